Context: an optimization exercise on an open-source flow, tuned for small area, a short achievable clock period and few clock cycles. The choices shown serve that exercise and are no tape-out recipe. RTL that was checked went through simulation tests only; none was proved equivalent to the original. The runs stand in the order in which they began. Some may have run side by side, so a run need not build on the results above it, and the first need not be the original design. Not every run is shown, and edits may drop behaviour that the tests do not exercise. Only the layout flow was run in runs 2 to 12, 15, 16, 19, 21, 22, 37, 39, 42, 45, 46, 48 and 49; the RTL was not checked for function there. The flow treats the clock pin as an ideal source, which a real chip does not have.

$ cat flow/config.mk
export PLATFORM = sky130hd
export DESIGN_NAME = xlr8_float_div
export DESIGN_NICKNAME = xlr8_float_div
export VERILOG_FILES = /design/flow/design.v
export SDC_FILE = /design/flow/constraint.sdc
export NUM_CORES = 4
export LEC_CHECK = 0
export CAP_MARGIN = 20
export CORE_MARGIN = 2
export CORE_UTILIZATION = 40
export SLEW_MARGIN = 20
$ cat flow/constraint.sdc
create_clock -name core_clock -period 5.0 [get_ports {clk}]
set_input_delay 1.0000 -clock core_clock [delete_from_list [all_inputs] [get_ports {clk}]]
set_output_delay 1.0000 -clock core_clock [all_outputs]
set_load 0.01 [all_outputs]
$ cat flow/design.v
module xlr8_fdiv
  #(parameter DENOM_W = 32,
    parameter NUMER_W = 32,
    parameter EXP_W   = 8,
    parameter FRAC_W =  23,
    parameter QUOTI_W = 32,
    parameter REMAI_W = DENOM_W)
  (input logic clk,
   input logic                rst_n,
   input logic                clken,
   input logic [DENOM_W-1:0]  denom,
   input logic [NUMER_W-1:0]  numer,
   input logic                start,  
   output logic [QUOTI_W-1:0] q_out
   );
   localparam MANT_W = FRAC_W+1;
   localparam QUO_W = MANT_W+3;
   localparam CNT_W = $clog2(MANT_W+1);
   localparam SUB_W = 28;  
  logic                       sign;
  logic [EXP_W-1:0]           exp_q;
  logic [EXP_W-1:0]           temp_exp;
  logic [EXP_W-1:0]           exp_numer;
  logic [EXP_W-1:0]           exp_denom;
  logic [FRAC_W-1:0]          frac_numer;
  logic [FRAC_W-1:0]          frac_denom;
  logic [MANT_W-1:0]          mant_numer;
  logic [MANT_W-1:0]          mant_denom;
  logic [MANT_W-1:0]          mant_q;
  logic                     exp_numer_0;
  logic                     exp_denom_0;
  logic                     exp_numer_255;
  logic                     exp_denom_255;
  logic                     frac_numer_0;
  logic                     frac_denom_0;
  logic                     numer_nan;
  logic                     denom_nan;
  logic                     numer_inf;
  logic                     denom_inf;
  logic                     numer_0;
  logic                     denom_0;
  logic [CNT_W-1:0]         cnt;
  logic [CNT_W-1:0]         cnt_nxt;
  logic [MANT_W:0]          q_rnd;
   logic [QUO_W:0]          quotient;
   logic [QUO_W:0]          quotient_nxt;
   logic                    bsy;
  logic [MANT_W-1:0]        divisor, divisor_nxt;
  logic [MANT_W:0]          dividend, dividend_nxt, dividend_mux;
  logic                     quotient_val;        
  logic [QUO_W:0] q_adjst;
  logic [EXP_W-1:0] exp_adjst;
  assign exp_numer = numer[23 +: EXP_W];
  assign exp_denom = denom[23 +: EXP_W];
  assign frac_numer = numer[FRAC_W-1:0];
  assign frac_denom = denom[FRAC_W-1:0];
  assign mant_numer = {1'b1,numer[FRAC_W-1:0]};
  assign mant_denom = {1'b1,denom[FRAC_W-1:0]};
  always_ff @(posedge clk or negedge rst_n)
    if (!rst_n) begin
      sign <= 1'b0;
      temp_exp <= 8'h0;
    end
    else begin
      sign <= numer[31]^denom[31];  
      temp_exp <= exp_numer - exp_denom + 'd127;  
    end
  always_comb begin
    exp_numer_0 = exp_numer == 0;
    exp_denom_0 = exp_denom == 0;
    exp_numer_255 = exp_numer == 8'hff;
    exp_denom_255 = exp_denom == 8'hff;
    frac_numer_0 = frac_numer == 0;
    frac_denom_0 = frac_denom == 0;
    numer_nan = (exp_numer_255) && !frac_numer_0;
    denom_nan = (exp_denom_255) && !frac_denom_0;
    numer_inf = (exp_numer_255) && frac_numer_0;
    denom_inf = (exp_denom_255) && frac_denom_0;
    numer_0 = exp_numer_0;
    denom_0 = exp_denom_0;
  end
  always_comb begin
    if (numer_nan || denom_nan || (numer_0 && denom_0) || (numer_inf && denom_inf)) begin
      q_out = 32'h7fffffff;
    end
    else if (numer_inf || denom_0) begin
      q_out = {sign,8'hff,23'h0};
    end
         else if (numer_0 || denom_inf) begin
           q_out = {sign,31'h0};
         end
              else begin
                q_out = {sign,exp_adjst,q_rnd[FRAC_W-1:0]};
              end
  end  
   logic [23:0] rslt;
   logic        brw;       
  always_comb begin: calc_nxt
    {brw,rslt} = dividend - divisor;
     dividend_mux = brw ? dividend : rslt;
     dividend_nxt = dividend_mux << 1;
     quotient_nxt = (brw) ? {quotient[26:0],1'b0} : {quotient[26:0],1'b1};
     divisor_nxt = divisor;
    cnt_nxt = cnt - 'd1;
    bsy = |cnt;
  end
  always_ff @(posedge clk or negedge rst_n)
    if (!rst_n) begin
      cnt <= {CNT_W{1'b0}};
      dividend <= {25{1'b0}};
      divisor <= {MANT_W{1'b0}};
      quotient <= {QUO_W{1'b0}};
    end
    else begin
      if (clken) begin
         cnt <= start && !bsy ? SUB_W :
                   bsy ? cnt_nxt : cnt;
         divisor <= start && !bsy ? mant_denom :
                       bsy ? divisor_nxt :
                       divisor;
        dividend <= start && !bsy ? {1'b0, mant_numer} :
                        bsy ? dividend_nxt :
                        dividend;
        quotient <= start && !bsy ? '0 :
                        bsy ? quotient_nxt :
                        quotient;
      end
    end  
  logic stcky, g, r;
  logic [25:0] q_inc_g;
  always_comb begin
    if (quotient >= 28'h8000000) begin
      exp_adjst = temp_exp ;
      q_adjst = quotient >>1;
    end
    else begin
      q_adjst = quotient;
      exp_adjst = temp_exp-1;
    end  
  end  
  always_comb begin
    stcky = q_adjst[0] || |dividend;
    g = q_adjst[2];
    r = q_adjst[1];
    q_inc_g = q_adjst[27:2] +1;
    q_rnd[0] = g&&!r&&!stcky ? 1'b0 : q_inc_g[1];
    q_rnd[24:1] = q_inc_g[25:2];
  end
  always_ff @(posedge clk) begin
    quotient_val <= bsy && (~|cnt_nxt);
  end
endmodule  
`timescale 1 ns / 1 ns
module xlr8_xf #(
                 parameter STGI_XF_CTRL_ADR   = 8'h10,
                 parameter STGI_XF_STATUS_ADR = 8'h11,
                 parameter STGI_XF_R0_ADR     = 8'h0C,  
                 parameter STGI_XF_R1_ADR     = 8'h0D,
                 parameter STGI_XF_R2_ADR     = 8'h0E,
                 parameter STGI_XF_R3_ADR     = 8'h0F,
                 parameter STGI_XF_PRELOAD_DELTA = 8'h03,
                 parameter STGI_XF_P0_LATENCY = 8'h01,     
                 parameter STGI_XF_P1_LATENCY = 8'h02,     
                 parameter STGI_XF_P2_LATENCY = 8'h05,     
                 parameter STGI_XF_P3_LATENCY = 8'h03,     
                 parameter STGI_XF_P4_LATENCY = 8'h1C,     
                 parameter STGI_XF_P5_LATENCY = 8'h06,     
                 parameter STGI_XF_P6_LATENCY = 8'h01,     
                 parameter STGI_XF_P7_LATENCY = 8'h01      
         )
   (cp2,
    ireset,
    adr,
    dbus_in,
    dbus_out,
    iore,
    iowe,
    out_en,
    core_ramadr,
    core_ramre,
    core_ramwe,
    core_dm_sel,
    gprf,
    xf_dataa,
    xf_datab,
    xf_en,
    xf_p0_result,
    xf_p1_result,
    xf_p2_result,
    xf_p3_result,
    xf_p4_result,
    xf_p5_result,
    xf_p6_result,
    xf_p7_result
    );
   input               ireset;
   input               cp2;
   input [5:0]         adr;
   input [7:0]         dbus_in;
   output[7:0]         dbus_out;
   input               iore;
   input               iowe;
   output              out_en;
   input [7:0]         core_ramadr;
   input               core_ramre;
   input               core_ramwe;
   input               core_dm_sel;
   input [8*32-1:0]     gprf;
   output [31:0]        xf_dataa;
   output [31:0]        xf_datab;
   output [7:0]         xf_en;          
   input [31:0]         xf_p0_result;
   input [31:0]         xf_p1_result;
   input [31:0]         xf_p2_result;
   input [31:0]         xf_p3_result;
   input [31:0]         xf_p4_result;
   input [31:0]         xf_p5_result;
   input [31:0]         xf_p6_result;
   input [31:0]         xf_p7_result;
   localparam STGI_XF_P0_CMD  = 3'h0;
   localparam STGI_XF_P1_CMD  = 3'h1;
   localparam STGI_XF_P2_CMD  = 3'h2;
   localparam STGI_XF_P3_CMD  = 3'h3;
   localparam STGI_XF_P4_CMD  = 3'h4;
   localparam STGI_XF_P5_CMD  = 3'h5;
   localparam STGI_XF_P6_CMD  = 3'h6;
   localparam STGI_XF_P7_CMD  = 3'h7;
   localparam CTRL_DM_LOC   = (STGI_XF_CTRL_ADR   >= 16'h60) ? 1 : 0;
   localparam STATUS_DM_LOC = (STGI_XF_STATUS_ADR >= 16'h60) ? 1 : 0;
   localparam R_DM_LOC      = (STGI_XF_R0_ADR     >= 16'h60) ? 1 : 0;
   logic [31:0]         result; 
   logic [7:0]  ctrl_reg;
   logic [7:0]  status_reg;
   logic [31:0] xf_dataa;
   logic [31:0] xf_datab;
   logic [7:0]  xf_sel;
   logic [2:0]  current_cmd;
   logic [7:0]  port_complete;
   logic        fp_complete;
   logic        function_start;
   logic        function_active;
   logic [7:0]  result_tc;
   logic ctrl_adr;
   logic status_adr;
   logic r0_adr;
   logic r1_adr;
   logic r2_adr;
   logic r3_adr;
   logic ctrl_re;
   logic ctrl_we;
   logic status_re;
   logic r0_re;
   logic r1_re;
   logic r2_re;
   logic r3_re;
   logic [7:0]         xf_en;          
   assign ctrl_adr   = CTRL_DM_LOC   ? 
                       (core_dm_sel && core_ramadr == STGI_XF_CTRL_ADR) :
                       ({2'h0,adr} == STGI_XF_CTRL_ADR);
   assign status_adr = STATUS_DM_LOC ? 
                       (core_dm_sel && core_ramadr == STGI_XF_STATUS_ADR) :
                       ({2'h0,adr} == STGI_XF_STATUS_ADR);
   assign r0_adr    = R_DM_LOC     ? 
                       (core_dm_sel && core_ramadr == STGI_XF_R0_ADR) :
                       ({2'h0,adr} == STGI_XF_R0_ADR);
   assign r1_adr    = R_DM_LOC     ? 
                       (core_dm_sel && core_ramadr == STGI_XF_R1_ADR) :
                       ({2'h0,adr} == STGI_XF_R1_ADR);
   assign r2_adr     = R_DM_LOC      ? 
                       (core_dm_sel && core_ramadr == STGI_XF_R2_ADR) :
                       ({2'h0,adr} == STGI_XF_R2_ADR);
   assign r3_adr     = R_DM_LOC      ? 
                       (core_dm_sel && core_ramadr == STGI_XF_R3_ADR) :
                       ({2'h0,adr} == STGI_XF_R3_ADR);
   assign ctrl_re   = ctrl_adr   && (CTRL_DM_LOC   ? core_ramre : iore);
   assign ctrl_we   = ctrl_adr   && (CTRL_DM_LOC   ? core_ramwe : iowe);
   assign status_re = status_adr && (STATUS_DM_LOC ? core_ramre : iore);
   assign r0_re     = r0_adr     && (R_DM_LOC      ? core_ramre : iore);
   assign r1_re     = r1_adr     && (R_DM_LOC      ? core_ramre : iore);
   assign r2_re     = r2_adr     && (R_DM_LOC      ? core_ramre : iore);
   assign r3_re     = r3_adr     && (R_DM_LOC      ? core_ramre : iore);
   assign dbus_out = ({8{ctrl_re}}   & ctrl_reg)        |
                     ({8{status_re}} & status_reg)      |
                     ({8{r0_re}}     & result[7:0])     |
                     ({8{r1_re}}     & result[15:8])    |
                     ({8{r2_re}}     & result[23:16])   |
                     ({8{r3_re}}     & result[31:24]);
   assign out_en   = ctrl_re   ||
                     status_re ||
                     r0_re     ||
                     r1_re     ||
                     r2_re     ||
                     r3_re;
   always@(posedge cp2 or negedge ireset) begin: ctrlreg
      if (!ireset) begin
         ctrl_reg <= 8'h00;
      end
      else begin
         ctrl_reg <= (ctrl_we) ? {1'b0, dbus_in[6:0]} : ctrl_reg;
      end
   end
   assign current_cmd = (ctrl_we) ? dbus_in[2:0] : ctrl_reg[2:0];
   assign function_start = ctrl_we & (dbus_in[6] == 1'b1);
   always@(posedge cp2 or negedge ireset)
     begin
        if (!ireset) begin
           function_active <= 1'h0;
        end
        else begin
           if (function_start && ~fp_complete) begin
              function_active <= 1'b1;
           end else if (fp_complete) begin
              function_active <= 1'b0;
           end
        end
     end
   always@(posedge cp2 or negedge ireset)
     begin
        if (!ireset) begin
           status_reg <= 8'h00;
        end
        else begin
           if (fp_complete) begin
              status_reg[7] <= 1'b1;
              status_reg[6] <= ~|xf_sel;  
              status_reg[5:0] <= 6'h0;
           end else if (function_start) begin  
              status_reg <= 8'h00;
           end else if (dbus_out[7] && status_re) begin  
              status_reg[7] <= 1'b0;
           end
        end  
     end  
   always@(posedge cp2 or negedge ireset)
     begin
        if (!ireset) begin
           xf_dataa <= 32'h00000000;
           xf_datab <= 32'h00000000;
        end
        else begin   
           xf_dataa <= gprf[22*8 +: 4*8];
           xf_datab <= gprf[18*8 +: 4*8];
        end
     end  
   always_comb begin
      xf_sel[0] = (current_cmd == STGI_XF_P0_CMD) && (STGI_XF_P0_LATENCY != 8'd0);
      xf_sel[1] = (current_cmd == STGI_XF_P1_CMD) && (STGI_XF_P1_LATENCY != 8'd0);
      xf_sel[2] = (current_cmd == STGI_XF_P2_CMD) && (STGI_XF_P2_LATENCY != 8'd0);
      xf_sel[3] = (current_cmd == STGI_XF_P3_CMD) && (STGI_XF_P3_LATENCY != 8'd0);
      xf_sel[4] = (current_cmd == STGI_XF_P4_CMD) && (STGI_XF_P4_LATENCY != 8'd0);
      xf_sel[5] = (current_cmd == STGI_XF_P5_CMD) && (STGI_XF_P5_LATENCY != 8'd0);
      xf_sel[6] = (current_cmd == STGI_XF_P6_CMD) && (STGI_XF_P6_LATENCY != 8'd0);
      xf_sel[7] = (current_cmd == STGI_XF_P7_CMD) && (STGI_XF_P7_LATENCY != 8'd0);
   end
   always_comb xf_en = xf_sel & {8{function_start}};
   always_comb begin
      port_complete[0] = (((STGI_XF_PRELOAD_DELTA >= STGI_XF_P0_LATENCY) && function_start) ||
                          ((result_tc == STGI_XF_P0_LATENCY) && function_active)) && 
                         (current_cmd == STGI_XF_P0_CMD);
      port_complete[1] = (((STGI_XF_PRELOAD_DELTA >= STGI_XF_P1_LATENCY) && function_start) ||
                          ((result_tc == STGI_XF_P1_LATENCY) && function_active)) && 
                         (current_cmd == STGI_XF_P1_CMD);
      port_complete[2] = (((STGI_XF_PRELOAD_DELTA >= STGI_XF_P2_LATENCY) && function_start) ||
                          ((result_tc == STGI_XF_P2_LATENCY) && function_active)) && 
                         (current_cmd == STGI_XF_P2_CMD);
      port_complete[3] = (((STGI_XF_PRELOAD_DELTA >= STGI_XF_P3_LATENCY) && function_start) ||
                          ((result_tc == STGI_XF_P3_LATENCY) && function_active)) && 
                         (current_cmd == STGI_XF_P3_CMD);
      port_complete[4] = (((STGI_XF_PRELOAD_DELTA >= STGI_XF_P4_LATENCY) && function_start) ||
                          ((result_tc == STGI_XF_P4_LATENCY) && function_active)) && 
                         (current_cmd == STGI_XF_P4_CMD);
      port_complete[5] = (((STGI_XF_PRELOAD_DELTA >= STGI_XF_P5_LATENCY) && function_start) ||
                          ((result_tc == STGI_XF_P5_LATENCY) && function_active)) && 
                         (current_cmd == STGI_XF_P5_CMD);
      port_complete[6] = (((STGI_XF_PRELOAD_DELTA >= STGI_XF_P6_LATENCY) && function_start) ||
                          ((result_tc == STGI_XF_P6_LATENCY) && function_active)) && 
                         (current_cmd == STGI_XF_P6_CMD);
      port_complete[7] = (((STGI_XF_PRELOAD_DELTA >= STGI_XF_P7_LATENCY) && function_start) ||
                          ((result_tc == STGI_XF_P7_LATENCY) && function_active)) && 
                         (current_cmd == STGI_XF_P7_CMD);
   end
   assign fp_complete = |port_complete;
   always@(posedge cp2 or negedge ireset)
     begin: resulttimingchain
        if (!ireset) begin
           result_tc <= STGI_XF_PRELOAD_DELTA;
           result <= 32'h00000000;
        end
        else begin
           if ((result_tc > STGI_XF_PRELOAD_DELTA) || function_start) begin 
                result_tc <= result_tc + 1;
           end
           if (fp_complete) begin: snagresults
              result_tc <= STGI_XF_PRELOAD_DELTA;
              case (port_complete)
                8'h01: result <= xf_p0_result;
                8'h02: result <= xf_p1_result;
                8'h04: result <= xf_p2_result;
                8'h08: result <= xf_p3_result;
                8'h10: result <= xf_p4_result;
                8'h20: result <= xf_p5_result;
                8'h40: result <= xf_p6_result;
                8'h80: result <= xf_p7_result;
                default: result <= result;
              endcase  
           end  
        end
     end  
   wire _unused_ok = &{1'b0,
                       gprf[255:208],gprf[143:0],  
                       1'b0};
endmodule 
`timescale 1 ns / 1 ns
module xlr8_float_div
  (input  logic        clk,
   input  logic        rstn,
   input  logic [5:0]  adr,
   input  logic [7:0]  dbus_in,
   output logic [7:0]  dbus_out,
   input  logic        iore,
   input  logic        iowe,
   output logic        out_en,
   input  logic [31:0] opa,    
   input  logic [31:0] opb     
   );
   logic [31:0] xf_dataa;
   logic [31:0] xf_datab;
   logic [7:0]  xf_en;
   logic [31:0] xf_p3_result;
   logic [8*32-1:0] gprf;
   assign gprf = {48'h0, opa, opb, 144'h0};
   xlr8_xf
     #(.STGI_XF_PRELOAD_DELTA (8'd3),
       .STGI_XF_P0_LATENCY    (8'd0),
       .STGI_XF_P1_LATENCY    (8'd0),
       .STGI_XF_P2_LATENCY    (8'd0),
       .STGI_XF_P3_LATENCY    (8'd32),
       .STGI_XF_P4_LATENCY    (8'd0),
       .STGI_XF_P5_LATENCY    (8'd0),
       .STGI_XF_P6_LATENCY    (8'd0),
       .STGI_XF_P7_LATENCY    (8'd0),
       .STGI_XF_CTRL_ADR      (8'h10),
       .STGI_XF_STATUS_ADR    (8'h11),
       .STGI_XF_R0_ADR        (8'h0C),
       .STGI_XF_R1_ADR        (8'h0D),
       .STGI_XF_R2_ADR        (8'h0E),
       .STGI_XF_R3_ADR        (8'h0F))
   xf_inst
     (.ireset       (rstn),
      .cp2          (clk),
      .adr          (adr),
      .dbus_in      (dbus_in),
      .dbus_out     (dbus_out),
      .iore         (iore),
      .iowe         (iowe),
      .out_en       (out_en),
      .core_ramadr  (8'h00),
      .core_ramre   (1'b0),
      .core_ramwe   (1'b0),
      .core_dm_sel  (1'b0),
      .gprf         (gprf),
      .xf_dataa     (xf_dataa),
      .xf_datab     (xf_datab),
      .xf_en        (xf_en),
      .xf_p0_result (32'h0),
      .xf_p1_result (32'h0),
      .xf_p2_result (32'h0),
      .xf_p3_result (xf_p3_result),
      .xf_p4_result (32'h0),
      .xf_p5_result (32'h0),
      .xf_p6_result (32'h0),
      .xf_p7_result (32'h0));
   xlr8_fdiv
     fdiv_inst
       (.clk    (clk),
        .rst_n  (rstn),
        .clken  (1'b1),
        .start  (xf_en[3]),
        .numer  (xf_dataa),
        .denom  (xf_datab),
        .q_out  (xf_p3_result));
endmodule
$ cat flow/run.sh
#!/bin/bash
# synth_recipe.tcl (not shown) runs the flow's synth.tcl, then flattens the netlist and writes it again
# the make line also repeats each setting of config.mk as NAME=value (left out here)
make -C /OpenROAD-flow-scripts/flow DESIGN_CONFIG=/design/flow/config.mk WORK_HOME=/design/flow/orfs CLKGATE_MAP_FILE= SYNTH_SCRIPT=/design/flow/synth_recipe.tcl finish
==> parameters.txt, run 1 <==
Parameter                              Value

Run status
  Run status  no timing/DRC/antenna violations

Route
  Detailed-route wire length per cell    15.7 um
  Violation count after the first detailed-route iteration    around 570
  Antenna-violating nets left    0
  Number of vias per cell after detailed routing    5.26
  Final routed DRC violation total    0
  Detailed Route WL    24.8 mm
  Via Count    8,272
  First-pass DRT Iterations    4

Global route
  Aggregate global-route resource usage    ~17%
  Global-route wire length before repair    40.7 mm
  Number of antenna violations at the first check in global routing    0
  Via count of the first global-routing pass    8,108
  Leftover overflow at the end of global routing    0
  Pin count of the biggest net entering global routing    97

Floorplan
  Total die area    0.0287 mm^2
  Count of pins on the block boundary    91
  Height of the chip    169 um
  Initial Utilization    around two fifths
  Row count    60
  Area of the core region    0.0270 mm^2
  Horizontal die dimension    169 um

STA
  Post-route fraction of the period consumed by the critical path    just under 90%
  Final slew viol count    0
  Fin Clk Skew    0.0118 ns
  Final Hold Violating Endpoints    0
  # setup viols final    0
  Shortest clock period the worst path allows after layout    4.35 ns
  Relative slew slack    between 30 and 40%
  Pin slew with the least headroom to its limit    0.931 ns
  Unrepaired setup endpoints after global routing    no
  Sum Neg Setup Slack    0 ns
  Highest clock rate    230 MHz

CTS
  Total number of clock tree sinks    205
  Post-CTS setup buffers    0
  Clock edge transition at the registers on the reported setup and hold paths    0.06 ns
  Clock insertion delay at the later pin of the skew report    about 0.52 ns
  # resized after CTS    0
  Number of hold buffers added after cts    0
  H-tree Lvls    1
  Number of buffers created by CTS    25
  Clock tree root driver cell    clkbuf_16
  Number of buffers on the longest clock path    3
  TritonCTS clock tree    done

Logic synthesis
  Top post-synthesis cells by area    dfrtp_1 46%, nand2_1 6.9%, ha_1 4.8%
  Proportion of synthesized flip-flops having asynchronous set or reset    between 90% and 100%
  Post-Syn Area    roughly 0.011 mm^2
  Post-synth cell types    68
  Post-synthesis sequential area ratio    a little under half
  Net count after synthesis    between 1,000 and 1,500
  Top-area cell type share of the netlist area    46.4%
  Yosys warning count    2
  Cell type contributing the most total cell area after synthesis    dfrtp_1
  Number of instances in the synthesized netlist    1,145
  Post-synth EDFFs    0
  Mean instance size in the synthesized netlist    9.56 um^2
  Number of synthesized register bits    205
  Synth Flop Type    dfrtp_1

Placed design
  Port Buffers    89
  Placement-stage cell area    0.0122 mm^2
  Final weighted congestion of routability-driven global placement    0.895
  Post-DP HPWL    between 15 and 20 mm

Critical path
  Max FO, Critical Path    8
  Data arrival, critical path    about 3.4 ns
  Required time of the critical path    4.00 ns
  Critical setup path kind    primary input to primary output
  Critical Path Source Type    primary input
  Category of the worst setup path capture point    primary output

Layout
  Syn-to-layout area delta    18.7%
  Largest registers    xf_inst.result: 32 flops, xf_inst.xf_dataa: 32 flops, xf_inst.xf_datab: 32 flops
  Ratio of cells with drive above 1 in the final layout    9.16%
  Inserted Diodes    0
  Final design instance area without fill    0.0130 mm^2
  Net count, final    1,343

Flow run
  Total of max-cap violations    0

Worst hold path
  Class of the tightest hold or removal check    flip-flop to flip-flop
## path summary, 6_finish.rpt
| kind | from | slack, ns | end | cells past startpoint |
|---|---|---|---|---|
| max in group asynchronous | rstn | 3.49 | xf_inst.xf_dataa[9] | 2 |
| worst max register to register | fdiv_inst.dividend[0] | 1.41 | fdiv_inst.dividend[6] | 13 |
| worst min register to register | xf_inst.xf_datab[31] | 0.44 | fdiv_inst.sign | 1 |
| min in group asynchronous | rstn | 0.52 | xf_inst.result_tc[4] | 1 |
| worst min-delay path | xf_inst.xf_datab[31] | 0.44 | fdiv_inst.sign | 1 |
| worst max-delay path | adr[1] | 0.65 | dbus_out[0] | 7 |
## stage by stage
| stage | worst slack [ns] | hold WS, ns | cells | utilization, % |
|---|---|---|---|---|
| 5_1_grt | 0.486 | 0.448 | 1574 | 48.2 |
| 3_3_place_gp | 0.725 | 0.421 | 1531 | 45.1 |
| 2_1_floorplan | 1.25 | 0.417 | 1145 | - |
| 6_report | 0.655 | 0.439 | 1574 | 48.2 |
| 4_1_cts | 0.671 | 0.444 | 1574 | 48.2 |
| 3_5_place_dp | 0.673 | 0.434 | 1531 | 45.1 |
## cell type report
class                           count  area, um^2
Fill cell                        2560       14000
Multi-Input combinational cell    833        5370
Sequential cell                   205        5130
Timing Repair Buffer              107        1050
Clock buffer                       31         688
Tap cell                          341         427
Inverter                           45         169
Clock inverter                     12         156
## worst max-delay path, stage by stage
cell and delay (ns):
clkdlybuf4s50_1 0.51, or3b_2 0.52, nor2_1 0.43, nand2_1 0.09
o21ai_0 0.09, a221o_1 0.15, clkdlybuf4s50_1 0.54
## layer usage
layer  track usage (%)  share of wire (%)  up-vias
met1              22.4                 45     3962
li1                  -                  -     4133
met5                 0                  0        -
met3              2.03                3.1       33
met4              3.86                2.0        0
met2              31.3                 50      144
## cells in the mapped netlist (3+ instances only)
cell type,number
a211o_1,5
a211oi_1,4
a21o_1,9
a21oi_1,70
a221o_1,12
a31oi_1,15
and2_1,12
and3_1,17
buf_1,4
buf_2,4
buf_4,6
buf_6,3
clkbuf_1,45
dfrtp_1,203
ha_1,42
inv_1,45
mux2_2,15
mux2_4,17
mux2i_1,27
nand2_1,202
nand2b_1,10
nand3_1,33
nand4_1,12
nor2_1,59
nor2b_1,8
nor3_1,11
nor4_1,22
o211ai_1,6
o21a_1,5
o21ai_0,85
o21bai_1,4
o221ai_1,3
or3_1,7
or4_1,3
xnor2_1,53
xor2_1,24
## cell usage in the layout (no fill, tap or decap), drive strengths merged, types with 4 or more instances in the layout
cell,n
xor2,24
and3,17
mux2i,27
nor2b,8
a211oi,4
xnor2,53
a211o,5
clkbuf,32
nor2,59
a21o,9
o21ai,86
nor4,22
ha,42
buf,18
or3,7
o21bai,4
dfrtp,203
a21oi,70
mux2,32
o211ai,6
nand2b,10
a2111oi,4
inv,48
nor3,11
nand3,33
o21a,6
and2,12
nand4,12
clkdlybuf4s50,88
a31oi,16
a221o,12
nand2,204
## logic make-up after synthesis
group | share of synthesized area, %
buffers and inverters | 4.12
flip-flops | 46.9
multiplexers | 6.34
adder cells (fa/ha/maj) | 5.16
AO/OA/AOI/OAI | 14.1
AND/OR/NAND/NOR | 17.2
XOR/XNOR | 6.16
Testbench counts, summed over its fixed seeds: cycles 84,000.
Power of run 1 is not shown: the default activity estimate is doubtful for this run.
==> run 2, diff against run 1 <==
==> flow/design.v (replaced) <==
module xlr8_fdiv
  #(parameter K = 3)
  (input  logic        clk,
   input  logic        rst_n,
   input  logic        start_div,   
   input  logic        start_nop,   
   input  logic [31:0] numer,
   input  logic [31:0] denom,
   output logic        fin,
   output logic [31:0] result);
   localparam NCYC = (27 + K - 1) / K;      
   localparam LASTK = 27 - (NCYC - 1) * K;  
   logic [3:0]  cnt;         
   logic        busy;
   logic        rnd;         
   logic [23:0] dvs;         
   logic [23:0] rem;         
   logic        q1;          
   logic [24:0] t1;
   assign t1 = {1'b0, 1'b1, numer[22:0]} - {1'b0, 1'b1, denom[22:0]};
   logic [23:0] r_row [0:K];
   logic [K-1:0] q_row;
   logic [25:0] t_row [0:K-1];
   logic [23:0] rem_nxt;
   logic [27:0] q_nxt;
   always_comb begin
      r_row[0] = rem;
      for (int i = 0; i < K; i++) begin
         t_row[i] = {1'b0, r_row[i], 1'b0} - {2'b00, dvs};
         q_row[K-1-i] = !t_row[i][25];
         r_row[i+1] = t_row[i][25] ? {r_row[i][22:0], 1'b0} : t_row[i][23:0];
      end
      if (fin && LASTK != K) begin
         rem_nxt = r_row[LASTK];
         q_nxt = {result[27-LASTK:0], q_row[K-1 -: LASTK]};
      end
      else begin
         rem_nxt = r_row[K];
         q_nxt = {result[27-K:0], q_row};
      end
   end
   logic [7:0]  exp_n, exp_d, exp_q;
   logic        n_nan, d_nan, n_inf, d_inf, n_0, d_0;
   logic        norm, stcky, g, r;
   logic [27:0] q_adjst;
   logic [25:0] q_inc_g;
   logic [24:0] q_rnd;
   logic [31:0] q_out;
   always_comb begin
      exp_n = numer[30:23];
      exp_d = denom[30:23];
      n_nan = (exp_n == 8'hff) && (numer[22:0] != 0);
      d_nan = (exp_d == 8'hff) && (denom[22:0] != 0);
      n_inf = (exp_n == 8'hff) && (numer[22:0] == 0);
      d_inf = (exp_d == 8'hff) && (denom[22:0] == 0);
      n_0 = (exp_n == 0);
      d_0 = (exp_d == 0);
      norm = result[27];
      q_adjst = norm ? {1'b0, result[27:1]} : result[27:0];
      exp_q = exp_n - exp_d + 8'd126 + {7'd0, norm};
      stcky = q_adjst[0] || (|rem);
      g = q_adjst[2];
      r = q_adjst[1];
      q_inc_g = q_adjst[27:2] + 26'd1;
      q_rnd[0] = (g && !r && !stcky) ? 1'b0 : q_inc_g[1];
      q_rnd[24:1] = q_inc_g[25:2];
      if (n_nan || d_nan || (n_0 && d_0) || (n_inf && d_inf))
        q_out = 32'h7fffffff;
      else if (n_inf || d_0)
        q_out = {numer[31] ^ denom[31], 8'hff, 23'h0};
      else if (n_0 || d_inf)
        q_out = {numer[31] ^ denom[31], 31'h0};
      else
        q_out = {numer[31] ^ denom[31], exp_q, q_rnd[22:0]};
   end
   assign busy = (cnt != 4'd0);
   assign fin = (NCYC == 1) ? start_div : (busy && cnt == 4'd1);
   always_ff @(posedge clk or negedge rst_n)
     if (!rst_n) begin
        cnt <= 4'd0;
        rnd <= 1'b0;
     end
     else begin
        rnd <= fin;
        if (start_div)
          cnt <= NCYC[3:0] - 4'd1;
        else if (busy)
          cnt <= cnt - 4'd1;
     end
   always_ff @(posedge clk)
     dvs <= {1'b1, denom[22:0]};
   always_ff @(posedge clk)
     if (start_div || busy)
       rem <= rem_nxt;
     else begin
        rem <= t1[24] ? {1'b1, numer[22:0]} : t1[23:0];
        q1 <= !t1[24];
     end
   always_ff @(posedge clk or negedge rst_n)
     if (!rst_n)
       result <= 32'h0;
     else if (start_nop)
       result <= 32'h0;
     else if (start_div)
       result <= {4'h0, result[26-K:0], q1, q_row};
     else if (busy)
       result <= {4'h0, q_nxt};
     else if (rnd)
       result <= q_out;
endmodule  
`timescale 1 ns / 1 ns
module xlr8_xf
  (input  logic        clk,
   input  logic        rstn,
   input  logic [5:0]  adr,
   input  logic [7:0]  dbus_in,
   output logic [7:0]  dbus_out,
   input  logic        iore,
   input  logic        iowe,
   output logic        out_en,
   output logic        start_div,   
   output logic        start_nop,   
   input  logic        fin,         
   input  logic [31:0] result);
   logic [6:0] ctrl_reg;
   logic       flag;       
   logic       unsup;      
   logic       ctrl_we;
   logic       status_re;
   logic       start;
   logic [7:0] rbyte;
   logic [7:0] creg;
   assign ctrl_we   = iowe && (adr == 6'h10);
   assign status_re = iore && (adr == 6'h11);
   assign start     = ctrl_we && dbus_in[6];
   assign start_div = start && (dbus_in[2:0] == 3'd3);
   assign start_nop = start && (dbus_in[2:0] != 3'd3);
   assign out_en = iore && !adr[5] &&
                   (adr[4] ? (adr[3:1] == 3'b000) : (adr[3:2] == 2'b11));
   always_comb begin
      case (adr[1:0])
        2'd0:    rbyte = result[7:0];
        2'd1:    rbyte = result[15:8];
        2'd2:    rbyte = result[23:16];
        default: rbyte = result[31:24];
      endcase
      creg = adr[0] ? {flag, unsup, 6'h00} : {1'b0, ctrl_reg};
      dbus_out = adr[4] ? creg : rbyte;
   end
   always_ff @(posedge clk or negedge rstn)
     if (!rstn)
       ctrl_reg <= 7'h00;
     else if (ctrl_we)
       ctrl_reg <= dbus_in[6:0];
   always_ff @(posedge clk or negedge rstn)
     if (!rstn) begin
        flag  <= 1'b0;
        unsup <= 1'b0;
     end
     else if (start_nop) begin
        flag  <= 1'b1;
        unsup <= 1'b1;
     end
     else if (fin) begin
        flag  <= 1'b1;
        unsup <= 1'b0;
     end
     else if (start) begin
        flag  <= 1'b0;
        unsup <= 1'b0;
     end
     else if (status_re)
       flag <= 1'b0;
endmodule
`timescale 1 ns / 1 ns
module xlr8_float_div
  (input  logic        clk,
   input  logic        rstn,
   input  logic [5:0]  adr,
   input  logic [7:0]  dbus_in,
   output logic [7:0]  dbus_out,
   input  logic        iore,
   input  logic        iowe,
   output logic        out_en,
   input  logic [31:0] opa,    
   input  logic [31:0] opb     
   );
   logic        start_div;
   logic        start_nop;
   logic        fin;
   logic [31:0] result;
   xlr8_xf xf_inst
     (.clk       (clk),
      .rstn      (rstn),
      .adr       (adr),
      .dbus_in   (dbus_in),
      .dbus_out  (dbus_out),
      .iore      (iore),
      .iowe      (iowe),
      .out_en    (out_en),
      .start_div (start_div),
      .start_nop (start_nop),
      .fin       (fin),
      .result    (result));
   xlr8_fdiv fdiv_inst
     (.clk       (clk),
      .rst_n     (rstn),
      .start_div (start_div),
      .start_nop (start_nop),
      .numer     (opa),
      .denom     (opb),
      .fin       (fin),
      .result    (result));
endmodule
==> parameters.txt, run 2 <==
Parameter                              Value

Critical path
  Required time of the critical path    5.30 ns
  Worst path slowest cell    a2111oi_4
  Max FO, Critical Path    8
  Critical Path Source Type    flip-flop
  Buf/Inv on CP    7
  Category of the worst setup path capture point    flip-flop
  CP delay by family, top    compound AO/OA/AOI/OAI gates
  Critical setup path kind    flip-flop to flip-flop
  Data arrival, critical path    between 7 and 8 ns
  Slowest cell delay on critical path    0.39 ns

Worst hold path
  Class of the tightest hold or removal check    flip-flop to flip-flop

Placed design
  Final weighted congestion of routability-driven global placement    0.987
  Port Buffers    89
  Placement-stage cell area    about 0.015 mm^2
  Post-DP HPWL    35.0 mm
  Setup Slack @ Placement    -2.36 ns

Logic synthesis
  Net count after synthesis    1,732
  Post-synth EDFFs    1
  Top-area cell type share of the netlist area    11.7%
  Post-synth cell types    87
  Proportion of synthesized flip-flops having asynchronous set or reset    48.9%
  Yosys warning count    4
  Top post-synthesis cells by area    ha_1 12%, dfrtp_1 10%, dfxtp_1 8.2%
  Synth top cells by count    140 x nand2_1, 128 x a21oi_1, 123 x nor2_1
  Synth Flop Type    dfxtp_1
  Cell type contributing the most total cell area after synthesis    ha_1
  Post-synthesis sequential area ratio    18.5%
  Mean instance size in the synthesized netlist    7.43 um^2
  Leading cell type by number of instances after synthesis    nand2_1
  Number of instances in the synthesized netlist    approximately 1,500
  Post-Syn Area    0.0114 mm^2
  Number of synthesized register bits    94

Floorplan
  Initial Utilization    40.9%
  Height of the chip    173 um
  Total die area    0.0300 mm^2
  Row count    61
  Count of pins on the block boundary    91
  Area of the core region    0.0280 mm^2
  Horizontal die dimension    173 um

STA
  Fin Clk Skew    0.0120 ns
  Pin slew with the least headroom to its limit    1.14 ns
  Unrepaired setup endpoints after global routing    yes
  Final Hold Violating Endpoints    0
  Post-route fraction of the period consumed by the critical path    137%
  # setup viols final    25
  Worst Slack Setup Final    -1.86 ns
  Relative slew slack    23.1%
  Highest clock rate    around 150 MHz
  Shortest clock period the worst path allows after layout    roughly 7 ns
  Final slew viol count    0

Global route
  Aggregate global-route resource usage    29.8%
  Global-route wire length before repair    71.4 mm
  Via count of the first global-routing pass    13,100
  Number of antenna violations at the first check in global routing    0
  Pin count of the biggest net entering global routing    47
  Leftover overflow at the end of global routing    0

Route
  Via Count    ~14,000
  Antenna-violating nets left    0
  Number of vias per cell after detailed routing    5.86
  Detailed Route WL    roughly 46 mm
  First-pass DRT Iterations    5
  Final routed DRC violation total    0
  Violation count after the first detailed-route iteration    roughly 1,200
  Detailed-route wire length per cell    20.0 um

Flow run
  Total of max-cap violations    0

Layout
  Largest registers    fdiv_inst.result: 32 flops, fdiv_inst.rem: 24 flops, fdiv_inst.dvs: 23 flops
  Final design instance area without fill    0.0171 mm^2
  Net count, final    approximately 2,100
  Max reg flops    32
  Finished Core Util    60.9%
  Largest reg by FF count    fdiv_inst.result
  Most common library cell in the layout ignoring fill and taps    buf_4
  Ratio of cells with drive above 1 in the final layout    31.7%
  Top library cells by usage in the layout, fill and taps aside    354 x buf_4, 138 x nand2_1, 117 x nor2_1
  Inserted Diodes    0
  Fill cells    2,469
  Syn-to-layout area delta    49.1%

CTS
  Total number of clock tree sinks    94
  Clock tree root driver cell    clkbuf_16
  H-tree Lvls    3
  Number of buffers on the longest clock path    2
  Clock edge transition at the registers on the reported setup and hold paths    0.08 ns
  Number of hold buffers added after cts    0
  Clock insertion delay at the later pin of the skew report    ~0.36 ns
  TritonCTS clock tree    done
  Number of buffers created by CTS    9

Run status
  Layout Check Fail Reasons    negative setup slack
  Run status    complete, but fails checks
-- run 2: cell count changes after synthesis, moves of 47 or more --
cell     before  now
a21oi_1      70  128
dfrtp_1     203   46
nor2_1       59  123
nand2_1     202  140
dfxtp_1       0   47
inv_1        45  110
ha_1         42  107
-- run 2: per-layer routing --
metal  part of all wire, %  vias up  global-route usage [%]  wire (um)
met1                    43     6471                    38.4      19900
li1                      -     6479                       -          -
met4                   5.1        0                    13.5       2390
met2                    46      564                    49.2      21400
met5                     0        -                       0          0
met3                   5.9      115                    4.29       2760
-- run 2: logic make-up (layout without fill, tap and decap cells) --
logic type | count (synthesis) | after routing | synth area share [%]
buffers and inverters | 192 | 601 | 6.88
AND/OR/NAND/NOR | 501 | 501 | 21.1
flip-flops | 94 | 94 | 18.5
adder cells (fa/ha/maj) | 110 | 110 | 12.2
AO/OA/AOI/OAI | 502 | 502 | 29.6
XOR/XNOR | 98 | 98 | 7.50
multiplexers | 43 | 43 | 4.24
-- run 2: what timing repair did --
item / CTS / global route
pin swaps: 42 / 39
resized for setup: 165 / 67
gates cloned: 2 / 1
setup endpoints to repair: 25 / 25
buffers inserted: 54 / 18
-- run 2: cell type report --
class | count | area (um^2) | share of cell area [%]
repair buffers | 475 | 4040 | 23.7
multi-input cells | 1254 | 9700 | 56.8
flip-flops and latches | 94 | 2140 | 12.5
inverters | 110 | 413 | 2.42
well taps | 378 | 473 | 2.77
clock buffers | 10 | 229 | 1.34
clock inverters | 6 | 76.3 | 0.447
-- run 2: path summary, 6_finish.rpt --
kind                            slack, ns                   end  cells after the start                start
worst min-delay path                 0.51   xf_inst.ctrl_reg[6]                      1  xf_inst.ctrl_reg[6]
min in group asynchronous            0.64   xf_inst.ctrl_reg[3]                      1                 rstn
worst min register to register       0.51   xf_inst.ctrl_reg[6]                      1  xf_inst.ctrl_reg[6]
worst max register to register      -1.86     fdiv_inst.rem[13]                     32     fdiv_inst.rem[9]
max in group asynchronous            3.91  fdiv_inst.result[30]                      1                 rstn
worst max-delay path                -1.86     fdiv_inst.rem[13]                     32     fdiv_inst.rem[9]
-- run 2: stage by stage --
stage | TNS [ns] | hold WS [ns] | instances
global placement | -54.30 | 0.477 | 2240
finish | -44.17 | 0.509 | 2327
floorplan | -39.76 | 0.443 | 1540
global route | -51.02 | 0.512 | 2327
detailed placement | -56.22 | 0.485 | 2240
CTS | -39.35 | 0.503 | 2311
Power of run 2 is not shown: default switching activity piles up to over one toggle a cycle in this logic, so the estimate is an artifact.
==> run 3, diff against run 2 <==
--- a/flow/design.v
+++ b/flow/design.v
@@ -1,5 +1,5 @@
 module xlr8_fdiv
-  #(parameter K = 3)
+  #(parameter K = 2)
   (input  logic        clk,
    input  logic        rst_n,
    input  logic        start_div,   
==> parameters.txt, run 3 <==
Parameter                              Value

Critical path
  Max FO, Critical Path    17
  Required time of the critical path    5.25 ns
  Category of the worst setup path capture point    flip-flop
  Data arrival, critical path    around 5 ns
  Critical Path Source Type    flip-flop
  Critical setup path kind    flip-flop to flip-flop

Route
  Wire length on met3    1.98 mm
  Violation count after the first detailed-route iteration    746
  Number of vias per cell after detailed routing    5.68
  Post-Route M1 WL    about 15 mm
  First-pass DRT Iterations    5
  Final routed DRC violation total    0
  Routed met2 length    15.4 mm
  Antenna-violating nets left    0
  Top layer in use    met4
  Via Count    10,400
  Detailed Route WL    33.1 mm
  Detailed-route wire length per cell    18.0 um

STA
  Final Hold Violating Endpoints    0
  Pin slew with the least headroom to its limit    between 0.9 and 1 ns
  # setup viols final    0
  Final slew viol count    0
  Highest clock rate    205 MHz
  Post-route fraction of the period consumed by the critical path    97.6%
  Shortest clock period the worst path allows after layout    4.88 ns
  Relative slew slack    roughly two fifths
  Fin Clk Skew    between 0.01 and 0.015 ns
  Worst Slack Setup Final    0.121 ns

Floorplan
  Initial Utilization    40.7%
  Count of pins on the block boundary    91
  Horizontal die dimension    164 um
  Area of the core region    0.0251 mm^2
  Row count    58
  Total die area    ~0.027 mm^2
  Height of the chip    164 um

Layout
  Max reg flops    32
  Most common library cell in the layout ignoring fill and taps    nand2_1
  Top library cells by usage in the layout, fill and taps aside    161 x nand2_1, 120 x buf_4, 110 x a21oi_1
  Post-Layout Cell Count    1,837
  Largest registers    fdiv_inst.result: 32 flops, fdiv_inst.rem: 24 flops, fdiv_inst.dvs: 23 flops
  Net count, final    approximately 1,700
  Syn-to-layout area delta    23.4%
  Ratio of cells with drive above 1 in the final layout    14.2%
  Finished Core Util    approximately half
  Inserted Diodes    0
  Largest reg by FF count    fdiv_inst.result

Logic synthesis
  Post-synth EDFFs    1
  Leading cell type by number of instances after synthesis    nand2_1
  Number of synthesized register bits    94
  Post-synthesis sequential area ratio    20.8%
  Number of instances in the synthesized netlist    1,362
  Post-Syn Area    0.0102 mm^2
  Proportion of synthesized flip-flops having asynchronous set or reset    48.9%
  Yosys warning count    4
  Cell type contributing the most total cell area after synthesis    dfrtp_1
  Top post-synthesis cells by area    dfrtp_1 11%, ha_1 10%, dfxtp_1 9.2%
  Net count after synthesis    1,531
  Top-area cell type share of the netlist area    a little under an eighth
  Synth Flop Type    dfxtp_1
  Synth top cells by count    161 x nand2_1, 117 x a21oi_1, 104 x o21ai_0
  Post-synth cell types    78
  Mean instance size in the synthesized netlist    7.50 um^2

Placed design
  Setup Slack @ Placement    -0.142 ns
  Post-DP HPWL    25.3 mm
  Final weighted congestion of routability-driven global placement    slightly above 0.9
  Port Buffers    89
  Number of cells after detailed placement    1,817

Global route
  Number of antenna violations at the first check in global routing    0
  Pin count of the biggest net entering global routing    47
  Routing usage on met3    2.95%
  Leftover overflow at the end of global routing    0
  Most used routing layer in global routing    met2
  Grt met1 use    34.5%
  Global-route wire length before repair    52.7 mm
  Aggregate global-route resource usage    24.8%
  Via count of the first global-routing pass    9,967
  GR met2 Demand/Resource    41.1%

CTS
  Number of buffers on the longest clock path    2
  Total number of clock tree sinks    94
  Clock insertion delay at the later pin of the skew report    0.36 ns
  Clock edge transition at the registers on the reported setup and hold paths    0.07 ns
  TritonCTS clock tree    done
  H-tree Lvls    3
  Clock tree root driver cell    clkbuf_16
  Number of buffers created by CTS    9

Flow run
  Total of max-cap violations    0

Run status
  Run status  no timing/DRC/antenna violations

Worst hold path
  Class of the tightest hold or removal check    flip-flop to flip-flop
run 3: changes by cell type after synthesis, sizes merged, moves of 22 or more:
cell    change
ha         -23
nor2       -52
a211oi     -22
mux2i      +32
o22ai      +23
nor3       -27
run 3: cells by family after synthesis:
logic type	Yosys count	synth area share, %
AOI/OAI and AO/OA	426	26.5
DFF	94	20.8
adders and majority gates	87	10.9
xor gates and xnor gates	99	8.49
and+or+nand+nor	404	19.0
muxes	70	7.33
buffers and inverters	182	7.08
run 3: critical path: stages, from the launching register on:
cell and delay [ns]:
dfxtp_1 0.31, inv_1 0.06, ha_1 0.32, nand4_1 0.14, or3_4 0.41, a21oi_4 0.18, o21ai_2 0.10, a21oi_2 0.25
nor2_2 0.09, buf_12 0.15, buf_8 0.15, o21ai_0 0.25, buf_4 0.17, ha_1 0.23, nor2b_1 0.14, a41o_1 0.22
or4_4 0.44, a21oi_4 0.16, o31ai_2 0.09, inv_1 0.12, o21ai_4 0.09, buf_12 0.17, or4_1 0.40, o311a_1 0.11
run 3: final cells by class:
type,count,area [um^2]
multi-input combinational,1086,7550
fill,2539,12500
clock inverter,5,57.6
clock buffer,11,233
sequential,94,2120
inverter,98,368
timing repair buffer,213,1870
tap,330,413
run 3: repair_timing:
action,4_1_cts,5_1_grt
setup endpoints to repair,9,24
resized for setup,9,32
hold buffers,0,0
cloned,0,1
pin swaps,0,10
buffers inserted,0,3
run 3: worst paths after layout:
check | end | cells past startpoint | start | slack [ns]
worst max-delay path | fdiv_inst.rem[1] | 23 | fdiv_inst.dvs[10] | 0.12
worst min-delay path | xf_inst.ctrl_reg[6] | 2 | xf_inst.ctrl_reg[6] | 0.48
worst max register to register | fdiv_inst.rem[1] | 23 | fdiv_inst.dvs[10] | 0.12
worst min register to register | xf_inst.ctrl_reg[6] | 2 | xf_inst.ctrl_reg[6] | 0.48
max in group asynchronous | fdiv_inst.result[9] | 2 | rstn | 3.82
min in group asynchronous | xf_inst.ctrl_reg[5] | 2 | rstn | 0.75
run 3: stage by stage:
stage	instance area (um^2)	hold slack [ns]	setup TNS [ns]
3_3_place_gp	12100	0.466	-0.688
2_1_floorplan	10200	0.443	0
6_report	12600	0.482	0
3_5_place_dp	12100	0.472	-0.685
5_1_grt	12600	0.505	-0.341
4_1_cts	12400	0.487	0
Power of run 3 is not shown: the default activity estimate is doubtful for this run.
==> run 4, diff against run 3 <==
--- a/flow/design.v
+++ b/flow/design.v
@@ -1,5 +1,5 @@
 module xlr8_fdiv
-  #(parameter K = 2)
+  #(parameter K = 1)
   (input  logic        clk,
    input  logic        rst_n,
    input  logic        start_div,   
@@ -8,35 +8,22 @@
    input  logic [31:0] denom,
    output logic        fin,
    output logic [31:0] result);
-   localparam NCYC = (27 + K - 1) / K;      
-   localparam LASTK = 27 - (NCYC - 1) * K;  
-   logic [3:0]  cnt;         
+   localparam NCYC = 28 / K;    
+   logic [4:0]  cnt;         
    logic        busy;
    logic        rnd;         
-   logic [23:0] dvs;         
-   logic [23:0] rem;         
-   logic        q1;          
-   logic [24:0] t1;
-   assign t1 = {1'b0, 1'b1, numer[22:0]} - {1'b0, 1'b1, denom[22:0]};
-   logic [23:0] r_row [0:K];
+   logic [22:0] dvs;         
+   logic [24:0] dvd;         
+   logic [24:0] d_row [0:K];
    logic [K-1:0] q_row;
    logic [25:0] t_row [0:K-1];
-   logic [23:0] rem_nxt;
-   logic [27:0] q_nxt;
    always_comb begin
-      r_row[0] = rem;
+      d_row[0] = dvd;
       for (int i = 0; i < K; i++) begin
-         t_row[i] = {1'b0, r_row[i], 1'b0} - {2'b00, dvs};
+         t_row[i] = {1'b0, d_row[i]} - {2'b01, dvs};
          q_row[K-1-i] = !t_row[i][25];
-         r_row[i+1] = t_row[i][25] ? {r_row[i][22:0], 1'b0} : t_row[i][23:0];
-      end
-      if (fin && LASTK != K) begin
-         rem_nxt = r_row[LASTK];
-         q_nxt = {result[27-LASTK:0], q_row[K-1 -: LASTK]};
-      end
-      else begin
-         rem_nxt = r_row[K];
-         q_nxt = {result[27-K:0], q_row};
+         d_row[i+1] = t_row[i][25] ? {d_row[i][23:0], 1'b0}
+                                   : {t_row[i][23:0], 1'b0};
       end
    end
    logic [7:0]  exp_n, exp_d, exp_q;
@@ -58,7 +45,7 @@
       norm = result[27];
       q_adjst = norm ? {1'b0, result[27:1]} : result[27:0];
       exp_q = exp_n - exp_d + 8'd126 + {7'd0, norm};
-      stcky = q_adjst[0] || (|rem);
+      stcky = q_adjst[0] || (|dvd);
       g = q_adjst[2];
       r = q_adjst[1];
       q_inc_g = q_adjst[27:2] + 26'd1;
@@ -73,38 +60,34 @@
       else
         q_out = {numer[31] ^ denom[31], exp_q, q_rnd[22:0]};
    end
-   assign busy = (cnt != 4'd0);
-   assign fin = (NCYC == 1) ? start_div : (busy && cnt == 4'd1);
+   assign busy = (cnt != 5'd0);
+   assign fin = (NCYC == 1) ? start_div : (busy && cnt == 5'd1);
    always_ff @(posedge clk or negedge rst_n)
      if (!rst_n) begin
-        cnt <= 4'd0;
+        cnt <= 5'd0;
         rnd <= 1'b0;
      end
      else begin
         rnd <= fin;
         if (start_div)
-          cnt <= NCYC[3:0] - 4'd1;
+          cnt <= NCYC[4:0] - 5'd1;
         else if (busy)
-          cnt <= cnt - 4'd1;
+          cnt <= cnt - 5'd1;
      end
    always_ff @(posedge clk)
-     dvs <= {1'b1, denom[22:0]};
+     dvs <= denom[22:0];
    always_ff @(posedge clk)
      if (start_div || busy)
-       rem <= rem_nxt;
-     else begin
-        rem <= t1[24] ? {1'b1, numer[22:0]} : t1[23:0];
-        q1 <= !t1[24];
-     end
+       dvd <= d_row[K];
+     else
+       dvd <= {2'b01, numer[22:0]};
    always_ff @(posedge clk or negedge rst_n)
      if (!rst_n)
        result <= 32'h0;
      else if (start_nop)
        result <= 32'h0;
-     else if (start_div)
-       result <= {4'h0, result[26-K:0], q1, q_row};
-     else if (busy)
-       result <= {4'h0, q_nxt};
+     else if (start_div || busy)
+       result <= {result[31-K:0], q_row};
      else if (rnd)
        result <= q_out;
 endmodule  
==> parameters.txt, run 4 <==
Parameter                              Value

Placed design
  Setup Slack @ Placement    between 0.7 and 0.8 ns
  Final weighted congestion of routability-driven global placement    0.887
  Port Buffers    89
  Post-DP HPWL    14.4 mm
  Number of cells after detailed placement    1,153

CTS
  Total number of clock tree sinks    95
  # resized after CTS    0
  Number of hold buffers added after cts    0
  Clock tree root driver cell    clkbuf_16
  Number of buffers created by CTS    9
  Post-CTS setup buffers    0
  Number of buffers on the longest clock path    2
  TritonCTS clock tree    done
  Clock edge transition at the registers on the reported setup and hold paths    0.07 ns
  H-tree Lvls    3
  Clock insertion delay at the later pin of the skew report    0.36 ns

Logic synthesis
  Net count after synthesis    1,001
  Yosys warning count    4
  Cell type contributing the most total cell area after synthesis    dfrtp_1
  Leading cell type by number of instances after synthesis    nand2_1
  Top-area cell type share of the netlist area    16.6%
  Post-synth EDFFs    0
  Synth top cells by count    98 x nand2_1, 79 x a21oi_1, 72 x o21ai_0
  Post-synthesis sequential area ratio    30.2%
  Proportion of synthesized flip-flops having asynchronous set or reset    49.5%
  Top post-synthesis cells by area    dfrtp_1 17%, dfxtp_1 14%, ha_1 7.1%
  Number of instances in the synthesized netlist    877
  Post-synth cell types    73
  Mean instance size in the synthesized netlist    about 8 um^2
  Synth Flop Type    dfxtp_1
  Post-Syn Area    0.00707 mm^2
  Number of synthesized register bits    95

STA
  Pin slew with the least headroom to its limit    0.734 ns
  Post-route fraction of the period consumed by the critical path    84.5%
  Highest clock rate    237 MHz
  Shortest clock period the worst path allows after layout    4.22 ns
  Unrepaired setup endpoints after global routing    no
  Final slew viol count    0
  # setup viols final    0
  Sum Neg Setup Slack    0 ns
  Final Hold Violating Endpoints    0
  Fin Clk Skew    0.00832 ns
  Relative slew slack    51.1%
  Worst Slack Setup Final    a little under 0.8 ns

Critical path
  Required time of the critical path    4.00 ns
  Data arrival, critical path    3.22 ns
  Max FO, Critical Path    12
  Critical setup path kind    primary input to primary output
  Critical Path Source Type    primary input
  Category of the worst setup path capture point    primary output

Layout
  Largest registers    fdiv_inst.result: 32 flops, fdiv_inst.dvd: 25 flops, fdiv_inst.dvs: 23 flops
  Net count, final    1,063
  Max reg flops    32
  Finished Core Util    48.6%
  Fill cells    roughly 1,700
  Top library cells by usage in the layout, fill and taps aside    98 x nand2_1, 88 x clkdlybuf4s50_1, 79 x a21oi_1
  Ratio of cells with drive above 1 in the final layout    6.57%
  Post-Layout Cell Count    1,168
  Most common library cell in the layout ignoring fill and taps    nand2_1
  Syn-to-layout area delta    18.9%
  Largest reg by FF count    fdiv_inst.result
  Inserted Diodes    0

Flow run
  Total of max-cap violations    0

Floorplan
  Horizontal die dimension    approximately 140 um
  Total die area    0.0188 mm^2
  Row count    48
  Initial Utilization    between 40% and 50%
  Area of the core region    0.0173 mm^2
  Count of pins on the block boundary    91
  Height of the chip    137 um

Global route
  Number of antenna violations at the first check in global routing    0
  Pin count of the biggest net entering global routing    66
  Leftover overflow at the end of global routing    0
  Global-route wire length before repair    31.9 mm
  Aggregate global-route resource usage    21.6%
  Via count of the first global-routing pass    6,151

Route
  First-pass DRT Iterations    4
  Number of vias per cell after detailed routing    5.54
  Detailed Route WL    approximately 19 mm
  Detailed-route wire length per cell    16.6 um
  Final routed DRC violation total    0
  Violation count after the first detailed-route iteration    roughly 460
  Antenna-violating nets left    0
  Via Count    6,473

Worst hold path
  Class of the tightest hold or removal check    flip-flop to flip-flop

Run status
  Run status  no timing/DRC/antenna violations
-- run 4: logic make-up after synthesis --
kind of cell	count (synthesis)	synth area share (%)
AOI/OAI and AO/OA	265	24.7
and+or+nand+nor	260	17.7
buffers and inverters	122	7.17
DFF	95	30.2
xor gates and xnor gates	55	6.81
adders and majority gates	42	7.64
muxes	38	5.77
-- run 4: metal layers --
metal	vias to the layer above	wire, um	global-route usage (%)
met1	3028	9720	31.6
met2	154	8330	31.8
met4	0	374	7.22
met3	27	912	3.85
met5	-	0	0
li1	3264	-	-
-- run 4: area by class of cell --
class / instances / area [um^2] / share of cell area (%)
inverter: 71 / 267 / 3.17
multi-input combinational: 660 / 4450 / 52.9
timing repair buffer: 102 / 983 / 11.7
clock buffer: 12 / 268 / 3.18
clock inverter: 3 / 23.8 / 0.283
tap: 225 / 282 / 3.35
sequential: 95 / 2140 / 25.4
-- run 4: worst paths after layout --
kind                                      startpoint              endpoint  slack (ns)  cells after the start
min in group asynchronous                       rstn      fdiv_inst.cnt[4]        0.72                      2
worst min register to register      fdiv_inst.dvd[0]      fdiv_inst.dvd[1]        0.49                      2
worst max register to register  fdiv_inst.result[27]  fdiv_inst.result[29]        1.78                     12
max in group asynchronous                       rstn   xf_inst.ctrl_reg[4]        3.82                      2
worst max-delay path                          adr[0]           dbus_out[2]        0.78                      6
worst min-delay path                fdiv_inst.dvd[0]      fdiv_inst.dvd[1]        0.49                      2
-- run 4: critical path: stages --
cell             delay [ns]
clkdlybuf4s50_1        0.77
buf_4                  0.28
mux2i_1                0.28
o21ai_0                0.13
o221a_2                0.28
clkdlybuf4s50_1        0.48
-- run 4: through the flow --
stage	instance area (um^2)	hold WS [ns]
finish	8410	0.493
global route	8410	0.537
CTS	8410	0.493
detailed placement	8120	0.482
global placement	8120	0.471
floorplan	7070	0.445
Power of run 4 is not shown: the default activity estimate is doubtful for this run.
==> run 5, diff against run 4 <==
--- a/flow/design.v
+++ b/flow/design.v
@@ -1,5 +1,5 @@
 module xlr8_fdiv
-  #(parameter K = 1)
+  #(parameter K = 2)
   (input  logic        clk,
    input  logic        rst_n,
    input  logic        start_div,   
==> parameters.txt, run 5 <==
Parameter                              Value

Run status
  Run status  no timing/DRC/antenna violations

Logic synthesis
  Post-Syn Area    0.00858 mm^2
  Number of synthesized register bits    95
  Mean instance size in the synthesized netlist    7.82 um^2
  Area share of fa/ha/maj cells after synthesis    9.74%
  Portion of netlist area occupied by mux cells    5.42%
  Post-synthesis sequential area ratio    24.9%
  Number of instances in the synthesized netlist    1,097
  Leading cell type by number of instances after synthesis    a21oi_1
  Post-synth cell types    78
  Xor and xnor fraction of the mapped netlist area    8.16%
  Proportion of synthesized flip-flops having asynchronous set or reset    49.5%
  Net count after synthesis    roughly 1,200
  Top-area cell type share of the netlist area    13.7%
  Top post-synthesis cells by area    dfrtp_1 14%, dfxtp_1 11%, ha_1 9.0%
  Cell type contributing the most total cell area after synthesis    dfrtp_1
  Synth Area in Compound Gates    26.5%
  Synth Flop Type    dfxtp_1
  Synth top cells by count    106 x a21oi_1, 104 x nor2_1, 85 x nand2_1
  Main combinational cell family by area after synthesis    compound AO/OA/AOI/OAI gates
  Yosys warning count    4
  Post-synth EDFFs    0
  Simple-Gate Fraction of Synth Area    about a fifth

Global route
  Routing usage on met3    3.97%
  Aggregate global-route resource usage    24.1%
  GR met2 Demand/Resource    between 40% and 50%
  Leftover overflow at the end of global routing    0
  Global-route wire length before repair    roughly 43 mm
  Via count of the first global-routing pass    8,430
  Grt met1 use    32.4%
  Pin count of the biggest net entering global routing    between 40 and 50
  Number of antenna violations at the first check in global routing    0
  Most used routing layer in global routing    met2

CTS
  TritonCTS clock tree    done
  H-tree Lvls    3
  Clock tree root driver cell    clkbuf_16
  Number of buffers on the longest clock path    2
  Clock edge transition at the registers on the reported setup and hold paths    0.08 ns
  Total number of clock tree sinks    95
  Number of buffers created by CTS    9
  Clock insertion delay at the later pin of the skew report    around 0.37 ns

STA
  Final slew viol count    0
  Relative slew slack    between 50 and 60%
  Unrepaired setup endpoints after global routing    yes
  Post-route fraction of the period consumed by the critical path    a little over nine tenths
  Fin Clk Skew    0.0127 ns
  Final Hold Violating Endpoints    0
  Highest clock rate    just over 200 MHz
  Shortest clock period the worst path allows after layout    4.85 ns
  # setup viols final    0
  Smallest hold slack    approximately 0.52 ns
  Pin slew with the least headroom to its limit    about 0.72 ns

Critical path
  Required time of the critical path    about 5.3 ns
  Critical setup path kind    flip-flop to flip-flop
  Data arrival, critical path    5.10 ns
  Max FO, Critical Path    6
  Critical Path Source Type    flip-flop
  Worst path slowest cell    a2111oi_4
  Buf/Inv on CP    4
  Critical path cell sequence    inv_4, ha_4, o21a_1, o211ai_1, a211o_1, o21ai_4, a41oi_2, a211oi_4, buf_12, buf_12, mux2_4, ha_4, a21o_4, nor4_4, o21ai_2, a2111oi_4, o21ai_2, buf_4, a211o_1, a21o_1, o211ai_1, a21oi_1
  CP delay by family, top    compound AO/OA/AOI/OAI gates
  Category of the worst setup path capture point    flip-flop
  Slowest cell delay on critical path    around 0.42 ns

Route
  Final routed DRC violation total    0
  First-pass DRT Iterations    5
  Antenna-violating nets left    0
  Detailed-route wire length per cell    17.3 um
  Detailed Route WL    27.1 mm
  Number of vias per cell after detailed routing    5.62
  Violation count after the first detailed-route iteration    about 730
  Via Count    8,773

Placed design
  Placement-stage cell area    0.0106 mm^2
  Post-DP HPWL    19.8 mm
  Final weighted congestion of routability-driven global placement    just under 0.9
  Port Buffers    89

Layout
  Most common library cell in the layout ignoring fill and taps    buf_4
  Inserted Diodes    0
  Largest registers    fdiv_inst.result: 32 flops, fdiv_inst.dvd: 25 flops, fdiv_inst.dvs: 23 flops
  Net count, final    1,429
  Max reg flops    32
  Largest reg by FF count    fdiv_inst.result
  Top library cells by usage in the layout, fill and taps aside    146 x buf_4, 104 x nor2_1, 97 x a21oi_1
  Ratio of cells with drive above 1 in the final layout    21.4%
  Final design instance area without fill    0.0115 mm^2
  Syn-to-layout area delta    33.5%

Worst hold path
  Class of the tightest hold or removal check    flip-flop to flip-flop

Flow run
  Total of max-cap violations    0

Floorplan
  Area of the core region    0.0210 mm^2
  Total die area    0.0226 mm^2
  Height of the chip    150 um
  Row count    53
  Count of pins on the block boundary    91
  Horizontal die dimension    between 150 and 200 um
  Initial Utilization    roughly two fifths
==> run 5: logic make-up after synthesis <==
| logic type | Yosys count |
|---|---|
| compound gates | 344 |
| xor+xnor | 80 |
| fa+ha+maj | 65 |
| buf+inv | 137 |
| flops | 95 |
| mux | 40 |
| simple gates | 336 |
==> run 5: layer usage <==
metal	routed length (um)	vias to the layer above
li1	-	4329
met1	12300	4176
met2	12700	237
met3	1650	31
met4	466	0
met5	0	-
==> run 5: metrics by stage <==
stage,setup WS [ns],std cells,setup TNS [ns],util [%]
3_3_place_gp,-0.390,1531,-7.08,50.4
5_1_grt,-0.0593,1562,-0.192,54.5
2_1_floorplan,0.0479,1097,0,-
3_5_place_dp,-0.404,1531,-7.75,50.4
6_report,0.148,1562,0,54.5
4_1_cts,0.0335,1554,0,53.1
==> run 5: path summary, 6_finish.rpt <==
path | from | endpoint | slack [ns] | cells past startpoint
setup / recovery | fdiv_inst.dvs[5] | fdiv_inst.dvd[20] | 0.15 | 22
hold / removal | xf_inst.ctrl_reg[3] | xf_inst.ctrl_reg[3] | 0.52 | 1
setup reg to reg | fdiv_inst.dvs[5] | fdiv_inst.dvd[20] | 0.15 | 22
hold reg to reg | xf_inst.ctrl_reg[3] | xf_inst.ctrl_reg[3] | 0.52 | 1
max in group asynchronous | rstn | fdiv_inst.result[29] | 3.84 | 2
min in group asynchronous | rstn | fdiv_inst.cnt[3] | 0.74 | 2
==> run 5: cell type report <==
cell class / count / area [um^2]
clock buffer: 9 / 225
clock inverter: 7 / 63.8
fill: 1964 / 9570
inverter: 69 / 262
multi-input combinational: 865 / 6310
sequential: 95 / 2140
tap: 275 / 344
timing repair buffer: 242 / 2110
==> run 5: what timing repair did <==
item / CTS / global route
hold buffers: 0 / 0
pin swaps: 16 / 34
cloned: 0 / 0
endpoints found under the hold margin: 0 / 0
setup endpoints to repair: 25 / 24
buffers inserted: 8 / 8
gates resized for setup: 32 / 46
Power of run 5 is not shown: the default activity estimate is doubtful for this run.
==> run 6, diff against run 5 <==
--- a/flow/design.v
+++ b/flow/design.v
@@ -1,5 +1,5 @@
 module xlr8_fdiv
-  #(parameter K = 2)
+  #(parameter K = 1)
   (input  logic        clk,
    input  logic        rst_n,
    input  logic        start_div,   
--- a/flow/config.mk
+++ b/flow/config.mk
@@ -8,4 +8,5 @@
 export CAP_MARGIN = 20
 export CORE_MARGIN = 2
 export CORE_UTILIZATION = 40
+export SETUP_SLACK_MARGIN = 2.0
 export SLEW_MARGIN = 20
==> parameters.txt, run 6 <==
Parameter                              Value

Floorplan
  Initial Utilization    40.9%
  Area of the core region    0.0173 mm^2
  Horizontal die dimension    between 100 and 150 um
  Count of pins on the block boundary    91
  Total die area    0.0188 mm^2
  Row count    48
  Height of the chip    around 140 um

CTS
  Clock insertion delay at the later pin of the skew report    0.35 ns
  H-tree Lvls    3
  Clock edge transition at the registers on the reported setup and hold paths    around 0.070 ns
  # resized after CTS    101
  Number of buffers on the longest clock path    2
  Total number of clock tree sinks    between 90 and 100
  TritonCTS clock tree    done
  Clock tree root driver cell    clkbuf_16
  Number of buffers created by CTS    9
  Number of hold buffers added after cts    0
  Post-CTS setup buffers    9

Logic synthesis
  Number of instances in the synthesized netlist    877
  Leading cell type by number of instances after synthesis    nand2_1
  Yosys warning count    4
  Post-synth cell types    73
  Post-synthesis sequential area ratio    a little under a third
  Top-area cell type share of the netlist area    16.6%
  Proportion of synthesized flip-flops having asynchronous set or reset    just under 50%
  Mean instance size in the synthesized netlist    8.06 um^2
  Post-Syn Area    0.00707 mm^2
  Net count after synthesis    about 1,000
  Synth top cells by count    98 x nand2_1, 79 x a21oi_1, 72 x o21ai_0
  Cell type contributing the most total cell area after synthesis    dfrtp_1
  Synth Flop Type    dfxtp_1
  Number of synthesized register bits    95
  Post-synth EDFFs    0
  Top post-synthesis cells by area    dfrtp_1 17%, dfxtp_1 14%, ha_1 7.1%

Placed design
  Final weighted congestion of routability-driven global placement    0.871
  Post-DP HPWL    approximately 15 mm
  Port Buffers    just under 90

Layout
  Inserted Diodes    0
  Top library cells by usage in the layout, fill and taps aside    94 x nand2_1, 71 x a21oi_1, 66 x inv_1, 66 x clkdlybuf4s50_1, 61 x o21ai_0
  Syn-to-layout area delta    26.3%
  Most common library cell in the layout ignoring fill and taps    nand2_1
  Net count, final    around 1,100
  Largest registers    fdiv_inst.result: 32 flops, fdiv_inst.dvd: 25 flops, fdiv_inst.dvs: 23 flops
  Max reg flops    32
  Ratio of cells with drive above 1 in the final layout    between 10% and 20%
  Largest reg by FF count    fdiv_inst.result

Worst hold path
  Class of the tightest hold or removal check    flip-flop to flip-flop
  Critical hold path startpoint    fdiv_inst.dvd[0]

Route
  Via Count    6,725
  Final routed DRC violation total    0
  Antenna-violating nets left    0
  Detailed Route WL    20.9 mm
  Number of vias per cell after detailed routing    about 5.6
  First-pass DRT Iterations    5
  Detailed-route wire length per cell    around 17 um
  Violation count after the first detailed-route iteration    555

Run status
  Run status  no timing/DRC/antenna violations

Critical path
  Required time of the critical path    ~4.0 ns
  Critical setup path kind    primary input to primary output
  Critical Path Source Type    primary input
  Max FO, Critical Path    7
  Launching instance or port of the critical path    adr[0]
  Data arrival, critical path    2.01 ns
  Category of the worst setup path capture point    primary output
  Worst reg2reg path startpoint    fdiv_inst.dvd[18]

STA
  Sum Neg Setup Slack    0 ns
  Unrepaired setup endpoints after global routing    yes
  Highest clock rate    332 MHz
  Final slew viol count    0
  Post-route fraction of the period consumed by the critical path    60.2%
  Shortest clock period the worst path allows after layout    between 3 and 4 ns
  # setup viols final    0
  Fin Clk Skew    0.00752 ns
  Pin slew with the least headroom to its limit    0.640 ns
  Relative slew slack    between 50% and 60%
  Final Hold Violating Endpoints    0

Global route
  Global-route wire length before repair    32.6 mm
  Leftover overflow at the end of global routing    0
  Number of antenna violations at the first check in global routing    0
  Via count of the first global-routing pass    6,290
  Aggregate global-route resource usage    22.1%
  Pin count of the biggest net entering global routing    66

Flow run
  Total of max-cap violations    0
-- run 6: cell types whose count changed after synthesis, sizes merged, moves of 11 or more --
cell	before	now
a211oi	34	3
a21oi	106	79
clkbuf	49	28
ha	62	40
mux2	19	2
mux2i	18	34
nand2	85	98
nor2	104	50
nor3	24	13
o211ai	18	7
o31ai	4	31
xnor2	55	34
-- run 6: logic make-up (layout without fill, tap and decap cells) --
logic type / after synthesis / after routing / synth area share [%]
muxes: 38 / 38 / 5.77
xor gates and xnor gates: 55 / 55 / 6.81
DFF: 95 / 95 / 30.2
adders and majority gates: 42 / 42 / 7.64
and+or+nand+nor: 260 / 260 / 17.7
AOI/OAI and AO/OA: 265 / 268 / 24.7
buffers and inverters: 122 / 209 / 7.17
-- run 6: metrics by stage --
step / setup slack, ns / cell area [um^2] / hold slack [ns] / std cells / utilization (%)
after floorplan: 1.89 / 7090 / 0.445 / 877 / -
after global placement: 0.762 / 8150 / 0.488 / 1154 / 47.1
after detailed placement: 0.734 / 8150 / 0.494 / 1154 / 47.1
after CTS: 1.97 / 8610 / 0.508 / 1179 / 49.8
after global routing: 1.89 / 8930 / 0.537 / 1192 / 51.7
final: 1.99 / 8930 / 0.506 / 1192 / 51.7
-- run 6: per-layer routing --
metal / vias to the layer above / track usage, % / part of all wire (%)
met5: - / 0 / 0
li1: 3320 / - / -
met2: 193 / 33.8 / 45
met3: 25 / 2.89 / 5.0
met1: 3187 / 32.1 / 49
met4: 0 / 7.50 / 1.7
-- run 6: final timing paths --
check,end,slack (ns),cells past startpoint
worst max-delay path,dbus_out[5],1.99,7
worst min-delay path,fdiv_inst.dvd[1],0.51,2
worst max register to register,fdiv_inst.dvd[17],2.13,9
worst min register to register,fdiv_inst.dvd[1],0.51,2
min in group asynchronous,fdiv_inst.cnt[3],0.74,2
max in group asynchronous,fdiv_inst.result[27],3.77,2
-- run 6: area by class of cell --
type | instances | area, um^2
clock inverters | 2 | 17.5
well taps | 225 | 282
multi-input cells | 663 | 4770
clock buffers | 14 | 287
inverters | 71 | 267
fillers | 1665 | 8360
repair buffers | 122 | 1170
flip-flops and latches | 95 | 2140
-- run 6: critical path, stage by stage --
cell and delay, ns:
buf_8 0.10, buf_8 0.13, buf_6 0.11, mux2i_1 0.15, o21ai_1 0.10, o221a_2 0.29
buf_6 0.12
Power of run 6 is not shown: the default activity estimate is doubtful for this run.
==> run 7, diff against run 6 <==
--- a/flow/config.mk
+++ b/flow/config.mk
@@ -5,8 +5,9 @@
 export SDC_FILE = /design/flow/constraint.sdc
 export NUM_CORES = 4
 export LEC_CHECK = 0
+export ABC_CLOCK_PERIOD_IN_PS = 2500
 export CAP_MARGIN = 20
 export CORE_MARGIN = 2
 export CORE_UTILIZATION = 40
-export SETUP_SLACK_MARGIN = 2.0
+export SETUP_SLACK_MARGIN = 2.5
 export SLEW_MARGIN = 20
==> parameters.txt, run 7 <==
Parameter                              Value

Floorplan
  Initial Utilization    40.9%
  Total die area    0.0188 mm^2
  Horizontal die dimension    137 um
  Height of the chip    137 um
  Count of pins on the block boundary    ~90
  Area of the core region    0.0173 mm^2
  Row count    48

STA
  Sum Neg Setup Slack    0 ns
  Final Hold Violating Endpoints    0
  Smallest hold slack    0.505 ns
  Pin slew with the least headroom to its limit    about 0.9 ns
  # setup viols final    0
  Unrepaired setup endpoints after global routing    yes
  Highest clock rate    ~330 MHz
  Fin Clk Skew    0.00830 ns
  Post-route fraction of the period consumed by the critical path    60.8%
  Relative slew slack    39.1%
  Shortest clock period the worst path allows after layout    3.04 ns
  Final slew viol count    0

Critical path
  Depth of the most critical reg-to-reg path    10
  Critical setup path kind    primary input to primary output
  Reg-to-reg setup timing slack    2.28 ns
  Worst R2R End    fdiv_inst.result[21]
  Data arrival, critical path    2.04 ns
  End point of the critical path    dbus_out[5]
  Max FO, Critical Path    6
  Worst reg2reg path startpoint    fdiv_inst.result[27]
  Category of the worst setup path capture point    primary output
  Critical Path Source Type    primary input
  Launching instance or port of the critical path    adr[0]
  Required time of the critical path    4.00 ns

Logic synthesis
  Post-Syn Area    0.00707 mm^2
  Top-area cell type share of the netlist area    16.6%
  Proportion of synthesized flip-flops having asynchronous set or reset    just under 50%
  Synth top cells by count    98 x nand2_1, 79 x a21oi_1, 72 x o21ai_0
  Number of instances in the synthesized netlist    between 800 and 900
  Top post-synthesis cells by area    dfrtp_1 17%, dfxtp_1 14%, ha_1 7.1%
  Post-synth cell types    73
  Yosys warning count    4
  Net count after synthesis    approximately 1,000
  Number of synthesized register bits    95
  Post-synth EDFFs    0
  Synth Flop Type    dfxtp_1
  Cell type contributing the most total cell area after synthesis    dfrtp_1
  Post-synthesis sequential area ratio    30.2%
  Leading cell type by number of instances after synthesis    nand2_1
  Mean instance size in the synthesized netlist    8.06 um^2

Route
  Violation count after the first detailed-route iteration    550
  Routed met2 length    10.8 mm
  Post-Route M1 WL    10.8 mm
  Antenna-violating nets left    0
  Top layer in use    met4
  Wire length on met3    1.59 mm
  Final routed DRC violation total    0
  Number of vias per cell after detailed routing    5.85
  Detailed-route wire length per cell    19.3 um
  First-pass DRT Iterations    5
  Via Count    7,209
  Detailed Route WL    23.8 mm

Layout
  Fill cells    1,534
  Area of the multi-input gates    0.00541 mm^2
  Inserted Diodes    0
  Largest reg by FF count    fdiv_inst.result
  Max reg flops    32
  Top library cells by usage in the layout, fill and taps aside    92 x nand2_1, 57 x inv_1, 49 x a21oi_1
  Seq. cell area    approximately 0.0021 mm^2
  Largest registers    fdiv_inst.result: 32 flops, fdiv_inst.dvd: 25 flops, fdiv_inst.dvs: 23 flops
  Syn-to-layout area delta    42.6%
  Net count, final    1,126
  Most common library cell in the layout ignoring fill and taps    nand2_1
  Ratio of cells with drive above 1 in the final layout    28.1%

Run status
  Run status  no timing/DRC/antenna violations

Global route
  Aggregate global-route resource usage    24.6%
  GR met2 Demand/Resource    37.0%
  Most used routing layer in global routing    met2
  Leftover overflow at the end of global routing    0
  Global-route wire length before repair    35.4 mm
  Routing usage on met3    4.78%
  Pin count of the biggest net entering global routing    66
  Grt met1 use    35.3%
  Number of antenna violations at the first check in global routing    0
  Via count of the first global-routing pass    6,515

CTS
  TritonCTS clock tree    done
  Clock insertion delay at the later pin of the skew report    between 0.3 and 0.4 ns
  H-tree Lvls    3
  Clock tree root driver cell    clkbuf_16
  Number of buffers on the longest clock path    2
  Total number of clock tree sinks    95
  Number of buffers created by CTS    9
  Clock edge transition at the registers on the reported setup and hold paths    about 0.070 ns
  Number of hold buffers added after cts    0

Worst hold path
  Class of the tightest hold or removal check    flip-flop to flip-flop

Placed design
  Port Buffers    roughly 90
  Final weighted congestion of routability-driven global placement    0.873
  Post-DP HPWL    14.6 mm

Flow run
  Total of max-cap violations    0
==> run 7: cell counts after synthesis <==
Identical to the previous run, type by type.
==> run 7: cells by family (layout without fill, tap and decap cells) <==
group / count (synthesis) / in the layout / synth area share, %
multiplexers: 38 / 38 / 5.77
adder cells (fa/ha/maj): 42 / 42 / 7.64
XOR/XNOR: 55 / 55 / 6.81
flip-flops: 95 / 95 / 30.2
AO/OA/AOI/OAI: 265 / 271 / 24.7
AND/OR/NAND/NOR: 260 / 262 / 17.7
buffers and inverters: 122 / 244 / 7.17
==> run 7: critical path, cell delays in order <==
cell and delay (ns):
buf_12 0.11, buf_12 0.13, buf_4 0.13, mux2i_1 0.18, o21ai_1 0.09, o221a_2 0.27
buf_6 0.12
==> run 7: timing repair <==
action | in CTS | in global routing
pin swaps | 79 | 65
setup endpoints to repair | 80 | 69
endpoints found under the hold margin | 0 | 0
setup buffers | 31 | 20
cloned | 10 | 3
resized for setup | 246 | 95
==> run 7: cell type report <==
cell class              count  area share (%)
well taps                 225            2.79
clock buffers              10            2.48
multi-input cells         668            53.6
inverters                  71            2.72
repair buffers            157            16.7
clock inverters             6           0.459
flip-flops and latches     95            21.3
==> run 7: stage by stage <==
step / instances / worst slack, ns / utilization [%] / area [um^2]
6_report: 1232 / 1.96 / 58.3 / 10100
4_1_cts: 1209 / 1.96 / 55.0 / 9520
5_1_grt: 1232 / 1.94 / 58.3 / 10100
2_1_floorplan: 877 / 2.11 / - / 7370
3_3_place_gp: 1152 / 0.856 / 47.9 / 8290
3_5_place_dp: 1152 / 0.843 / 47.9 / 8290
==> run 7: worst min-delay path by stage <==
stage | slack, ns | to | cells after the start | start
floorplan | 0.44 | fdiv_inst.result[31] | 2 | fdiv_inst.result[31]
global placement | 0.48 | fdiv_inst.cnt[1] | 2 | fdiv_inst.cnt[1]
detailed placement | 0.48 | fdiv_inst.dvd[1] | 2 | fdiv_inst.dvd[0]
CTS | 0.50 | fdiv_inst.dvd[1] | 2 | fdiv_inst.dvd[0]
global route | 0.54 | fdiv_inst.dvd[1] | 2 | fdiv_inst.dvd[0]
finish | 0.51 | fdiv_inst.cnt[1] | 2 | fdiv_inst.cnt[1]
Power of run 7 is not shown: the default activity estimate is doubtful for this run.
==> run 8, diff against run 7 <==
--- a/flow/design.v
+++ b/flow/design.v
@@ -1,5 +1,5 @@
 module xlr8_fdiv
-  #(parameter K = 1)
+  #(parameter K = 2)
   (input  logic        clk,
    input  logic        rst_n,
    input  logic        start_div,   
--- a/flow/config.mk
+++ b/flow/config.mk
@@ -5,9 +5,9 @@
 export SDC_FILE = /design/flow/constraint.sdc
 export NUM_CORES = 4
 export LEC_CHECK = 0
-export ABC_CLOCK_PERIOD_IN_PS = 2500
+export ABC_CLOCK_PERIOD_IN_PS = 2400
 export CAP_MARGIN = 20
 export CORE_MARGIN = 2
 export CORE_UTILIZATION = 40
-export SETUP_SLACK_MARGIN = 2.5
+export SETUP_SLACK_MARGIN = 2.0
 export SLEW_MARGIN = 20
==> parameters.txt, run 8 <==
Parameter                              Value

Run status
  Run status  no timing/DRC/antenna violations

Floorplan
  Area of the core region    0.0210 mm^2
  Horizontal die dimension    150 um
  Row count    between 50 and 60
  Initial Utilization    40.8%
  Count of pins on the block boundary    91
  Total die area    0.0226 mm^2
  Height of the chip    150 um

Layout
  Finished Core Util    59.3%
  Seq. cell area    0.00215 mm^2
  Largest reg by FF count    fdiv_inst.result
  Ratio of cells with drive above 1 in the final layout    32.8%
  Net count, final    1,431
  Most common library cell in the layout ignoring fill and taps    buf_4
  Max reg flops    32
  Top library cells by usage in the layout, fill and taps aside    117 x buf_4, 94 x nor2_1, 77 x nand2_1
  Fill cells    1,804
  Area of the multi-input gates    0.00704 mm^2
  Syn-to-layout area delta    45.3%
  Largest registers    fdiv_inst.result: 32 flops, fdiv_inst.dvd: 25 flops, fdiv_inst.dvs: 23 flops

Route
  Antenna-violating nets left    0
  Detailed-route wire length per cell    18.7 um
  Detailed Route WL    29.2 mm
  Final routed DRC violation total    0
  Via Count    9,003
  Violation count after the first detailed-route iteration    491
  First-pass DRT Iterations    5
  Number of vias per cell after detailed routing    5.75

Logic synthesis
  Number of instances in the synthesized netlist    1,097
  Mean instance size in the synthesized netlist    7.82 um^2
  Top post-synthesis cells by area    dfrtp_1 14%, dfxtp_1 11%, ha_1 9.0%
  Post-Syn Area    0.00858 mm^2
  Post-synth cell types    78
  Cell type contributing the most total cell area after synthesis    dfrtp_1
  Post-synth EDFFs    0
  Post-synthesis sequential area ratio    24.9%
  Synth Flop Type    dfxtp_1
  Leading cell type by number of instances after synthesis    a21oi_1
  Net count after synthesis    1,244
  Number of synthesized register bits    95
  Yosys warning count    4
  Top-area cell type share of the netlist area    13.7%
  Proportion of synthesized flip-flops having asynchronous set or reset    49.5%
  Synth top cells by count    106 x a21oi_1, 104 x nor2_1, 85 x nand2_1

CTS
  TritonCTS clock tree    done
  Number of buffers on the longest clock path    2
  Clock edge transition at the registers on the reported setup and hold paths    0.08 ns
  Clock insertion delay at the later pin of the skew report    0.37 ns
  Total number of clock tree sinks    95
  Clock tree root driver cell    clkbuf_16
  Number of buffers created by CTS    9
  Number of hold buffers added after cts    0
  H-tree Lvls    3

Critical path
  Data arrival, critical path    between 5 and 6 ns
  CP delay by family, top    compound AO/OA/AOI/OAI gates
  Required time of the critical path    5.25 ns
  Slowest cell delay on critical path    roughly 0.34 ns
  Max FO, Critical Path    5
  Critical Path Source Type    flip-flop
  Category of the worst setup path capture point    flip-flop
  Most used cell along the critical path    buf_6
  Buf/Inv on CP    6
  Worst path slowest cell    a211o_1
  Critical setup path kind    flip-flop to flip-flop

STA
  Highest clock rate    205 MHz
  Pin slew with the least headroom to its limit    slightly below 0.9 ns
  Final Hold Violating Endpoints    0
  # setup viols final    0
  Shortest clock period the worst path allows after layout    4.87 ns
  Post-route fraction of the period consumed by the critical path    97.4%
  Final slew viol count    0
  Unrepaired setup endpoints after global routing    yes
  Sum Neg Setup Slack    0 ns
  Fin Clk Skew    0.0139 ns
  Relative slew slack    around two fifths

Placed design
  Final weighted congestion of routability-driven global placement    0.878
  Post-DP HPWL    approximately 20 mm
  Port Buffers    89

Global route
  Aggregate global-route resource usage    25.3%
  Pin count of the biggest net entering global routing    61
  Via count of the first global-routing pass    8,504
  Leftover overflow at the end of global routing    0
  Number of antenna violations at the first check in global routing    1
  Global-route wire length before repair    between 40 and 50 mm

Worst hold path
  Class of the tightest hold or removal check    flip-flop to flip-flop

Flow run
  Total of max-cap violations    0
-- run 8: path summary, 6_finish.rpt --
check | end | slack (ns) | depth (start not counted) | from
hold reg to reg | xf_inst.ctrl_reg[3] | 0.51 | 1 | xf_inst.ctrl_reg[3]
setup / recovery | fdiv_inst.dvd[6] | 0.13 | 25 | fdiv_inst.dvs[6]
setup reg to reg | fdiv_inst.dvd[6] | 0.13 | 25 | fdiv_inst.dvs[6]
max in group asynchronous | fdiv_inst.result[7] | 3.79 | 2 | rstn
hold / removal | xf_inst.ctrl_reg[3] | 0.51 | 1 | xf_inst.ctrl_reg[3]
min in group asynchronous | fdiv_inst.cnt[0] | 0.73 | 2 | rstn
-- run 8: repair_timing --
action,CTS,global route
pin swaps,75,86
endpoints found under the setup margin,67,59
buffers inserted,29,21
gates cloned,7,2
resized for setup,227,152
-- run 8: area by class of cell --
type | count | share of cell area (%)
repair buffers | 242 | 18.6
clock inverters | 7 | 1.05
clock buffers | 9 | 1.81
diodes | 1 | 0.0201
multi-input cells | 867 | 56.5
well taps | 275 | 2.76
inverters | 69 | 2.11
flip-flops and latches | 95 | 17.2
-- run 8: through the flow --
stage,area [um^2],hold WS [ns],instances,setup WS (ns)
detailed placement,10600,0.492,1489,-0.0590
global placement,10600,0.487,1489,-0.0520
CTS,11800,0.515,1541,0.182
floorplan,8900,0.468,1097,0.352
global route,12500,0.535,1564,-0.0616
finish,12500,0.514,1565,0.129
-- run 8: metal layers --
layer | global-route usage, % | share of wire (%)
met1 | 34.8 | 46
met2 | 40.7 | 46
met3 | 3.79 | 6.0
met4 | 8.40 | 2.6
met5 | 0 | 0
-- run 8: logic make-up (layout without fill, tap and decap cells) --
group / after synthesis / count (layout) / share of synthesized area, %
compound gates: 344 / 345 / 26.5
xor+xnor: 80 / 80 / 8.16
fa+ha+maj: 65 / 65 / 9.74
buf+inv: 137 / 327 / 6.52
flops: 95 / 95 / 24.9
mux: 40 / 40 / 5.42
other cells: 0 / 1 / 0
simple gates: 336 / 337 / 18.8
-- run 8: worst register-to-register path, delay by kind of cell (launching register included) --
kind | cells | cell delay, ns
multiplexers | 1 | 0.33
adder cells (fa/ha/maj) | 2 | 0.54
buffers and inverters | 6 | 0.78
AO/OA/AOI/OAI | 13 | 2.52
flip-flops | 1 | 0.32
AND/OR/NAND/NOR | 3 | 0.27
Power of run 8 is not shown: the default activity estimate is doubtful for this run.
==> run 9, diff against run 8 <==
--- a/flow/design.v
+++ b/flow/design.v
@@ -1,5 +1,4 @@
 module xlr8_fdiv
-  #(parameter K = 2)
   (input  logic        clk,
    input  logic        rst_n,
    input  logic        start_div,   
@@ -8,22 +7,37 @@
    input  logic [31:0] denom,
    output logic        fin,
    output logic [31:0] result);
-   localparam NCYC = 28 / K;    
+   localparam NCYC = 14;
    logic [4:0]  cnt;         
    logic        busy;
    logic        rnd;         
    logic [22:0] dvs;         
    logic [24:0] dvd;         
-   logic [24:0] d_row [0:K];
-   logic [K-1:0] q_row;
-   logic [25:0] t_row [0:K-1];
+   logic [25:0] dvs3;        
+   logic [25:0] x;
+   logic [26:0] t1, t2, t3;
+   logic [1:0]  q_dig;
+   logic [24:0] d_nxt;
    always_comb begin
-      d_row[0] = dvd;
-      for (int i = 0; i < K; i++) begin
-         t_row[i] = {1'b0, d_row[i]} - {2'b01, dvs};
-         q_row[K-1-i] = !t_row[i][25];
-         d_row[i+1] = t_row[i][25] ? {d_row[i][23:0], 1'b0}
-                                   : {t_row[i][23:0], 1'b0};
+      x  = {dvd, 1'b0};
+      t1 = {1'b0, x} - {3'b001, dvs};
+      t2 = {1'b0, x} - {2'b01, dvs, 1'b0};
+      t3 = {1'b0, x} - {1'b0, dvs3};
+      if (!t3[26]) begin
+         q_dig = 2'd3;
+         d_nxt = {t3[23:0], 1'b0};
+      end
+      else if (!t2[26]) begin
+         q_dig = 2'd2;
+         d_nxt = {t2[23:0], 1'b0};
+      end
+      else if (!t1[26]) begin
+         q_dig = 2'd1;
+         d_nxt = {t1[23:0], 1'b0};
+      end
+      else begin
+         q_dig = 2'd0;
+         d_nxt = {x[23:0], 1'b0};
       end
    end
    logic [7:0]  exp_n, exp_d, exp_q;
@@ -75,10 +89,13 @@
           cnt <= cnt - 5'd1;
      end
    always_ff @(posedge clk)
-     dvs <= denom[22:0];
+     begin
+        dvs <= denom[22:0];
+        dvs3 <= {2'b01, denom[22:0]} + {1'b1, denom[22:0], 1'b0};
+     end
    always_ff @(posedge clk)
      if (start_div || busy)
-       dvd <= d_row[K];
+       dvd <= d_nxt;
      else
        dvd <= {2'b01, numer[22:0]};
    always_ff @(posedge clk or negedge rst_n)
@@ -87,7 +104,7 @@
      else if (start_nop)
        result <= 32'h0;
      else if (start_div || busy)
-       result <= {result[31-K:0], q_row};
+       result <= {result[29:0], q_dig};
      else if (rnd)
        result <= q_out;
 endmodule  
--- a/flow/config.mk
+++ b/flow/config.mk
@@ -5,7 +5,6 @@
 export SDC_FILE = /design/flow/constraint.sdc
 export NUM_CORES = 4
 export LEC_CHECK = 0
-export ABC_CLOCK_PERIOD_IN_PS = 2400
 export CAP_MARGIN = 20
 export CORE_MARGIN = 2
 export CORE_UTILIZATION = 40
==> parameters.txt, run 9 <==
Parameter                              Value

CTS
  Number of buffers created by CTS    17
  Clock edge transition at the registers on the reported setup and hold paths    0.05 ns
  Clock tree root driver cell    clkbuf_16
  TritonCTS clock tree    done
  Number of hold buffers added after cts    0
  H-tree Lvls    4
  Total number of clock tree sinks    120
  Clock insertion delay at the later pin of the skew report    0.42 ns
  Number of buffers on the longest clock path    2

Global route
  GR met2 Demand/Resource    between 40% and 50%
  Grt met1 use    between 20% and 30%
  Number of antenna violations at the first check in global routing    0
  Global-route wire length before repair    53.9 mm
  Via count of the first global-routing pass    around 11,000
  Pin count of the biggest net entering global routing    48
  Leftover overflow at the end of global routing    0
  Most used routing layer in global routing    met2
  Aggregate global-route resource usage    23.0%
  Routing usage on met3    2.47%

Layout
  Ratio of cells with drive above 1 in the final layout    around 17%
  Fill cells    2,655
  Largest registers    fdiv_inst.result: 32 flops, fdiv_inst.dvd: 25 flops, fdiv_inst.dvs3: 25 flops
  Top library cells by usage in the layout, fill and taps aside    131 x nand2_1, 124 x inv_1, 117 x o21ai_0
  Net count, final    about 1,800
  Most common library cell in the layout ignoring fill and taps    nand2_1
  Area of the multi-input gates    0.00864 mm^2
  Seq. cell area    0.00267 mm^2
  Max reg flops    32
  Syn-to-layout area delta    26.9%
  Inserted Diodes    0
  Largest reg by FF count    fdiv_inst.result

Floorplan
  Horizontal die dimension    172 um
  Initial Utilization    40.7%
  Row count    61
  Height of the chip    172 um
  Total die area    around 0.03 mm^2
  Area of the core region    0.0279 mm^2
  Count of pins on the block boundary    between 90 and 100

STA
  Fin Clk Skew    ~0.013 ns
  Post-route fraction of the period consumed by the critical path    60.6%
  Highest clock rate    between 300 and 400 MHz
  Unrepaired setup endpoints after global routing    yes
  Final slew viol count    0
  Relative slew slack    between 50% and 60%
  Final Hold Violating Endpoints    0
  Sum Neg Setup Slack    0 ns
  Pin slew with the least headroom to its limit    0.624 ns
  # setup viols final    0
  Shortest clock period the worst path allows after layout    3.03 ns

Route
  Detailed Route WL    35.1 mm
  Violation count after the first detailed-route iteration    708
  Detailed-route wire length per cell    17.9 um
  Via Count    11,000
  First-pass DRT Iterations    5
  Final routed DRC violation total    0
  Number of vias per cell after detailed routing    5.59
  Antenna-violating nets left    0

Logic synthesis
  Yosys warning count    2
  Net count after synthesis    1,657
  Proportion of synthesized flip-flops having asynchronous set or reset    39.2%
  Cell type contributing the most total cell area after synthesis    ha_1
  Leading cell type by number of instances after synthesis    o21ai_0
  Number of instances in the synthesized netlist    1,449
  Synth top cells by count    134 x o21ai_0, 132 x nand2_1, 130 x inv_1
  Number of synthesized register bits    120
  Synth Flop Type    dfxtp_1
  Top post-synthesis cells by area    ha_1 13%, dfxtp_1 13%, dfrtp_1 10%
  Post-synth EDFFs    0
  Post-synthesis sequential area ratio    23.3%
  Post-synth cell types    80
  Top-area cell type share of the netlist area    13.4%
  Mean instance size in the synthesized netlist    ~7.8 um^2
  Post-Syn Area    about 0.011 mm^2

Worst hold path
  Class of the tightest hold or removal check    flip-flop to flip-flop
  Worst hold stages    1

Flow run
  Total of max-cap violations    0

Critical path
  Critical Path Source Type    primary input
  Critical setup path kind    primary input to primary output
  Data arrival, critical path    2.03 ns
  Category of the worst setup path capture point    primary output
  Required time of the critical path    4.00 ns
  Max FO, Critical Path    12
  Depth of the most critical reg-to-reg path    12
  Reg-to-reg setup timing slack    2.07 ns

Placed design
  Port Buffers    89
  Post-DP HPWL    25.5 mm
  Final weighted congestion of routability-driven global placement    0.915

Run status
  Run status  no timing/DRC/antenna violations
[run 9: cell type report]
cell class / instances / share of cell area [%]
clock buffer: 19 / 3.16
clock inverter: 13 / 0.913
inverter: 131 / 3.42
multi-input combinational: 1141 / 60.1
sequential: 120 / 18.5
tap: 378 / 3.29
timing repair buffer: 162 / 10.6
[run 9: kinds of logic after synthesis]
family / count (synthesis) / synth area share, %
multiplexers: 33 / 3.36
buffers and inverters: 190 / 6.62
flip-flops: 120 / 23.3
XOR/XNOR: 117 / 9.04
AND/OR/NAND/NOR: 399 / 17.3
AO/OA/AOI/OAI: 464 / 26.2
adder cells (fa/ha/maj): 126 / 14.2
[run 9: path summary, 6_finish.rpt]
check / endpoint / startpoint
worst max-delay path: dbus_out[4] / adr[0]
worst min-delay path: fdiv_inst.result[31] / fdiv_inst.result[31]
worst max register to register: fdiv_inst.dvd[5] / fdiv_inst.dvd[1]
worst min register to register: fdiv_inst.result[31] / fdiv_inst.result[31]
max in group asynchronous: fdiv_inst.result[27] / rstn
min in group asynchronous: fdiv_inst.result[21] / rstn
[run 9: through the flow]
stage / worst slack (ns) / hold slack (ns) / instances / utilization [%] / cell area [um^2]
3_3_place_gp: 0.844 / 0.484 / 1874 / 45.2 / 12600
4_1_cts: 1.95 / 0.504 / 1942 / 49.7 / 13800
3_5_place_dp: 0.830 / 0.488 / 1874 / 45.2 / 12600
5_1_grt: 1.94 / 0.524 / 1964 / 51.6 / 14400
6_report: 1.97 / 0.511 / 1964 / 51.6 / 14400
2_1_floorplan: 1.87 / 0.445 / 1449 / - / 11400
[run 9: timing repair]
action | CTS | global route
cloned | 3 | 5
buffers inserted | 33 | 17
pin swaps | 33 | 38
gates resized for setup | 173 | 99
setup endpoints to repair | 77 | 67
[run 9: critical path: stages]
cell and delay (ns):
buf_12 0.13, buf_8 0.12, buf_4 0.14, o21ai_0 0.20, o221a_2 0.22, clkdlybuf4s15_2 0.22
[run 9: routing by layer]
layer | vias to the layer above | wire (um)
met2 | 274 | 17200
li1 | 5431 | -
met3 | 64 | 1530
met4 | 0 | 1180
met1 | 5210 | 15100
met5 | - | 0
Power of run 9 is not shown: the default activity estimate is doubtful for this run.
==> run 10, diff against run 9 <==
--- a/flow/config.mk
+++ b/flow/config.mk
@@ -8,5 +8,5 @@
 export CAP_MARGIN = 20
 export CORE_MARGIN = 2
 export CORE_UTILIZATION = 40
-export SETUP_SLACK_MARGIN = 2.0
+export SETUP_SLACK_MARGIN = 1.6
 export SLEW_MARGIN = 20
==> parameters.txt, run 10 <==
Parameter                              Value

Run status
  Run status  no timing/DRC/antenna violations

CTS
  Clock tree root driver cell    clkbuf_16
  Clock edge transition at the registers on the reported setup and hold paths    roughly 0.060 ns
  Clock insertion delay at the later pin of the skew report    roughly 0.44 ns
  Number of hold buffers added after cts    0
  H-tree Lvls    4
  Number of buffers created by CTS    17
  TritonCTS clock tree    done
  Number of buffers on the longest clock path    2
  Total number of clock tree sinks    120

Layout
  Largest registers    fdiv_inst.result: 32 flops, fdiv_inst.dvd: 25 flops, fdiv_inst.dvs3: 25 flops
  Top library cells by usage in the layout, fill and taps aside    131 x nand2_1, 130 x inv_1, 123 x o21ai_0
  Syn-to-layout area delta    20.3%
  Largest reg by FF count    fdiv_inst.result
  Net count, final    roughly 1,800
  Inserted Diodes    0
  Max reg flops    32
  Most common library cell in the layout ignoring fill and taps    nand2_1
  Ratio of cells with drive above 1 in the final layout    9.99%

Logic synthesis
  Post-Syn Area    0.0113 mm^2
  Yosys warning count    2
  Leading cell type by number of instances after synthesis    o21ai_0
  Synth Flop Type    dfxtp_1
  Number of synthesized register bits    120
  Post-synth cell types    80
  Post-synthesis sequential area ratio    23.3%
  Cell type contributing the most total cell area after synthesis    ha_1
  Number of instances in the synthesized netlist    1,449
  Top post-synthesis cells by area    ha_1 13%, dfxtp_1 13%, dfrtp_1 10%
  Post-synth EDFFs    0
  Proportion of synthesized flip-flops having asynchronous set or reset    39.2%
  Mean instance size in the synthesized netlist    7.82 um^2
  Top-area cell type share of the netlist area    13.4%
  Synth top cells by count    134 x o21ai_0, 132 x nand2_1, 130 x inv_1
  Net count after synthesis    1,657

STA
  Highest clock rate    298 MHz
  Relative slew slack    a little over half
  Shortest clock period the worst path allows after layout    between 3 and 4 ns
  # setup viols final    0
  Fin Clk Skew    0.0134 ns
  Final Hold Violating Endpoints    0
  Final slew viol count    0
  Pin slew with the least headroom to its limit    around 0.7 ns
  Post-route fraction of the period consumed by the critical path    67.2%
  Unrepaired setup endpoints after global routing    yes
  Sum Neg Setup Slack    0 ns

Flow run
  Total of max-cap violations    0

Critical path
  Max FO, Critical Path    15
  Data arrival, critical path    2.36 ns
  Category of the worst setup path capture point    primary output
  Critical Path Source Type    primary input
  Critical setup path kind    primary input to primary output
  Required time of the critical path    4.00 ns

Global route
  Leftover overflow at the end of global routing    0
  Pin count of the biggest net entering global routing    48
  Most used routing layer in global routing    met2
  Grt met1 use    28.7%
  Via count of the first global-routing pass    10,200
  Routing usage on met3    2.79%
  GR met2 Demand/Resource    39.2%
  Global-route wire length before repair    about 53 mm
  Number of antenna violations at the first check in global routing    0
  Aggregate global-route resource usage    a little under a quarter

Floorplan
  Row count    around 60
  Total die area    0.0297 mm^2
  Initial Utilization    40.7%
  Count of pins on the block boundary    91
  Area of the core region    0.0279 mm^2
  Horizontal die dimension    172 um
  Height of the chip    about 170 um

Route
  Final routed DRC violation total    0
  Detailed-route wire length per cell    17.2 um
  Wire length on met3    1.59 mm
  Antenna-violating nets left    0
  Via Count    10,800
  Post-Route M1 WL    about 15 mm
  Number of vias per cell after detailed routing    5.59
  Routed met2 length    ~16 mm
  First-pass DRT Iterations    9
  Top layer in use    met4
  Detailed Route WL    33.3 mm
  Violation count after the first detailed-route iteration    629

Placed design
  Post-DP HPWL    25.3 mm
  Port Buffers    89
  Final weighted congestion of routability-driven global placement    0.936

Worst hold path
  Class of the tightest hold or removal check    flip-flop to flip-flop
run 10: logic make-up (layout without fill, tap and decap cells):
logic type               count (synthesis)  after routing  share of synthesized area (%)
AO/OA/AOI/OAI                          464            464                           26.2
AND/OR/NAND/NOR                        399            399                           17.3
buffers and inverters                  190            302                           6.62
adder cells (fa/ha/maj)                126            126                           14.2
flip-flops                             120            120                           23.3
XOR/XNOR                               117            117                           9.04
multiplexers                            33             33                           3.36
run 10: layout make-up:
type	instances	area, um^2
repair buffers	139	1330
well taps	378	473
flip-flops and latches	120	2640
fillers	2700	14200
multi-input cells	1139	8110
inverters	131	492
clock inverters	14	163
clock buffers	18	429
run 10: what timing repair did:
action | CTS | global route
gates cloned | 1 | 1
resized for setup | 54 | 32
setup buffers | 20 | 9
hold endpoints to repair | 0 | 0
endpoints found under the setup margin | 70 | 63
pin swaps | 10 | 10
run 10: critical path, stage by stage:
cell and delay [ns]:
buf_6 0.17, mux4_1 0.57, inv_1 0.07, o21ai_0 0.06, clkdlybuf4s50_1 0.48
run 10: path summary, 6_finish.rpt:
| check | start | endpoint | depth (start not counted) | slack [ns] |
|---|---|---|---|---|
| min in group asynchronous | rstn | fdiv_inst.result[22] | 2 | 0.66 |
| worst min-delay path | fdiv_inst.result[31] | fdiv_inst.result[31] | 1 | 0.51 |
| worst max-delay path | adr[0] | dbus_out[7] | 5 | 1.64 |
| worst min register to register | fdiv_inst.result[31] | fdiv_inst.result[31] | 1 | 0.51 |
| max in group asynchronous | rstn | xf_inst.flag | 2 | 3.89 |
| worst max register to register | fdiv_inst.dvd[18] | fdiv_inst.dvd[16] | 10 | 1.77 |
run 10: metrics by stage:
| stage | instance area [um^2] | cells | setup WS [ns] | hold slack (ns) | util [%] |
|---|---|---|---|---|---|
| final | 13600 | 1939 | 1.64 | 0.513 | 49.0 |
| after global routing | 13600 | 1939 | 1.56 | 0.535 | 49.0 |
| after CTS | 13500 | 1929 | 1.43 | 0.516 | 48.3 |
| after detailed placement | 12600 | 1876 | 0.734 | 0.498 | 45.2 |
| after global placement | 12600 | 1876 | 0.772 | 0.491 | 45.2 |
| after floorplan | 11300 | 1449 | 1.75 | 0.445 | - |
Power of run 10 is not shown: the default activity estimate is doubtful for this run.
==> run 11, diff against run 10 <==
--- a/flow/design.v
+++ b/flow/design.v
@@ -7,13 +7,12 @@
    input  logic [31:0] denom,
    output logic        fin,
    output logic [31:0] result);
-   localparam NCYC = 14;
-   logic [4:0]  cnt;         
+   logic [3:0]  cnt;         
    logic        busy;
-   logic        rnd;         
+   logic        last;        
    logic [22:0] dvs;         
+   logic [25:0] dvs3;        
    logic [24:0] dvd;         
-   logic [25:0] dvs3;        
    logic [25:0] x;
    logic [26:0] t1, t2, t3;
    logic [1:0]  q_dig;
@@ -42,10 +41,8 @@
    end
    logic [7:0]  exp_n, exp_d, exp_q;
    logic        n_nan, d_nan, n_inf, d_inf, n_0, d_0;
-   logic        norm, stcky, g, r;
-   logic [27:0] q_adjst;
-   logic [25:0] q_inc_g;
-   logic [24:0] q_rnd;
+   logic        norm;
+   logic [22:0] inc, m_rnd;
    logic [31:0] q_out;
    always_comb begin
       exp_n = numer[30:23];
@@ -56,15 +53,15 @@
       d_inf = (exp_d == 8'hff) && (denom[22:0] == 0);
       n_0 = (exp_n == 0);
       d_0 = (exp_d == 0);
-      norm = result[27];
-      q_adjst = norm ? {1'b0, result[27:1]} : result[27:0];
+      norm = result[23];
       exp_q = exp_n - exp_d + 8'd126 + {7'd0, norm};
-      stcky = q_adjst[0] || (|dvd);
-      g = q_adjst[2];
-      r = q_adjst[1];
-      q_inc_g = q_adjst[27:2] + 26'd1;
-      q_rnd[0] = (g && !r && !stcky) ? 1'b0 : q_inc_g[1];
-      q_rnd[24:1] = q_inc_g[25:2];
+      for (int i = 0; i < 23; i++)
+        inc[i] = result[i] ^ (i == 0 || &(result[22:0] | ~((23'd1 << i) - 23'd1)));
+      if (norm)          
+        m_rnd = q_dig[1] ? inc : result[22:0];
+      else               
+        m_rnd = (q_dig == 2'd3) ? {inc[21:0], 1'b0}
+                                : {result[21:0], q_dig[1] | q_dig[0]};
       if (n_nan || d_nan || (n_0 && d_0) || (n_inf && d_inf))
         q_out = 32'h7fffffff;
       else if (n_inf || d_0)
@@ -72,29 +69,25 @@
       else if (n_0 || d_inf)
         q_out = {numer[31] ^ denom[31], 31'h0};
       else
-        q_out = {numer[31] ^ denom[31], exp_q, q_rnd[22:0]};
+        q_out = {numer[31] ^ denom[31], exp_q, m_rnd};
    end
-   assign busy = (cnt != 5'd0);
-   assign fin = (NCYC == 1) ? start_div : (busy && cnt == 5'd1);
+   assign busy = (cnt != 4'd0);
+   assign fin  = (cnt == 4'd2);
+   assign last = (cnt == 4'd1);
    always_ff @(posedge clk or negedge rst_n)
-     if (!rst_n) begin
-        cnt <= 5'd0;
-        rnd <= 1'b0;
-     end
-     else begin
-        rnd <= fin;
-        if (start_div)
-          cnt <= NCYC[4:0] - 5'd1;
-        else if (busy)
-          cnt <= cnt - 5'd1;
-     end
+     if (!rst_n)
+       cnt <= 4'd0;
+     else if (start_div)
+       cnt <= 4'd12;
+     else if (busy)
+       cnt <= cnt - 4'd1;
    always_ff @(posedge clk)
      begin
         dvs <= denom[22:0];
         dvs3 <= {2'b01, denom[22:0]} + {1'b1, denom[22:0], 1'b0};
      end
    always_ff @(posedge clk)
-     if (start_div || busy)
+     if (start_div || (busy && !last))
        dvd <= d_nxt;
      else
        dvd <= {2'b01, numer[22:0]};
@@ -103,10 +96,10 @@
        result <= 32'h0;
      else if (start_nop)
        result <= 32'h0;
+     else if (last)
+       result <= q_out;
      else if (start_div || busy)
        result <= {result[29:0], q_dig};
-     else if (rnd)
-       result <= q_out;
 endmodule  
 `timescale 1 ns / 1 ns
 module xlr8_xf
--- a/flow/config.mk
+++ b/flow/config.mk
@@ -8,5 +8,5 @@
 export CAP_MARGIN = 20
 export CORE_MARGIN = 2
 export CORE_UTILIZATION = 40
-export SETUP_SLACK_MARGIN = 1.6
+export SETUP_SLACK_MARGIN = 2.0
 export SLEW_MARGIN = 20
==> parameters.txt, run 11 <==
Parameter                              Value

CTS
  Total number of clock tree sinks    118
  Number of buffers on the longest clock path    2
  H-tree Lvls    4
  Clock edge transition at the registers on the reported setup and hold paths    0.07 ns
  TritonCTS clock tree    done
  Clock tree root driver cell    clkbuf_16
  Number of buffers created by CTS    17
  Clock insertion delay at the later pin of the skew report    0.43 ns

Worst hold path
  Worst hold stages    2
  Class of the tightest hold or removal check    flip-flop to flip-flop
  Critical hold path startpoint    fdiv_inst.result[31]
  Worst Hold End    fdiv_inst.result[31]

Route
  Detailed-route wire length per cell    17.9 um
  Antenna-violating nets left    0
  Number of vias per cell after detailed routing    between 5 and 6
  Final routed DRC violation total    0
  First-pass DRT Iterations    5
  Detailed Route WL    35.3 mm
  Via Count    11,200
  Violation count after the first detailed-route iteration    between 600 and 700

Logic synthesis
  Leading cell type by number of instances after synthesis    ha_1
  Post-synth EDFFs    0
  Top post-synthesis cells by area    ha_1 14%, dfxtp_1 13%, dfrtp_1 10%
  Cell type contributing the most total cell area after synthesis    ha_1
  Post-synthesis sequential area ratio    23.1%
  Post-synth cell types    78
  Mean instance size in the synthesized netlist    7.90 um^2
  Net count after synthesis    1,635
  Synth Flop Type    dfxtp_1
  Proportion of synthesized flip-flops having asynchronous set or reset    a little under two fifths
  Yosys warning count    2
  Top-area cell type share of the netlist area    14.2%
  Number of synthesized register bits    118
  Synth top cells by count    127 x ha_1, 126 x inv_1, 122 x nand2_1
  Post-Syn Area    0.0112 mm^2
  Number of instances in the synthesized netlist    1,421

Layout
  Largest reg by FF count    fdiv_inst.result
  Net count, final    1,800
  Ratio of cells with drive above 1 in the final layout    25.8%
  Inserted Diodes    0
  Most common library cell in the layout ignoring fill and taps    nand2_1
  Fill cells    2,502
  Seq. cell area    0.00264 mm^2
  Area of the multi-input gates    0.00916 mm^2
  Largest registers    fdiv_inst.result: 32 flops, fdiv_inst.dvs3: 26 flops, fdiv_inst.dvd: 25 flops
  Top library cells by usage in the layout, fill and taps aside    114 x nand2_1, 109 x inv_1, 88 x buf_4
  Syn-to-layout area delta    37.7%
  Max reg flops    32

Global route
  Via count of the first global-routing pass    ~11,000
  Pin count of the biggest net entering global routing    46
  Leftover overflow at the end of global routing    0
  Number of antenna violations at the first check in global routing    0
  Aggregate global-route resource usage    23.7%
  Global-route wire length before repair    55.0 mm

STA
  Final slew viol count    0
  Highest clock rate    273 MHz
  Unrepaired setup endpoints after global routing    yes
  # setup viols final    0
  Final Hold Violating Endpoints    0
  Shortest clock period the worst path allows after layout    3.67 ns
  Relative slew slack    47.7%
  Sum Neg Setup Slack    0 ns
  Fin Clk Skew    0.0189 ns
  Pin slew with the least headroom to its limit    0.778 ns
  Worst Slack Setup Final    1.33 ns
  Post-route fraction of the period consumed by the critical path    between 70% and 80%

Placed design
  Final weighted congestion of routability-driven global placement    0.878
  Port Buffers    89
  Setup Slack @ Placement    just under 0.8 ns
  Post-DP HPWL    between 20 and 25 mm

Critical path
  Max FO, Critical Path    5
  Critical setup path kind    flip-flop to flip-flop
  Depth of the most critical reg-to-reg path    18
  Buf/Inv on CP    3
  Worst reg2reg path startpoint    fdiv_inst.dvd[0]
  Slowest cell delay on critical path    roughly 0.4 ns
  Required time of the critical path    between 5 and 6 ns
  Worst path slowest cell    fa_2
  Critical path cell sequence    fa_2, a211oi_2, o21a_2, o22ai_4, o32ai_4, o32ai_4, a311oi_4, buf_6, o21ai_4, ha_4, buf_12, nor2b_4, buf_4, a21oi_1, o21ai_1, nor3_1, o221ai_1, o21ai_1
  CP delay by family, top    compound AO/OA/AOI/OAI gates
  Reg-to-reg setup timing slack    1.33 ns
  Category of the worst setup path capture point    flip-flop
  Data arrival, critical path    approximately 4.0 ns
  Critical Path Source Type    flip-flop
  Worst R2R End    fdiv_inst.result[19]

Floorplan
  Row count    a little over 60
  Area of the core region    0.0277 mm^2
  Total die area    0.0294 mm^2
  Horizontal die dimension    171 um
  Initial Utilization    40.5%
  Count of pins on the block boundary    91
  Height of the chip    171 um

Run status
  Run status  no timing/DRC/antenna violations

Flow run
  Total of max-cap violations    0
run 11: cell count changes in the layout (fill, tap and decap cells not counted), sizes merged, moves of 13 or more:
cell / previous run / this run
buf: 52 / 132
clkdlybuf4s50: 73 / 42
a21oi: 120 / 101
o221ai: 4 / 22
a21o: 41 / 25
o21ai: 135 / 119
o31ai: 6 / 19
run 11: kinds of logic (layout without fill, tap and decap cells):
group / count (synthesis) / after routing / synth area share, %
AOI/OAI and AO/OA: 460 / 460 / 27.8
adders and majority gates: 132 / 132 / 15.1
DFF: 118 / 118 / 23.1
and+or+nand+nor: 390 / 390 / 16.7
xor gates and xnor gates: 101 / 101 / 7.88
muxes: 28 / 28 / 2.78
buffers and inverters: 192 / 369 / 6.70
run 11: how the worst max path moves through the flow:
stage,start,to,slack (ns),cells after the start
floorplan,fdiv_inst.dvs3[0],fdiv_inst.result[8],1.62,20
global placement,adr[0],dbus_out[5],0.83,6
detailed placement,opb[1],fdiv_inst.dvs3[23],0.78,13
CTS,fdiv_inst.dvd[0],fdiv_inst.result[22],1.36,16
global route,fdiv_inst.dvs3[0],fdiv_inst.result[14],1.18,19
finish,fdiv_inst.dvd[0],fdiv_inst.result[19],1.33,18
run 11: per-layer routing:
metal / GRT usage [%] / part of all wire, % / vias to the layer above
met4: 8.73 / 2.7 / 0
met5: 0 / 0 / -
met3: 2.90 / 5.1 / 61
li1: - / - / 5504
met1: 29.3 / 43 / 5261
met2: 42.1 / 49 / 351
run 11: metrics by stage:
step / area (um^2) / hold WS [ns] / util (%) / std cells
floorplan: 11400 / 0.443 / - / 1421
global placement: 12700 / 0.472 / 45.8 / 1845
detailed placement: 12700 / 0.477 / 45.8 / 1845
CTS: 14600 / 0.491 / 52.8 / 1941
global route: 15500 / 0.515 / 55.8 / 1976
finish: 15500 / 0.482 / 55.8 / 1976
run 11: area by class of cell:
class	count	area share [%]
tap	378	3.06
timing repair buffer	212	13.6
clock inverter	13	1.10
inverter	126	3.09
sequential	118	17.1
clock buffer	18	2.84
multi-input combinational	1111	59.3
run 11: what timing repair did:
| action | CTS | global route |
|---|---|---|
| hold buffers | 0 | 0 |
| pin swaps | 82 | 96 |
| endpoints found under the setup margin | 79 | 70 |
| resized for setup | 268 | 160 |
| buffers inserted | 60 | 35 |
| gates cloned | 5 | 0 |
| endpoints found under the hold margin | 0 | 0 |
Power of run 11 is not shown: the default activity estimate is doubtful for this run.
==> run 12, diff against run 11 <==
--- a/flow/config.mk
+++ b/flow/config.mk
@@ -8,5 +8,5 @@
 export CAP_MARGIN = 20
 export CORE_MARGIN = 2
 export CORE_UTILIZATION = 40
-export SETUP_SLACK_MARGIN = 2.0
+export SETUP_SLACK_MARGIN = 2.3
 export SLEW_MARGIN = 20
==> parameters.txt, run 12 <==
Parameter                              Value

CTS
  Number of buffers created by CTS    17
  Total number of clock tree sinks    118
  Clock tree root driver cell    clkbuf_16
  TritonCTS clock tree    done
  Clock insertion delay at the later pin of the skew report    0.44 ns
  Clock edge transition at the registers on the reported setup and hold paths    roughly 0.070 ns
  Number of hold buffers added after cts    0
  H-tree Lvls    4
  Number of buffers on the longest clock path    2

Layout
  Net count, final    1,789
  Largest reg by FF count    fdiv_inst.result
  Ratio of cells with drive above 1 in the final layout    26.4%
  Syn-to-layout area delta    36.4%
  Fill cells    2,526
  Area of the multi-input gates    slightly above 0.009 mm^2
  Seq. cell area    0.00262 mm^2
  Max reg flops    32
  Top library cells by usage in the layout, fill and taps aside    113 x nand2_1, 105 x inv_1, 87 x ha_1
  Most common library cell in the layout ignoring fill and taps    nand2_1
  Final design instance area without fill    0.0153 mm^2
  Inserted Diodes    0
  Largest registers    fdiv_inst.result: 32 flops, fdiv_inst.dvs3: 26 flops, fdiv_inst.dvd: 25 flops

Logic synthesis
  Synth Flop Type    dfxtp_1
  Number of instances in the synthesized netlist    around 1,400
  Mean instance size in the synthesized netlist    7.90 um^2
  Post-Syn Area    between 0.01 and 0.015 mm^2
  Post-synth EDFFs    0
  Net count after synthesis    about 1,600
  Number of synthesized register bits    118
  Cell type contributing the most total cell area after synthesis    ha_1
  Leading cell type by number of instances after synthesis    ha_1
  Synth top cells by count    127 x ha_1, 126 x inv_1, 122 x nand2_1
  Proportion of synthesized flip-flops having asynchronous set or reset    a little under two fifths
  Post-synth cell types    slightly below 80
  Yosys warning count    2
  Post-synthesis sequential area ratio    23.1%
  Top-area cell type share of the netlist area    between 10% and 20%
  Top post-synthesis cells by area    ha_1 14%, dfxtp_1 13%, dfrtp_1 10%

Floorplan
  Area of the core region    0.0277 mm^2
  Height of the chip    171 um
  Horizontal die dimension    between 150 and 200 um
  Count of pins on the block boundary    91
  Row count    between 60 and 70
  Initial Utilization    40.5%
  Total die area    0.0294 mm^2

Critical path
  CP delay by family, top    compound AO/OA/AOI/OAI gates
  Worst reg2reg path startpoint    fdiv_inst.dvd[0]
  Data arrival, critical path    3.91 ns
  Category of the worst setup path capture point    flip-flop
  Slowest cell delay on critical path    between 0.4 and 0.5 ns
  Required time of the critical path    5.31 ns
  Worst path slowest cell    fa_1
  Critical setup path kind    flip-flop to flip-flop
  Critical path cell sequence    buf_4, fa_1, a21o_1, a22oi_1, a21o_1, o31ai_4, o2111ai_4, and2_1, o21ai_4, ha_4, buf_4, nand3_2, xor2_1, nor3_1, o32a_1, a22o_1
  Critical Path Source Type    flip-flop
  Buf/Inv on CP    2
  Launching instance or port of the critical path    fdiv_inst.dvd[0]
  Max FO, Critical Path    6

Route
  Final routed DRC violation total    0
  Antenna-violating nets left    0
  Number of vias per cell after detailed routing    between 5 and 6
  First-pass DRT Iterations    7
  Detailed Route WL    34.9 mm
  Violation count after the first detailed-route iteration    738
  Detailed-route wire length per cell    17.8 um
  Via Count    about 11,000

STA
  Relative slew slack    38.9%
  Highest clock rate    277 MHz
  Smallest hold slack    approximately 0.49 ns
  Pin slew with the least headroom to its limit    0.916 ns
  Unrepaired setup endpoints after global routing    yes
  # setup viols final    0
  Fin Clk Skew    0.0187 ns
  Final Hold Violating Endpoints    0
  Worst Slack Setup Final    1.39 ns
  Sum Neg Setup Slack    0 ns
  Shortest clock period the worst path allows after layout    3.61 ns
  Final slew viol count    0
  Post-route fraction of the period consumed by the critical path    72.1%

Placed design
  Placement-stage cell area    0.0129 mm^2
  Final weighted congestion of routability-driven global placement    0.873
  Setup Slack @ Placement    about 0.75 ns
  Post-DP HPWL    24.3 mm
  Port Buffers    89

Worst hold path
  Class of the tightest hold or removal check    flip-flop to flip-flop
  Critical hold path startpoint    fdiv_inst.result[31]

Global route
  Number of antenna violations at the first check in global routing    0
  Via count of the first global-routing pass    10,600
  Global-route wire length before repair    54.5 mm
  Leftover overflow at the end of global routing    0
  Pin count of the biggest net entering global routing    46
  Aggregate global-route resource usage    23.4%

Flow run
  Total of max-cap violations    0

Run status
  Run status  no timing/DRC/antenna violations
[run 12: cell counts after synthesis]
No cell type changed its count.
[run 12: per-stage QoR]
| stage | util, % | instances |
|---|---|---|
| final | 55.2 | 1966 |
| after global routing | 55.2 | 1966 |
| after CTS | 53.2 | 1942 |
| after detailed placement | 46.4 | 1842 |
| after global placement | 46.4 | 1842 |
| after floorplan | - | 1421 |
[run 12: worst paths after layout]
path / end / slack (ns) / cells past startpoint
setup / recovery: fdiv_inst.result[22] / 1.39 / 16
hold / removal: fdiv_inst.result[31] / 0.49 / 2
setup reg to reg: fdiv_inst.result[22] / 1.39 / 16
hold reg to reg: fdiv_inst.result[31] / 0.49 / 2
max in group asynchronous: fdiv_inst.result[2] / 4.00 / 1
min in group asynchronous: xf_inst.ctrl_reg[3] / 0.57 / 1
[run 12: timing repair]
action | CTS | global route
setup buffers | 63 | 23
gates resized for setup | 371 | 120
pin swaps | 84 | 70
cloned | 5 | 1
endpoints found under the setup margin | 87 | 72
[run 12: final cells by class]
cell class              count  area share (%)
clock inverters            13           0.875
flip-flops and latches    118            17.1
multi-input cells        1111            60.0
repair buffers            201            12.7
well taps                 378            3.09
clock buffers              19            2.97
inverters                 126            3.25
[run 12: worst min-delay path: stages, from the launching register on]
cell,delay [ns]
dfrtp_1,0.34
nand2_1,0.05
o31ai_1,0.06
[run 12: logic make-up after synthesis]
| family | Yosys count | share of synthesized area, % |
|---|---|---|
| XOR/XNOR | 101 | 7.88 |
| flip-flops | 118 | 23.1 |
| AO/OA/AOI/OAI | 460 | 27.8 |
| multiplexers | 28 | 2.78 |
| AND/OR/NAND/NOR | 390 | 16.7 |
| buffers and inverters | 192 | 6.70 |
| adder cells (fa/ha/maj) | 132 | 15.1 |
[run 12: per-layer routing]
metal | global-route usage [%] | vias up | part of all wire, %
met5 | 0 | - | 0
met4 | 7.96 | 0 | 2.3
li1 | - | 5482 | -
met3 | 2.90 | 52 | 5.0
met1 | 29.6 | 5253 | 44
met2 | 40.9 | 346 | 49
Power of run 12 is not shown: the default activity estimate is doubtful for this run.
==> run 13, diff against run 12 <==
--- a/flow/design.v
+++ b/flow/design.v
@@ -9,7 +9,7 @@
    output logic [31:0] result);
    logic [3:0]  cnt;         
    logic        busy;
-   logic        last;        
+   logic        rnd;         
    logic [22:0] dvs;         
    logic [25:0] dvs3;        
    logic [24:0] dvd;         
@@ -53,15 +53,14 @@
       d_inf = (exp_d == 8'hff) && (denom[22:0] == 0);
       n_0 = (exp_n == 0);
       d_0 = (exp_d == 0);
-      norm = result[23];
+      norm = result[25];
       exp_q = exp_n - exp_d + 8'd126 + {7'd0, norm};
-      for (int i = 0; i < 23; i++)
-        inc[i] = result[i] ^ (i == 0 || &(result[22:0] | ~((23'd1 << i) - 23'd1)));
+      inc = result[24:2] + 23'd1;
       if (norm)          
-        m_rnd = q_dig[1] ? inc : result[22:0];
+        m_rnd = result[1] ? inc : result[24:2];
       else               
-        m_rnd = (q_dig == 2'd3) ? {inc[21:0], 1'b0}
-                                : {result[21:0], q_dig[1] | q_dig[0]};
+        m_rnd = (result[1] && result[0]) ? {inc[21:0], 1'b0}
+                                         : {result[23:2], result[1] | result[0]};
       if (n_nan || d_nan || (n_0 && d_0) || (n_inf && d_inf))
         q_out = 32'h7fffffff;
       else if (n_inf || d_0)
@@ -72,22 +71,26 @@
         q_out = {numer[31] ^ denom[31], exp_q, m_rnd};
    end
    assign busy = (cnt != 4'd0);
-   assign fin  = (cnt == 4'd2);
-   assign last = (cnt == 4'd1);
+   assign fin  = (cnt == 4'd1);
    always_ff @(posedge clk or negedge rst_n)
-     if (!rst_n)
-       cnt <= 4'd0;
-     else if (start_div)
-       cnt <= 4'd12;
-     else if (busy)
-       cnt <= cnt - 4'd1;
+     if (!rst_n) begin
+        cnt <= 4'd0;
+        rnd <= 1'b0;
+     end
+     else begin
+        rnd <= fin;
+        if (start_div)
+          cnt <= 4'd12;
+        else if (busy)
+          cnt <= cnt - 4'd1;
+     end
    always_ff @(posedge clk)
      begin
         dvs <= denom[22:0];
         dvs3 <= {2'b01, denom[22:0]} + {1'b1, denom[22:0], 1'b0};
      end
    always_ff @(posedge clk)
-     if (start_div || (busy && !last))
+     if (start_div || busy)
        dvd <= d_nxt;
      else
        dvd <= {2'b01, numer[22:0]};
@@ -96,10 +99,10 @@
        result <= 32'h0;
      else if (start_nop)
        result <= 32'h0;
-     else if (last)
-       result <= q_out;
      else if (start_div || busy)
        result <= {result[29:0], q_dig};
+     else if (rnd)
+       result <= q_out;
 endmodule  
 `timescale 1 ns / 1 ns
 module xlr8_xf
--- a/flow/config.mk
+++ b/flow/config.mk
@@ -7,6 +7,6 @@
 export LEC_CHECK = 0
 export CAP_MARGIN = 20
 export CORE_MARGIN = 2
-export CORE_UTILIZATION = 40
-export SETUP_SLACK_MARGIN = 2.3
+export CORE_UTILIZATION = 60
+export SETUP_SLACK_MARGIN = 2.0
 export SLEW_MARGIN = 20
==> parameters.txt, run 13 <==
Parameter                              Value

Run status
  Run status  no timing/DRC/antenna violations

Floorplan
  Total die area    0.0197 mm^2
  Count of pins on the block boundary    91
  Horizontal die dimension    ~140 um
  Area of the core region    0.0181 mm^2
  Row count    49
  Height of the chip    140 um
  Initial Utilization    around three fifths

Critical path
  Critical setup path kind    flip-flop to flip-flop
  Category of the worst setup path capture point    flip-flop
  Reg-to-reg setup timing slack    1.84 ns
  Worst R2R End    fdiv_inst.dvd[24]
  Worst path slowest cell    or3_4
  Critical path cell sequence    inv_1, ha_1, nor2b_1, o2111ai_2, and3_4, nor3_1, or3_4, o21ai_4, buf_4, nand4_4, buf_4, a21oi_1, or3_1
  Critical Path Source Type    flip-flop
  Depth of the most critical reg-to-reg path    13
  Required time of the critical path    roughly 5.4 ns
  Worst reg2reg path startpoint    fdiv_inst.dvs[1]
  Data arrival, critical path    3.54 ns
  Most used cell along the critical path    buf_4
  Slowest cell delay on critical path    0.43 ns
  Max FO, Critical Path    5

STA
  Unrepaired setup endpoints after global routing    yes
  # setup viols final    0
  Shortest clock period the worst path allows after layout    3.16 ns
  Post-route fraction of the period consumed by the critical path    between 60% and 70%
  Worst Slack Setup Final    roughly 1.8 ns
  Pin slew with the least headroom to its limit    1.07 ns
  Sum Neg Setup Slack    0 ns
  Highest clock rate    about 320 MHz
  Relative slew slack    28.7%
  Final Hold Violating Endpoints    0
  Final slew viol count    0
  Fin Clk Skew    0.0111 ns

Logic synthesis
  Synth top cells by count    134 x inv_1, 125 x a21oi_1, 124 x nand2_1
  Post-Syn Area    0.0111 mm^2
  Net count after synthesis    1,660
  Synth Area in Compound Gates    26.7%
  Top post-synthesis cells by area    ha_1 14%, dfxtp_1 13%, dfrtp_1 10%
  Leading cell type by number of instances after synthesis    inv_1
  Number of instances in the synthesized netlist    1,451
  Main combinational cell family by area after synthesis    compound AO/OA/AOI/OAI gates
  Mean instance size in the synthesized netlist    just under 8 um^2
  Post-synthesis sequential area ratio    a little under a quarter
  Number of synthesized register bits    between 100 and 150
  Post-synth EDFFs    0
  Cell type contributing the most total cell area after synthesis    ha_1
  Xor and xnor fraction of the mapped netlist area    8.09%
  Proportion of synthesized flip-flops having asynchronous set or reset    38.7%
  Post-synth cell types    78
  Portion of netlist area occupied by mux cells    1.96%
  Top-area cell type share of the netlist area    about 14%
  Synth Flop Type    dfxtp_1
  Simple-Gate Fraction of Synth Area    18.3%
  Area share of fa/ha/maj cells after synthesis    14.6%
  Yosys warning count    2

CTS
  Total number of clock tree sinks    119
  H-tree Lvls    4
  Clock tree root driver cell    clkbuf_16
  TritonCTS clock tree    done
  Clock edge transition at the registers on the reported setup and hold paths    0.06 ns
  Clock insertion delay at the later pin of the skew report    0.43 ns
  Number of buffers created by CTS    17
  Number of buffers on the longest clock path    2
  Number of hold buffers added after cts    0

Route
  Detailed Route WL    36.4 mm
  First-pass DRT Iterations    8
  Final routed DRC violation total    0
  Antenna-violating nets left    0
  Number of vias per cell after detailed routing    6.42
  Top layer in use    met4
  Post-Route M1 WL    about 14 mm
  Detailed-route wire length per cell    19.8 um
  Routed met2 length    17.4 mm
  Wire length on met3    2.82 mm
  Via Count    11,800
  Violation count after the first detailed-route iteration    1,281

Layout
  Largest registers    fdiv_inst.result: 32 flops, fdiv_inst.dvd: 25 flops, fdiv_inst.dvs3: 25 flops
  Max reg flops    32
  Top library cells by usage in the layout, fill and taps aside    125 x inv_1, 120 x nand2_1, 105 x ha_1
  Net count, final    1,810
  Fill cells    ~1,200
  Largest reg by FF count    fdiv_inst.result
  Seq. cell area    about 0.0026 mm^2
  Ratio of cells with drive above 1 in the final layout    21.0%
  Most common library cell in the layout ignoring fill and taps    inv_1
  Inserted Diodes    0
  Area of the multi-input gates    0.00887 mm^2
  Syn-to-layout area delta    32.6%

Global route
  Pin count of the biggest net entering global routing    59
  Aggregate global-route resource usage    around a third
  Via count of the first global-routing pass    between 10,000 and 15,000
  Global-route wire length before repair    about 55 mm
  Leftover overflow at the end of global routing    0
  Number of antenna violations at the first check in global routing    0

Worst hold path
  Worst Hold End    xf_inst.unsup
  Class of the tightest hold or removal check    flip-flop to flip-flop
  Worst hold stages    2
  Critical hold path startpoint    xf_inst.unsup

Placed design
  Final weighted congestion of routability-driven global placement    0.896
  Setup Slack @ Placement    0.724 ns
  Post-DP HPWL    23.0 mm
  Port Buffers    89

Flow run
  Total of max-cap violations    0
==> run 13: final cells by class <==
type,count,area share (%)
multi-input combinational,1139,60.0
sequential,119,17.8
timing repair buffer,190,12.4
inverter,134,3.44
clock buffer,19,3.14
tap,229,1.94
clock inverter,12,1.27
==> run 13: kinds of logic (layout without fill, tap and decap cells) <==
family                   Yosys count  after routing
multiplexers                      18             18
XOR/XNOR                         103            103
flip-flops                       119            119
AND/OR/NAND/NOR                  419            422
adder cells (fa/ha/maj)          127            127
buffers and inverters            197            355
AO/OA/AOI/OAI                    468            469
==> run 13: stage by stage <==
stage / cells / hold WS, ns / instance area (um^2) / util, %
final: 1842 / 0.516 / 14800 / 81.7
after global routing: 1842 / 0.549 / 14800 / 81.7
after CTS: 1804 / 0.517 / 13900 / 76.8
after detailed placement: 1720 / 0.504 / 12300 / 68.0
after global placement: 1720 / 0.488 / 12300 / 68.0
after floorplan: 1451 / 0.445 / 11300 / -
==> run 13: worst max-delay path by stage <==
| stage | startpoint | to | slack [ns] | depth (start not counted) |
|---|---|---|---|---|
| 2_1_floorplan | opb[0] | fdiv_inst.dvs3[23] | 1.89 | 13 |
| 3_3_place_gp | adr[1] | fdiv_inst.dvd[20] | 0.81 | 11 |
| 3_5_place_dp | adr[1] | fdiv_inst.dvd[6] | 0.72 | 10 |
| 4_1_cts | adr[1] | out_en | 1.91 | 6 |
| 5_1_grt | fdiv_inst.dvd[0] | fdiv_inst.dvd[24] | 1.80 | 13 |
| 6_report | fdiv_inst.dvs[1] | fdiv_inst.dvd[24] | 1.84 | 13 |
==> run 13: worst max-delay path: cells and delay by family, from the launching register on <==
kind	cells	cell delay [ns]
compound gates	3	0.69
flops	1	0.37
buf+inv	3	0.47
simple gates	6	1.28
fa+ha+maj	1	0.27
==> run 13: repair_timing <==
item / in CTS / in global routing
resized for setup: 206 / 140
cloned: 3 / 4
hold endpoints to repair: 0 / 0
endpoints found under the setup margin: 81 / 70
buffers inserted: 50 / 34
pin swaps: 46 / 63
==> run 13: layer usage <==
layer  up-vias  GRT usage [%]
met5         -              0
met4         0           17.1
met3       182           5.06
met2       652           60.3
met1      5457           41.0
li1       5542              -
Testbench counts for the RTL of run 13, summed over its fixed seeds: cycles 43,200.
Power of run 13 is not shown: the default activity estimate is doubtful for this run.
==> run 14, diff against run 13 <==
--- a/flow/config.mk
+++ b/flow/config.mk
@@ -7,6 +7,6 @@
 export LEC_CHECK = 0
 export CAP_MARGIN = 20
 export CORE_MARGIN = 2
-export CORE_UTILIZATION = 60
+export CORE_UTILIZATION = 40
 export SETUP_SLACK_MARGIN = 2.0
 export SLEW_MARGIN = 20
==> parameters.txt, run 14 <==
Parameter                              Value

Run status
  Run status  no timing/DRC/antenna violations

Route
  First-pass DRT Iterations    5
  Via Count    11,000
  Detailed Route WL    about 34 mm
  Number of vias per cell after detailed routing    5.60
  Antenna-violating nets left    0
  Final routed DRC violation total    0
  Detailed-route wire length per cell    17.4 um
  Violation count after the first detailed-route iteration    510

Layout
  Fill cells    between 2,000 and 3,000
  Ratio of cells with drive above 1 in the final layout    17.9%
  Largest registers    fdiv_inst.result: 32 flops, fdiv_inst.dvd: 25 flops, fdiv_inst.dvs3: 25 flops
  Inserted Diodes    0
  Net count, final    1,781
  Most common library cell in the layout ignoring fill and taps    inv_1
  Top library cells by usage in the layout, fill and taps aside    129 x inv_1, 119 x nand2_1, 107 x ha_1
  Max reg flops    32
  Syn-to-layout area delta    29.2%
  Largest reg by FF count    fdiv_inst.result
  Finished Core Util    52.1%

Critical path
  Critical path cell sequence    buf_6, or4b_4, o21ai_2, and3b_1, buf_2
  Data arrival, critical path    2.00 ns
  Slowest cell delay on critical path    0.57 ns
  Buf/Inv on CP    2
  Worst reg2reg path startpoint    fdiv_inst.dvd[2]
  Reg-to-reg setup timing slack    2.00 ns
  CP delay by family, top    simple AND/OR/NAND/NOR gates
  Worst R2R End    fdiv_inst.dvd[22]
  Worst path slowest cell    or4b_4
  Required time of the critical path    4.00 ns
  Critical setup path kind    primary input to primary output
  Category of the worst setup path capture point    primary output
  Max FO, Critical Path    3
  Critical Path Source Type    primary input
  Depth of the most critical reg-to-reg path    12

CTS
  Total number of clock tree sinks    119
  Number of hold buffers added after cts    0
  Number of buffers created by CTS    17
  H-tree Lvls    4
  Clock insertion delay at the later pin of the skew report    0.43 ns
  Clock edge transition at the registers on the reported setup and hold paths    about 0.060 ns
  Number of buffers on the longest clock path    2
  Clock tree root driver cell    clkbuf_16
  TritonCTS clock tree    done

Placed design
  Post-DP HPWL    between 20 and 25 mm
  Setup Slack @ Placement    between 0.6 and 0.7 ns
  Port Buffers    89
  Final weighted congestion of routability-driven global placement    0.930

Logic synthesis
  Top-area cell type share of the netlist area    13.7%
  Yosys warning count    2
  Main combinational cell family by area after synthesis    compound AO/OA/AOI/OAI gates
  Post-Syn Area    0.0111 mm^2
  Number of synthesized register bits    around 120
  Post-synth cell types    slightly below 80
  Post-synth EDFFs    0
  Synth Area in Compound Gates    26.7%
  Area share of fa/ha/maj cells after synthesis    between 10% and 20%
  Xor and xnor fraction of the mapped netlist area    8.09%
  Number of instances in the synthesized netlist    between 1,000 and 1,500
  Simple-Gate Fraction of Synth Area    18.3%
  Synth Flop Type    dfxtp_1
  Cell type contributing the most total cell area after synthesis    ha_1
  Net count after synthesis    1,660
  Mean instance size in the synthesized netlist    7.68 um^2
  Portion of netlist area occupied by mux cells    1.96%
  Leading cell type by number of instances after synthesis    inv_1
  Top post-synthesis cells by area    ha_1 14%, dfxtp_1 13%, dfrtp_1 10%
  Proportion of synthesized flip-flops having asynchronous set or reset    38.7%
  Post-synthesis sequential area ratio    23.4%
  Synth top cells by count    134 x inv_1, 125 x a21oi_1, 124 x nand2_1

STA
  Worst Slack Setup Final    approximately 2.0 ns
  Final Hold Violating Endpoints    0
  Smallest hold slack    between 0.5 and 0.6 ns
  # setup viols final    0
  Pin slew with the least headroom to its limit    0.643 ns
  Fin Clk Skew    0.0196 ns
  Sum Neg Setup Slack    0 ns
  Post-route fraction of the period consumed by the critical path    60.1%
  Shortest clock period the worst path allows after layout    3.00 ns
  Highest clock rate    333 MHz
  Relative slew slack    57.1%
  Final slew viol count    0
  Unrepaired setup endpoints after global routing    yes

Global route
  Global-route wire length before repair    53.3 mm
  Pin count of the biggest net entering global routing    59
  Aggregate global-route resource usage    23.0%
  Via count of the first global-routing pass    about 11,000
  Number of antenna violations at the first check in global routing    0
  Leftover overflow at the end of global routing    0

Floorplan
  Area of the core region    0.0276 mm^2
  Horizontal die dimension    171 um
  Count of pins on the block boundary    91
  Height of the chip    between 150 and 200 um
  Initial Utilization    40.3%
  Total die area    0.0292 mm^2
  Row count    61

Worst hold path
  Critical hold path startpoint    xf_inst.unsup
  Worst hold stages    2
  Class of the tightest hold or removal check    flip-flop to flip-flop
  Worst Hold End    xf_inst.unsup

Flow run
  Total of max-cap violations    0
run 14: worst max-delay path by stage:
stage,startpoint,to,slack [ns],depth (start not counted)
after floorplan,opb[0],fdiv_inst.dvs3[23],1.89,13
after global placement,adr[4],fdiv_inst.dvd[21],0.73,11
after detailed placement,adr[4],fdiv_inst.dvd[6],0.69,11
after CTS,opb[23],fdiv_inst.result[29],1.95,15
after global routing,fdiv_inst.dvd[0],fdiv_inst.dvd[22],1.90,15
final,adr[3],out_en,2.00,5
run 14: final cells by class:
type	instances	area, um^2	share of cell area, %
Tap cell	378	473	3.28
Clock buffer	18	450	3.13
Clock inverter	13	135	0.938
Timing Repair Buffer	162	1520	10.6
Multi-Input combinational cell	1138	8690	60.3
Sequential cell	119	2630	18.2
Inverter	134	505	3.51
run 14: what timing repair did:
item,CTS,global route
resized for setup,183,88
cloned,1,2
pin swaps,42,37
buffers inserted,39,16
endpoints found under the setup margin,79,64
run 14: metal layers:
metal	vias up	wire [um]	global-route usage, %
met2	309	16600	40.3
met5	-	0	0
met4	0	859	8.29
li1	5483	-	-
met1	5137	15200	29.1
met3	51	1480	2.73
run 14: cell families after synthesis:
family / after synthesis
compound gates: 468
xor+xnor: 103
fa+ha+maj: 127
buf+inv: 197
flops: 119
mux: 18
simple gates: 419
run 14: per-stage QoR:
| step | area (um^2) | cells |
|---|---|---|
| after floorplan | 11300 | 1451 |
| after global placement | 12500 | 1873 |
| after detailed placement | 12500 | 1873 |
| after CTS | 13900 | 1944 |
| after global routing | 14400 | 1962 |
| final | 14400 | 1962 |
run 14: worst reg2reg max path: stages (launching register included):
cell	delay (ns)
dfxtp_4	0.38
ha_4	0.24
o211ai_1	0.27
a21oi_4	0.07
o41ai_4	0.34
a2111oi_2	0.12
buf_4	0.17
o21a_4	0.22
a211o_1	0.32
buf_6	0.20
nand2_8	0.14
nor2_1	0.08
a311o_1	0.32
Power of run 14 is not shown: the default activity estimate is doubtful for this run.
==> run 15, diff against run 14 <==
--- a/flow/design.v
+++ b/flow/design.v
@@ -7,42 +7,23 @@
    input  logic [31:0] denom,
    output logic        fin,
    output logic [31:0] result);
-   logic [3:0]  cnt;         
+   logic [4:0]  cnt;         
    logic        busy;
    logic        rnd;         
+   logic        norm;        
    logic [22:0] dvs;         
-   logic [25:0] dvs3;        
    logic [24:0] dvd;         
-   logic [25:0] x;
-   logic [26:0] t1, t2, t3;
-   logic [1:0]  q_dig;
+   logic [25:0] t;
+   logic        q;
    logic [24:0] d_nxt;
    always_comb begin
-      x  = {dvd, 1'b0};
-      t1 = {1'b0, x} - {3'b001, dvs};
-      t2 = {1'b0, x} - {2'b01, dvs, 1'b0};
-      t3 = {1'b0, x} - {1'b0, dvs3};
-      if (!t3[26]) begin
-         q_dig = 2'd3;
-         d_nxt = {t3[23:0], 1'b0};
-      end
-      else if (!t2[26]) begin
-         q_dig = 2'd2;
-         d_nxt = {t2[23:0], 1'b0};
-      end
-      else if (!t1[26]) begin
-         q_dig = 2'd1;
-         d_nxt = {t1[23:0], 1'b0};
-      end
-      else begin
-         q_dig = 2'd0;
-         d_nxt = {x[23:0], 1'b0};
-      end
+      t = {1'b0, dvd} - {2'b01, dvs};
+      q = !t[25];
+      d_nxt = q ? {t[23:0], 1'b0} : {dvd[23:0], 1'b0};
    end
    logic [7:0]  exp_n, exp_d, exp_q;
    logic        n_nan, d_nan, n_inf, d_inf, n_0, d_0;
-   logic        norm;
-   logic [22:0] inc, m_rnd;
+   logic [22:0] m_rnd;
    logic [31:0] q_out;
    always_comb begin
       exp_n = numer[30:23];
@@ -53,14 +34,8 @@
       d_inf = (exp_d == 8'hff) && (denom[22:0] == 0);
       n_0 = (exp_n == 0);
       d_0 = (exp_d == 0);
-      norm = result[25];
       exp_q = exp_n - exp_d + 8'd126 + {7'd0, norm};
-      inc = result[24:2] + 23'd1;
-      if (norm)          
-        m_rnd = result[1] ? inc : result[24:2];
-      else               
-        m_rnd = (result[1] && result[0]) ? {inc[21:0], 1'b0}
-                                         : {result[23:2], result[1] | result[0]};
+      m_rnd = result[23:1] + {22'd0, result[0]};
       if (n_nan || d_nan || (n_0 && d_0) || (n_inf && d_inf))
         q_out = 32'h7fffffff;
       else if (n_inf || d_0)
@@ -70,25 +45,25 @@
       else
         q_out = {numer[31] ^ denom[31], exp_q, m_rnd};
    end
-   assign busy = (cnt != 4'd0);
-   assign fin  = (cnt == 4'd1);
+   assign busy = (cnt != 5'd0);
+   assign fin = busy && (cnt == 5'd1);
    always_ff @(posedge clk or negedge rst_n)
      if (!rst_n) begin
-        cnt <= 4'd0;
+        cnt <= 5'd0;
         rnd <= 1'b0;
      end
      else begin
         rnd <= fin;
         if (start_div)
-          cnt <= 4'd12;
+          cnt <= q ? 5'd24 : 5'd25;
         else if (busy)
-          cnt <= cnt - 4'd1;
+          cnt <= cnt - 5'd1;
      end
    always_ff @(posedge clk)
-     begin
-        dvs <= denom[22:0];
-        dvs3 <= {2'b01, denom[22:0]} + {1'b1, denom[22:0], 1'b0};
-     end
+     if (start_div)
+       norm <= q;
+   always_ff @(posedge clk)
+     dvs <= denom[22:0];
    always_ff @(posedge clk)
      if (start_div || busy)
        dvd <= d_nxt;
@@ -99,8 +74,8 @@
        result <= 32'h0;
      else if (start_nop)
        result <= 32'h0;
-     else if (start_div || busy)
-       result <= {result[29:0], q_dig};
+     else if (busy || (start_div && q))
+       result <= {result[30:0], q};
      else if (rnd)
        result <= q_out;
 endmodule  
==> parameters.txt, run 15 <==
Parameter                              Value

Layout
  Seq cells    96
  Fill cells    1,490
  Seq. cell area    0.00217 mm^2
  Top library cells by usage in the layout, fill and taps aside    76 x nand2_1, 66 x clkdlybuf4s50_1, 65 x inv_1, 65 x nor2_1, 57 x a21oi_1
  Inserted Diodes    0
  Dominant kind of cell by area    multi-input combinational cells
  Area of the multi-input gates    0.00424 mm^2
  Net count, final    between 1,000 and 1,500
  Most common library cell in the layout ignoring fill and taps    nand2_1
  Largest registers    fdiv_inst.result: 32 flops, fdiv_inst.dvd: 25 flops, fdiv_inst.dvs: 23 flops
  Number of multi-input combinational cells in the layout    602
  Number of signal-net inverters in the final layout    69
  Largest reg by FF count    fdiv_inst.result
  Ratio of cells with drive above 1 in the final layout    17.5%
  Register fraction of the total cell area    ~25%
  Syn-to-layout area delta    30.9%
  Clock network area share    3.38%
  Bufs w/o clock    137
  Max reg flops    32
  Final-layout non-clock buffer area share    15.7%
  Multi-input gate share of the layout cell area    49.4%
  Clock buffer cells    9

Floorplan
  Initial Utilization    41.1%
  Height of the chip    ~130 um
  Area of the core region    0.0159 mm^2
  Horizontal die dimension    132 um
  Count of pins on the block boundary    91
  Total die area    0.0174 mm^2
  Well-tap cell count    216
  Row count    46

STA
  # setup viols final    0
  Unrepaired setup endpoints after global routing    yes
  Final Hold Violating Endpoints    0
  Shortest clock period the worst path allows after layout    3.03 ns
  Smallest hold slack    0.493 ns
  Relative slew slack    43.9%
  Post-route fraction of the period consumed by the critical path    60.6%
  Pin slew with the least headroom to its limit    0.834 ns
  Sum Neg Setup Slack    0 ns
  Fin Clk Skew    about 0.018 ns
  Final slew viol count    0
  Highest clock rate    between 300 and 400 MHz

CTS
  H-tree Lvls    3
  Total number of clock tree sinks    96
  Number of buffers created by CTS    9
  TritonCTS clock tree    done
  Clock edge transition at the registers on the reported setup and hold paths    ~0.070 ns
  Clock tree root driver cell    clkbuf_16
  Number of hold buffers added after cts    0
  Clock insertion delay at the later pin of the skew report    roughly 0.37 ns
  Number of buffers on the longest clock path    2

Placed design
  Port Buffers    89
  Post-DP HPWL    about 14 mm
  Final weighted congestion of routability-driven global placement    0.915

Critical path
  Required time of the critical path    4.00 ns
  Max FO, Critical Path    12
  Data arrival, critical path    2.03 ns
  Reg-to-reg setup timing slack    2.18 ns
  Critical setup path kind    primary input to primary output
  Critical Path Source Type    primary input
  Category of the worst setup path capture point    primary output

Global route
  Aggregate global-route resource usage    21.9%
  Number of antenna violations at the first check in global routing    0
  Leftover overflow at the end of global routing    0
  Global-route wire length before repair    30.9 mm
  Pin count of the biggest net entering global routing    48
  Via count of the first global-routing pass    around 6,000

Logic synthesis
  Leading cell type by number of instances after synthesis    nand2_1
  Number of instances in the synthesized netlist    approximately 800
  Top-area cell type share of the netlist area    17.9%
  Synth top cells by count    83 x nand2_1, 72 x nor2_1, 67 x a21oi_1, 67 x inv_1, 57 x o21ai_0
  Post-Syn Area    0.00656 mm^2
  Simple-Gate Fraction of Synth Area    18.9%
  Mean instance size in the synthesized netlist    8.13 um^2
  Post-synth cell types    71
  Portion of netlist area occupied by mux cells    2.08%
  Synth Flop Type    dfxtp_1
  Xor and xnor fraction of the mapped netlist area    6.28%
  Area share of fa/ha/maj cells after synthesis    roughly 8.4%
  Synth Area in Compound Gates    24.3%
  Post-synth EDFFs    1
  Number of synthesized register bits    96
  Cell type contributing the most total cell area after synthesis    dfrtp_1
  Main combinational cell family by area after synthesis    compound AO/OA/AOI/OAI gates
  Top post-synthesis cells by area    dfrtp_1 18%, dfxtp_1 15%, ha_1 7.8%
  Post-synthesis sequential area ratio    between 30 and 40%
  Proportion of synthesized flip-flops having asynchronous set or reset    49.0%
  Yosys warning count    2
  Net count after synthesis    just over 900

Flow run
  Total of max-cap violations    0

Route
  First-pass DRT Iterations    5
  Number of vias per cell after detailed routing    5.65
  Violation count after the first detailed-route iteration    435
  Antenna-violating nets left    0
  Detailed Route WL    19.5 mm
  Final routed DRC violation total    0
  Detailed-route wire length per cell    17.1 um
  Via Count    6,423

Run status
  Run status  no timing/DRC/antenna violations

Worst hold path
  Class of the tightest hold or removal check    flip-flop to flip-flop
run 15: cell count changes in the layout (fill, tap and decap cells not counted), moves of 18 or more:
cell	change
a21oi_1	-44
o21ai_0	-47
buf_4	-24
nand2_1	-43
ha_1	-70
nor2_1	-39
inv_1	-64
xnor2_1	-48
clkdlybuf4s50_1	+18
run 15: cell families (layout without fill, tap and decap cells):
logic type | Yosys count | count (layout)
xor+xnor | 47 | 47
simple gates | 253 | 253
buf+inv | 110 | 222
mux | 11 | 11
flops | 96 | 96
compound gates | 247 | 248
fa+ha+maj | 43 | 43
run 15: repair_timing:
item | CTS | global route
gates resized for setup | 92 | 66
gates cloned | 3 | 1
setup buffers | 13 | 16
pin swaps | 12 | 23
endpoints found under the setup margin | 69 | 50
run 15: through the flow:
| stage | instances | instance area (um^2) | utilization, % | setup slack, ns |
|---|---|---|---|---|
| finish | 1136 | 8580 | 53.8 | 1.97 |
| global route | 1136 | 8580 | 53.8 | 1.93 |
| CTS | 1119 | 8260 | 51.8 | 1.92 |
| detailed placement | 1087 | 7650 | 48.0 | 0.644 |
| global placement | 1087 | 7650 | 48.0 | 0.729 |
| floorplan | 807 | 6600 | - | 1.89 |
run 15: layer usage:
layer  vias up  share of wire, %  GRT usage [%]
li1       3106                 -              -
met1      3063                47           30.9
met2       220                44           34.2
met3        34               6.2           3.61
met4         0               2.8           7.00
met5         -                 0              0
run 15: worst max-delay path: stages:
cell	delay [ns]
buf_12	0.12
mux2i_1	0.29
o21ai_1	0.10
o221a_2	0.24
dlygate4sd2_1	0.28
run 15: path summary, 6_finish.rpt:
path                                        from                   end  cells after the start
worst min-delay path            fdiv_inst.dvd[7]      fdiv_inst.dvd[8]                      2
worst min register to register  fdiv_inst.dvd[7]      fdiv_inst.dvd[8]                      2
worst max register to register  fdiv_inst.dvs[6]  fdiv_inst.result[27]                     11
min in group asynchronous                   rstn   xf_inst.ctrl_reg[0]                      2
worst max-delay path                      adr[0]           dbus_out[1]                      5
max in group asynchronous                   rstn  fdiv_inst.result[26]                      2
Power of run 15 is not shown: the default activity estimate is doubtful for this run.
==> run 16, diff against run 15 <==
--- a/flow/config.mk
+++ b/flow/config.mk
@@ -8,5 +8,5 @@
 export CAP_MARGIN = 20
 export CORE_MARGIN = 2
 export CORE_UTILIZATION = 40
-export SETUP_SLACK_MARGIN = 2.0
+export SETUP_SLACK_MARGIN = 2.4
 export SLEW_MARGIN = 20
==> parameters.txt, run 16 <==
Parameter                              Value

Logic synthesis
  Net count after synthesis    932
  Synth top cells by count    83 x nand2_1, 72 x nor2_1, 67 x a21oi_1, 67 x inv_1, 57 x o21ai_0
  Cell type contributing the most total cell area after synthesis    dfrtp_1
  Proportion of synthesized flip-flops having asynchronous set or reset    49.0%
  Yosys warning count    2
  Synth Flop Type    dfxtp_1
  Mean instance size in the synthesized netlist    8.13 um^2
  Post-synth EDFFs    1
  Leading cell type by number of instances after synthesis    nand2_1
  Post-Syn Area    roughly 0.0066 mm^2
  Top-area cell type share of the netlist area    17.9%
  Number of synthesized register bits    96
  Top post-synthesis cells by area    dfrtp_1 18%, dfxtp_1 15%, ha_1 7.8%
  Post-synth cell types    71
  Number of instances in the synthesized netlist    807
  Post-synthesis sequential area ratio    roughly 33%

Global route
  Number of antenna violations at the first check in global routing    0
  Leftover overflow at the end of global routing    0
  Via count of the first global-routing pass    6,386
  GR met2 Demand/Resource    around 37%
  Pin count of the biggest net entering global routing    48
  Aggregate global-route resource usage    between 20% and 30%
  Grt met1 use    32.5%
  Most used routing layer in global routing    met2
  Routing usage on met3    5.23%
  Global-route wire length before repair    33.1 mm

Floorplan
  Initial Utilization    41.1%
  Height of the chip    132 um
  Row count    46
  Count of pins on the block boundary    a little over 90
  Area of the core region    0.0159 mm^2
  Horizontal die dimension    roughly 130 um
  Total die area    0.0174 mm^2

Layout
  Fill cells    1,367
  Net count, final    1,087
  Final design instance area without fill    0.00962 mm^2
  Largest registers    fdiv_inst.result: 32 flops, fdiv_inst.dvd: 25 flops, fdiv_inst.dvs: 23 flops
  Syn-to-layout area delta    46.7%
  Largest reg by FF count    fdiv_inst.result
  Inserted Diodes    0
  Most common library cell in the layout ignoring fill and taps    clkdlybuf4s50_1
  Ratio of cells with drive above 1 in the final layout    27.7%
  Top library cells by usage in the layout, fill and taps aside    66 x clkdlybuf4s50_1, 65 x inv_1, 65 x nor2_1
  Max reg flops    32

STA
  Final Hold Violating Endpoints    0
  Worst Slack Setup Final    1.86 ns
  Unrepaired setup endpoints after global routing    yes
  Relative slew slack    36.1%
  Fin Clk Skew    0.0128 ns
  Pin slew with the least headroom to its limit    0.949 ns
  Highest clock rate    319 MHz
  Post-route fraction of the period consumed by the critical path    between 60% and 70%
  Shortest clock period the worst path allows after layout    3.14 ns
  Sum Neg Setup Slack    0 ns
  Final slew viol count    0
  # setup viols final    0

Route
  Violation count after the first detailed-route iteration    ~560
  First-pass DRT Iterations    5
  Final routed DRC violation total    0
  Antenna-violating nets left    0
  Detailed Route WL    22.1 mm
  Number of vias per cell after detailed routing    roughly 5.8
  Via Count    6,848
  Detailed-route wire length per cell    18.7 um

CTS
  Clock edge transition at the registers on the reported setup and hold paths    0.07 ns
  H-tree Lvls    3
  Number of buffers created by CTS    9
  Number of buffers on the longest clock path    2
  Total number of clock tree sinks    96
  Clock insertion delay at the later pin of the skew report    0.37 ns
  Number of hold buffers added after cts    0
  Clock tree root driver cell    clkbuf_16
  TritonCTS clock tree    done

Critical path
  Worst R2R End    fdiv_inst.result[30]
  Category of the worst setup path capture point    primary output
  Data arrival, critical path    2.14 ns
  Required time of the critical path    4.00 ns
  Worst reg2reg path startpoint    fdiv_inst.dvs[18]
  Depth of the most critical reg-to-reg path    11
  Critical setup path kind    primary input to primary output
  Max FO, Critical Path    5
  Critical path cell sequence    buf_8, buf_6, or4b_4, o21ai_2, and3b_2, buf_6
  Reg-to-reg setup timing slack    about 2 ns
  Most used cell along the critical path    buf_6
  Critical Path Source Type    primary input
  Worst path slowest cell    or4b_4
  Slowest cell delay on critical path    0.57 ns

Flow run
  Total of max-cap violations    0

Run status
  Run status  no timing/DRC/antenna violations

Worst hold path
  Worst Hold End    fdiv_inst.dvd[8]
  Critical hold path startpoint    fdiv_inst.dvd[7]
  Class of the tightest hold or removal check    flip-flop to flip-flop
  Worst hold stages    2

Placed design
  Post-DP HPWL    between 10 and 15 mm
  Placement-stage cell area    0.00773 mm^2
  Port Buffers    between 80 and 90
  Setup Slack @ Placement    0.806 ns
  Final weighted congestion of routability-driven global placement    0.903
## run 16: cell counts after synthesis
No cell type changed its count.
## run 16: layer usage
layer	share of wire [%]	wire, um	vias up
li1	-	-	3217
met1	44	9840	3303
met2	46	10200	288
met3	7.5	1650	40
met4	2.0	435	0
met5	0	0	-
## run 16: cell families after synthesis
| group | Yosys count | share of synthesized area [%] |
|---|---|---|
| fa+ha+maj | 43 | 8.43 |
| mux | 11 | 2.08 |
| flops | 96 | 33.0 |
| buf+inv | 110 | 6.96 |
| simple gates | 253 | 18.9 |
| xor+xnor | 47 | 6.27 |
| compound gates | 247 | 24.3 |
## run 16: final cells by class
cell class | count | area, um^2 | area share [%]
Clock buffer | 9 | 225 | 2.34
Clock inverter | 7 | 67.6 | 0.702
Inverter | 69 | 277 | 2.87
Multi-Input combinational cell | 607 | 4680 | 48.7
Sequential cell | 96 | 2170 | 22.5
Tap cell | 216 | 270 | 2.81
Timing Repair Buffer | 178 | 1920 | 20.0
Timing Repair inverter | 1 | 8.76 | 0.0910
## run 16: timing repair
| item | CTS | global route |
|---|---|---|
| gates resized for setup | 163 | 115 |
| pin swaps | 36 | 35 |
| endpoints found under the setup margin | 72 | 66 |
| cloned | 10 | 10 |
| setup buffers | 35 | 24 |
## run 16: per-stage QoR
| stage | instances | util, % | hold slack (ns) |
|---|---|---|---|
| 4_1_cts | 1149 | 55.4 | 0.491 |
| 2_1_floorplan | 807 | - | 0.450 |
| 3_3_place_gp | 1088 | 48.5 | 0.469 |
| 3_5_place_dp | 1088 | 48.5 | 0.469 |
| 6_report | 1183 | 60.4 | 0.493 |
| 5_1_grt | 1183 | 60.4 | 0.513 |
## run 16: worst max-delay path by stage
stage | from | to | slack, ns | cells after the start
global route | adr[1] | fdiv_inst.result[11] | 1.83 | 12
global placement | adr[4] | fdiv_inst.result[12] | 0.86 | 12
floorplan | adr[4] | fdiv_inst.result[11] | 1.93 | 10
detailed placement | adr[4] | fdiv_inst.result[19] | 0.81 | 12
CTS | adr[1] | out_en | 1.86 | 6
finish | adr[1] | out_en | 1.86 | 6
## run 16: critical path: cells and delay by family
family,cells,cell delay [ns]
simple gates,2,0.75
buf+inv,3,0.31
compound gates,1,0.07
Power of run 16 is not shown: the default activity estimate is doubtful for this run.
==> run 17, diff against run 16 <==
--- a/flow/design.v
+++ b/flow/design.v
@@ -24,6 +24,7 @@
    logic [7:0]  exp_n, exp_d, exp_q;
    logic        n_nan, d_nan, n_inf, d_inf, n_0, d_0;
    logic [22:0] m_rnd;
+   logic [8:0]  s9;
    logic [31:0] q_out;
    always_comb begin
       exp_n = numer[30:23];
@@ -34,8 +35,10 @@
       d_inf = (exp_d == 8'hff) && (denom[22:0] == 0);
       n_0 = (exp_n == 0);
       d_0 = (exp_d == 0);
-      exp_q = exp_n - exp_d + 8'd126 + {7'd0, norm};
-      m_rnd = result[23:1] + {22'd0, result[0]};
+      s9 = {exp_n, 1'b1} + {~exp_d, norm};
+      exp_q = (s9[8:1] - 8'd1) ^ 8'h80;
+      for (int i = 0; i < 23; i++)
+        m_rnd[i] = result[i+1] ^ (result[0] && (i == 0 || &(result[23:1] | ~((23'd1 << i) - 23'd1))));
       if (n_nan || d_nan || (n_0 && d_0) || (n_inf && d_inf))
         q_out = 32'h7fffffff;
       else if (n_inf || d_0)
@@ -74,7 +77,7 @@
        result <= 32'h0;
      else if (start_nop)
        result <= 32'h0;
-     else if (busy || (start_div && q))
+     else if (start_div || busy)
        result <= {result[30:0], q};
      else if (rnd)
        result <= q_out;
@@ -106,8 +109,7 @@
    assign start     = ctrl_we && dbus_in[6];
    assign start_div = start && (dbus_in[2:0] == 3'd3);
    assign start_nop = start && (dbus_in[2:0] != 3'd3);
-   assign out_en = iore && !adr[5] &&
-                   (adr[4] ? (adr[3:1] == 3'b000) : (adr[3:2] == 2'b11));
+   assign out_en = iore && ((adr[5:2] == 4'b0011) || (adr[5:1] == 5'b01000));
    always_comb begin
       case (adr[1:0])
         2'd0:    rbyte = result[7:0];
--- a/flow/config.mk
+++ b/flow/config.mk
@@ -5,8 +5,9 @@
 export SDC_FILE = /design/flow/constraint.sdc
 export NUM_CORES = 4
 export LEC_CHECK = 0
+export ABC_CLOCK_PERIOD_IN_PS = 2600
 export CAP_MARGIN = 20
 export CORE_MARGIN = 2
 export CORE_UTILIZATION = 40
-export SETUP_SLACK_MARGIN = 2.4
+export SETUP_SLACK_MARGIN = 2.2
 export SLEW_MARGIN = 20
==> parameters.txt, run 17 <==
Parameter                              Value

STA
  # setup viols final    0
  Highest clock rate    334 MHz
  Pin slew with the least headroom to its limit    0.622 ns
  Shortest clock period the worst path allows after layout    around 3 ns
  Relative slew slack    ~59%
  Post-route fraction of the period consumed by the critical path    about 60%
  Fin Clk Skew    around 0.011 ns
  Final slew viol count    0
  Sum Neg Setup Slack    0 ns
  Unrepaired setup endpoints after global routing    yes
  Final Hold Violating Endpoints    0
  Worst Slack Setup Final    about 2.0 ns

Global route
  Number of antenna violations at the first check in global routing    1
  Aggregate global-route resource usage    22.3%
  Global-route wire length before repair    29.9 mm
  Pin count of the biggest net entering global routing    48
  Leftover overflow at the end of global routing    0
  Via count of the first global-routing pass    6,067

Layout
  Largest registers    fdiv_inst.result: 32 flops, fdiv_inst.dvd: 25 flops, fdiv_inst.dvs: 23 flops
  Top library cells by usage in the layout, fill and taps aside    81 x nand2_1, 51 x nor2_1, 48 x buf_4
  Max reg flops    32
  Fill cells    roughly 1,400
  Post-Layout Cell Count    about 1,100
  Net count, final    between 1,000 and 1,500
  Most common library cell in the layout ignoring fill and taps    nand2_1
  Ratio of cells with drive above 1 in the final layout    28.2%
  Largest reg by FF count    fdiv_inst.result
  Syn-to-layout area delta    45.1%
  Inserted Diodes    0

Logic synthesis
  Post-synthesis sequential area ratio    about a third
  Synth top cells by count    86 x nand2_1, 80 x o21ai_0, 56 x nor2_1
  Post-Syn Area    0.00640 mm^2
  Post-synth cell types    72
  Number of synthesized register bits    96
  Cell type contributing the most total cell area after synthesis    dfrtp_1
  Top post-synthesis cells by area    dfrtp_1 18%, dfxtp_1 15%, ha_1 6.8%
  Net count after synthesis    888
  Mean instance size in the synthesized netlist    8.32 um^2
  Leading cell type by number of instances after synthesis    nand2_1
  Proportion of synthesized flip-flops having asynchronous set or reset    49.0%
  Post-synth EDFFs    1
  Top-area cell type share of the netlist area    18.4%
  Number of instances in the synthesized netlist    769
  Yosys warning count    2
  Synth Flop Type    dfxtp_1

Floorplan
  Total die area    0.0170 mm^2
  Initial Utilization    40.6%
  Height of the chip    131 um
  Row count    46
  Horizontal die dimension    131 um
  Count of pins on the block boundary    91
  Area of the core region    0.0158 mm^2

Route
  Top layer in use    met5
  Via Count    6,358
  Detailed Route WL    between 20 and 25 mm
  First-pass DRT Iterations    6
  Wire length on met3    1.12 mm
  Number of vias per cell after detailed routing    between 5 and 6
  Final routed DRC violation total    0
  Post-Route M1 WL    8.59 mm
  Detailed-route wire length per cell    18.0 um
  Violation count after the first detailed-route iteration    493
  Antenna-violating nets left    0
  Routed met2 length    approximately 10 mm

CTS
  Number of buffers on the longest clock path    2
  Number of buffers created by CTS    9
  Clock insertion delay at the later pin of the skew report    0.36 ns
  Clock edge transition at the registers on the reported setup and hold paths    ~0.060 ns
  Clock tree root driver cell    clkbuf_16
  Number of hold buffers added after cts    0
  Total number of clock tree sinks    96
  TritonCTS clock tree    done
  H-tree Lvls    3

Critical path
  Reg-to-reg setup timing slack    2.27 ns
  Worst R2R End    fdiv_inst.dvd[22]
  Depth of the most critical reg-to-reg path    12
  Critical Path Source Type    primary input
  Required time of the critical path    4.00 ns
  Worst reg2reg path startpoint    fdiv_inst.dvd[13]
  Category of the worst setup path capture point    primary output
  Critical setup path kind    primary input to primary output
  Data arrival, critical path    1.99 ns
  Max FO, Critical Path    2

Worst hold path
  Critical hold path startpoint    xf_inst.unsup
  Worst Hold End    xf_inst.unsup
  Class of the tightest hold or removal check    flip-flop to flip-flop
  Worst hold stages    2

Run status
  Run status  no timing/DRC/antenna violations

Flow run
  Total of max-cap violations    0

Placed design
  Port Buffers    89
  Number of cells after detailed placement    1,044
  Setup Slack @ Placement    0.813 ns
  Final weighted congestion of routability-driven global placement    0.842
  Post-DP HPWL    12.6 mm
## run 17: what timing repair did
| action | 4_1_cts | 5_1_grt |
|---|---|---|
| cloned | 5 | 10 |
| endpoints found under the setup margin | 75 | 65 |
| gates resized for setup | 190 | 143 |
| setup buffers | 18 | 33 |
| pin swaps | 39 | 53 |
## run 17: stage by stage
stage | util, % | cell area (um^2) | hold WS [ns]
floorplan | - | 6550 | 0.446
global placement | 47.6 | 7500 | 0.477
detailed placement | 47.6 | 7500 | 0.499
CTS | 53.5 | 8430 | 0.514
global route | 58.9 | 9290 | 0.543
finish | 58.9 | 9290 | 0.505
## run 17: cell families (layout without fill, tap and decap cells)
kind of cell	count (synthesis)	after routing	share of synthesized area, %
compound gates	242	242	25.3
xor+xnor	53	53	7.25
fa+ha+maj	37	37	7.47
buf+inv	90	225	6.06
flops	96	96	33.9
mux	11	11	2.13
simple gates	240	246	18.0
## run 17: worst max-delay path: stages
cell and delay [ns]:
buf_6 0.09, or4b_4 0.53, o21ai_2 0.07, and3b_2 0.19
buf_6 0.10
## run 17: layout make-up
type / instances / area, um^2 / area share, %
tap: 216 / 270 / 2.91
clock buffer: 14 / 295 / 3.18
clock inverter: 2 / 10.0 / 0.108
sequential: 96 / 2170 / 23.4
inverter: 51 / 196 / 2.12
timing repair buffer: 158 / 1730 / 18.7
multi-input combinational: 589 / 4610 / 49.6
## run 17: worst max-delay path by stage
| stage | endpoint | cells past startpoint | slack, ns | start |
|---|---|---|---|---|
| 2_1_floorplan | fdiv_inst.result[10] | 11 | 2.09 | adr[4] |
| 3_3_place_gp | out_en | 5 | 0.83 | adr[4] |
| 3_5_place_dp | out_en | 5 | 0.81 | adr[4] |
| 4_1_cts | out_en | 5 | 1.94 | adr[1] |
| 5_1_grt | out_en | 5 | 1.98 | adr[3] |
| 6_report | out_en | 5 | 2.01 | adr[3] |
## run 17: per-layer routing
metal | track usage [%] | up-vias
met1 | 28.1 | 3071
met5 | 0 | -
met2 | 38.5 | 203
li1 | - | 3046
met3 | 4.40 | 36
met4 | 7.63 | 2
Testbench counts for the RTL of run 17, summed over its fixed seeds: cycles 73,192.
Power of run 17 is not shown: the default activity estimate is doubtful for this run.
==> run 18, diff against run 17 <==
--- a/flow/config.mk
+++ b/flow/config.mk
@@ -5,9 +5,8 @@
 export SDC_FILE = /design/flow/constraint.sdc
 export NUM_CORES = 4
 export LEC_CHECK = 0
-export ABC_CLOCK_PERIOD_IN_PS = 2600
 export CAP_MARGIN = 20
 export CORE_MARGIN = 2
 export CORE_UTILIZATION = 40
-export SETUP_SLACK_MARGIN = 2.2
+export SETUP_SLACK_MARGIN = 2.0
 export SLEW_MARGIN = 20
==> parameters.txt, run 18 <==
Parameter                              Value

Logic synthesis
  Synth Flop Type    dfxtp_1
  Post-synth cell types    72
  Number of instances in the synthesized netlist    769
  Cell type contributing the most total cell area after synthesis    dfrtp_1
  Post-synthesis sequential area ratio    33.9%
  Number of synthesized register bits    96
  Net count after synthesis    888
  Leading cell type by number of instances after synthesis    nand2_1
  Top-area cell type share of the netlist area    18.4%
  Post-synth EDFFs    1
  Post-Syn Area    0.00640 mm^2
  Mean instance size in the synthesized netlist    between 8 and 9 um^2
  Proportion of synthesized flip-flops having asynchronous set or reset    49.0%
  Top post-synthesis cells by area    dfrtp_1 18%, dfxtp_1 15%, ha_1 6.8%
  Synth top cells by count    86 x nand2_1, 80 x o21ai_0, 56 x nor2_1
  Yosys warning count    2

STA
  Shortest clock period the worst path allows after layout    3.00 ns
  Fin Clk Skew    0.0121 ns
  Pin slew with the least headroom to its limit    between 0.6 and 0.7 ns
  Unrepaired setup endpoints after global routing    yes
  # setup viols final    0
  Highest clock rate    roughly 330 MHz
  Post-route fraction of the period consumed by the critical path    around 60%
  Relative slew slack    58.0%
  Sum Neg Setup Slack    0 ns
  Final Hold Violating Endpoints    0
  Final slew viol count    0

Flow run
  Total of max-cap violations    0

Route
  Final routed DRC violation total    0
  Detailed Route WL    18.5 mm
  Violation count after the first detailed-route iteration    357
  Number of vias per cell after detailed routing    between 5 and 6
  Detailed-route wire length per cell    17.0 um
  First-pass DRT Iterations    5
  Antenna-violating nets left    0
  Via Count    6,076

Global route
  Via count of the first global-routing pass    5,888
  Pin count of the biggest net entering global routing    48
  Aggregate global-route resource usage    between 20% and 30%
  Global-route wire length before repair    29.1 mm
  Number of antenna violations at the first check in global routing    0
  Leftover overflow at the end of global routing    0

CTS
  Number of hold buffers added after cts    0
  Clock edge transition at the registers on the reported setup and hold paths    0.07 ns
  Total number of clock tree sinks    96
  Clock tree root driver cell    clkbuf_16
  Number of buffers created by CTS    9
  H-tree Lvls    3
  Number of buffers on the longest clock path    2
  TritonCTS clock tree    done
  Clock insertion delay at the later pin of the skew report    0.35 ns

Critical path
  Max FO, Critical Path    3
  Critical Path Source Type    primary input
  Reg-to-reg setup timing slack    2.07 ns
  Depth of the most critical reg-to-reg path    11
  Data arrival, critical path    2.00 ns
  Worst R2R End    fdiv_inst.result[0]
  Required time of the critical path    4.00 ns
  Critical setup path kind    primary input to primary output
  Category of the worst setup path capture point    primary output
  Worst reg2reg path startpoint    fdiv_inst.dvd[13]

Layout
  Syn-to-layout area delta    30.9%
  Top library cells by usage in the layout, fill and taps aside    81 x nand2_1, 68 x o21ai_0, 62 x clkdlybuf4s50_1
  Fill cells    1,486
  Most common library cell in the layout ignoring fill and taps    nand2_1
  Ratio of cells with drive above 1 in the final layout    18.8%
  Inserted Diodes    0
  Largest reg by FF count    fdiv_inst.result
  Max reg flops    32
  Net count, final    985
  Largest registers    fdiv_inst.result: 32 flops, fdiv_inst.dvd: 25 flops, fdiv_inst.dvs: 23 flops

Worst hold path
  Worst hold stages    1
  Critical hold path startpoint    fdiv_inst.result[31]
  Class of the tightest hold or removal check    flip-flop to flip-flop
  Worst Hold End    fdiv_inst.result[31]

Floorplan
  Row count    46
  Area of the core region    0.0158 mm^2
  Count of pins on the block boundary    91
  Total die area    0.0170 mm^2
  Horizontal die dimension    131 um
  Initial Utilization    40.6%
  Height of the chip    131 um

Placed design
  Port Buffers    89
  Final weighted congestion of routability-driven global placement    approximately 0.86
  Post-DP HPWL    about 13 mm

Run status
  Run status  no timing/DRC/antenna violations
## run 18: what timing repair did
item	in CTS	in global routing
pin swaps	19	27
setup endpoints to repair	75	62
resized for setup	114	71
cloned	2	2
setup buffers	10	12
## run 18: metrics by stage
step	cell area (um^2)	hold slack, ns	util [%]	cells	setup slack [ns]
6_report	8380	0.515	53.1	1087	2.00
5_1_grt	8380	0.543	53.1	1087	1.94
4_1_cts	8030	0.519	50.9	1073	1.97
3_5_place_dp	7440	0.494	47.2	1045	0.750
3_3_place_gp	7440	0.484	47.2	1045	0.795
2_1_floorplan	6410	0.446	-	769	2.02
## run 18: worst max path at each step
stage,start,end,slack [ns],depth (start not counted)
after floorplan,opb[24],fdiv_inst.result[30],2.02,11
after global placement,adr[4],fdiv_inst.result[0],0.79,7
after detailed placement,adr[4],fdiv_inst.result[0],0.75,7
after CTS,adr[1],out_en,1.97,5
after global routing,adr[2],out_en,1.94,5
final,adr[2],out_en,2.00,5
## run 18: worst max-delay path: stages
cell and delay, ns:
buf_6 0.09, or4b_4 0.56, o21ai_2 0.07, and3b_1 0.15, buf_2 0.12
## run 18: final cells by class
class | instances | area [um^2] | share of cell area (%)
multi-input combinational | 586 | 4260 | 50.8
timing repair buffer | 122 | 1160 | 13.8
inverter | 51 | 191 | 2.28
sequential | 96 | 2170 | 25.9
clock inverter | 5 | 67.6 | 0.806
clock buffer | 11 | 264 | 3.15
tap | 216 | 270 | 3.23
## run 18: layer usage
metal	wire length, um	GRT usage, %	part of all wire [%]	up-vias
li1	-	-	-	2956
met1	8300	28.1	45	2937
met2	9110	37.1	49	167
met3	862	3.18	4.7	16
met4	204	5.76	1.1	0
met5	0	0	0	-
## run 18: cell families after synthesis
| family | synth area share [%] |
|---|---|
| mux | 2.13 |
| flops | 33.9 |
| fa+ha+maj | 7.47 |
| compound gates | 25.3 |
| simple gates | 18.0 |
| buf+inv | 6.06 |
| xor+xnor | 7.25 |
Power of run 18 is not shown: the default activity estimate is doubtful for this run.
==> run 19, diff against run 18 <==
--- a/flow/design.v
+++ b/flow/design.v
@@ -9,7 +9,7 @@
    output logic [31:0] result);
    logic [4:0]  cnt;         
    logic        busy;
-   logic        rnd;         
+   logic        last;        
    logic        norm;        
    logic [22:0] dvs;         
    logic [24:0] dvd;         
@@ -23,7 +23,7 @@
    end
    logic [7:0]  exp_n, exp_d, exp_q;
    logic        n_nan, d_nan, n_inf, d_inf, n_0, d_0;
-   logic [22:0] m_rnd;
+   logic [22:0] inc, m_rnd;
    logic [8:0]  s9;
    logic [31:0] q_out;
    always_comb begin
@@ -37,8 +37,8 @@
       d_0 = (exp_d == 0);
       s9 = {exp_n, 1'b1} + {~exp_d, norm};
       exp_q = (s9[8:1] - 8'd1) ^ 8'h80;
-      for (int i = 0; i < 23; i++)
-        m_rnd[i] = result[i+1] ^ (result[0] && (i == 0 || &(result[23:1] | ~((23'd1 << i) - 23'd1))));
+      inc = result[22:0] + 23'd1;
+      m_rnd = q ? inc : result[22:0];
       if (n_nan || d_nan || (n_0 && d_0) || (n_inf && d_inf))
         q_out = 32'h7fffffff;
       else if (n_inf || d_0)
@@ -49,26 +49,22 @@
         q_out = {numer[31] ^ denom[31], exp_q, m_rnd};
    end
    assign busy = (cnt != 5'd0);
-   assign fin = busy && (cnt == 5'd1);
+   assign fin  = (cnt == 5'd2);
+   assign last = (cnt == 5'd1);
    always_ff @(posedge clk or negedge rst_n)
-     if (!rst_n) begin
-        cnt <= 5'd0;
-        rnd <= 1'b0;
-     end
-     else begin
-        rnd <= fin;
-        if (start_div)
-          cnt <= q ? 5'd24 : 5'd25;
-        else if (busy)
-          cnt <= cnt - 5'd1;
-     end
+     if (!rst_n)
+       cnt <= 5'd0;
+     else if (start_div)
+       cnt <= q ? 5'd24 : 5'd25;
+     else if (busy)
+       cnt <= cnt - 5'd1;
    always_ff @(posedge clk)
      if (start_div)
        norm <= q;
    always_ff @(posedge clk)
      dvs <= denom[22:0];
    always_ff @(posedge clk)
-     if (start_div || busy)
+     if (start_div || (busy && !last))
        dvd <= d_nxt;
      else
        dvd <= {2'b01, numer[22:0]};
@@ -77,10 +73,10 @@
        result <= 32'h0;
      else if (start_nop)
        result <= 32'h0;
+     else if (last)
+       result <= q_out;
      else if (start_div || busy)
        result <= {result[30:0], q};
-     else if (rnd)
-       result <= q_out;
 endmodule  
 `timescale 1 ns / 1 ns
 module xlr8_xf
==> parameters.txt, run 19 <==
Parameter                              Value

Run status
  Run status  no timing/DRC/antenna violations

Logic synthesis
  Top post-synthesis cells by area    dfrtp_1 17%, dfxtp_1 15%, o21ai_0 6.8%
  Number of instances in the synthesized netlist    826
  Proportion of synthesized flip-flops having asynchronous set or reset    48.4%
  Synth top cells by count    98 x nand2_1, 90 x o21ai_0, 60 x nor2_1
  Area share of fa/ha/maj cells after synthesis    7.25%
  Simple-Gate Fraction of Synth Area    approximately a fifth
  Synth Flop Type    dfxtp_1
  Cell type contributing the most total cell area after synthesis    dfrtp_1
  Main combinational cell family by area after synthesis    compound AO/OA/AOI/OAI gates
  Yosys warning count    2
  Xor and xnor fraction of the mapped netlist area    under 10%
  Synth Area in Compound Gates    25.6%
  Post-synth EDFFs    1
  Post-synthesis sequential area ratio    32.5%
  Portion of netlist area occupied by mux cells    2.05%
  Net count after synthesis    945
  Number of synthesized register bits    95
  Leading cell type by number of instances after synthesis    nand2_1
  Mean instance size in the synthesized netlist    7.98 um^2
  Post-synth cell types    69
  Top-area cell type share of the netlist area    roughly 17%
  Post-Syn Area    0.00659 mm^2

Worst hold path
  Class of the tightest hold or removal check    flip-flop to flip-flop
  Critical hold path startpoint    fdiv_inst.result[31]
  Worst hold stages    2

Layout
  Net count, final    1,050
  Largest reg by FF count    fdiv_inst.result
  Syn-to-layout area delta    35.7%
  Ratio of cells with drive above 1 in the final layout    19.3%
  Top library cells by usage in the layout, fill and taps aside    95 x nand2_1, 65 x o21ai_0, 56 x nor2_1
  Largest registers    fdiv_inst.result: 32 flops, fdiv_inst.dvd: 25 flops, fdiv_inst.dvs: 23 flops
  Most common library cell in the layout ignoring fill and taps    nand2_1
  Max reg flops    32
  Inserted Diodes    0

Global route
  Leftover overflow at the end of global routing    0
  Via count of the first global-routing pass    6,379
  Pin count of the biggest net entering global routing    47
  Number of antenna violations at the first check in global routing    0
  Aggregate global-route resource usage    between 20 and 25%
  Global-route wire length before repair    32.1 mm

Floorplan
  Initial Utilization    41.2%
  Horizontal die dimension    roughly 130 um
  Area of the core region    0.0160 mm^2
  Count of pins on the block boundary    91
  Height of the chip    between 100 and 150 um
  Row count    46
  Total die area    0.0175 mm^2

STA
  Relative slew slack    58.4%
  Pin slew with the least headroom to its limit    0.624 ns
  Unrepaired setup endpoints after global routing    yes
  Highest clock rate    330 MHz
  Sum Neg Setup Slack    0 ns
  Fin Clk Skew    about 0.0076 ns
  Final Hold Violating Endpoints    0
  Final slew viol count    0
  Post-route fraction of the period consumed by the critical path    60.6%
  # setup viols final    0
  Shortest clock period the worst path allows after layout    3.03 ns

Placed design
  Post-DP HPWL    13.0 mm
  Port Buffers    89
  Final weighted congestion of routability-driven global placement    0.842

Critical path
  Reg-to-reg setup timing slack    2.09 ns
  Worst reg2reg path startpoint    fdiv_inst.dvs[11]
  Launching instance or port of the critical path    adr[3]
  End point of the critical path    out_en
  Depth of the most critical reg-to-reg path    11
  Max FO, Critical Path    3
  Category of the worst setup path capture point    primary output
  Required time of the critical path    4.00 ns
  Worst R2R End    fdiv_inst.dvd[18]
  Critical setup path kind    primary input to primary output
  Critical Path Source Type    primary input
  Data arrival, critical path    2.03 ns

CTS
  Number of buffers created by CTS    9
  TritonCTS clock tree    done
  Clock insertion delay at the later pin of the skew report    0.35 ns
  Clock edge transition at the registers on the reported setup and hold paths    0.06 ns
  Number of buffers on the longest clock path    2
  Clock tree root driver cell    clkbuf_16
  H-tree Lvls    3
  Total number of clock tree sinks    95

Route
  Violation count after the first detailed-route iteration    roughly 400
  First-pass DRT Iterations    5
  Via Count    6,548
  Antenna-violating nets left    0
  Detailed Route WL    about 20 mm
  Final routed DRC violation total    0
  Number of vias per cell after detailed routing    5.69
  Detailed-route wire length per cell    17.0 um

Flow run
  Total of max-cap violations    0
run 19: worst min-delay path by stage:
| stage | to | slack (ns) |
|---|---|---|
| floorplan | fdiv_inst.result[31] | 0.44 |
| finish | fdiv_inst.result[31] | 0.47 |
| CTS | fdiv_inst.result[31] | 0.48 |
| detailed placement | fdiv_inst.result[31] | 0.46 |
| global placement | fdiv_inst.result[31] | 0.45 |
| global route | fdiv_inst.result[31] | 0.49 |
run 19: kinds of logic after synthesis:
group | Yosys count
AND/OR/NAND/NOR | 281
flip-flops | 95
buffers and inverters | 100
multiplexers | 11
adder cells (fa/ha/maj) | 37
AO/OA/AOI/OAI | 264
XOR/XNOR | 38
run 19: critical path, stage by stage:
cell	delay, ns
buf_6	0.09
or4b_4	0.57
o21ai_2	0.07
and3b_1	0.19
buf_6	0.11
run 19: what timing repair did:
| item | in CTS | in global routing |
|---|---|---|
| pin swaps | 33 | 24 |
| resized for setup | 168 | 78 |
| buffers inserted | 21 | 10 |
| hold buffers | 0 | 0 |
| gates cloned | 4 | 2 |
| endpoints found under the setup margin | 74 | 44 |
run 19: layer usage:
metal	part of all wire, %	GRT usage [%]	vias up
li1	-	-	3223
met3	5.0	4.46	21
met5	0	0	-
met1	45	29.1	3102
met2	48	38.2	202
met4	1.2	5.08	0
run 19: stage by stage:
stage,hold WS [ns],std cells,instance area (um^2),worst slack (ns),util [%]
after floorplan,0.443,826,6630,1.94,-
after global placement,0.454,1099,7640,0.730,47.7
after detailed placement,0.465,1099,7640,0.731,47.7
after CTS,0.479,1139,8520,1.95,53.3
after global routing,0.494,1151,8950,1.92,55.9
final,0.474,1151,8950,1.97,55.9
run 19: layout make-up:
| type | count | area [um^2] |
|---|---|---|
| clock inverter | 4 | 30.0 |
| clock buffer | 11 | 275 |
| multi-input combinational | 632 | 4580 |
| tap | 216 | 270 |
| fill | 1517 | 7050 |
| inverter | 57 | 214 |
| sequential | 95 | 2140 |
| timing repair buffer | 136 | 1440 |
Power of run 19 is not shown: the default activity estimate is doubtful for this run.
==> run 20, diff against run 19 <==
--- a/flow/design.v
+++ b/flow/design.v
@@ -9,7 +9,7 @@
    output logic [31:0] result);
    logic [4:0]  cnt;         
    logic        busy;
-   logic        last;        
+   logic        rnd;         
    logic        norm;        
    logic [22:0] dvs;         
    logic [24:0] dvd;         
@@ -23,7 +23,7 @@
    end
    logic [7:0]  exp_n, exp_d, exp_q;
    logic        n_nan, d_nan, n_inf, d_inf, n_0, d_0;
-   logic [22:0] inc, m_rnd;
+   logic [22:0] m_rnd;
    logic [8:0]  s9;
    logic [31:0] q_out;
    always_comb begin
@@ -37,8 +37,8 @@
       d_0 = (exp_d == 0);
       s9 = {exp_n, 1'b1} + {~exp_d, norm};
       exp_q = (s9[8:1] - 8'd1) ^ 8'h80;
-      inc = result[22:0] + 23'd1;
-      m_rnd = q ? inc : result[22:0];
+      for (int i = 0; i < 23; i++)
+        m_rnd[i] = result[i+1] ^ (result[0] && (i == 0 || &(result[23:1] | ~((23'd1 << i) - 23'd1))));
       if (n_nan || d_nan || (n_0 && d_0) || (n_inf && d_inf))
         q_out = 32'h7fffffff;
       else if (n_inf || d_0)
@@ -49,22 +49,26 @@
         q_out = {numer[31] ^ denom[31], exp_q, m_rnd};
    end
    assign busy = (cnt != 5'd0);
-   assign fin  = (cnt == 5'd2);
-   assign last = (cnt == 5'd1);
+   assign fin = busy && (cnt == 5'd1);
    always_ff @(posedge clk or negedge rst_n)
-     if (!rst_n)
-       cnt <= 5'd0;
-     else if (start_div)
-       cnt <= q ? 5'd24 : 5'd25;
-     else if (busy)
-       cnt <= cnt - 5'd1;
+     if (!rst_n) begin
+        cnt <= 5'd0;
+        rnd <= 1'b0;
+     end
+     else begin
+        rnd <= fin;
+        if (start_div)
+          cnt <= q ? 5'd24 : 5'd25;
+        else if (busy)
+          cnt <= cnt - 5'd1;
+     end
    always_ff @(posedge clk)
      if (start_div)
        norm <= q;
    always_ff @(posedge clk)
      dvs <= denom[22:0];
    always_ff @(posedge clk)
-     if (start_div || (busy && !last))
+     if (start_div || busy)
        dvd <= d_nxt;
      else
        dvd <= {2'b01, numer[22:0]};
@@ -73,10 +77,10 @@
        result <= 32'h0;
      else if (start_nop)
        result <= 32'h0;
-     else if (last)
-       result <= q_out;
      else if (start_div || busy)
        result <= {result[30:0], q};
+     else if (rnd)
+       result <= q_out;
 endmodule  
 `timescale 1 ns / 1 ns
 module xlr8_xf
--- a/flow/config.mk
+++ b/flow/config.mk
@@ -7,6 +7,6 @@
 export LEC_CHECK = 0
 export CAP_MARGIN = 20
 export CORE_MARGIN = 2
-export CORE_UTILIZATION = 40
+export CORE_UTILIZATION = 30
 export SETUP_SLACK_MARGIN = 2.0
 export SLEW_MARGIN = 20
==> parameters.txt, run 20 <==
Parameter                              Value

STA
  Fin Clk Skew    0.00960 ns
  Pin slew with the least headroom to its limit    0.623 ns
  Smallest hold slack    0.487 ns
  Relative slew slack    ~58%
  Unrepaired setup endpoints after global routing    yes
  Highest clock rate    331 MHz
  Post-route fraction of the period consumed by the critical path    a little over 60%
  Sum Neg Setup Slack    0 ns
  Final Hold Violating Endpoints    0
  Shortest clock period the worst path allows after layout    3.02 ns
  # setup viols final    0
  Final slew viol count    0

Critical path
  Required time of the critical path    ~4.0 ns
  Critical path cell sequence    buf_6, or4b_4, o21ai_2, and3b_1, buf_2
  Critical Path Source Type    primary input
  Number of cells on the critical path    5
  Critical setup path kind    primary input to primary output
  Buf/Inv on CP    2
  Reg-to-reg setup timing slack    2.09 ns
  Max FO, Critical Path    3
  Worst R2R End    fdiv_inst.dvd[4]
  CP delay by family, top    simple AND/OR/NAND/NOR gates
  Category of the worst setup path capture point    primary output
  Worst path slowest cell    or4b_4
  Worst reg2reg path startpoint    fdiv_inst.dvs[11]
  Depth of the most critical reg-to-reg path    12
  Launching instance or port of the critical path    adr[3]
  Data arrival, critical path    2.02 ns
  Slowest cell delay on critical path    0.57 ns

Worst hold path
  Critical hold path startpoint    fdiv_inst.dvd[22]
  Worst hold stages    2
  Worst Hold End    fdiv_inst.dvd[23]
  Class of the tightest hold or removal check    flip-flop to flip-flop

Global route
  Global-route wire length before repair    29.0 mm
  Aggregate global-route resource usage    approximately 16%
  Via count of the first global-routing pass    5,567
  Number of antenna violations at the first check in global routing    0
  Pin count of the biggest net entering global routing    48
  Leftover overflow at the end of global routing    0

Route
  Antenna-violating nets left    0
  Violation count after the first detailed-route iteration    about 320
  Final routed DRC violation total    0
  Via Count    5,900
  Number of vias per cell after detailed routing    5.13
  Detailed Route WL    18.5 mm
  Detailed-route wire length per cell    16.1 um
  First-pass DRT Iterations    5

Layout
  Fill cells    2,147
  Inserted Diodes    0
  Largest registers    fdiv_inst.result: 32 flops, fdiv_inst.dvd: 25 flops, fdiv_inst.dvs: 23 flops
  Most common library cell in the layout ignoring fill and taps    nand2_1
  Area of the multi-input gates    0.00423 mm^2
  Top library cells by usage in the layout, fill and taps aside    81 x nand2_1, 66 x o21ai_0, 58 x clkdlybuf4s50_1
  Largest reg by FF count    fdiv_inst.result
  Net count, final    990
  Seq. cell area    0.00217 mm^2
  Syn-to-layout area delta    33.3%
  Ratio of cells with drive above 1 in the final layout    17.6%
  Finished Core Util    40.7%
  Max reg flops    32

CTS
  Clock edge transition at the registers on the reported setup and hold paths    0.07 ns
  Number of hold buffers added after cts    0
  H-tree Lvls    3
  TritonCTS clock tree    done
  Clock insertion delay at the later pin of the skew report    0.35 ns
  Total number of clock tree sinks    96
  Number of buffers on the longest clock path    2
  Number of buffers created by CTS    9
  Clock tree root driver cell    clkbuf_16

Floorplan
  Count of pins on the block boundary    91
  Horizontal die dimension    150 um
  Total die area    ~0.023 mm^2
  Row count    53
  Height of the chip    150 um
  Initial Utilization    30.5%
  Area of the core region    0.0210 mm^2

Run status
  Run status  no timing/DRC/antenna violations

Logic synthesis
  Post-Syn Area    0.00640 mm^2
  Cell type contributing the most total cell area after synthesis    dfrtp_1
  Top-area cell type share of the netlist area    18.4%
  Post-synth EDFFs    1
  Number of instances in the synthesized netlist    769
  Synth top cells by count    86 x nand2_1, 80 x o21ai_0, 56 x nor2_1
  Top post-synthesis cells by area    dfrtp_1 18%, dfxtp_1 15%, ha_1 6.8%
  Net count after synthesis    888
  Yosys warning count    2
  Mean instance size in the synthesized netlist    8.32 um^2
  Proportion of synthesized flip-flops having asynchronous set or reset    49.0%
  Synth Flop Type    dfxtp_1
  Leading cell type by number of instances after synthesis    nand2_1
  Post-synth cell types    just over 70
  Post-synthesis sequential area ratio    around a third
  Number of synthesized register bits    96

Placed design
  Port Buffers    a little under 90
  Post-DP HPWL    between 10 and 15 mm
  Final weighted congestion of routability-driven global placement    between 0.8 and 0.9

Flow run
  Total of max-cap violations    0
[run 20: cell types whose count changed in the layout (fill, tap and decap cells not counted), moves of 10 or more]
| cell | delta |
|---|---|
| a31oi_1 | -26 |
| clkdlybuf4s50_1 | +21 |
| a21oi_2 | +19 |
| o2111ai_1 | +15 |
| dlygate4sd2_1 | -14 |
| nand2_1 | -14 |
| xor2_1 | +14 |
| o21ai_2 | -13 |
| nor3_1 | -10 |
[run 20: tightest hold or removal path, stage by stage (launching register included)]
cell     delay, ns
dfxtp_1       0.34
a21oi_1       0.06
o21ai_0       0.06
[run 20: cell type report]
cell class	count	area share, %
timing repair buffer	127	15.5
multi-input combinational	586	49.6
tap	275	4.03
sequential	96	25.4
clock inverter	5	0.381
clock buffer	11	2.84
inverter	51	2.24
[run 20: worst max-delay path by stage]
stage	end	slack [ns]
after floorplan	fdiv_inst.result[30]	2.02
after global placement	fdiv_inst.result[0]	0.58
after detailed placement	fdiv_inst.result[0]	0.58
after CTS	dbus_out[1]	1.94
after global routing	out_en	1.95
final	out_en	1.98
[run 20: cells by family after synthesis]
kind of cell	after synthesis	synth area share, %
multiplexers	11	2.13
adder cells (fa/ha/maj)	37	7.47
AO/OA/AOI/OAI	242	25.3
AND/OR/NAND/NOR	240	18.0
XOR/XNOR	53	7.25
flip-flops	96	33.9
buffers and inverters	90	6.06
[run 20: timing repair]
action | 4_1_cts | 5_1_grt
buffers inserted | 11 | 13
pin swaps | 18 | 23
cloned | 3 | 3
endpoints found under the setup margin | 75 | 63
resized for setup | 111 | 58
[run 20: through the flow]
step                      instances  instance area, um^2  worst slack (ns)
after floorplan                 769                 6410              2.02
after global placement         1105                 7530             0.580
after detailed placement       1105                 7530             0.577
after CTS                      1135                 8200              1.94
after global routing           1151                 8530              1.95
final                          1151                 8530              1.98
[run 20: layer usage]
| metal | vias to the layer above | part of all wire (%) | track usage (%) |
|---|---|---|---|
| met4 | 0 | 1.4 | 4.91 |
| met2 | 113 | 49 | 26.8 |
| li1 | 2963 | - | - |
| met5 | - | 0 | 0 |
| met1 | 2804 | 45 | 22.2 |
| met3 | 20 | 3.7 | 2.53 |
Testbench counts for the RTL of run 20, summed over its fixed seeds: cycles 73,192.
Power of run 20 is not shown: the default activity estimate is doubtful for this run.
==> run 21, diff against run 20 <==
--- a/flow/design.v
+++ b/flow/design.v
@@ -7,24 +7,47 @@
    input  logic [31:0] denom,
    output logic        fin,
    output logic [31:0] result);
-   logic [4:0]  cnt;         
-   logic        busy;
+   logic [3:0]  dcnt;        
+   logic        vld;         
+   logic        pend;        
    logic        rnd;         
-   logic        norm;        
+   logic [22:0] fa;          
    logic [22:0] dvs;         
+   logic [25:0] dvs3;        
    logic [24:0] dvd;         
-   logic [25:0] t;
-   logic        q;
+   logic [25:0] quo;         
+   logic        chg;         
+   logic [3:0]  dcnt_nxt;
+   logic [25:0] x;
+   logic [26:0] t1, t2, t3;
+   logic [1:0]  q_dig;
    logic [24:0] d_nxt;
    always_comb begin
-      t = {1'b0, dvd} - {2'b01, dvs};
-      q = !t[25];
-      d_nxt = q ? {t[23:0], 1'b0} : {dvd[23:0], 1'b0};
+      x  = {dvd, 1'b0};
+      t1 = {1'b0, x} - {3'b001, dvs};
+      t2 = {1'b0, x} - {2'b01, dvs, 1'b0};
+      t3 = {1'b0, x} - {1'b0, dvs3};
+      if (!t3[26]) begin
+         q_dig = 2'd3;
+         d_nxt = {t3[23:0], 1'b0};
+      end
+      else if (!t2[26]) begin
+         q_dig = 2'd2;
+         d_nxt = {t2[23:0], 1'b0};
+      end
+      else if (!t1[26]) begin
+         q_dig = 2'd1;
+         d_nxt = {t1[23:0], 1'b0};
+      end
+      else begin
+         q_dig = 2'd0;
+         d_nxt = {x[23:0], 1'b0};
+      end
    end
    logic [7:0]  exp_n, exp_d, exp_q;
    logic        n_nan, d_nan, n_inf, d_inf, n_0, d_0;
-   logic [22:0] m_rnd;
-   logic [8:0]  s9;
+   logic        norm;
+   logic [22:0] inc, m_rnd;
    logic [31:0] q_out;
    always_comb begin
       exp_n = numer[30:23];
@@ -35,10 +58,14 @@
       d_inf = (exp_d == 8'hff) && (denom[22:0] == 0);
       n_0 = (exp_n == 0);
       d_0 = (exp_d == 0);
-      s9 = {exp_n, 1'b1} + {~exp_d, norm};
-      exp_q = (s9[8:1] - 8'd1) ^ 8'h80;
-      for (int i = 0; i < 23; i++)
-        m_rnd[i] = result[i+1] ^ (result[0] && (i == 0 || &(result[23:1] | ~((23'd1 << i) - 23'd1))));
+      norm = quo[25];
+      exp_q = exp_n - exp_d + 8'd126 + {7'd0, norm};
+      inc = quo[24:2] + 23'd1;
+      if (norm)          
+        m_rnd = quo[1] ? inc : quo[24:2];
+      else               
+        m_rnd = (quo[1] && quo[0]) ? {inc[21:0], 1'b0}
+                                   : {quo[23:2], quo[1] | quo[0]};
       if (n_nan || d_nan || (n_0 && d_0) || (n_inf && d_inf))
         q_out = 32'h7fffffff;
       else if (n_inf || d_0)
@@ -48,37 +75,40 @@
       else
         q_out = {numer[31] ^ denom[31], exp_q, m_rnd};
    end
-   assign busy = (cnt != 5'd0);
-   assign fin = busy && (cnt == 5'd1);
+   assign chg = !vld || (numer[22:0] != fa) || (denom[22:0] != dvs);
+   assign dcnt_nxt = chg ? 4'd0 : (dcnt == 4'd13) ? dcnt : dcnt + 4'd1;
+   assign fin = (pend || start_div) && (dcnt_nxt == 4'd13);
    always_ff @(posedge clk or negedge rst_n)
      if (!rst_n) begin
-        cnt <= 5'd0;
-        rnd <= 1'b0;
+        vld  <= 1'b0;
+        dcnt <= 4'd0;
+        pend <= 1'b0;
+        rnd  <= 1'b0;
      end
      else begin
-        rnd <= fin;
-        if (start_div)
-          cnt <= q ? 5'd24 : 5'd25;
-        else if (busy)
-          cnt <= cnt - 5'd1;
+        vld  <= 1'b1;
+        dcnt <= dcnt_nxt;
+        pend <= (pend || start_div) && !fin;
+        rnd  <= fin;
      end
    always_ff @(posedge clk)
-     if (start_div)
-       norm <= q;
+     begin
+        fa <= numer[22:0];
+        dvs <= denom[22:0];
+        dvs3 <= {2'b01, denom[22:0]} + {1'b1, denom[22:0], 1'b0};
+     end
    always_ff @(posedge clk)
-     dvs <= denom[22:0];
-   always_ff @(posedge clk)
-     if (start_div || busy)
-       dvd <= d_nxt;
-     else
+     if (chg)
        dvd <= {2'b01, numer[22:0]};
+     else if (dcnt != 4'd13) begin
+        dvd <= d_nxt;
+        quo <= {quo[23:0], q_dig};
+     end
    always_ff @(posedge clk or negedge rst_n)
      if (!rst_n)
        result <= 32'h0;
      else if (start_nop)
        result <= 32'h0;
-     else if (start_div || busy)
-       result <= {result[30:0], q};
      else if (rnd)
        result <= q_out;
 endmodule  
@@ -109,7 +139,8 @@
    assign start     = ctrl_we && dbus_in[6];
    assign start_div = start && (dbus_in[2:0] == 3'd3);
    assign start_nop = start && (dbus_in[2:0] != 3'd3);
-   assign out_en = iore && ((adr[5:2] == 4'b0011) || (adr[5:1] == 5'b01000));
+   assign out_en = iore && !adr[5] &&
+                   (adr[4] ? (adr[3:1] == 3'b000) : (adr[3:2] == 2'b11));
    always_comb begin
       case (adr[1:0])
         2'd0:    rbyte = result[7:0];
--- a/flow/config.mk
+++ b/flow/config.mk
@@ -7,6 +7,6 @@
 export LEC_CHECK = 0
 export CAP_MARGIN = 20
 export CORE_MARGIN = 2
-export CORE_UTILIZATION = 30
+export CORE_UTILIZATION = 40
 export SETUP_SLACK_MARGIN = 2.0
 export SLEW_MARGIN = 20
==> parameters.txt, run 21 <==
Parameter                              Value

Run status
  Run status  no timing/DRC/antenna violations

STA
  Relative slew slack    between 20 and 25%
  Shortest clock period the worst path allows after layout    3.31 ns
  Final Hold Violating Endpoints    0
  Post-route fraction of the period consumed by the critical path    66.2%
  Unrepaired setup endpoints after global routing    yes
  Pin slew with the least headroom to its limit    1.17 ns
  Sum Neg Setup Slack    0 ns
  # setup viols final    0
  Final slew viol count    0
  Fin Clk Skew    between 0.02 and 0.025 ns
  Highest clock rate    ~300 MHz

Route
  First-pass DRT Iterations    8
  Via Count    12,100
  Detailed-route wire length per cell    around 19 um
  Antenna-violating nets left    0
  Number of vias per cell after detailed routing    5.62
  Detailed Route WL    39.8 mm
  Violation count after the first detailed-route iteration    between 800 and 900
  Final routed DRC violation total    0

Layout
  Inserted Diodes    0
  Largest registers    fdiv_inst.result: 32 flops, fdiv_inst.quo: 26 flops
  Net count, final    1,901
  Fill cells    2,995
  Syn-to-layout area delta    27.8%
  Top library cells by usage in the layout, fill and taps aside    129 x inv_1, 117 x nor2_1, 101 x a21oi_1, 101 x ha_1, 97 x nand2_1
  Ratio of cells with drive above 1 in the final layout    between 10% and 20%
  Most common library cell in the layout ignoring fill and taps    inv_1
  Max reg flops    32
  Largest reg by FF count    fdiv_inst.result

Critical path
  Reg-to-reg setup timing slack    1.69 ns
  Critical setup path kind    flip-flop to flip-flop
  Max FO, Critical Path    4
  Depth of the most critical reg-to-reg path    15
  Worst R2R End    fdiv_inst.dvd[17]
  Category of the worst setup path capture point    flip-flop
  Required time of the critical path    around 5.3 ns
  Data arrival, critical path    3.62 ns
  Critical Path Source Type    flip-flop
  Worst reg2reg path startpoint    fdiv_inst.dvd[0]

CTS
  Total number of clock tree sinks    170
  Clock tree root driver cell    clkbuf_16
  Clock insertion delay at the later pin of the skew report    0.45 ns
  Number of buffers created by CTS    17
  H-tree Lvls    4
  TritonCTS clock tree    done
  Clock edge transition at the registers on the reported setup and hold paths    0.07 ns
  Number of buffers on the longest clock path    2

Logic synthesis
  Number of synthesized register bits    170
  Yosys warning count    2
  Mean instance size in the synthesized netlist    8.53 um^2
  Post-synth EDFFs    49
  Net count after synthesis    1,743
  Synth Flop Type    dfxtp_1
  Post-synth cell types    87
  Top post-synthesis cells by area    ha_1 12%, edfxtp_1 11%, dfxtp_1 11%
  Top-area cell type share of the netlist area    11.7%
  Number of instances in the synthesized netlist    1,534
  Synth top cells by count    135 x inv_1, 123 x nor2_1, 122 x ha_1
  Leading cell type by number of instances after synthesis    inv_1
  Proportion of synthesized flip-flops having asynchronous set or reset    28.2%
  Cell type contributing the most total cell area after synthesis    ha_1
  Post-Syn Area    0.0131 mm^2
  Post-synthesis sequential area ratio    31.6%

Global route
  GR met2 Demand/Resource    41.0%
  Number of antenna violations at the first check in global routing    0
  Aggregate global-route resource usage    23.0%
  Most used routing layer in global routing    met2
  Routing usage on met3    2.65%
  Via count of the first global-routing pass    11,700
  Leftover overflow at the end of global routing    0
  Pin count of the biggest net entering global routing    between 50 and 60
  Global-route wire length before repair    61.4 mm
  Grt met1 use    29.0%

Placed design
  Post-DP HPWL    28.5 mm
  Port Buffers    89
  Final weighted congestion of routability-driven global placement    0.911

Flow run
  Total of max-cap violations    0

Floorplan
  Initial Utilization    40.4%
  Total die area    roughly 0.034 mm^2
  Row count    66
  Height of the chip    185 um
  Area of the core region    0.0324 mm^2
  Horizontal die dimension    about 180 um
  Count of pins on the block boundary    between 90 and 100

Worst hold path
  Class of the tightest hold or removal check    flip-flop to flip-flop
  Critical hold path startpoint    xf_inst.ctrl_reg[6]
  Worst Hold End    xf_inst.ctrl_reg[6]
  Worst hold stages    2
==> run 21: changes by cell type after synthesis, sizes merged, moves of 51 or more <==
cell and delta:
a21oi +54, ha +87, inv +84, nor2 +66
o21ai +51, xnor2 +82
==> run 21: worst max path at each step <==
stage                           from  slack [ns]                end  cells after the start
detailed placement           opb[22]        0.78   fdiv_inst.dvd[0]                      8
CTS                 fdiv_inst.dvd[0]        1.79  fdiv_inst.dvd[17]                     14
global route        fdiv_inst.dvd[0]        1.63  fdiv_inst.dvd[10]                     15
floorplan           fdiv_inst.dvd[0]        1.92  fdiv_inst.dvd[22]                     14
global placement             opb[22]        0.79   fdiv_inst.dvd[0]                      8
finish              fdiv_inst.dvd[0]        1.69  fdiv_inst.dvd[17]                     15
==> run 21: logic make-up after synthesis <==
group	share of synthesized area (%)
other	0.0287
AOI/OAI and AO/OA	23.1
muxes	2.40
xor gates and xnor gates	9.64
adders and majority gates	12.4
and+or+nand+nor	15.2
DFF	31.6
buffers and inverters	5.59
==> run 21: metrics by stage <==
step	hold slack [ns]	instances	setup WS, ns	instance area [um^2]	utilization [%]
after global routing	0.492	2147	1.63	16700	51.6
final	0.481	2147	1.69	16700	51.6
after floorplan	0.421	1534	1.92	13200	-
after CTS	0.481	2122	1.79	16100	49.9
after global placement	0.459	2034	0.791	14500	44.9
after detailed placement	0.464	2034	0.783	14500	44.9
==> run 21: timing repair <==
action	in CTS	in global routing
pin swaps	57	49
setup buffers	50	24
hold buffers	0	0
endpoints found under the setup margin	136	103
gates resized for setup	212	96
cloned	6	1
==> run 21: area by class of cell <==
cell class              instances  area (um^2)  area share [%]
inverters                     135          517            3.09
well taps                     442          553            3.31
flip-flops and latches        170         4140            24.7
multi-input cells            1185         9270            55.4
clock buffers                  18          439            2.63
repair buffers                183         1660            9.90
clock inverters                14          150           0.898
==> run 21: per-layer routing <==
metal	up-vias	part of all wire (%)
met2	395	49
met3	58	4.9
met1	5743	43
met5	-	0
met4	0	2.3
li1	5879	-
==> run 21: critical path, stage by stage (launching register included) <==
cell      delay, ns
edfxtp_1       0.40
inv_2          0.06
buf_4          0.13
fa_2           0.35
nand2b_4       0.16
a21oi_4        0.14
o211a_1        0.23
nor4_2         0.06
buf_4          0.15
or4_4          0.52
a21oi_2        0.16
buf_6          0.16
nor2_4         0.04
a22o_1         0.23
a311oi_2       0.26
a21o_1         0.12
Power of run 21 is not shown: the default activity estimate is doubtful for this run.
==> run 22, diff against run 21 <==
--- a/flow/design.v
+++ b/flow/design.v
@@ -100,10 +100,11 @@
    always_ff @(posedge clk)
      if (chg)
        dvd <= {2'b01, numer[22:0]};
-     else if (dcnt != 4'd13) begin
-        dvd <= d_nxt;
-        quo <= {quo[23:0], q_dig};
-     end
+     else
+       dvd <= d_nxt;
+   always_ff @(posedge clk)
+     if (!chg && dcnt != 4'd13)
+       quo <= {quo[23:0], q_dig};
    always_ff @(posedge clk or negedge rst_n)
      if (!rst_n)
        result <= 32'h0;
==> parameters.txt, run 22 <==
Parameter                              Value

Run status
  Run status  no timing/DRC/antenna violations

Route
  Via Count    ~12,000
  Final routed DRC violation total    0
  First-pass DRT Iterations    7
  Antenna-violating nets left    0
  Detailed-route wire length per cell    18.2 um
  Detailed Route WL    38.6 mm
  Number of vias per cell after detailed routing    5.64
  Violation count after the first detailed-route iteration    768

Logic synthesis
  Post-synthesis sequential area ratio    30.2%
  Net count after synthesis    1,767
  Post-Syn Area    roughly 0.013 mm^2
  Synth top cells by count    133 x inv_1, 131 x a21oi_1, 131 x nor2_1
  Top post-synthesis cells by area    dfxtp_1 15%, ha_1 12%, dfrtp_1 9.3%
  Cell type contributing the most total cell area after synthesis    dfxtp_1
  Synth Flop Type    dfxtp_1
  Number of instances in the synthesized netlist    1,558
  Number of synthesized register bits    170
  Leading cell type by number of instances after synthesis    inv_1
  Post-synth EDFFs    26
  Mean instance size in the synthesized netlist    8.30 um^2
  Post-synth cell types    85
  Top-area cell type share of the netlist area    between 10 and 15%
  Yosys warning count    2
  Proportion of synthesized flip-flops having asynchronous set or reset    about 28%

Floorplan
  Count of pins on the block boundary    91
  Row count    65
  Horizontal die dimension    184 um
  Initial Utilization    40.8%
  Total die area    approximately 0.034 mm^2
  Height of the chip    between 150 and 200 um
  Area of the core region    0.0317 mm^2

Layout
  Inserted Diodes    0
  Largest registers    fdiv_inst.result: 32 flops, fdiv_inst.quo: 26 flops
  Top library cells by usage in the layout, fill and taps aside    126 x nor2_1, 119 x a21oi_1, 118 x inv_1
  Max reg flops    32
  Largest reg by FF count    fdiv_inst.result
  Post-Layout Cell Count    between 2,000 and 2,500
  Finished Core Util    52.2%
  Net count, final    roughly 1,900
  Ratio of cells with drive above 1 in the final layout    20.1%
  Syn-to-layout area delta    28.1%
  Fill cells    2,948
  Final design instance area without fill    0.0166 mm^2
  Most common library cell in the layout ignoring fill and taps    nor2_1

Placed design
  Final weighted congestion of routability-driven global placement    0.966
  Post-DP HPWL    28.1 mm
  Setup Slack @ Placement    between 0.6 and 0.7 ns
  Placement-stage cell area    0.0143 mm^2
  Port Buffers    89
  Number of cells after detailed placement    2,014

Flow run
  Total of max-cap violations    0

CTS
  Clock edge transition at the registers on the reported setup and hold paths    0.07 ns
  Number of hold buffers added after cts    0
  Total number of clock tree sinks    170
  TritonCTS clock tree    done
  H-tree Lvls    4
  Clock insertion delay at the later pin of the skew report    0.46 ns
  Clock tree root driver cell    clkbuf_16
  Number of buffers created by CTS    17
  Number of buffers on the longest clock path    2

Critical path
  Category of the worst setup path capture point    flip-flop
  Required time of the critical path    5.38 ns
  Worst path slowest cell    a2111oi_4
  Worst reg2reg path startpoint    fdiv_inst.dvs[1]
  Slowest cell delay on critical path    roughly 0.4 ns
  Critical setup path kind    primary input to flip-flop
  Critical path cell sequence    clkdlybuf4s15_2, inv_1, ha_1, o21ai_0, nand2b_1, a21oi_1, a211oi_2, nor2_2, o31a_1, a2111oi_4, nor2_1, o21bai_1, xnor2_1
  Max FO, Critical Path    5
  Data arrival, critical path    3.46 ns
  Launching instance or port of the critical path    opb[6]
  Critical Path Source Type    primary input

STA
  Shortest clock period the worst path allows after layout    3.09 ns
  Fin Clk Skew    0.0182 ns
  Unrepaired setup endpoints after global routing    yes
  Final Hold Violating Endpoints    0
  Final slew viol count    0
  Worst Slack Setup Final    1.91 ns
  Relative slew slack    30.2%
  Post-route fraction of the period consumed by the critical path    61.7%
  # setup viols final    0
  Smallest hold slack    0.475 ns
  Pin slew with the least headroom to its limit    1.05 ns
  Sum Neg Setup Slack    0 ns
  Highest clock rate    324 MHz

Global route
  Global-route wire length before repair    59.2 mm
  Number of antenna violations at the first check in global routing    0
  Pin count of the biggest net entering global routing    38
  Leftover overflow at the end of global routing    0
  Via count of the first global-routing pass    11,300
  Aggregate global-route resource usage    between 20% and 30%

Worst hold path
  Critical hold path startpoint    xf_inst.ctrl_reg[6]
  Class of the tightest hold or removal check    flip-flop to flip-flop
## run 22: cell types whose count changed after synthesis, sizes merged, moves of 7 or more
cell | previous run | this run
edfxtp | 49 | 26
nand4 | 41 | 21
o22ai | 4 | 11
nor3 | 25 | 36
xor2 | 37 | 80
dfxtp | 73 | 96
nand2 | 99 | 110
or3 | 2 | 11
nor2 | 123 | 132
and3 | 15 | 22
nand3 | 37 | 29
a31oi | 32 | 20
a21oi | 118 | 132
xnor2 | 107 | 76
## run 22: cells by family (layout without fill, tap and decap cells)
| group | Yosys count | count (layout) | share of synthesized area [%] |
|---|---|---|---|
| compound gates | 457 | 457 | 22.4 |
| xor+xnor | 156 | 156 | 10.6 |
| fa+ha+maj | 127 | 127 | 12.6 |
| buf+inv | 185 | 344 | 5.75 |
| flops | 170 | 170 | 30.2 |
| mux | 27 | 27 | 2.37 |
| other cells | 1 | 1 | 0.0290 |
| simple gates | 435 | 435 | 16.1 |
## run 22: final cells by class
type | count | area [um^2] | area share, %
Timing Repair Buffer | 178 | 1770 | 10.7
Multi-Input combinational cell | 1203 | 9290 | 56.1
Sequential cell | 170 | 3940 | 23.8
Inverter | 134 | 510 | 3.08
Tap cell | 402 | 503 | 3.04
Clock inverter | 12 | 87.6 | 0.529
Clock buffer | 20 | 468 | 2.83
## run 22: worst paths after layout
check	end	slack [ns]	cells past startpoint
worst max-delay path	fdiv_inst.dvs3[23]	1.91	13
worst min-delay path	xf_inst.ctrl_reg[6]	0.48	2
worst max register to register	fdiv_inst.dvd[24]	2.00	14
worst min register to register	xf_inst.ctrl_reg[6]	0.48	2
max in group asynchronous	fdiv_inst.result[28]	3.96	2
min in group asynchronous	fdiv_inst.result[6]	0.50	1
## run 22: worst max-delay path, delay by kind of cell
kind	cells	cell delay (ns)
buffers and inverters	2	0.31
AOI/OAI and AO/OA	6	1.44
adders and majority gates	1	0.31
xor gates and xnor gates	1	0.14
and+or+nand+nor	3	0.25
## run 22: per-layer routing
metal | vias to the layer above | share of wire (%) | track usage [%]
met5 | - | 0 | 0
met4 | 0 | 3.6 | 9.09
met3 | 74 | 5.7 | 3.76
met2 | 399 | 44 | 35.4
met1 | 5604 | 46 | 30.5
li1 | 5867 | - | -
## run 22: repair_timing
item,CTS,global route
gates resized for setup,250,125
pin swaps,58,82
cloned,1,5
setup endpoints to repair,107,96
buffers inserted,37,30
endpoints found under the hold margin,0,0
Power of run 22 is not shown: the default activity estimate is doubtful for this run.
==> run 23, diff against run 22 <==
==> flow/design.v: back to that of run 17 <==
--- a/flow/config.mk
+++ b/flow/config.mk
@@ -5,6 +5,7 @@
 export SDC_FILE = /design/flow/constraint.sdc
 export NUM_CORES = 4
 export LEC_CHECK = 0
+export ABC_AREA = 1
 export CAP_MARGIN = 20
 export CORE_MARGIN = 2
 export CORE_UTILIZATION = 40
==> parameters.txt, run 23 <==
Parameter                              Value

Global route
  Number of antenna violations at the first check in global routing    0
  Routing usage on met3    roughly 2.2%
  Aggregate global-route resource usage    21.0%
  Grt met1 use    roughly 27%
  Global-route wire length before repair    33.5 mm
  Leftover overflow at the end of global routing    0
  GR met2 Demand/Resource    36.7%
  Via count of the first global-routing pass    7,006
  Most used routing layer in global routing    met2
  Pin count of the biggest net entering global routing    48

Worst hold path
  Worst Hold End    fdiv_inst.result[29]
  Worst hold stages    2
  Class of the tightest hold or removal check    flip-flop to flip-flop
  Critical hold path startpoint    fdiv_inst.result[29]

Layout
  Most common library cell in the layout ignoring fill and taps    nand2_1
  Max reg flops    32
  Ratio of cells with drive above 1 in the final layout    under 10%
  Net count, final    around 1,300
  Largest reg by FF count    fdiv_inst.result
  Inserted Diodes    0
  Seq. cell area    0.00217 mm^2
  Top library cells by usage in the layout, fill and taps aside    310 x nand2_1, 146 x inv_1, 96 x nor2_1
  Syn-to-layout area delta    20.7%
  Fill cells    1,829
  Largest registers    fdiv_inst.result: 32 flops, fdiv_inst.dvd: 25 flops, fdiv_inst.dvs: 23 flops
  Area of the multi-input gates    between 0.004 and 0.005 mm^2

Critical path
  Critical Path Source Type    primary input
  Data arrival, critical path    1.97 ns
  Critical path cell sequence    buf_8, clkinv_4, nand2_4, inv_2, nand2_1, o221ai_1, o21ai_1, nand2_1, buf_2
  Most used cell along the critical path    nand2_1
  Worst reg2reg path startpoint    fdiv_inst.dvs[8]
  Reg-to-reg setup timing slack    2.48 ns
  Critical setup path kind    primary input to primary output
  Worst path slowest cell    o21ai_1
  Required time of the critical path    4.00 ns
  Category of the worst setup path capture point    primary output
  Slowest cell delay on critical path    0.21 ns
  Max FO, Critical Path    9
  Depth of the most critical reg-to-reg path    11
  Worst R2R End    fdiv_inst.dvd[6]

Logic synthesis
  Number of synthesized register bits    96
  Post-synthesis sequential area ratio    30.0%
  Synth Flop Type    dfxtp_1
  Post-synth cell types    48
  Yosys warning count    2
  Portion of netlist area occupied by mux cells    0.623%
  Main combinational cell family by area after synthesis    simple AND/OR/NAND/NOR gates
  Net count after synthesis    1,236
  Simple-Gate Fraction of Synth Area    35.8%
  Xor and xnor fraction of the mapped netlist area    2.18%
  Mean instance size in the synthesized netlist    6.47 um^2
  Number of instances in the synthesized netlist    1,117
  Top post-synthesis cells by area    nand2_1 16%, dfrtp_1 16%, dfxtp_1 13%
  Post-synth EDFFs    1
  Area share of fa/ha/maj cells after synthesis    6.61%
  Cell type contributing the most total cell area after synthesis    nand2_1
  Leading cell type by number of instances after synthesis    nand2_1
  Synth top cells by count    314 x nand2_1, 151 x inv_1, 99 x nor2_1
  Post-Syn Area    0.00723 mm^2
  Synth Area in Compound Gates    14.3%
  Proportion of synthesized flip-flops having asynchronous set or reset    49.0%
  Top-area cell type share of the netlist area    16.3%

Floorplan
  Area of the core region    0.0178 mm^2
  Total die area    0.0192 mm^2
  Initial Utilization    40.5%
  Horizontal die dimension    138 um
  Row count    49
  Height of the chip    138 um
  Count of pins on the block boundary    91

STA
  Final slew viol count    0
  Highest clock rate    ~340 MHz
  Pin slew with the least headroom to its limit    ~0.64 ns
  Final Hold Violating Endpoints    0
  Fin Clk Skew    roughly 0.015 ns
  # setup viols final    0
  Relative slew slack    57.5%
  Smallest hold slack    0.484 ns
  Sum Neg Setup Slack    0 ns
  Post-route fraction of the period consumed by the critical path    59.3%
  Unrepaired setup endpoints after global routing    yes
  Shortest clock period the worst path allows after layout    2.97 ns

CTS
  Total number of clock tree sinks    96
  Number of buffers created by CTS    9
  Clock tree root driver cell    clkbuf_16
  TritonCTS clock tree    done
  Clock edge transition at the registers on the reported setup and hold paths    0.07 ns
  Number of hold buffers added after cts    0
  Number of buffers on the longest clock path    2
  Clock insertion delay at the later pin of the skew report    0.36 ns
  H-tree Lvls    3

Placed design
  Final weighted congestion of routability-driven global placement    0.911
  Port Buffers    between 80 and 90
  Post-DP HPWL    15.2 mm

Route
  Antenna-violating nets left    0
  First-pass DRT Iterations    5
  Detailed Route WL    just under 20 mm
  Final routed DRC violation total    0
  Violation count after the first detailed-route iteration    349
  Number of vias per cell after detailed routing    between 5 and 6
  Detailed-route wire length per cell    approximately 14 um
  Via Count    7,275

Flow run
  Total of max-cap violations    0

Run status
  Run status  no timing/DRC/antenna violations
-- run 23: cell count changes after synthesis, moves of 48 or more --
cell	delta
a21oi_1	-69
dfxtp_1	-48
ha_1	-87
nand2_1	+204
nand3_1	+66
xnor2_1	-64
xor2_1	-74
-- run 23: critical path: cells and delay by family --
kind                   cells  cell delay, ns
buffers and inverters      4            0.42
AO/OA/AOI/OAI              2            0.32
AND/OR/NAND/NOR            3            0.22
-- run 23: routing by layer --
layer,up-vias,share of wire [%]
li1,3807,-
met1,3312,46
met2,128,49
met3,28,2.7
met4,0,2.3
met5,-,0
-- run 23: kinds of logic (layout without fill, tap and decap cells) --
family,Yosys count,count (layout)
buffers and inverters,185,272
and+or+nand+nor,585,585
xor gates and xnor gates,18,18
AOI/OAI and AO/OA,192,192
muxes,4,4
adders and majority gates,37,37
DFF,96,96
-- run 23: area by class of cell --
class | instances | area share, %
clock inverter | 7 | 0.990
multi-input combinational | 836 | 50.4
inverter | 158 | 7.00
timing repair buffer | 98 | 10.9
tap | 229 | 3.29
sequential | 96 | 24.8
clock buffer | 9 | 2.58
-- run 23: worst max path at each step --
stage                                end  cells past startpoint    start
CTS                          dbus_out[6]                      7   adr[0]
floorplan                    dbus_out[0]                      5   adr[0]
global placement             dbus_out[6]                      7   adr[0]
finish                       dbus_out[1]                      9   adr[0]
detailed placement           dbus_out[2]                      9   adr[0]
global route        fdiv_inst.result[27]                     15  opb[24]
-- run 23: through the flow --
stage / setup slack (ns) / util [%] / std cells / instance area [um^2]
6_report: 2.03 / 48.9 / 1433 / 8720
5_1_grt: 1.99 / 48.9 / 1433 / 8720
4_1_cts: 1.94 / 48.5 / 1432 / 8660
3_5_place_dp: 0.992 / 46.4 / 1413 / 8270
3_3_place_gp: 0.991 / 46.4 / 1413 / 8270
2_1_floorplan: 2.25 / - / 1117 / 7230
-- run 23: timing repair --
action	CTS	global route
pin swaps	8	7
endpoints found under the setup margin	51	35
gates resized for setup	59	33
hold endpoints to repair	0	0
cloned	0	0
buffers inserted	3	1
Testbench counts for the RTL of run 23, summed over its fixed seeds: cycles 73,192.
Power of run 23 is not shown: the default activity estimate is doubtful for this run.
==> run 24, diff against run 23 <==
--- a/flow/design.v
+++ b/flow/design.v
@@ -7,38 +7,65 @@
    input  logic [31:0] denom,
    output logic        fin,
    output logic [31:0] result);
-   logic [4:0]  cnt;         
-   logic        busy;
+   logic [3:0]  dcnt;        
+   logic        vld;         
+   logic        pend;        
    logic        rnd;         
-   logic        norm;        
+   logic [22:0] fa;          
    logic [22:0] dvs;         
+   logic [25:0] dvs3;        
    logic [24:0] dvd;         
-   logic [25:0] t;
-   logic        q;
+   logic [25:0] quo;         
+   logic        chg;         
+   logic [3:0]  dcnt_nxt;
+   logic [25:0] x;
+   logic [26:0] t1, t2, t3;
+   logic [1:0]  q_dig;
    logic [24:0] d_nxt;
    always_comb begin
-      t = {1'b0, dvd} - {2'b01, dvs};
-      q = !t[25];
-      d_nxt = q ? {t[23:0], 1'b0} : {dvd[23:0], 1'b0};
+      x  = {dvd, 1'b0};
+      t1 = {1'b0, x} - {3'b001, dvs};
+      t2 = {1'b0, x} - {2'b01, dvs, 1'b0};
+      t3 = {1'b0, x} - {1'b0, dvs3};
+      if (!t3[26]) begin
+         q_dig = 2'd3;
+         d_nxt = {t3[23:0], 1'b0};
+      end
+      else if (!t2[26]) begin
+         q_dig = 2'd2;
+         d_nxt = {t2[23:0], 1'b0};
+      end
+      else if (!t1[26]) begin
+         q_dig = 2'd1;
+         d_nxt = {t1[23:0], 1'b0};
+      end
+      else begin
+         q_dig = 2'd0;
+         d_nxt = {x[23:0], 1'b0};
+      end
    end
    logic [7:0]  exp_n, exp_d, exp_q;
    logic        n_nan, d_nan, n_inf, d_inf, n_0, d_0;
-   logic [22:0] m_rnd;
-   logic [8:0]  s9;
+   logic        norm;
+   logic [22:0] inc, m_rnd;
    logic [31:0] q_out;
    always_comb begin
       exp_n = numer[30:23];
       exp_d = denom[30:23];
-      n_nan = (exp_n == 8'hff) && (numer[22:0] != 0);
-      d_nan = (exp_d == 8'hff) && (denom[22:0] != 0);
-      n_inf = (exp_n == 8'hff) && (numer[22:0] == 0);
-      d_inf = (exp_d == 8'hff) && (denom[22:0] == 0);
+      n_nan = (exp_n == 8'hff) && (fa != 0);
+      d_nan = (exp_d == 8'hff) && (dvs != 0);
+      n_inf = (exp_n == 8'hff) && (fa == 0);
+      d_inf = (exp_d == 8'hff) && (dvs == 0);
       n_0 = (exp_n == 0);
       d_0 = (exp_d == 0);
-      s9 = {exp_n, 1'b1} + {~exp_d, norm};
-      exp_q = (s9[8:1] - 8'd1) ^ 8'h80;
-      for (int i = 0; i < 23; i++)
-        m_rnd[i] = result[i+1] ^ (result[0] && (i == 0 || &(result[23:1] | ~((23'd1 << i) - 23'd1))));
+      norm = quo[25];
+      exp_q = exp_n - exp_d + 8'd126 + {7'd0, norm};
+      inc = quo[24:2] + 23'd1;
+      if (norm)          
+        m_rnd = quo[1] ? inc : quo[24:2];
+      else               
+        m_rnd = (quo[1] && quo[0]) ? {inc[21:0], 1'b0}
+                                   : {quo[23:2], quo[1] | quo[0]};
       if (n_nan || d_nan || (n_0 && d_0) || (n_inf && d_inf))
         q_out = 32'h7fffffff;
       else if (n_inf || d_0)
@@ -48,37 +75,41 @@
       else
         q_out = {numer[31] ^ denom[31], exp_q, m_rnd};
    end
-   assign busy = (cnt != 5'd0);
-   assign fin = busy && (cnt == 5'd1);
+   assign chg = !vld || (numer[22:0] != fa) || (denom[22:0] != dvs);
+   assign dcnt_nxt = chg ? 4'd0 : (dcnt == 4'd13) ? dcnt : dcnt + 4'd1;
+   assign fin = (pend || start_div) && (dcnt_nxt == 4'd13);
    always_ff @(posedge clk or negedge rst_n)
      if (!rst_n) begin
-        cnt <= 5'd0;
-        rnd <= 1'b0;
+        vld  <= 1'b0;
+        dcnt <= 4'd0;
+        pend <= 1'b0;
+        rnd  <= 1'b0;
      end
      else begin
-        rnd <= fin;
-        if (start_div)
-          cnt <= q ? 5'd24 : 5'd25;
-        else if (busy)
-          cnt <= cnt - 5'd1;
+        vld  <= 1'b1;
+        dcnt <= dcnt_nxt;
+        pend <= (pend || start_div) && !fin;
+        rnd  <= fin;
      end
    always_ff @(posedge clk)
-     if (start_div)
-       norm <= q;
+     begin
+        fa <= numer[22:0];
+        dvs <= denom[22:0];
+        dvs3 <= {2'b01, denom[22:0]} + {1'b1, denom[22:0], 1'b0};
+     end
    always_ff @(posedge clk)
-     dvs <= denom[22:0];
+     if (chg)
+       dvd <= {2'b01, numer[22:0]};
+     else
+       dvd <= d_nxt;
    always_ff @(posedge clk)
-     if (start_div || busy)
-       dvd <= d_nxt;
-     else
-       dvd <= {2'b01, numer[22:0]};
+     if (!chg && dcnt != 4'd13)
+       quo <= {quo[23:0], q_dig};
    always_ff @(posedge clk or negedge rst_n)
      if (!rst_n)
        result <= 32'h0;
      else if (start_nop)
        result <= 32'h0;
-     else if (start_div || busy)
-       result <= {result[30:0], q};
      else if (rnd)
        result <= q_out;
 endmodule  
@@ -109,7 +140,8 @@
    assign start     = ctrl_we && dbus_in[6];
    assign start_div = start && (dbus_in[2:0] == 3'd3);
    assign start_nop = start && (dbus_in[2:0] != 3'd3);
-   assign out_en = iore && ((adr[5:2] == 4'b0011) || (adr[5:1] == 5'b01000));
+   assign out_en = iore && !adr[5] &&
+                   (adr[4] ? (adr[3:1] == 3'b000) : (adr[3:2] == 2'b11));
    always_comb begin
       case (adr[1:0])
         2'd0:    rbyte = result[7:0];
--- a/flow/config.mk
+++ b/flow/config.mk
@@ -5,7 +5,6 @@
 export SDC_FILE = /design/flow/constraint.sdc
 export NUM_CORES = 4
 export LEC_CHECK = 0
-export ABC_AREA = 1
 export CAP_MARGIN = 20
 export CORE_MARGIN = 2
 export CORE_UTILIZATION = 40
==> parameters.txt, run 24 <==
Parameter                              Value

CTS
  Clock tree root driver cell    clkbuf_16
  H-tree Lvls    4
  Number of buffers on the longest clock path    2
  Clock edge transition at the registers on the reported setup and hold paths    0.07 ns
  Total number of clock tree sinks    170
  Number of buffers created by CTS    17
  TritonCTS clock tree    done
  Clock insertion delay at the later pin of the skew report    0.44 ns

Critical path
  Worst R2R End    fdiv_inst.dvd[18]
  CP delay by family, top    buffers and inverters
  Critical Path Source Type    primary input
  Reg-to-reg setup timing slack    2.06 ns
  Worst reg2reg path startpoint    fdiv_inst.dvd[0]
  Critical path cell sequence    clkdlybuf4s50_1, xnor2_1, nand4_1, nor4_4, buf_4, nand3_4, buf_6, and2_0, a211o_1
  Depth of the most critical reg-to-reg path    11
  Required time of the critical path    approximately 5.3 ns
  Critical setup path kind    primary input to flip-flop
  Category of the worst setup path capture point    flip-flop
  Max FO, Critical Path    17
  Data arrival, critical path    3.31 ns
  Slowest cell delay on critical path    0.50 ns
  Buf/Inv on CP    3
  Worst path slowest cell    clkdlybuf4s50_1

Logic synthesis
  Number of synthesized register bits    170
  Net count after synthesis    1,761
  Synth top cells by count    124 x a21oi_1, 118 x inv_1, 111 x ha_1
  Synth Flop Type    dfxtp_1
  Mean instance size in the synthesized netlist    8.42 um^2
  Top post-synthesis cells by area    dfxtp_1 15%, ha_1 11%, dfrtp_1 9.1%
  Yosys warning count    2
  Post-synth EDFFs    26
  Post-synthesis sequential area ratio    29.7%
  Number of instances in the synthesized netlist    1,563
  Leading cell type by number of instances after synthesis    a21oi_1
  Cell type contributing the most total cell area after synthesis    dfxtp_1
  Post-synth cell types    94
  Post-Syn Area    0.0132 mm^2
  Proportion of synthesized flip-flops having asynchronous set or reset    28.2%
  Top-area cell type share of the netlist area    14.6%

STA
  # setup viols final    0
  Post-route fraction of the period consumed by the critical path    59.6%
  Fin Clk Skew    0.0109 ns
  Pin slew with the least headroom to its limit    0.918 ns
  Relative slew slack    around two fifths
  Final slew viol count    0
  Sum Neg Setup Slack    0 ns
  Worst Slack Setup Final    2.02 ns
  Highest clock rate    336 MHz
  Unrepaired setup endpoints after global routing    yes
  Shortest clock period the worst path allows after layout    2.98 ns
  Final Hold Violating Endpoints    0

Floorplan
  Horizontal die dimension    ~190 um
  Height of the chip    185 um
  Total die area    approximately 0.034 mm^2
  Area of the core region    0.0325 mm^2
  Initial Utilization    between 40% and 50%
  Count of pins on the block boundary    91
  Row count    66

Worst hold path
  Class of the tightest hold or removal check    flip-flop to flip-flop
  Worst Hold End    fdiv_inst.quo[2]
  Worst hold stages    0
  Critical hold path startpoint    fdiv_inst.quo[0]

Placed design
  Setup Slack @ Placement    0.744 ns
  Number of cells after detailed placement    between 2,000 and 2,500
  Port Buffers    89
  Final weighted congestion of routability-driven global placement    approximately 0.93
  Post-DP HPWL    30.7 mm

Global route
  Global-route wire length before repair    62.6 mm
  Leftover overflow at the end of global routing    0
  Pin count of the biggest net entering global routing    57
  Number of antenna violations at the first check in global routing    1
  Via count of the first global-routing pass    11,800
  Aggregate global-route resource usage    between 20% and 30%

Layout
  Post-Layout Cell Count    2,171
  Syn-to-layout area delta    26.6%
  Net count, final    1,913
  Seq. cell area    roughly 0.004 mm^2
  Top library cells by usage in the layout, fill and taps aside    108 x a21oi_1, 107 x nand2_1, 101 x inv_1
  Largest reg by FF count    fdiv_inst.result
  Largest registers    fdiv_inst.result: 32 flops, fdiv_inst.quo: 26 flops
  Fill cells    3,096
  Most common library cell in the layout ignoring fill and taps    a21oi_1
  Max reg flops    32
  Ratio of cells with drive above 1 in the final layout    20.8%
  Area of the multi-input gates    0.00958 mm^2

Flow run
  Total of max-cap violations    0

Route
  Violation count after the first detailed-route iteration    677
  First-pass DRT Iterations    6
  Final routed DRC violation total    0
  Via Count    12,400
  Number of vias per cell after detailed routing    5.73
  Detailed Route WL    ~42 mm
  Detailed-route wire length per cell    19.2 um
  Antenna-violating nets left    0

Run status
  Run status  no timing/DRC/antenna violations
==> run 24: cell types whose count changed after synthesis, moves of 35 or more <==
cell     change
a21oi_1     +62
nand3_1     -41
xnor2_1     +91
ha_1        +76
dfxtp_1     +48
a21o_1      +35
nand2_1    -204
==> run 24: logic make-up after synthesis <==
kind of cell    synth area share (%)
compound gates                  24.3
xor+xnor                        9.19
fa+ha+maj                       11.3
buf+inv                         5.36
flops                           29.7
mux                             2.35
other cells                   0.0285
simple gates                    17.8
==> run 24: per-stage QoR <==
| stage | util, % | area (um^2) | hold slack (ns) |
|---|---|---|---|
| floorplan | - | 13200 | 0.421 |
| global placement | 44.5 | 14500 | 0.447 |
| detailed placement | 44.5 | 14500 | 0.453 |
| CTS | 48.8 | 15800 | 0.468 |
| global route | 51.3 | 16700 | 0.496 |
| finish | 51.3 | 16700 | 0.472 |
==> run 24: final cells by class <==
type	instances	area share [%]
multi-input combinational	1234	57.5
sequential	170	23.6
timing repair buffer	173	9.02
tap	442	3.32
clock buffer	24	3.17
inverter	119	2.72
clock inverter	8	0.624
antenna	1	0.0150
==> run 24: worst max path at each step <==
| stage | start | to | slack (ns) | cells past startpoint |
|---|---|---|---|---|
| final | opa[6] | fdiv_inst.dvd[14] | 2.02 | 9 |
| after global routing | opb[1] | fdiv_inst.dvs3[23] | 1.85 | 15 |
| after CTS | opb[2] | fdiv_inst.dvs3[23] | 1.88 | 14 |
| after detailed placement | adr[0] | dbus_out[3] | 0.74 | 5 |
| after global placement | adr[0] | dbus_out[3] | 0.74 | 5 |
| after floorplan | opb[2] | fdiv_inst.dvs3[17] | 2.00 | 10 |
==> run 24: timing repair <==
item / 4_1_cts / 5_1_grt
setup endpoints to repair: 110 / 76
gates cloned: 3 / 3
pin swaps: 44 / 58
hold buffers: 0 / 0
setup buffers: 42 / 34
resized for setup: 160 / 168
==> run 24: routing by layer <==
layer	global-route usage (%)	part of all wire, %	vias up
met2	39.4	47	385
li1	-	-	6069
met3	3.78	4.7	120
met4	14.5	6.2	0
met1	28.4	42	5865
met5	0	0	-
Testbench counts for the RTL of run 24, summed over its fixed seeds: cycles 35,992.
Power of run 24 is not shown: the default activity estimate is doubtful for this run.
==> run 25, diff against run 24 <==
--- a/flow/config.mk
+++ b/flow/config.mk
@@ -7,6 +7,6 @@
 export LEC_CHECK = 0
 export CAP_MARGIN = 20
 export CORE_MARGIN = 2
-export CORE_UTILIZATION = 40
-export SETUP_SLACK_MARGIN = 2.0
+export CORE_UTILIZATION = 45
+export SETUP_SLACK_MARGIN = 2.1
 export SLEW_MARGIN = 20
==> parameters.txt, run 25 <==
Parameter                              Value

Run status
  Run status  no timing/DRC/antenna violations

Route
  Via Count    12,900
  Number of vias per cell after detailed routing    slightly above 6
  Final routed DRC violation total    0
  Detailed Route WL    about 46 mm
  Detailed-route wire length per cell    21.5 um
  Antenna-violating nets left    0
  Violation count after the first detailed-route iteration    approximately 930
  First-pass DRT Iterations    7

Critical path
  Launching instance or port of the critical path    adr[0]
  Max FO, Critical Path    6
  End point of the critical path    dbus_out[3]
  Data arrival, critical path    2.04 ns
  Reg-to-reg setup timing slack    2.08 ns
  Worst reg2reg path startpoint    fdiv_inst.dvd[0]
  Critical Path Source Type    primary input
  Critical setup path kind    primary input to primary output
  Required time of the critical path    4.00 ns
  Category of the worst setup path capture point    primary output
  Worst R2R End    fdiv_inst.dvd[20]
  Depth of the most critical reg-to-reg path    14

Logic synthesis
  Number of synthesized register bits    between 150 and 200
  Post-synth cell types    between 90 and 100
  Number of instances in the synthesized netlist    1,563
  Yosys warning count    2
  Post-synth EDFFs    26
  Top post-synthesis cells by area    dfxtp_1 15%, ha_1 11%, dfrtp_1 9.1%
  Synth top cells by count    124 x a21oi_1, 118 x inv_1, 111 x ha_1
  Proportion of synthesized flip-flops having asynchronous set or reset    28.2%
  Cell type contributing the most total cell area after synthesis    dfxtp_1
  Mean instance size in the synthesized netlist    about 8.4 um^2
  Post-Syn Area    0.0132 mm^2
  Synth Flop Type    dfxtp_1
  Post-synthesis sequential area ratio    29.7%
  Net count after synthesis    1,761
  Top-area cell type share of the netlist area    14.6%
  Leading cell type by number of instances after synthesis    a21oi_1

CTS
  Clock edge transition at the registers on the reported setup and hold paths    approximately 0.070 ns
  TritonCTS clock tree    done
  Clock tree root driver cell    clkbuf_16
  Clock insertion delay at the later pin of the skew report    approximately 0.46 ns
  Total number of clock tree sinks    170
  Number of buffers created by CTS    17
  H-tree Lvls    4
  Number of buffers on the longest clock path    2

Layout
  Most common library cell in the layout ignoring fill and taps    nand2_1
  Net count, final    between 1,500 and 2,000
  Largest reg by FF count    fdiv_inst.result
  Top library cells by usage in the layout, fill and taps aside    107 x nand2_1, 105 x a21oi_1, 103 x inv_1
  Syn-to-layout area delta    33.5%
  Post-Layout Cell Count    2,130
  Finished Core Util    61.0%
  Fill cells    2,521
  Final design instance area without fill    about 0.018 mm^2
  Largest registers    fdiv_inst.result: 32 flops, fdiv_inst.quo: 26 flops
  Max reg flops    32
  Inserted Diodes    0
  Ratio of cells with drive above 1 in the final layout    between 20% and 30%

Placed design
  Port Buffers    89
  Setup Slack @ Placement    about 0.84 ns
  Final weighted congestion of routability-driven global placement    0.914
  Placement-stage cell area    0.0145 mm^2
  Number of cells after detailed placement    2,004
  Post-DP HPWL    32.5 mm

Global route
  Leftover overflow at the end of global routing    0
  Global-route wire length before repair    68.6 mm
  Number of antenna violations at the first check in global routing    0
  Via count of the first global-routing pass    12,200
  Pin count of the biggest net entering global routing    between 50 and 60
  Aggregate global-route resource usage    28.7%

STA
  Smallest hold slack    0.485 ns
  Pin slew with the least headroom to its limit    0.971 ns
  Final slew viol count    0
  # setup viols final    0
  Sum Neg Setup Slack    0 ns
  Post-route fraction of the period consumed by the critical path    approximately three fifths
  Fin Clk Skew    ~0.016 ns
  Final Hold Violating Endpoints    0
  Unrepaired setup endpoints after global routing    yes
  Worst Slack Setup Final    1.96 ns
  Highest clock rate    329 MHz
  Relative slew slack    35.3%
  Shortest clock period the worst path allows after layout    ~3 ns

Floorplan
  Area of the core region    0.0288 mm^2
  Horizontal die dimension    175 um
  Height of the chip    roughly 170 um
  Row count    62
  Initial Utilization    45.7%
  Total die area    0.0306 mm^2
  Count of pins on the block boundary    91

Flow run
  Total of max-cap violations    0

Worst hold path
  Class of the tightest hold or removal check    flip-flop to flip-flop
-- run 25: cell types whose count changed in the layout (fill, tap and decap cells not counted), sizes merged, moves of 2 or more --
cell / previous run / this run
clkdlybuf4s50: 44 / 29
buf: 93 / 123
bufinv: 2 / 0
dlymetal6s2s: 11 / 14
inv: 120 / 126
-- run 25: worst min path at each step --
stage	from	end	slack [ns]	depth (start not counted)
after global routing	fdiv_inst.quo[0]	fdiv_inst.quo[2]	0.51	0
after CTS	xf_inst.ctrl_reg[6]	xf_inst.ctrl_reg[6]	0.48	2
final	xf_inst.ctrl_reg[6]	xf_inst.ctrl_reg[6]	0.48	2
after detailed placement	fdiv_inst.quo[0]	fdiv_inst.quo[2]	0.47	0
after global placement	xf_inst.ctrl_reg[6]	xf_inst.ctrl_reg[6]	0.46	2
after floorplan	fdiv_inst.quo[4]	fdiv_inst.quo[6]	0.42	0
-- run 25: repair_timing --
action,CTS,global route
setup buffers,39,43
pin swaps,72,102
setup endpoints to repair,108,101
resized for setup,290,251
hold buffers,0,0
gates cloned,5,7
-- run 25: cell families after synthesis --
| kind of cell | Yosys count | synth area share, % |
|---|---|---|
| other cells | 1 | 0.0285 |
| buf+inv | 165 | 5.36 |
| flops | 170 | 29.7 |
| mux | 27 | 2.35 |
| xor+xnor | 138 | 9.19 |
| compound gates | 489 | 24.3 |
| simple gates | 457 | 17.8 |
| fa+ha+maj | 116 | 11.3 |
-- run 25: routing by layer --
layer / global-route usage (%) / routed length [um]
met3: 4.16 / 2740
met2: 45.7 / 21100
met1: 39.3 / 20400
met4: 11.5 / 1550
met5: 0 / 0
-- run 25: worst max-delay path: stages --
cell and delay [ns]:
buf_12 0.11, buf_12 0.12, buf_16 0.13, mux2i_4 0.18, o21ai_2 0.18, o221a_2 0.22, buf_6 0.10
-- run 25: layout make-up --
class                           instances  area, um^2  share of cell area [%]
Clock inverter                         12         121                   0.691
Tap cell                              384         480                    2.74
Sequential cell                       170        3950                    22.5
Clock buffer                           20         467                    2.66
Inverter                              119         475                    2.71
Multi-Input combinational cell       1232       10100                    57.5
Timing Repair Buffer                  193        1970                    11.2
Power of run 25 is not shown: the default activity estimate is doubtful for this run.
==> run 26, diff against run 25 <==
--- a/flow/config.mk
+++ b/flow/config.mk
@@ -7,6 +7,6 @@
 export LEC_CHECK = 0
 export CAP_MARGIN = 20
 export CORE_MARGIN = 2
-export CORE_UTILIZATION = 45
-export SETUP_SLACK_MARGIN = 2.1
+export CORE_UTILIZATION = 40
+export SETUP_SLACK_MARGIN = 1.9
 export SLEW_MARGIN = 20
==> parameters.txt, run 26 <==
Parameter                              Value

STA
  Post-route fraction of the period consumed by the critical path    around 62%
  Shortest clock period the worst path allows after layout    3.11 ns
  Unrepaired setup endpoints after global routing    no
  Fin Clk Skew    0.00753 ns
  Final slew viol count    0
  Sum Neg Setup Slack    0 ns
  Highest clock rate    roughly 320 MHz
  # setup viols final    0
  Final Hold Violating Endpoints    0
  Relative slew slack    a little over a third
  Pin slew with the least headroom to its limit    0.953 ns

CTS
  Clock edge transition at the registers on the reported setup and hold paths    0.07 ns
  Clock insertion delay at the later pin of the skew report    0.45 ns
  Number of buffers created by CTS    17
  H-tree Lvls    4
  TritonCTS clock tree    done
  Number of buffers on the longest clock path    2
  Clock tree root driver cell    clkbuf_16
  Total number of clock tree sinks    170

Logic synthesis
  Post-synth cell types    94
  Synth Flop Type    dfxtp_1
  Net count after synthesis    1,761
  Leading cell type by number of instances after synthesis    a21oi_1
  Synth top cells by count    124 x a21oi_1, 118 x inv_1, 111 x ha_1
  Top-area cell type share of the netlist area    around 15%
  Yosys warning count    2
  Proportion of synthesized flip-flops having asynchronous set or reset    28.2%
  Mean instance size in the synthesized netlist    8.42 um^2
  Number of synthesized register bits    170
  Top post-synthesis cells by area    dfxtp_1 15%, ha_1 11%, dfrtp_1 9.1%
  Cell type contributing the most total cell area after synthesis    dfxtp_1
  Post-synthesis sequential area ratio    29.7%
  Number of instances in the synthesized netlist    1,563
  Post-Syn Area    0.0132 mm^2
  Post-synth EDFFs    26

Placed design
  Post-DP HPWL    30.9 mm
  Port Buffers    89
  Final weighted congestion of routability-driven global placement    0.938

Layout
  Largest registers    fdiv_inst.result: 32 flops, fdiv_inst.quo: 26 flops
  Inserted Diodes    0
  Most common library cell in the layout ignoring fill and taps    a21oi_1
  Top library cells by usage in the layout, fill and taps aside    115 x a21oi_1, 112 x inv_1, 108 x nand2_1
  Net count, final    1,884
  Syn-to-layout area delta    21.7%
  Max reg flops    32
  Ratio of cells with drive above 1 in the final layout    between 10 and 15%
  Largest reg by FF count    fdiv_inst.result

Route
  Number of vias per cell after detailed routing    slightly below 6
  Detailed-route wire length per cell    19.3 um
  First-pass DRT Iterations    5
  Via Count    12,300
  Final routed DRC violation total    0
  Detailed Route WL    41.2 mm
  Violation count after the first detailed-route iteration    866
  Antenna-violating nets left    0

Global route
  Leftover overflow at the end of global routing    0
  Pin count of the biggest net entering global routing    57
  Number of antenna violations at the first check in global routing    0
  Aggregate global-route resource usage    23.7%
  Global-route wire length before repair    roughly 63 mm
  Via count of the first global-routing pass    around 12,000

Floorplan
  Initial Utilization    40.5%
  Area of the core region    0.0325 mm^2
  Row count    66
  Count of pins on the block boundary    91
  Total die area    0.0344 mm^2
  Height of the chip    185 um
  Horizontal die dimension    185 um

Critical path
  Max FO, Critical Path    10
  Category of the worst setup path capture point    flip-flop
  Critical Path Source Type    primary input
  Reg-to-reg setup timing slack    2.00 ns
  Launching instance or port of the critical path    opa[17]
  Worst reg2reg path startpoint    fdiv_inst.dvs[0]
  Required time of the critical path    5.39 ns
  Critical setup path kind    primary input to flip-flop
  Data arrival, critical path    3.51 ns

Run status
  Run status  no timing/DRC/antenna violations

Flow run
  Total of max-cap violations    0

Worst hold path
  Critical hold path startpoint    fdiv_inst.quo[0]
  Class of the tightest hold or removal check    flip-flop to flip-flop
[run 26: cell counts after synthesis]
No cell type changed its count.
[run 26: area by class of cell]
class | instances | area [um^2]
clock buffer | 20 | 468
clock inverter | 12 | 115
fill | 3119 | 16400
inverter | 119 | 452
multi-input combinational | 1231 | 9190
sequential | 170 | 3910
tap | 442 | 553
timing repair buffer | 147 | 1320
[run 26: worst paths after layout]
| check | end | depth (start not counted) |
|---|---|---|
| worst min register to register | fdiv_inst.quo[2] | 0 |
| min in group asynchronous | xf_inst.ctrl_reg[3] | 1 |
| worst max-delay path | fdiv_inst.dvd[14] | 8 |
| worst max register to register | fdiv_inst.dvd[9] | 13 |
| worst min-delay path | fdiv_inst.quo[2] | 0 |
| max in group asynchronous | fdiv_inst.result[2] | 1 |
[run 26: repair_timing]
item                       in CTS  in global routing
cloned                          2                  1
setup endpoints to repair      87                 44
hold buffers                    0                  0
pin swaps                      25                 30
setup buffers                  30                 18
gates resized for setup       129                 77
[run 26: worst max-delay path, stage by stage]
cell,delay (ns)
clkdlybuf4s50_1,0.55
xnor2_1,0.31
nand4_1,0.21
nor4_4,0.41
and3_4,0.38
o211ai_4,0.18
a211oi_1,0.31
a211o_1,0.15
[run 26: stage by stage]
stage          instance area (um^2)  hold WS, ns  utilization [%]  cells  setup slack, ns
2_1_floorplan                 13200        0.421                -   1563             1.91
3_3_place_gp                  14400        0.445             44.5   2058            0.722
3_5_place_dp                  14400        0.444             44.5   2058            0.706
4_1_cts                       15600        0.463             48.1   2122             1.88
5_1_grt                       16000        0.477             49.3   2141             1.88
6_report                      16000        0.467             49.3   2141             1.89
[run 26: kinds of logic after synthesis]
| group | after synthesis | synth area share, % |
|---|---|---|
| buffers and inverters | 165 | 5.36 |
| other | 1 | 0.0285 |
| multiplexers | 27 | 2.35 |
| adder cells (fa/ha/maj) | 116 | 11.3 |
| flip-flops | 170 | 29.7 |
| AO/OA/AOI/OAI | 489 | 24.3 |
| AND/OR/NAND/NOR | 457 | 17.8 |
| XOR/XNOR | 138 | 9.19 |
[run 26: routing by layer]
metal	global-route usage, %	routed length (um)
met4	13.7	2320
met1	29.5	17700
met5	0	0
met3	3.09	1630
met2	39.3	19600
Power of run 26 is not shown: the default activity estimate is doubtful for this run.
==> run 27, diff against run 26 <==
--- a/flow/config.mk
+++ b/flow/config.mk
@@ -8,5 +8,7 @@
 export CAP_MARGIN = 20
 export CORE_MARGIN = 2
 export CORE_UTILIZATION = 40
-export SETUP_SLACK_MARGIN = 1.9
+export CTS_BUF_LIST = sky130_fd_sc_hd__clkbuf_2 sky130_fd_sc_hd__clkbuf_4 sky130_fd_sc_hd__clkbuf_8
+export CTS_CLUSTER_SIZE = 30
+export SETUP_SLACK_MARGIN = 2.0
 export SLEW_MARGIN = 20
==> parameters.txt, run 27 <==
Parameter                              Value

Placed design
  Post-DP HPWL    30.7 mm
  Final weighted congestion of routability-driven global placement    0.929
  Port Buffers    89
  Placement-stage cell area    roughly 0.014 mm^2

Route
  Via Count    12,400
  First-pass DRT Iterations    5
  Post-Route M1 WL    between 15 and 20 mm
  Detailed Route WL    41.6 mm
  Wire length on met3    2.06 mm
  Detailed-route wire length per cell    19.3 um
  Number of vias per cell after detailed routing    ~5.7
  Routed met2 length    19.5 mm
  Antenna-violating nets left    0
  Final routed DRC violation total    0
  Top layer in use    met4
  Violation count after the first detailed-route iteration    737

CTS
  H-tree Lvls    4
  Clock insertion delay at the later pin of the skew report    between 0.4 and 0.5 ns
  Number of buffers on the longest clock path    2
  Clock edge transition at the registers on the reported setup and hold paths    0.09 ns
  Clock tree root driver cell    clkbuf_8
  Number of buffers created by CTS    17
  Total number of clock tree sinks    170
  Number of hold buffers added after cts    0
  TritonCTS clock tree    done

Logic synthesis
  Post-synth cell types    94
  Post-Syn Area    about 0.013 mm^2
  Top-area cell type share of the netlist area    14.6%
  Number of synthesized register bits    170
  Mean instance size in the synthesized netlist    around 8.4 um^2
  Top post-synthesis cells by area    dfxtp_1 15%, ha_1 11%, dfrtp_1 9.1%
  Number of instances in the synthesized netlist    1,563
  Cell type contributing the most total cell area after synthesis    dfxtp_1
  Post-synth EDFFs    26
  Proportion of synthesized flip-flops having asynchronous set or reset    28.2%
  Net count after synthesis    1,761
  Synth top cells by count    124 x a21oi_1, 118 x inv_1, 111 x ha_1
  Yosys warning count    2
  Synth Flop Type    dfxtp_1
  Post-synthesis sequential area ratio    29.7%
  Leading cell type by number of instances after synthesis    a21oi_1

Floorplan
  Initial Utilization    40.5%
  Count of pins on the block boundary    91
  Horizontal die dimension    185 um
  Total die area    0.0344 mm^2
  Area of the core region    around 0.032 mm^2
  Height of the chip    185 um
  Row count    66

STA
  Final slew viol count    0
  Sum Neg Setup Slack    0 ns
  Fin Clk Skew    0.0165 ns
  Final Hold Violating Endpoints    0
  # setup viols final    0
  Shortest clock period the worst path allows after layout    2.98 ns
  Relative slew slack    39.1%
  Pin slew with the least headroom to its limit    0.913 ns
  Highest clock rate    336 MHz
  Unrepaired setup endpoints after global routing    yes
  Post-route fraction of the period consumed by the critical path    59.5%

Layout
  Most common library cell in the layout ignoring fill and taps    a21oi_1
  Final design instance area without fill    about 0.016 mm^2
  Finished Core Util    roughly half
  Seq. cell area    0.00392 mm^2
  Largest registers    fdiv_inst.result: 32 flops, fdiv_inst.quo: 26 flops
  Largest reg by FF count    fdiv_inst.result
  Syn-to-layout area delta    23.5%
  Top library cells by usage in the layout, fill and taps aside    112 x a21oi_1, 107 x nand2_1, 102 x inv_1
  Net count, final    about 1,900
  Max reg flops    32
  Fill cells    3,141
  Ratio of cells with drive above 1 in the final layout    19.0%
  Area of the multi-input gates    0.00946 mm^2

Critical path
  Reg-to-reg setup timing slack    around 2.0 ns
  Worst reg2reg path startpoint    fdiv_inst.dvs[3]
  Category of the worst setup path capture point    primary output
  Critical Path Source Type    primary input
  Max FO, Critical Path    16
  Depth of the most critical reg-to-reg path    12
  End point of the critical path    dbus_out[2]
  Launching instance or port of the critical path    adr[0]
  Required time of the critical path    4.00 ns
  Worst R2R End    fdiv_inst.dvd[23]
  Data arrival, critical path    1.98 ns
  Critical setup path kind    primary input to primary output

Global route
  Leftover overflow at the end of global routing    0
  Pin count of the biggest net entering global routing    57
  Aggregate global-route resource usage    around a quarter
  Number of antenna violations at the first check in global routing    1
  Via count of the first global-routing pass    11,900
  Global-route wire length before repair    62.5 mm

Run status
  Run status  no timing/DRC/antenna violations

Flow run
  Total of max-cap violations    0

Worst hold path
  Critical hold path startpoint    fdiv_inst.quo[0]
  Class of the tightest hold or removal check    flip-flop to flip-flop
run 27: cell counts after synthesis:
No cell type changed its count.
run 27: final cells by class:
| cell class | instances | area share (%) |
|---|---|---|
| Sequential cell | 170 | 24.2 |
| Clock buffer | 22 | 1.79 |
| Antenna cell | 1 | 0.0154 |
| Clock inverter | 10 | 1.01 |
| Tap cell | 442 | 3.40 |
| Inverter | 119 | 2.79 |
| Timing Repair Buffer | 163 | 8.65 |
| Multi-Input combinational cell | 1234 | 58.2 |
run 27: cell families after synthesis:
| logic type | count (synthesis) | share of synthesized area, % |
|---|---|---|
| and+or+nand+nor | 457 | 17.8 |
| AOI/OAI and AO/OA | 489 | 24.3 |
| muxes | 27 | 2.35 |
| DFF | 170 | 29.7 |
| adders and majority gates | 116 | 11.3 |
| other | 1 | 0.0285 |
| buffers and inverters | 165 | 5.36 |
| xor gates and xnor gates | 138 | 9.19 |
run 27: what timing repair did:
item,CTS,global route
buffers inserted,43,22
pin swaps,38,52
resized for setup,151,138
cloned,4,3
setup endpoints to repair,101,74
run 27: per-layer routing:
metal | vias up | global-route usage, %
li1 | 6053 | -
met1 | 5900 | 28.3
met2 | 364 | 38.8
met3 | 105 | 4.25
met4 | 0 | 15.4
met5 | - | 0
run 27: per-stage QoR:
stage	hold WS, ns	std cells	worst slack (ns)
4_1_cts	0.473	2135	2.00
6_report	0.479	2161	2.02
2_1_floorplan	0.421	1563	2.00
5_1_grt	0.502	2160	1.96
3_5_place_dp	0.453	2056	0.744
3_3_place_gp	0.447	2056	0.741
run 27: how the worst min path moves through the flow:
| stage | slack, ns | depth (start not counted) | endpoint |
|---|---|---|---|
| floorplan | 0.42 | 0 | fdiv_inst.quo[6] |
| global placement | 0.45 | 0 | fdiv_inst.quo[2] |
| detailed placement | 0.45 | 0 | fdiv_inst.quo[2] |
| CTS | 0.47 | 0 | fdiv_inst.quo[2] |
| global route | 0.50 | 0 | fdiv_inst.quo[2] |
| finish | 0.48 | 0 | fdiv_inst.quo[2] |
run 27: critical path, stage by stage:
cell and delay (ns):
buf_12 0.13, mux2i_1 0.19, o21ai_0 0.10, o221a_2 0.27, dlygate4sd2_1 0.28
Power of run 27 is not shown: the default activity estimate is doubtful for this run.
==> run 28, diff against run 27 <==
--- a/flow/config.mk
+++ b/flow/config.mk
@@ -8,7 +8,7 @@
 export CAP_MARGIN = 20
 export CORE_MARGIN = 2
 export CORE_UTILIZATION = 40
-export CTS_BUF_LIST = sky130_fd_sc_hd__clkbuf_2 sky130_fd_sc_hd__clkbuf_4 sky130_fd_sc_hd__clkbuf_8
-export CTS_CLUSTER_SIZE = 30
+export CTS_BUF_LIST = sky130_fd_sc_hd__clkbuf_4 sky130_fd_sc_hd__clkbuf_8
+export CTS_CLUSTER_SIZE = 50
 export SETUP_SLACK_MARGIN = 2.0
 export SLEW_MARGIN = 20
==> parameters.txt, run 28 <==
Parameter                              Value

Run status
  Run status  no timing/DRC/antenna violations

Logic synthesis
  Yosys warning count    2
  Number of synthesized register bits    170
  Post-synthesis sequential area ratio    29.7%
  Synth Flop Type    dfxtp_1
  Cell type contributing the most total cell area after synthesis    dfxtp_1
  Leading cell type by number of instances after synthesis    a21oi_1
  Top-area cell type share of the netlist area    14.6%
  Post-synth cell types    94
  Net count after synthesis    approximately 1,800
  Top post-synthesis cells by area    dfxtp_1 15%, ha_1 11%, dfrtp_1 9.1%
  Proportion of synthesized flip-flops having asynchronous set or reset    28.2%
  Number of instances in the synthesized netlist    1,563
  Post-synth EDFFs    26
  Mean instance size in the synthesized netlist    8.42 um^2
  Synth top cells by count    124 x a21oi_1, 118 x inv_1, 111 x ha_1
  Post-Syn Area    approximately 0.013 mm^2

STA
  Final Hold Violating Endpoints    0
  Highest clock rate    between 300 and 400 MHz
  Final slew viol count    0
  Post-route fraction of the period consumed by the critical path    59.5%
  # setup viols final    0
  Relative slew slack    39.1%
  Worst Slack Setup Final    2.02 ns
  Unrepaired setup endpoints after global routing    yes
  Sum Neg Setup Slack    0 ns
  Pin slew with the least headroom to its limit    0.913 ns
  Fin Clk Skew    0.0165 ns
  Shortest clock period the worst path allows after layout    2.98 ns

Route
  Final routed DRC violation total    0
  First-pass DRT Iterations    5
  Via Count    roughly 12,000
  Violation count after the first detailed-route iteration    737
  Detailed-route wire length per cell    19.3 um
  Detailed Route WL    between 40 and 50 mm
  Number of vias per cell after detailed routing    5.75
  Antenna-violating nets left    0

Placed design
  Final weighted congestion of routability-driven global placement    0.929
  Port Buffers    89
  Number of cells after detailed placement    2,056
  Setup Slack @ Placement    ~0.74 ns
  Post-DP HPWL    between 30 and 40 mm

Critical path
  Depth of the most critical reg-to-reg path    12
  Slowest cell delay on critical path    around 0.28 ns
  Critical path cell sequence    buf_12, mux2i_1, o21ai_0, o221a_2, dlygate4sd2_1
  CP delay by family, top    buffers and inverters
  Required time of the critical path    about 4.0 ns
  Category of the worst setup path capture point    primary output
  Worst R2R End    fdiv_inst.dvd[23]
  Critical Path Source Type    primary input
  Reg-to-reg setup timing slack    2.04 ns
  Data arrival, critical path    1.98 ns
  Critical setup path kind    primary input to primary output
  Worst path slowest cell    dlygate4sd2_1
  Worst reg2reg path startpoint    fdiv_inst.dvs[3]
  Buf/Inv on CP    2
  Max FO, Critical Path    16

CTS
  Clock insertion delay at the later pin of the skew report    ~0.48 ns
  Number of buffers on the longest clock path    2
  Total number of clock tree sinks    170
  Number of hold buffers added after cts    0
  TritonCTS clock tree    done
  Clock tree root driver cell    clkbuf_8
  H-tree Lvls    4
  Number of buffers created by CTS    17
  Clock edge transition at the registers on the reported setup and hold paths    0.09 ns

Layout
  Largest registers    fdiv_inst.result: 32 flops, fdiv_inst.quo: 26 flops
  Post-Layout Cell Count    2,161
  Syn-to-layout area delta    23.5%
  Top library cells by usage in the layout, fill and taps aside    112 x a21oi_1, 107 x nand2_1, 102 x inv_1
  Most common library cell in the layout ignoring fill and taps    a21oi_1
  Finished Core Util    approximately half
  Net count, final    1,903
  Largest reg by FF count    fdiv_inst.result
  Max reg flops    32
  Ratio of cells with drive above 1 in the final layout    about a fifth

Worst hold path
  Critical hold path startpoint    fdiv_inst.quo[0]
  Worst hold stages    0
  Class of the tightest hold or removal check    flip-flop to flip-flop
  Worst Hold End    fdiv_inst.quo[2]

Floorplan
  Height of the chip    around 190 um
  Total die area    approximately 0.034 mm^2
  Initial Utilization    40.5%
  Row count    66
  Count of pins on the block boundary    91
  Horizontal die dimension    ~190 um
  Area of the core region    0.0325 mm^2

Flow run
  Total of max-cap violations    0

Global route
  Global-route wire length before repair    62.5 mm
  Aggregate global-route resource usage    23.6%
  Pin count of the biggest net entering global routing    57
  Number of antenna violations at the first check in global routing    1
  Via count of the first global-routing pass    11,900
  Leftover overflow at the end of global routing    0
==> run 28: cell type report <==
class | instances | area [um^2]
Antenna cell | 1 | 2.50
Clock buffer | 22 | 290
Clock inverter | 10 | 164
Fill cell | 3141 | 16200
Inverter | 119 | 453
Multi-Input combinational cell | 1234 | 9460
Sequential cell | 170 | 3920
Tap cell | 442 | 553
Timing Repair Buffer | 163 | 1410
==> run 28: cell families (layout without fill, tap and decap cells) <==
family | after synthesis | count (layout) | synth area share, %
AOI/OAI and AO/OA | 489 | 491 | 24.3
and+or+nand+nor | 457 | 461 | 17.8
DFF | 170 | 170 | 29.7
buffers and inverters | 165 | 314 | 5.36
xor gates and xnor gates | 138 | 138 | 9.19
adders and majority gates | 116 | 116 | 11.3
muxes | 27 | 27 | 2.35
other | 1 | 2 | 0.0285
==> run 28: per-stage QoR <==
stage          instance area (um^2)  hold slack (ns)
2_1_floorplan                 13200            0.421
3_3_place_gp                  14500            0.447
3_5_place_dp                  14500            0.453
4_1_cts                       15600            0.473
5_1_grt                       16200            0.502
6_report                      16200            0.479
==> run 28: worst max path at each step <==
stage	start	end	slack, ns	cells past startpoint
2_1_floorplan	opb[2]	fdiv_inst.dvs3[17]	2.00	10
5_1_grt	fdiv_inst.dvs[3]	fdiv_inst.dvd[23]	1.96	12
6_report	adr[0]	dbus_out[2]	2.02	5
3_3_place_gp	adr[0]	dbus_out[3]	0.74	5
4_1_cts	fdiv_inst.dvs[6]	fdiv_inst.dvd[19]	2.00	11
3_5_place_dp	adr[0]	dbus_out[3]	0.74	5
==> run 28: repair_timing <==
action | CTS | global route
resized for setup | 151 | 138
setup endpoints to repair | 101 | 74
gates cloned | 4 | 3
setup buffers | 43 | 22
pin swaps | 38 | 52
==> run 28: layer usage <==
layer / wire, um / vias up / track usage (%)
met5: 0 / - / 0
met4: 2720 / 0 / 15.4
met3: 2060 / 105 / 4.25
met2: 19500 / 364 / 38.8
met1: 17400 / 5900 / 28.3
li1: - / 6053 / -
Power of run 28 is not shown: the default activity estimate is doubtful for this run.
==> run 29, diff against run 28 <==
--- a/flow/config.mk
+++ b/flow/config.mk
@@ -9,6 +9,6 @@
 export CORE_MARGIN = 2
 export CORE_UTILIZATION = 40
 export CTS_BUF_LIST = sky130_fd_sc_hd__clkbuf_4 sky130_fd_sc_hd__clkbuf_8
-export CTS_CLUSTER_SIZE = 50
+export CTS_CLUSTER_SIZE = 30
 export SETUP_SLACK_MARGIN = 2.0
 export SLEW_MARGIN = 20
==> parameters.txt, run 29 <==
Parameter                              Value

Logic synthesis
  Post-synth cell types    94
  Yosys warning count    2
  Leading cell type by number of instances after synthesis    a21oi_1
  Top post-synthesis cells by area    dfxtp_1 15%, ha_1 11%, dfrtp_1 9.1%
  Post-synthesis sequential area ratio    roughly 30%
  Synth Flop Type    dfxtp_1
  Cell type contributing the most total cell area after synthesis    dfxtp_1
  Number of instances in the synthesized netlist    around 1,600
  Mean instance size in the synthesized netlist    8.42 um^2
  Number of synthesized register bits    170
  Post-synth EDFFs    26
  Post-Syn Area    0.0132 mm^2
  Top-area cell type share of the netlist area    ~15%
  Synth top cells by count    124 x a21oi_1, 118 x inv_1, 111 x ha_1
  Net count after synthesis    1,761
  Proportion of synthesized flip-flops having asynchronous set or reset    28.2%

Critical path
  CP delay by family, top    buffers and inverters
  Max FO, Critical Path    16
  Worst path slowest cell    dlygate4sd2_1
  Required time of the critical path    4.00 ns
  Critical path cell sequence    buf_12, mux2i_1, o21ai_0, o221a_2, dlygate4sd2_1
  Buf/Inv on CP    2
  Critical setup path kind    primary input to primary output
  Category of the worst setup path capture point    primary output
  Worst reg2reg path startpoint    fdiv_inst.dvs[3]
  Critical Path Source Type    primary input
  Slowest cell delay on critical path    about 0.28 ns
  Launching instance or port of the critical path    adr[0]
  Data arrival, critical path    ~2.0 ns

Floorplan
  Row count    between 60 and 70
  Horizontal die dimension    185 um
  Initial Utilization    40.5%
  Height of the chip    about 190 um
  Total die area    between 0.03 and 0.04 mm^2
  Area of the core region    0.0325 mm^2
  Count of pins on the block boundary    91

Route
  Antenna-violating nets left    0
  First-pass DRT Iterations    5
  Via Count    12,400
  Final routed DRC violation total    0
  Detailed Route WL    41.6 mm
  Violation count after the first detailed-route iteration    around 740
  Detailed-route wire length per cell    19.3 um
  Number of vias per cell after detailed routing    5.75

CTS
  H-tree Lvls    4
  Number of buffers created by CTS    17
  Clock edge transition at the registers on the reported setup and hold paths    0.09 ns
  Number of buffers on the longest clock path    2
  TritonCTS clock tree    done
  Clock tree root driver cell    clkbuf_8
  Number of hold buffers added after cts    0
  Total number of clock tree sinks    170
  Clock insertion delay at the later pin of the skew report    around 0.48 ns

Placed design
  Port Buffers    89
  Final weighted congestion of routability-driven global placement    0.929
  Post-DP HPWL    between 30 and 40 mm

STA
  Smallest hold slack    around 0.48 ns
  Shortest clock period the worst path allows after layout    2.98 ns
  # setup viols final    0
  Unrepaired setup endpoints after global routing    yes
  Relative slew slack    between 30% and 40%
  Fin Clk Skew    between 0.015 and 0.02 ns
  Pin slew with the least headroom to its limit    0.913 ns
  Highest clock rate    336 MHz
  Final Hold Violating Endpoints    0
  Sum Neg Setup Slack    0 ns
  Post-route fraction of the period consumed by the critical path    around three fifths
  Final slew viol count    0

Global route
  Leftover overflow at the end of global routing    0
  Pin count of the biggest net entering global routing    57
  Number of antenna violations at the first check in global routing    1
  Via count of the first global-routing pass    ~12,000
  Aggregate global-route resource usage    23.6%
  Global-route wire length before repair    62.5 mm

Layout
  Largest registers    fdiv_inst.result: 32 flops, fdiv_inst.quo: 26 flops
  Top library cells by usage in the layout, fill and taps aside    112 x a21oi_1, 107 x nand2_1, 102 x inv_1
  Max reg flops    32
  Fill cells    3,141
  Largest reg by FF count    fdiv_inst.result
  Seq. cell area    0.00392 mm^2
  Syn-to-layout area delta    23.5%
  Area of the multi-input gates    0.00946 mm^2
  Ratio of cells with drive above 1 in the final layout    19.0%
  Most common library cell in the layout ignoring fill and taps    a21oi_1
  Net count, final    1,903

Worst hold path
  Class of the tightest hold or removal check    flip-flop to flip-flop
  Critical hold path startpoint    fdiv_inst.quo[0]

Run status
  Run status  no timing/DRC/antenna violations

Flow run
  Total of max-cap violations    0
run 29: cell counts after synthesis:
No cell type changed its count.
run 29: final timing paths:
kind	endpoint	slack, ns	depth (start not counted)
min in group asynchronous	xf_inst.ctrl_reg[4]	0.61	2
max in group asynchronous	fdiv_inst.dcnt[0]	3.95	2
worst max-delay path	dbus_out[2]	2.02	5
worst min-delay path	fdiv_inst.quo[2]	0.48	0
worst max register to register	fdiv_inst.dvd[23]	2.04	12
worst min register to register	fdiv_inst.quo[2]	0.48	0
run 29: logic make-up (layout without fill, tap and decap cells):
family / Yosys count / after routing / share of synthesized area (%)
buf+inv: 165 / 314 / 5.36
compound gates: 489 / 491 / 24.3
xor+xnor: 138 / 138 / 9.19
mux: 27 / 27 / 2.35
fa+ha+maj: 116 / 116 / 11.3
simple gates: 457 / 461 / 17.8
flops: 170 / 170 / 29.7
other cells: 1 / 2 / 0.0285
run 29: per-stage QoR:
stage	cell area [um^2]	util [%]	setup slack (ns)	cells
3_3_place_gp	14500	44.5	0.741	2056
3_5_place_dp	14500	44.5	0.744	2056
5_1_grt	16200	50.1	1.96	2160
6_report	16200	50.1	2.02	2161
2_1_floorplan	13200	-	2.00	1563
4_1_cts	15600	48.2	2.00	2135
run 29: what timing repair did:
action | 4_1_cts | 5_1_grt
endpoints found under the hold margin | 0 | 0
setup endpoints to repair | 101 | 74
gates cloned | 4 | 3
setup buffers | 43 | 22
pin swaps | 38 | 52
resized for setup | 151 | 138
run 29: worst register-to-register path, stage by stage, from the launching register on:
cell	delay (ns)
dfxtp_1	0.43
inv_2	0.12
ha_4	0.30
o21a_1	0.13
o31a_1	0.25
o2111ai_2	0.18
a21oi_2	0.30
o211ai_2	0.16
nor3b_4	0.19
nor2_4	0.17
buf_6	0.18
a31oi_1	0.10
a221o_1	0.32
run 29: routing by layer:
layer / vias to the layer above / global-route usage [%] / routed length, um
met2: 364 / 38.8 / 19500
met3: 105 / 4.25 / 2060
li1: 6053 / - / -
met1: 5900 / 28.3 / 17400
met4: 0 / 15.4 / 2720
met5: - / 0 / 0
run 29: final cells by class:
cell class                      count  area share (%)
Tap cell                          442            3.40
Sequential cell                   170            24.2
Clock buffer                       22            1.79
Clock inverter                     10            1.01
Antenna cell                        1          0.0154
Multi-Input combinational cell   1234            58.2
Timing Repair Buffer              163            8.65
Inverter                          119            2.79
Power of run 29 is not shown: the default activity estimate is doubtful for this run.
==> run 30, diff against run 29 <==
==> flow/design.v: back to that of run 17 <==
==> parameters.txt, run 30 <==
Parameter                              Value

Layout
  Largest registers    fdiv_inst.result: 32 flops, fdiv_inst.dvd: 25 flops, fdiv_inst.dvs: 23 flops
  Seq. cell area    roughly 0.0022 mm^2
  Number of multi-input combinational cells in the layout    around 600
  Inserted Diodes    0
  Final-layout non-clock buffer area share    13.7%
  Syn-to-layout area delta    27.9%
  Area of the multi-input gates    between 0.004 and 0.005 mm^2
  Bufs w/o clock    113
  Ratio of cells with drive above 1 in the final layout    17.2%
  Clock network area share    2.87%
  Multi-input gate share of the layout cell area    51.3%
  Finished Core Util    51.9%
  Fill cells    1,496
  Top library cells by usage in the layout, fill and taps aside    82 x nand2_1, 68 x o21ai_0, 56 x clkdlybuf4s50_1
  Register fraction of the total cell area    26.5%
  Dominant kind of cell by area    multi-input combinational cells
  Most common library cell in the layout ignoring fill and taps    nand2_1
  Number of signal-net inverters in the final layout    51
  Largest reg by FF count    fdiv_inst.result
  Clock buffer cells    10
  Seq cells    96
  Max reg flops    32
  Net count, final    975

Critical path
  Required time of the critical path    approximately 4.0 ns
  Critical path cell sequence    buf_6, or4b_4, o21ai_2, and3b_1, buf_2
  Category of the worst setup path capture point    primary output
  Max FO, Critical Path    3
  Data arrival, critical path    approximately 2.0 ns
  Worst path slowest cell    or4b_4
  Critical Path Source Type    primary input
  Slowest cell delay on critical path    0.56 ns
  Critical setup path kind    primary input to primary output

Logic synthesis
  Net count after synthesis    888
  Post-synthesis sequential area ratio    33.9%
  Mean instance size in the synthesized netlist    8.32 um^2
  Synth Flop Type    dfxtp_1
  Leading cell type by number of instances after synthesis    nand2_1
  Post-synth cell types    about 70
  Post-synth EDFFs    1
  Proportion of synthesized flip-flops having asynchronous set or reset    49.0%
  Cell type contributing the most total cell area after synthesis    dfrtp_1
  Yosys warning count    2
  Synth top cells by count    86 x nand2_1, 80 x o21ai_0, 56 x nor2_1
  Number of instances in the synthesized netlist    769
  Top-area cell type share of the netlist area    18.4%
  Number of synthesized register bits    96
  Post-Syn Area    0.00640 mm^2
  Top post-synthesis cells by area    dfrtp_1 18%, dfxtp_1 15%, ha_1 6.8%

Flow run
  Total of max-cap violations    0

Floorplan
  Initial Utilization    40.6%
  Total die area    around 0.017 mm^2
  Area of the core region    0.0158 mm^2
  Horizontal die dimension    131 um
  Row count    46
  Well-tap cell count    216
  Height of the chip    131 um
  Count of pins on the block boundary    91

STA
  Final Hold Violating Endpoints    0
  Pin slew with the least headroom to its limit    0.641 ns
  Shortest clock period the worst path allows after layout    3.00 ns
  Fin Clk Skew    0.0190 ns
  Final slew viol count    0
  Unrepaired setup endpoints after global routing    yes
  Post-route fraction of the period consumed by the critical path    60.0%
  Relative slew slack    57.3%
  Highest clock rate    333 MHz
  Sum Neg Setup Slack    0 ns
  # setup viols final    0

Placed design
  Post-DP HPWL    approximately 13 mm
  Final weighted congestion of routability-driven global placement    0.863
  Port Buffers    89

Global route
  Aggregate global-route resource usage    21.2%
  Via count of the first global-routing pass    5,847
  Leftover overflow at the end of global routing    0
  Number of antenna violations at the first check in global routing    0
  Global-route wire length before repair    28.9 mm
  Pin count of the biggest net entering global routing    48

CTS
  Clock edge transition at the registers on the reported setup and hold paths    0.09 ns
  Clock insertion delay at the later pin of the skew report    0.38 ns
  H-tree Lvls    3
  Number of buffers created by CTS    9
  Number of buffers on the longest clock path    2
  Total number of clock tree sinks    96
  Number of hold buffers added after cts    0
  TritonCTS clock tree    done
  Clock tree root driver cell    clkbuf_8

Route
  Number of vias per cell after detailed routing    5.61
  Detailed Route WL    18.2 mm
  Via Count    6,037
  Detailed-route wire length per cell    16.9 um
  Antenna-violating nets left    0
  Final routed DRC violation total    0
  Violation count after the first detailed-route iteration    approximately 380
  First-pass DRT Iterations    4

Run status
  Run status  no timing/DRC/antenna violations

Worst hold path
  Class of the tightest hold or removal check    flip-flop to flip-flop
run 30: cell count changes in the layout (fill, tap and decap cells not counted), moves of 28 or more:
| cell | previous run | this run |
|---|---|---|
| xnor2_1 | 93 | 23 |
| a21oi_1 | 112 | 45 |
| buf_4 | 72 | 17 |
| ha_1 | 82 | 27 |
| inv_1 | 102 | 48 |
| dfxtp_1 | 84 | 46 |
| nand3_1 | 52 | 19 |
| nor2_1 | 82 | 52 |
| o211ai_1 | 30 | 2 |
run 30: worst max-delay path, delay by kind of cell:
family | cells | cell delay (ns)
and+or+nand+nor | 2 | 0.71
AOI/OAI and AO/OA | 1 | 0.07
buffers and inverters | 2 | 0.21
run 30: timing repair:
item / CTS / global route
resized for setup: 113 / 69
setup endpoints to repair: 72 / 63
buffers inserted: 8 / 5
cloned: 2 / 1
pin swaps: 19 / 22
run 30: cells by family (layout without fill, tap and decap cells):
| family | Yosys count | in the layout | share of synthesized area, % |
|---|---|---|---|
| adders and majority gates | 37 | 37 | 7.47 |
| DFF | 96 | 96 | 33.9 |
| and+or+nand+nor | 240 | 242 | 18.0 |
| AOI/OAI and AO/OA | 242 | 242 | 25.3 |
| xor gates and xnor gates | 53 | 53 | 7.25 |
| buffers and inverters | 90 | 180 | 6.06 |
| muxes | 11 | 11 | 2.13 |
run 30: worst paths after layout:
check                                startpoint                    to  slack, ns  cells past startpoint
setup / recovery                         adr[2]                out_en       2.00                      5
min in group asynchronous                  rstn   xf_inst.ctrl_reg[1]       0.71                      2
setup reg to reg              fdiv_inst.dvd[12]   fdiv_inst.result[0]       2.09                     11
max in group asynchronous                  rstn   fdiv_inst.result[5]       3.84                      2
hold reg to reg            fdiv_inst.result[31]  fdiv_inst.result[31]       0.52                      1
hold / removal             fdiv_inst.result[31]  fdiv_inst.result[31]       0.52                      1
run 30: stage by stage:
stage          std cells  cell area [um^2]  hold WS [ns]  setup WS (ns)
2_1_floorplan        769              6410         0.446           2.02
3_3_place_gp        1045              7440         0.484          0.795
3_5_place_dp        1045              7440         0.494          0.750
4_1_cts             1071              7920         0.526           1.97
5_1_grt             1077              8190         0.550           1.94
6_report            1077              8190         0.520           2.00
run 30: per-layer routing:
metal  track usage (%)  wire length [um]
met5                 0                 0
met4              5.44               177
met3              2.93               956
met2              36.5              8960
met1              28.3              8140
Testbench counts for the RTL of run 30, summed over its fixed seeds: cycles 73,192.
Power of run 30 is not shown: the default activity estimate is doubtful for this run.
==> run 31, diff against run 30 <==
==> flow/design.v: back to that of run 24 <==
==> flow/flow/run.sh (new file) <==
#!/bin/bash
# Own layout flow: the standard flow, with port buffers that the
# resizer may later size freely. The standard synthesis runs unchanged
# first; the layout steps then run with
#   BUFFER_PORTS_ARGS=-buffer_cell sky130_fd_sc_hd__buf_2
#     (port buffers are plain buffers instead of delay cells)
#   MATCH_CELL_FOOTPRINT=0
#     (the resizer may change a cell for one of another footprint)
# Each step's full output goes to a log file in the work folder.
set -euo pipefail
bash standard.sh synth > synth.log 2>&1
bash standard.sh MATCH_CELL_FOOTPRINT=0 \
  "BUFFER_PORTS_ARGS=-buffer_cell sky130_fd_sc_hd__buf_2" finish > layout.log 2>&1
test -s out/final.def
==> flow/standard.sh (new file) <==
#!/bin/bash
# synth_recipe.tcl (not shown) runs the flow's synth.tcl, then flattens the netlist and writes it again
# the make line also repeats each setting of config.mk as NAME=value (left out here)
make -C /OpenROAD-flow-scripts/flow DESIGN_CONFIG=/design/flow/config.mk WORK_HOME=/design/flow/orfs CLKGATE_MAP_FILE= SYNTH_SCRIPT=/design/flow/synth_recipe.tcl "${@:-finish}"
--- a/flow/config.mk
+++ b/flow/config.mk
@@ -10,5 +10,5 @@
 export CORE_UTILIZATION = 40
 export CTS_BUF_LIST = sky130_fd_sc_hd__clkbuf_4 sky130_fd_sc_hd__clkbuf_8
 export CTS_CLUSTER_SIZE = 30
-export SETUP_SLACK_MARGIN = 2.0
+export SETUP_SLACK_MARGIN = 2.2
 export SLEW_MARGIN = 20
removed: flow/run.sh
==> parameters.txt, run 31 <==
Parameter                              Value

Run status
  Run status  no timing/DRC/antenna violations

Critical path
  Max FO, Critical Path    8
  Critical setup path kind    flip-flop to flip-flop
  Category of the worst setup path capture point    flip-flop
  Critical Path Source Type    flip-flop
  Reg-to-reg setup timing slack    2.07 ns
  Depth of the most critical reg-to-reg path    12
  Data arrival, critical path    roughly 3.3 ns
  Worst reg2reg path startpoint    fdiv_inst.dvs[0]
  Required time of the critical path    5.36 ns
  Worst R2R End    fdiv_inst.dvd[19]

STA
  Relative slew slack    a little under two fifths
  Unrepaired setup endpoints after global routing    yes
  Post-route fraction of the period consumed by the critical path    58.6%
  Final Hold Violating Endpoints    0
  Fin Clk Skew    ~0.016 ns
  Sum Neg Setup Slack    0 ns
  Highest clock rate    342 MHz
  Pin slew with the least headroom to its limit    roughly 0.93 ns
  Final slew viol count    0
  Shortest clock period the worst path allows after layout    around 2.9 ns
  # setup viols final    0

Route
  Number of vias per cell after detailed routing    5.81
  Antenna-violating nets left    0
  Detailed Route WL    around 43 mm
  First-pass DRT Iterations    5
  Detailed-route wire length per cell    19.7 um
  Via Count    12,600
  Violation count after the first detailed-route iteration    slightly above 1,000
  Final routed DRC violation total    0

Logic synthesis
  Top post-synthesis cells by area    dfxtp_1 15%, ha_1 11%, dfrtp_1 9.1%
  Post-synth cell types    94
  Synth Flop Type    dfxtp_1
  Mean instance size in the synthesized netlist    ~8.4 um^2
  Leading cell type by number of instances after synthesis    a21oi_1
  Number of instances in the synthesized netlist    approximately 1,600
  Number of synthesized register bits    170
  Post-synthesis sequential area ratio    29.7%
  Post-synth EDFFs    26
  Post-Syn Area    0.0132 mm^2
  Proportion of synthesized flip-flops having asynchronous set or reset    around 28%
  Net count after synthesis    1,761
  Top-area cell type share of the netlist area    14.6%
  Cell type contributing the most total cell area after synthesis    dfxtp_1
  Yosys warning count    2
  Synth top cells by count    124 x a21oi_1, 118 x inv_1, 111 x ha_1

Layout
  Max reg flops    32
  Area of the multi-input gates    around 0.0098 mm^2
  Most common library cell in the layout ignoring fill and taps    nand2_1
  Top library cells by usage in the layout, fill and taps aside    107 x nand2_1, 105 x a21oi_1, 101 x xnor2_1
  Syn-to-layout area delta    26.0%
  Ratio of cells with drive above 1 in the final layout    26.3%
  Fill cells    3,033
  Seq. cell area    roughly 0.004 mm^2
  Inserted Diodes    0
  Post-Layout Cell Count    2,171
  Largest registers    fdiv_inst.result: 32 flops, fdiv_inst.quo: 26 flops
  Largest reg by FF count    fdiv_inst.result
  Net count, final    1,914

CTS
  TritonCTS clock tree    done
  Clock edge transition at the registers on the reported setup and hold paths    ~0.090 ns
  Number of buffers on the longest clock path    2
  # resized after CTS    170
  Clock tree root driver cell    clkbuf_8
  H-tree Lvls    4
  Clock insertion delay at the later pin of the skew report    0.47 ns
  Number of hold buffers added after cts    0
  Post-CTS setup buffers    50
  Number of buffers created by CTS    17
  Total number of clock tree sinks    170

Floorplan
  Height of the chip    185 um
  Total die area    around 0.034 mm^2
  Row count    66
  Area of the core region    0.0325 mm^2
  Initial Utilization    40.5%
  Horizontal die dimension    185 um
  Count of pins on the block boundary    91

Placed design
  Final weighted congestion of routability-driven global placement    0.963
  Post-DP HPWL    30.8 mm
  Number of cells after detailed placement    2,056
  Port Buffers    89

Worst hold path
  Worst hold stages    0
  Worst Hold End    fdiv_inst.quo[2]
  Critical hold path startpoint    fdiv_inst.quo[0]
  Class of the tightest hold or removal check    flip-flop to flip-flop

Global route
  Leftover overflow at the end of global routing    0
  Pin count of the biggest net entering global routing    58
  Via count of the first global-routing pass    11,500
  Global-route wire length before repair    63.1 mm
  Number of antenna violations at the first check in global routing    0
  Aggregate global-route resource usage    23.9%

Flow run
  Total of max-cap violations    0
-- run 31: metrics by stage --
| stage | hold WS (ns) | worst slack [ns] | utilization [%] | cell area (um^2) |
|---|---|---|---|---|
| 6_report | 0.490 | 2.07 | 51.1 | 16600 |
| 5_1_grt | 0.517 | 1.97 | 51.1 | 16600 |
| 2_1_floorplan | 0.421 | 2.02 | - | 13300 |
| 3_3_place_gp | 0.448 | 1.28 | 43.5 | 14100 |
| 4_1_cts | 0.480 | 2.11 | 48.4 | 15700 |
| 3_5_place_dp | 0.449 | 1.25 | 43.5 | 14100 |
-- run 31: worst max-delay path, stage by stage (launching register included) --
cell,delay [ns]
dfxtp_4,0.39
buf_6,0.10
inv_2,0.03
fa_2,0.42
a21oi_4,0.21
o2bb2ai_4,0.11
o21a_4,0.24
a21oi_4,0.18
o221ai_4,0.18
a21o_4,0.30
mux2_2,0.28
o211ai_1,0.25
a31oi_1,0.12
-- run 31: cell type report --
cell class              instances  share of cell area (%)
clock inverters                10                   0.845
repair buffers                174                    8.55
well taps                     442                    3.34
clock buffers                  22                    1.75
inverters                     119                    2.78
multi-input cells            1234                    59.0
flip-flops and latches        170                    23.8
-- run 31: worst max-delay path by stage --
stage / start / to / slack, ns / cells past startpoint
after floorplan: opb[0] / fdiv_inst.dvs3[23] / 2.02 / 12
after global placement: fdiv_inst.dvd[1] / fdiv_inst.dvd[1] / 1.28 / 9
after detailed placement: fdiv_inst.dvd[1] / fdiv_inst.dvd[1] / 1.25 / 9
after CTS: adr[0] / dbus_out[7] / 2.11 / 5
after global routing: fdiv_inst.dvd[0] / fdiv_inst.dvd[18] / 1.97 / 14
final: fdiv_inst.dvs[0] / fdiv_inst.dvd[19] / 2.07 / 12
-- run 31: logic make-up (layout without fill, tap and decap cells) --
kind of cell / Yosys count / in the layout / share of synthesized area [%]
xor gates and xnor gates: 138 / 138 / 9.19
adders and majority gates: 116 / 116 / 11.3
other: 1 / 1 / 0.0285
DFF: 170 / 170 / 29.7
AOI/OAI and AO/OA: 489 / 490 / 24.3
buffers and inverters: 165 / 325 / 5.36
muxes: 27 / 27 / 2.35
and+or+nand+nor: 457 / 462 / 17.8
-- run 31: per-layer routing --
layer  GRT usage [%]  vias to the layer above  wire length (um)
met5               0                        -                 0
met4            8.60                        0              1390
met3            3.03                       78              2340
met2            38.3                      410             19300
met1            32.9                     6055             19700
li1                -                     6077                 -
Testbench counts for the RTL of run 31, summed over its fixed seeds: cycles 35,992.
Power of run 31 is not shown: the default activity estimate is doubtful for this run.
==> run 32, diff against run 31 <==
--- a/flow/config.mk
+++ b/flow/config.mk
@@ -10,5 +10,5 @@
 export CORE_UTILIZATION = 40
 export CTS_BUF_LIST = sky130_fd_sc_hd__clkbuf_4 sky130_fd_sc_hd__clkbuf_8
 export CTS_CLUSTER_SIZE = 30
-export SETUP_SLACK_MARGIN = 2.2
+export SETUP_SLACK_MARGIN = 2.4
 export SLEW_MARGIN = 20
==> parameters.txt, run 32 <==
Parameter                              Value

CTS
  Clock edge transition at the registers on the reported setup and hold paths    roughly 0.090 ns
  Number of buffers created by CTS    17
  Total number of clock tree sinks    170
  TritonCTS clock tree    done
  H-tree Lvls    4
  Number of buffers on the longest clock path    2
  Clock tree root driver cell    clkbuf_8
  Clock insertion delay at the later pin of the skew report    0.48 ns

STA
  Sum Neg Setup Slack    0 ns
  Relative slew slack    34.6%
  Unrepaired setup endpoints after global routing    yes
  Final Hold Violating Endpoints    0
  Fin Clk Skew    0.0220 ns
  Highest clock rate    between 300 and 400 MHz
  # setup viols final    0
  Post-route fraction of the period consumed by the critical path    59.8%
  Final slew viol count    0
  Pin slew with the least headroom to its limit    just under 1 ns
  Shortest clock period the worst path allows after layout    2.99 ns

Logic synthesis
  Post-Syn Area    0.0132 mm^2
  Synth top cells by count    124 x a21oi_1, 118 x inv_1, 111 x ha_1
  Post-synthesis sequential area ratio    29.7%
  Top-area cell type share of the netlist area    14.6%
  Net count after synthesis    1,761
  Post-synth EDFFs    26
  Cell type contributing the most total cell area after synthesis    dfxtp_1
  Post-synth cell types    94
  Top post-synthesis cells by area    dfxtp_1 15%, ha_1 11%, dfrtp_1 9.1%
  Mean instance size in the synthesized netlist    8.42 um^2
  Yosys warning count    2
  Synth Flop Type    dfxtp_1
  Leading cell type by number of instances after synthesis    a21oi_1
  Number of synthesized register bits    170
  Number of instances in the synthesized netlist    between 1,500 and 2,000
  Proportion of synthesized flip-flops having asynchronous set or reset    28.2%

Critical path
  Category of the worst setup path capture point    primary output
  Launching instance or port of the critical path    adr[0]
  Required time of the critical path    approximately 4.0 ns
  Data arrival, critical path    1.99 ns
  Critical Path Source Type    primary input
  Max FO, Critical Path    8
  Critical setup path kind    primary input to primary output
  Worst reg2reg path startpoint    fdiv_inst.dvs[0]

Layout
  Largest reg by FF count    fdiv_inst.result
  Fill cells    3,026
  Syn-to-layout area delta    30.8%
  Finished Core Util    53.0%
  Inserted Diodes    0
  Largest registers    fdiv_inst.result: 32 flops, fdiv_inst.quo: 26 flops
  Net count, final    1,955
  Most common library cell in the layout ignoring fill and taps    a21oi_1
  Top library cells by usage in the layout, fill and taps aside    105 x a21oi_1, 101 x xnor2_1, 98 x inv_1, 98 x nand2_1, 89 x buf_4
  Max reg flops    32
  Ratio of cells with drive above 1 in the final layout    29.6%

Route
  Via Count    approximately 13,000
  Number of vias per cell after detailed routing    5.83
  Detailed-route wire length per cell    20.3 um
  Antenna-violating nets left    0
  First-pass DRT Iterations    5
  Violation count after the first detailed-route iteration    950
  Detailed Route WL    ~45 mm
  Final routed DRC violation total    0

Placed design
  Post-DP HPWL    32.1 mm
  Port Buffers    a little under 90
  Final weighted congestion of routability-driven global placement    0.958

Flow run
  Total of max-cap violations    0

Floorplan
  Total die area    around 0.034 mm^2
  Count of pins on the block boundary    91
  Height of the chip    185 um
  Area of the core region    0.0325 mm^2
  Initial Utilization    40.5%
  Row count    66
  Horizontal die dimension    roughly 190 um

Global route
  Aggregate global-route resource usage    25.1%
  Pin count of the biggest net entering global routing    57
  Number of antenna violations at the first check in global routing    1
  Via count of the first global-routing pass    12,200
  Global-route wire length before repair    66.6 mm
  Leftover overflow at the end of global routing    0

Worst hold path
  Class of the tightest hold or removal check    flip-flop to flip-flop
  Critical hold path startpoint    xf_inst.ctrl_reg[6]

Run status
  Run status  no timing/DRC/antenna violations
[run 32: worst paths after layout]
path,end,slack (ns),cells past startpoint
worst max-delay path,dbus_out[6],2.01,5
worst min register to register,xf_inst.ctrl_reg[6],0.49,2
worst min-delay path,xf_inst.ctrl_reg[6],0.49,2
worst max register to register,fdiv_inst.dvd[19],2.06,13
max in group asynchronous,fdiv_inst.result[28],3.95,2
min in group asynchronous,xf_inst.ctrl_reg[1],0.63,2
[run 32: stage by stage]
step           hold WS, ns  instance area (um^2)  instances  setup slack (ns)
2_1_floorplan        0.421                 13600       1563              2.02
3_3_place_gp         0.459                 14300       2055              1.36
3_5_place_dp         0.468                 14300       2055              1.35
4_1_cts              0.497                 16200       2167              2.02
5_1_grt              0.508                 17200       2212              1.94
6_report             0.485                 17200       2212              2.01
[run 32: cell families after synthesis]
group / Yosys count / share of synthesized area, %
flops: 170 / 29.7
buf+inv: 165 / 5.36
compound gates: 489 / 24.3
simple gates: 457 / 17.8
fa+ha+maj: 116 / 11.3
other cells: 1 / 0.0285
xor+xnor: 138 / 9.19
mux: 27 / 2.35
[run 32: critical path, cell delays in order]
cell and delay [ns]:
buf_16 0.13, mux4_2 0.57, nand2_2 0.09, o21ai_2 0.05, buf_2 0.13
[run 32: repair_timing]
action	in CTS	in global routing
gates cloned	6	2
gates resized for setup	204	139
setup buffers	74	43
endpoints found under the setup margin	93	82
pin swaps	79	93
hold buffers	0	0
[run 32: layout make-up]
type | instances | area [um^2] | area share [%]
multi-input cells | 1232 | 9960 | 57.9
flip-flops and latches | 170 | 3960 | 23.0
repair buffers | 217 | 1870 | 10.8
well taps | 442 | 553 | 3.21
inverters | 119 | 482 | 2.80
clock buffers | 19 | 255 | 1.48
clock inverters | 13 | 133 | 0.771
[run 32: routing by layer]
layer | share of wire, % | GRT usage, % | up-vias
met5 | 0.031 | 0 | -
met4 | 4.6 | 11.6 | 2
met3 | 6.1 | 3.78 | 108
met2 | 47 | 42.1 | 464
met1 | 42 | 31.7 | 6175
li1 | - | - | 6149
Power of run 32 is not shown: the default activity estimate is doubtful for this run.
==> run 33, diff against run 32 <==
--- a/flow/config.mk
+++ b/flow/config.mk
@@ -10,5 +10,5 @@
 export CORE_UTILIZATION = 40
 export CTS_BUF_LIST = sky130_fd_sc_hd__clkbuf_4 sky130_fd_sc_hd__clkbuf_8
 export CTS_CLUSTER_SIZE = 30
-export SETUP_SLACK_MARGIN = 2.4
+export SETUP_SLACK_MARGIN = 2.0
 export SLEW_MARGIN = 20
==> parameters.txt, run 33 <==
Parameter                              Value

Placed design
  Port Buffers    89
  Final weighted congestion of routability-driven global placement    0.940
  Post-DP HPWL    30.8 mm

Logic synthesis
  Mean instance size in the synthesized netlist    8.42 um^2
  Post-Syn Area    0.0132 mm^2
  Yosys warning count    2
  Number of synthesized register bits    170
  Post-synth EDFFs    26
  Proportion of synthesized flip-flops having asynchronous set or reset    between 20% and 30%
  Top post-synthesis cells by area    dfxtp_1 15%, ha_1 11%, dfrtp_1 9.1%
  Post-synthesis sequential area ratio    29.7%
  Top-area cell type share of the netlist area    between 10% and 20%
  Number of instances in the synthesized netlist    1,563
  Synth Flop Type    dfxtp_1
  Synth top cells by count    124 x a21oi_1, 118 x inv_1, 111 x ha_1
  Cell type contributing the most total cell area after synthesis    dfxtp_1
  Leading cell type by number of instances after synthesis    a21oi_1
  Post-synth cell types    between 90 and 100
  Net count after synthesis    1,761

Layout
  Area of the multi-input gates    roughly 0.009 mm^2
  Max reg flops    32
  Seq. cell area    ~0.0039 mm^2
  Net count, final    1,885
  Ratio of cells with drive above 1 in the final layout    19.7%
  Top library cells by usage in the layout, fill and taps aside    114 x a21oi_1, 110 x nand2_1, 106 x inv_1
  Most common library cell in the layout ignoring fill and taps    a21oi_1
  Fill cells    3,211
  Largest reg by FF count    fdiv_inst.result
  Largest registers    fdiv_inst.result: 32 flops, fdiv_inst.quo: 26 flops
  Syn-to-layout area delta    18.0%

STA
  Unrepaired setup endpoints after global routing    yes
  # setup viols final    0
  Pin slew with the least headroom to its limit    0.958 ns
  Highest clock rate    roughly 330 MHz
  Post-route fraction of the period consumed by the critical path    60.0%
  Final Hold Violating Endpoints    0
  Shortest clock period the worst path allows after layout    3.00 ns
  Fin Clk Skew    about 0.017 ns
  Sum Neg Setup Slack    0 ns
  Relative slew slack    a little over a third
  Final slew viol count    0

Critical path
  Depth of the most critical reg-to-reg path    11
  Reg-to-reg setup timing slack    roughly 2.1 ns
  Critical setup path kind    primary input to primary output
  Data arrival, critical path    roughly 2 ns
  Launching instance or port of the critical path    adr[0]
  Max FO, Critical Path    13
  Worst R2R End    fdiv_inst.dvd[1]
  Worst reg2reg path startpoint    fdiv_inst.dvs[6]
  Critical Path Source Type    primary input
  Required time of the critical path    4.00 ns
  Category of the worst setup path capture point    primary output

CTS
  Number of buffers created by CTS    17
  Clock insertion delay at the later pin of the skew report    between 0.4 and 0.5 ns
  TritonCTS clock tree    done
  Clock edge transition at the registers on the reported setup and hold paths    around 0.1 ns
  Number of buffers on the longest clock path    2
  Clock tree root driver cell    clkbuf_8
  H-tree Lvls    4
  Total number of clock tree sinks    170
  Number of hold buffers added after cts    0

Floorplan
  Row count    66
  Area of the core region    0.0325 mm^2
  Horizontal die dimension    185 um
  Height of the chip    185 um
  Count of pins on the block boundary    91
  Initial Utilization    40.5%
  Total die area    0.0344 mm^2

Global route
  Global-route wire length before repair    ~61 mm
  Leftover overflow at the end of global routing    0
  Via count of the first global-routing pass    11,400
  Aggregate global-route resource usage    a little under a quarter
  Number of antenna violations at the first check in global routing    1
  Pin count of the biggest net entering global routing    57

Route
  Antenna-violating nets left    0
  Final routed DRC violation total    0
  Via Count    12,300
  Detailed Route WL    41.3 mm
  Violation count after the first detailed-route iteration    roughly 900
  Number of vias per cell after detailed routing    5.76
  Detailed-route wire length per cell    19.3 um
  First-pass DRT Iterations    5

Worst hold path
  Class of the tightest hold or removal check    flip-flop to flip-flop
  Worst Hold End    xf_inst.ctrl_reg[6]
  Critical hold path startpoint    xf_inst.ctrl_reg[6]
  Worst hold stages    2

Flow run
  Total of max-cap violations    0

Run status
  Run status  no timing/DRC/antenna violations
## run 33: routing by layer
metal / share of wire (%) / global-route usage (%)
met2: 47 / 38.2
met5: 0 / 0
met1: 42 / 28.7
met4: 5.6 / 13.5
met3: 4.9 / 3.68
## run 33: stage by stage
step / utilization (%) / std cells / hold WS [ns] / worst slack, ns / area [um^2]
after floorplan: - / 1563 / 0.421 / 2.00 / 13200
after global placement: 43.1 / 2053 / 0.445 / 1.24 / 14000
after detailed placement: 43.1 / 2053 / 0.468 / 1.24 / 14000
after CTS: 46.0 / 2112 / 0.480 / 2.00 / 14900
after global routing: 47.8 / 2142 / 0.507 / 1.96 / 15500
final: 47.8 / 2143 / 0.491 / 2.00 / 15500
## run 33: cell type report
| type | count | area share (%) |
|---|---|---|
| flip-flops and latches | 170 | 25.3 |
| inverters | 119 | 2.92 |
| multi-input cells | 1233 | 59.1 |
| clock inverters | 12 | 1.20 |
| diodes | 1 | 0.0161 |
| repair buffers | 146 | 6.21 |
| clock buffers | 20 | 1.69 |
| well taps | 442 | 3.56 |
## run 33: what timing repair did
item / 4_1_cts / 5_1_grt
gates cloned: 3 / 4
resized for setup: 62 / 78
pin swaps: 22 / 28
setup endpoints to repair: 64 / 77
setup buffers: 24 / 26
## run 33: cells by family after synthesis
group | count (synthesis) | synth area share, %
XOR/XNOR | 138 | 9.19
flip-flops | 170 | 29.7
multiplexers | 27 | 2.35
buffers and inverters | 165 | 5.36
adder cells (fa/ha/maj) | 116 | 11.3
AO/OA/AOI/OAI | 489 | 24.3
AND/OR/NAND/NOR | 457 | 17.8
other | 1 | 0.0285
## run 33: worst max-delay path: stages
cell and delay, ns:
buf_16 0.13, mux2i_1 0.12, o21ai_0 0.35, o221a_2 0.27
buf_2 0.12
## run 33: worst max-delay path by stage
stage                              end  slack [ns]  cells after the start
floorplan           fdiv_inst.dvs3[17]        2.00                     10
global placement      fdiv_inst.dvd[1]        1.24                      9
detailed placement    fdiv_inst.dvd[1]        1.24                      9
CTS                   fdiv_inst.dvd[1]        2.00                     12
global route          fdiv_inst.dvd[7]        1.96                     10
finish                     dbus_out[1]        2.00                      5
Power of run 33 is not shown: the default activity estimate is doubtful for this run.
==> run 34, diff against run 33 <==
==> flow/flow/run.sh (replaced) <==
#!/bin/bash
set -euo pipefail
bash standard.sh synth > synth.log 2>&1
bash standard.sh MATCH_CELL_FOOTPRINT=0 \
  "BUFFER_PORTS_ARGS=-buffer_cell sky130_fd_sc_hd__buf_1" \
  "CTS_ARGS=-sink_clustering_enable -repair_clock_nets -sink_clustering_size 30 -buf_list {sky130_fd_sc_hd__clkbuf_4 sky130_fd_sc_hd__clkbuf_8} -dont_use_dummy_load" \
  finish > layout.log 2>&1
test -s out/final.def
==> parameters.txt, run 34 <==
Parameter                              Value

Layout
  Area of the multi-input gates    0.00921 mm^2
  Final design instance area without fill    0.0154 mm^2
  Ratio of cells with drive above 1 in the final layout    between 10% and 20%
  Largest reg by FF count    fdiv_inst.result
  Syn-to-layout area delta    17.0%
  Max reg flops    32
  Most common library cell in the layout ignoring fill and taps    a21oi_1
  Net count, final    ~1,900
  Top library cells by usage in the layout, fill and taps aside    115 x a21oi_1, 108 x nand2_1, 105 x inv_1
  Largest registers    fdiv_inst.result: 32 flops, fdiv_inst.quo: 26 flops
  Finished Core Util    47.4%
  Fill cells    around 3,200
  Seq. cell area    0.00393 mm^2

Worst hold path
  Worst hold stages    0
  Class of the tightest hold or removal check    flip-flop to flip-flop
  Worst Hold End    fdiv_inst.quo[2]
  Critical hold path startpoint    fdiv_inst.quo[0]

Floorplan
  Horizontal die dimension    around 190 um
  Area of the core region    around 0.032 mm^2
  Count of pins on the block boundary    91
  Initial Utilization    40.5%
  Total die area    around 0.034 mm^2
  Height of the chip    185 um
  Row count    between 60 and 70

STA
  Unrepaired setup endpoints after global routing    yes
  Relative slew slack    36.9%
  Post-route fraction of the period consumed by the critical path    between 50% and 60%
  Final slew viol count    0
  Shortest clock period the worst path allows after layout    2.99 ns
  # setup viols final    0
  Highest clock rate    334 MHz
  Sum Neg Setup Slack    0 ns
  Worst Slack Setup Final    2.01 ns
  Final Hold Violating Endpoints    0
  Fin Clk Skew    roughly 0.035 ns
  Pin slew with the least headroom to its limit    0.947 ns

Logic synthesis
  Net count after synthesis    1,761
  Leading cell type by number of instances after synthesis    a21oi_1
  Proportion of synthesized flip-flops having asynchronous set or reset    between 20% and 30%
  Post-synthesis sequential area ratio    29.7%
  Mean instance size in the synthesized netlist    8.42 um^2
  Number of synthesized register bits    170
  Number of instances in the synthesized netlist    1,563
  Post-synth EDFFs    26
  Post-synth cell types    94
  Post-Syn Area    roughly 0.013 mm^2
  Synth top cells by count    124 x a21oi_1, 118 x inv_1, 111 x ha_1
  Cell type contributing the most total cell area after synthesis    dfxtp_1
  Top post-synthesis cells by area    dfxtp_1 15%, ha_1 11%, dfrtp_1 9.1%
  Yosys warning count    2
  Synth Flop Type    dfxtp_1
  Top-area cell type share of the netlist area    14.6%

Placed design
  Placement-stage cell area    between 0.01 and 0.015 mm^2
  Post-DP HPWL    between 30 and 40 mm
  Setup Slack @ Placement    1.18 ns
  Port Buffers    89
  Final weighted congestion of routability-driven global placement    0.986

Global route
  Via count of the first global-routing pass    11,600
  Global-route wire length before repair    62.8 mm
  Aggregate global-route resource usage    a little under a quarter
  Leftover overflow at the end of global routing    0
  Number of antenna violations at the first check in global routing    1
  Pin count of the biggest net entering global routing    57

Critical path
  Reg-to-reg setup timing slack    roughly 2.0 ns
  Category of the worst setup path capture point    primary output
  Depth of the most critical reg-to-reg path    12
  Required time of the critical path    ~4.0 ns
  Worst reg2reg path startpoint    fdiv_inst.dvd[0]
  Data arrival, critical path    1.99 ns
  Critical setup path kind    primary input to primary output
  Max FO, Critical Path    8
  Critical Path Source Type    primary input
  Worst R2R End    fdiv_inst.dvd[24]

Route
  Violation count after the first detailed-route iteration    751
  First-pass DRT Iterations    5
  Number of vias per cell after detailed routing    5.83
  Detailed-route wire length per cell    19.5 um
  Antenna-violating nets left    0
  Detailed Route WL    approximately 42 mm
  Final routed DRC violation total    0
  Via Count    12,500

CTS
  H-tree Lvls    4
  Number of buffers on the longest clock path    2
  Clock edge transition at the registers on the reported setup and hold paths    0.08 ns
  TritonCTS clock tree    done
  Total number of clock tree sinks    170
  Clock tree root driver cell    clkbuf_8
  Clock insertion delay at the later pin of the skew report    ~0.48 ns
  Number of buffers created by CTS    17

Run status
  Run status  no timing/DRC/antenna violations

Flow run
  Total of max-cap violations    0
run 34: cell counts after synthesis:
Identical to the previous run, type by type.
run 34: final cells by class:
cell class	count	area share, %
clock buffers	17	1.52
inverters	119	2.94
repair buffers	162	6.56
multi-input cells	1233	59.8
flip-flops and latches	170	25.5
well taps	442	3.59
diodes	2	0.0325
run 34: metrics by stage:
stage,instances,hold WS [ns]
floorplan,1563,0.421
finish,2145,0.480
global route,2143,0.500
CTS,2112,0.476
detailed placement,2056,0.445
global placement,2056,0.468
run 34: routing by layer:
metal  GRT usage [%]  routed length (um)  part of all wire [%]
met1            30.0               17500                    42
met2            38.9               19500                    47
met3            3.09                2420                   5.8
met4            13.4                2370                   5.7
met5               0                   0                     0
run 34: how the worst max path moves through the flow:
stage | startpoint | endpoint | slack, ns | cells past startpoint
floorplan | opb[2] | fdiv_inst.dvs3[17] | 2.00 | 10
global placement | opb[2] | fdiv_inst.dvd[5] | 1.24 | 10
detailed placement | opb[2] | fdiv_inst.dvd[5] | 1.18 | 10
CTS | fdiv_inst.dvd[0] | fdiv_inst.dvd[20] | 1.89 | 13
global route | fdiv_inst.dvs[8] | fdiv_inst.dvd[20] | 1.91 | 11
finish | adr[0] | dbus_out[0] | 2.01 | 6
run 34: what timing repair did:
item,4_1_cts,5_1_grt
setup buffers,35,29
setup endpoints to repair,76,76
pin swaps,25,50
cloned,4,2
resized for setup,86,109
hold buffers,0,0
run 34: logic make-up (layout without fill, tap and decap cells):
family	Yosys count	after routing	synth area share (%)
and+or+nand+nor	457	460	17.8
other	1	3	0.0285
buffers and inverters	165	298	5.36
DFF	170	170	29.7
adders and majority gates	116	116	11.3
xor gates and xnor gates	138	138	9.19
muxes	27	27	2.35
AOI/OAI and AO/OA	489	491	24.3
run 34: critical path, stage by stage:
cell and delay [ns]:
buf_12 0.12, buf_4 0.13, mux2i_1 0.12, o21ai_1 0.22, o221a_2 0.24, buf_1 0.15
Power of run 34 is not shown: the default activity estimate is doubtful for this run.
==> run 35, diff against run 34 <==
==> flow/design.v: back to that of run 17 <==
--- a/flow/config.mk
+++ b/flow/config.mk
@@ -10,5 +10,5 @@
 export CORE_UTILIZATION = 40
 export CTS_BUF_LIST = sky130_fd_sc_hd__clkbuf_4 sky130_fd_sc_hd__clkbuf_8
 export CTS_CLUSTER_SIZE = 30
-export SETUP_SLACK_MARGIN = 2.0
+export SETUP_SLACK_MARGIN = 2.2
 export SLEW_MARGIN = 20
==> parameters.txt, run 35 <==
Parameter                              Value

Run status
  Run status  no timing/DRC/antenna violations

Route
  Violation count after the first detailed-route iteration    approximately 450
  Antenna-violating nets left    0
  Detailed Route WL    18.0 mm
  Number of vias per cell after detailed routing    5.48
  Via Count    5,941
  Detailed-route wire length per cell    16.6 um
  Final routed DRC violation total    0
  First-pass DRT Iterations    5

Global route
  Via count of the first global-routing pass    between 5,000 and 6,000
  Leftover overflow at the end of global routing    0
  Global-route wire length before repair    between 20 and 30 mm
  Aggregate global-route resource usage    20.4%
  Pin count of the biggest net entering global routing    48
  Number of antenna violations at the first check in global routing    0

Floorplan
  Count of pins on the block boundary    91
  Initial Utilization    40.6%
  Horizontal die dimension    about 130 um
  Total die area    0.0170 mm^2
  Area of the core region    between 0.015 and 0.02 mm^2
  Row count    between 40 and 50
  Height of the chip    131 um

Critical path
  Slowest cell delay on critical path    0.53 ns
  Most used cell along the critical path    buf_6
  Worst path slowest cell    or4b_4
  Critical path cell sequence    buf_6, or4b_4, o21ai_2, and3b_2, buf_6
  Buf/Inv on CP    2
  Data arrival, critical path    2.05 ns
  CP delay by family, top    simple AND/OR/NAND/NOR gates
  Required time of the critical path    4.00 ns
  Critical Path Source Type    primary input
  Max FO, Critical Path    16
  Critical setup path kind    primary input to primary output
  Category of the worst setup path capture point    primary output

CTS
  Clock tree root driver cell    clkbuf_8
  TritonCTS clock tree    done
  Number of hold buffers added after cts    0
  Clock insertion delay at the later pin of the skew report    0.38 ns
  H-tree Lvls    3
  Total number of clock tree sinks    96
  Number of buffers created by CTS    9
  Number of buffers on the longest clock path    2
  Clock edge transition at the registers on the reported setup and hold paths    approximately 0.090 ns

Placed design
  Number of cells after detailed placement    1,043
  Port Buffers    89
  Post-DP HPWL    11.6 mm
  Setup Slack @ Placement    1.03 ns
  Final weighted congestion of routability-driven global placement    0.817
  Placement-stage cell area    approximately 0.0070 mm^2

Flow run
  Total of max-cap violations    0

Layout
  Largest registers    fdiv_inst.result: 32 flops, fdiv_inst.dvd: 25 flops, fdiv_inst.dvs: 23 flops
  Largest reg by FF count    fdiv_inst.result
  Max reg flops    32
  Finished Core Util    50.0%
  Syn-to-layout area delta    23.3%
  Net count, final    990
  Ratio of cells with drive above 1 in the final layout    between 20 and 25%
  Post-Layout Cell Count    1,085
  Inserted Diodes    0
  Final design instance area without fill    0.00789 mm^2
  Most common library cell in the layout ignoring fill and taps    nand2_1
  Top library cells by usage in the layout, fill and taps aside    82 x nand2_1, 73 x buf_1, 52 x nor2_1

STA
  Post-route fraction of the period consumed by the critical path    61.0%
  Highest clock rate    328 MHz
  Sum Neg Setup Slack    0 ns
  Relative slew slack    42.5%
  # setup viols final    0
  Smallest hold slack    0.518 ns
  Pin slew with the least headroom to its limit    0.862 ns
  Worst Slack Setup Final    1.95 ns
  Shortest clock period the worst path allows after layout    around 3.0 ns
  Fin Clk Skew    around 0.022 ns
  Final slew viol count    0
  Final Hold Violating Endpoints    0
  Unrepaired setup endpoints after global routing    yes

Logic synthesis
  Post-synth cell types    72
  Number of instances in the synthesized netlist    a little under 800
  Top-area cell type share of the netlist area    18.4%
  Top post-synthesis cells by area    dfrtp_1 18%, dfxtp_1 15%, ha_1 6.8%
  Mean instance size in the synthesized netlist    8.32 um^2
  Number of synthesized register bits    96
  Cell type contributing the most total cell area after synthesis    dfrtp_1
  Post-synthesis sequential area ratio    33.9%
  Post-Syn Area    0.00640 mm^2
  Synth Flop Type    dfxtp_1
  Yosys warning count    2
  Proportion of synthesized flip-flops having asynchronous set or reset    49.0%
  Synth top cells by count    86 x nand2_1, 80 x o21ai_0, 56 x nor2_1
  Post-synth EDFFs    1
  Net count after synthesis    between 800 and 900
  Leading cell type by number of instances after synthesis    nand2_1

Worst hold path
  Class of the tightest hold or removal check    flip-flop to flip-flop
run 35: changes by cell type after synthesis, sizes merged, moves of 27 or more:
| cell | previous run | this run |
|---|---|---|
| inv | 119 | 51 |
| nor3 | 45 | 14 |
| xnor2 | 103 | 25 |
| dfxtp | 96 | 48 |
| o21ai | 126 | 81 |
| nor2 | 84 | 57 |
| o211ai | 32 | 3 |
| nand3 | 55 | 19 |
| ha | 111 | 35 |
| a21oi | 128 | 64 |
run 35: layer usage:
metal | part of all wire [%] | global-route usage [%] | wire length [um] | vias up
met4 | 2.2 | 7.13 | 398 | 0
met3 | 4.7 | 3.50 | 847 | 28
li1 | - | - | - | 2959
met1 | 47 | 27.8 | 8500 | 2807
met2 | 46 | 32.6 | 8220 | 147
met5 | 0 | 0 | 0 | -
run 35: cell type report:
class                   instances  area (um^2)
clock buffers                   9          124
flip-flops and latches         96         2180
inverters                      51          191
repair buffers                126          828
multi-input cells             587         4300
well taps                     216          270
fillers                      1534         7880
run 35: logic make-up after synthesis:
family / after synthesis / synth area share, %
buffers and inverters: 90 / 6.06
muxes: 11 / 2.13
xor gates and xnor gates: 53 / 7.25
DFF: 96 / 33.9
and+or+nand+nor: 240 / 18.0
AOI/OAI and AO/OA: 242 / 25.3
adders and majority gates: 37 / 7.47
run 35: worst register-to-register path: cells and delay by family, from the launching register on:
| kind | cells | cell delay (ns) |
|---|---|---|
| AND/OR/NAND/NOR | 2 | 0.36 |
| multiplexers | 1 | 0.26 |
| adder cells (fa/ha/maj) | 1 | 0.26 |
| AO/OA/AOI/OAI | 5 | 0.96 |
| buffers and inverters | 3 | 0.41 |
| flip-flops | 1 | 0.32 |
run 35: path summary, 6_finish.rpt:
kind | start | endpoint | slack [ns] | cells after the start
worst min register to register | xf_inst.unsup | xf_inst.unsup | 0.52 | 2
min in group asynchronous | rstn | fdiv_inst.result[20] | 0.72 | 2
max in group asynchronous | rstn | fdiv_inst.result[8] | 3.85 | 2
worst max-delay path | adr[1] | out_en | 1.95 | 5
worst min-delay path | xf_inst.unsup | xf_inst.unsup | 0.52 | 2
worst max register to register | fdiv_inst.dvs[14] | fdiv_inst.result[0] | 2.32 | 12
run 35: timing repair:
item | in CTS | in global routing
resized for setup | 86 | 67
pin swaps | 16 | 31
endpoints found under the setup margin | 68 | 64
cloned | 6 | 4
setup buffers | 10 | 13
Testbench counts for the RTL of run 35, summed over its fixed seeds: cycles 73,192.
Power of run 35 is not shown: the default activity estimate is doubtful for this run.
==> run 36, diff against run 35 <==
--- a/flow/config.mk
+++ b/flow/config.mk
@@ -10,5 +10,5 @@
 export CORE_UTILIZATION = 40
 export CTS_BUF_LIST = sky130_fd_sc_hd__clkbuf_4 sky130_fd_sc_hd__clkbuf_8
 export CTS_CLUSTER_SIZE = 30
-export SETUP_SLACK_MARGIN = 2.2
+export SETUP_SLACK_MARGIN = 2.0
 export SLEW_MARGIN = 20
==> parameters.txt, run 36 <==
Parameter                              Value

Layout
  Largest registers    fdiv_inst.result: 32 flops, fdiv_inst.dvd: 25 flops, fdiv_inst.dvs: 23 flops
  Area of the multi-input gates    approximately 0.0040 mm^2
  Post-Layout Cell Count    1,064
  Seq. cell area    between 0.002 and 0.0025 mm^2
  Fill cells    around 1,600
  Most common library cell in the layout ignoring fill and taps    nand2_1
  Top library cells by usage in the layout, fill and taps aside    84 x nand2_1, 79 x buf_1, 68 x o21ai_0
  Inserted Diodes    0
  Syn-to-layout area delta    14.9%
  Ratio of cells with drive above 1 in the final layout    roughly an eighth
  Net count, final    between 900 and 1,000
  Max reg flops    32
  Largest reg by FF count    fdiv_inst.result

Global route
  Global-route wire length before repair    26.4 mm
  Aggregate global-route resource usage    19.7%
  Pin count of the biggest net entering global routing    48
  Leftover overflow at the end of global routing    0
  Number of antenna violations at the first check in global routing    0
  Via count of the first global-routing pass    5,237

Logic synthesis
  Post-synthesis sequential area ratio    33.9%
  Synth Flop Type    dfxtp_1
  Net count after synthesis    888
  Number of instances in the synthesized netlist    769
  Post-synth EDFFs    1
  Leading cell type by number of instances after synthesis    nand2_1
  Top post-synthesis cells by area    dfrtp_1 18%, dfxtp_1 15%, ha_1 6.8%
  Yosys warning count    2
  Cell type contributing the most total cell area after synthesis    dfrtp_1
  Post-Syn Area    0.00640 mm^2
  Synth top cells by count    86 x nand2_1, 80 x o21ai_0, 56 x nor2_1
  Number of synthesized register bits    96
  Mean instance size in the synthesized netlist    8.32 um^2
  Post-synth cell types    72
  Top-area cell type share of the netlist area    18.4%
  Proportion of synthesized flip-flops having asynchronous set or reset    around 50%

Worst hold path
  Critical hold path startpoint    xf_inst.unsup
  Class of the tightest hold or removal check    flip-flop to flip-flop

CTS
  Clock edge transition at the registers on the reported setup and hold paths    about 0.10 ns
  Total number of clock tree sinks    96
  Clock tree root driver cell    clkbuf_8
  H-tree Lvls    3
  Clock insertion delay at the later pin of the skew report    about 0.37 ns
  Number of buffers on the longest clock path    2
  Number of hold buffers added after cts    0
  Number of buffers created by CTS    9
  TritonCTS clock tree    done

Route
  Detailed-route wire length per cell    15.9 um
  First-pass DRT Iterations    5
  Violation count after the first detailed-route iteration    between 300 and 400
  Final routed DRC violation total    0
  Via Count    5,802
  Number of vias per cell after detailed routing    5.45
  Antenna-violating nets left    0
  Detailed Route WL    16.9 mm

STA
  Fin Clk Skew    between 0.03 and 0.04 ns
  Worst Slack Setup Final    1.93 ns
  Highest clock rate    325 MHz
  Final Hold Violating Endpoints    0
  Pin slew with the least headroom to its limit    between 1 and 1.5 ns
  Relative slew slack    29.4%
  Final slew viol count    0
  Post-route fraction of the period consumed by the critical path    61.5%
  Shortest clock period the worst path allows after layout    3.07 ns
  Sum Neg Setup Slack    0 ns
  Unrepaired setup endpoints after global routing    yes
  # setup viols final    0

Critical path
  Worst path slowest cell    mux4_2
  CP delay by family, top    multiplexers
  Slowest cell delay on critical path    ~0.52 ns
  Critical Path Source Type    primary input
  Required time of the critical path    about 4.0 ns
  Launching instance or port of the critical path    adr[0]
  Critical path cell sequence    buf_12, buf_8, mux4_2, nor2_1, a21oi_1, buf_2
  Buf/Inv on CP    3
  Category of the worst setup path capture point    primary output
  Max FO, Critical Path    6
  Data arrival, critical path    2.07 ns
  Critical setup path kind    primary input to primary output
  Worst reg2reg path startpoint    fdiv_inst.dvd[13]

Floorplan
  Height of the chip    ~130 um
  Row count    46
  Total die area    0.0170 mm^2
  Horizontal die dimension    131 um
  Count of pins on the block boundary    91
  Area of the core region    ~0.016 mm^2
  Initial Utilization    40.6%

Placed design
  Number of cells after detailed placement    1,043
  Final weighted congestion of routability-driven global placement    0.796
  Port Buffers    between 80 and 90
  Post-DP HPWL    11.9 mm
  Setup Slack @ Placement    0.951 ns

Run status
  Run status  no timing/DRC/antenna violations

Flow run
  Total of max-cap violations    0
==> run 36: logic make-up (layout without fill, tap and decap cells) <==
group	count (synthesis)	after routing	share of synthesized area, %
AND/OR/NAND/NOR	240	241	18.0
XOR/XNOR	53	53	7.25
buffers and inverters	90	168	6.06
multiplexers	11	11	2.13
adder cells (fa/ha/maj)	37	37	7.47
flip-flops	96	96	33.9
AO/OA/AOI/OAI	242	242	25.3
==> run 36: area by class of cell <==
class / instances / share of cell area [%]
Multi-Input combinational cell: 584 / 54.5
Sequential cell: 96 / 29.5
Clock buffer: 9 / 1.68
Timing Repair Buffer: 108 / 8.08
Inverter: 51 / 2.60
Tap cell: 216 / 3.67
==> run 36: worst paths after layout <==
path,slack (ns),depth (start not counted),end
setup reg to reg,2.09,11,fdiv_inst.result[0]
hold reg to reg,0.51,2,xf_inst.unsup
min in group asynchronous,0.71,2,xf_inst.ctrl_reg[5]
setup / recovery,1.93,6,dbus_out[6]
max in group asynchronous,3.82,2,fdiv_inst.result[10]
hold / removal,0.51,2,xf_inst.unsup
==> run 36: worst reg2reg max path, cell delays in order, from the launching register on <==
cell and delay (ns):
dfxtp_1 0.39, ha_4 0.24, a21o_1 0.22, a31o_1 0.20
a221o_1 0.38, a31oi_4 0.21, o211ai_4 0.14, o41ai_4 0.29
buf_4 0.20, buf_12 0.15, a221oi_1 0.08, mux2_2 0.27
==> run 36: timing repair <==
item | in CTS | in global routing
gates cloned | 4 | 0
hold endpoints to repair | 0 | 0
buffers inserted | 4 | 4
resized for setup | 46 | 38
pin swaps | 5 | 6
endpoints found under the setup margin | 67 | 45
==> run 36: metal layers <==
metal  global-route usage (%)  wire (um)  vias to the layer above
li1                         -          -                     2916
met1                     28.3       8450                     2762
met2                     30.9       7770                      109
met3                     2.40        461                       15
met4                     6.07        185                        0
met5                        0          0                        -
==> run 36: stage by stage <==
step	hold WS, ns	util (%)	cell area (um^2)
after floorplan	0.446	-	6410
after global placement	0.489	43.6	6880
after detailed placement	0.485	43.6	6880
after CTS	0.523	45.7	7200
after global routing	0.549	46.6	7360
final	0.513	46.6	7360
Power of run 36 is not shown: the default activity estimate is doubtful for this run.
==> run 37, diff against run 36 <==
--- a/flow/design.v
+++ b/flow/design.v
@@ -23,9 +23,8 @@
    end
    logic [7:0]  exp_n, exp_d, exp_q;
    logic        n_nan, d_nan, n_inf, d_inf, n_0, d_0;
-   logic [22:0] m_rnd;
+   logic [1:0]  spc;         
    logic [8:0]  s9;
-   logic [31:0] q_out;
    always_comb begin
       exp_n = numer[30:23];
       exp_d = denom[30:23];
@@ -35,18 +34,28 @@
       d_inf = (exp_d == 8'hff) && (denom[22:0] == 0);
       n_0 = (exp_n == 0);
       d_0 = (exp_d == 0);
+      if (n_nan || d_nan || (n_0 && d_0) || (n_inf && d_inf))
+        spc = 2'd3;
+      else if (n_inf || d_0)
+        spc = 2'd2;
+      else if (n_0 || d_inf)
+        spc = 2'd1;
+      else
+        spc = 2'd0;
       s9 = {exp_n, 1'b1} + {~exp_d, norm};
       exp_q = (s9[8:1] - 8'd1) ^ 8'h80;
+   end
+   logic [22:0] m_rnd;
+   logic [31:0] q_out;
+   always_comb begin
       for (int i = 0; i < 23; i++)
         m_rnd[i] = result[i+1] ^ (result[0] && (i == 0 || &(result[23:1] | ~((23'd1 << i) - 23'd1))));
-      if (n_nan || d_nan || (n_0 && d_0) || (n_inf && d_inf))
-        q_out = 32'h7fffffff;
-      else if (n_inf || d_0)
-        q_out = {numer[31] ^ denom[31], 8'hff, 23'h0};
-      else if (n_0 || d_inf)
-        q_out = {numer[31] ^ denom[31], 31'h0};
-      else
-        q_out = {numer[31] ^ denom[31], exp_q, m_rnd};
+      case (dvs[10:9])
+        2'd3:    q_out = 32'h7fffffff;
+        2'd2:    q_out = {dvs[8], 8'hff, 23'h0};
+        2'd1:    q_out = {dvs[8], 31'h0};
+        default: q_out = {dvs[8], dvs[7:0], m_rnd};
+      endcase
    end
    assign busy = (cnt != 5'd0);
    assign fin = busy && (cnt == 5'd1);
@@ -66,7 +75,10 @@
      if (start_div)
        norm <= q;
    always_ff @(posedge clk)
-     dvs <= denom[22:0];
+     if (fin)
+       dvs <= {12'd0, spc, numer[31] ^ denom[31], exp_q};
+     else
+       dvs <= denom[22:0];
    always_ff @(posedge clk)
      if (start_div || busy)
        dvd <= d_nxt;
--- a/flow/config.mk
+++ b/flow/config.mk
@@ -10,5 +10,7 @@
 export CORE_UTILIZATION = 40
 export CTS_BUF_LIST = sky130_fd_sc_hd__clkbuf_4 sky130_fd_sc_hd__clkbuf_8
 export CTS_CLUSTER_SIZE = 30
-export SETUP_SLACK_MARGIN = 2.0
+export SETUP_SLACK_MARGIN = 2.3
 export SLEW_MARGIN = 20
+export SYNTH_HIERARCHICAL = 1
+export SYNTH_MINIMUM_KEEP_SIZE = 0
==> parameters.txt, run 37 <==
Parameter                              Value

CTS
  Number of hold buffers added after cts    0
  H-tree Lvls    3
  Number of buffers on the longest clock path    2
  Clock edge transition at the registers on the reported setup and hold paths    ~0.090 ns
  Total number of clock tree sinks    96
  TritonCTS clock tree    done
  Number of buffers created by CTS    9
  Clock insertion delay at the later pin of the skew report    0.39 ns
  Clock tree root driver cell    clkbuf_8

Global route
  Pin count of the biggest net entering global routing    48
  Leftover overflow at the end of global routing    0
  Via count of the first global-routing pass    slightly above 6,000
  Number of antenna violations at the first check in global routing    0
  Aggregate global-route resource usage    21.8%
  Global-route wire length before repair    31.7 mm

Logic synthesis
  Post-Syn Area    0.00677 mm^2
  Mean instance size in the synthesized netlist    8.11 um^2
  Post-synth cell types    between 60 and 70
  Cell type contributing the most total cell area after synthesis    dfrtp_1
  Post-synthesis sequential area ratio    32.0%
  Yosys warning count    8
  Net count after synthesis    954
  Proportion of synthesized flip-flops having asynchronous set or reset    49.0%
  Synth top cells by count    105 x a21oi_1, 90 x nand2_1, 71 x nor2_1
  Top-area cell type share of the netlist area    17.4%
  Number of instances in the synthesized netlist    835
  Synth Flop Type    dfxtp_1
  Leading cell type by number of instances after synthesis    a21oi_1
  Top post-synthesis cells by area    dfrtp_1 17%, dfxtp_1 14%, a21oi_1 7.8%
  Number of synthesized register bits    96
  Post-synth EDFFs    1

Route
  Wire length on met3    974 um
  Detailed-route wire length per cell    17.2 um
  Detailed Route WL    20.4 mm
  Post-Route M1 WL    9.67 mm
  Violation count after the first detailed-route iteration    449
  Top layer in use    met4
  Antenna-violating nets left    0
  Final routed DRC violation total    0
  Routed met2 length    about 9.2 mm
  Via Count    6,718
  Number of vias per cell after detailed routing    5.66
  First-pass DRT Iterations    5

Critical path
  Data arrival, critical path    2.00 ns
  Critical setup path kind    primary input to primary output
  Category of the worst setup path capture point    primary output
  Launching instance or port of the critical path    adr[0]
  Worst reg2reg path startpoint    fdiv_inst.cnt[0]
  Worst R2R End    fdiv_inst.result[18]
  Reg-to-reg setup timing slack    approximately 2.2 ns
  Depth of the most critical reg-to-reg path    10
  Critical Path Source Type    primary input
  End point of the critical path    dbus_out[1]
  Required time of the critical path    approximately 4.0 ns
  Max FO, Critical Path    6

STA
  Relative slew slack    23.5%
  Pin slew with the least headroom to its limit    1.15 ns
  Final slew viol count    0
  Shortest clock period the worst path allows after layout    3.00 ns
  # setup viols final    0
  Final Hold Violating Endpoints    0
  Post-route fraction of the period consumed by the critical path    60.1%
  Highest clock rate    333 MHz
  Unrepaired setup endpoints after global routing    yes
  Sum Neg Setup Slack    0 ns
  Fin Clk Skew    0.0274 ns

Layout
  Max reg flops    32
  Largest reg by FF count    fdiv_inst.result
  Syn-to-layout area delta    32.9%
  Post-Layout Cell Count    approximately 1,200
  Ratio of cells with drive above 1 in the final layout    27.3%
  Largest registers    fdiv_inst.result: 32 flops, fdiv_inst.dvd: 25 flops, fdiv_inst.dvs: 23 flops
  Most common library cell in the layout ignoring fill and taps    buf_1
  Fill cells    1,520
  Top library cells by usage in the layout, fill and taps aside    73 x buf_1, 64 x a21oi_1, 62 x nand2_1
  Net count, final    approximately 1,100
  Inserted Diodes    0

Placed design
  Number of cells after detailed placement    1,108
  Port Buffers    just under 90
  Final weighted congestion of routability-driven global placement    ~0.84
  Post-DP HPWL    approximately 13 mm

Floorplan
  Area of the core region    0.0166 mm^2
  Height of the chip    134 um
  Horizontal die dimension    134 um
  Count of pins on the block boundary    91
  Initial Utilization    40.8%
  Row count    47
  Total die area    0.0180 mm^2

Worst hold path
  Worst Hold End    fdiv_inst.dvd[23]
  Critical hold path startpoint    fdiv_inst.dvd[22]
  Class of the tightest hold or removal check    flip-flop to flip-flop
  Worst hold stages    2

Flow run
  Total of max-cap violations    0

Run status
  Run status  no timing/DRC/antenna violations
[run 37: changes by cell type in the layout (fill, tap and decap cells not counted), moves of 11 or more]
cell       previous run  this run
nand2_4               1        17
buf_4                11        41
nand2_1              84        62
mux2i_1               8        20
inv_1                50        39
o211ai_1              2        21
a21oi_2              17        42
o2111ai_1            17         0
a21oi_1              47        64
o21ai_0              68        18
buf_6                 4        20
[run 37: what timing repair did]
action                                  4_1_cts  5_1_grt
gates resized for setup                      69      161
cloned                                        5        4
pin swaps                                    11       66
endpoints found under the setup margin       71       70
setup buffers                                26       35
[run 37: cell type report]
class,count,area [um^2],area share (%)
Timing Repair Buffer,163,1240,13.8
Sequential cell,96,2170,24.2
Timing Repair inverter,1,8.76,0.0974
Inverter,43,181,2.02
Multi-Input combinational cell,655,4990,55.5
Tap cell,220,275,3.06
Clock buffer,9,124,1.38
[run 37: modules after synthesis (local to each module, per instance), a selection]
module / flip-flops and latches / area [um^2]
xlr8_xf: 9 / 731
xlr8_fdiv: 87 / 6040
[run 37: per-layer routing]
metal  up-vias  track usage (%)
met5         -                0
met4         0             6.32
met3        42             2.34
met2       217             34.2
met1      3181             31.9
li1       3278                -
[run 37: metrics by stage]
| stage | setup WS (ns) | hold slack [ns] | utilization [%] | instance area [um^2] |
|---|---|---|---|---|
| after floorplan | 2.04 | 0.439 | - | 7030 |
| after global routing | 1.96 | 0.526 | 54.2 | 9000 |
| after CTS | 2.00 | 0.493 | 48.3 | 8020 |
| after global placement | 0.748 | 0.485 | 44.6 | 7400 |
| after detailed placement | 0.725 | 0.485 | 44.6 | 7400 |
| final | 2.00 | 0.496 | 54.2 | 9000 |
[run 37: logic make-up after synthesis]
group                    share of synthesized area [%]
adder cells (fa/ha/maj)                           7.06
AND/OR/NAND/NOR                                   20.1
buffers and inverters                             5.30
XOR/XNOR                                          6.86
AO/OA/AOI/OAI                                     22.2
multiplexers                                      6.43
flip-flops                                        32.0
[run 37: worst max-delay path: stages]
cell and delay (ns):
buf_8 0.10, buf_8 0.12, buf_4 0.16, mux2_4 0.31, o22ai_2 0.11, a21oi_2 0.07
clkbuf_2 0.13
Power of run 37 is not shown: the default activity estimate is doubtful for this run.
==> run 38, diff against run 37 <==
--- a/flow/design.v
+++ b/flow/design.v
@@ -23,8 +23,9 @@
    end
    logic [7:0]  exp_n, exp_d, exp_q;
    logic        n_nan, d_nan, n_inf, d_inf, n_0, d_0;
-   logic [1:0]  spc;         
+   logic [22:0] m_rnd;
    logic [8:0]  s9;
+   logic [31:0] q_out;
    always_comb begin
       exp_n = numer[30:23];
       exp_d = denom[30:23];
@@ -34,28 +35,18 @@
       d_inf = (exp_d == 8'hff) && (denom[22:0] == 0);
       n_0 = (exp_n == 0);
       d_0 = (exp_d == 0);
-      if (n_nan || d_nan || (n_0 && d_0) || (n_inf && d_inf))
-        spc = 2'd3;
-      else if (n_inf || d_0)
-        spc = 2'd2;
-      else if (n_0 || d_inf)
-        spc = 2'd1;
-      else
-        spc = 2'd0;
       s9 = {exp_n, 1'b1} + {~exp_d, norm};
       exp_q = (s9[8:1] - 8'd1) ^ 8'h80;
-   end
-   logic [22:0] m_rnd;
-   logic [31:0] q_out;
-   always_comb begin
       for (int i = 0; i < 23; i++)
         m_rnd[i] = result[i+1] ^ (result[0] && (i == 0 || &(result[23:1] | ~((23'd1 << i) - 23'd1))));
-      case (dvs[10:9])
-        2'd3:    q_out = 32'h7fffffff;
-        2'd2:    q_out = {dvs[8], 8'hff, 23'h0};
-        2'd1:    q_out = {dvs[8], 31'h0};
-        default: q_out = {dvs[8], dvs[7:0], m_rnd};
-      endcase
+      if (n_nan || d_nan || (n_0 && d_0) || (n_inf && d_inf))
+        q_out = 32'h7fffffff;
+      else if (n_inf || d_0)
+        q_out = {numer[31] ^ denom[31], 8'hff, 23'h0};
+      else if (n_0 || d_inf)
+        q_out = {numer[31] ^ denom[31], 31'h0};
+      else
+        q_out = {numer[31] ^ denom[31], exp_q, m_rnd};
    end
    assign busy = (cnt != 5'd0);
    assign fin = busy && (cnt == 5'd1);
@@ -75,10 +66,7 @@
      if (start_div)
        norm <= q;
    always_ff @(posedge clk)
-     if (fin)
-       dvs <= {12'd0, spc, numer[31] ^ denom[31], exp_q};
-     else
-       dvs <= denom[22:0];
+     dvs <= denom[22:0];
    always_ff @(posedge clk)
      if (start_div || busy)
        dvd <= d_nxt;
==> parameters.txt, run 38 <==
Parameter                              Value

Layout
  Top library cells by usage in the layout, fill and taps aside    77 x nor2_1, 72 x buf_1, 58 x a21oi_1
  Post-Layout Cell Count    1,094
  Net count, final    999
  Most common library cell in the layout ignoring fill and taps    nor2_1
  Largest registers    fdiv_inst.result: 32 flops, fdiv_inst.dvd: 25 flops, fdiv_inst.dvs: 23 flops
  Final design instance area without fill    0.00806 mm^2
  Syn-to-layout area delta    22.1%
  Ratio of cells with drive above 1 in the final layout    20.0%
  Fill cells    roughly 1,600
  Inserted Diodes    0
  Max reg flops    32
  Largest reg by FF count    fdiv_inst.result
  Finished Core Util    between 50 and 60%

Worst hold path
  Critical hold path startpoint    xf_inst.ctrl_reg[6]
  Worst hold stages    1
  Class of the tightest hold or removal check    flip-flop to flip-flop
  Worst Hold End    xf_inst.ctrl_reg[6]

Critical path
  Depth of the most critical reg-to-reg path    11
  Max FO, Critical Path    2
  Worst R2R End    fdiv_inst.dvd[2]
  Slowest cell delay on critical path    0.54 ns
  Critical setup path kind    primary input to primary output
  Reg-to-reg setup timing slack    2.40 ns
  Required time of the critical path    roughly 4.0 ns
  Critical path cell sequence    buf_12, or4b_4, o21ai_2, and3b_2, buf_6
  Category of the worst setup path capture point    primary output
  Critical Path Source Type    primary input
  Worst path slowest cell    or4b_4
  Data arrival, critical path    1.99 ns
  Worst reg2reg path startpoint    fdiv_inst.dvs[20]
  Launching instance or port of the critical path    adr[1]

STA
  Post-route fraction of the period consumed by the critical path    roughly 60%
  Relative slew slack    between 50% and 60%
  Sum Neg Setup Slack    0 ns
  Final Hold Violating Endpoints    0
  Worst Slack Setup Final    2.01 ns
  Smallest hold slack    approximately 0.52 ns
  Unrepaired setup endpoints after global routing    yes
  Shortest clock period the worst path allows after layout    2.99 ns
  Final slew viol count    0
  Fin Clk Skew    between 0.02 and 0.03 ns
  # setup viols final    0
  Highest clock rate    335 MHz
  Pin slew with the least headroom to its limit    0.645 ns

Floorplan
  Total die area    between 0.015 and 0.02 mm^2
  Initial Utilization    41.2%
  Area of the core region    around 0.016 mm^2
  Horizontal die dimension    ~130 um
  Row count    46
  Count of pins on the block boundary    between 90 and 100
  Height of the chip    132 um

CTS
  Total number of clock tree sinks    96
  Clock insertion delay at the later pin of the skew report    0.38 ns
  Number of buffers created by CTS    9
  H-tree Lvls    3
  Number of hold buffers added after cts    0
  Number of buffers on the longest clock path    2
  Clock edge transition at the registers on the reported setup and hold paths    0.10 ns
  Clock tree root driver cell    clkbuf_8
  TritonCTS clock tree    done

Route
  Detailed-route wire length per cell    16.1 um
  Violation count after the first detailed-route iteration    roughly 370
  Final routed DRC violation total    0
  Via Count    6,008
  Detailed Route WL    17.6 mm
  Antenna-violating nets left    0
  Number of vias per cell after detailed routing    between 5 and 6
  First-pass DRT Iterations    5

Logic synthesis
  Post-synth EDFFs    1
  Synth top cells by count    82 x nor2_1, 71 x a21oi_1, 63 x nand2_1
  Yosys warning count    8
  Synth Flop Type    dfxtp_1
  Cell type contributing the most total cell area after synthesis    dfrtp_1
  Top-area cell type share of the netlist area    between 10% and 20%
  Number of synthesized register bits    96
  Net count after synthesis    ~900
  Proportion of synthesized flip-flops having asynchronous set or reset    between 40% and 50%
  Post-synthesis sequential area ratio    32.8%
  Number of instances in the synthesized netlist    779
  Top post-synthesis cells by area    dfrtp_1 18%, dfxtp_1 15%, ha_1 6.6%
  Post-Syn Area    0.00660 mm^2
  Leading cell type by number of instances after synthesis    nor2_1
  Mean instance size in the synthesized netlist    8.47 um^2
  Post-synth cell types    73

Run status
  Run status  no timing/DRC/antenna violations

Global route
  Aggregate global-route resource usage    20.0%
  Number of antenna violations at the first check in global routing    0
  Pin count of the biggest net entering global routing    48
  Leftover overflow at the end of global routing    0
  Via count of the first global-routing pass    5,586
  Global-route wire length before repair    28.4 mm

Placed design
  Port Buffers    89
  Number of cells after detailed placement    1,057
  Final weighted congestion of routability-driven global placement    between 0.8 and 0.9
  Placement-stage cell area    roughly 0.0073 mm^2
  Setup Slack @ Placement    0.969 ns
  Post-DP HPWL    roughly 12 mm

Flow run
  Total of max-cap violations    0
-- run 38: cell types whose count changed in the layout (fill, tap and decap cells not counted), moves of 7 or more --
cell	delta
o22ai_1	-10
o21ai_1	-9
buf_4	-18
nand2_1	-8
a21oi_2	-28
nor2_1	+16
nand2_4	-15
and2_1	-10
o21ai_0	+13
a22oi_1	+7
buf_6	-14
-- run 38: layout make-up --
type | instances | area, um^2 | area share [%]
Clock buffer | 9 | 124 | 1.54
Inverter | 46 | 179 | 2.22
Timing Repair Buffer | 123 | 786 | 9.75
Multi-Input combinational cell | 604 | 4530 | 56.2
Sequential cell | 96 | 2170 | 26.9
Tap cell | 216 | 270 | 3.35
-- run 38: kinds of logic (layout without fill, tap and decap cells) --
| group | count (synthesis) | after routing | synth area share (%) |
|---|---|---|---|
| AOI/OAI and AO/OA | 212 | 212 | 20.6 |
| and+or+nand+nor | 259 | 261 | 19.8 |
| xor gates and xnor gates | 54 | 54 | 7.17 |
| muxes | 40 | 40 | 6.83 |
| adders and majority gates | 37 | 37 | 7.24 |
| DFF | 96 | 96 | 32.8 |
| buffers and inverters | 81 | 178 | 5.54 |
-- run 38: Yosys stat by module, one instance, submodules excluded, excerpt --
module	times used	cell area (um^2)	flip-flops and latches	cells
xlr8_fdiv	1	5870	87	707
xlr8_xf	1	731	9	72
-- run 38: worst max-delay path by stage --
stage | endpoint | slack, ns
final | out_en | 2.01
after global routing | out_en | 1.98
after CTS | out_en | 2.00
after detailed placement | fdiv_inst.result[3] | 0.97
after floorplan | fdiv_inst.result[30] | 1.97
after global placement | fdiv_inst.result[17] | 0.99
-- run 38: critical path, delay by kind of cell --
kind / cells / cell delay, ns
AND/OR/NAND/NOR: 2 / 0.73
buffers and inverters: 2 / 0.20
AO/OA/AOI/OAI: 1 / 0.07
-- run 38: layer usage --
layer / up-vias / share of wire, % / GRT usage, %
li1: 3015 / - / -
met4: 0 / 1.1 / 5.62
met1: 2882 / 50 / 29.2
met2: 98 / 46 / 31.1
met5: - / 0 / 0
met3: 13 / 2.9 / 2.30
-- run 38: timing repair --
action / 4_1_cts / 5_1_grt
pin swaps: 16 / 22
endpoints found under the setup margin: 68 / 59
gates resized for setup: 56 / 58
cloned: 2 / 0
setup buffers: 14 / 12
Testbench counts for the RTL of run 38, summed over its fixed seeds: cycles 73,192.
Power of run 38 is not shown: the default activity estimate is doubtful for this run.
==> run 39, diff against run 38 <==
--- a/flow/design.v
+++ b/flow/design.v
@@ -102,14 +102,62 @@
    logic       ctrl_we;
    logic       status_re;
    logic       start;
-   logic [7:0] rbyte;
-   logic [7:0] creg;
    assign ctrl_we   = iowe && (adr == 6'h10);
    assign status_re = iore && (adr == 6'h11);
    assign start     = ctrl_we && dbus_in[6];
    assign start_div = start && (dbus_in[2:0] == 3'd3);
    assign start_nop = start && (dbus_in[2:0] != 3'd3);
+   xlr8_xf_oe oe_inst
+     (.adr    (adr),
+      .iore   (iore),
+      .out_en (out_en));
+   xlr8_xf_rd rd_inst
+     (.adr      (adr),
+      .ctrl_reg (ctrl_reg),
+      .flag     (flag),
+      .unsup    (unsup),
+      .result   (result),
+      .dbus_out (dbus_out));
+   always_ff @(posedge clk or negedge rstn)
+     if (!rstn)
+       ctrl_reg <= 7'h00;
+     else if (ctrl_we)
+       ctrl_reg <= dbus_in[6:0];
+   always_ff @(posedge clk or negedge rstn)
+     if (!rstn) begin
+        flag  <= 1'b0;
+        unsup <= 1'b0;
+     end
+     else if (start_nop) begin
+        flag  <= 1'b1;
+        unsup <= 1'b1;
+     end
+     else if (fin) begin
+        flag  <= 1'b1;
+        unsup <= 1'b0;
+     end
+     else if (start) begin
+        flag  <= 1'b0;
+        unsup <= 1'b0;
+     end
+     else if (status_re)
+       flag <= 1'b0;
+endmodule
+module xlr8_xf_oe
+  (input  logic [5:0] adr,
+   input  logic       iore,
+   output logic       out_en);
    assign out_en = iore && ((adr[5:2] == 4'b0011) || (adr[5:1] == 5'b01000));
+endmodule
+module xlr8_xf_rd
+  (input  logic [5:0]  adr,
+   input  logic [6:0]  ctrl_reg,
+   input  logic        flag,
+   input  logic        unsup,
+   input  logic [31:0] result,
+   output logic [7:0]  dbus_out);
+   logic [7:0] rbyte;
+   logic [7:0] creg;
    always_comb begin
       case (adr[1:0])
         2'd0:    rbyte = result[7:0];
@@ -120,30 +168,6 @@
       creg = adr[0] ? {flag, unsup, 6'h00} : {1'b0, ctrl_reg};
       dbus_out = adr[4] ? creg : rbyte;
    end
-   always_ff @(posedge clk or negedge rstn)
-     if (!rstn)
-       ctrl_reg <= 7'h00;
-     else if (ctrl_we)
-       ctrl_reg <= dbus_in[6:0];
-   always_ff @(posedge clk or negedge rstn)
-     if (!rstn) begin
-        flag  <= 1'b0;
-        unsup <= 1'b0;
-     end
-     else if (start_nop) begin
-        flag  <= 1'b1;
-        unsup <= 1'b1;
-     end
-     else if (fin) begin
-        flag  <= 1'b1;
-        unsup <= 1'b0;
-     end
-     else if (start) begin
-        flag  <= 1'b0;
-        unsup <= 1'b0;
-     end
-     else if (status_re)
-       flag <= 1'b0;
 endmodule
 `timescale 1 ns / 1 ns
 module xlr8_float_div
--- a/flow/config.mk
+++ b/flow/config.mk
@@ -10,7 +10,7 @@
 export CORE_UTILIZATION = 40
 export CTS_BUF_LIST = sky130_fd_sc_hd__clkbuf_4 sky130_fd_sc_hd__clkbuf_8
 export CTS_CLUSTER_SIZE = 30
-export SETUP_SLACK_MARGIN = 2.3
+export SETUP_SLACK_MARGIN = 2.0
 export SLEW_MARGIN = 20
 export SYNTH_HIERARCHICAL = 1
 export SYNTH_MINIMUM_KEEP_SIZE = 0
==> parameters.txt, run 39 <==
Parameter                              Value

STA
  # setup viols final    0
  Highest clock rate    roughly 330 MHz
  Post-route fraction of the period consumed by the critical path    60.1%
  Shortest clock period the worst path allows after layout    between 3 and 4 ns
  Final Hold Violating Endpoints    0
  Relative slew slack    53.4%
  Fin Clk Skew    0.0349 ns
  Sum Neg Setup Slack    0 ns
  Pin slew with the least headroom to its limit    about 0.70 ns
  Smallest hold slack    0.518 ns
  Final slew viol count    0
  Unrepaired setup endpoints after global routing    yes

CTS
  Total number of clock tree sinks    96
  TritonCTS clock tree    done
  H-tree Lvls    3
  Number of buffers created by CTS    9
  Clock insertion delay at the later pin of the skew report    around 0.38 ns
  Number of buffers on the longest clock path    2
  Number of hold buffers added after cts    0
  Clock tree root driver cell    clkbuf_8
  Clock edge transition at the registers on the reported setup and hold paths    ~0.090 ns

Placed design
  Final weighted congestion of routability-driven global placement    0.836
  Post-DP HPWL    12.1 mm
  Port Buffers    89

Run status
  Run status  no timing/DRC/antenna violations

Layout
  Largest reg by FF count    fdiv_inst.result
  Inserted Diodes    0
  Most common library cell in the layout ignoring fill and taps    buf_1
  Ratio of cells with drive above 1 in the final layout    a little under an eighth
  Syn-to-layout area delta    13.9%
  Top library cells by usage in the layout, fill and taps aside    80 x buf_1, 79 x nor2_1, 65 x a21oi_1
  Max reg flops    32
  Net count, final    between 900 and 1,000
  Largest registers    fdiv_inst.result: 32 flops, fdiv_inst.dvd: 25 flops, fdiv_inst.dvs: 23 flops

Critical path
  Critical setup path kind    primary input to primary output
  Required time of the critical path    4.00 ns
  Critical Path Source Type    primary input
  Data arrival, critical path    2.00 ns
  Category of the worst setup path capture point    primary output
  Max FO, Critical Path    6

Global route
  Pin count of the biggest net entering global routing    48
  GR met2 Demand/Resource    between 30% and 40%
  Via count of the first global-routing pass    5,562
  Grt met1 use    26.6%
  Routing usage on met3    between 2 and 3%
  Number of antenna violations at the first check in global routing    0
  Aggregate global-route resource usage    19.2%
  Leftover overflow at the end of global routing    0
  Global-route wire length before repair    ~27 mm
  Most used routing layer in global routing    met2

Logic synthesis
  Net count after synthesis    900
  Top-area cell type share of the netlist area    17.7%
  Synth top cells by count    82 x nor2_1, 66 x a21oi_1, 58 x nand2_1
  Top post-synthesis cells by area    dfrtp_1 18%, dfxtp_1 14%, ha_1 6.6%
  Yosys warning count    9
  Number of instances in the synthesized netlist    781
  Proportion of synthesized flip-flops having asynchronous set or reset    between 40% and 50%
  Post-synthesis sequential area ratio    32.5%
  Mean instance size in the synthesized netlist    around 8.5 um^2
  Cell type contributing the most total cell area after synthesis    dfrtp_1
  Synth Flop Type    dfxtp_1
  Number of synthesized register bits    between 90 and 100
  Leading cell type by number of instances after synthesis    nor2_1
  Post-synth cell types    78
  Post-synth EDFFs    1
  Post-Syn Area    0.00666 mm^2

Floorplan
  Row count    47
  Initial Utilization    between 40% and 50%
  Area of the core region    0.0164 mm^2
  Count of pins on the block boundary    91
  Horizontal die dimension    around 130 um
  Total die area    0.0177 mm^2
  Height of the chip    133 um

Route
  Via Count    approximately 5,900
  Detailed-route wire length per cell    15.8 um
  Number of vias per cell after detailed routing    5.46
  Violation count after the first detailed-route iteration    a little over 400
  Wire length on met3    598 um
  Antenna-violating nets left    0
  First-pass DRT Iterations    5
  Top layer in use    met4
  Post-Route M1 WL    8.28 mm
  Detailed Route WL    approximately 17 mm
  Final routed DRC violation total    0
  Routed met2 length    7.90 mm

Worst hold path
  Class of the tightest hold or removal check    flip-flop to flip-flop

Flow run
  Total of max-cap violations    0
run 39: cell types whose count changed after synthesis, sizes merged, moves of 5 or more:
cell and delta:
o221ai -6, a21oi -5, nand2 -5, mux2i +13
a21o +7, mux2 -6
run 39: worst paths after layout:
kind	slack, ns	from	end	depth (start not counted)
max	2.00	adr[0]	dbus_out[3]	6
min	0.52	xf_inst.ctrl_reg[3]	xf_inst.ctrl_reg[3]	1
max reg2reg	2.33	fdiv_inst.dvs[16]	fdiv_inst.dvd[2]	11
min reg2reg	0.52	xf_inst.ctrl_reg[3]	xf_inst.ctrl_reg[3]	1
max in group asynchronous	3.82	rstn	fdiv_inst.result[27]	2
min in group asynchronous	0.73	rstn	xf_inst.ctrl_reg[0]	2
run 39: worst max-delay path, stage by stage:
cell	delay, ns
buf_4	0.14
buf_12	0.15
mux2i_1	0.26
o22ai_1	0.16
a21o_1	0.17
buf_1	0.12
run 39: final cells by class:
class | instances | area [um^2]
Sequential cell | 96 | 2170
Tap cell | 220 | 275
Clock buffer | 9 | 124
Inverter | 45 | 171
Multi-Input combinational cell | 608 | 4320
Fill cell | 1646 | 8820
Timing Repair Buffer | 104 | 526
run 39: cell families after synthesis:
kind of cell / Yosys count / synth area share [%]
xor gates and xnor gates: 54 / 7.10
DFF: 96 / 32.5
muxes: 45 / 7.02
buffers and inverters: 78 / 5.58
AOI/OAI and AO/OA: 211 / 20.5
adders and majority gates: 37 / 7.17
and+or+nand+nor: 260 / 20.1
run 39: per-module statistics from Yosys, one instance, submodules excluded, excerpt:
module | flops+latches | copies in the design | area, um^2 | cells inside
xlr8_xf_oe | 0 | 1 | 28.8 | 4
xlr8_fdiv | 87 | 1 | 5870 | 707
xlr8_xf | 9 | 1 | 415 | 28
xlr8_xf_rd | 0 | 1 | 352 | 42
run 39: timing repair:
action	CTS	global route
gates resized for setup	15	38
cloned	2	1
endpoints found under the setup margin	65	39
setup buffers	2	3
pin swaps	2	2
run 39: stage by stage:
stage	utilization (%)	area [um^2]	cells	setup slack [ns]
5_1_grt	46.2	7590	1082	1.90
6_report	46.2	7590	1082	2.00
3_3_place_gp	43.7	7170	1065	1.24
3_5_place_dp	43.7	7170	1065	1.24
4_1_cts	45.0	7380	1078	1.98
2_1_floorplan	-	6690	781	1.97
Power of run 39 is not shown: the default activity estimate is doubtful for this run.
==> run 40, diff against run 39 <==
--- a/flow/design.v
+++ b/flow/design.v
@@ -102,22 +102,24 @@
    logic       ctrl_we;
    logic       status_re;
    logic       start;
+   logic [7:0] rbyte;
+   logic [7:0] creg;
    assign ctrl_we   = iowe && (adr == 6'h10);
    assign status_re = iore && (adr == 6'h11);
    assign start     = ctrl_we && dbus_in[6];
    assign start_div = start && (dbus_in[2:0] == 3'd3);
    assign start_nop = start && (dbus_in[2:0] != 3'd3);
-   xlr8_xf_oe oe_inst
-     (.adr    (adr),
-      .iore   (iore),
-      .out_en (out_en));
-   xlr8_xf_rd rd_inst
-     (.adr      (adr),
-      .ctrl_reg (ctrl_reg),
-      .flag     (flag),
-      .unsup    (unsup),
-      .result   (result),
-      .dbus_out (dbus_out));
+   assign out_en = iore && ((adr[5:2] == 4'b0011) || (adr[5:1] == 5'b01000));
+   always_comb begin
+      case (adr[1:0])
+        2'd0:    rbyte = result[7:0];
+        2'd1:    rbyte = result[15:8];
+        2'd2:    rbyte = result[23:16];
+        default: rbyte = result[31:24];
+      endcase
+      creg = adr[0] ? {flag, unsup, 6'h00} : {1'b0, ctrl_reg};
+      dbus_out = adr[4] ? creg : rbyte;
+   end
    always_ff @(posedge clk or negedge rstn)
      if (!rstn)
        ctrl_reg <= 7'h00;
@@ -142,32 +144,6 @@
      end
      else if (status_re)
        flag <= 1'b0;
-endmodule
-module xlr8_xf_oe
-  (input  logic [5:0] adr,
-   input  logic       iore,
-   output logic       out_en);
-   assign out_en = iore && ((adr[5:2] == 4'b0011) || (adr[5:1] == 5'b01000));
-endmodule
-module xlr8_xf_rd
-  (input  logic [5:0]  adr,
-   input  logic [6:0]  ctrl_reg,
-   input  logic        flag,
-   input  logic        unsup,
-   input  logic [31:0] result,
-   output logic [7:0]  dbus_out);
-   logic [7:0] rbyte;
-   logic [7:0] creg;
-   always_comb begin
-      case (adr[1:0])
-        2'd0:    rbyte = result[7:0];
-        2'd1:    rbyte = result[15:8];
-        2'd2:    rbyte = result[23:16];
-        default: rbyte = result[31:24];
-      endcase
-      creg = adr[0] ? {flag, unsup, 6'h00} : {1'b0, ctrl_reg};
-      dbus_out = adr[4] ? creg : rbyte;
-   end
 endmodule
 `timescale 1 ns / 1 ns
 module xlr8_float_div
==> parameters.txt, run 40 <==
Parameter                              Value

STA
  Pin slew with the least headroom to its limit    0.635 ns
  Fin Clk Skew    0.0336 ns
  Highest clock rate    approximately 340 MHz
  Post-route fraction of the period consumed by the critical path    59.7%
  Smallest hold slack    0.521 ns
  Sum Neg Setup Slack    0 ns
  # setup viols final    0
  Unrepaired setup endpoints after global routing    yes
  Relative slew slack    57.6%
  Final slew viol count    0
  Final Hold Violating Endpoints    0
  Shortest clock period the worst path allows after layout    2.98 ns

Layout
  Largest reg by FF count    fdiv_inst.result
  Top library cells by usage in the layout, fill and taps aside    79 x nor2_1, 79 x buf_1, 66 x a21oi_1
  Fill cells    1,641
  Seq. cell area    0.00217 mm^2
  Final design instance area without fill    ~0.0076 mm^2
  Largest registers    fdiv_inst.result: 32 flops, fdiv_inst.dvd: 25 flops, fdiv_inst.dvs: 23 flops
  Area of the multi-input gates    0.00423 mm^2
  Post-Layout Cell Count    around 1,100
  Inserted Diodes    0
  Ratio of cells with drive above 1 in the final layout    between 10% and 20%
  Net count, final    988
  Syn-to-layout area delta    14.6%
  Max reg flops    32

CTS
  Total number of clock tree sinks    96
  H-tree Lvls    3
  Number of buffers created by CTS    9
  Number of hold buffers added after cts    0
  Clock tree root driver cell    clkbuf_8
  Clock edge transition at the registers on the reported setup and hold paths    0.09 ns
  Clock insertion delay at the later pin of the skew report    0.39 ns
  Number of buffers on the longest clock path    2
  TritonCTS clock tree    done

Route
  Via Count    between 5,000 and 6,000
  Number of vias per cell after detailed routing    around 5.4
  Antenna-violating nets left    0
  Detailed-route wire length per cell    15.7 um
  First-pass DRT Iterations    7
  Final routed DRC violation total    0
  Detailed Route WL    17.0 mm
  Violation count after the first detailed-route iteration    417

Placed design
  Number of cells after detailed placement    1,056
  Final weighted congestion of routability-driven global placement    0.858
  Post-DP HPWL    12.4 mm
  Placement-stage cell area    0.00709 mm^2
  Port Buffers    89

Logic synthesis
  Post-synth EDFFs    1
  Post-synth cell types    73
  Yosys warning count    8
  Proportion of synthesized flip-flops having asynchronous set or reset    49.0%
  Top-area cell type share of the netlist area    17.8%
  Top post-synthesis cells by area    dfrtp_1 18%, dfxtp_1 15%, ha_1 6.6%
  Mean instance size in the synthesized netlist    8.47 um^2
  Post-synthesis sequential area ratio    32.8%
  Net count after synthesis    898
  Synth Flop Type    dfxtp_1
  Number of synthesized register bits    96
  Cell type contributing the most total cell area after synthesis    dfrtp_1
  Synth top cells by count    82 x nor2_1, 71 x a21oi_1, 63 x nand2_1
  Post-Syn Area    0.00660 mm^2
  Number of instances in the synthesized netlist    779
  Leading cell type by number of instances after synthesis    nor2_1

Critical path
  Max FO, Critical Path    5
  Worst path slowest cell    or4b_4
  CP delay by family, top    simple AND/OR/NAND/NOR gates
  Buf/Inv on CP    2
  Required time of the critical path    4.00 ns
  Critical path cell sequence    clkbuf_2, or4b_4, o21ai_1, and3b_1, buf_2
  Slowest cell delay on critical path    0.47 ns
  Data arrival, critical path    1.98 ns
  Critical setup path kind    primary input to primary output
  Critical Path Source Type    primary input
  Category of the worst setup path capture point    primary output

Floorplan
  Area of the core region    0.0160 mm^2
  Count of pins on the block boundary    91
  Row count    46
  Initial Utilization    41.2%
  Height of the chip    132 um
  Total die area    0.0175 mm^2
  Horizontal die dimension    132 um

Run status
  Run status  no timing/DRC/antenna violations

Global route
  Pin count of the biggest net entering global routing    48
  Grt met1 use    28.2%
  GR met2 Demand/Resource    29.6%
  Most used routing layer in global routing    met2
  Global-route wire length before repair    about 27 mm
  Aggregate global-route resource usage    just under 20%
  Via count of the first global-routing pass    5,386
  Routing usage on met3    2.38%
  Number of antenna violations at the first check in global routing    0
  Leftover overflow at the end of global routing    0

Flow run
  Total of max-cap violations    0

Worst hold path
  Class of the tightest hold or removal check    flip-flop to flip-flop
[run 40: repair_timing]
action                                  4_1_cts  5_1_grt
hold endpoints to repair                      0        0
resized for setup                            29       30
pin swaps                                     3       10
setup buffers                                 7       10
cloned                                        1        0
endpoints found under the setup margin       66       31
[run 40: cells by family (layout without fill, tap and decap cells)]
| logic type | count (synthesis) | count (layout) | synth area share (%) |
|---|---|---|---|
| simple gates | 259 | 260 | 19.8 |
| compound gates | 212 | 212 | 20.6 |
| flops | 96 | 96 | 32.8 |
| buf+inv | 81 | 168 | 5.54 |
| xor+xnor | 54 | 54 | 7.17 |
| mux | 40 | 40 | 6.83 |
| fa+ha+maj | 37 | 37 | 7.24 |
[run 40: Yosys stat by module (local to each module, per instance), excerpt]
module | cell area (um^2) | copies in the design | flip-flops and latches
xlr8_fdiv | 5870 | 1 | 87
xlr8_xf | 731 | 1 | 9
[run 40: final timing paths]
kind                       slack [ns]                start  cells after the start                   end
setup / recovery                 2.02               adr[4]                      5                out_en
hold / removal                   0.52  xf_inst.ctrl_reg[5]                      1   xf_inst.ctrl_reg[5]
setup reg to reg                 2.28       fdiv_inst.norm                     10  fdiv_inst.result[30]
hold reg to reg                  0.52  xf_inst.ctrl_reg[5]                      1   xf_inst.ctrl_reg[5]
max in group asynchronous        3.83                 rstn                      2  fdiv_inst.result[10]
min in group asynchronous        0.71                 rstn                      2  fdiv_inst.result[13]
[run 40: area by class of cell]
class / instances / share of cell area [%]
Clock buffer: 9 / 1.64
Timing Repair Buffer: 113 / 7.93
Tap cell: 216 / 3.57
Inverter: 46 / 2.32
Sequential cell: 96 / 28.7
Multi-Input combinational cell: 603 / 55.9
[run 40: layer usage]
layer / share of wire [%] / routed length (um)
met1: 51 / 8620
met2: 45 / 7620
met3: 3.2 / 549
met4: 1.3 / 214
met5: 0 / 0
[run 40: stage by stage]
step	utilization, %	worst slack, ns
finish	47.3	2.02
detailed placement	44.3	0.881
floorplan	-	1.96
global placement	44.3	0.890
global route	47.3	1.97
CTS	45.9	2.00
Testbench counts for the RTL of run 40, summed over its fixed seeds: cycles 73,192.
Power of run 40 is not shown: the default activity estimate is doubtful for this run.
==> run 41, diff against run 40 <==
==> flow/design.v: back to that of run 24 <==
==> parameters.txt, run 41 <==
Parameter                              Value

Global route
  GR met2 Demand/Resource    36.3%
  Grt met1 use    around 29%
  Global-route wire length before repair    57.2 mm
  Leftover overflow at the end of global routing    0
  Pin count of the biggest net entering global routing    49
  Routing usage on met3    3.16%
  Via count of the first global-routing pass    between 10,000 and 15,000
  Aggregate global-route resource usage    21.5%
  Most used routing layer in global routing    met2
  Number of antenna violations at the first check in global routing    0

Layout
  Top library cells by usage in the layout, fill and taps aside    127 x nand2_1, 105 x nor2_1, 101 x xnor2_1
  Inserted Diodes    0
  Largest registers    fdiv_inst.result: 32 flops, fdiv_inst.dvs3: 26 flops, fdiv_inst.quo: 26 flops
  Ratio of cells with drive above 1 in the final layout    14.9%
  Fill cells    3,100
  Final design instance area without fill    0.0149 mm^2
  Syn-to-layout area delta    16.3%
  Most common library cell in the layout ignoring fill and taps    nand2_1
  Largest reg by FF count    fdiv_inst.result
  Post-Layout Cell Count    2,036
  Net count, final    1,834
  Finished Core Util    47.2%
  Max reg flops    32

Critical path
  Critical Path Source Type    flip-flop
  Worst path slowest cell    fa_2
  Most used cell along the critical path    buf_6
  Required time of the critical path    5.36 ns
  Depth of the most critical reg-to-reg path    16
  Category of the worst setup path capture point    flip-flop
  Data arrival, critical path    3.56 ns
  Max FO, Critical Path    7
  Critical setup path kind    flip-flop to flip-flop
  Critical path cell sequence    buf_6, inv_2, fa_2, a211oi_4, or3_4, nand4_1, and4b_2, o31ai_4, buf_6, buf_12, buf_4, mux2_4, nand2_2, o21ai_2, nand2_1, a2bb2oi_1
  Slowest cell delay on critical path    0.42 ns

Logic synthesis
  Post-synthesis sequential area ratio    30.5%
  Post-Syn Area    0.0128 mm^2
  Mean instance size in the synthesized netlist    8.53 um^2
  Top post-synthesis cells by area    dfxtp_1 15%, ha_1 11%, dfrtp_1 9.4%
  Net count after synthesis    1,699
  Synth top cells by count    132 x nand2_1, 111 x ha_1, 108 x a21oi_1, 108 x nor2_1, 105 x inv_1
  Proportion of synthesized flip-flops having asynchronous set or reset    28.2%
  Top-area cell type share of the netlist area    15.0%
  Cell type contributing the most total cell area after synthesis    dfxtp_1
  Post-synth EDFFs    26
  Post-synth cell types    93
  Yosys warning count    8
  Number of synthesized register bits    170
  Number of instances in the synthesized netlist    1,501
  Synth Flop Type    dfxtp_1
  Leading cell type by number of instances after synthesis    nand2_1

Worst hold path
  Worst hold stages    0
  Class of the tightest hold or removal check    flip-flop to flip-flop

Run status
  Run status  no timing/DRC/antenna violations

STA
  Final Hold Violating Endpoints    0
  Final slew viol count    0
  # setup viols final    0
  Smallest hold slack    0.489 ns
  Unrepaired setup endpoints after global routing    yes
  Relative slew slack    55.8%
  Worst Slack Setup Final    ~1.8 ns
  Pin slew with the least headroom to its limit    0.662 ns
  Fin Clk Skew    0.0495 ns
  Post-route fraction of the period consumed by the critical path    63.9%
  Shortest clock period the worst path allows after layout    3.19 ns
  Highest clock rate    313 MHz
  Sum Neg Setup Slack    0 ns

Placed design
  Placement-stage cell area    0.0136 mm^2
  Setup Slack @ Placement    1.11 ns
  Port Buffers    between 80 and 90
  Final weighted congestion of routability-driven global placement    about 0.95
  Number of cells after detailed placement    1,955
  Post-DP HPWL    27.3 mm

Floorplan
  Initial Utilization    40.6%
  Row count    65
  Area of the core region    about 0.032 mm^2
  Height of the chip    183 um
  Total die area    0.0335 mm^2
  Horizontal die dimension    183 um
  Count of pins on the block boundary    ~90

Route
  Violation count after the first detailed-route iteration    approximately 760
  Final routed DRC violation total    0
  Detailed-route wire length per cell    17.8 um
  Via Count    11,500
  Number of vias per cell after detailed routing    5.67
  Antenna-violating nets left    0
  First-pass DRT Iterations    7
  Detailed Route WL    ~36 mm

CTS
  Number of buffers on the longest clock path    2
  TritonCTS clock tree    done
  H-tree Lvls    4
  Clock insertion delay at the later pin of the skew report    just under 0.5 ns
  Clock tree root driver cell    clkbuf_8
  Total number of clock tree sinks    170
  Number of buffers created by CTS    17
  Clock edge transition at the registers on the reported setup and hold paths    around 0.10 ns

Flow run
  Total of max-cap violations    0
-- run 41: changes by cell type after synthesis, moves of 28 or more --
| cell | previous run | this run |
|---|---|---|
| nand3_1 | 14 | 43 |
| dfxtp_1 | 48 | 96 |
| xor2_1 | 18 | 46 |
| a21oi_1 | 71 | 108 |
| ha_1 | 35 | 111 |
| a211oi_1 | 8 | 38 |
| inv_1 | 46 | 105 |
| nand2_1 | 63 | 132 |
| xnor2_1 | 36 | 101 |
-- run 41: cell type report --
class / instances / area (um^2) / share of cell area [%]
multi-input combinational: 1179 / 8730 / 58.6
sequential: 170 / 3930 / 26.4
timing repair buffer: 161 / 1080 / 7.29
tap: 402 / 503 / 3.38
inverter: 106 / 410 / 2.76
clock buffer: 17 / 234 / 1.57
timing repair inverter: 1 / 5.00 / 0.0336
-- run 41: final timing paths --
kind	to	slack, ns	startpoint
max	fdiv_inst.dvd[6]	1.81	fdiv_inst.dvs3[0]
min	fdiv_inst.quo[2]	0.49	fdiv_inst.quo[0]
max reg2reg	fdiv_inst.dvd[6]	1.81	fdiv_inst.dvs3[0]
min reg2reg	fdiv_inst.quo[2]	0.49	fdiv_inst.quo[0]
max in group asynchronous	fdiv_inst.vld	3.93	rstn
min in group asynchronous	fdiv_inst.result[9]	0.63	rstn
-- run 41: worst max-delay path: cells and delay by family (launching register included) --
family / cells / cell delay (ns)
buf+inv: 5 / 0.52
simple gates: 5 / 0.82
flops: 1 / 0.40
fa+ha+maj: 1 / 0.42
compound gates: 4 / 0.61
mux: 1 / 0.29
-- run 41: metal layers --
layer  up-vias  routed length (um)
li1       5743                   -
met1      5424               17000
met2       331               16900
met3        40                1710
met4         0                 722
met5         -                   0
-- run 41: cell families after synthesis --
family	share of synthesized area [%]
AOI/OAI and AO/OA	23.3
xor gates and xnor gates	10.1
adders and majority gates	11.6
buffers and inverters	4.82
DFF	30.5
muxes	2.72
other	0.0293
and+or+nand+nor	17.0
-- run 41: per-module statistics from Yosys (local to each module, per instance), a selection --
module | cells inside | times used | cell area (um^2)
xlr8_fdiv | 1429 | 1 | 12100
xlr8_xf | 72 | 1 | 731
-- run 41: timing repair --
item | in CTS | in global routing
hold buffers | 0 | 0
pin swaps | 43 | 21
endpoints found under the setup margin | 67 | 55
gates resized for setup | 98 | 56
setup buffers | 43 | 14
gates cloned | 5 | 2
Testbench counts for the RTL of run 41, summed over its fixed seeds: cycles 35,992.
Power of run 41 is not shown: the default activity estimate is doubtful for this run.
==> run 42, diff against run 41 <==
==> flow/design.v: back to that of run 19 <==
==> parameters.txt, run 42 <==
Parameter                              Value

Run status
  Run status  no timing/DRC/antenna violations

Route
  Via Count    6,034
  Final routed DRC violation total    0
  Number of vias per cell after detailed routing    5.57
  Routed met2 length    8.12 mm
  Antenna-violating nets left    0
  Detailed-route wire length per cell    16.5 um
  Post-Route M1 WL    8.56 mm
  Top layer in use    met4
  Detailed Route WL    17.9 mm
  Wire length on met3    936 um
  First-pass DRT Iterations    5
  Violation count after the first detailed-route iteration    478

Critical path
  Category of the worst setup path capture point    primary output
  Slowest cell delay on critical path    0.55 ns
  Critical path cell sequence    buf_12, or4b_4, o21ai_2, and3b_1, buf_2
  CP delay by family, top    simple AND/OR/NAND/NOR gates
  Worst path slowest cell    or4b_4
  Data arrival, critical path    2.01 ns
  Critical setup path kind    primary input to primary output
  Buf/Inv on CP    2
  Critical Path Source Type    primary input
  Max FO, Critical Path    3
  Required time of the critical path    4.00 ns

Floorplan
  Area of the core region    0.0159 mm^2
  Count of pins on the block boundary    a little over 90
  Row count    46
  Total die area    0.0173 mm^2
  Initial Utilization    41.0%
  Height of the chip    132 um
  Horizontal die dimension    132 um

Layout
  Largest reg by FF count    fdiv_inst.result
  Seq. cell area    about 0.0021 mm^2
  Area of the multi-input gates    0.00438 mm^2
  Max reg flops    32
  Syn-to-layout area delta    20.2%
  Most common library cell in the layout ignoring fill and taps    buf_1
  Post-Layout Cell Count    about 1,100
  Top library cells by usage in the layout, fill and taps aside    79 x buf_1, 68 x nand2_1, 62 x nor2_1
  Final design instance area without fill    approximately 0.0078 mm^2
  Finished Core Util    about half
  Ratio of cells with drive above 1 in the final layout    17.7%
  Largest registers    fdiv_inst.result: 32 flops, fdiv_inst.dvd: 25 flops, fdiv_inst.dvs: 23 flops
  Fill cells    1,576
  Net count, final    990
  Inserted Diodes    0

Placed design
  Placement-stage cell area    between 0.007 and 0.008 mm^2
  Setup Slack @ Placement    approximately 1.1 ns
  Number of cells after detailed placement    1,045
  Post-DP HPWL    roughly 12 mm
  Port Buffers    89
  Final weighted congestion of routability-driven global placement    0.832

STA
  Final slew viol count    0
  Shortest clock period the worst path allows after layout    3.01 ns
  # setup viols final    0
  Fin Clk Skew    0.0213 ns
  Smallest hold slack    ~0.46 ns
  Sum Neg Setup Slack    0 ns
  Final Hold Violating Endpoints    0
  Post-route fraction of the period consumed by the critical path    60.2%
  Relative slew slack    a little under half
  Pin slew with the least headroom to its limit    approximately 0.8 ns
  Unrepaired setup endpoints after global routing    yes
  Worst Slack Setup Final    1.99 ns
  Highest clock rate    about 330 MHz

CTS
  Total number of clock tree sinks    95
  H-tree Lvls    3
  TritonCTS clock tree    done
  Number of buffers on the longest clock path    2
  Clock insertion delay at the later pin of the skew report    0.39 ns
  Number of hold buffers added after cts    0
  Clock edge transition at the registers on the reported setup and hold paths    0.10 ns
  Clock tree root driver cell    clkbuf_8
  Number of buffers created by CTS    9

Logic synthesis
  Area share of fa/ha/maj cells after synthesis    7.53%
  Top post-synthesis cells by area    dfrtp_1 18%, dfxtp_1 15%, ha_1 6.9%
  Main combinational cell family by area after synthesis    compound AO/OA/AOI/OAI gates
  Post-synthesis sequential area ratio    32.9%
  Top-area cell type share of the netlist area    17.7%
  Synth top cells by count    72 x nand2_1, 66 x nor2_1, 48 x a21oi_1, 48 x dfxtp_1
  Post-Syn Area    0.00651 mm^2
  Simple-Gate Fraction of Synth Area    18.5%
  Number of synthesized register bits    95
  Net count after synthesis    between 800 and 900
  Post-synth EDFFs    1
  Cell type contributing the most total cell area after synthesis    dfrtp_1
  Proportion of synthesized flip-flops having asynchronous set or reset    48.4%
  Yosys warning count    8
  Xor and xnor fraction of the mapped netlist area    6.46%
  Number of instances in the synthesized netlist    765
  Mean instance size in the synthesized netlist    8.51 um^2
  Portion of netlist area occupied by mux cells    under 10%
  Synth Area in Compound Gates    21.7%
  Leading cell type by number of instances after synthesis    nand2_1
  Synth Flop Type    dfxtp_1
  Post-synth cell types    between 60 and 70

Global route
  Pin count of the biggest net entering global routing    47
  Leftover overflow at the end of global routing    0
  Aggregate global-route resource usage    around a fifth
  Number of antenna violations at the first check in global routing    0
  Global-route wire length before repair    28.5 mm
  Via count of the first global-routing pass    5,574

Worst hold path
  Class of the tightest hold or removal check    flip-flop to flip-flop

Flow run
  Total of max-cap violations    0
run 42: cell count changes after synthesis, moves of 25 or more:
cell      before  now
xnor2_1      101   29
a21o_1        36    7
a211oi_1      38    4
nand3_1       43   16
nand2_1      132   72
a21oi_1      108   48
inv_1        105   46
o211ai_1      38    7
ha_1         111   36
dfxtp_1       96   48
edfxtp_1      26    1
nor2_1       108   66
xor2_1        46   19
run 42: worst reg2reg max path, stage by stage, from the launching register on:
cell,delay (ns)
dfxtp_2,0.35
inv_1,0.05
ha_1,0.27
nor2b_1,0.14
o31a_1,0.35
o2111ai_2,0.21
a21oi_2,0.09
nor2_2,0.13
a211o_4,0.21
clkinv_8,0.06
o31ai_4,0.24
buf_6,0.18
clkbuf_16,0.16
mux2_2,0.32
run 42: cell type report:
class | count | share of cell area, %
flip-flops and latches | 95 | 27.4
clock buffers | 9 | 1.58
repair inverters | 1 | 0.112
well taps | 216 | 3.45
multi-input cells | 594 | 55.9
inverters | 47 | 2.49
repair buffers | 122 | 9.03
run 42: Yosys stat by module (local to each module, per instance), excerpt:
module / times used / flip-flops and latches / cells / cell area [um^2]
xlr8_fdiv: 1 / 86 / 693 / 5780
xlr8_xf: 1 / 9 / 72 / 731
run 42: final timing paths:
kind                                       endpoint  slack, ns  cells past startpoint              from
worst max-delay path                         out_en       1.99                      5            adr[1]
worst min-delay path               fdiv_inst.dvd[5]       0.46                      2  fdiv_inst.dvd[4]
worst max register to register  fdiv_inst.result[7]       2.14                     13  fdiv_inst.dvs[1]
worst min register to register     fdiv_inst.dvd[5]       0.46                      2  fdiv_inst.dvd[4]
max in group asynchronous          fdiv_inst.cnt[4]       3.87                      2              rstn
min in group asynchronous       fdiv_inst.result[4]       0.70                      2              rstn
run 42: timing repair:
action | CTS | global route
resized for setup | 55 | 39
cloned | 4 | 3
hold endpoints to repair | 0 | 0
pin swaps | 9 | 27
endpoints found under the setup margin | 59 | 36
setup buffers | 13 | 10
run 42: metal layers:
metal / vias up / track usage (%)
li1: 3002 / -
met1: 2848 / 29.0
met2: 166 / 31.9
met3: 18 / 2.85
met4: 0 / 5.62
met5: - / 0
run 42: logic make-up (layout without fill, tap and decap cells):
logic type                 after synthesis  count (layout)
DFF                                     95              95
xor gates and xnor gates                48              48
adders and majority gates               38              38
buffers and inverters                   78             179
muxes                                   43              43
AOI/OAI and AO/OA                      214             215
and+or+nand+nor                        249             250
Power of run 42 is not shown: the default activity estimate is doubtful for this run.
==> run 43, diff against run 42 <==
--- a/flow/design.v
+++ b/flow/design.v
@@ -7,9 +7,8 @@
    input  logic [31:0] denom,
    output logic        fin,
    output logic [31:0] result);
-   logic [4:0]  cnt;         
-   logic        busy;
-   logic        last;        
+   logic        busy;        
+   logic        rnd;         
    logic        norm;        
    logic [22:0] dvs;         
    logic [24:0] dvd;         
@@ -23,7 +22,7 @@
    end
    logic [7:0]  exp_n, exp_d, exp_q;
    logic        n_nan, d_nan, n_inf, d_inf, n_0, d_0;
-   logic [22:0] inc, m_rnd;
+   logic [22:0] m_rnd;
    logic [8:0]  s9;
    logic [31:0] q_out;
    always_comb begin
@@ -37,8 +36,8 @@
       d_0 = (exp_d == 0);
       s9 = {exp_n, 1'b1} + {~exp_d, norm};
       exp_q = (s9[8:1] - 8'd1) ^ 8'h80;
-      inc = result[22:0] + 23'd1;
-      m_rnd = q ? inc : result[22:0];
+      for (int i = 0; i < 23; i++)
+        m_rnd[i] = result[i+1] ^ (result[0] && (i == 0 || &(result[23:1] | ~((23'd1 << i) - 23'd1))));
       if (n_nan || d_nan || (n_0 && d_0) || (n_inf && d_inf))
         q_out = 32'h7fffffff;
       else if (n_inf || d_0)
@@ -48,23 +47,23 @@
       else
         q_out = {numer[31] ^ denom[31], exp_q, m_rnd};
    end
-   assign busy = (cnt != 5'd0);
-   assign fin  = (cnt == 5'd2);
-   assign last = (cnt == 5'd1);
+   assign fin = busy && (norm ? result[24] : result[25]);
    always_ff @(posedge clk or negedge rst_n)
-     if (!rst_n)
-       cnt <= 5'd0;
-     else if (start_div)
-       cnt <= q ? 5'd24 : 5'd25;
-     else if (busy)
-       cnt <= cnt - 5'd1;
+     if (!rst_n) begin
+        busy <= 1'b0;
+        rnd <= 1'b0;
+     end
+     else begin
+        rnd <= fin;
+        busy <= (busy && !fin) || start_div;
+     end
    always_ff @(posedge clk)
      if (start_div)
        norm <= q;
    always_ff @(posedge clk)
      dvs <= denom[22:0];
    always_ff @(posedge clk)
-     if (start_div || (busy && !last))
+     if (start_div || busy)
        dvd <= d_nxt;
      else
        dvd <= {2'b01, numer[22:0]};
@@ -73,10 +72,12 @@
        result <= 32'h0;
      else if (start_nop)
        result <= 32'h0;
-     else if (last)
+     else if (start_div)
+       result <= {30'h0, 1'b1, q};
+     else if (busy)
+       result <= {result[30:0], q};
+     else if (rnd)
        result <= q_out;
-     else if (start_div || busy)
-       result <= {result[30:0], q};
 endmodule  
 `timescale 1 ns / 1 ns
 module xlr8_xf
==> parameters.txt, run 43 <==
Parameter                              Value

Run status
  Run status  no timing/DRC/antenna violations

STA
  Relative slew slack    30.7%
  Sum Neg Setup Slack    0 ns
  Fin Clk Skew    0.0287 ns
  Shortest clock period the worst path allows after layout    between 2 and 3 ns
  # setup viols final    0
  Pin slew with the least headroom to its limit    1.04 ns
  Post-route fraction of the period consumed by the critical path    59.6%
  Highest clock rate    335 MHz
  Final slew viol count    0
  Final Hold Violating Endpoints    0
  Unrepaired setup endpoints after global routing    yes

Global route
  Via count of the first global-routing pass    5,348
  Most used routing layer in global routing    met2
  Global-route wire length before repair    25.7 mm
  Aggregate global-route resource usage    19.6%
  Pin count of the biggest net entering global routing    44
  GR met2 Demand/Resource    between 30% and 40%
  Routing usage on met3    3.26%
  Leftover overflow at the end of global routing    0
  Grt met1 use    25.8%
  Number of antenna violations at the first check in global routing    0

Logic synthesis
  Top post-synthesis cells by area    dfrtp_1 17%, dfxtp_1 16%, ha_1 6.5%
  Post-synth cell types    70
  Leading cell type by number of instances after synthesis    o21ai_0
  Post-synth EDFFs    1
  Cell type contributing the most total cell area after synthesis    dfrtp_1
  Net count after synthesis    849
  Mean instance size in the synthesized netlist    approximately 8.4 um^2
  Number of synthesized register bits    92
  Yosys warning count    8
  Post-Syn Area    around 0.0062 mm^2
  Top-area cell type share of the netlist area    17.4%
  Synth Flop Type    dfxtp_1
  Synth top cells by count    78 x o21ai_0, 71 x nand2_1, 53 x nor2_1
  Proportion of synthesized flip-flops having asynchronous set or reset    46.7%
  Number of instances in the synthesized netlist    733
  Post-synthesis sequential area ratio    33.5%

Worst hold path
  Class of the tightest hold or removal check    flip-flop to flip-flop
  Worst hold stages    2

CTS
  Clock insertion delay at the later pin of the skew report    0.39 ns
  Clock edge transition at the registers on the reported setup and hold paths    0.08 ns
  # resized after CTS    18
  H-tree Lvls    3
  Post-CTS setup buffers    4
  TritonCTS clock tree    done
  Number of hold buffers added after cts    0
  Number of buffers created by CTS    9
  Number of buffers on the longest clock path    2
  Clock tree root driver cell    clkbuf_8
  Total number of clock tree sinks    92

Placed design
  Final weighted congestion of routability-driven global placement    between 0.8 and 0.9
  Post-DP HPWL    11.7 mm
  Port Buffers    89

Route
  Detailed Route WL    roughly 16 mm
  Number of vias per cell after detailed routing    5.47
  First-pass DRT Iterations    5
  Violation count after the first detailed-route iteration    315
  Via Count    5,502
  Final routed DRC violation total    0
  Antenna-violating nets left    0
  Detailed-route wire length per cell    15.8 um

Critical path
  Worst path slowest cell    or4b_4
  Slowest cell delay on critical path    between 0.4 and 0.5 ns
  Category of the worst setup path capture point    primary output
  Critical setup path kind    primary input to primary output
  Required time of the critical path    around 4 ns
  Depth of the most critical reg-to-reg path    11
  Number of cells on the critical path    5
  CP delay by family, top    simple AND/OR/NAND/NOR gates
  Data arrival, critical path    1.98 ns
  Buf/Inv on CP    2
  Critical Path Source Type    primary input
  Critical path cell sequence    buf_2, or4b_4, o21ai_2, and3b_1, buf_2
  Max FO, Critical Path    5
  Most used cell along the critical path    buf_2

Flow run
  Total of max-cap violations    0

Floorplan
  Horizontal die dimension    roughly 130 um
  Total die area    0.0164 mm^2
  Height of the chip    128 um
  Area of the core region    0.0151 mm^2
  Row count    45
  Count of pins on the block boundary    91
  Initial Utilization    roughly two fifths

Layout
  Largest reg by FF count    fdiv_inst.result
  Most common library cell in the layout ignoring fill and taps    buf_1
  Largest registers    fdiv_inst.result: 32 flops, fdiv_inst.dvd: 25 flops, fdiv_inst.dvs: 23 flops
  Ratio of cells with drive above 1 in the final layout    9.55%
  Max reg flops    32
  Top library cells by usage in the layout, fill and taps aside    82 x buf_1, 77 x o21ai_0, 70 x nand2_1
  Net count, final    935
  Syn-to-layout area delta    13.2%
  Inserted Diodes    0
==> run 43: changes by cell type after synthesis, moves of 4 or more <==
cell,before,now
a31oi_1,22,5
nor2_1,66,53
mux2i_1,4,20
nand3_1,16,10
o21a_1,11,28
o21ai_0,46,78
ha_1,36,32
nor3_1,21,9
a22o_1,22,1
or3_1,8,4
mux2_2,36,15
==> run 43: worst paths after layout <==
check / from / endpoint / slack (ns)
max in group asynchronous: rstn / fdiv_inst.result[25] / 3.89
hold reg to reg: fdiv_inst.dvd[20] / fdiv_inst.dvd[21] / 0.49
min in group asynchronous: rstn / xf_inst.ctrl_reg[5] / 0.69
hold / removal: fdiv_inst.dvd[20] / fdiv_inst.dvd[21] / 0.49
setup / recovery: adr[4] / out_en / 2.02
setup reg to reg: fdiv_inst.dvs[1] / fdiv_inst.dvd[14] / 2.26
==> run 43: logic make-up after synthesis <==
| group | synth area share, % |
|---|---|
| and+or+nand+nor | 17.8 |
| adders and majority gates | 7.13 |
| xor gates and xnor gates | 6.52 |
| DFF | 33.5 |
| buffers and inverters | 5.06 |
| AOI/OAI and AO/OA | 23.3 |
| muxes | 6.71 |
==> run 43: Yosys stat by module (local to each module, per instance), excerpt <==
module,cell area [um^2],cells,times used,flops+latches
xlr8_xf,731,72,1,9
xlr8_fdiv,5450,661,1,83
==> run 43: per-stage QoR <==
| step | instance area [um^2] | setup slack (ns) | utilization (%) | hold slack [ns] | cells |
|---|---|---|---|---|---|
| after CTS | 6900 | 1.96 | 45.6 | 0.494 | 1002 |
| after global routing | 6990 | 1.95 | 46.1 | 0.543 | 1005 |
| after global placement | 6700 | 1.39 | 44.2 | 0.470 | 989 |
| after detailed placement | 6700 | 1.38 | 44.2 | 0.482 | 989 |
| final | 6990 | 2.02 | 46.1 | 0.492 | 1005 |
| after floorplan | 6190 | 2.00 | - | 0.459 | 733 |
==> run 43: per-layer routing <==
metal / share of wire (%) / wire length [um]
met1: 48 / 7680
met5: 0 / 0
met4: 1.4 / 220
met2: 46 / 7370
met3: 3.7 / 586
==> run 43: final cells by class <==
| class | instances | area, um^2 |
|---|---|---|
| clock buffers | 9 | 124 |
| well taps | 188 | 235 |
| repair buffers | 104 | 493 |
| fillers | 1473 | 8160 |
| multi-input cells | 563 | 3880 |
| inverters | 49 | 188 |
| flip-flops and latches | 92 | 2070 |
Testbench counts for the RTL of run 43, summed over its fixed seeds: cycles 73,192.
Power of run 43 is not shown: the default activity estimate is doubtful for this run.
==> run 44, diff against run 43 <==
--- a/flow/config.mk
+++ b/flow/config.mk
@@ -12,5 +12,3 @@
 export CTS_CLUSTER_SIZE = 30
 export SETUP_SLACK_MARGIN = 2.0
 export SLEW_MARGIN = 20
-export SYNTH_HIERARCHICAL = 1
-export SYNTH_MINIMUM_KEEP_SIZE = 0
==> parameters.txt, run 44 <==
Parameter                              Value

Global route
  Global-route wire length before repair    27.2 mm
  Via count of the first global-routing pass    5,353
  Aggregate global-route resource usage    between 20% and 30%
  Leftover overflow at the end of global routing    0
  Pin count of the biggest net entering global routing    55
  Number of antenna violations at the first check in global routing    0

CTS
  Number of buffers created by CTS    9
  # resized after CTS    18
  H-tree Lvls    3
  Post-CTS setup buffers    1
  Clock tree root driver cell    clkbuf_8
  Number of buffers on the longest clock path    2
  TritonCTS clock tree    done
  Clock insertion delay at the later pin of the skew report    0.39 ns
  Number of hold buffers added after cts    0
  Clock edge transition at the registers on the reported setup and hold paths    around 0.07 ns
  Total number of clock tree sinks    92

Logic synthesis
  Post-synth cell types    75
  Leading cell type by number of instances after synthesis    nand2_1
  Post-synthesis sequential area ratio    32.4%
  Post-synth EDFFs    1
  Number of instances in the synthesized netlist    791
  Top-area cell type share of the netlist area    16.8%
  Mean instance size in the synthesized netlist    roughly 8.1 um^2
  Post-Syn Area    about 0.0064 mm^2
  Number of synthesized register bits    92
  Net count after synthesis    approximately 910
  Yosys warning count    2
  Top post-synthesis cells by area    dfrtp_1 17%, dfxtp_1 15%, ha_1 6.3%
  Synth Flop Type    dfxtp_1
  Cell type contributing the most total cell area after synthesis    dfrtp_1
  Synth top cells by count    96 x nand2_1, 77 x nor2_1, 54 x inv_1
  Proportion of synthesized flip-flops having asynchronous set or reset    a little under half

Worst hold path
  Class of the tightest hold or removal check    flip-flop to flip-flop

Layout
  Inserted Diodes    0
  Finished Core Util    45.5%
  Top library cells by usage in the layout, fill and taps aside    95 x nand2_1, 82 x buf_1, 75 x nor2_1
  Net count, final    between 900 and 1,000
  Syn-to-layout area delta    12.4%
  Max reg flops    32
  Largest registers    fdiv_inst.result: 32 flops, fdiv_inst.dvd: 25 flops, fdiv_inst.dvs: 23 flops
  Most common library cell in the layout ignoring fill and taps    nand2_1
  Ratio of cells with drive above 1 in the final layout    roughly a tenth
  Largest reg by FF count    fdiv_inst.result

STA
  Pin slew with the least headroom to its limit    approximately 0.58 ns
  Final slew viol count    0
  Shortest clock period the worst path allows after layout    2.93 ns
  Final Hold Violating Endpoints    0
  Post-route fraction of the period consumed by the critical path    about 60%
  Worst Slack Setup Final    2.07 ns
  Fin Clk Skew    0.0337 ns
  Smallest hold slack    0.477 ns
  Highest clock rate    342 MHz
  # setup viols final    0
  Sum Neg Setup Slack    0 ns
  Unrepaired setup endpoints after global routing    yes
  Relative slew slack    60.8%

Route
  First-pass DRT Iterations    5
  Detailed-route wire length per cell    between 15 and 20 um
  Antenna-violating nets left    0
  Number of vias per cell after detailed routing    between 5 and 6
  Via Count    5,864
  Detailed Route WL    17.1 mm
  Final routed DRC violation total    0
  Violation count after the first detailed-route iteration    339

Critical path
  Launching instance or port of the critical path    adr[0]
  Critical Path Source Type    primary input
  End point of the critical path    dbus_out[6]
  Worst R2R End    fdiv_inst.dvd[1]
  Max FO, Critical Path    15
  Category of the worst setup path capture point    primary output
  Reg-to-reg setup timing slack    2.23 ns
  Depth of the most critical reg-to-reg path    11
  Required time of the critical path    4.00 ns
  Critical setup path kind    primary input to primary output
  Data arrival, critical path    1.93 ns
  Worst reg2reg path startpoint    fdiv_inst.dvs[12]

Floorplan
  Height of the chip    130 um
  Horizontal die dimension    around 130 um
  Area of the core region    about 0.016 mm^2
  Row count    46
  Total die area    0.0170 mm^2
  Count of pins on the block boundary    91
  Initial Utilization    40.5%

Placed design
  Final weighted congestion of routability-driven global placement    0.872
  Setup Slack @ Placement    about 1.3 ns
  Post-DP HPWL    12.4 mm
  Port Buffers    89

Run status
  Run status  no timing/DRC/antenna violations

Flow run
  Total of max-cap violations    0
[run 44: cell count changes in the layout (fill, tap and decap cells not counted), sizes merged, moves of 11 or more]
cell | previous run | this run
a31oi | 5 | 26
nor3 | 9 | 20
o21a | 28 | 3
o21ai | 82 | 47
nor2 | 53 | 77
nand2 | 71 | 96
[run 44: worst min path at each step]
| stage | start | endpoint | slack, ns | depth (start not counted) |
|---|---|---|---|---|
| 6_report | fdiv_inst.dvd[8] | fdiv_inst.dvd[9] | 0.48 | 2 |
| 5_1_grt | fdiv_inst.dvd[6] | fdiv_inst.dvd[7] | 0.49 | 2 |
| 4_1_cts | fdiv_inst.dvd[6] | fdiv_inst.dvd[7] | 0.47 | 2 |
| 2_1_floorplan | fdiv_inst.dvd[22] | fdiv_inst.dvd[23] | 0.45 | 2 |
| 3_3_place_gp | fdiv_inst.dvd[19] | fdiv_inst.dvd[20] | 0.46 | 2 |
| 3_5_place_dp | fdiv_inst.dvd[8] | fdiv_inst.dvd[9] | 0.47 | 2 |
[run 44: metrics by stage]
stage	area, um^2	instances
global placement	6880	1063
CTS	7060	1073
floorplan	6390	791
global route	7180	1076
detailed placement	6880	1063
finish	7180	1076
[run 44: cell type report]
cell class / count / area, um^2
fill: 1653 / 8590
multi-input combinational: 601 / 4050
sequential: 92 / 2070
timing repair buffer: 101 / 454
tap: 216 / 270
inverter: 57 / 216
clock buffer: 9 / 124
[run 44: logic make-up (layout without fill, tap and decap cells)]
kind of cell | count (synthesis) | after routing | share of synthesized area, %
buffers and inverters | 99 | 167 | 6.31
AND/OR/NAND/NOR | 289 | 289 | 22.3
multiplexers | 18 | 18 | 3.33
flip-flops | 92 | 92 | 32.4
adder cells (fa/ha/maj) | 34 | 34 | 6.90
XOR/XNOR | 51 | 51 | 6.99
AO/OA/AOI/OAI | 208 | 209 | 21.8
[run 44: worst max-delay path: stages]
cell and delay, ns:
buf_12 0.12, mux4_2 0.52, nand2_1 0.08, o21ai_1 0.06, buf_2 0.14
[run 44: metal layers]
layer | GRT usage (%) | part of all wire [%] | up-vias
met1 | 28.6 | 49 | 2770
met3 | 4.47 | 4.4 | 16
met4 | 4.76 | 1.4 | 0
met5 | 0 | 0 | -
li1 | - | - | 2951
met2 | 32.1 | 45 | 127
Power of run 44 is not shown: the default activity estimate is doubtful for this run.
==> run 45, diff against run 44 <==
--- a/flow/design.v
+++ b/flow/design.v
@@ -47,7 +47,8 @@
       else
         q_out = {numer[31] ^ denom[31], exp_q, m_rnd};
    end
-   assign fin = busy && (norm ? result[24] : result[25]);
+   assign fin = busy && ((result[24] && result[23]) || (result[25] && !result[24]));
+   assign norm = result[25];
    always_ff @(posedge clk or negedge rst_n)
      if (!rst_n) begin
         busy <= 1'b0;
@@ -57,9 +58,6 @@
         rnd <= fin;
         busy <= (busy && !fin) || start_div;
      end
-   always_ff @(posedge clk)
-     if (start_div)
-       norm <= q;
    always_ff @(posedge clk)
      dvs <= denom[22:0];
    always_ff @(posedge clk)
--- a/flow/config.mk
+++ b/flow/config.mk
@@ -12,3 +12,5 @@
 export CTS_CLUSTER_SIZE = 30
 export SETUP_SLACK_MARGIN = 2.0
 export SLEW_MARGIN = 20
+export SYNTH_HIERARCHICAL = 1
+export SYNTH_MINIMUM_KEEP_SIZE = 0
==> parameters.txt, run 45 <==
Parameter                              Value

Critical path
  Critical path cell sequence    buf_1, or4b_4, o21ai_1, and3b_1, buf_2
  Worst path slowest cell    or4b_4
  Critical Path Source Type    primary input
  Buf/Inv on CP    2
  Required time of the critical path    4.00 ns
  Reg-to-reg setup timing slack    2.15 ns
  Slowest cell delay on critical path    0.55 ns
  Max FO, Critical Path    2
  Critical setup path kind    primary input to primary output
  Category of the worst setup path capture point    primary output
  Data arrival, critical path    1.99 ns
  CP delay by family, top    simple AND/OR/NAND/NOR gates

STA
  Sum Neg Setup Slack    0 ns
  Final Hold Violating Endpoints    0
  Shortest clock period the worst path allows after layout    2.99 ns
  Post-route fraction of the period consumed by the critical path    59.9%
  Fin Clk Skew    0.0175 ns
  Unrepaired setup endpoints after global routing    yes
  # setup viols final    0
  Pin slew with the least headroom to its limit    roughly 0.81 ns
  Relative slew slack    a little under half
  Final slew viol count    0
  Highest clock rate    334 MHz

Route
  First-pass DRT Iterations    4
  Detailed-route wire length per cell    about 16 um
  Number of vias per cell after detailed routing    5.49
  Antenna-violating nets left    0
  Detailed Route WL    16.2 mm
  Via Count    5,641
  Final routed DRC violation total    0
  Violation count after the first detailed-route iteration    348

Layout
  Ratio of cells with drive above 1 in the final layout    9.55%
  Largest reg by FF count    fdiv_inst.result
  Max reg flops    32
  Net count, final    between 900 and 1,000
  Final design instance area without fill    around 0.007 mm^2
  Inserted Diodes    0
  Top library cells by usage in the layout, fill and taps aside    83 x buf_1, 82 x nand2_1, 59 x o21ai_0
  Most common library cell in the layout ignoring fill and taps    buf_1
  Syn-to-layout area delta    12.0%
  Largest registers    fdiv_inst.result: 32 flops, fdiv_inst.dvd: 25 flops, fdiv_inst.dvs: 23 flops

Global route
  Pin count of the biggest net entering global routing    44
  Aggregate global-route resource usage    19.3%
  Leftover overflow at the end of global routing    0
  Number of antenna violations at the first check in global routing    0
  Global-route wire length before repair    26.0 mm
  Via count of the first global-routing pass    just over 5,000

Logic synthesis
  Yosys warning count    8
  Top-area cell type share of the netlist area    17.2%
  Number of synthesized register bits    91
  Top post-synthesis cells by area    dfrtp_1 17%, dfxtp_1 15%, ha_1 6.4%
  Leading cell type by number of instances after synthesis    nand2_1
  Cell type contributing the most total cell area after synthesis    dfrtp_1
  Post-Syn Area    0.00627 mm^2
  Synth Flop Type    dfxtp_1
  Synth top cells by count    82 x nand2_1, 61 x o21ai_0, 49 x inv_1, 49 x nor2_1, 48 x dfxtp_1
  Mean instance size in the synthesized netlist    8.45 um^2
  Post-synth EDFFs    0
  Post-synth cell types    76
  Post-synthesis sequential area ratio    about a third
  Net count after synthesis    858
  Number of instances in the synthesized netlist    742
  Proportion of synthesized flip-flops having asynchronous set or reset    around 47%

Floorplan
  Height of the chip    around 130 um
  Row count    45
  Initial Utilization    just over 40%
  Total die area    0.0167 mm^2
  Horizontal die dimension    129 um
  Count of pins on the block boundary    around 90
  Area of the core region    0.0153 mm^2

CTS
  Clock edge transition at the registers on the reported setup and hold paths    ~0.090 ns
  Number of hold buffers added after cts    0
  Total number of clock tree sinks    91
  Clock insertion delay at the later pin of the skew report    0.37 ns
  H-tree Lvls    3
  Clock tree root driver cell    clkbuf_8
  TritonCTS clock tree    done
  Number of buffers on the longest clock path    2
  Number of buffers created by CTS    9

Placed design
  Final weighted congestion of routability-driven global placement    0.816
  Post-DP HPWL    11.7 mm
  Port Buffers    89
  Placement-stage cell area    0.00677 mm^2

Run status
  Run status  no timing/DRC/antenna violations

Worst hold path
  Class of the tightest hold or removal check    flip-flop to flip-flop

Flow run
  Total of max-cap violations    0
[run 45: layout make-up]
type                            count  area (um^2)
Fill cell                        1522         8240
Multi-Input combinational cell    567         3940
Sequential cell                    91         2040
Timing Repair Buffer              101          472
Tap cell                          211          264
Inverter                           49          188
Clock buffer                        9          124
[run 45: cells by family after synthesis]
kind of cell | count (synthesis) | share of synthesized area (%)
xor+xnor | 50 | 6.98
simple gates | 248 | 20.6
fa+ha+maj | 34 | 7.02
mux | 21 | 4.03
buf+inv | 86 | 5.97
compound gates | 212 | 23.0
flops | 91 | 32.5
[run 45: routing by layer]
layer	global-route usage, %	routed length [um]
met1	28.4	8140
met2	30.0	7320
met3	2.77	591
met4	4.48	122
met5	0	0
[run 45: final timing paths]
check | start | end | cells after the start
worst max-delay path | adr[3] | out_en | 5
worst min-delay path | fdiv_inst.dvd[5] | fdiv_inst.dvd[6] | 2
worst max register to register | fdiv_inst.dvs[8] | fdiv_inst.dvd[22] | 10
worst min register to register | fdiv_inst.dvd[5] | fdiv_inst.dvd[6] | 2
max in group asynchronous | rstn | fdiv_inst.result[26] | 2
min in group asynchronous | rstn | fdiv_inst.result[15] | 2
[run 45: repair_timing]
item,4_1_cts,5_1_grt
endpoints found under the setup margin,38,27
pin swaps,3,2
endpoints found under the hold margin,0,0
buffers inserted,4,0
gates cloned,0,2
resized for setup,17,14
[run 45: modules after synthesis, one instance, submodules excluded, a selection]
module     flip-flops and latches  times used  area [um^2]
xlr8_xf                         9           1          731
xlr8_fdiv                      82           1         5540
[run 45: tightest hold or removal path, stage by stage, from the launching register on]
cell	delay [ns]
dfxtp_1	0.32
nand2_1	0.06
a31oi_1	0.07
[run 45: per-stage QoR]
stage	worst slack, ns	instances	hold slack [ns]	util, %
after floorplan	2.01	742	0.445	-
after global placement	1.36	1012	0.464	44.3
after detailed placement	1.36	1013	0.465	44.3
after CTS	1.98	1026	0.476	45.6
after global routing	1.97	1028	0.482	46.0
final	2.01	1028	0.476	46.0
Power of run 45 is not shown: the default activity estimate is doubtful for this run.
==> run 46, diff against run 45 <==
--- a/flow/design.v
+++ b/flow/design.v
@@ -9,7 +9,6 @@
    output logic [31:0] result);
    logic        busy;        
    logic        rnd;         
-   logic        norm;        
    logic [22:0] dvs;         
    logic [24:0] dvd;         
    logic [25:0] t;
@@ -22,9 +21,8 @@
    end
    logic [7:0]  exp_n, exp_d, exp_q;
    logic        n_nan, d_nan, n_inf, d_inf, n_0, d_0;
-   logic [22:0] m_rnd;
+   logic [1:0]  spc;         
    logic [8:0]  s9;
-   logic [31:0] q_out;
    always_comb begin
       exp_n = numer[30:23];
       exp_d = denom[30:23];
@@ -34,21 +32,30 @@
       d_inf = (exp_d == 8'hff) && (denom[22:0] == 0);
       n_0 = (exp_n == 0);
       d_0 = (exp_d == 0);
-      s9 = {exp_n, 1'b1} + {~exp_d, norm};
+      if (n_nan || d_nan || (n_0 && d_0) || (n_inf && d_inf))
+        spc = 2'd3;
+      else if (n_inf || d_0)
+        spc = 2'd2;
+      else if (n_0 || d_inf)
+        spc = 2'd1;
+      else
+        spc = 2'd0;
+      s9 = {exp_n, 1'b1} + {~exp_d, result[24]};
       exp_q = (s9[8:1] - 8'd1) ^ 8'h80;
+   end
+   logic [22:0] m_rnd;
+   logic [31:0] q_out;
+   always_comb begin
       for (int i = 0; i < 23; i++)
         m_rnd[i] = result[i+1] ^ (result[0] && (i == 0 || &(result[23:1] | ~((23'd1 << i) - 23'd1))));
-      if (n_nan || d_nan || (n_0 && d_0) || (n_inf && d_inf))
-        q_out = 32'h7fffffff;
-      else if (n_inf || d_0)
-        q_out = {numer[31] ^ denom[31], 8'hff, 23'h0};
-      else if (n_0 || d_inf)
-        q_out = {numer[31] ^ denom[31], 31'h0};
-      else
-        q_out = {numer[31] ^ denom[31], exp_q, m_rnd};
+      case (dvs[10:9])
+        2'd3:    q_out = 32'h7fffffff;
+        2'd2:    q_out = {dvs[8], 8'hff, 23'h0};
+        2'd1:    q_out = {dvs[8], 31'h0};
+        default: q_out = {dvs[8], dvs[7:0], m_rnd};
+      endcase
    end
    assign fin = busy && ((result[24] && result[23]) || (result[25] && !result[24]));
-   assign norm = result[25];
    always_ff @(posedge clk or negedge rst_n)
      if (!rst_n) begin
         busy <= 1'b0;
@@ -59,7 +66,10 @@
         busy <= (busy && !fin) || start_div;
      end
    always_ff @(posedge clk)
-     dvs <= denom[22:0];
+     if (fin)
+       dvs <= {12'd0, spc, numer[31] ^ denom[31], exp_q};
+     else
+       dvs <= denom[22:0];
    always_ff @(posedge clk)
      if (start_div || busy)
        dvd <= d_nxt;
==> parameters.txt, run 46 <==
Parameter                              Value

Run status
  Run status  no timing/DRC/antenna violations

STA
  # setup viols final    0
  Smallest hold slack    0.488 ns
  Sum Neg Setup Slack    0 ns
  Highest clock rate    333 MHz
  Shortest clock period the worst path allows after layout    3.00 ns
  Unrepaired setup endpoints after global routing    yes
  Relative slew slack    between 30% and 40%
  Pin slew with the least headroom to its limit    0.925 ns
  Final Hold Violating Endpoints    0
  Final slew viol count    0
  Post-route fraction of the period consumed by the critical path    60.0%
  Fin Clk Skew    0.0212 ns

Global route
  Number of antenna violations at the first check in global routing    0
  Global-route wire length before repair    ~28 mm
  Aggregate global-route resource usage    20.7%
  Pin count of the biggest net entering global routing    44
  Via count of the first global-routing pass    5,501
  Leftover overflow at the end of global routing    0

Floorplan
  Height of the chip    130 um
  Initial Utilization    40.5%
  Total die area    0.0169 mm^2
  Horizontal die dimension    130 um
  Row count    46
  Area of the core region    0.0157 mm^2
  Count of pins on the block boundary    91

CTS
  Clock insertion delay at the later pin of the skew report    roughly 0.38 ns
  Number of buffers created by CTS    9
  Clock edge transition at the registers on the reported setup and hold paths    roughly 0.07 ns
  Clock tree root driver cell    clkbuf_8
  H-tree Lvls    3
  TritonCTS clock tree    done
  Number of buffers on the longest clock path    2
  Total number of clock tree sinks    91

Critical path
  Critical setup path kind    primary input to primary output
  Category of the worst setup path capture point    primary output
  Worst reg2reg path startpoint    fdiv_inst.dvs[10]
  Required time of the critical path    4.00 ns
  Worst path slowest cell    or4b_4
  Buf/Inv on CP    2
  Slowest cell delay on critical path    0.56 ns
  Depth of the most critical reg-to-reg path    10
  Worst R2R End    fdiv_inst.dvd[24]
  Max FO, Critical Path    2
  CP delay by family, top    simple AND/OR/NAND/NOR gates
  Reg-to-reg setup timing slack    2.21 ns
  Critical Path Source Type    primary input
  Data arrival, critical path    roughly 2 ns
  Critical path cell sequence    buf_12, or4b_4, o21ai_2, and3b_1, buf_2

Placed design
  Number of cells after detailed placement    between 1,000 and 1,500
  Post-DP HPWL    12.9 mm
  Port Buffers    around 90
  Final weighted congestion of routability-driven global placement    roughly 0.86

Logic synthesis
  Post-synth cell types    68
  Post-synth EDFFs    0
  Post-Syn Area    0.00636 mm^2
  Leading cell type by number of instances after synthesis    nand2_1
  Post-synthesis sequential area ratio    32.0%
  Proportion of synthesized flip-flops having asynchronous set or reset    47.3%
  Top-area cell type share of the netlist area    16.9%
  Number of instances in the synthesized netlist    799
  Mean instance size in the synthesized netlist    7.96 um^2
  Synth Flop Type    dfxtp_1
  Number of synthesized register bits    91
  Yosys warning count    8
  Synth top cells by count    105 x nand2_1, 62 x a21oi_1, 58 x nor2_1
  Net count after synthesis    just over 900
  Top post-synthesis cells by area    dfrtp_1 17%, dfxtp_1 15%, ha_1 6.3%
  Cell type contributing the most total cell area after synthesis    dfrtp_1

Worst hold path
  Class of the tightest hold or removal check    flip-flop to flip-flop
  Worst hold stages    2
  Critical hold path startpoint    fdiv_inst.dvd[9]
  Worst Hold End    fdiv_inst.dvd[10]

Layout
  Net count, final    995
  Max reg flops    32
  Most common library cell in the layout ignoring fill and taps    nand2_1
  Area of the multi-input gates    ~0.0041 mm^2
  Largest registers    fdiv_inst.result: 32 flops, fdiv_inst.dvd: 25 flops, fdiv_inst.dvs: 23 flops
  Post-Layout Cell Count    1,093
  Largest reg by FF count    fdiv_inst.result
  Syn-to-layout area delta    13.6%
  Inserted Diodes    0
  Fill cells    1,628
  Seq. cell area    0.00204 mm^2
  Ratio of cells with drive above 1 in the final layout    9.01%
  Finished Core Util    46.0%
  Top library cells by usage in the layout, fill and taps aside    105 x nand2_1, 82 x buf_1, 58 x nor2_1, 58 x a21oi_1, 47 x dfxtp_1

Route
  Via Count    5,997
  Number of vias per cell after detailed routing    5.49
  Detailed Route WL    ~17 mm
  Final routed DRC violation total    0
  Detailed-route wire length per cell    15.7 um
  Violation count after the first detailed-route iteration    421
  First-pass DRT Iterations    5
  Antenna-violating nets left    0

Flow run
  Total of max-cap violations    0
[run 46: area by class of cell]
type | instances | area share, %
Clock buffer | 9 | 1.71
Inverter | 45 | 2.34
Multi-Input combinational cell | 626 | 56.9
Sequential cell | 91 | 28.2
Tap cell | 216 | 3.74
Timing Repair Buffer | 106 | 7.13
[run 46: how the worst max path moves through the flow]
stage | slack, ns | from | depth (start not counted) | endpoint
after CTS | 1.95 | adr[3] | 5 | out_en
after detailed placement | 1.30 | adr[0] | 11 | fdiv_inst.result[15]
final | 2.00 | adr[1] | 5 | out_en
after global placement | 1.35 | adr[0] | 11 | fdiv_inst.result[15]
after global routing | 1.93 | adr[1] | 5 | out_en
after floorplan | 1.93 | adr[1] | 11 | fdiv_inst.result[15]
[run 46: cell families (layout without fill, tap and decap cells)]
kind of cell               count (synthesis)  after routing  share of synthesized area [%]
and+or+nand+nor                          295            295                           23.3
AOI/OAI and AO/OA                        233            233                           23.0
DFF                                       91             91                           32.0
buffers and inverters                     82            160                           4.92
xor gates and xnor gates                  44             44                           6.06
adders and majority gates                 34             34                           6.92
muxes                                     20             20                           3.81
[run 46: through the flow]
step / setup slack (ns) / cell area [um^2]
after floorplan: 1.93 / 6430
after global placement: 1.35 / 6970
after detailed placement: 1.30 / 6970
after CTS: 1.95 / 7130
after global routing: 1.93 / 7230
final: 2.00 / 7230
[run 46: per-module statistics from Yosys, one instance, submodules excluded, excerpt]
module	flops+latches	area (um^2)
xlr8_fdiv	82	5630
xlr8_xf	9	731
[run 46: routing by layer]
metal / up-vias / GRT usage, % / routed length (um)
li1: 3044 / - / -
met1: 2802 / 29.7 / 8640
met2: 127 / 32.5 / 7630
met3: 24 / 3.57 / 614
met4: 0 / 5.00 / 244
met5: - / 0 / 0
[run 46: tightest hold or removal path: stages (launching register included)]
cell and delay, ns:
dfxtp_1 0.33, nand2_1 0.06, a31oi_1 0.07
[run 46: timing repair]
action	in CTS	in global routing
resized for setup	18	16
endpoints found under the setup margin	40	27
hold buffers	0	0
setup buffers	1	5
pin swaps	3	4
Power of run 46 is not shown: the default activity estimate is doubtful for this run.
==> run 47, diff against run 46 <==
--- a/flow/design.v
+++ b/flow/design.v
@@ -9,6 +9,7 @@
    output logic [31:0] result);
    logic        busy;        
    logic        rnd;         
+   logic        norm;        
    logic [22:0] dvs;         
    logic [24:0] dvd;         
    logic [25:0] t;
@@ -21,8 +22,9 @@
    end
    logic [7:0]  exp_n, exp_d, exp_q;
    logic        n_nan, d_nan, n_inf, d_inf, n_0, d_0;
-   logic [1:0]  spc;         
+   logic [22:0] m_rnd;
    logic [8:0]  s9;
+   logic [31:0] q_out;
    always_comb begin
       exp_n = numer[30:23];
       exp_d = denom[30:23];
@@ -32,30 +34,20 @@
       d_inf = (exp_d == 8'hff) && (denom[22:0] == 0);
       n_0 = (exp_n == 0);
       d_0 = (exp_d == 0);
-      if (n_nan || d_nan || (n_0 && d_0) || (n_inf && d_inf))
-        spc = 2'd3;
-      else if (n_inf || d_0)
-        spc = 2'd2;
-      else if (n_0 || d_inf)
-        spc = 2'd1;
-      else
-        spc = 2'd0;
-      s9 = {exp_n, 1'b1} + {~exp_d, result[24]};
+      s9 = {exp_n, 1'b1} + {~exp_d, norm};
       exp_q = (s9[8:1] - 8'd1) ^ 8'h80;
-   end
-   logic [22:0] m_rnd;
-   logic [31:0] q_out;
-   always_comb begin
       for (int i = 0; i < 23; i++)
         m_rnd[i] = result[i+1] ^ (result[0] && (i == 0 || &(result[23:1] | ~((23'd1 << i) - 23'd1))));
-      case (dvs[10:9])
-        2'd3:    q_out = 32'h7fffffff;
-        2'd2:    q_out = {dvs[8], 8'hff, 23'h0};
-        2'd1:    q_out = {dvs[8], 31'h0};
-        default: q_out = {dvs[8], dvs[7:0], m_rnd};
-      endcase
+      if (n_nan || d_nan || (n_0 && d_0) || (n_inf && d_inf))
+        q_out = 32'h7fffffff;
+      else if (n_inf || d_0)
+        q_out = {numer[31] ^ denom[31], 8'hff, 23'h0};
+      else if (n_0 || d_inf)
+        q_out = {numer[31] ^ denom[31], 31'h0};
+      else
+        q_out = {numer[31] ^ denom[31], exp_q, m_rnd};
    end
-   assign fin = busy && ((result[24] && result[23]) || (result[25] && !result[24]));
+   assign fin = busy && (norm ? result[24] : result[25]);
    always_ff @(posedge clk or negedge rst_n)
      if (!rst_n) begin
         busy <= 1'b0;
@@ -66,10 +58,10 @@
         busy <= (busy && !fin) || start_div;
      end
    always_ff @(posedge clk)
-     if (fin)
-       dvs <= {12'd0, spc, numer[31] ^ denom[31], exp_q};
-     else
-       dvs <= denom[22:0];
+     if (start_div)
+       norm <= q;
+   always_ff @(posedge clk)
+     dvs <= denom[22:0];
    always_ff @(posedge clk)
      if (start_div || busy)
        dvd <= d_nxt;
--- a/flow/config.mk
+++ b/flow/config.mk
@@ -10,7 +10,7 @@
 export CORE_UTILIZATION = 40
 export CTS_BUF_LIST = sky130_fd_sc_hd__clkbuf_4 sky130_fd_sc_hd__clkbuf_8
 export CTS_CLUSTER_SIZE = 30
-export SETUP_SLACK_MARGIN = 2.0
+export SETUP_SLACK_MARGIN = 2.15
 export SLEW_MARGIN = 20
 export SYNTH_HIERARCHICAL = 1
 export SYNTH_MINIMUM_KEEP_SIZE = 0
==> parameters.txt, run 47 <==
Parameter                              Value

Layout
  Largest registers    fdiv_inst.result: 32 flops, fdiv_inst.dvd: 25 flops, fdiv_inst.dvs: 23 flops
  Inserted Diodes    0
  Area of the multi-input gates    0.00397 mm^2
  Most common library cell in the layout ignoring fill and taps    buf_1
  Syn-to-layout area delta    16.5%
  Net count, final    about 940
  Seq. cell area    about 0.0021 mm^2
  Max reg flops    32
  Ratio of cells with drive above 1 in the final layout    a little over an eighth
  Fill cells    ~1,500
  Top library cells by usage in the layout, fill and taps aside    75 x buf_1, 74 x o21ai_0, 67 x nand2_1
  Largest reg by FF count    fdiv_inst.result

Placed design
  Post-DP HPWL    11.8 mm
  Final weighted congestion of routability-driven global placement    0.840
  Port Buffers    89

Global route
  Aggregate global-route resource usage    20.2%
  Leftover overflow at the end of global routing    0
  Via count of the first global-routing pass    5,453
  Global-route wire length before repair    about 27 mm
  Number of antenna violations at the first check in global routing    0
  Pin count of the biggest net entering global routing    44

Worst hold path
  Worst hold stages    2
  Worst Hold End    fdiv_inst.dvd[21]
  Critical hold path startpoint    fdiv_inst.dvd[20]
  Class of the tightest hold or removal check    flip-flop to flip-flop

CTS
  Total number of clock tree sinks    92
  Clock insertion delay at the later pin of the skew report    between 0.3 and 0.4 ns
  Number of buffers created by CTS    9
  Clock edge transition at the registers on the reported setup and hold paths    0.06 ns
  Number of buffers on the longest clock path    2
  Clock tree root driver cell    clkbuf_8
  H-tree Lvls    3
  TritonCTS clock tree    done

Critical path
  Category of the worst setup path capture point    primary output
  Depth of the most critical reg-to-reg path    12
  Data arrival, critical path    between 1.5 and 2 ns
  Worst reg2reg path startpoint    fdiv_inst.dvs[10]
  Required time of the critical path    4.00 ns
  Critical setup path kind    primary input to primary output
  Max FO, Critical Path    2
  Worst R2R End    fdiv_inst.dvd[6]
  Reg-to-reg setup timing slack    approximately 2.3 ns
  Critical Path Source Type    primary input

STA
  Highest clock rate    about 340 MHz
  # setup viols final    0
  Final Hold Violating Endpoints    0
  Pin slew with the least headroom to its limit    about 0.76 ns
  Sum Neg Setup Slack    0 ns
  Fin Clk Skew    0.0229 ns
  Final slew viol count    0
  Shortest clock period the worst path allows after layout    2.98 ns
  Post-route fraction of the period consumed by the critical path    59.7%
  Unrepaired setup endpoints after global routing    yes
  Relative slew slack    49.1%

Route
  Number of vias per cell after detailed routing    5.54
  First-pass DRT Iterations    5
  Detailed Route WL    about 16 mm
  Antenna-violating nets left    0
  Detailed-route wire length per cell    16.1 um
  Via Count    ~5,600
  Violation count after the first detailed-route iteration    261
  Final routed DRC violation total    0

Logic synthesis
  Leading cell type by number of instances after synthesis    o21ai_0
  Number of synthesized register bits    92
  Top post-synthesis cells by area    dfrtp_1 17%, dfxtp_1 16%, ha_1 6.5%
  Net count after synthesis    roughly 850
  Top-area cell type share of the netlist area    17.4%
  Post-synth EDFFs    1
  Post-synth cell types    70
  Post-Syn Area    around 0.0062 mm^2
  Mean instance size in the synthesized netlist    roughly 8.4 um^2
  Synth Flop Type    dfxtp_1
  Synth top cells by count    78 x o21ai_0, 71 x nand2_1, 53 x nor2_1
  Yosys warning count    8
  Number of instances in the synthesized netlist    733
  Cell type contributing the most total cell area after synthesis    dfrtp_1
  Post-synthesis sequential area ratio    between 30% and 40%
  Proportion of synthesized flip-flops having asynchronous set or reset    approximately 47%

Floorplan
  Height of the chip    128 um
  Total die area    0.0164 mm^2
  Count of pins on the block boundary    91
  Area of the core region    0.0151 mm^2
  Initial Utilization    between 40% and 50%
  Horizontal die dimension    128 um
  Row count    45

Flow run
  Total of max-cap violations    0

Run status
  Run status  no timing/DRC/antenna violations
[run 47: kinds of logic (layout without fill, tap and decap cells)]
logic type	count (synthesis)	in the layout	share of synthesized area, %
AND/OR/NAND/NOR	216	216	17.8
multiplexers	37	37	6.71
flip-flops	92	92	33.5
adder cells (fa/ha/maj)	34	34	7.13
XOR/XNOR	46	46	6.52
AO/OA/AOI/OAI	230	230	23.3
buffers and inverters	78	170	5.06
[run 47: Yosys stat by module (local to each module, per instance), a selection]
module,area (um^2),cells
xlr8_xf,731,72
xlr8_fdiv,5450,661
[run 47: layout make-up]
class                      count  share of cell area [%]
timing repair inverter         1                  0.0696
inverter                      49                    2.61
multi-input combinational    563                    55.2
timing repair buffer         111                    8.43
clock buffer                   9                    1.72
tap                          188                    3.27
sequential                    92                    28.7
[run 47: how the worst max path moves through the flow]
stage                     startpoint          end  slack, ns  cells past startpoint
after global placement        adr[0]  dbus_out[6]       1.40                      5
after floorplan               adr[1]       out_en       2.08                      4
final                         adr[1]       out_en       2.02                      5
after global routing          adr[1]       out_en       1.98                      5
after detailed placement      adr[0]  dbus_out[6]       1.38                      5
after CTS                     adr[3]       out_en       2.02                      5
[run 47: per-layer routing]
metal / track usage [%] / vias up / routed length (um)
li1: - / 2818 / -
met1: 26.4 / 2644 / 7680
met2: 33.6 / 127 / 7570
met3: 3.34 / 27 / 655
met4: 7.18 / 0 / 400
met5: 0 / - / 0
[run 47: per-stage QoR]
stage          area (um^2)  util, %  setup slack, ns  hold slack [ns]  cells
5_1_grt               7200     47.5             1.98            0.534   1013
4_1_cts               7020     46.3             2.02            0.492   1005
2_1_floorplan         6230        -             2.08            0.459    733
6_report              7200     47.5             2.02            0.489   1013
3_5_place_dp          6720     44.4             1.38            0.476    988
3_3_place_gp          6720     44.4             1.40            0.479    988
[run 47: worst max-delay path, stage by stage]
cell and delay, ns:
buf_12 0.10, or4b_4 0.54, o21ai_2 0.06, and3b_2 0.19
buf_6 0.09
[run 47: repair_timing]
| item | 4_1_cts | 5_1_grt |
|---|---|---|
| hold buffers | 0 | 0 |
| pin swaps | 4 | 12 |
| endpoints found under the setup margin | 43 | 47 |
| gates cloned | 1 | 2 |
| resized for setup | 30 | 39 |
| buffers inserted | 7 | 6 |
Testbench counts for the RTL of run 47, summed over its fixed seeds: cycles 73,192.
Power of run 47 is not shown: the default activity estimate is doubtful for this run.
==> run 48, diff against run 47 <==
--- a/flow/design.v
+++ b/flow/design.v
@@ -106,7 +106,12 @@
    assign start     = ctrl_we && dbus_in[6];
    assign start_div = start && (dbus_in[2:0] == 3'd3);
    assign start_nop = start && (dbus_in[2:0] != 3'd3);
-   assign out_en = iore && ((adr[5:2] == 4'b0011) || (adr[5:1] == 5'b01000));
+   logic oe_k, oe_na4, oe_t1, oe_t2;
+   xlr8_xf_nor3  oe_g0 (.a(adr[3]), .b(adr[2]), .c(adr[1]), .y(oe_k));
+   xlr8_xf_inv   oe_g1 (.a(adr[4]), .y(oe_na4));
+   xlr8_xf_nand4 oe_g2 (.a(iore), .b(adr[3]), .c(adr[2]), .d(oe_na4), .y(oe_t1));
+   xlr8_xf_nand3 oe_g3 (.a(iore), .b(adr[4]), .c(oe_k), .y(oe_t2));
+   xlr8_xf_a21oi oe_g4 (.a1(oe_t1), .a2(oe_t2), .b1(adr[5]), .y(out_en));
    always_comb begin
       case (adr[1:0])
         2'd0:    rbyte = result[7:0];
@@ -141,6 +146,21 @@
      end
      else if (status_re)
        flag <= 1'b0;
+endmodule
+module xlr8_xf_inv   (input logic a, output logic y);
+   assign y = ~a;
+endmodule
+module xlr8_xf_nor3  (input logic a, b, c, output logic y);
+   assign y = ~(a | b | c);
+endmodule
+module xlr8_xf_nand3 (input logic a, b, c, output logic y);
+   assign y = ~(a & b & c);
+endmodule
+module xlr8_xf_nand4 (input logic a, b, c, d, output logic y);
+   assign y = ~(a & b & c & d);
+endmodule
+module xlr8_xf_a21oi (input logic a1, a2, b1, output logic y);
+   assign y = ~((a1 & a2) | b1);
 endmodule
 `timescale 1 ns / 1 ns
 module xlr8_float_div
--- a/flow/config.mk
+++ b/flow/config.mk
@@ -10,7 +10,7 @@
 export CORE_UTILIZATION = 40
 export CTS_BUF_LIST = sky130_fd_sc_hd__clkbuf_4 sky130_fd_sc_hd__clkbuf_8
 export CTS_CLUSTER_SIZE = 30
-export SETUP_SLACK_MARGIN = 2.15
+export SETUP_SLACK_MARGIN = 2.0
 export SLEW_MARGIN = 20
 export SYNTH_HIERARCHICAL = 1
 export SYNTH_MINIMUM_KEEP_SIZE = 0
==> parameters.txt, run 48 <==
Parameter                              Value

Run status
  Run status  no timing/DRC/antenna violations

Logic synthesis
  Net count after synthesis    850
  Area share of fa/ha/maj cells after synthesis    a little over 7%
  Synth top cells by count    77 x o21ai_0, 70 x nand2_1, 53 x nor2_1
  Mean instance size in the synthesized netlist    8.43 um^2
  Synth Flop Type    dfxtp_1
  Xor and xnor fraction of the mapped netlist area    approximately 6.5%
  Leading cell type by number of instances after synthesis    o21ai_0
  Proportion of synthesized flip-flops having asynchronous set or reset    between 40% and 50%
  Post-synth cell types    69
  Main combinational cell family by area after synthesis    compound AO/OA/AOI/OAI gates
  Post-synthesis sequential area ratio    33.4%
  Cell type contributing the most total cell area after synthesis    dfrtp_1
  Post-Syn Area    between 0.006 and 0.007 mm^2
  Top post-synthesis cells by area    dfrtp_1 17%, dfxtp_1 16%, ha_1 6.5%
  Yosys warning count    8
  Post-synth EDFFs    1
  Portion of netlist area occupied by mux cells    6.69%
  Simple-Gate Fraction of Synth Area    18.0%
  Top-area cell type share of the netlist area    ~17%
  Number of instances in the synthesized netlist    734
  Number of synthesized register bits    92
  Synth Area in Compound Gates    23.3%

Floorplan
  Horizontal die dimension    128 um
  Total die area    0.0165 mm^2
  Initial Utilization    40.9%
  Height of the chip    128 um
  Area of the core region    about 0.015 mm^2
  Row count    45
  Count of pins on the block boundary    91

Placed design
  Placement-stage cell area    between 0.006 and 0.007 mm^2
  Number of cells after detailed placement    991
  Setup Slack @ Placement    around 1.3 ns
  Post-DP HPWL    about 12 mm
  Final weighted congestion of routability-driven global placement    roughly 0.84
  Port Buffers    89

Global route
  Global-route wire length before repair    26.4 mm
  Leftover overflow at the end of global routing    0
  Via count of the first global-routing pass    5,413
  Number of antenna violations at the first check in global routing    0
  Pin count of the biggest net entering global routing    44
  Aggregate global-route resource usage    about a fifth

STA
  Relative slew slack    48.6%
  Pin slew with the least headroom to its limit    0.767 ns
  # setup viols final    0
  Final Hold Violating Endpoints    0
  Unrepaired setup endpoints after global routing    yes
  Sum Neg Setup Slack    0 ns
  Worst Slack Setup Final    between 2 and 2.5 ns
  Fin Clk Skew    0.0190 ns
  Final slew viol count    0
  Post-route fraction of the period consumed by the critical path    59.4%
  Shortest clock period the worst path allows after layout    about 3.0 ns
  Highest clock rate    about 340 MHz
  Smallest hold slack    between 0.4 and 0.5 ns

CTS
  H-tree Lvls    3
  Total number of clock tree sinks    92
  TritonCTS clock tree    done
  Number of buffers created by CTS    9
  Clock edge transition at the registers on the reported setup and hold paths    0.08 ns
  Clock insertion delay at the later pin of the skew report    approximately 0.38 ns
  Clock tree root driver cell    clkbuf_8
  Number of buffers on the longest clock path    2

Layout
  Ratio of cells with drive above 1 in the final layout    10.0%
  Top library cells by usage in the layout, fill and taps aside    84 x buf_1, 77 x o21ai_0, 68 x nand2_1
  Post-Layout Cell Count    1,008
  Net count, final    roughly 940
  Largest registers    fdiv_inst.result: 32 flops, fdiv_inst.dvd: 25 flops, fdiv_inst.dvs: 23 flops
  Max reg flops    32
  Largest reg by FF count    fdiv_inst.result
  Final design instance area without fill    0.00702 mm^2
  Syn-to-layout area delta    13.4%
  Most common library cell in the layout ignoring fill and taps    buf_1
  Finished Core Util    46.4%
  Inserted Diodes    0

Critical path
  Category of the worst setup path capture point    primary output
  Required time of the critical path    4.00 ns
  Max FO, Critical Path    12
  Critical setup path kind    primary input to primary output
  Critical Path Source Type    primary input
  Data arrival, critical path    1.97 ns
  Depth of the most critical reg-to-reg path    11

Route
  First-pass DRT Iterations    4
  Final routed DRC violation total    0
  Antenna-violating nets left    0
  Number of vias per cell after detailed routing    5.48
  Violation count after the first detailed-route iteration    376
  Detailed-route wire length per cell    approximately 16 um
  Via Count    roughly 5,500
  Detailed Route WL    roughly 16 mm

Flow run
  Total of max-cap violations    0

Worst hold path
  Worst hold stages    2
  Class of the tightest hold or removal check    flip-flop to flip-flop
-- run 48: changes by cell type in the layout (fill, tap and decap cells not counted), sizes merged, moves of 2 or more --
cell | before | now
clkinvlp | 2 | 0
inv | 47 | 49
clkbuf | 17 | 12
buf | 103 | 100
a21oi | 49 | 51
-- run 48: critical path, stage by stage --
cell and delay, ns:
clkbuf_2 0.27, mux4_2 0.38, nand2_1 0.08, o21ai_0 0.09, buf_2 0.15
-- run 48: path summary, 6_finish.rpt --
check	startpoint	end	slack, ns
worst max-delay path	adr[1]	dbus_out[6]	2.03
worst min-delay path	fdiv_inst.dvd[20]	fdiv_inst.dvd[21]	0.50
worst max register to register	fdiv_inst.dvs[11]	fdiv_inst.dvd[16]	2.14
worst min register to register	fdiv_inst.dvd[20]	fdiv_inst.dvd[21]	0.50
max in group asynchronous	rstn	fdiv_inst.result[25]	3.88
min in group asynchronous	rstn	xf_inst.ctrl_reg[1]	0.69
-- run 48: cell type report --
class                           instances  area (um^2)
Clock buffer                            9          124
Multi-Input combinational cell        566         3930
Inverter                               50          188
Fill cell                            1518         8120
Tap cell                              188          235
Sequential cell                        92         2070
Timing Repair Buffer                  103          484
-- run 48: cells by family after synthesis --
family / Yosys count
buffers and inverters: 78
AND/OR/NAND/NOR: 217
adder cells (fa/ha/maj): 34
flip-flops: 92
XOR/XNOR: 46
AO/OA/AOI/OAI: 230
multiplexers: 37
-- run 48: modules after synthesis (local to each module, per instance), a selection --
module / cells inside / copies in the design / area, um^2
xlr8_xf_inv: 1 / 1 / 3.75
xlr8_xf_a21oi: 1 / 1 / 8.76
xlr8_fdiv: 661 / 1 / 5450
xlr8_xf_nand3: 1 / 1 / 5.00
xlr8_xf_nand4: 1 / 1 / 6.26
xlr8_xf: 68 / 1 / 712
xlr8_xf_nor3: 1 / 1 / 10.0
-- run 48: routing by layer --
layer | vias to the layer above | track usage (%) | wire length (um)
met5 | - | 0 | 0
met4 | 0 | 6.85 | 309
met3 | 18 | 3.16 | 528
met2 | 85 | 33.7 | 7440
met1 | 2605 | 27.0 | 7830
li1 | 2811 | - | -
-- run 48: timing repair --
| action | in CTS | in global routing |
|---|---|---|
| buffers inserted | 2 | 4 |
| endpoints found under the setup margin | 34 | 26 |
| hold buffers | 0 | 0 |
| cloned | 1 | 1 |
| pin swaps | 2 | 3 |
| resized for setup | 12 | 20 |
Power of run 48 is not shown: the default activity estimate is doubtful for this run.
==> run 49, diff against run 48 <==
--- a/flow/config.mk
+++ b/flow/config.mk
@@ -10,7 +10,7 @@
 export CORE_UTILIZATION = 40
 export CTS_BUF_LIST = sky130_fd_sc_hd__clkbuf_4 sky130_fd_sc_hd__clkbuf_8
 export CTS_CLUSTER_SIZE = 30
-export SETUP_SLACK_MARGIN = 2.0
+export SETUP_SLACK_MARGIN = 2.2
 export SLEW_MARGIN = 20
 export SYNTH_HIERARCHICAL = 1
 export SYNTH_MINIMUM_KEEP_SIZE = 0
==> parameters.txt, run 49 <==
Parameter                              Value

Global route
  Aggregate global-route resource usage    20.4%
  Via count of the first global-routing pass    5,437
  Leftover overflow at the end of global routing    0
  Number of antenna violations at the first check in global routing    0
  Global-route wire length before repair    26.5 mm
  Pin count of the biggest net entering global routing    44

Route
  First-pass DRT Iterations    4
  Violation count after the first detailed-route iteration    302
  Via Count    5,523
  Detailed-route wire length per cell    16.3 um
  Detailed Route WL    about 17 mm
  Antenna-violating nets left    0
  Routed met2 length    approximately 8.0 mm
  Number of vias per cell after detailed routing    approximately 5.4
  Final routed DRC violation total    0
  Top layer in use    met4
  Wire length on met3    493 um
  Post-Route M1 WL    7.83 mm

CTS
  H-tree Lvls    3
  Total number of clock tree sinks    approximately 90
  Clock insertion delay at the later pin of the skew report    0.39 ns
  Clock edge transition at the registers on the reported setup and hold paths    about 0.070 ns
  Clock tree root driver cell    clkbuf_8
  Number of buffers on the longest clock path    2
  TritonCTS clock tree    done
  Number of buffers created by CTS    9
  Number of hold buffers added after cts    0

Floorplan
  Count of pins on the block boundary    between 90 and 100
  Row count    45
  Total die area    0.0165 mm^2
  Area of the core region    0.0151 mm^2
  Initial Utilization    40.9%
  Horizontal die dimension    ~130 um
  Height of the chip    128 um

Critical path
  Required time of the critical path    approximately 4 ns
  End point of the critical path    dbus_out[6]
  Critical Path Source Type    primary input
  Critical path cell sequence    buf_12, mux4_2, nand2_1, o21ai_1, buf_2
  Critical setup path kind    primary input to primary output
  Worst path slowest cell    mux4_2
  Slowest cell delay on critical path    between 0.5 and 0.6 ns
  Data arrival, critical path    between 1.5 and 2 ns
  Reg-to-reg setup timing slack    2.29 ns
  Worst R2R End    fdiv_inst.dvd[20]
  Depth of the most critical reg-to-reg path    12
  Category of the worst setup path capture point    primary output
  Max FO, Critical Path    6
  Launching instance or port of the critical path    adr[0]
  Worst reg2reg path startpoint    fdiv_inst.dvs[12]

Logic synthesis
  Leading cell type by number of instances after synthesis    o21ai_0
  Top-area cell type share of the netlist area    17.4%
  Post-synth cell types    69
  Number of instances in the synthesized netlist    roughly 730
  Mean instance size in the synthesized netlist    8.43 um^2
  Cell type contributing the most total cell area after synthesis    dfrtp_1
  Yosys warning count    8
  Net count after synthesis    850
  Xor and xnor fraction of the mapped netlist area    6.51%
  Post-synth EDFFs    1
  Synth top cells by count    77 x o21ai_0, 70 x nand2_1, 53 x nor2_1
  Synth Flop Type    dfxtp_1
  Post-Syn Area    about 0.0062 mm^2
  Simple-Gate Fraction of Synth Area    18.0%
  Post-synthesis sequential area ratio    33.4%
  Synth Area in Compound Gates    a little under a quarter
  Area share of fa/ha/maj cells after synthesis    7.11%
  Portion of netlist area occupied by mux cells    6.69%
  Number of synthesized register bits    92
  Main combinational cell family by area after synthesis    compound AO/OA/AOI/OAI gates
  Top post-synthesis cells by area    dfrtp_1 17%, dfxtp_1 16%, ha_1 6.5%
  Proportion of synthesized flip-flops having asynchronous set or reset    between 40% and 50%

Placed design
  Post-DP HPWL    11.8 mm
  Final weighted congestion of routability-driven global placement    0.846
  Port Buffers    slightly below 90
  Number of cells after detailed placement    989

STA
  # setup viols final    0
  Unrepaired setup endpoints after global routing    yes
  Fin Clk Skew    roughly 0.023 ns
  Highest clock rate    344 MHz
  Post-route fraction of the period consumed by the critical path    58.1%
  Final Hold Violating Endpoints    0
  Relative slew slack    48.1%
  Pin slew with the least headroom to its limit    0.774 ns
  Shortest clock period the worst path allows after layout    2.90 ns
  Final slew viol count    0
  Sum Neg Setup Slack    0 ns

Layout
  Largest registers    fdiv_inst.result: 32 flops, fdiv_inst.dvd: 25 flops, fdiv_inst.dvs: 23 flops
  Syn-to-layout area delta    19.6%
  Post-Layout Cell Count    1,018
  Most common library cell in the layout ignoring fill and taps    buf_1
  Largest reg by FF count    fdiv_inst.result
  Ratio of cells with drive above 1 in the final layout    16.1%
  Top library cells by usage in the layout, fill and taps aside    75 x buf_1, 72 x o21ai_0, 65 x nand2_1
  Max reg flops    32
  Inserted Diodes    0
  Net count, final    948

Worst hold path
  Worst hold stages    2
  Class of the tightest hold or removal check    flip-flop to flip-flop

Run status
  Run status  no timing/DRC/antenna violations

Flow run
  Total of max-cap violations    0
-- run 49: what timing repair did --
item / in CTS / in global routing
endpoints found under the setup margin: 64 / 54
gates cloned: 3 / 0
pin swaps: 10 / 17
setup buffers: 11 / 6
resized for setup: 38 / 46
-- run 49: kinds of logic after synthesis --
kind of cell	Yosys count
compound gates	230
xor+xnor	46
fa+ha+maj	34
buf+inv	78
flops	92
mux	37
simple gates	217
-- run 49: worst min path at each step --
stage	from	to
global route	fdiv_inst.dvd[20]	fdiv_inst.dvd[21]
detailed placement	fdiv_inst.dvd[20]	fdiv_inst.dvd[21]
CTS	fdiv_inst.dvd[20]	fdiv_inst.dvd[21]
floorplan	fdiv_inst.dvd[13]	fdiv_inst.dvd[14]
global placement	fdiv_inst.dvd[20]	fdiv_inst.dvd[21]
finish	fdiv_inst.dvd[20]	fdiv_inst.dvd[21]
-- run 49: final cells by class --
| class | count | area [um^2] |
|---|---|---|
| Clock buffer | 9 | 124 |
| Fill cell | 1487 | 7740 |
| Inverter | 50 | 191 |
| Multi-Input combinational cell | 564 | 4140 |
| Sequential cell | 92 | 2070 |
| Tap cell | 188 | 235 |
| Timing Repair Buffer | 114 | 641 |
| Timing Repair inverter | 1 | 7.51 |
-- run 49: stage by stage --
stage	setup WS, ns	hold slack [ns]	area (um^2)	util (%)
floorplan	2.21	0.459	6300	-
global placement	1.28	0.471	6790	44.8
detailed placement	1.23	0.480	6790	44.8
CTS	2.10	0.490	7150	47.2
global route	2.09	0.520	7410	48.9
finish	2.10	0.486	7410	48.9
-- run 49: layer usage --
| layer | vias to the layer above | track usage, % |
|---|---|---|
| met4 | 0 | 6.33 |
| li1 | 2830 | - |
| met3 | 16 | 4.86 |
| met2 | 79 | 34.5 |
| met1 | 2598 | 25.8 |
| met5 | - | 0 |
-- run 49: critical path, delay by kind of cell --
| kind | cells | cell delay [ns] |
|---|---|---|
| multiplexers | 1 | 0.51 |
| AND/OR/NAND/NOR | 1 | 0.10 |
| buffers and inverters | 2 | 0.23 |
| AO/OA/AOI/OAI | 1 | 0.06 |
Power of run 49 is not shown: the default activity estimate is doubtful for this run.
==> run 50, diff against run 49 <==
--- a/flow/design.v
+++ b/flow/design.v
@@ -106,12 +106,7 @@
    assign start     = ctrl_we && dbus_in[6];
    assign start_div = start && (dbus_in[2:0] == 3'd3);
    assign start_nop = start && (dbus_in[2:0] != 3'd3);
-   logic oe_k, oe_na4, oe_t1, oe_t2;
-   xlr8_xf_nor3  oe_g0 (.a(adr[3]), .b(adr[2]), .c(adr[1]), .y(oe_k));
-   xlr8_xf_inv   oe_g1 (.a(adr[4]), .y(oe_na4));
-   xlr8_xf_nand4 oe_g2 (.a(iore), .b(adr[3]), .c(adr[2]), .d(oe_na4), .y(oe_t1));
-   xlr8_xf_nand3 oe_g3 (.a(iore), .b(adr[4]), .c(oe_k), .y(oe_t2));
-   xlr8_xf_a21oi oe_g4 (.a1(oe_t1), .a2(oe_t2), .b1(adr[5]), .y(out_en));
+   assign out_en = iore && ((adr[5:2] == 4'b0011) || (adr[5:1] == 5'b01000));
    always_comb begin
       case (adr[1:0])
         2'd0:    rbyte = result[7:0];
@@ -146,21 +141,6 @@
      end
      else if (status_re)
        flag <= 1'b0;
-endmodule
-module xlr8_xf_inv   (input logic a, output logic y);
-   assign y = ~a;
-endmodule
-module xlr8_xf_nor3  (input logic a, b, c, output logic y);
-   assign y = ~(a | b | c);
-endmodule
-module xlr8_xf_nand3 (input logic a, b, c, output logic y);
-   assign y = ~(a & b & c);
-endmodule
-module xlr8_xf_nand4 (input logic a, b, c, d, output logic y);
-   assign y = ~(a & b & c & d);
-endmodule
-module xlr8_xf_a21oi (input logic a1, a2, b1, output logic y);
-   assign y = ~((a1 & a2) | b1);
 endmodule
 `timescale 1 ns / 1 ns
 module xlr8_float_div
--- a/flow/config.mk
+++ b/flow/config.mk
@@ -5,12 +5,13 @@
 export SDC_FILE = /design/flow/constraint.sdc
 export NUM_CORES = 4
 export LEC_CHECK = 0
+export ABC_CLOCK_PERIOD_IN_PS = 2000
 export CAP_MARGIN = 20
 export CORE_MARGIN = 2
 export CORE_UTILIZATION = 40
 export CTS_BUF_LIST = sky130_fd_sc_hd__clkbuf_4 sky130_fd_sc_hd__clkbuf_8
 export CTS_CLUSTER_SIZE = 30
-export SETUP_SLACK_MARGIN = 2.2
+export SETUP_SLACK_MARGIN = 2.0
 export SLEW_MARGIN = 20
 export SYNTH_HIERARCHICAL = 1
 export SYNTH_MINIMUM_KEEP_SIZE = 0
==> parameters.txt, run 50 <==
Parameter                              Value

CTS
  Clock tree root driver cell    clkbuf_8
  TritonCTS clock tree    done
  Number of buffers created by CTS    9
  Clock edge transition at the registers on the reported setup and hold paths    approximately 0.080 ns
  Number of buffers on the longest clock path    2
  Total number of clock tree sinks    92
  Clock insertion delay at the later pin of the skew report    0.39 ns
  Number of hold buffers added after cts    0
  H-tree Lvls    3

Critical path
  Worst path slowest cell    or4b_4
  Data arrival, critical path    a little under 2 ns
  Reg-to-reg setup timing slack    2.26 ns
  Max FO, Critical Path    5
  Worst reg2reg path startpoint    fdiv_inst.dvs[1]
  Slowest cell delay on critical path    0.49 ns
  Most used cell along the critical path    buf_2
  Depth of the most critical reg-to-reg path    11
  Critical setup path kind    primary input to primary output
  Worst R2R End    fdiv_inst.dvd[14]
  Critical Path Source Type    primary input
  Category of the worst setup path capture point    primary output
  Required time of the critical path    ~4.0 ns
  Critical path cell sequence    buf_2, or4b_4, o21ai_2, and3b_1, buf_2

Logic synthesis
  Cell type contributing the most total cell area after synthesis    dfrtp_1
  Top post-synthesis cells by area    dfrtp_1 17%, dfxtp_1 16%, ha_1 6.5%
  Post-synth cell types    70
  Yosys warning count    8
  Post-synthesis sequential area ratio    33.5%
  Mean instance size in the synthesized netlist    8.43 um^2
  Proportion of synthesized flip-flops having asynchronous set or reset    between 40% and 50%
  Number of instances in the synthesized netlist    733
  Leading cell type by number of instances after synthesis    o21ai_0
  Net count after synthesis    849
  Top-area cell type share of the netlist area    17.4%
  Synth top cells by count    78 x o21ai_0, 71 x nand2_1, 53 x nor2_1
  Post-synth EDFFs    1
  Synth Flop Type    dfxtp_1
  Number of synthesized register bits    a little over 90
  Post-Syn Area    0.00618 mm^2

Run status
  Run status  no timing/DRC/antenna violations

STA
  Highest clock rate    335 MHz
  # setup viols final    0
  Post-route fraction of the period consumed by the critical path    59.6%
  Relative slew slack    approximately 30%
  Sum Neg Setup Slack    0 ns
  Final slew viol count    0
  Unrepaired setup endpoints after global routing    yes
  Pin slew with the least headroom to its limit    1.04 ns
  Final Hold Violating Endpoints    0
  Shortest clock period the worst path allows after layout    approximately 3.0 ns
  Fin Clk Skew    approximately 0.029 ns

Placed design
  Post-DP HPWL    11.7 mm
  Port Buffers    89
  Final weighted congestion of routability-driven global placement    0.816
  Placement-stage cell area    around 0.0067 mm^2

Global route
  Number of antenna violations at the first check in global routing    0
  Via count of the first global-routing pass    5,348
  Pin count of the biggest net entering global routing    44
  Leftover overflow at the end of global routing    0
  Global-route wire length before repair    25.7 mm
  Aggregate global-route resource usage    19.6%

Route
  Number of vias per cell after detailed routing    5.47
  Detailed Route WL    between 15 and 20 mm
  Via Count    5,502
  Detailed-route wire length per cell    15.8 um
  Antenna-violating nets left    0
  Violation count after the first detailed-route iteration    315
  Final routed DRC violation total    0
  First-pass DRT Iterations    5

Worst hold path
  Class of the tightest hold or removal check    flip-flop to flip-flop
  Worst Hold End    fdiv_inst.dvd[21]
  Critical hold path startpoint    fdiv_inst.dvd[20]
  Worst hold stages    2

Layout
  Most common library cell in the layout ignoring fill and taps    buf_1
  Largest reg by FF count    fdiv_inst.result
  Syn-to-layout area delta    13.2%
  Largest registers    fdiv_inst.result: 32 flops, fdiv_inst.dvd: 25 flops, fdiv_inst.dvs: 23 flops
  Net count, final    935
  Ratio of cells with drive above 1 in the final layout    9.55%
  Top library cells by usage in the layout, fill and taps aside    82 x buf_1, 77 x o21ai_0, 70 x nand2_1
  Inserted Diodes    0
  Max reg flops    32
  Final design instance area without fill    ~0.0070 mm^2

Floorplan
  Total die area    approximately 0.016 mm^2
  Initial Utilization    a little over 40%
  Area of the core region    between 0.015 and 0.02 mm^2
  Horizontal die dimension    128 um
  Height of the chip    128 um
  Count of pins on the block boundary    91
  Row count    between 40 and 50

Flow run
  Total of max-cap violations    0
run 50: cell count changes after synthesis, sizes merged:
cell / delta
nand2: +1
o21ai: +1
a21oi: -1
nand3: -1
and3b: +1
nand4: -1
nor3: -1
clkbuf: +1
inv: -1
run 50: cell families (layout without fill, tap and decap cells):
family,after synthesis,after routing,synth area share [%]
compound gates,230,230,23.3
fa+ha+maj,34,34,7.13
simple gates,216,216,17.8
buf+inv,78,162,5.06
flops,92,92,33.5
mux,37,37,6.71
xor+xnor,46,46,6.52
run 50: metrics by stage:
stage               utilization (%)  worst slack (ns)  hold slack [ns]  std cells
finish                         46.1              2.02            0.492       1005
global route                   46.1              1.95            0.543       1005
CTS                            45.6              1.96            0.494       1002
detailed placement             44.2              1.38            0.482        989
global placement               44.2              1.39            0.470        989
floorplan                         -              2.00            0.459        733
run 50: worst max path at each step:
stage | start | endpoint | slack (ns) | cells after the start
after floorplan | adr[1] | fdiv_inst.dvd[1] | 2.00 | 6
after global placement | adr[0] | dbus_out[6] | 1.39 | 5
after detailed placement | adr[0] | fdiv_inst.dvd[14] | 1.38 | 7
after CTS | adr[0] | dbus_out[6] | 1.96 | 5
after global routing | opa[23] | fdiv_inst.result[30] | 1.95 | 11
final | adr[4] | out_en | 2.02 | 5
run 50: area by class of cell:
type                    instances  area (um^2)
clock buffers                   9          124
fillers                      1473         8160
inverters                      49          188
multi-input cells             563         3880
flip-flops and latches         92         2070
well taps                     188          235
repair buffers                104          493
run 50: metal layers:
layer / up-vias / track usage (%) / part of all wire (%) / routed length (um)
met5: - / 0 / 0 / 0
met4: 0 / 5.82 / 1.4 / 220
met3: 15 / 3.26 / 3.7 / 586
met2: 99 / 33.0 / 46 / 7370
met1: 2598 / 25.8 / 48 / 7680
li1: 2790 / - / - / -
run 50: per-module statistics from Yosys (local to each module, per instance), excerpt:
module     cells  area (um^2)  flops+latches  times used
xlr8_xf       72          731              9           1
xlr8_fdiv    661         5450             83           1
run 50: repair_timing:
action                                  4_1_cts  5_1_grt
setup buffers                                 4        3
gates resized for setup                      18       18
hold endpoints to repair                      0        0
pin swaps                                     3        2
endpoints found under the setup margin       34       28
run 50: worst max-delay path, delay by kind of cell:
family / cells / cell delay, ns
and+or+nand+nor: 2 / 0.65
buffers and inverters: 2 / 0.28
AOI/OAI and AO/OA: 1 / 0.06
Testbench counts for the RTL of run 50, summed over its fixed seeds: cycles 73,192.
Power of run 50 is not shown: the default activity estimate is doubtful for this run.
==> run 51, diff against run 50 <==
--- a/flow/config.mk
+++ b/flow/config.mk
@@ -5,7 +5,7 @@
 export SDC_FILE = /design/flow/constraint.sdc
 export NUM_CORES = 4
 export LEC_CHECK = 0
-export ABC_CLOCK_PERIOD_IN_PS = 2000
+export ABC_CLOCK_PERIOD_IN_PS = 3500
 export CAP_MARGIN = 20
 export CORE_MARGIN = 2
 export CORE_UTILIZATION = 40
==> parameters.txt, run 51 <==
Parameter                              Value

Flow run
  Total of max-cap violations    0

Critical path
  Max FO, Critical Path    5
  Buf/Inv on CP    2
  Critical Path Source Type    primary input
  Required time of the critical path    4.00 ns
  Slowest cell delay on critical path    0.49 ns
  Category of the worst setup path capture point    primary output
  Data arrival, critical path    about 2.0 ns
  Most used cell along the critical path    buf_2
  Critical path cell sequence    buf_2, or4b_4, o21ai_2, and3b_1, buf_2
  CP delay by family, top    simple AND/OR/NAND/NOR gates
  Worst path slowest cell    or4b_4
  Critical setup path kind    primary input to primary output

Layout
  Inserted Diodes    0
  Largest registers    fdiv_inst.result: 32 flops, fdiv_inst.dvd: 25 flops, fdiv_inst.dvs: 23 flops
  Syn-to-layout area delta    13.2%
  Max reg flops    32
  Top library cells by usage in the layout, fill and taps aside    82 x buf_1, 77 x o21ai_0, 70 x nand2_1
  Largest reg by FF count    fdiv_inst.result
  Ratio of cells with drive above 1 in the final layout    9.55%
  Net count, final    roughly 940
  Fill cells    ~1,500
  Most common library cell in the layout ignoring fill and taps    buf_1

Logic synthesis
  Number of instances in the synthesized netlist    ~730
  Yosys warning count    8
  Proportion of synthesized flip-flops having asynchronous set or reset    46.7%
  Cell type contributing the most total cell area after synthesis    dfrtp_1
  Post-Syn Area    approximately 0.006 mm^2
  Leading cell type by number of instances after synthesis    o21ai_0
  Post-synth EDFFs    1
  Post-synthesis sequential area ratio    roughly a third
  Net count after synthesis    849
  Synth top cells by count    78 x o21ai_0, 71 x nand2_1, 53 x nor2_1
  Post-synth cell types    70
  Top-area cell type share of the netlist area    17.4%
  Number of synthesized register bits    92
  Top post-synthesis cells by area    dfrtp_1 17%, dfxtp_1 16%, ha_1 6.5%
  Synth Flop Type    dfxtp_1
  Mean instance size in the synthesized netlist    around 8.4 um^2

Route
  Number of vias per cell after detailed routing    5.47
  Detailed-route wire length per cell    15.8 um
  Final routed DRC violation total    0
  Via Count    about 5,500
  Detailed Route WL    between 15 and 20 mm
  First-pass DRT Iterations    5
  Antenna-violating nets left    0
  Violation count after the first detailed-route iteration    315

STA
  Unrepaired setup endpoints after global routing    yes
  Fin Clk Skew    0.0287 ns
  Final slew viol count    0
  Relative slew slack    around 30%
  Post-route fraction of the period consumed by the critical path    59.6%
  Final Hold Violating Endpoints    0
  Sum Neg Setup Slack    0 ns
  # setup viols final    0
  Pin slew with the least headroom to its limit    1.04 ns
  Shortest clock period the worst path allows after layout    2.98 ns
  Highest clock rate    335 MHz

Floorplan
  Horizontal die dimension    about 130 um
  Count of pins on the block boundary    91
  Total die area    0.0164 mm^2
  Initial Utilization    around two fifths
  Area of the core region    0.0151 mm^2
  Height of the chip    around 130 um
  Row count    between 40 and 50

Global route
  Number of antenna violations at the first check in global routing    0
  Pin count of the biggest net entering global routing    between 40 and 50
  Global-route wire length before repair    25.7 mm
  Leftover overflow at the end of global routing    0
  Aggregate global-route resource usage    19.6%
  Via count of the first global-routing pass    5,348

Placed design
  Final weighted congestion of routability-driven global placement    0.816
  Port Buffers    a little under 90
  Post-DP HPWL    roughly 12 mm

CTS
  Number of hold buffers added after cts    0
  Number of buffers created by CTS    9
  Clock insertion delay at the later pin of the skew report    0.39 ns
  TritonCTS clock tree    done
  H-tree Lvls    3
  Clock edge transition at the registers on the reported setup and hold paths    0.08 ns
  Total number of clock tree sinks    92
  Clock tree root driver cell    clkbuf_8
  Number of buffers on the longest clock path    2

Worst hold path
  Class of the tightest hold or removal check    flip-flop to flip-flop

Run status
  Run status  no timing/DRC/antenna violations
-- run 51: cell counts in the layout (fill, tap and decap cells not counted) --
No cell type changed its count.
-- run 51: final cells by class --
cell class	count	area (um^2)	share of cell area [%]
Clock buffer	9	124	1.77
Inverter	49	188	2.69
Multi-Input combinational cell	563	3880	55.5
Sequential cell	92	2070	29.6
Tap cell	188	235	3.37
Timing Repair Buffer	104	493	7.05
-- run 51: final timing paths --
check,startpoint,to,slack [ns],cells past startpoint
hold / removal,fdiv_inst.dvd[20],fdiv_inst.dvd[21],0.49,2
hold reg to reg,fdiv_inst.dvd[20],fdiv_inst.dvd[21],0.49,2
max in group asynchronous,rstn,fdiv_inst.result[25],3.89,2
setup reg to reg,fdiv_inst.dvs[1],fdiv_inst.dvd[14],2.26,11
setup / recovery,adr[4],out_en,2.02,5
min in group asynchronous,rstn,xf_inst.ctrl_reg[5],0.69,2
-- run 51: per-module statistics from Yosys, one instance, submodules excluded, excerpt --
module	cell area [um^2]	cells	copies in the design	flops+latches
xlr8_xf	731	72	1	9
xlr8_fdiv	5450	661	1	83
-- run 51: cells by family (layout without fill, tap and decap cells) --
| logic type | count (synthesis) | in the layout | synth area share (%) |
|---|---|---|---|
| AO/OA/AOI/OAI | 230 | 230 | 23.3 |
| XOR/XNOR | 46 | 46 | 6.52 |
| adder cells (fa/ha/maj) | 34 | 34 | 7.13 |
| buffers and inverters | 78 | 162 | 5.06 |
| flip-flops | 92 | 92 | 33.5 |
| multiplexers | 37 | 37 | 6.71 |
| AND/OR/NAND/NOR | 216 | 216 | 17.8 |
-- run 51: routing by layer --
metal,vias to the layer above,wire length (um),global-route usage [%]
met4,0,220,5.82
met2,99,7370,33.0
met3,15,586,3.26
met1,2598,7680,25.8
li1,2790,-,-
met5,-,0,0
-- run 51: metrics by stage --
stage	instances	util [%]	setup WS (ns)	hold WS (ns)	cell area (um^2)
finish	1005	46.1	2.02	0.492	6990
global route	1005	46.1	1.95	0.543	6990
CTS	1002	45.6	1.96	0.494	6900
detailed placement	989	44.2	1.38	0.482	6700
global placement	989	44.2	1.39	0.470	6700
floorplan	733	-	2.00	0.459	6190
-- run 51: what timing repair did --
item,4_1_cts,5_1_grt
endpoints found under the setup margin,34,28
setup buffers,4,3
pin swaps,3,2
resized for setup,18,18
Power of run 51 is not shown: the default activity estimate is doubtful for this run.
==> run 52, diff against run 51 <==
--- a/flow/config.mk
+++ b/flow/config.mk
@@ -5,10 +5,9 @@
 export SDC_FILE = /design/flow/constraint.sdc
 export NUM_CORES = 4
 export LEC_CHECK = 0
-export ABC_CLOCK_PERIOD_IN_PS = 3500
 export CAP_MARGIN = 20
 export CORE_MARGIN = 2
-export CORE_UTILIZATION = 40
+export CORE_UTILIZATION = 30
 export CTS_BUF_LIST = sky130_fd_sc_hd__clkbuf_4 sky130_fd_sc_hd__clkbuf_8
 export CTS_CLUSTER_SIZE = 30
 export SETUP_SLACK_MARGIN = 2.0
==> parameters.txt, run 52 <==
Parameter                              Value

Logic synthesis
  Mean instance size in the synthesized netlist    between 8 and 9 um^2
  Top-area cell type share of the netlist area    around 17%
  Proportion of synthesized flip-flops having asynchronous set or reset    46.7%
  Yosys warning count    8
  Number of synthesized register bits    92
  Post-synthesis sequential area ratio    33.5%
  Number of instances in the synthesized netlist    733
  Top post-synthesis cells by area    dfrtp_1 17%, dfxtp_1 16%, ha_1 6.5%
  Post-synth EDFFs    1
  Leading cell type by number of instances after synthesis    o21ai_0
  Net count after synthesis    between 800 and 900
  Synth Flop Type    dfxtp_1
  Cell type contributing the most total cell area after synthesis    dfrtp_1
  Synth top cells by count    78 x o21ai_0, 71 x nand2_1, 53 x nor2_1
  Post-synth cell types    70
  Post-Syn Area    0.00618 mm^2

Critical path
  Critical setup path kind    primary input to primary output
  Reg-to-reg setup timing slack    2.16 ns
  Critical path cell sequence    buf_4, or4b_4, o21ai_2, and3b_1, buf_2
  Data arrival, critical path    about 2.0 ns
  Slowest cell delay on critical path    approximately 0.5 ns
  Buf/Inv on CP    2
  Number of cells on the critical path    5
  Worst R2R End    fdiv_inst.dvd[14]
  Launching instance or port of the critical path    adr[1]
  Required time of the critical path    around 4 ns
  CP delay by family, top    simple AND/OR/NAND/NOR gates
  Worst reg2reg path startpoint    fdiv_inst.dvs[5]
  Worst path slowest cell    or4b_4
  End point of the critical path    out_en
  Max FO, Critical Path    11
  Category of the worst setup path capture point    primary output
  Critical Path Source Type    primary input
  Depth of the most critical reg-to-reg path    11

Route
  Final routed DRC violation total    0
  Detailed-route wire length per cell    about 16 um
  Antenna-violating nets left    0
  Via Count    5,599
  First-pass DRT Iterations    5
  Number of vias per cell after detailed routing    between 5 and 6
  Detailed Route WL    about 17 mm
  Violation count after the first detailed-route iteration    269

STA
  Shortest clock period the worst path allows after layout    about 3 ns
  Post-route fraction of the period consumed by the critical path    60.3%
  Fin Clk Skew    0.0199 ns
  Sum Neg Setup Slack    0 ns
  Unrepaired setup endpoints after global routing    yes
  Pin slew with the least headroom to its limit    0.957 ns
  Final slew viol count    0
  Highest clock rate    ~330 MHz
  Final Hold Violating Endpoints    0
  Relative slew slack    35.8%
  # setup viols final    0

Global route
  Grt met1 use    approximately 20%
  Leftover overflow at the end of global routing    0
  Aggregate global-route resource usage    between 10% and 20%
  Routing usage on met3    3.02%
  Pin count of the biggest net entering global routing    44
  Number of antenna violations at the first check in global routing    0
  Via count of the first global-routing pass    5,483
  Global-route wire length before repair    27.6 mm
  Most used routing layer in global routing    met2
  GR met2 Demand/Resource    27.4%

CTS
  Number of hold buffers added after cts    0
  H-tree Lvls    3
  Clock edge transition at the registers on the reported setup and hold paths    0.10 ns
  Clock insertion delay at the later pin of the skew report    0.37 ns
  Number of buffers on the longest clock path    2
  Total number of clock tree sinks    92
  Number of buffers created by CTS    9
  Clock tree root driver cell    clkbuf_8
  TritonCTS clock tree    done

Layout
  Largest registers    fdiv_inst.result: 32 flops, fdiv_inst.dvd: 25 flops, fdiv_inst.dvs: 23 flops
  Most common library cell in the layout ignoring fill and taps    buf_1
  Top library cells by usage in the layout, fill and taps aside    79 x buf_1, 74 x o21ai_0, 68 x nand2_1
  Largest reg by FF count    fdiv_inst.result
  Inserted Diodes    0
  Max reg flops    32
  Syn-to-layout area delta    16.9%
  Ratio of cells with drive above 1 in the final layout    12.1%
  Net count, final    939

Floorplan
  Horizontal die dimension    147 um
  Initial Utilization    30.5%
  Row count    52
  Total die area    0.0218 mm^2
  Height of the chip    about 150 um
  Area of the core region    0.0202 mm^2
  Count of pins on the block boundary    91

Run status
  Run status  no timing/DRC/antenna violations

Worst hold path
  Class of the tightest hold or removal check    flip-flop to flip-flop

Placed design
  Final weighted congestion of routability-driven global placement    about 0.83
  Port Buffers    89
  Post-DP HPWL    12.4 mm

Flow run
  Total of max-cap violations    0
==> run 52: per-layer routing <==
layer / vias to the layer above / part of all wire [%]
li1: 2804 / -
met1: 2671 / 46
met2: 106 / 48
met3: 18 / 4.1
met4: 0 / 1.7
met5: - / 0
==> run 52: how the worst min path moves through the flow <==
stage	from	endpoint	cells past startpoint
after floorplan	fdiv_inst.dvd[13]	fdiv_inst.dvd[14]	1
after global placement	fdiv_inst.dvd[20]	fdiv_inst.dvd[21]	2
after detailed placement	fdiv_inst.dvd[20]	fdiv_inst.dvd[21]	2
after CTS	fdiv_inst.dvd[20]	fdiv_inst.dvd[21]	2
after global routing	fdiv_inst.dvd[20]	fdiv_inst.dvd[21]	2
final	fdiv_inst.dvd[20]	fdiv_inst.dvd[21]	2
==> run 52: stage by stage <==
stage          util, %  instance area, um^2  hold WS, ns  setup slack, ns  std cells
2_1_floorplan        -                 6190        0.459             2.00        733
3_3_place_gp      33.6                 6800        0.486             1.34       1070
3_5_place_dp      33.6                 6800        0.489             1.33       1070
4_1_cts           35.0                 7080        0.504             1.93       1087
5_1_grt           35.7                 7220        0.526             1.95       1091
6_report          35.7                 7220        0.505             1.99       1091
==> run 52: Yosys stat by module, one instance, submodules excluded, a selection <==
module / flip-flops and latches / times used
xlr8_fdiv: 83 / 1
xlr8_xf: 9 / 1
==> run 52: logic make-up (layout without fill, tap and decap cells) <==
group                      after synthesis  after routing  synth area share, %
and+or+nand+nor                        216            217                 17.8
AOI/OAI and AO/OA                      230            231                 23.3
buffers and inverters                   78            164                 5.06
adders and majority gates               34             34                 7.13
DFF                                     92             92                 33.5
xor gates and xnor gates                46             46                 6.52
muxes                                   37             37                 6.71
==> run 52: timing repair <==
item / CTS / global route
gates resized for setup: 26 / 32
pin swaps: 3 / 9
endpoints found under the setup margin: 61 / 46
cloned: 2 / 1
buffers inserted: 6 / 3
==> run 52: layout make-up <==
| class | count | area, um^2 |
|---|---|---|
| Timing Repair Buffer | 106 | 539 |
| Fill cell | 2082 | 13000 |
| Clock buffer | 9 | 124 |
| Sequential cell | 92 | 2070 |
| Tap cell | 270 | 338 |
| Inverter | 49 | 184 |
| Multi-Input combinational cell | 565 | 3970 |
Power of run 52 is not shown: the default activity estimate is doubtful for this run.
==> run 53, diff against run 52 <==
--- a/flow/config.mk
+++ b/flow/config.mk
@@ -7,7 +7,7 @@
 export LEC_CHECK = 0
 export CAP_MARGIN = 20
 export CORE_MARGIN = 2
-export CORE_UTILIZATION = 30
+export CORE_UTILIZATION = 50
 export CTS_BUF_LIST = sky130_fd_sc_hd__clkbuf_4 sky130_fd_sc_hd__clkbuf_8
 export CTS_CLUSTER_SIZE = 30
 export SETUP_SLACK_MARGIN = 2.0
==> parameters.txt, run 53 <==
Parameter                              Value

STA
  Unrepaired setup endpoints after global routing    yes
  Pin slew with the least headroom to its limit    1.07 ns
  Relative slew slack    28.5%
  Shortest clock period the worst path allows after layout    3.02 ns
  Post-route fraction of the period consumed by the critical path    about 60%
  Fin Clk Skew    0.0244 ns
  # setup viols final    0
  Final Hold Violating Endpoints    0
  Final slew viol count    0
  Sum Neg Setup Slack    0 ns
  Highest clock rate    331 MHz

CTS
  Number of buffers created by CTS    9
  H-tree Lvls    3
  Clock edge transition at the registers on the reported setup and hold paths    approximately 0.090 ns
  Number of hold buffers added after cts    0
  Clock insertion delay at the later pin of the skew report    0.38 ns
  Total number of clock tree sinks    92
  Number of buffers on the longest clock path    2
  TritonCTS clock tree    done
  Clock tree root driver cell    clkbuf_8

Critical path
  Critical setup path kind    primary input to primary output
  Required time of the critical path    approximately 4 ns
  Data arrival, critical path    2.02 ns
  Worst path slowest cell    or4b_4
  Critical path cell sequence    buf_1, or4b_4, o21ai_2, and3b_1, buf_2
  Max FO, Critical Path    4
  Critical Path Source Type    primary input
  Category of the worst setup path capture point    primary output
  Slowest cell delay on critical path    0.56 ns

Route
  Detailed-route wire length per cell    17.1 um
  First-pass DRT Iterations    5
  Final routed DRC violation total    0
  Number of vias per cell after detailed routing    5.86
  Antenna-violating nets left    0
  Violation count after the first detailed-route iteration    approximately 390
  Via Count    5,657
  Detailed Route WL    approximately 17 mm

Placed design
  Post-DP HPWL    about 12 mm
  Port Buffers    89
  Placement-stage cell area    0.00664 mm^2
  Final weighted congestion of routability-driven global placement    0.896

Logic synthesis
  Number of instances in the synthesized netlist    around 730
  Synth top cells by count    78 x o21ai_0, 71 x nand2_1, 53 x nor2_1
  Top-area cell type share of the netlist area    17.4%
  Main combinational cell family by area after synthesis    compound AO/OA/AOI/OAI gates
  Number of synthesized register bits    92
  Post-synth cell types    70
  Mean instance size in the synthesized netlist    8.43 um^2
  Xor and xnor fraction of the mapped netlist area    6.52%
  Cell type contributing the most total cell area after synthesis    dfrtp_1
  Top post-synthesis cells by area    dfrtp_1 17%, dfxtp_1 16%, ha_1 6.5%
  Synth Area in Compound Gates    23.3%
  Leading cell type by number of instances after synthesis    o21ai_0
  Portion of netlist area occupied by mux cells    6.71%
  Yosys warning count    8
  Area share of fa/ha/maj cells after synthesis    7.13%
  Net count after synthesis    849
  Simple-Gate Fraction of Synth Area    ~18%
  Post-Syn Area    0.00618 mm^2
  Post-synth EDFFs    1
  Proportion of synthesized flip-flops having asynchronous set or reset    46.7%
  Synth Flop Type    dfxtp_1
  Post-synthesis sequential area ratio    33.5%

Flow run
  Total of max-cap violations    0

Worst hold path
  Class of the tightest hold or removal check    flip-flop to flip-flop

Floorplan
  Total die area    0.0133 mm^2
  Row count    40
  Initial Utilization    51.4%
  Horizontal die dimension    115 um
  Height of the chip    between 100 and 150 um
  Area of the core region    0.0120 mm^2
  Count of pins on the block boundary    91

Layout
  Max reg flops    32
  Inserted Diodes    0
  Largest reg by FF count    fdiv_inst.result
  Top library cells by usage in the layout, fill and taps aside    81 x buf_1, 75 x o21ai_0, 69 x nand2_1
  Most common library cell in the layout ignoring fill and taps    buf_1
  Final design instance area without fill    0.00699 mm^2
  Finished Core Util    58.2%
  Syn-to-layout area delta    13.2%
  Net count, final    936
  Largest registers    fdiv_inst.result: 32 flops, fdiv_inst.dvd: 25 flops, fdiv_inst.dvs: 23 flops
  Ratio of cells with drive above 1 in the final layout    10.4%

Global route
  Number of antenna violations at the first check in global routing    0
  Pin count of the biggest net entering global routing    44
  Global-route wire length before repair    roughly 27 mm
  Aggregate global-route resource usage    25.5%
  Leftover overflow at the end of global routing    0
  Via count of the first global-routing pass    5,431

Run status
  Run status  no timing/DRC/antenna violations
[run 53: cell counts after synthesis]
No cell type changed its count.
[run 53: area by class of cell]
cell class	count	area, um^2
fill	1107	5020
tap	147	184
sequential	92	2070
multi-input combinational	565	3940
timing repair buffer	103	487
inverter	49	188
clock buffer	9	124
[run 53: path summary, 6_finish.rpt]
kind                                    from                    to  slack [ns]  cells past startpoint
min reg2reg                fdiv_inst.dvd[20]     fdiv_inst.dvd[21]        0.49                      2
max                                   adr[3]                out_en        1.98                      5
max reg2reg                 fdiv_inst.dvs[1]     fdiv_inst.dvd[14]        2.20                     11
min in group asynchronous               rstn   xf_inst.ctrl_reg[1]        0.68                      2
max in group asynchronous               rstn  fdiv_inst.result[28]        3.91                      2
min                        fdiv_inst.dvd[20]     fdiv_inst.dvd[21]        0.49                      2
[run 53: logic make-up (layout without fill, tap and decap cells)]
group / Yosys count / after routing
DFF: 92 / 92
xor gates and xnor gates: 46 / 46
adders and majority gates: 34 / 34
AOI/OAI and AO/OA: 230 / 231
muxes: 37 / 37
buffers and inverters: 78 / 161
and+or+nand+nor: 216 / 217
[run 53: metal layers]
layer,routed length [um],share of wire [%],vias to the layer above,track usage (%)
met3,643,3.9,20,5.38
met5,0,0,-,0
met1,7290,44,2696,31.5
li1,-,-,2800,-
met4,323,2.0,0,6.67
met2,8270,50,141,45.3
[run 53: worst max-delay path: cells and delay by family]
kind	cells	cell delay, ns
compound gates	1	0.08
simple gates	2	0.72
buf+inv	2	0.22
[run 53: per-module statistics from Yosys (local to each module, per instance), excerpt]
module | times used | area [um^2] | flip-flops and latches
xlr8_xf | 1 | 731 | 9
xlr8_fdiv | 1 | 5450 | 83
[run 53: per-stage QoR]
stage / worst slack, ns / std cells / hold slack, ns
finish: 1.98 / 965 / 0.492
global route: 1.88 / 965 / 0.537
detailed placement: 1.28 / 946 / 0.484
floorplan: 2.00 / 733 / 0.459
CTS: 1.96 / 961 / 0.499
global placement: 1.35 / 946 / 0.479
[run 53: what timing repair did]
| action | 4_1_cts | 5_1_grt |
|---|---|---|
| gates resized for setup | 20 | 29 |
| setup buffers | 5 | 3 |
| pin swaps | 4 | 11 |
| cloned | 1 | 1 |
| setup endpoints to repair | 57 | 34 |
| endpoints found under the hold margin | 0 | 0 |
Power of run 53 is not shown: the default activity estimate is doubtful for this run.

[what the ideal ports hide]
How much do the figures lean on ideal ports? The routed layouts below were timed once more, with nothing changed but the port constraints. Step 1 (the two cells are an assumption about what drives the block):
set clk [get_ports {clk}]
set_driving_cell -lib_cell sky130_fd_sc_hd__clkbuf_16 $clk
set_driving_cell -lib_cell sky130_fd_sc_hd__buf_2 [delete_from_list [all_inputs] $clk]
Step 2, shift: input delay + t, output delay - t, t = (earliest + latest rising clock arrival at the registers) / 2. This alone moves slack from input paths to output paths. a / b / c = ideal / step 1 / step 2; a / b = the first two.
run	t, ns	slack for setup (ns)	hold WS [ns]	latest minus earliest clock arrival (ns)	worst register clock-pin slew, ns
run 1	0.559	0.655 / 0.631 / 0.631	0.439 / 0.439 / 0.439	0.012 / 0.012	0.06 / 0.06
run 2	0.409	-1.861 / -1.861 / -1.861	0.509 / 0.509 / 0.509	0.015 / 0.015	0.08 / 0.08
run 3	0.403	0.121 / 0.121 / 0.121	0.482 / 0.482 / 0.482	0.014 / 0.014	0.08 / 0.08
run 4	0.397	0.775 / 0.735 / 0.735	0.493 / 0.493 / 0.493	0.010 / 0.009	0.07 / 0.07
run 5	0.411	0.148 / 0.148 / 0.148	0.517 / 0.517 / 0.517	0.014 / 0.015	0.08 / 0.08
run 6	0.395	1.988 / 1.933 / 1.642	0.506 / 0.506 / 0.506	0.007 / 0.008	0.07 / 0.07
run 7	0.397	1.961 / 1.906 / 1.804	0.505 / 0.505 / 0.505	0.008 / 0.009	0.07 / 0.07
run 8	0.408	0.129 / 0.129 / 0.129	0.514 / 0.514 / 0.514	0.016 / 0.015	0.08 / 0.08
run 9	0.467	1.971 / 1.922 / 1.602	0.511 / 0.511 / 0.511	0.014 / 0.014	0.07 / 0.07
run 10	0.480	1.640 / 1.601 / 1.236	0.513 / 0.513 / 0.513	0.014 / 0.013	0.07 / 0.07
run 11	0.477	1.333 / 1.333 / 1.316	0.482 / 0.482 / 0.482	0.019 / 0.018	0.07 / 0.07
run 12	0.477	1.394 / 1.394 / 1.394	0.488 / 0.488 / 0.488	0.019 / 0.019	0.08 / 0.08
run 13	0.478	1.836 / 1.836 / 1.452	0.516 / 0.516 / 0.516	0.011 / 0.011	0.06 / 0.06
run 14	0.465	1.997 / 1.965 / 1.589	0.500 / 0.500 / 0.500	0.020 / 0.020	0.07 / 0.07
run 15	0.399	1.969 / 1.896 / 1.635	0.493 / 0.493 / 0.493	0.018 / 0.018	0.08 / 0.08
run 16	0.404	1.865 / 1.801 / 1.483	0.493 / 0.493 / 0.493	0.013 / 0.013	0.07 / 0.07
run 17	0.395	2.010 / 1.876 / 1.820	0.505 / 0.505 / 0.505	0.013 / 0.012	0.07 / 0.07
run 18	0.386	2.000 / 1.932 / 1.715	0.515 / 0.515 / 0.515	0.012 / 0.012	0.08 / 0.08
run 19	0.391	1.971 / 1.910 / 1.635	0.474 / 0.474 / 0.474	0.008 / 0.008	0.07 / 0.07
run 20	0.397	1.979 / 1.850 / 1.709	0.487 / 0.487 / 0.487	0.009 / 0.010	0.07 / 0.07
run 21	0.483	1.691 / 1.691 / 1.295	0.481 / 0.481 / 0.481	0.026 / 0.025	0.09 / 0.09
run 22	0.493	1.914 / 1.886 / 1.424	0.475 / 0.474 / 0.475	0.019 / 0.019	0.08 / 0.08
run 23	0.399	2.033 / 1.979 / 1.754	0.484 / 0.484 / 0.484	0.015 / 0.015	0.09 / 0.09
run 24	0.481	2.022 / 1.973 / 1.528	0.472 / 0.472 / 0.472	0.011 / 0.011	0.07 / 0.07
run 25	0.504	1.963 / 1.908 / 1.586	0.485 / 0.485 / 0.485	0.016 / 0.016	0.08 / 0.08
run 26	0.493	1.888 / 1.913 / 1.420	0.467 / 0.467 / 0.467	0.008 / 0.008	0.07 / 0.07
run 27	0.510	2.024 / 1.961 / 1.556	0.479 / 0.479 / 0.479	0.017 / 0.017	0.10 / 0.10
run 28	0.510	2.024 / 1.961 / 1.556	0.479 / 0.479 / 0.479	0.017 / 0.017	0.10 / 0.10
run 29	0.510	2.024 / 1.961 / 1.556	0.479 / 0.479 / 0.479	0.017 / 0.017	0.10 / 0.10
run 30	0.406	1.999 / 1.925 / 1.640	0.520 / 0.520 / 0.520	0.020 / 0.019	0.11 / 0.11
run 31	0.504	2.072 / 1.884 / 1.692	0.490 / 0.490 / 0.490	0.016 / 0.016	0.10 / 0.10
run 32	0.520	2.011 / 1.876 / 1.677	0.485 / 0.485 / 0.485	0.023 / 0.023	0.11 / 0.11
run 33	0.526	2.002 / 1.900 / 1.546	0.491 / 0.491 / 0.491	0.018 / 0.018	0.10 / 0.10
run 34	0.502	2.009 / 1.896 / 1.548	0.480 / 0.480 / 0.480	0.035 / 0.035	0.09 / 0.09
run 35	0.410	1.951 / 1.903 / 1.857	0.518 / 0.518 / 0.518	0.021 / 0.022	0.10 / 0.10
run 36	0.396	1.926 / 1.864 / 1.695	0.513 / 0.513 / 0.513	0.033 / 0.033	0.10 / 0.10
run 37	0.411	1.996 / 1.948 / 1.693	0.496 / 0.496 / 0.496	0.027 / 0.028	0.10 / 0.10
run 38	0.402	2.013 / 1.967 / 1.755	0.516 / 0.516 / 0.516	0.026 / 0.026	0.10 / 0.10
run 39	0.401	1.997 / 1.970 / 1.687	0.518 / 0.518 / 0.518	0.036 / 0.036	0.11 / 0.11
run 40	0.408	2.017 / 1.941 / 1.632	0.521 / 0.521 / 0.521	0.033 / 0.034	0.11 / 0.11
run 41	0.508	1.805 / 1.805 / 1.536	0.489 / 0.489 / 0.489	0.049 / 0.049	0.11 / 0.11
run 42	0.415	1.988 / 1.933 / 1.673	0.464 / 0.464 / 0.464	0.021 / 0.021	0.10 / 0.10
run 43	0.411	2.018 / 1.957 / 1.691	0.492 / 0.492 / 0.492	0.028 / 0.029	0.10 / 0.10
run 44	0.406	2.073 / 2.005 / 1.747	0.477 / 0.477 / 0.477	0.034 / 0.034	0.10 / 0.10
run 45	0.396	2.007 / 1.984 / 1.736	0.476 / 0.476 / 0.476	0.023 / 0.024	0.09 / 0.09
run 46	0.406	1.998 / 1.949 / 1.684	0.488 / 0.488 / 0.488	0.022 / 0.022	0.09 / 0.09
run 47	0.408	2.015 / 1.967 / 1.829	0.489 / 0.489 / 0.489	0.024 / 0.024	0.09 / 0.09
run 48	0.410	2.032 / 1.943 / 1.722	0.497 / 0.497 / 0.497	0.020 / 0.020	0.09 / 0.09
run 49	0.412	2.096 / 1.981 / 1.831	0.486 / 0.486 / 0.486	0.024 / 0.024	0.09 / 0.09
run 50	0.411	2.018 / 1.957 / 1.691	0.492 / 0.492 / 0.492	0.028 / 0.029	0.10 / 0.10
run 51	0.411	2.018 / 1.957 / 1.691	0.492 / 0.492 / 0.492	0.028 / 0.029	0.10 / 0.10
run 52	0.409	1.987 / 1.943 / 1.748	0.505 / 0.505 / 0.505	0.028 / 0.028	0.10 / 0.10
run 53	0.406	1.982 / 1.944 / 1.606	0.492 / 0.492 / 0.492	0.024 / 0.024	0.09 / 0.09
The setup slack of run 24, which loses most, moves by -0.049 ns with the drivers and by -0.494 ns with both steps.
